Context: an optimization exercise on an open-source flow, tuned for small area and a short achievable clock period. The choices shown serve that exercise and are no tape-out recipe.
RTL that was checked went through simulation tests only; none was proved equivalent to the original.
Runs are listed by start time; runs that overlapped did not see each other's results, and the first one shown may already differ from the original design.
Not every run is shown, and edits may drop behaviour that the tests do not exercise.
Only the layout flow was run in runs 2, 8, 9, 13, 16 to 18 and 20; the RTL was not checked for function there.
Power and IR drop assume default switching activity.

<file path="design/flow/config.mk">
export PLATFORM = sky130hd
export DESIGN_NAME = ALU_TOP
export DESIGN_NICKNAME = ALU_TOP
export VERILOG_FILES = /design/flow/design.v
export SDC_FILE = /design/flow/constraint.sdc
export NUM_CORES = 4
export LEC_CHECK = 0
export ABC_CLOCK_PERIOD_IN_PS = 90000
export CAP_MARGIN = 20
export CORE_MARGIN = 2
export CORE_UTILIZATION = 40
export SLEW_MARGIN = 20
</file>
<file path="design/flow/constraint.sdc">
create_clock -name core_clock -period 90.0 [get_ports {CLK}]
set_input_delay 18.0000 -clock core_clock [delete_from_list [all_inputs] [get_ports {CLK}]]
set_output_delay 18.0000 -clock core_clock [all_outputs]
set_load 0.01 [all_outputs]
</file>
<file path="design/flow/design.v">
module Decoder (
    input wire [1:0] ALU_FUN_Upper,
    output reg Arith_Enable, Logic_Enable, CMP_Enable, SHIFT_Enable
);
    always @(*) begin
        Arith_Enable = 1'b0;
        Logic_Enable = 1'b0;
        CMP_Enable = 1'b0;
        SHIFT_Enable = 1'b0;
        case (ALU_FUN_Upper)
            2'b00: Arith_Enable = 1'b1;
            2'b01: Logic_Enable = 1'b1;
            2'b10: CMP_Enable = 1'b1;
            2'b11: SHIFT_Enable = 1'b1;
        endcase
    end
endmodule
module ARITHMETIC_UNIT #(parameter width = 16)
(
    input wire signed [width-1:0] A, B,
    input wire [1:0] ALU_FUN_Lower,
    input wire Arith_Enable, CLK, RST,
    output reg signed [(width*2)-1:0] Arith_OUT,
    output reg Carry_OUT,
    output reg Arith_Flag
);
    reg [(width*2)-1:0] Arith_OUT_Comb;
    wire Carry_OUT_Comb;
    assign Carry_OUT_Comb = Arith_OUT_Comb[width];
    always @(*) begin
        if (Arith_Enable) begin
            Arith_OUT_Comb = 'b0;
            case (ALU_FUN_Lower)
                2'b00: Arith_OUT_Comb = A + B;
                2'b01: Arith_OUT_Comb = A - B;
                2'b10: Arith_OUT_Comb = A * B;
                2'b11: if (B != 0) Arith_OUT_Comb = A / B;
            endcase
        end else begin
            Arith_OUT_Comb = 'b0;
        end
    end
    always @(posedge CLK, negedge RST) begin
        if (!RST) begin
            Arith_OUT <= 'b0;
            Carry_OUT <= 1'b0;
            Arith_Flag <= 1'b0;
        end else begin
            Arith_OUT <= Arith_OUT_Comb;
            Carry_OUT <= Carry_OUT_Comb;
            Arith_Flag <= Arith_Enable;
        end
    end
endmodule
module lOGIC_UNIT #(parameter width = 16)
(
    input wire [width-1:0] A, B,
    input wire [1:0] ALU_FUN_Lower,
    input wire Logic_Enable, CLK, RST,
    output reg [width-1:0] Logic_OUT,
    output reg Logic_Flag
);
    reg [width-1:0] Logic_OUT_Comb;
    always @(*) begin
        if (Logic_Enable) begin
            Logic_OUT_Comb = 'b0;
            case (ALU_FUN_Lower)
                2'b00: Logic_OUT_Comb = A & B;
                2'b01: Logic_OUT_Comb = A | B;
                2'b10: Logic_OUT_Comb = ~(A & B);
                2'b11: Logic_OUT_Comb = ~(A | B);
            endcase
        end else begin
            Logic_OUT_Comb = 'b0;
        end
    end
    always @(posedge CLK, negedge RST) begin
        if (!RST) begin
            Logic_OUT <= 'b0;
            Logic_Flag <= 1'b0;
        end else begin
            Logic_OUT <= Logic_OUT_Comb;
            Logic_Flag <= Logic_Enable;
        end
    end
endmodule
module CMP_UNIT #(parameter width = 16)
(
    input wire [width-1:0] A, B,
    input wire [1:0] ALU_FUN_Lower,
    input wire CMP_Enable, CLK, RST,
    output reg [width-1:0] CMP_OUT,
    output reg CMP_Flag
);
    reg [width-1:0] CMP_OUT_Comb;
    always @(*) begin
        if (CMP_Enable) begin
            CMP_OUT_Comb = 'b0;
            case (ALU_FUN_Lower)
                2'b00: CMP_OUT_Comb = 'b0;
                2'b01: begin
                    if (A == B)
                        CMP_OUT_Comb = 'b1;
                    else
                        CMP_OUT_Comb = 'b0;
                end
                2'b10: begin
                    if (A > B)
                        CMP_OUT_Comb = 'b10;
                    else
                        CMP_OUT_Comb = 'b0;
                end
                2'b11: begin
                    if (A < B)
                        CMP_OUT_Comb = 'b11;
                    else
                        CMP_OUT_Comb = 'b0;
                end
            endcase
        end else begin
            CMP_OUT_Comb = 'b0;
        end
    end
    always @(posedge CLK, negedge RST) begin
        if (!RST) begin
            CMP_OUT <= 'b0;
            CMP_Flag <= 1'b0;
        end else begin
            CMP_OUT <= CMP_OUT_Comb;
            CMP_Flag <= CMP_Enable;
        end
    end
endmodule
module SHIFT_UNIT #(parameter width = 16)
(
    input wire [width-1:0] A, B,
    input wire [1:0] ALU_FUN_Lower,
    input wire SHIFT_Enable, CLK, RST,
    output reg [width:0] SHIFT_OUT,
    output reg SHIFT_Flag
);
    reg [width:0] SHIFT_OUT_Comb;
    always @(*) begin
        if (SHIFT_Enable) begin
            SHIFT_OUT_Comb = 'b0;
            case (ALU_FUN_Lower)
                2'b00: SHIFT_OUT_Comb = A >> 1;
                2'b01: SHIFT_OUT_Comb = A << 1;
                2'b10: SHIFT_OUT_Comb = B >> 1;
                2'b11: SHIFT_OUT_Comb = B << 1;
            endcase
        end else begin
            SHIFT_OUT_Comb = 'b0;
        end
    end
    always @(posedge CLK, negedge RST) begin
        if (!RST) begin
            SHIFT_OUT <= 'b0;
            SHIFT_Flag <= 1'b0;
        end else begin
            SHIFT_OUT <= SHIFT_OUT_Comb;
            SHIFT_Flag <= SHIFT_Enable;
        end
    end
endmodule
module ALU_TOP #(parameter width = 16)
(
    input wire [width-1:0] A, B,
    input wire [3:0] ALU_FUN,
    input wire CLK, RST,
    output wire [(width*2)-1:0] Arith_OUT,
    output wire [width-1:0] Logic_OUT, CMP_OUT,
    output wire [width:0] SHIFT_OUT,
    output wire Carry_OUT, Arith_Flag, Logic_Flag, CMP_Flag, SHIFT_Flag
);
    wire Arith_Enable, Logic_Enable, CMP_Enable, SHIFT_Enable;
    wire [1:0] ALU_FUN_Upper, ALU_FUN_Lower;
    assign ALU_FUN_Upper = ALU_FUN[3:2];
    assign ALU_FUN_Lower = ALU_FUN[1:0];
    Decoder Decoder(.ALU_FUN_Upper(ALU_FUN_Upper), .Arith_Enable(Arith_Enable), .Logic_Enable(Logic_Enable), .CMP_Enable(CMP_Enable), .SHIFT_Enable(SHIFT_Enable));
    ARITHMETIC_UNIT #(.width(width)) ARITHMETIC_UNIT(.A(A), .B(B), .ALU_FUN_Lower(ALU_FUN_Lower), .Arith_Enable(Arith_Enable), .CLK(CLK), .RST(RST), .Arith_OUT(Arith_OUT), .Carry_OUT(Carry_OUT), .Arith_Flag(Arith_Flag));
    lOGIC_UNIT #(.width(width)) lOGIC_UNIT(.A(A), .B(B), .ALU_FUN_Lower(ALU_FUN_Lower), .Logic_Enable(Logic_Enable), .CLK(CLK), .RST(RST), .Logic_OUT(Logic_OUT), .Logic_Flag(Logic_Flag));
    CMP_UNIT #(.width(width)) CMP_UNIT(.A(A), .B(B), .ALU_FUN_Lower(ALU_FUN_Lower), .CMP_Enable(CMP_Enable), .CLK(CLK), .RST(RST), .CMP_OUT(CMP_OUT), .CMP_Flag(CMP_Flag));
    SHIFT_UNIT #(.width(width)) SHIFT_UNIT(.A(A), .B(B), .ALU_FUN_Lower(ALU_FUN_Lower), .SHIFT_Enable(SHIFT_Enable), .CLK(CLK), .RST(RST), .SHIFT_OUT(SHIFT_OUT), .SHIFT_Flag(SHIFT_Flag));
endmodule
</file>
<file path="design/flow/run.sh">
#!/bin/bash
# synth_recipe.tcl (not shown) runs the flow's synth.tcl, then flattens the netlist and writes it again
# the make line also repeats each setting of config.mk as NAME=value (left out here)
make -C /OpenROAD-flow-scripts/flow DESIGN_CONFIG=/design/flow/config.mk WORK_HOME=/design/flow/orfs CLKGATE_MAP_FILE= SYNTH_SCRIPT=/design/flow/synth_recipe.tcl finish
</file>
==> results of run 1 <==
state kept, by name, summed over array words and instances, names as in the netlist:
name and flops:
ARITHMETIC_UNIT.Arith_Flag 1, SHIFT_UNIT.SHIFT_OUT 17, lOGIC_UNIT.Logic_Flag 1, SHIFT_UNIT.SHIFT_Flag 1
CMP_UNIT.CMP_Flag 1, lOGIC_UNIT.Logic_OUT 16, CMP_UNIT.CMP_OUT 2, ARITHMETIC_UNIT.Arith_OUT 32
Yosys cell counts, drive strengths merged, types with 27 or more instances:
| cell type | n | area, µm² |
|---|---|---|
| ha | 662 | 8280 |
| nand2 | 633 | 2380 |
| nor2 | 610 | 2290 |
| a21oi | 490 | 2460 |
| inv | 476 | 1790 |
| o21ai | 328 | 1640 |
| xnor2 | 285 | 2500 |
| fa | 264 | 5290 |
| clkbuf | 177 | 664 |
| nand3 | 174 | 871 |
| nor3 | 173 | 866 |
| a21o | 171 | 1290 |
| xor2 | 133 | 1160 |
| o21a | 122 | 916 |
| a31oi | 87 | 551 |
| a211oi | 81 | 613 |
| o211ai | 81 | 613 |
| dfrtp | 71 | 1780 |
| nor2b | 66 | 413 |
| or3 | 66 | 413 |
| and2 | 65 | 407 |
| and3 | 64 | 400 |
| nand2b | 62 | 388 |
| buf | 59 | 294 |
| nand4 | 59 | 369 |
| mux2i | 50 | 504 |
| o31ai | 50 | 380 |
| o21bai | 45 | 338 |
| mux2 | 44 | 495 |
| or2 | 41 | 257 |
| nor4 | 38 | 272 |
| a21boi | 36 | 270 |
| a2111oi | 29 | 258 |
| a221oi | 28 | 245 |
| a31o | 28 | 245 |
| a211o | 27 | 236 |
worst max path at each step:
stage	slack, ps	start	end
finish	2910	B[1]	ARITHMETIC_UNIT.Arith_OUT[18]
global route	-240	B[1]	ARITHMETIC_UNIT.Arith_OUT[24]
floorplan	60	B[0]	ARITHMETIC_UNIT.Arith_OUT[26]
detailed placement	-2700	B[2]	ARITHMETIC_UNIT.Arith_OUT[18]
global placement	-1740	B[2]	ARITHMETIC_UNIT.Arith_OUT[18]
CTS	110	B[0]	ARITHMETIC_UNIT.Arith_OUT[22]
final cells by class:
class,count,area share
tap,1500,0.0360
clock buffer,10,0.00439
timing repair buffer,438,0.0708
inverter,486,0.0351
sequential,71,0.0341
clock inverter,6,0.00134
multi-input combinational,5624,0.818
cells by family after synthesis:
| logic type | after synthesis |
|---|---|
| simple gates | 2142 |
| compound gates | 1862 |
| fa+ha+maj | 926 |
| buf+inv | 722 |
| xor+xnor | 418 |
| mux | 108 |
| flops | 71 |
| other cells | 2 |
timing repair:
item,in CTS,in global routing
buffers inserted,9,20
resized for setup,36,180
gates cloned,0,2
setup endpoints to repair,32,32
endpoints found under the hold margin,0,0
pin swaps,4,14
per-layer routing:
metal,GRT usage,part of all wire,vias to the layer above
li1,-,-,23200
met1,0.456,0.45,24200
met2,0.505,0.43,2164
met3,0.0499,0.083,328
met4,0.112,0.038,2
met5,0,0.000066,-
per-stage QoR:
stage | TNS, ps | area, µm² | cells | hold WS [ps]
3_5_place_dp | -73370 | 50700 | 8088 | 17980
3_3_place_gp | -41270 | 50700 | 8088 | 17980
5_1_grt | -2090 | 52100 | 8135 | 17580
6_report | 0 | 52100 | 8135 | 17540
2_1_floorplan | 0 | 46200 | 6415 | 17700
4_1_cts | 0 | 51200 | 8113 | 17550
==> reports/results.ini, run 1 <==
[clock_tree]
tritoncts = built
cts_made_buffers = 9
hold_buffers = 0
clock-sinks = 71
cts_buffer_depth = 2
h-tree-depth = 3
cts_root_buf = clkbuf_16
clk_pin_slew_worst_paths_ps = 70

[setup_path]
cp_max_fo = 31
worst-path-buf-inv = 35
cp.required_ps = 90300
critPathLaunchType = primary input
criticalPathCategory = primary input to register
cpLargestDelayFamily = compound AO/OA/AOI/OAI gates
slowest_stage = o41ai_1
path_common_cell = ha_1
cp_slowest_stage_delay_ps = 770
worstSetupPathDepth = 290
end_kind = register
cp.arrival_ps = 87390

[global_route]
grt_use_total = 0.325
grt_pass1_wl_mm = 293
gr-total-overflow = 0
grt_max_degree = 49
grt_pass1_vias = 47600
antenna_found_initial = 1

[placed_design]
dpl.hpwl_mm = 155
place.gp.congestion = 1.02
io_buffers = 109
pre_cts_slack_ps = -2700

[detailed_routing]
firstDrtPassIters = 5
wire_per_inst_um = 24.1
drt_first_iter_violations = 4903
postRouteAntennaNets = 0
vias_per_cell = 6.13
wl_mm = 196
drc = 0
vias = 49900

[sta]
fmax_mhz = 11.5
slew_headroom = 0.206
finalHoldViolations = 0
setup_ws_ps = 2910
finalCritPeriodShare = 0.968
maxSlewViolCount = 0
min_period_ps = 87090
setup_viol = 0
tightest_slew_ps = 1190

[synthesis]
yosys-mux-area-fraction = 0.0289
synth_edf_count = 0
ys_warn_count = 5
synth_compound_area_frac = 0.272
syn_avg_cell_area_um2 = 7.29
yosysSeqAreaShare = 0.0390
ys_ff_latch = 71
yosys.area_share.simple = 0.221
postSynth.asyncResetShare = 1.00
yosys_most_used_dff = dfrtp_1
ys_types = 97
synth_xor_xnor_area_share = 0.0803
synth_top_family_by_area = adder cells
syn_inst = 6251
synthesis.area_um2 = 45600
synthAdderAreaFrac = 0.298

[floorplanning]
die_w_um = 342
initial_core_util = 0.404
die-area_um2 = 117000
rows = 123
die_h_um = 342
ios = 124
coreArea_um2 = 113000

[cells_and_area]
final_nets = 7594
area_delta_synth_final_pct = 14.4
seqCellArea_um2 = 1780
utilization = 0.462
diodes = 0
n_fill_cell = 11500
mostFrequentLayoutCells = ha_1, nand2_1, nor2_1
final_common_cell = ha_1
drive_gt1_frac = 0.103
multiInputGateArea_um2 = 42700

[flow_run]
maxCapViolations = 0

[min_path]
hp-class = primary input to asynchronous set/reset pin

[status]
status = complete, no violations

Power of run 1 is not shown: default switching activity piles up to over one toggle a cycle in this logic, so the estimate is an artifact.
==> run 2: too many edits to list; what changed since run 1 <==
design/flow/design.v: 185 -> 1944 lines; modules unchanged: 5
  ARITHMETIC_UNIT: edited, 37 -> 1796 lines, shown in part
==> module ARITHMETIC_UNIT, changes in run 2, first 55 of 1806 lines <==
@@ -7,21 +7,1780 @@
     output reg Carry_OUT,
     output reg Arith_Flag
 );
-    reg [(width*2)-1:0] Arith_OUT_Comb;
-    wire Carry_OUT_Comb;
-    assign Carry_OUT_Comb = Arith_OUT_Comb[width];
+    wire [15:0] q;
+    wire [16:0] sum17 = {A[15], A} + {B[15], B};
+    wire [16:0] dif17 = {A[15], A} - {B[15], B};
+    wire pp_0_0 = A[0] & B[0];
+    wire pp_0_1 = A[0] & B[1];
+    wire pp_0_2 = A[0] & B[2];
+    wire pp_0_3 = A[0] & B[3];
+    wire pp_0_4 = A[0] & B[4];
+    wire pp_0_5 = A[0] & B[5];
+    wire pp_0_6 = A[0] & B[6];
+    wire pp_0_7 = A[0] & B[7];
+    wire pp_0_8 = A[0] & B[8];
+    wire pp_0_9 = A[0] & B[9];
+    wire pp_0_10 = A[0] & B[10];
+    wire pp_0_11 = A[0] & B[11];
+    wire pp_0_12 = A[0] & B[12];
+    wire pp_0_13 = A[0] & B[13];
+    wire pp_0_14 = A[0] & B[14];
+    wire pp_0_15 = ~(A[0] & B[15]);
+    wire pp_1_0 = A[1] & B[0];
+    wire pp_1_1 = A[1] & B[1];
+    wire pp_1_2 = A[1] & B[2];
+    wire pp_1_3 = A[1] & B[3];
+    wire pp_1_4 = A[1] & B[4];
+    wire pp_1_5 = A[1] & B[5];
+    wire pp_1_6 = A[1] & B[6];
+    wire pp_1_7 = A[1] & B[7];
+    wire pp_1_8 = A[1] & B[8];
+    wire pp_1_9 = A[1] & B[9];
+    wire pp_1_10 = A[1] & B[10];
+    wire pp_1_11 = A[1] & B[11];
+    wire pp_1_12 = A[1] & B[12];
+    wire pp_1_13 = A[1] & B[13];
+    wire pp_1_14 = A[1] & B[14];
+    wire pp_1_15 = ~(A[1] & B[15]);
+    wire pp_2_0 = A[2] & B[0];
+    wire pp_2_1 = A[2] & B[1];
+    wire pp_2_2 = A[2] & B[2];
+    wire pp_2_3 = A[2] & B[3];
+    wire pp_2_4 = A[2] & B[4];
+    wire pp_2_5 = A[2] & B[5];
+    wire pp_2_6 = A[2] & B[6];
+    wire pp_2_7 = A[2] & B[7];
+    wire pp_2_8 = A[2] & B[8];
+    wire pp_2_9 = A[2] & B[9];
+    wire pp_2_10 = A[2] & B[10];
+    wire pp_2_11 = A[2] & B[11];
+    wire pp_2_12 = A[2] & B[12];
==> run 2 against run 1 <==
Still clean on timing, DRC and antenna. Synthesized area is 59% lower. Worst setup slack better by 34000 ps. Die area is 58% lower. Via count is 67% lower.
==> reports/results.ini, run 2 <==
[synthesis]
yosysTopAreaCell = fa_1
synthTopCellsByCount = fa_1, nor2_1, inv_1
syn_avg_cell_area_um2 = 8.61
yosys_most_used_dff = dfrtp_1
ys_ff_latch = 71
synth_edf_count = 0
synthesis.area_um2 = 18800
ys_types = 93
postSynth.asyncResetShare = 1.00
netlist_top_cells_area = fa_1, ha_1, dfrtp_1, nor2_1, inv_1
yosysSeqAreaShare = 0.0946
ys_warn_count = 5
syn_inst = 2182
synthDominantCellAreaShare = 0.289
synth_most_common_cell = fa_1

[setup_path]
slowest_stage = clkdlybuf4s50_1
criticalPathCategory = primary input to register
cp_max_fo = 24
end_kind = register
cp.arrival_ps = 52960
cp.required_ps = 90210
worst-path-buf-inv = 8
path_common_cell = ha_1
critPathLaunchType = primary input
cp_slowest_stage_delay_ps = 890
cpLargestDelayFamily = compound AO/OA/AOI/OAI gates

[clock_tree]
cts_made_buffers = 9
cts_root_buf = clkbuf_16
tritoncts = built
h-tree-depth = 3
hold_buffers = 0
cts_buffer_depth = 2
clk_pin_slew_worst_paths_ps = 70
post_cts_buffers = 0
post_cts_resized = 0
clock-sinks = 71

[global_route]
grt_pass1_wl_mm = 101
grt_pass1_vias = 17100
antenna_found_initial = 1
grt_use_total = 0.277
gr-total-overflow = 0
grt_max_degree = 72

[detailed_routing]
vias_per_cell = 5.80
wl_mm = 66.0
drt_first_iter_violations = 1441
wire_per_inst_um = 23.1
vias = 16600
drc = 0
firstDrtPassIters = 5
postRouteAntennaNets = 0

[cells_and_area]
reg.largest.list = ARITHMETIC_UNIT.Arith_OUT: 32 flops, SHIFT_UNIT.SHIFT_OUT: 17 flops, lOGIC_UNIT.Logic_OUT: 16 flops
area_delta_synth_final_pct = 11.0
largest_register = ARITHMETIC_UNIT.Arith_OUT
largest_register_ffs = 32
final_common_cell = fa_1
stdcell_count = 2854
diodes = 0
drive_gt1_frac = 0.0814
mostFrequentLayoutCells = fa_1, nor2_1, inv_1
final_nets = 2718

[min_path]
hp-class = primary input to asynchronous set/reset pin

[floorplanning]
die-area_um2 = 48700
die_h_um = 221
die_w_um = 221
ios = 124
initial_core_util = 0.404
coreArea_um2 = 46500
rows = 79

[placed_design]
place.gp.congestion = 0.952
dpl.hpwl_mm = 50.6
io_buffers = 109
dp_cells = 2837

[power]
power_density_nw_per_um2 = 21.7
max-vdd-ir-drop_uv = 24.8
power_mw = 0.454
p_leak_nw = 9.53

[sta]
finalCritPeriodShare = 0.586
maxSlewViolCount = 0
grt_setup_unrepaired = no
fin_tns_setup_ps = 0
min_period_ps = 52750
setup_viol = 0
slew_headroom = 0.290
fmax_mhz = 19.0
tightest_slew_ps = 1060
finalHoldViolations = 0

[status]
status = complete, no violations

[flow_run]
maxCapViolations = 0

-- run 2: logic make-up after synthesis --
kind of cell,after synthesis,synth area share
and+or+nand+nor,648,0.155
adders and majority gates,438,0.400
AOI/OAI and AO/OA,419,0.149
buffers and inverters,398,0.0847
xor gates and xnor gates,125,0.0587
muxes,82,0.0577
DFF,71,0.0946
other,1,0.000200
-- run 2: final cells by class --
type,instances,area (µm²)
Multi-Input combinational cell,1726,15500
Fill cell,4570,25600
Clock inverter,7,81.3
Sequential cell,71,1780
Inverter,272,1020
Tap cell,607,759
Timing Repair Buffer,162,1470
Clock buffer,9,225
-- run 2: layer usage --
metal | up-vias | routed length, µm | part of all wire | GRT usage
li1 | 7310 | - | - | -
met1 | 8328 | 27600 | 0.42 | 0.367
met2 | 770 | 30600 | 0.46 | 0.451
met3 | 148 | 5380 | 0.081 | 0.0504
met4 | 2 | 2400 | 0.036 | 0.103
met5 | - | 18 | 0.00027 | 0
-- run 2: path summary, 6_finish.rpt --
kind / startpoint / to / cells after the start
max in group asynchronous: RST / ARITHMETIC_UNIT.Arith_OUT[11] / 1
setup / recovery: B[14] / ARITHMETIC_UNIT.Arith_OUT[30] / 120
hold / removal: RST / ARITHMETIC_UNIT.Arith_OUT[16] / 1
min in group core_clock: ALU_FUN[0] / CMP_UNIT.CMP_OUT[0] / 3
-- run 2: stage by stage --
stage                     area [µm²]  worst slack (ps)  hold slack, ps  utilization
final                          20900             37250           17780        0.449
after global placement         20500             38100           18210        0.442
after detailed placement       20500             37110           18220        0.442
after CTS                      20800             37450           17810        0.449
after global routing           20900             34880           17860        0.449
after floorplan                18800             41800           17700            -
-- run 2: where the power goes --
group | internal [mW] | switching, mW | leakage (nW) | total [mW]
Sequential | 0.0361 | 0.00139 | 0.954 | 0.0374
Clock | 0.0218 | 0.0176 | 0.140 | 0.0395
Combinational | 0.161 | 0.216 | 8.44 | 0.377
Total | 0.219 | 0.235 | 9.53 | 0.454
## Run 3: large edit since run 2, in outline
design/flow/design.v: 1944 -> 1590 lines; modules unchanged: 3
  ARITHMETIC_UNIT: edited, 1796 -> 1458 lines, shown in part
  CMP_UNIT: edited, 47 -> 30 lines
  ALU_TOP: edited, 20 -> 21 lines
==> module ARITHMETIC_UNIT as of run 3, first 37 of 1458 lines <==
module ARITHMETIC_UNIT #(parameter width = 16)
(
    input wire signed [width-1:0] A, B,
    input wire [3:0] ALU_FUN,
    input wire Arith_Enable, CLK, RST,
    output reg signed [(width*2)-1:0] Arith_OUT,
    output reg Carry_OUT,
    output reg Arith_Flag,
    output wire A_eq_B, A_lt_B
);
    wire [15:0] q;
    wire sub = ALU_FUN[0] | ALU_FUN[3];
    wire [16:0] as17 = {A[15], A} + ({B[15], B} ^ {17{sub}}) + {16'b0, sub};
    assign A_eq_B = ~|as17[15:0];
    assign A_lt_B = as17[16] ^ A[15] ^ B[15];    
    wire bneg0 = B[1];
    wire bone0 = B[0] ^ 1'b0;
    wire btwo0 = (B[1] & ~B[0] & ~1'b0) | (~B[1] & B[0] & 1'b0);
    wire bp_0_0 = ~(((bone0 & A[0]) | (btwo0 & 1'b0)) ^ bneg0);
    wire bp_0_1 = ~(((bone0 & A[1]) | (btwo0 & A[0])) ^ bneg0);
    wire bp_0_2 = ~(((bone0 & A[2]) | (btwo0 & A[1])) ^ bneg0);
    wire bp_0_3 = ~(((bone0 & A[3]) | (btwo0 & A[2])) ^ bneg0);
    wire bp_0_4 = ~(((bone0 & A[4]) | (btwo0 & A[3])) ^ bneg0);
    wire bp_0_5 = ~(((bone0 & A[5]) | (btwo0 & A[4])) ^ bneg0);
    wire bp_0_6 = ~(((bone0 & A[6]) | (btwo0 & A[5])) ^ bneg0);
    wire bp_0_7 = ~(((bone0 & A[7]) | (btwo0 & A[6])) ^ bneg0);
    wire bp_0_8 = ~(((bone0 & A[8]) | (btwo0 & A[7])) ^ bneg0);
    wire bp_0_9 = ~(((bone0 & A[9]) | (btwo0 & A[8])) ^ bneg0);
    wire bp_0_10 = ~(((bone0 & A[10]) | (btwo0 & A[9])) ^ bneg0);
    wire bp_0_11 = ~(((bone0 & A[11]) | (btwo0 & A[10])) ^ bneg0);
    wire bp_0_12 = ~(((bone0 & A[12]) | (btwo0 & A[11])) ^ bneg0);
    wire bp_0_13 = ~(((bone0 & A[13]) | (btwo0 & A[12])) ^ bneg0);
    wire bp_0_14 = ~(((bone0 & A[14]) | (btwo0 & A[13])) ^ bneg0);
    wire bp_0_15 = ~(((bone0 & A[15]) | (btwo0 & A[14])) ^ bneg0);
    wire bp_0_16 = ((bone0 & A[15]) | (btwo0 & A[15])) ^ bneg0;
    wire bnn0 = ~bneg0;
    wire bneg1 = B[3];
==> module CMP_UNIT as of run 3 <==
module CMP_UNIT #(parameter width = 16)
(
    input wire A_eq_B, A_lt_B,
    input wire [1:0] ALU_FUN_Lower,
    input wire CMP_Enable, CLK, RST,
    output wire [width-1:0] CMP_OUT,
    output reg CMP_Flag
);
    reg [1:0] cmp_bits;
    reg [1:0] CMP_Comb;
    always @(*) begin
        case (ALU_FUN_Lower)
            2'b01: CMP_Comb = A_eq_B ? 2'b01 : 2'b00;
            2'b10: CMP_Comb = (!A_eq_B && !A_lt_B) ? 2'b10 : 2'b00;
            2'b11: CMP_Comb = A_lt_B ? 2'b11 : 2'b00;
            default: CMP_Comb = 2'b00;
        endcase
        if (!CMP_Enable) CMP_Comb = 2'b00;
    end
    always @(posedge CLK, negedge RST) begin
        if (!RST) begin
            cmp_bits <= 2'b0;
            CMP_Flag <= 1'b0;
        end else begin
            cmp_bits <= CMP_Comb;
            CMP_Flag <= CMP_Enable;
        end
    end
    assign CMP_OUT = {{(width-2){1'b0}}, cmp_bits};
endmodule
==> module ALU_TOP as of run 3 <==
module ALU_TOP #(parameter width = 16)
(
    input wire [width-1:0] A, B,
    input wire [3:0] ALU_FUN,
    input wire CLK, RST,
    output wire [(width*2)-1:0] Arith_OUT,
    output wire [width-1:0] Logic_OUT, CMP_OUT,
    output wire [width:0] SHIFT_OUT,
    output wire Carry_OUT, Arith_Flag, Logic_Flag, CMP_Flag, SHIFT_Flag
);
    wire Arith_Enable, Logic_Enable, CMP_Enable, SHIFT_Enable;
    wire A_eq_B, A_lt_B;
    wire [1:0] ALU_FUN_Upper, ALU_FUN_Lower;
    assign ALU_FUN_Upper = ALU_FUN[3:2];
    assign ALU_FUN_Lower = ALU_FUN[1:0];
    Decoder Decoder(.ALU_FUN_Upper(ALU_FUN_Upper), .Arith_Enable(Arith_Enable), .Logic_Enable(Logic_Enable), .CMP_Enable(CMP_Enable), .SHIFT_Enable(SHIFT_Enable));
    ARITHMETIC_UNIT #(.width(width)) ARITHMETIC_UNIT(.A(A), .B(B), .ALU_FUN(ALU_FUN), .Arith_Enable(Arith_Enable), .CLK(CLK), .RST(RST), .Arith_OUT(Arith_OUT), .Carry_OUT(Carry_OUT), .Arith_Flag(Arith_Flag), .A_eq_B(A_eq_B), .A_lt_B(A_lt_B));
    lOGIC_UNIT #(.width(width)) lOGIC_UNIT(.A(A), .B(B), .ALU_FUN_Lower(ALU_FUN_Lower), .Logic_Enable(Logic_Enable), .CLK(CLK), .RST(RST), .Logic_OUT(Logic_OUT), .Logic_Flag(Logic_Flag));
    CMP_UNIT #(.width(width)) CMP_UNIT(.A_eq_B(A_eq_B), .A_lt_B(A_lt_B), .ALU_FUN_Lower(ALU_FUN_Lower), .CMP_Enable(CMP_Enable), .CLK(CLK), .RST(RST), .CMP_OUT(CMP_OUT), .CMP_Flag(CMP_Flag));
    SHIFT_UNIT #(.width(width)) SHIFT_UNIT(.A(A), .B(B), .ALU_FUN_Lower(ALU_FUN_Lower), .SHIFT_Enable(SHIFT_Enable), .CLK(CLK), .RST(RST), .SHIFT_OUT(SHIFT_OUT), .SHIFT_Flag(SHIFT_Flag));
endmodule
--- a/design/flow/config.mk
+++ b/design/flow/config.mk
@@ -5,6 +5,7 @@
 export SDC_FILE = /design/flow/constraint.sdc
 export NUM_CORES = 4
 export LEC_CHECK = 0
+export ABC_AREA = 1
 export ABC_CLOCK_PERIOD_IN_PS = 90000
 export CAP_MARGIN = 20
 export CORE_MARGIN = 2
==> run 3 against run 2 <==
Power shrank 3.6%. Combinational power shrank 5%. Final area shrank 14%. Worst hold slack lost 2.0 ps. Global-route usage shrank 1.6 points. Worst setup slack gained 70 ps. Non-clock buffer count shrank 20. Die area shrank 14%. Flip-flop and latch count is the same. Maximum frequency grew 0.13%. Synthesized cell count shrank 5.6%. Critical path depth grew 57.
==> reports/results.ini, run 3 <==
[setup_path]
worstSetupPathDepth = 177
critPathLaunchType = primary input
cp_slowest_stage_delay_ps = 830
worst-path-buf-inv = 23
cp_max_fo = 23
path_common_cell = nand2_1
cp.arrival_ps = 52890
slowest_stage = clkdlybuf4s50_1
end_kind = register
criticalPathCategory = primary input to register
cpLargestDelayFamily = simple AND/OR/NAND/NOR gates
cp.required_ps = 90200

[global_route]
grt_pass1_wl_mm = 84.5
grt_use_total = 0.261
gr-total-overflow = 0
grt_pass1_vias = 15000
antenna_found_initial = 0
grt_max_degree = 72

[power]
p_leak_nw = 8.59
pwr-share-clk = 0.097
max-vdd-ir-drop_uv = 35.5
power_density_nw_per_um2 = 24.3
p_sw_mw = 0.227
sw_frac_of_total = 0.518
power_mw = 0.437
sequentialPowerShare = 0.085
p_comb_frac = 0.818
p_int_mw = 0.211

[synthesis]
postSynth.asyncResetShare = 1.00
yosysSeqAreaShare = 0.110
ys_warn_count = 5
ys_ff_latch = 71
synthDominantCellAreaShare = 0.217
synthTopCellsByCount = nand2_1, inv_1, xor2_1
syn_inst = 2060
ys_types = 63
synth_edf_count = 0
syn_avg_cell_area_um2 = 7.85
synth_most_common_cell = nand2_1
synthesis.area_um2 = 16200
yosysTopAreaCell = fa_1
yosys_most_used_dff = dfrtp_1
netlist_top_cells_area = fa_1, ha_1, dfrtp_1, xor2_1, nand2_1

[clock_tree]
cts_buffer_depth = 2
clk_pin_slew_worst_paths_ps = 70
post_cts_buffers = 0
clock-sinks = 71
hold_buffers = 0
cts_made_buffers = 9
cts_root_buf = clkbuf_16
h-tree-depth = 3
post_cts_resized = 0
tritoncts = built

[cells_and_area]
final_nets = 2462
drive_gt1_frac = 0.0669
final_common_cell = nand2_1
fin_area_um2 = 18000
reg.largest.list = ARITHMETIC_UNIT.Arith_OUT: 32 flops, SHIFT_UNIT.SHIFT_OUT: 17 flops, lOGIC_UNIT.Logic_OUT: 16 flops
largest_register = ARITHMETIC_UNIT.Arith_OUT
n_fill_cell = 4030
seqCellArea_um2 = 1780
largest_register_ffs = 32
mostFrequentLayoutCells = nand2_1, inv_1, xor2_1
diodes = 0
area_delta_synth_final_pct = 11.3
multiInputGateArea_um2 = 12900
utilization = 0.452

[sta]
finalCritPeriodShare = 0.585
maxSlewViolCount = 0
min_period_ps = 52680
fmax_mhz = 19.0
grt_setup_unrepaired = no
finalHoldViolations = 0
slew_headroom = 0.252
setup_ws_ps = 37320
setup_viol = 0
tightest_slew_ps = 1120
fin_tns_setup_ps = 0

[placed_design]
pre_cts_slack_ps = 37310
place_area_um2 = 17700
io_buffers = 109
dpl.hpwl_mm = 40.8
place.gp.congestion = 0.889

[detailed_routing]
vias = 14800
firstDrtPassIters = 6
wl_mm = 53.5
wire_per_inst_um = 20.3
drt_first_iter_violations = 1171
drc = 0
vias_per_cell = 5.61
postRouteAntennaNets = 0

[floorplanning]
initial_core_util = 0.406
die_h_um = 205
die_w_um = 205
rows = 73
ios = 124
coreArea_um2 = 39800
die-area_um2 = 42100

[flow_run]
maxCapViolations = 0

[min_path]
hp-class = primary input to asynchronous set/reset pin

[status]
status = complete, no violations

-- run 3: area by class of cell --
class	instances	area share
multi-input combinational	1603	0.715
sequential	71	0.0986
timing repair buffer	142	0.0739
inverter	277	0.0577
tap	525	0.0365
clock buffer	10	0.0133
clock inverter	6	0.00514
-- run 3: metal layers --
layer,share of wire,routed length [µm],track usage,vias up
li1,-,-,-,6863
met1,0.41,22100,0.336,7227
met2,0.48,25700,0.434,548
met3,0.060,3220,0.0315,127
met4,0.045,2410,0.122,0
met5,0,0,0,-
-- run 3: power by group through the flow --
stage                     logic [mW]  clock network (mW)  registers (mW)
final                          0.358              0.0423          0.0373
after global routing           0.414              0.0442          0.0377
after CTS                      0.367              0.0432          0.0374
after detailed placement       0.364                   0          0.0380
after global placement         0.357                   0          0.0379
after floorplan                0.241                   0          0.0399
-- run 3: per-stage QoR --
stage,hold slack (ps),std cells
after floorplan,17700,2073
after global placement,18210,2618
after detailed placement,18220,2618
after CTS,17810,2634
after global routing,17870,2634
final,17770,2634
-- run 3: worst max path at each step --
stage,slack [ps],end,startpoint
after floorplan,42450,ARITHMETIC_UNIT.Arith_OUT[21],B[15]
after global placement,38630,ARITHMETIC_UNIT.Arith_OUT[20],A[2]
after detailed placement,37310,ARITHMETIC_UNIT.Arith_OUT[20],A[2]
after CTS,37630,ARITHMETIC_UNIT.Arith_OUT[20],A[2]
after global routing,33790,ARITHMETIC_UNIT.Arith_OUT[20],A[2]
final,37320,ARITHMETIC_UNIT.Arith_OUT[20],A[7]
-- run 3: cell families (layout without fill, tap and decap cells) --
kind of cell | after synthesis | count (layout) | share of synthesized area
AO/OA/AOI/OAI | 520 | 520 | 0.187
XOR/XNOR | 238 | 238 | 0.133
adder cells (fa/ha/maj) | 320 | 320 | 0.329
buffers and inverters | 399 | 435 | 0.0998
flip-flops | 71 | 71 | 0.110
multiplexers | 2 | 2 | 0.00124
other | 1 | 14 | 0.000232
AND/OR/NAND/NOR | 509 | 509 | 0.140
==> run 4: changes to the inputs <==
--- a/design/flow/config.mk
+++ b/design/flow/config.mk
@@ -9,5 +9,6 @@
 export ABC_CLOCK_PERIOD_IN_PS = 90000
 export CAP_MARGIN = 20
 export CORE_MARGIN = 2
-export CORE_UTILIZATION = 40
+export CORE_UTILIZATION = 65
+export PLACE_DENSITY = 0.8
 export SLEW_MARGIN = 20
==> run 4 against run 3 <==
Still clean on timing, DRC and antenna. Count of clock-buffer cells in the layout is 1 lower. Wire length is 5.2% lower. Maximum frequency is 1.1% higher. Clock power is 8.3% lower. Sequential power is 2% higher. Power is 1.6% lower. Critical endpoint is now ARITHMETIC_UNIT.Arith_OUT[16].
==> reports/results.ini, run 4 <==
[synthesis]
syn_inst = 2060
ys_ff_latch = 71
ys_types = 63
synthDominantCellAreaShare = 0.217
synth_most_common_cell = nand2_1
netlist_top_cells_area = fa_1, ha_1, dfrtp_1, xor2_1, nand2_1
yosysTopAreaCell = fa_1
yosysSeqAreaShare = 0.110
synthesis.area_um2 = 16200
yosys_most_used_dff = dfrtp_1
synthTopCellsByCount = nand2_1, inv_1, xor2_1
ys_warn_count = 5
synth_edf_count = 0
syn_avg_cell_area_um2 = 7.85
postSynth.asyncResetShare = 1.00

[clock_tree]
cts_made_buffers = 9
cts_buffer_depth = 2
cts_root_buf = clkbuf_16
tritoncts = built
post_cts_resized = 0
h-tree-depth = 3
hold_buffers = 0
clock-sinks = 71
post_cts_buffers = 0
clk_pin_slew_worst_paths_ps = 70

[detailed_routing]
drc = 0
vias = 15300
postRouteAntennaNets = 0
wl_mm = 50.7
drt_first_iter_violations = 2012
vias_per_cell = 6.27
firstDrtPassIters = 6
wire_per_inst_um = 20.8

[sta]
setup_viol = 0
fmax_mhz = 19.2
finalCritPeriodShare = 0.579
tightest_slew_ps = 908
fin_tns_setup_ps = 0
slew_headroom = 0.395
maxSlewViolCount = 0
whs_ps = 17770
grt_setup_unrepaired = no
min_period_ps = 52080
setup_ws_ps = 37920
finalHoldViolations = 0

[setup_path]
slowest_stage = o31ai_4
path_common_cell = nand2_1
cp_slowest_stage_delay_ps = 660
cp.arrival_ps = 52280
cp.required_ps = 90190
criticalPathCategory = primary input to register
cp_max_fo = 25
critPathLaunchType = primary input
end_kind = register

[global_route]
gr-total-overflow = 0
grt_max_degree = 72
grt_use_total = 0.390
antenna_found_initial = 0
grt_pass1_vias = 15100
grt_pass1_wl_mm = 80.6

[min_path]
hp-class = primary input to asynchronous set/reset pin

[cells_and_area]
final_nets = 2462
drive_gt1_frac = 0.0664
diodes = 0
reg.largest.list = ARITHMETIC_UNIT.Arith_OUT: 32 flops, SHIFT_UNIT.SHIFT_OUT: 17 flops, lOGIC_UNIT.Logic_OUT: 16 flops
area_delta_synth_final_pct = 9.60
utilization = 0.727
multiInputGateArea_um2 = 12900
largest_register = ARITHMETIC_UNIT.Arith_OUT
fin_area_um2 = 17700
final_common_cell = nand2_1
largest_register_ffs = 32
stdcell_count = 2433
n_fill_cell = 1971
seqCellArea_um2 = 1780
mostFrequentLayoutCells = nand2_1, inv_1, xor2_1

[floorplanning]
ios = 124
rows = 57
initial_core_util = 0.663
coreArea_um2 = 24400
die-area_um2 = 26200
die_h_um = 162
die_w_um = 162

[status]
status = complete, no violations

[placed_design]
place.gp.congestion = 0.986
io_buffers = 109
pre_cts_slack_ps = 37980
place_area_um2 = 17400
dpl.hpwl_mm = 38.4
dp_cells = 2417

[flow_run]
maxCapViolations = 0

[power]
max-vdd-ir-drop_uv = 55.6
power_density_nw_per_um2 = 24.3
power_mw = 0.430
p_leak_nw = 8.58

[run 4: cell counts after synthesis]
Identical to the previous run, type by type.
[run 4: area by class of cell]
type | instances | area share
Inverter | 277 | 0.0586
Clock inverter | 7 | 0.00487
Clock buffer | 9 | 0.0127
Multi-Input combinational cell | 1603 | 0.726
Timing Repair Buffer | 142 | 0.0751
Tap cell | 324 | 0.0229
Sequential cell | 71 | 0.100
[run 4: how the worst max path moves through the flow]
stage	startpoint	endpoint	slack [ps]	cells after the start
6_report	B[15]	ARITHMETIC_UNIT.Arith_OUT[16]	37920	181
5_1_grt	B[15]	ARITHMETIC_UNIT.Arith_OUT[21]	34500	183
3_3_place_gp	B[15]	ARITHMETIC_UNIT.Arith_OUT[16]	39150	180
4_1_cts	B[15]	ARITHMETIC_UNIT.Arith_OUT[21]	38270	183
3_5_place_dp	B[15]	ARITHMETIC_UNIT.Arith_OUT[26]	37980	181
2_1_floorplan	B[15]	ARITHMETIC_UNIT.Arith_OUT[21]	42450	183
[run 4: kinds of logic (layout without fill, tap and decap cells)]
group                    after synthesis  in the layout  share of synthesized area
AO/OA/AOI/OAI                        520            520                      0.187
XOR/XNOR                             238            238                      0.133
adder cells (fa/ha/maj)              320            320                      0.329
buffers and inverters                399            435                     0.0998
flip-flops                            71             71                      0.110
multiplexers                           2              2                    0.00124
other                                  1             14                   0.000232
AND/OR/NAND/NOR                      509            509                      0.140
[run 4: layer usage]
layer  routed length, µm  vias to the layer above  GRT usage  part of all wire
met2               22300                      986      0.609              0.44
met1               19800                     7164      0.537              0.39
met5                   0                        -          0                 0
met3                5740                      254     0.0621              0.11
met4                2880                        0      0.180             0.057
li1                    -                     6847          -                 -
[run 4: power breakdown]
part / switching, mW / leakage [nW] / total (mW) / internal [mW]
Clock: 0.0167 / 0.150 / 0.0388 / 0.0221
Combinational: 0.207 / 7.47 / 0.354 / 0.147
Sequential: 0.00183 / 0.955 / 0.0379 / 0.0360
Total: 0.225 / 8.58 / 0.430 / 0.205
[run 4: critical path, delay by kind of cell]
family	cells	cell delay, ps
AND/OR/NAND/NOR	67	9710
XOR/XNOR	8	1240
adder cells (fa/ha/maj)	23	8980
AO/OA/AOI/OAI	54	9110
buffers and inverters	29	5130
--- run 5: outline of the changes from run 4 ---
design/flow/design.v: 1590 -> 1334 lines; modules unchanged: 5
  ARITHMETIC_UNIT: edited, 1458 -> 1202 lines, shown in part
==> module ARITHMETIC_UNIT, changes in run 5, first 45 of 1626 lines <==
@@ -482,951 +482,695 @@
         assign alo[gi] = alo[gi-1] | A[gi-1];
     end endgenerate
     wire [15:0] ua = A ^ ({16{sa}} & alo);    
-    wire d1_p289 = ua[15] ^ ob[0];
-    wire d1_g290 = ua[15] & ob[0];
-    wire d1_g291 = d1_g290 | (d1_p289 & nsb);
-    wire d1_s292 = d1_p289 ^ nsb;
+    wire d1_g289 = ua[15] & ob[0];
+    wire d1_t290 = ua[15] | ob[0];
+    wire d1_G291 = d1_g289 | (d1_t290 & nsb);
     wire hz1 = ~|nb[15:1];
-    assign q[15] = hz1 & d1_g291;
-    wire r1_293 = q[15] ? d1_s292 : ua[15];
-    wire d2_p294 = ua[14] ^ ob[0];
-    wire d2_g295 = ua[14] & ob[0];
-    wire d2_p296 = r1_293 ^ ob[1];
-    wire d2_g297 = r1_293 & ob[1];
-    wire d2_g298 = d2_g295 | (d2_p294 & nsb);
-    wire d2_G299 = d2_g297 | (d2_p296 & d2_g298);
-    wire d2_P300 = d2_p296 & d2_p294;
-    wire d2_s301 = d2_p294 ^ nsb;
-    wire d2_s302 = d2_p296 ^ d2_g298;
+    assign q[15] = hz1 & d1_G291;
+    wire r1_292 = ua[15] ^ (q[15] & (ob[0] ^ nsb));
+    wire d2_g293 = ua[14] & ob[0];
+    wire d2_g294 = r1_292 & ob[1];
+    wire d2_t295 = ua[14] | ob[0];
+    wire d2_t296 = r1_292 | ob[1];
+    wire d2_G297 = d2_g293 | (d2_t295 & nsb);
+    wire d2_G298 = d2_g294 | (d2_t296 & d2_G297);
     wire hz2 = ~|nb[15:2];
-    assign q[14] = hz2 & d2_G299;
-    wire r2_303 = q[14] ? d2_s301 : ua[14];
-    wire r2_304 = q[14] ? d2_s302 : r1_293;
-    wire d3_p305 = ua[13] ^ ob[0];
-    wire d3_g306 = ua[13] & ob[0];
-    wire d3_p307 = r2_303 ^ ob[1];
-    wire d3_g308 = r2_303 & ob[1];
-    wire d3_p309 = r2_304 ^ ob[2];
-    wire d3_g310 = r2_304 & ob[2];
-    wire d3_g311 = d3_g306 | (d3_p305 & nsb);
-    wire d3_G312 = d3_g308 | (d3_p307 & d3_g311);
-    wire d3_P313 = d3_p307 & d3_p305;
-    wire d3_G314 = d3_g310 | (d3_p309 & d3_G312);
--- a/design/flow/config.mk
+++ b/design/flow/config.mk
@@ -9,6 +9,5 @@
 export ABC_CLOCK_PERIOD_IN_PS = 90000
 export CAP_MARGIN = 20
 export CORE_MARGIN = 2
-export CORE_UTILIZATION = 65
-export PLACE_DENSITY = 0.8
+export CORE_UTILIZATION = 40
 export SLEW_MARGIN = 20
==> run 5 against run 4 <==
Maximum frequency increased by 42%. Still clean on timing, DRC and antenna. Highest routed layer unchanged. Core utilization is 29 points lower. Via count increased by 26%. Synthesized area up 13%. Non-clock buffer count is 12 higher. Sequential power about the same. Worst setup slack gained 15000 ps.
==> reports/results.ini, run 5 <==
[status]
status = complete, no violations

[synthesis]
yosysTopAreaCell = nand2_1
synthTopCellsByCount = nand2_1, inv_1, nand3_1
synth_most_common_cell = nand2_1
synth_edf_count = 0
syn_inst = 2827
yosysSeqAreaShare = 0.0970
netlist_top_cells_area = nand2_1, fa_1, xor2_1, dfrtp_1, nand3_1
yosys_most_used_dff = dfrtp_1
syn_avg_cell_area_um2 = 6.48
ys_types = 65
postSynth.asyncResetShare = 1.00
ys_warn_count = 5
synthDominantCellAreaShare = 0.152
ys_ff_latch = 71
synthesis.area_um2 = 18300

[detailed_routing]
firstDrtPassIters = 6
wire_per_inst_um = 19.3
drt_first_iter_violations = 1832
vias_per_cell = 5.58
postRouteAntennaNets = 0
vias = 19200
wl_mm = 66.3
drc = 0

[setup_path]
worst-path-buf-inv = 16
cp_max_fo = 25
criticalPathCategory = primary input to register
critPathLaunchType = primary input
cp.required_ps = 90270
cp.arrival_ps = 37020
path_common_cell = nand2_1
cpLargestDelayFamily = simple AND/OR/NAND/NOR gates
cp_slowest_stage_delay_ps = 780
end_kind = register
slowest_stage = a21oi_1

[global_route]
grt_use_total = 0.277
grt_pass1_wl_mm = 102
antenna_found_initial = 0
gr-total-overflow = 0
grt_max_degree = 72
grt_pass1_vias = 18600

[clock_tree]
clock-sinks = 71
post_cts_buffers = 0
hold_buffers = 0
tritoncts = built
post_cts_resized = 0
h-tree-depth = 3
cts_made_buffers = 9
cts_buffer_depth = 2
cts_root_buf = clkbuf_16
clk_pin_slew_worst_paths_ps = 80

[floorplanning]
rows = 78
initial_core_util = 0.405
coreArea_um2 = 45300
die-area_um2 = 47500
die_h_um = 218
ios = 124
die_w_um = 218

[sta]
setup_ws_ps = 53250
grt_setup_unrepaired = no
slew_headroom = 0.266
finalHoldViolations = 0
fin_tns_setup_ps = 0
fmax_mhz = 27.2
whs_ps = 17780
maxSlewViolCount = 0
min_period_ps = 36750
finalCritPeriodShare = 0.408
setup_viol = 0
tightest_slew_ps = 1100

[cells_and_area]
mostFrequentLayoutCells = nand2_1, inv_1, nand3_1
final_common_cell = nand2_1
drive_gt1_frac = 0.0988
stdcell_count = 3443
diodes = 0
largest_register_ffs = 32
n_fill_cell = 4783
final_nets = 3035
reg.largest.list = ARITHMETIC_UNIT.Arith_OUT: 32 flops, SHIFT_UNIT.SHIFT_OUT: 17 flops, lOGIC_UNIT.Logic_OUT: 16 flops
largest_register = ARITHMETIC_UNIT.Arith_OUT
area_delta_synth_final_pct = 7.56

[placed_design]
io_buffers = 109
place.gp.congestion = 0.922
pre_cts_slack_ps = 53180
dpl.hpwl_mm = 50.0
dp_cells = 3427

[power]
max-vdd-ir-drop_uv = 52.3
power_density_nw_per_um2 = 23.4
p_leak_nw = 10.1
sequentialPowerShare = 0.081
p_sw_mw = 0.256
sw_frac_of_total = 0.554
pwr-share-clk = 0.082
p_int_mw = 0.206
p_comb_frac = 0.836

[flow_run]
maxCapViolations = 0

[min_path]
hp-class = primary input to asynchronous set/reset pin

run 5: worst max-delay path by stage:
stage                      from                            end  slack (ps)  cells past startpoint
final                     B[15]  ARITHMETIC_UNIT.Arith_OUT[18]       53250                    143
after global routing      B[15]  ARITHMETIC_UNIT.Arith_OUT[31]       50880                    141
after floorplan           B[15]  ARITHMETIC_UNIT.Arith_OUT[21]       57870                    156
after detailed placement  B[15]  ARITHMETIC_UNIT.Arith_OUT[17]       53180                    141
after global placement    B[15]  ARITHMETIC_UNIT.Arith_OUT[20]       53620                    139
after CTS                 B[15]  ARITHMETIC_UNIT.Arith_OUT[17]       53500                    141
run 5: kinds of logic after synthesis:
kind of cell / count (synthesis) / share of synthesized area
multiplexers: 2 / 0.00109
flip-flops: 71 / 0.0970
buffers and inverters: 568 / 0.145
other: 1 / 0.000205
AND/OR/NAND/NOR: 1362 / 0.343
AO/OA/AOI/OAI: 435 / 0.144
XOR/XNOR: 229 / 0.116
adder cells (fa/ha/maj): 159 / 0.154
run 5: metrics by stage:
| stage | util | power [mW] | instance area, µm² |
|---|---|---|---|
| after global placement | 0.428 | 0.417 | 19400 |
| after detailed placement | 0.428 | 0.426 | 19400 |
| final | 0.435 | 0.462 | 19700 |
| after CTS | 0.435 | 0.466 | 19700 |
| after global routing | 0.435 | 0.512 | 19700 |
| after floorplan | - | 0.293 | 18400 |
run 5: per-layer routing:
layer	up-vias	track usage	part of all wire
met5	-	0	0
met4	0	0.134	0.045
met3	173	0.0317	0.072
met2	825	0.473	0.48
met1	9081	0.346	0.40
li1	9146	-	-
run 5: power groups by stage:
stage	clock network (mW)	logic [mW]	registers [mW]
floorplan	0	0.253	0.0397
global placement	0	0.379	0.0381
detailed placement	0	0.388	0.0382
CTS	0.0387	0.390	0.0376
global route	0.0398	0.434	0.0378
finish	0.0380	0.386	0.0376
run 5: cell type report:
| class | instances | area (µm²) | area share |
|---|---|---|---|
| Inverter | 401 | 1510 | 0.0767 |
| Timing Repair Buffer | 154 | 1420 | 0.0719 |
| Tap cell | 600 | 751 | 0.0381 |
| Clock inverter | 6 | 68.8 | 0.00349 |
| Sequential cell | 71 | 1780 | 0.0902 |
| Clock buffer | 10 | 229 | 0.0116 |
| Multi-Input combinational cell | 2201 | 14000 | 0.708 |
==> run 6: changes to the inputs <==
==> design/flow/flow/run.sh (new file) <==
#!/bin/bash
# The standard layout (standard.sh: ORFS synthesis through finish), with
# ORFS's timing repair asked for extra setup slack.  The clock period and the
# constraints are the design's; the margin only makes repair_timing work on the
# paths to the registers, which otherwise have slack to spare.
set -euo pipefail
export SETUP_SLACK_MARGIN=56
bash standard.sh > standard.log 2>&1
==> design/flow/standard.sh (new file) <==
#!/bin/bash
# synth_recipe.tcl (not shown) runs the flow's synth.tcl, then flattens the netlist and writes it again
# the make line also repeats each setting of config.mk as NAME=value (left out here)
make -C /OpenROAD-flow-scripts/flow DESIGN_CONFIG=/design/flow/config.mk WORK_HOME=/design/flow/orfs CLKGATE_MAP_FILE= SYNTH_SCRIPT=/design/flow/synth_recipe.tcl "${@:-finish}"
removed: design/flow/run.sh
==> run 6 against run 5 <==
First-iteration DRC count grew 5.1%. Critical path depth grew 1. Critical endpoint is now ARITHMETIC_UNIT.Arith_OUT[16]. Power grew 11%. Clock power is essentially flat. Non-clock buffer count grew 158. Synthesized cell count is the same. Final cell count grew 5.1%. Count of clock-buffer cells in the layout is the same. Final area grew 18%.
==> reports/results.ini, run 6 <==
[cells_and_area]
fin_area_um2 = 23200
multiInputGateArea_um2 = 15800
reg.largest.list = ARITHMETIC_UNIT.Arith_OUT: 32 flops, SHIFT_UNIT.SHIFT_OUT: 17 flops, lOGIC_UNIT.Logic_OUT: 16 flops
final_nets = 3211
final_common_cell = nand2_1
mostFrequentLayoutCells = nand2_1, inv_1, xor2_1
drive_gt1_frac = 0.267
largest_register = ARITHMETIC_UNIT.Arith_OUT
largest_register_ffs = 32
area_delta_synth_final_pct = 26.6
seqCellArea_um2 = 1780
n_fill_cell = 4460

[detailed_routing]
wire_per_inst_um = 20.0
wl_met2_mm = 34.5
firstDrtPassIters = 6
vias_per_cell = 5.70
vias = 20600
drc = 0
dr_wl_met3_mm = 5.84
drt_first_iter_violations = 1926
wl_mm = 72.5
highest_layer = met5
wl_met1_mm = 27.6
postRouteAntennaNets = 0

[sta]
fmax_mhz = 29.9
tightest_slew_ps = 1180
maxSlewViolCount = 0
setup_viol = 0
finalHoldViolations = 0
slew_headroom = 0.212
grt_setup_unrepaired = yes
fin_tns_setup_ps = 0
finalCritPeriodShare = 0.372
min_period_ps = 33440

[global_route]
antenna_found_initial = 2
grt_max_degree = 72
gr-total-overflow = 0
grt_pass1_vias = 19000
grt_use_total = 0.284
grt_pass1_wl_mm = 105

[synthesis]
synthTopCellsByCount = nand2_1, inv_1, nand3_1
ys_types = 65
syn_inst = 2827
yosysSeqAreaShare = 0.0970
synthDominantCellAreaShare = 0.152
postSynth.asyncResetShare = 1.00
ys_ff_latch = 71
synth_edf_count = 0
netlist_top_cells_area = nand2_1, fa_1, xor2_1, dfrtp_1, nand3_1
syn_avg_cell_area_um2 = 6.48
synthesis.area_um2 = 18300
yosys_most_used_dff = dfrtp_1
yosysTopAreaCell = nand2_1
ys_warn_count = 5
synth_most_common_cell = nand2_1

[clock_tree]
clock-sinks = 71
h-tree-depth = 3
clk_pin_slew_worst_paths_ps = 80
cts_root_buf = clkbuf_16
tritoncts = built
hold_buffers = 0
cts_made_buffers = 9
cts_buffer_depth = 2

[flow_run]
maxCapViolations = 0

[placed_design]
place_area_um2 = 19400
io_buffers = 109
place.gp.congestion = 0.922
dpl.hpwl_mm = 50.0

[floorplanning]
die_h_um = 218
die_w_um = 218
coreArea_um2 = 45300
initial_core_util = 0.405
ios = 124
die-area_um2 = 47500
rows = 78

[setup_path]
end_kind = register
critPathLaunchType = primary input
cp_slowest_stage_delay_ps = 560
path_common_cell = nand2_2
slowest_stage = dlygate4sd2_1
cp.required_ps = 90210
criticalPathCategory = primary input to register
cp_max_fo = 19
cp.arrival_ps = 33650

[status]
status = complete, no violations

[power]
power_mw = 0.513
power_density_nw_per_um2 = 22.1
max-vdd-ir-drop_uv = 51.2
p_leak_nw = 11.3

[min_path]
hp-class = primary input to asynchronous set/reset pin

[run 6: cell counts after synthesis]
No cell type changed its count.
[run 6: routing by layer]
layer	track usage	vias up
met3	0.0448	247
met4	0.144	2
met2	0.481	1026
met1	0.347	9831
li1	-	9536
met5	0	-
[run 6: report_power, final]
group / switching, mW / internal [mW]
registers: 0.00164 / 0.0359
logic: 0.264 / 0.173
clock network: 0.0165 / 0.0216
total: 0.283 / 0.231
[run 6: logic make-up after synthesis]
group                      after synthesis  synth area share
AOI/OAI and AO/OA                      435             0.144
xor gates and xnor gates               229             0.116
muxes                                    2           0.00109
and+or+nand+nor                       1362             0.343
adders and majority gates              159             0.154
DFF                                     71            0.0970
buffers and inverters                  568             0.145
other                                    1          0.000205
[run 6: area by class of cell]
type                            instances  share of cell area
Sequential cell                        71              0.0766
Timing Repair inverter                  7             0.00167
Clock buffer                           10             0.00987
Tap cell                              600              0.0324
Multi-Input combinational cell       2212               0.683
Clock inverter                          6             0.00297
Timing Repair Buffer                  312               0.124
Inverter                              401              0.0694
Antenna cell                            1            0.000108
[run 6: path summary, 6_finish.rpt]
check | to | startpoint | slack (ps)
worst max-delay path | ARITHMETIC_UNIT.Arith_OUT[16] | A[7] | 56560
worst min-delay path | lOGIC_UNIT.Logic_OUT[9] | RST | 17780
max in group asynchronous | ARITHMETIC_UNIT.Arith_OUT[10] | RST | 71590
min in group core_clock | SHIFT_UNIT.SHIFT_OUT[0] | A[1] | 18090
[run 6: per-stage QoR]
| step | hold slack (ps) | cells | utilization | setup slack, ps |
|---|---|---|---|---|
| after floorplan | 17700 | 2840 | - | 57870 |
| after global placement | 18210 | 3427 | 0.428 | 53620 |
| after detailed placement | 18210 | 3427 | 0.428 | 53180 |
| after CTS | 17810 | 3484 | 0.449 | 56000 |
| after global routing | 17870 | 3620 | 0.512 | 55530 |
| final | 17780 | 3620 | 0.512 | 56560 |
[run 6: worst max-delay path, delay by kind of cell]
kind            cells  cell delay (ps)
compound gates      8             1220
buf+inv            12             1850
simple gates      123            12270
xor+xnor            1              250
[run 6: repair_timing]
action / 4_1_cts / 5_1_grt
resized for setup: 99 / 490
cloned: 9 / 11
pin swaps: 13 / 241
buffers inserted: 32 / 121
setup endpoints to repair: 32 / 32
==> run 7: changes to the inputs <==
==> design/flow/run.sh (new file) <==
#!/bin/bash
# synth_recipe.tcl (not shown) runs the flow's synth.tcl, then flattens the netlist and writes it again
# the make line also repeats each setting of config.mk as NAME=value (left out here)
make -C /OpenROAD-flow-scripts/flow DESIGN_CONFIG=/design/flow/config.mk WORK_HOME=/design/flow/orfs CLKGATE_MAP_FILE= SYNTH_SCRIPT=/design/flow/synth_recipe.tcl finish
--- a/design/flow/config.mk
+++ b/design/flow/config.mk
@@ -9,5 +9,6 @@
 export ABC_CLOCK_PERIOD_IN_PS = 90000
 export CAP_MARGIN = 20
 export CORE_MARGIN = 2
-export CORE_UTILIZATION = 40
+export CORE_UTILIZATION = 65
+export PLACE_DENSITY = 0.8
 export SLEW_MARGIN = 20
removed: design/flow/flow/run.sh
removed: design/flow/standard.sh
==> run 7 against run 6 <==
Combinational power decreased by 18%. Via count decreased by 3.8%. Sequential share of layout area increased by 1.5 points. Maximum frequency decreased by 9.6%. Final cell count decreased by 11%. Die area decreased by 38%. Wire length decreased by 11%. Critical path depth decreased by 2. Critical endpoint is now ARITHMETIC_UNIT.Arith_OUT[20]. Largest cell class unchanged.
==> reports/results.ini, run 7 <==
[global_route]
grt_pass1_vias = 18700
grt_use_total = 0.434
grt_max_degree = 72
antenna_found_initial = 2
gr-total-overflow = 0
grt_pass1_wl_mm = 98.5

[sta]
slew_headroom = 0.249
tightest_slew_ps = 1120
fin_tns_setup_ps = 0
setup_ws_ps = 53020
min_period_ps = 36980
finalCritPeriodShare = 0.411
maxSlewViolCount = 0
fmax_mhz = 27.0
grt_setup_unrepaired = no
setup_viol = 0
finalHoldViolations = 0
whs_ps = 17770

[detailed_routing]
drc = 0
vias = 19900
wire_per_inst_um = 19.9
postRouteAntennaNets = 0
vias_per_cell = 6.15
drt_first_iter_violations = 2245
wl_mm = 64.2
firstDrtPassIters = 6

[flow_run]
maxCapViolations = 0

[clock_tree]
clk_pin_slew_worst_paths_ps = 70
tritoncts = built
cts_root_buf = clkbuf_16
post_cts_resized = 0
cts_buffer_depth = 2
h-tree-depth = 3
clock-sinks = 71
post_cts_buffers = 0
cts_made_buffers = 9
hold_buffers = 0

[floorplanning]
coreArea_um2 = 27800
ios = 124
die_w_um = 172
initial_core_util = 0.659
rows = 61
die_h_um = 172
die-area_um2 = 29500

[setup_path]
cp.arrival_ps = 37240
critPathLaunchType = primary input
slowest_stage = a21oi_1
criticalPathCategory = primary input to register
cp.required_ps = 90270
cpLargestDelayFamily = simple AND/OR/NAND/NOR gates
worst-path-buf-inv = 17
cp_slowest_stage_delay_ps = 770
cp_max_fo = 25
path_common_cell = nand2_1
end_kind = register

[cells_and_area]
utilization = 0.701
mostFrequentLayoutCells = nand2_1, inv_1, nand3_1
area_delta_synth_final_pct = 6.32
largest_register_ffs = 32
largest_register = ARITHMETIC_UNIT.Arith_OUT
reg.largest.list = ARITHMETIC_UNIT.Arith_OUT: 32 flops, SHIFT_UNIT.SHIFT_OUT: 17 flops, lOGIC_UNIT.Logic_OUT: 16 flops
final_nets = 3038
drive_gt1_frac = 0.0991
n_fill_cell = 2494
final_common_cell = nand2_1

[placed_design]
dpl.hpwl_mm = 47.3
place.gp.congestion = 0.983
pre_cts_slack_ps = 53250
io_buffers = 109

[synthesis]
ys_types = 65
syn_inst = 2827
yosysSeqAreaShare = 0.0970
synthTopCellsByCount = nand2_1, inv_1, nand3_1
synthDominantCellAreaShare = 0.152
synth_most_common_cell = nand2_1
ys_warn_count = 5
synthesis.area_um2 = 18300
netlist_top_cells_area = nand2_1, fa_1, xor2_1, dfrtp_1, nand3_1
yosys_most_used_dff = dfrtp_1
synth_edf_count = 0
yosysTopAreaCell = nand2_1
postSynth.asyncResetShare = 1.00
syn_avg_cell_area_um2 = 6.48
ys_ff_latch = 71

[power]
max-vdd-ir-drop_uv = 57.1
p_leak_nw = 10.2
power_mw = 0.438
power_density_nw_per_um2 = 22.5

[status]
status = complete, no violations

[min_path]
hp-class = primary input to asynchronous set/reset pin

run 7: cell count changes in the layout (fill, tap and decap cells not counted), sizes merged, moves of 2 or more:
cell / change
buf: -156
clkdlybuf4s50: +16
clkinvlp: -14
inv: +9
dlygate4sd2: -6
nand2: -5
nand3: -5
clkbuf: -4
clkdlybuf4s15: -3
clkinv: -2
dlymetal6s2s: -2
run 7: path summary, 6_finish.rpt:
check	from	to	cells past startpoint
min in group core_clock	B[15]	SHIFT_UNIT.SHIFT_OUT[16]	4
min	RST	ARITHMETIC_UNIT.Arith_OUT[21]	1
max	B[15]	ARITHMETIC_UNIT.Arith_OUT[20]	142
max in group asynchronous	RST	SHIFT_UNIT.SHIFT_OUT[13]	1
run 7: routing by layer:
layer,routed length (µm),up-vias,GRT usage
li1,-,9149,-
met1,23300,9084,0.509
met2,29400,1263,0.722
met3,6980,358,0.0986
met4,4560,0,0.269
met5,0,-,0
run 7: final cells by class:
type	instances	area, µm²	share of cell area
timing repair buffer	157	1440	0.0739
inverter	401	1510	0.0776
sequential	71	1780	0.0912
multi-input combinational	2201	13900	0.716
antenna	2	5.00	0.000257
clock inverter	7	103	0.00527
clock buffer	9	225	0.0116
tap	378	473	0.0243
run 7: kinds of logic after synthesis:
kind of cell,Yosys count,share of synthesized area
DFF,71,0.0970
muxes,2,0.00109
other,1,0.000205
xor gates and xnor gates,229,0.116
buffers and inverters,568,0.145
adders and majority gates,159,0.154
and+or+nand+nor,1362,0.343
AOI/OAI and AO/OA,435,0.144
run 7: report_power, final:
group	internal (mW)	switching [mW]
clock network	0.0247	0.0165
registers	0.0359	0.00148
logic	0.138	0.221
run 7: metrics by stage:
| stage | cell area, µm² | cells |
|---|---|---|
| after floorplan | 18400 | 2840 |
| after global placement | 19100 | 3208 |
| after detailed placement | 19100 | 3208 |
| after CTS | 19500 | 3224 |
| after global routing | 19500 | 3224 |
| final | 19500 | 3226 |
--- run 8: outline of the changes from run 7 ---
design/flow/design.v: 1334 -> 1322 lines; modules unchanged: 5
  ARITHMETIC_UNIT: edited, 1202 -> 1190 lines, shown in part
==> module ARITHMETIC_UNIT, changes in run 8, first 42 of 1277 lines <==
@@ -522,655 +522,643 @@
     wire d4_t320 = r3_312 | ob[3];
     wire d4_G321 = d4_g313 | (d4_t317 & nsb);
     wire d4_G322 = d4_g314 | (d4_t318 & d4_G321);
-    wire d4_G323 = d4_g316 | (d4_t320 & d4_g315);
-    wire d4_T324 = d4_t320 & d4_t319;
-    wire d4_G325 = d4_G323 | (d4_T324 & d4_G322);
-    wire d4_G326 = d4_g315 | (d4_t319 & d4_G322);
+    wire d4_G323 = d4_g315 | (d4_t319 & d4_G322);
+    wire d4_G324 = d4_g316 | (d4_t320 & d4_G323);
     wire hz4 = ~|nb[15:4];
-    assign q[12] = hz4 & d4_G325;
-    wire r4_327 = ua[12] ^ (q[12] & (ob[0] ^ nsb));
-    wire r4_328 = r3_310 ^ (q[12] & (ob[1] ^ d4_G321));
-    wire r4_329 = r3_311 ^ (q[12] & (ob[2] ^ d4_G322));
-    wire r4_330 = r3_312 ^ (q[12] & (ob[3] ^ d4_G326));
-    wire d5_g331 = ua[11] & ob[0];
-    wire d5_g332 = r4_327 & ob[1];
-    wire d5_g333 = r4_328 & ob[2];
-    wire d5_g334 = r4_329 & ob[3];
-    wire d5_g335 = r4_330 & ob[4];
-    wire d5_t336 = ua[11] | ob[0];
-    wire d5_t337 = r4_327 | ob[1];
-    wire d5_t338 = r4_328 | ob[2];
-    wire d5_t339 = r4_329 | ob[3];
-    wire d5_t340 = r4_330 | ob[4];
-    wire d5_G341 = d5_g331 | (d5_t336 & nsb);
+    assign q[12] = hz4 & d4_G324;
+    wire r4_325 = ua[12] ^ (q[12] & (ob[0] ^ nsb));
+    wire r4_326 = r3_310 ^ (q[12] & (ob[1] ^ d4_G321));
+    wire r4_327 = r3_311 ^ (q[12] & (ob[2] ^ d4_G322));
+    wire r4_328 = r3_312 ^ (q[12] & (ob[3] ^ d4_G323));
+    wire d5_g329 = ua[11] & ob[0];
+    wire d5_g330 = r4_325 & ob[1];
+    wire d5_g331 = r4_326 & ob[2];
+    wire d5_g332 = r4_327 & ob[3];
+    wire d5_g333 = r4_328 & ob[4];
+    wire d5_t334 = ua[11] | ob[0];
+    wire d5_t335 = r4_325 | ob[1];
+    wire d5_t336 = r4_326 | ob[2];
+    wire d5_t337 = r4_327 | ob[3];
+    wire d5_t338 = r4_328 | ob[4];
--- a/design/flow/config.mk
+++ b/design/flow/config.mk
@@ -9,6 +9,5 @@
 export ABC_CLOCK_PERIOD_IN_PS = 90000
 export CAP_MARGIN = 20
 export CORE_MARGIN = 2
-export CORE_UTILIZATION = 65
-export PLACE_DENSITY = 0.8
+export CORE_UTILIZATION = 40
 export SLEW_MARGIN = 20
==> run 8 against run 7 <==
Still clean. Wire length hardly changed. Via count is 4.0% lower. Non-clock buffer count is 9 lower. Global-route usage is 16 points lower. Sequential share of layout area hardly changed. Combinational power is 5% higher. Critical path depth is 3 higher. Clock power is 15% lower. Core utilization is 26 points lower. Worst hold slack better by 9.3 ps. Critical path type unchanged. Critical endpoint unchanged. Largest cell class unchanged. Highest routed layer is now met5.
==> reports/results.ini, run 8 <==
[global_route]
grt_pass1_wl_mm = 101
gr-total-overflow = 0
grt_pass1_vias = 18400
antenna_found_initial = 2
grt_use_total = 0.273
grt_max_degree = 72

[cells_and_area]
fin_area_um2 = 19600
reg.largest.list = ARITHMETIC_UNIT.Arith_OUT: 32 flops, SHIFT_UNIT.SHIFT_OUT: 17 flops, lOGIC_UNIT.Logic_OUT: 16 flops
mostFrequentLayoutCells = nand2_1, inv_1, nand3_1
largest_register_ffs = 32
largest_register = ARITHMETIC_UNIT.Arith_OUT
n_fill_cell = 4699
stdcell_count = 3415
final_nets = 3013
final_common_cell = nand2_1
area_delta_synth_final_pct = 8.07
utilization = 0.440
drive_gt1_frac = 0.100

[floorplanning]
die_w_um = 217
die_h_um = 217
initial_core_util = 0.407
rows = 77
ios = 124
coreArea_um2 = 44400
die-area_um2 = 46900

[power]
power_density_nw_per_um2 = 22.9
power_mw = 0.448
p_leak_nw = 10.0
max-vdd-ir-drop_uv = 53.9

[setup_path]
cpLargestDelayFamily = simple AND/OR/NAND/NOR gates
critPathLaunchType = primary input
cp_slowest_stage_delay_ps = 930
criticalPathCategory = primary input to register
path_common_cell = nand2_1
end_kind = register
cp_max_fo = 25
cp.required_ps = 90210
cp.arrival_ps = 39070
slowest_stage = clkinv_1
worst-path-buf-inv = 17

[placed_design]
dp_cells = 3396
io_buffers = 109
pre_cts_slack_ps = 51110
place.gp.congestion = 0.950
place_area_um2 = 19300
dpl.hpwl_mm = 48.4

[detailed_routing]
dr_wl_met3_mm = 4.46
vias_per_cell = 5.58
drt_first_iter_violations = 1800
wire_per_inst_um = 18.8
wl_met2_mm = 30.2
postRouteAntennaNets = 0
highest_layer = met5
drc = 0
wl_met1_mm = 26.2
vias = 19100
wl_mm = 64.2
firstDrtPassIters = 6

[flow_run]
maxCapViolations = 0

[sta]
tightest_slew_ps = 1130
maxSlewViolCount = 0
finalCritPeriodShare = 0.432
fin_tns_setup_ps = 0
grt_setup_unrepaired = no
whs_ps = 17780
setup_viol = 0
finalHoldViolations = 0
min_period_ps = 38860
slew_headroom = 0.242
fmax_mhz = 25.7
setup_ws_ps = 51140

[synthesis]
netlist_top_cells_area = nand2_1, fa_1, xor2_1, dfrtp_1, inv_1
syn_inst = 2809
ys_ff_latch = 71
synthesis.area_um2 = 18100
ys_warn_count = 5
synth_most_common_cell = nand2_1
yosysTopAreaCell = nand2_1
yosys_most_used_dff = dfrtp_1
postSynth.asyncResetShare = 1.00
synth_edf_count = 0
synthDominantCellAreaShare = 0.151
syn_avg_cell_area_um2 = 6.44
ys_types = 72
synthTopCellsByCount = nand2_1, inv_1, nand3_1
yosysSeqAreaShare = 0.0982

[clock_tree]
tritoncts = built
clock-sinks = 71
post_cts_resized = 0
cts_root_buf = clkbuf_16
hold_buffers = 0
cts_buffer_depth = 2
clk_pin_slew_worst_paths_ps = 60
h-tree-depth = 3
cts_made_buffers = 9
post_cts_buffers = 0

[status]
status = complete, no violations

[min_path]
hp-class = primary input to asynchronous set/reset pin

run 8: changes by cell type after synthesis, moves of 7 or more:
cell / change
nand2_1: -11
nand2_2: +11
nor2_1: +16
nand3_1: -19
a21oi_1: -7
buf_2: +11
run 8: cells by family (layout without fill, tap and decap cells):
group	after synthesis	in the layout	share of synthesized area
DFF	71	71	0.0982
adders and majority gates	159	159	0.156
and+or+nand+nor	1349	1349	0.343
other	1	16	0.000207
xor gates and xnor gates	234	234	0.118
AOI/OAI and AO/OA	426	426	0.142
muxes	2	2	0.00111
buffers and inverters	567	566	0.141
run 8: path summary, 6_finish.rpt:
check	start	to	slack, ps	depth (start not counted)
max	B[15]	ARITHMETIC_UNIT.Arith_OUT[20]	51140	145
min	RST	CMP_UNIT.CMP_Flag	17780	1
max in group asynchronous	RST	ARITHMETIC_UNIT.Arith_OUT[10]	71610	1
min in group core_clock	ALU_FUN[1]	lOGIC_UNIT.Logic_OUT[3]	18290	3
run 8: report_power, final:
part | switching (mW) | leakage (nW) | internal, mW
Sequential | 0.00138 | 0.955 | 0.0359
Combinational | 0.231 | 8.92 | 0.145
Clock | 0.0161 | 0.137 | 0.0188
run 8: area by class of cell:
| cell class | instances | area (µm²) | share of cell area |
|---|---|---|---|
| Tap cell | 592 | 741 | 0.0379 |
| Clock inverter | 6 | 45.0 | 0.00230 |
| Antenna cell | 2 | 5.00 | 0.000256 |
| Multi-Input combinational cell | 2184 | 13800 | 0.708 |
| Inverter | 402 | 1540 | 0.0788 |
| Sequential cell | 71 | 1780 | 0.0909 |
| Timing Repair Buffer | 148 | 1370 | 0.0701 |
| Clock buffer | 10 | 229 | 0.0117 |
run 8: layer usage:
metal  up-vias  GRT usage
li1       9057          -
met1      9013      0.346
met2       808      0.457
met3       179     0.0285
met4         2      0.142
met5         -          0
==> run 9: changes to the inputs <==
--- a/design/flow/design.v
+++ b/design/flow/design.v
@@ -643,539 +643,421 @@
     wire d8_t416 = r7_400 | ob[7];
     wire d8_G417 = d8_g401 | (d8_t409 & nsb);
     wire d8_G418 = d8_g402 | (d8_t410 & d8_G417);
-    wire d8_G419 = d8_g404 | (d8_t412 & d8_g403);
-    wire d8_T420 = d8_t412 & d8_t411;
-    wire d8_G421 = d8_g406 | (d8_t414 & d8_g405);
-    wire d8_T422 = d8_t414 & d8_t413;
-    wire d8_G423 = d8_g408 | (d8_t416 & d8_g407);
-    wire d8_T424 = d8_t416 & d8_t415;
-    wire d8_G425 = d8_G419 | (d8_T420 & d8_G418);
-    wire d8_G426 = d8_G423 | (d8_T424 & d8_G421);
-    wire d8_T427 = d8_T424 & d8_T422;
-    wire d8_G428 = d8_G426 | (d8_T427 & d8_G425);
-    wire d8_G429 = d8_G421 | (d8_T422 & d8_G425);
-    wire d8_G430 = d8_g403 | (d8_t411 & d8_G418);
-    wire d8_G431 = d8_g405 | (d8_t413 & d8_G425);
-    wire d8_G432 = d8_g407 | (d8_t415 & d8_G429);
+    wire d8_G419 = d8_g403 | (d8_t411 & d8_G418);
+    wire d8_G420 = d8_g404 | (d8_t412 & d8_G419);
+    wire d8_G421 = d8_g405 | (d8_t413 & d8_G420);
+    wire d8_G422 = d8_g406 | (d8_t414 & d8_G421);
+    wire d8_G423 = d8_g407 | (d8_t415 & d8_G422);
+    wire d8_G424 = d8_g408 | (d8_t416 & d8_G423);
     wire hz8 = ~|nb[15:8];
-    assign q[8] = hz8 & d8_G428;
-    wire r8_433 = ua[8] ^ (q[8] & (ob[0] ^ nsb));
-    wire r8_434 = r7_394 ^ (q[8] & (ob[1] ^ d8_G417));
-    wire r8_435 = r7_395 ^ (q[8] & (ob[2] ^ d8_G418));
-    wire r8_436 = r7_396 ^ (q[8] & (ob[3] ^ d8_G430));
-    wire r8_437 = r7_397 ^ (q[8] & (ob[4] ^ d8_G425));
-    wire r8_438 = r7_398 ^ (q[8] & (ob[5] ^ d8_G431));
-    wire r8_439 = r7_399 ^ (q[8] & (ob[6] ^ d8_G429));
-    wire r8_440 = r7_400 ^ (q[8] & (ob[7] ^ d8_G432));
-    wire d9_g441 = ua[7] & ob[0];
-    wire d9_g442 = r8_433 & ob[1];
-    wire d9_g443 = r8_434 & ob[2];
-    wire d9_g444 = r8_435 & ob[3];
-    wire d9_g445 = r8_436 & ob[4];
-    wire d9_g446 = r8_437 & ob[5];
-    wire d9_g447 = r8_438 & ob[6];
-    wire d9_g448 = r8_439 & ob[7];
-    wire d9_g449 = r8_440 & ob[8];
-    wire d9_t450 = ua[7] | ob[0];
-    wire d9_t451 = r8_433 | ob[1];
-    wire d9_t452 = r8_434 | ob[2];
-    wire d9_t453 = r8_435 | ob[3];
-    wire d9_t454 = r8_436 | ob[4];
-    wire d9_t455 = r8_437 | ob[5];
-    wire d9_t456 = r8_438 | ob[6];
-    wire d9_t457 = r8_439 | ob[7];
-    wire d9_t458 = r8_440 | ob[8];
-    wire d9_G459 = d9_g441 | (d9_t450 & nsb);
-    wire d9_G460 = d9_g442 | (d9_t451 & d9_G459);
-    wire d9_G461 = d9_g444 | (d9_t453 & d9_g443);
-    wire d9_T462 = d9_t453 & d9_t452;
-    wire d9_G463 = d9_g446 | (d9_t455 & d9_g445);
-    wire d9_T464 = d9_t455 & d9_t454;
-    wire d9_G465 = d9_g448 | (d9_t457 & d9_g447);
-    wire d9_T466 = d9_t457 & d9_t456;
-    wire d9_G467 = d9_G461 | (d9_T462 & d9_G460);
-    wire d9_G468 = d9_G465 | (d9_T466 & d9_G463);
-    wire d9_T469 = d9_T466 & d9_T464;
-    wire d9_G470 = d9_G468 | (d9_T469 & d9_G467);
-    wire d9_G471 = d9_G463 | (d9_T464 & d9_G467);
-    wire d9_G472 = d9_g443 | (d9_t452 & d9_G460);
-    wire d9_G473 = d9_g445 | (d9_t454 & d9_G467);
-    wire d9_G474 = d9_g447 | (d9_t456 & d9_G471);
-    wire d9_G475 = d9_g449 | (d9_t458 & d9_G470);
+    assign q[8] = hz8 & d8_G424;
+    wire r8_425 = ua[8] ^ (q[8] & (ob[0] ^ nsb));
+    wire r8_426 = r7_394 ^ (q[8] & (ob[1] ^ d8_G417));
+    wire r8_427 = r7_395 ^ (q[8] & (ob[2] ^ d8_G418));
+    wire r8_428 = r7_396 ^ (q[8] & (ob[3] ^ d8_G419));
+    wire r8_429 = r7_397 ^ (q[8] & (ob[4] ^ d8_G420));
+    wire r8_430 = r7_398 ^ (q[8] & (ob[5] ^ d8_G421));
+    wire r8_431 = r7_399 ^ (q[8] & (ob[6] ^ d8_G422));
+    wire r8_432 = r7_400 ^ (q[8] & (ob[7] ^ d8_G423));
+    wire d9_g433 = ua[7] & ob[0];
+    wire d9_g434 = r8_425 & ob[1];
+    wire d9_g435 = r8_426 & ob[2];
+    wire d9_g436 = r8_427 & ob[3];
+    wire d9_g437 = r8_428 & ob[4];
+    wire d9_g438 = r8_429 & ob[5];
+    wire d9_g439 = r8_430 & ob[6];
+    wire d9_g440 = r8_431 & ob[7];
+    wire d9_g441 = r8_432 & ob[8];
+    wire d9_t442 = ua[7] | ob[0];
+    wire d9_t443 = r8_425 | ob[1];
+    wire d9_t444 = r8_426 | ob[2];
+    wire d9_t445 = r8_427 | ob[3];
+    wire d9_t446 = r8_428 | ob[4];
+    wire d9_t447 = r8_429 | ob[5];
+    wire d9_t448 = r8_430 | ob[6];
+    wire d9_t449 = r8_431 | ob[7];
+    wire d9_t450 = r8_432 | ob[8];
+    wire d9_G451 = d9_g433 | (d9_t442 & nsb);
+    wire d9_G452 = d9_g434 | (d9_t443 & d9_G451);
+    wire d9_G453 = d9_g435 | (d9_t444 & d9_G452);
+    wire d9_G454 = d9_g436 | (d9_t445 & d9_G453);
+    wire d9_G455 = d9_g437 | (d9_t446 & d9_G454);
+    wire d9_G456 = d9_g438 | (d9_t447 & d9_G455);
+    wire d9_G457 = d9_g439 | (d9_t448 & d9_G456);
+    wire d9_G458 = d9_g440 | (d9_t449 & d9_G457);
+    wire d9_G459 = d9_g441 | (d9_t450 & d9_G458);
     wire hz9 = ~|nb[15:9];
-    assign q[7] = hz9 & d9_G475;
-    wire r9_476 = ua[7] ^ (q[7] & (ob[0] ^ nsb));
-    wire r9_477 = r8_433 ^ (q[7] & (ob[1] ^ d9_G459));
-    wire r9_478 = r8_434 ^ (q[7] & (ob[2] ^ d9_G460));
-    wire r9_479 = r8_435 ^ (q[7] & (ob[3] ^ d9_G472));
-    wire r9_480 = r8_436 ^ (q[7] & (ob[4] ^ d9_G467));
-    wire r9_481 = r8_437 ^ (q[7] & (ob[5] ^ d9_G473));
-    wire r9_482 = r8_438 ^ (q[7] & (ob[6] ^ d9_G471));
-    wire r9_483 = r8_439 ^ (q[7] & (ob[7] ^ d9_G474));
-    wire r9_484 = r8_440 ^ (q[7] & (ob[8] ^ d9_G470));
-    wire d10_g485 = ua[6] & ob[0];
-    wire d10_g486 = r9_476 & ob[1];
-    wire d10_g487 = r9_477 & ob[2];
-    wire d10_g488 = r9_478 & ob[3];
-    wire d10_g489 = r9_479 & ob[4];
-    wire d10_g490 = r9_480 & ob[5];
-    wire d10_g491 = r9_481 & ob[6];
-    wire d10_g492 = r9_482 & ob[7];
-    wire d10_g493 = r9_483 & ob[8];
-    wire d10_g494 = r9_484 & ob[9];
-    wire d10_t495 = ua[6] | ob[0];
-    wire d10_t496 = r9_476 | ob[1];
-    wire d10_t497 = r9_477 | ob[2];
-    wire d10_t498 = r9_478 | ob[3];
-    wire d10_t499 = r9_479 | ob[4];
-    wire d10_t500 = r9_480 | ob[5];
-    wire d10_t501 = r9_481 | ob[6];
-    wire d10_t502 = r9_482 | ob[7];
-    wire d10_t503 = r9_483 | ob[8];
-    wire d10_t504 = r9_484 | ob[9];
-    wire d10_G505 = d10_g485 | (d10_t495 & nsb);
-    wire d10_G506 = d10_g486 | (d10_t496 & d10_G505);
-    wire d10_G507 = d10_g488 | (d10_t498 & d10_g487);
-    wire d10_T508 = d10_t498 & d10_t497;
-    wire d10_G509 = d10_g490 | (d10_t500 & d10_g489);
-    wire d10_T510 = d10_t500 & d10_t499;
-    wire d10_G511 = d10_g492 | (d10_t502 & d10_g491);
-    wire d10_T512 = d10_t502 & d10_t501;
-    wire d10_G513 = d10_g494 | (d10_t504 & d10_g493);
-    wire d10_T514 = d10_t504 & d10_t503;
-    wire d10_G515 = d10_G507 | (d10_T508 & d10_G506);
-    wire d10_G516 = d10_G511 | (d10_T512 & d10_G509);
-    wire d10_T517 = d10_T512 & d10_T510;
-    wire d10_G518 = d10_G516 | (d10_T517 & d10_G515);
-    wire d10_G519 = d10_G509 | (d10_T510 & d10_G515);
-    wire d10_G520 = d10_G513 | (d10_T514 & d10_G518);
-    wire d10_G521 = d10_g487 | (d10_t497 & d10_G506);
-    wire d10_G522 = d10_g489 | (d10_t499 & d10_G515);
-    wire d10_G523 = d10_g491 | (d10_t501 & d10_G519);
-    wire d10_G524 = d10_g493 | (d10_t503 & d10_G518);
+    assign q[7] = hz9 & d9_G459;
+    wire r9_460 = ua[7] ^ (q[7] & (ob[0] ^ nsb));
+    wire r9_461 = r8_425 ^ (q[7] & (ob[1] ^ d9_G451));
+    wire r9_462 = r8_426 ^ (q[7] & (ob[2] ^ d9_G452));
+    wire r9_463 = r8_427 ^ (q[7] & (ob[3] ^ d9_G453));
+    wire r9_464 = r8_428 ^ (q[7] & (ob[4] ^ d9_G454));
+    wire r9_465 = r8_429 ^ (q[7] & (ob[5] ^ d9_G455));
+    wire r9_466 = r8_430 ^ (q[7] & (ob[6] ^ d9_G456));
+    wire r9_467 = r8_431 ^ (q[7] & (ob[7] ^ d9_G457));
+    wire r9_468 = r8_432 ^ (q[7] & (ob[8] ^ d9_G458));
+    wire d10_g469 = ua[6] & ob[0];
+    wire d10_g470 = r9_460 & ob[1];
+    wire d10_g471 = r9_461 & ob[2];
+    wire d10_g472 = r9_462 & ob[3];
+    wire d10_g473 = r9_463 & ob[4];
+    wire d10_g474 = r9_464 & ob[5];
+    wire d10_g475 = r9_465 & ob[6];
+    wire d10_g476 = r9_466 & ob[7];
+    wire d10_g477 = r9_467 & ob[8];
+    wire d10_g478 = r9_468 & ob[9];
+    wire d10_t479 = ua[6] | ob[0];
+    wire d10_t480 = r9_460 | ob[1];
+    wire d10_t481 = r9_461 | ob[2];
+    wire d10_t482 = r9_462 | ob[3];
+    wire d10_t483 = r9_463 | ob[4];
+    wire d10_t484 = r9_464 | ob[5];
+    wire d10_t485 = r9_465 | ob[6];
+    wire d10_t486 = r9_466 | ob[7];
+    wire d10_t487 = r9_467 | ob[8];
+    wire d10_t488 = r9_468 | ob[9];
+    wire d10_G489 = d10_g469 | (d10_t479 & nsb);
+    wire d10_G490 = d10_g470 | (d10_t480 & d10_G489);
+    wire d10_G491 = d10_g471 | (d10_t481 & d10_G490);
+    wire d10_G492 = d10_g472 | (d10_t482 & d10_G491);
+    wire d10_G493 = d10_g473 | (d10_t483 & d10_G492);
+    wire d10_G494 = d10_g474 | (d10_t484 & d10_G493);
+    wire d10_G495 = d10_g475 | (d10_t485 & d10_G494);
+    wire d10_G496 = d10_g476 | (d10_t486 & d10_G495);
+    wire d10_G497 = d10_g477 | (d10_t487 & d10_G496);
+    wire d10_G498 = d10_g478 | (d10_t488 & d10_G497);
     wire hz10 = ~|nb[15:10];
-    assign q[6] = hz10 & d10_G520;
-    wire r10_525 = ua[6] ^ (q[6] & (ob[0] ^ nsb));
-    wire r10_526 = r9_476 ^ (q[6] & (ob[1] ^ d10_G505));
-    wire r10_527 = r9_477 ^ (q[6] & (ob[2] ^ d10_G506));
-    wire r10_528 = r9_478 ^ (q[6] & (ob[3] ^ d10_G521));
-    wire r10_529 = r9_479 ^ (q[6] & (ob[4] ^ d10_G515));
-    wire r10_530 = r9_480 ^ (q[6] & (ob[5] ^ d10_G522));
-    wire r10_531 = r9_481 ^ (q[6] & (ob[6] ^ d10_G519));
-    wire r10_532 = r9_482 ^ (q[6] & (ob[7] ^ d10_G523));
-    wire r10_533 = r9_483 ^ (q[6] & (ob[8] ^ d10_G518));
-    wire r10_534 = r9_484 ^ (q[6] & (ob[9] ^ d10_G524));
-    wire d11_g535 = ua[5] & ob[0];
-    wire d11_g536 = r10_525 & ob[1];
-    wire d11_g537 = r10_526 & ob[2];
-    wire d11_g538 = r10_527 & ob[3];
-    wire d11_g539 = r10_528 & ob[4];
-    wire d11_g540 = r10_529 & ob[5];
-    wire d11_g541 = r10_530 & ob[6];
-    wire d11_g542 = r10_531 & ob[7];
-    wire d11_g543 = r10_532 & ob[8];
-    wire d11_g544 = r10_533 & ob[9];
-    wire d11_g545 = r10_534 & ob[10];
-    wire d11_t546 = ua[5] | ob[0];
-    wire d11_t547 = r10_525 | ob[1];
-    wire d11_t548 = r10_526 | ob[2];
-    wire d11_t549 = r10_527 | ob[3];
-    wire d11_t550 = r10_528 | ob[4];
-    wire d11_t551 = r10_529 | ob[5];
-    wire d11_t552 = r10_530 | ob[6];
-    wire d11_t553 = r10_531 | ob[7];
-    wire d11_t554 = r10_532 | ob[8];
-    wire d11_t555 = r10_533 | ob[9];
-    wire d11_t556 = r10_534 | ob[10];
-    wire d11_G557 = d11_g535 | (d11_t546 & nsb);
-    wire d11_G558 = d11_g536 | (d11_t547 & d11_G557);
-    wire d11_G559 = d11_g538 | (d11_t549 & d11_g537);
-    wire d11_T560 = d11_t549 & d11_t548;
-    wire d11_G561 = d11_g540 | (d11_t551 & d11_g539);
-    wire d11_T562 = d11_t551 & d11_t550;
-    wire d11_G563 = d11_g542 | (d11_t553 & d11_g541);
-    wire d11_T564 = d11_t553 & d11_t552;
-    wire d11_G565 = d11_g544 | (d11_t555 & d11_g543);
-    wire d11_T566 = d11_t555 & d11_t554;
-    wire d11_G567 = d11_G559 | (d11_T560 & d11_G558);
-    wire d11_G568 = d11_G563 | (d11_T564 & d11_G561);
-    wire d11_T569 = d11_T564 & d11_T562;
-    wire d11_G570 = d11_G568 | (d11_T569 & d11_G567);
-    wire d11_G571 = d11_G561 | (d11_T562 & d11_G567);
-    wire d11_G572 = d11_G565 | (d11_T566 & d11_G570);
-    wire d11_G573 = d11_g537 | (d11_t548 & d11_G558);
-    wire d11_G574 = d11_g539 | (d11_t550 & d11_G567);
-    wire d11_G575 = d11_g541 | (d11_t552 & d11_G571);
-    wire d11_G576 = d11_g543 | (d11_t554 & d11_G570);
-    wire d11_G577 = d11_g545 | (d11_t556 & d11_G572);
+    assign q[6] = hz10 & d10_G498;
+    wire r10_499 = ua[6] ^ (q[6] & (ob[0] ^ nsb));
+    wire r10_500 = r9_460 ^ (q[6] & (ob[1] ^ d10_G489));
+    wire r10_501 = r9_461 ^ (q[6] & (ob[2] ^ d10_G490));
+    wire r10_502 = r9_462 ^ (q[6] & (ob[3] ^ d10_G491));
+    wire r10_503 = r9_463 ^ (q[6] & (ob[4] ^ d10_G492));
+    wire r10_504 = r9_464 ^ (q[6] & (ob[5] ^ d10_G493));
+    wire r10_505 = r9_465 ^ (q[6] & (ob[6] ^ d10_G494));
+    wire r10_506 = r9_466 ^ (q[6] & (ob[7] ^ d10_G495));
+    wire r10_507 = r9_467 ^ (q[6] & (ob[8] ^ d10_G496));
+    wire r10_508 = r9_468 ^ (q[6] & (ob[9] ^ d10_G497));
+    wire d11_g509 = ua[5] & ob[0];
+    wire d11_g510 = r10_499 & ob[1];
+    wire d11_g511 = r10_500 & ob[2];
+    wire d11_g512 = r10_501 & ob[3];
+    wire d11_g513 = r10_502 & ob[4];
+    wire d11_g514 = r10_503 & ob[5];
+    wire d11_g515 = r10_504 & ob[6];
+    wire d11_g516 = r10_505 & ob[7];
+    wire d11_g517 = r10_506 & ob[8];
+    wire d11_g518 = r10_507 & ob[9];
+    wire d11_g519 = r10_508 & ob[10];
+    wire d11_t520 = ua[5] | ob[0];
+    wire d11_t521 = r10_499 | ob[1];
+    wire d11_t522 = r10_500 | ob[2];
+    wire d11_t523 = r10_501 | ob[3];
+    wire d11_t524 = r10_502 | ob[4];
+    wire d11_t525 = r10_503 | ob[5];
+    wire d11_t526 = r10_504 | ob[6];
+    wire d11_t527 = r10_505 | ob[7];
+    wire d11_t528 = r10_506 | ob[8];
+    wire d11_t529 = r10_507 | ob[9];
+    wire d11_t530 = r10_508 | ob[10];
+    wire d11_G531 = d11_g509 | (d11_t520 & nsb);
+    wire d11_G532 = d11_g510 | (d11_t521 & d11_G531);
+    wire d11_G533 = d11_g511 | (d11_t522 & d11_G532);
+    wire d11_G534 = d11_g512 | (d11_t523 & d11_G533);
+    wire d11_G535 = d11_g513 | (d11_t524 & d11_G534);
+    wire d11_G536 = d11_g514 | (d11_t525 & d11_G535);
+    wire d11_G537 = d11_g515 | (d11_t526 & d11_G536);
+    wire d11_G538 = d11_g516 | (d11_t527 & d11_G537);
+    wire d11_G539 = d11_g517 | (d11_t528 & d11_G538);
+    wire d11_G540 = d11_g518 | (d11_t529 & d11_G539);
+    wire d11_G541 = d11_g519 | (d11_t530 & d11_G540);
     wire hz11 = ~|nb[15:11];
-    assign q[5] = hz11 & d11_G577;
-    wire r11_578 = ua[5] ^ (q[5] & (ob[0] ^ nsb));
-    wire r11_579 = r10_525 ^ (q[5] & (ob[1] ^ d11_G557));
-    wire r11_580 = r10_526 ^ (q[5] & (ob[2] ^ d11_G558));
-    wire r11_581 = r10_527 ^ (q[5] & (ob[3] ^ d11_G573));
-    wire r11_582 = r10_528 ^ (q[5] & (ob[4] ^ d11_G567));
-    wire r11_583 = r10_529 ^ (q[5] & (ob[5] ^ d11_G574));
-    wire r11_584 = r10_530 ^ (q[5] & (ob[6] ^ d11_G571));
-    wire r11_585 = r10_531 ^ (q[5] & (ob[7] ^ d11_G575));
-    wire r11_586 = r10_532 ^ (q[5] & (ob[8] ^ d11_G570));
-    wire r11_587 = r10_533 ^ (q[5] & (ob[9] ^ d11_G576));
-    wire r11_588 = r10_534 ^ (q[5] & (ob[10] ^ d11_G572));
-    wire d12_g589 = ua[4] & ob[0];
-    wire d12_g590 = r11_578 & ob[1];
-    wire d12_g591 = r11_579 & ob[2];
-    wire d12_g592 = r11_580 & ob[3];
-    wire d12_g593 = r11_581 & ob[4];
-    wire d12_g594 = r11_582 & ob[5];
-    wire d12_g595 = r11_583 & ob[6];
-    wire d12_g596 = r11_584 & ob[7];
-    wire d12_g597 = r11_585 & ob[8];
-    wire d12_g598 = r11_586 & ob[9];
-    wire d12_g599 = r11_587 & ob[10];
-    wire d12_g600 = r11_588 & ob[11];
-    wire d12_t601 = ua[4] | ob[0];
-    wire d12_t602 = r11_578 | ob[1];
-    wire d12_t603 = r11_579 | ob[2];
-    wire d12_t604 = r11_580 | ob[3];
-    wire d12_t605 = r11_581 | ob[4];
-    wire d12_t606 = r11_582 | ob[5];
-    wire d12_t607 = r11_583 | ob[6];
-    wire d12_t608 = r11_584 | ob[7];
-    wire d12_t609 = r11_585 | ob[8];
-    wire d12_t610 = r11_586 | ob[9];
-    wire d12_t611 = r11_587 | ob[10];
-    wire d12_t612 = r11_588 | ob[11];
-    wire d12_G613 = d12_g589 | (d12_t601 & nsb);
-    wire d12_G614 = d12_g590 | (d12_t602 & d12_G613);
-    wire d12_G615 = d12_g592 | (d12_t604 & d12_g591);
-    wire d12_T616 = d12_t604 & d12_t603;
-    wire d12_G617 = d12_g594 | (d12_t606 & d12_g593);
-    wire d12_T618 = d12_t606 & d12_t605;
-    wire d12_G619 = d12_g596 | (d12_t608 & d12_g595);
-    wire d12_T620 = d12_t608 & d12_t607;
-    wire d12_G621 = d12_g598 | (d12_t610 & d12_g597);
-    wire d12_T622 = d12_t610 & d12_t609;
-    wire d12_G623 = d12_g600 | (d12_t612 & d12_g599);
-    wire d12_T624 = d12_t612 & d12_t611;
-    wire d12_G625 = d12_G615 | (d12_T616 & d12_G614);
-    wire d12_G626 = d12_G619 | (d12_T620 & d12_G617);
-    wire d12_T627 = d12_T620 & d12_T618;
-    wire d12_G628 = d12_G623 | (d12_T624 & d12_G621);
-    wire d12_T629 = d12_T624 & d12_T622;
-    wire d12_G630 = d12_G626 | (d12_T627 & d12_G625);
-    wire d12_G631 = d12_G628 | (d12_T629 & d12_G630);
-    wire d12_G632 = d12_G617 | (d12_T618 & d12_G625);
-    wire d12_G633 = d12_G621 | (d12_T622 & d12_G630);
-    wire d12_G634 = d12_g591 | (d12_t603 & d12_G614);
-    wire d12_G635 = d12_g593 | (d12_t605 & d12_G625);
-    wire d12_G636 = d12_g595 | (d12_t607 & d12_G632);
-    wire d12_G637 = d12_g597 | (d12_t609 & d12_G630);
-    wire d12_G638 = d12_g599 | (d12_t611 & d12_G633);
+    assign q[5] = hz11 & d11_G541;
+    wire r11_542 = ua[5] ^ (q[5] & (ob[0] ^ nsb));
+    wire r11_543 = r10_499 ^ (q[5] & (ob[1] ^ d11_G531));
+    wire r11_544 = r10_500 ^ (q[5] & (ob[2] ^ d11_G532));
+    wire r11_545 = r10_501 ^ (q[5] & (ob[3] ^ d11_G533));
+    wire r11_546 = r10_502 ^ (q[5] & (ob[4] ^ d11_G534));
+    wire r11_547 = r10_503 ^ (q[5] & (ob[5] ^ d11_G535));
+    wire r11_548 = r10_504 ^ (q[5] & (ob[6] ^ d11_G536));
+    wire r11_549 = r10_505 ^ (q[5] & (ob[7] ^ d11_G537));
+    wire r11_550 = r10_506 ^ (q[5] & (ob[8] ^ d11_G538));
+    wire r11_551 = r10_507 ^ (q[5] & (ob[9] ^ d11_G539));
+    wire r11_552 = r10_508 ^ (q[5] & (ob[10] ^ d11_G540));
+    wire d12_g553 = ua[4] & ob[0];
+    wire d12_g554 = r11_542 & ob[1];
+    wire d12_g555 = r11_543 & ob[2];
+    wire d12_g556 = r11_544 & ob[3];
+    wire d12_g557 = r11_545 & ob[4];
+    wire d12_g558 = r11_546 & ob[5];
+    wire d12_g559 = r11_547 & ob[6];
+    wire d12_g560 = r11_548 & ob[7];
+    wire d12_g561 = r11_549 & ob[8];
+    wire d12_g562 = r11_550 & ob[9];
+    wire d12_g563 = r11_551 & ob[10];
+    wire d12_g564 = r11_552 & ob[11];
+    wire d12_t565 = ua[4] | ob[0];
+    wire d12_t566 = r11_542 | ob[1];
+    wire d12_t567 = r11_543 | ob[2];
+    wire d12_t568 = r11_544 | ob[3];
+    wire d12_t569 = r11_545 | ob[4];
+    wire d12_t570 = r11_546 | ob[5];
+    wire d12_t571 = r11_547 | ob[6];
+    wire d12_t572 = r11_548 | ob[7];
+    wire d12_t573 = r11_549 | ob[8];
+    wire d12_t574 = r11_550 | ob[9];
+    wire d12_t575 = r11_551 | ob[10];
+    wire d12_t576 = r11_552 | ob[11];
+    wire d12_G577 = d12_g553 | (d12_t565 & nsb);
+    wire d12_G578 = d12_g554 | (d12_t566 & d12_G577);
+    wire d12_G579 = d12_g555 | (d12_t567 & d12_G578);
+    wire d12_G580 = d12_g556 | (d12_t568 & d12_G579);
+    wire d12_G581 = d12_g557 | (d12_t569 & d12_G580);
+    wire d12_G582 = d12_g558 | (d12_t570 & d12_G581);
+    wire d12_G583 = d12_g559 | (d12_t571 & d12_G582);
+    wire d12_G584 = d12_g560 | (d12_t572 & d12_G583);
+    wire d12_G585 = d12_g561 | (d12_t573 & d12_G584);
+    wire d12_G586 = d12_g562 | (d12_t574 & d12_G585);
+    wire d12_G587 = d12_g563 | (d12_t575 & d12_G586);
+    wire d12_G588 = d12_g564 | (d12_t576 & d12_G587);
     wire hz12 = ~|nb[15:12];
-    assign q[4] = hz12 & d12_G631;
-    wire r12_639 = ua[4] ^ (q[4] & (ob[0] ^ nsb));
-    wire r12_640 = r11_578 ^ (q[4] & (ob[1] ^ d12_G613));
-    wire r12_641 = r11_579 ^ (q[4] & (ob[2] ^ d12_G614));
-    wire r12_642 = r11_580 ^ (q[4] & (ob[3] ^ d12_G634));
-    wire r12_643 = r11_581 ^ (q[4] & (ob[4] ^ d12_G625));
-    wire r12_644 = r11_582 ^ (q[4] & (ob[5] ^ d12_G635));
-    wire r12_645 = r11_583 ^ (q[4] & (ob[6] ^ d12_G632));
-    wire r12_646 = r11_584 ^ (q[4] & (ob[7] ^ d12_G636));
-    wire r12_647 = r11_585 ^ (q[4] & (ob[8] ^ d12_G630));
-    wire r12_648 = r11_586 ^ (q[4] & (ob[9] ^ d12_G637));
-    wire r12_649 = r11_587 ^ (q[4] & (ob[10] ^ d12_G633));
-    wire r12_650 = r11_588 ^ (q[4] & (ob[11] ^ d12_G638));
-    wire d13_g651 = ua[3] & ob[0];
-    wire d13_g652 = r12_639 & ob[1];
-    wire d13_g653 = r12_640 & ob[2];
-    wire d13_g654 = r12_641 & ob[3];
-    wire d13_g655 = r12_642 & ob[4];
-    wire d13_g656 = r12_643 & ob[5];
-    wire d13_g657 = r12_644 & ob[6];
-    wire d13_g658 = r12_645 & ob[7];
-    wire d13_g659 = r12_646 & ob[8];
-    wire d13_g660 = r12_647 & ob[9];
-    wire d13_g661 = r12_648 & ob[10];
-    wire d13_g662 = r12_649 & ob[11];
-    wire d13_g663 = r12_650 & ob[12];
-    wire d13_t664 = ua[3] | ob[0];
-    wire d13_t665 = r12_639 | ob[1];
-    wire d13_t666 = r12_640 | ob[2];
-    wire d13_t667 = r12_641 | ob[3];
-    wire d13_t668 = r12_642 | ob[4];
-    wire d13_t669 = r12_643 | ob[5];
-    wire d13_t670 = r12_644 | ob[6];
-    wire d13_t671 = r12_645 | ob[7];
-    wire d13_t672 = r12_646 | ob[8];
-    wire d13_t673 = r12_647 | ob[9];
-    wire d13_t674 = r12_648 | ob[10];
-    wire d13_t675 = r12_649 | ob[11];
-    wire d13_t676 = r12_650 | ob[12];
-    wire d13_G677 = d13_g651 | (d13_t664 & nsb);
-    wire d13_G678 = d13_g652 | (d13_t665 & d13_G677);
-    wire d13_G679 = d13_g654 | (d13_t667 & d13_g653);
-    wire d13_T680 = d13_t667 & d13_t666;
-    wire d13_G681 = d13_g656 | (d13_t669 & d13_g655);
-    wire d13_T682 = d13_t669 & d13_t668;
-    wire d13_G683 = d13_g658 | (d13_t671 & d13_g657);
-    wire d13_T684 = d13_t671 & d13_t670;
-    wire d13_G685 = d13_g660 | (d13_t673 & d13_g659);
-    wire d13_T686 = d13_t673 & d13_t672;
-    wire d13_G687 = d13_g662 | (d13_t675 & d13_g661);
-    wire d13_T688 = d13_t675 & d13_t674;
-    wire d13_G689 = d13_G679 | (d13_T680 & d13_G678);
-    wire d13_G690 = d13_G683 | (d13_T684 & d13_G681);
-    wire d13_T691 = d13_T684 & d13_T682;
-    wire d13_G692 = d13_G687 | (d13_T688 & d13_G685);
-    wire d13_T693 = d13_T688 & d13_T686;
-    wire d13_G694 = d13_G690 | (d13_T691 & d13_G689);
-    wire d13_G695 = d13_G692 | (d13_T693 & d13_G694);
-    wire d13_G696 = d13_G681 | (d13_T682 & d13_G689);
-    wire d13_G697 = d13_G685 | (d13_T686 & d13_G694);
-    wire d13_G698 = d13_g653 | (d13_t666 & d13_G678);
-    wire d13_G699 = d13_g655 | (d13_t668 & d13_G689);
-    wire d13_G700 = d13_g657 | (d13_t670 & d13_G696);
-    wire d13_G701 = d13_g659 | (d13_t672 & d13_G694);
-    wire d13_G702 = d13_g661 | (d13_t674 & d13_G697);
-    wire d13_G703 = d13_g663 | (d13_t676 & d13_G695);
+    assign q[4] = hz12 & d12_G588;
+    wire r12_589 = ua[4] ^ (q[4] & (ob[0] ^ nsb));
+    wire r12_590 = r11_542 ^ (q[4] & (ob[1] ^ d12_G577));
+    wire r12_591 = r11_543 ^ (q[4] & (ob[2] ^ d12_G578));
+    wire r12_592 = r11_544 ^ (q[4] & (ob[3] ^ d12_G579));
+    wire r12_593 = r11_545 ^ (q[4] & (ob[4] ^ d12_G580));
+    wire r12_594 = r11_546 ^ (q[4] & (ob[5] ^ d12_G581));
+    wire r12_595 = r11_547 ^ (q[4] & (ob[6] ^ d12_G582));
+    wire r12_596 = r11_548 ^ (q[4] & (ob[7] ^ d12_G583));
+    wire r12_597 = r11_549 ^ (q[4] & (ob[8] ^ d12_G584));
+    wire r12_598 = r11_550 ^ (q[4] & (ob[9] ^ d12_G585));
+    wire r12_599 = r11_551 ^ (q[4] & (ob[10] ^ d12_G586));
+    wire r12_600 = r11_552 ^ (q[4] & (ob[11] ^ d12_G587));
+    wire d13_g601 = ua[3] & ob[0];
+    wire d13_g602 = r12_589 & ob[1];
+    wire d13_g603 = r12_590 & ob[2];
+    wire d13_g604 = r12_591 & ob[3];
+    wire d13_g605 = r12_592 & ob[4];
+    wire d13_g606 = r12_593 & ob[5];
+    wire d13_g607 = r12_594 & ob[6];
+    wire d13_g608 = r12_595 & ob[7];
+    wire d13_g609 = r12_596 & ob[8];
+    wire d13_g610 = r12_597 & ob[9];
+    wire d13_g611 = r12_598 & ob[10];
+    wire d13_g612 = r12_599 & ob[11];
+    wire d13_g613 = r12_600 & ob[12];
+    wire d13_t614 = ua[3] | ob[0];
+    wire d13_t615 = r12_589 | ob[1];
+    wire d13_t616 = r12_590 | ob[2];
+    wire d13_t617 = r12_591 | ob[3];
+    wire d13_t618 = r12_592 | ob[4];
+    wire d13_t619 = r12_593 | ob[5];
+    wire d13_t620 = r12_594 | ob[6];
+    wire d13_t621 = r12_595 | ob[7];
+    wire d13_t622 = r12_596 | ob[8];
+    wire d13_t623 = r12_597 | ob[9];
+    wire d13_t624 = r12_598 | ob[10];
+    wire d13_t625 = r12_599 | ob[11];
+    wire d13_t626 = r12_600 | ob[12];
+    wire d13_G627 = d13_g601 | (d13_t614 & nsb);
+    wire d13_G628 = d13_g602 | (d13_t615 & d13_G627);
+    wire d13_G629 = d13_g603 | (d13_t616 & d13_G628);
+    wire d13_G630 = d13_g604 | (d13_t617 & d13_G629);
+    wire d13_G631 = d13_g605 | (d13_t618 & d13_G630);
+    wire d13_G632 = d13_g606 | (d13_t619 & d13_G631);
+    wire d13_G633 = d13_g607 | (d13_t620 & d13_G632);
+    wire d13_G634 = d13_g608 | (d13_t621 & d13_G633);
+    wire d13_G635 = d13_g609 | (d13_t622 & d13_G634);
+    wire d13_G636 = d13_g610 | (d13_t623 & d13_G635);
+    wire d13_G637 = d13_g611 | (d13_t624 & d13_G636);
+    wire d13_G638 = d13_g612 | (d13_t625 & d13_G637);
+    wire d13_G639 = d13_g613 | (d13_t626 & d13_G638);
     wire hz13 = ~|nb[15:13];
-    assign q[3] = hz13 & d13_G703;
-    wire r13_704 = ua[3] ^ (q[3] & (ob[0] ^ nsb));
-    wire r13_705 = r12_639 ^ (q[3] & (ob[1] ^ d13_G677));
-    wire r13_706 = r12_640 ^ (q[3] & (ob[2] ^ d13_G678));
-    wire r13_707 = r12_641 ^ (q[3] & (ob[3] ^ d13_G698));
-    wire r13_708 = r12_642 ^ (q[3] & (ob[4] ^ d13_G689));
-    wire r13_709 = r12_643 ^ (q[3] & (ob[5] ^ d13_G699));
-    wire r13_710 = r12_644 ^ (q[3] & (ob[6] ^ d13_G696));
-    wire r13_711 = r12_645 ^ (q[3] & (ob[7] ^ d13_G700));
-    wire r13_712 = r12_646 ^ (q[3] & (ob[8] ^ d13_G694));
-    wire r13_713 = r12_647 ^ (q[3] & (ob[9] ^ d13_G701));
-    wire r13_714 = r12_648 ^ (q[3] & (ob[10] ^ d13_G697));
-    wire r13_715 = r12_649 ^ (q[3] & (ob[11] ^ d13_G702));
-    wire r13_716 = r12_650 ^ (q[3] & (ob[12] ^ d13_G695));
-    wire d14_g717 = ua[2] & ob[0];
-    wire d14_g718 = r13_704 & ob[1];
-    wire d14_g719 = r13_705 & ob[2];
-    wire d14_g720 = r13_706 & ob[3];
-    wire d14_g721 = r13_707 & ob[4];
-    wire d14_g722 = r13_708 & ob[5];
-    wire d14_g723 = r13_709 & ob[6];
-    wire d14_g724 = r13_710 & ob[7];
-    wire d14_g725 = r13_711 & ob[8];
-    wire d14_g726 = r13_712 & ob[9];
-    wire d14_g727 = r13_713 & ob[10];
-    wire d14_g728 = r13_714 & ob[11];
-    wire d14_g729 = r13_715 & ob[12];
-    wire d14_g730 = r13_716 & ob[13];
-    wire d14_t731 = ua[2] | ob[0];
-    wire d14_t732 = r13_704 | ob[1];
-    wire d14_t733 = r13_705 | ob[2];
-    wire d14_t734 = r13_706 | ob[3];
-    wire d14_t735 = r13_707 | ob[4];
-    wire d14_t736 = r13_708 | ob[5];
-    wire d14_t737 = r13_709 | ob[6];
-    wire d14_t738 = r13_710 | ob[7];
-    wire d14_t739 = r13_711 | ob[8];
-    wire d14_t740 = r13_712 | ob[9];
-    wire d14_t741 = r13_713 | ob[10];
-    wire d14_t742 = r13_714 | ob[11];
-    wire d14_t743 = r13_715 | ob[12];
-    wire d14_t744 = r13_716 | ob[13];
-    wire d14_G745 = d14_g717 | (d14_t731 & nsb);
-    wire d14_G746 = d14_g718 | (d14_t732 & d14_G745);
-    wire d14_G747 = d14_g720 | (d14_t734 & d14_g719);
-    wire d14_T748 = d14_t734 & d14_t733;
-    wire d14_G749 = d14_g722 | (d14_t736 & d14_g721);
-    wire d14_T750 = d14_t736 & d14_t735;
-    wire d14_G751 = d14_g724 | (d14_t738 & d14_g723);
-    wire d14_T752 = d14_t738 & d14_t737;
-    wire d14_G753 = d14_g726 | (d14_t740 & d14_g725);
-    wire d14_T754 = d14_t740 & d14_t739;
-    wire d14_G755 = d14_g728 | (d14_t742 & d14_g727);
-    wire d14_T756 = d14_t742 & d14_t741;
-    wire d14_G757 = d14_g730 | (d14_t744 & d14_g729);
-    wire d14_T758 = d14_t744 & d14_t743;
-    wire d14_G759 = d14_G747 | (d14_T748 & d14_G746);
-    wire d14_G760 = d14_G751 | (d14_T752 & d14_G749);
-    wire d14_T761 = d14_T752 & d14_T750;
-    wire d14_G762 = d14_G755 | (d14_T756 & d14_G753);
-    wire d14_T763 = d14_T756 & d14_T754;
-    wire d14_G764 = d14_G760 | (d14_T761 & d14_G759);
-    wire d14_G765 = d14_G762 | (d14_T763 & d14_G764);
-    wire d14_G766 = d14_G749 | (d14_T750 & d14_G759);
-    wire d14_G767 = d14_G753 | (d14_T754 & d14_G764);
-    wire d14_G768 = d14_G757 | (d14_T758 & d14_G765);
-    wire d14_G769 = d14_g719 | (d14_t733 & d14_G746);
-    wire d14_G770 = d14_g721 | (d14_t735 & d14_G759);
-    wire d14_G771 = d14_g723 | (d14_t737 & d14_G766);
-    wire d14_G772 = d14_g725 | (d14_t739 & d14_G764);
-    wire d14_G773 = d14_g727 | (d14_t741 & d14_G767);
-    wire d14_G774 = d14_g729 | (d14_t743 & d14_G765);
+    assign q[3] = hz13 & d13_G639;
+    wire r13_640 = ua[3] ^ (q[3] & (ob[0] ^ nsb));
+    wire r13_641 = r12_589 ^ (q[3] & (ob[1] ^ d13_G627));
+    wire r13_642 = r12_590 ^ (q[3] & (ob[2] ^ d13_G628));
+    wire r13_643 = r12_591 ^ (q[3] & (ob[3] ^ d13_G629));
+    wire r13_644 = r12_592 ^ (q[3] & (ob[4] ^ d13_G630));
+    wire r13_645 = r12_593 ^ (q[3] & (ob[5] ^ d13_G631));
+    wire r13_646 = r12_594 ^ (q[3] & (ob[6] ^ d13_G632));
+    wire r13_647 = r12_595 ^ (q[3] & (ob[7] ^ d13_G633));
+    wire r13_648 = r12_596 ^ (q[3] & (ob[8] ^ d13_G634));
+    wire r13_649 = r12_597 ^ (q[3] & (ob[9] ^ d13_G635));
+    wire r13_650 = r12_598 ^ (q[3] & (ob[10] ^ d13_G636));
+    wire r13_651 = r12_599 ^ (q[3] & (ob[11] ^ d13_G637));
+    wire r13_652 = r12_600 ^ (q[3] & (ob[12] ^ d13_G638));
+    wire d14_g653 = ua[2] & ob[0];
+    wire d14_g654 = r13_640 & ob[1];
+    wire d14_g655 = r13_641 & ob[2];
+    wire d14_g656 = r13_642 & ob[3];
+    wire d14_g657 = r13_643 & ob[4];
+    wire d14_g658 = r13_644 & ob[5];
+    wire d14_g659 = r13_645 & ob[6];
+    wire d14_g660 = r13_646 & ob[7];
+    wire d14_g661 = r13_647 & ob[8];
+    wire d14_g662 = r13_648 & ob[9];
+    wire d14_g663 = r13_649 & ob[10];
+    wire d14_g664 = r13_650 & ob[11];
+    wire d14_g665 = r13_651 & ob[12];
+    wire d14_g666 = r13_652 & ob[13];
+    wire d14_t667 = ua[2] | ob[0];
+    wire d14_t668 = r13_640 | ob[1];
+    wire d14_t669 = r13_641 | ob[2];
+    wire d14_t670 = r13_642 | ob[3];
+    wire d14_t671 = r13_643 | ob[4];
+    wire d14_t672 = r13_644 | ob[5];
+    wire d14_t673 = r13_645 | ob[6];
+    wire d14_t674 = r13_646 | ob[7];
+    wire d14_t675 = r13_647 | ob[8];
+    wire d14_t676 = r13_648 | ob[9];
+    wire d14_t677 = r13_649 | ob[10];
+    wire d14_t678 = r13_650 | ob[11];
+    wire d14_t679 = r13_651 | ob[12];
+    wire d14_t680 = r13_652 | ob[13];
+    wire d14_G681 = d14_g653 | (d14_t667 & nsb);
+    wire d14_G682 = d14_g654 | (d14_t668 & d14_G681);
+    wire d14_G683 = d14_g655 | (d14_t669 & d14_G682);
+    wire d14_G684 = d14_g656 | (d14_t670 & d14_G683);
+    wire d14_G685 = d14_g657 | (d14_t671 & d14_G684);
+    wire d14_G686 = d14_g658 | (d14_t672 & d14_G685);
+    wire d14_G687 = d14_g659 | (d14_t673 & d14_G686);
+    wire d14_G688 = d14_g660 | (d14_t674 & d14_G687);
+    wire d14_G689 = d14_g661 | (d14_t675 & d14_G688);
+    wire d14_G690 = d14_g662 | (d14_t676 & d14_G689);
+    wire d14_G691 = d14_g663 | (d14_t677 & d14_G690);
+    wire d14_G692 = d14_g664 | (d14_t678 & d14_G691);
+    wire d14_G693 = d14_g665 | (d14_t679 & d14_G692);
+    wire d14_G694 = d14_g666 | (d14_t680 & d14_G693);
     wire hz14 = ~|nb[15:14];
-    assign q[2] = hz14 & d14_G768;
-    wire r14_775 = ua[2] ^ (q[2] & (ob[0] ^ nsb));
-    wire r14_776 = r13_704 ^ (q[2] & (ob[1] ^ d14_G745));
-    wire r14_777 = r13_705 ^ (q[2] & (ob[2] ^ d14_G746));
-    wire r14_778 = r13_706 ^ (q[2] & (ob[3] ^ d14_G769));
-    wire r14_779 = r13_707 ^ (q[2] & (ob[4] ^ d14_G759));
-    wire r14_780 = r13_708 ^ (q[2] & (ob[5] ^ d14_G770));
-    wire r14_781 = r13_709 ^ (q[2] & (ob[6] ^ d14_G766));
-    wire r14_782 = r13_710 ^ (q[2] & (ob[7] ^ d14_G771));
-    wire r14_783 = r13_711 ^ (q[2] & (ob[8] ^ d14_G764));
-    wire r14_784 = r13_712 ^ (q[2] & (ob[9] ^ d14_G772));
-    wire r14_785 = r13_713 ^ (q[2] & (ob[10] ^ d14_G767));
-    wire r14_786 = r13_714 ^ (q[2] & (ob[11] ^ d14_G773));
-    wire r14_787 = r13_715 ^ (q[2] & (ob[12] ^ d14_G765));
-    wire r14_788 = r13_716 ^ (q[2] & (ob[13] ^ d14_G774));
-    wire d15_g789 = ua[1] & ob[0];
-    wire d15_g790 = r14_775 & ob[1];
-    wire d15_g791 = r14_776 & ob[2];
-    wire d15_g792 = r14_777 & ob[3];
-    wire d15_g793 = r14_778 & ob[4];
-    wire d15_g794 = r14_779 & ob[5];
-    wire d15_g795 = r14_780 & ob[6];
-    wire d15_g796 = r14_781 & ob[7];
-    wire d15_g797 = r14_782 & ob[8];
-    wire d15_g798 = r14_783 & ob[9];
-    wire d15_g799 = r14_784 & ob[10];
-    wire d15_g800 = r14_785 & ob[11];
-    wire d15_g801 = r14_786 & ob[12];
-    wire d15_g802 = r14_787 & ob[13];
-    wire d15_g803 = r14_788 & ob[14];
-    wire d15_t804 = ua[1] | ob[0];
-    wire d15_t805 = r14_775 | ob[1];
-    wire d15_t806 = r14_776 | ob[2];
-    wire d15_t807 = r14_777 | ob[3];
-    wire d15_t808 = r14_778 | ob[4];
-    wire d15_t809 = r14_779 | ob[5];
-    wire d15_t810 = r14_780 | ob[6];
-    wire d15_t811 = r14_781 | ob[7];
-    wire d15_t812 = r14_782 | ob[8];
-    wire d15_t813 = r14_783 | ob[9];
-    wire d15_t814 = r14_784 | ob[10];
-    wire d15_t815 = r14_785 | ob[11];
-    wire d15_t816 = r14_786 | ob[12];
-    wire d15_t817 = r14_787 | ob[13];
-    wire d15_t818 = r14_788 | ob[14];
-    wire d15_G819 = d15_g789 | (d15_t804 & nsb);
-    wire d15_G820 = d15_g790 | (d15_t805 & d15_G819);
-    wire d15_G821 = d15_g792 | (d15_t807 & d15_g791);
-    wire d15_T822 = d15_t807 & d15_t806;
-    wire d15_G823 = d15_g794 | (d15_t809 & d15_g793);
-    wire d15_T824 = d15_t809 & d15_t808;
-    wire d15_G825 = d15_g796 | (d15_t811 & d15_g795);
-    wire d15_T826 = d15_t811 & d15_t810;
-    wire d15_G827 = d15_g798 | (d15_t813 & d15_g797);
-    wire d15_T828 = d15_t813 & d15_t812;
-    wire d15_G829 = d15_g800 | (d15_t815 & d15_g799);
-    wire d15_T830 = d15_t815 & d15_t814;
-    wire d15_G831 = d15_g802 | (d15_t817 & d15_g801);
-    wire d15_T832 = d15_t817 & d15_t816;
-    wire d15_G833 = d15_G821 | (d15_T822 & d15_G820);
-    wire d15_G834 = d15_G825 | (d15_T826 & d15_G823);
-    wire d15_T835 = d15_T826 & d15_T824;
-    wire d15_G836 = d15_G829 | (d15_T830 & d15_G827);
-    wire d15_T837 = d15_T830 & d15_T828;
-    wire d15_G838 = d15_G834 | (d15_T835 & d15_G833);
-    wire d15_G839 = d15_G836 | (d15_T837 & d15_G838);
-    wire d15_G840 = d15_G823 | (d15_T824 & d15_G833);
-    wire d15_G841 = d15_G827 | (d15_T828 & d15_G838);
-    wire d15_G842 = d15_G831 | (d15_T832 & d15_G839);
-    wire d15_G843 = d15_g791 | (d15_t806 & d15_G820);
-    wire d15_G844 = d15_g793 | (d15_t808 & d15_G833);
-    wire d15_G845 = d15_g795 | (d15_t810 & d15_G840);
-    wire d15_G846 = d15_g797 | (d15_t812 & d15_G838);
-    wire d15_G847 = d15_g799 | (d15_t814 & d15_G841);
-    wire d15_G848 = d15_g801 | (d15_t816 & d15_G839);
-    wire d15_G849 = d15_g803 | (d15_t818 & d15_G842);
+    assign q[2] = hz14 & d14_G694;
+    wire r14_695 = ua[2] ^ (q[2] & (ob[0] ^ nsb));
+    wire r14_696 = r13_640 ^ (q[2] & (ob[1] ^ d14_G681));
+    wire r14_697 = r13_641 ^ (q[2] & (ob[2] ^ d14_G682));
+    wire r14_698 = r13_642 ^ (q[2] & (ob[3] ^ d14_G683));
+    wire r14_699 = r13_643 ^ (q[2] & (ob[4] ^ d14_G684));
+    wire r14_700 = r13_644 ^ (q[2] & (ob[5] ^ d14_G685));
+    wire r14_701 = r13_645 ^ (q[2] & (ob[6] ^ d14_G686));
+    wire r14_702 = r13_646 ^ (q[2] & (ob[7] ^ d14_G687));
+    wire r14_703 = r13_647 ^ (q[2] & (ob[8] ^ d14_G688));
+    wire r14_704 = r13_648 ^ (q[2] & (ob[9] ^ d14_G689));
+    wire r14_705 = r13_649 ^ (q[2] & (ob[10] ^ d14_G690));
+    wire r14_706 = r13_650 ^ (q[2] & (ob[11] ^ d14_G691));
+    wire r14_707 = r13_651 ^ (q[2] & (ob[12] ^ d14_G692));
+    wire r14_708 = r13_652 ^ (q[2] & (ob[13] ^ d14_G693));
+    wire d15_g709 = ua[1] & ob[0];
+    wire d15_g710 = r14_695 & ob[1];
+    wire d15_g711 = r14_696 & ob[2];
+    wire d15_g712 = r14_697 & ob[3];
+    wire d15_g713 = r14_698 & ob[4];
+    wire d15_g714 = r14_699 & ob[5];
+    wire d15_g715 = r14_700 & ob[6];
+    wire d15_g716 = r14_701 & ob[7];
+    wire d15_g717 = r14_702 & ob[8];
+    wire d15_g718 = r14_703 & ob[9];
+    wire d15_g719 = r14_704 & ob[10];
+    wire d15_g720 = r14_705 & ob[11];
+    wire d15_g721 = r14_706 & ob[12];
+    wire d15_g722 = r14_707 & ob[13];
+    wire d15_g723 = r14_708 & ob[14];
+    wire d15_t724 = ua[1] | ob[0];
+    wire d15_t725 = r14_695 | ob[1];
+    wire d15_t726 = r14_696 | ob[2];
+    wire d15_t727 = r14_697 | ob[3];
+    wire d15_t728 = r14_698 | ob[4];
+    wire d15_t729 = r14_699 | ob[5];
+    wire d15_t730 = r14_700 | ob[6];
+    wire d15_t731 = r14_701 | ob[7];
+    wire d15_t732 = r14_702 | ob[8];
+    wire d15_t733 = r14_703 | ob[9];
+    wire d15_t734 = r14_704 | ob[10];
+    wire d15_t735 = r14_705 | ob[11];
+    wire d15_t736 = r14_706 | ob[12];
+    wire d15_t737 = r14_707 | ob[13];
+    wire d15_t738 = r14_708 | ob[14];
+    wire d15_G739 = d15_g709 | (d15_t724 & nsb);
+    wire d15_G740 = d15_g710 | (d15_t725 & d15_G739);
+    wire d15_G741 = d15_g711 | (d15_t726 & d15_G740);
+    wire d15_G742 = d15_g712 | (d15_t727 & d15_G741);
+    wire d15_G743 = d15_g713 | (d15_t728 & d15_G742);
+    wire d15_G744 = d15_g714 | (d15_t729 & d15_G743);
+    wire d15_G745 = d15_g715 | (d15_t730 & d15_G744);
+    wire d15_G746 = d15_g716 | (d15_t731 & d15_G745);
+    wire d15_G747 = d15_g717 | (d15_t732 & d15_G746);
+    wire d15_G748 = d15_g718 | (d15_t733 & d15_G747);
+    wire d15_G749 = d15_g719 | (d15_t734 & d15_G748);
+    wire d15_G750 = d15_g720 | (d15_t735 & d15_G749);
+    wire d15_G751 = d15_g721 | (d15_t736 & d15_G750);
+    wire d15_G752 = d15_g722 | (d15_t737 & d15_G751);
+    wire d15_G753 = d15_g723 | (d15_t738 & d15_G752);
     wire hz15 = ~|nb[15:15];
-    assign q[1] = hz15 & d15_G849;
-    wire r15_850 = ua[1] ^ (q[1] & (ob[0] ^ nsb));
-    wire r15_851 = r14_775 ^ (q[1] & (ob[1] ^ d15_G819));
-    wire r15_852 = r14_776 ^ (q[1] & (ob[2] ^ d15_G820));
-    wire r15_853 = r14_777 ^ (q[1] & (ob[3] ^ d15_G843));
-    wire r15_854 = r14_778 ^ (q[1] & (ob[4] ^ d15_G833));
-    wire r15_855 = r14_779 ^ (q[1] & (ob[5] ^ d15_G844));
-    wire r15_856 = r14_780 ^ (q[1] & (ob[6] ^ d15_G840));
-    wire r15_857 = r14_781 ^ (q[1] & (ob[7] ^ d15_G845));
-    wire r15_858 = r14_782 ^ (q[1] & (ob[8] ^ d15_G838));
-    wire r15_859 = r14_783 ^ (q[1] & (ob[9] ^ d15_G846));
-    wire r15_860 = r14_784 ^ (q[1] & (ob[10] ^ d15_G841));
-    wire r15_861 = r14_785 ^ (q[1] & (ob[11] ^ d15_G847));
-    wire r15_862 = r14_786 ^ (q[1] & (ob[12] ^ d15_G839));
-    wire r15_863 = r14_787 ^ (q[1] & (ob[13] ^ d15_G848));
-    wire r15_864 = r14_788 ^ (q[1] & (ob[14] ^ d15_G842));
-    wire d16_g865 = ua[0] & ob[0];
-    wire d16_g866 = r15_850 & ob[1];
-    wire d16_g867 = r15_851 & ob[2];
-    wire d16_g868 = r15_852 & ob[3];
-    wire d16_g869 = r15_853 & ob[4];
-    wire d16_g870 = r15_854 & ob[5];
-    wire d16_g871 = r15_855 & ob[6];
-    wire d16_g872 = r15_856 & ob[7];
-    wire d16_g873 = r15_857 & ob[8];
-    wire d16_g874 = r15_858 & ob[9];
-    wire d16_g875 = r15_859 & ob[10];
-    wire d16_g876 = r15_860 & ob[11];
-    wire d16_g877 = r15_861 & ob[12];
-    wire d16_g878 = r15_862 & ob[13];
-    wire d16_g879 = r15_863 & ob[14];
-    wire d16_g880 = r15_864 & ob[15];
-    wire d16_t881 = ua[0] | ob[0];
-    wire d16_t882 = r15_850 | ob[1];
-    wire d16_t883 = r15_851 | ob[2];
-    wire d16_t884 = r15_852 | ob[3];
-    wire d16_t885 = r15_853 | ob[4];
-    wire d16_t886 = r15_854 | ob[5];
-    wire d16_t887 = r15_855 | ob[6];
-    wire d16_t888 = r15_856 | ob[7];
-    wire d16_t889 = r15_857 | ob[8];
-    wire d16_t890 = r15_858 | ob[9];
-    wire d16_t891 = r15_859 | ob[10];
-    wire d16_t892 = r15_860 | ob[11];
-    wire d16_t893 = r15_861 | ob[12];
-    wire d16_t894 = r15_862 | ob[13];
-    wire d16_t895 = r15_863 | ob[14];
-    wire d16_t896 = r15_864 | ob[15];
-    wire d16_G897 = d16_g865 | (d16_t881 & nsb);
-    wire d16_G898 = d16_g866 | (d16_t882 & d16_G897);
-    wire d16_G899 = d16_g868 | (d16_t884 & d16_g867);
-    wire d16_T900 = d16_t884 & d16_t883;
-    wire d16_G901 = d16_g870 | (d16_t886 & d16_g869);
-    wire d16_T902 = d16_t886 & d16_t885;
-    wire d16_G903 = d16_g872 | (d16_t888 & d16_g871);
-    wire d16_T904 = d16_t888 & d16_t887;
-    wire d16_G905 = d16_g874 | (d16_t890 & d16_g873);
-    wire d16_T906 = d16_t890 & d16_t889;
-    wire d16_G907 = d16_g876 | (d16_t892 & d16_g875);
-    wire d16_T908 = d16_t892 & d16_t891;
-    wire d16_G909 = d16_g878 | (d16_t894 & d16_g877);
-    wire d16_T910 = d16_t894 & d16_t893;
-    wire d16_G911 = d16_g880 | (d16_t896 & d16_g879);
-    wire d16_T912 = d16_t896 & d16_t895;
-    wire d16_G913 = d16_G899 | (d16_T900 & d16_G898);
-    wire d16_G914 = d16_G903 | (d16_T904 & d16_G901);
-    wire d16_T915 = d16_T904 & d16_T902;
-    wire d16_G916 = d16_G907 | (d16_T908 & d16_G905);
-    wire d16_T917 = d16_T908 & d16_T906;
-    wire d16_G918 = d16_G911 | (d16_T912 & d16_G909);
-    wire d16_T919 = d16_T912 & d16_T910;
-    wire d16_G920 = d16_G914 | (d16_T915 & d16_G913);
-    wire d16_G921 = d16_G918 | (d16_T919 & d16_G916);
-    wire d16_T922 = d16_T919 & d16_T917;
-    wire d16_G923 = d16_G921 | (d16_T922 & d16_G920);
-    wire d16_G924 = d16_G916 | (d16_T917 & d16_G920);
-    wire d16_G925 = d16_G901 | (d16_T902 & d16_G913);
-    wire d16_G926 = d16_G905 | (d16_T906 & d16_G920);
-    wire d16_G927 = d16_G909 | (d16_T910 & d16_G924);
-    wire d16_G928 = d16_g867 | (d16_t883 & d16_G898);
-    wire d16_G929 = d16_g869 | (d16_t885 & d16_G913);
-    wire d16_G930 = d16_g871 | (d16_t887 & d16_G925);
-    wire d16_G931 = d16_g873 | (d16_t889 & d16_G920);
-    wire d16_G932 = d16_g875 | (d16_t891 & d16_G926);
-    wire d16_G933 = d16_g877 | (d16_t893 & d16_G924);
-    wire d16_G934 = d16_g879 | (d16_t895 & d16_G927);
-    assign q[0] = d16_G923;
+    assign q[1] = hz15 & d15_G753;
+    wire r15_754 = ua[1] ^ (q[1] & (ob[0] ^ nsb));
+    wire r15_755 = r14_695 ^ (q[1] & (ob[1] ^ d15_G739));
+    wire r15_756 = r14_696 ^ (q[1] & (ob[2] ^ d15_G740));
+    wire r15_757 = r14_697 ^ (q[1] & (ob[3] ^ d15_G741));
+    wire r15_758 = r14_698 ^ (q[1] & (ob[4] ^ d15_G742));
+    wire r15_759 = r14_699 ^ (q[1] & (ob[5] ^ d15_G743));
+    wire r15_760 = r14_700 ^ (q[1] & (ob[6] ^ d15_G744));
+    wire r15_761 = r14_701 ^ (q[1] & (ob[7] ^ d15_G745));
+    wire r15_762 = r14_702 ^ (q[1] & (ob[8] ^ d15_G746));
+    wire r15_763 = r14_703 ^ (q[1] & (ob[9] ^ d15_G747));
+    wire r15_764 = r14_704 ^ (q[1] & (ob[10] ^ d15_G748));
+    wire r15_765 = r14_705 ^ (q[1] & (ob[11] ^ d15_G749));
+    wire r15_766 = r14_706 ^ (q[1] & (ob[12] ^ d15_G750));
+    wire r15_767 = r14_707 ^ (q[1] & (ob[13] ^ d15_G751));
+    wire r15_768 = r14_708 ^ (q[1] & (ob[14] ^ d15_G752));
+    wire d16_g769 = ua[0] & ob[0];
+    wire d16_g770 = r15_754 & ob[1];
+    wire d16_g771 = r15_755 & ob[2];
+    wire d16_g772 = r15_756 & ob[3];
+    wire d16_g773 = r15_757 & ob[4];
+    wire d16_g774 = r15_758 & ob[5];
+    wire d16_g775 = r15_759 & ob[6];
+    wire d16_g776 = r15_760 & ob[7];
+    wire d16_g777 = r15_761 & ob[8];
+    wire d16_g778 = r15_762 & ob[9];
+    wire d16_g779 = r15_763 & ob[10];
+    wire d16_g780 = r15_764 & ob[11];
+    wire d16_g781 = r15_765 & ob[12];
+    wire d16_g782 = r15_766 & ob[13];
+    wire d16_g783 = r15_767 & ob[14];
+    wire d16_g784 = r15_768 & ob[15];
+    wire d16_t785 = ua[0] | ob[0];
+    wire d16_t786 = r15_754 | ob[1];
+    wire d16_t787 = r15_755 | ob[2];
+    wire d16_t788 = r15_756 | ob[3];
+    wire d16_t789 = r15_757 | ob[4];
+    wire d16_t790 = r15_758 | ob[5];
+    wire d16_t791 = r15_759 | ob[6];
+    wire d16_t792 = r15_760 | ob[7];
+    wire d16_t793 = r15_761 | ob[8];
+    wire d16_t794 = r15_762 | ob[9];
+    wire d16_t795 = r15_763 | ob[10];
+    wire d16_t796 = r15_764 | ob[11];
+    wire d16_t797 = r15_765 | ob[12];
+    wire d16_t798 = r15_766 | ob[13];
+    wire d16_t799 = r15_767 | ob[14];
+    wire d16_t800 = r15_768 | ob[15];
+    wire d16_G801 = d16_g769 | (d16_t785 & nsb);
+    wire d16_G802 = d16_g770 | (d16_t786 & d16_G801);
+    wire d16_G803 = d16_g771 | (d16_t787 & d16_G802);
+    wire d16_G804 = d16_g772 | (d16_t788 & d16_G803);
+    wire d16_G805 = d16_g773 | (d16_t789 & d16_G804);
+    wire d16_G806 = d16_g774 | (d16_t790 & d16_G805);
+    wire d16_G807 = d16_g775 | (d16_t791 & d16_G806);
+    wire d16_G808 = d16_g776 | (d16_t792 & d16_G807);
+    wire d16_G809 = d16_g777 | (d16_t793 & d16_G808);
+    wire d16_G810 = d16_g778 | (d16_t794 & d16_G809);
+    wire d16_G811 = d16_g779 | (d16_t795 & d16_G810);
+    wire d16_G812 = d16_g780 | (d16_t796 & d16_G811);
+    wire d16_G813 = d16_g781 | (d16_t797 & d16_G812);
+    wire d16_G814 = d16_g782 | (d16_t798 & d16_G813);
+    wire d16_G815 = d16_g783 | (d16_t799 & d16_G814);
+    wire d16_G816 = d16_g784 | (d16_t800 & d16_G815);
+    assign q[0] = d16_G816;
     wire sq = sa ^ sb;
     wire [15:0] qlo;
     assign qlo[0] = 1'b0;
==> run 9 against run 8 <==
Still clean on timing, DRC and antenna. Via count shrank 10%. First-iteration DRC count shrank 11%. Wire length is 6.1% lower. Final cell count shrank 8.6%. Worst setup slack better by 110 ps. Power fell by 2.8%. Sequential share of layout area is 0.17 points higher. Flip-flop and latch count did not move. Synthesized area decreased by 2.2%. Critical path depth grew 54. Final area down 1.8%. Largest cell class unchanged. Highest routed layer is now met4.
==> reports/results.ini, run 9 <==
[synthesis]
yosysTopAreaCell = fa_1
synth_edf_count = 0
ys_types = 71
synthesis.area_um2 = 17700
syn_avg_cell_area_um2 = 7.10
netlist_top_cells_area = fa_1, xor2_1, nand2_1, dfrtp_1, inv_1
ys_warn_count = 5
yosys_most_used_dff = dfrtp_1
yosysSeqAreaShare = 0.100
synthDominantCellAreaShare = 0.127
postSynth.asyncResetShare = 1.00
synthTopCellsByCount = nand2_1, inv_1, xor2_1
synth_most_common_cell = nand2_1
ys_ff_latch = 71
syn_inst = 2491

[placed_design]
place.gp.congestion = 0.991
io_buffers = 109
pre_cts_slack_ps = 51060
dpl.hpwl_mm = 45.4

[sta]
finalCritPeriodShare = 0.431
slew_headroom = 0.290
setup_ws_ps = 51250
finalHoldViolations = 0
whs_ps = 17780
tightest_slew_ps = 1060
fmax_mhz = 25.8
setup_viol = 0
fin_tns_setup_ps = 0
maxSlewViolCount = 0
min_period_ps = 38750
grt_setup_unrepaired = no

[detailed_routing]
drt_first_iter_violations = 1606
wire_per_inst_um = 19.3
vias = 17100
drc = 0
postRouteAntennaNets = 0
wl_mm = 60.3
vias_per_cell = 5.49
firstDrtPassIters = 5

[setup_path]
cp_slowest_stage_delay_ps = 650
worstSetupPathDepth = 199
slowest_stage = o2111ai_4
critPathLaunchType = primary input
startpoint = B[15]
end_kind = register
cp_max_fo = 26
criticalPathCategory = primary input to register
worst-path-buf-inv = 26
cp.required_ps = 90200
path_common_cell = nand3_2
cp.arrival_ps = 38950
cpLargestDelayFamily = simple AND/OR/NAND/NOR gates
endpoint = ARITHMETIC_UNIT.Arith_OUT[18]

[clock_tree]
post_cts_resized = 0
hold_buffers = 0
cts_made_buffers = 9
cts_buffer_depth = 2
h-tree-depth = 3
clock-sinks = 71
cts_root_buf = clkbuf_16
clk_pin_slew_worst_paths_ps = 80
tritoncts = built
post_cts_buffers = 0

[global_route]
grt_use_total = 0.260
gr-total-overflow = 0
grt_max_degree = 72
grt_pass1_vias = 16800
antenna_found_initial = 2
grt_pass1_wl_mm = 94.0

[cells_and_area]
largest_register = ARITHMETIC_UNIT.Arith_OUT
reg.largest.list = ARITHMETIC_UNIT.Arith_OUT: 32 flops, SHIFT_UNIT.SHIFT_OUT: 17 flops, lOGIC_UNIT.Logic_OUT: 16 flops
area_delta_synth_final_pct = 8.58
final_common_cell = nand2_1
mostFrequentLayoutCells = nand2_1, inv_1, xor2_1
final_nets = 2718
largest_register_ffs = 32
drive_gt1_frac = 0.137
seqCellArea_um2 = 1780
n_fill_cell = 4598
multiInputGateArea_um2 = 13300

[floorplanning]
ios = 124
die-area_um2 = 45900
die_w_um = 214
initial_core_util = 0.403
die_h_um = 214
rows = 77
coreArea_um2 = 43900

[power]
power_density_nw_per_um2 = 22.7
p_leak_nw = 9.46
max-vdd-ir-drop_uv = 34.1

[flow_run]
maxCapViolations = 0

[status]
status = complete, no violations

[min_path]
hp-class = primary input to asynchronous set/reset pin

==> run 9: worst min path at each step <==
stage	from	end	slack [ps]	cells past startpoint
6_report	RST	SHIFT_UNIT.SHIFT_OUT[2]	17780	1
5_1_grt	RST	lOGIC_UNIT.Logic_OUT[14]	17870	1
4_1_cts	RST	lOGIC_UNIT.Logic_OUT[14]	17820	1
3_5_place_dp	RST	SHIFT_UNIT.SHIFT_OUT[14]	18210	1
3_3_place_gp	RST	SHIFT_UNIT.SHIFT_OUT[12]	18200	1
2_1_floorplan	RST	ARITHMETIC_UNIT.Arith_Flag	17700	0
==> run 9: cell type report <==
cell class | instances | share of cell area
multi-input combinational | 1882 | 0.692
antenna | 2 | 0.000261
tap | 592 | 0.0386
timing repair buffer | 161 | 0.0765
sequential | 71 | 0.0925
inverter | 396 | 0.0819
clock buffer | 9 | 0.0117
clock inverter | 7 | 0.00652
==> run 9: cells by family (layout without fill, tap and decap cells) <==
family,count (synthesis),count (layout),synth area share
buf+inv,551,573,0.151
flops,71,71,0.100
simple gates,1010,1010,0.291
xor+xnor,288,288,0.155
mux,2,2,0.00113
compound gates,408,408,0.141
fa+ha+maj,160,160,0.161
other cells,1,16,0.000212
==> run 9: power by group <==
group          switching [mW]  total (mW)  internal [mW]  leakage (nW)
Combinational           0.212       0.354          0.141          8.33
Clock                  0.0167      0.0441         0.0274         0.171
Sequential            0.00134      0.0373         0.0359         0.955
Total                   0.230       0.435          0.205          9.46
==> run 9: per-stage QoR <==
step	power, mW	util	std cells	area (µm²)
floorplan	0.279	-	2504	17700
global placement	0.393	0.429	3102	18800
detailed placement	0.395	0.429	3102	18800
CTS	0.442	0.437	3118	19200
global route	0.484	0.437	3120	19200
finish	0.435	0.437	3120	19200
==> run 9: routing by layer <==
metal / GRT usage / routed length (µm) / vias to the layer above / part of all wire
li1: - / - / 8029 / -
met1: 0.324 / 24600 / 8254 / 0.41
met2: 0.451 / 29300 / 703 / 0.49
met3: 0.0226 / 3470 / 154 / 0.058
met4: 0.128 / 2960 / 0 / 0.049
met5: 0 / 0 / - / 0
==> run 10: changes to the inputs <==
==> design/flow/design.v: back to that of run 5 <==
--- a/design/flow/config.mk
+++ b/design/flow/config.mk
@@ -10,4 +10,5 @@
 export CAP_MARGIN = 20
 export CORE_MARGIN = 2
 export CORE_UTILIZATION = 40
+export PLACE_DENSITY = 0.75
 export SLEW_MARGIN = 20
==> run 10 against run 9 <==
Core utilization is 0.25 points lower. Flip-flop and latch count stayed put. Power is 1.8% lower. Final area is 2.5% higher. Clock power is about 10% lower.
==> reports/results.ini, run 10 <==
[status]
status = complete, no violations

[detailed_routing]
wl_met2_mm = 27.2
vias = 19200
highest_layer = met5
vias_per_cell = 5.59
firstDrtPassIters = 7
wl_met1_mm = 23.4
postRouteAntennaNets = 0
drc = 0
wl_mm = 59.4
drt_first_iter_violations = 2068
wire_per_inst_um = 17.3
dr_wl_met3_mm = 4.99

[setup_path]
end_kind = register
critPathLaunchType = primary input
slowest_stage = a21oi_1
path_common_cell = nand2_1
criticalPathCategory = primary input to register
cp_max_fo = 25
startpoint = B[15]
endpoint = ARITHMETIC_UNIT.Arith_OUT[16]
cp.required_ps = 90270
cp_slowest_stage_delay_ps = 720
cp.arrival_ps = 36760

[clock_tree]
clk_pin_slew_worst_paths_ps = 90
tritoncts = built
h-tree-depth = 3
post_cts_resized = 0
hold_buffers = 0
cts_buffer_depth = 2
cts_root_buf = clkbuf_16
cts_made_buffers = 9
post_cts_buffers = 0
clock-sinks = 71

[synthesis]
yosysTopAreaCell = nand2_1
synth_most_common_cell = nand2_1
yosysSeqAreaShare = 0.0970
postSynth.asyncResetShare = 1.00
synthDominantCellAreaShare = 0.152
yosys-mux-area-fraction = 0.00109
netlist_top_cells_area = nand2_1, fa_1, xor2_1, dfrtp_1, nand3_1
yosys.area_share.simple = 0.343
ys_types = 65
synth_compound_area_frac = 0.144
synthAdderAreaFrac = 0.154
syn_inst = 2827
synth_top_family_by_area = simple AND/OR/NAND/NOR gates
synthTopCellsByCount = nand2_1, inv_1, nand3_1
ys_ff_latch = 71
synth_edf_count = 0
ys_warn_count = 5
syn_avg_cell_area_um2 = 6.48
yosys_most_used_dff = dfrtp_1
synth_xor_xnor_area_share = 0.116
synthesis.area_um2 = 18300

[sta]
tightest_slew_ps = 1120
fin_tns_setup_ps = 0
fmax_mhz = 27.4
grt_setup_unrepaired = no
maxSlewViolCount = 0
finalHoldViolations = 0
min_period_ps = 36490
finalCritPeriodShare = 0.405
slew_headroom = 0.250
setup_viol = 0
setup_ws_ps = 53510

[global_route]
grt_max_degree = 63
grt_pass1_vias = 18000
grt_pass1_wl_mm = 93.4
gr-total-overflow = 0
antenna_found_initial = 2
grt_use_total = 0.248

[floorplanning]
rows = 78
initial_core_util = 0.405
ios = 124
die_w_um = 218
coreArea_um2 = 45300
die_h_um = 218
die-area_um2 = 47500

[placed_design]
dpl.hpwl_mm = 44.3
pre_cts_slack_ps = 53470
io_buffers = 109
place.gp.congestion = 0.967

[cells_and_area]
drive_gt1_frac = 0.0972
reg.largest.list = ARITHMETIC_UNIT.Arith_OUT: 32 flops, SHIFT_UNIT.SHIFT_OUT: 17 flops, lOGIC_UNIT.Logic_OUT: 16 flops
final_nets = 3032
area_delta_synth_final_pct = 7.42
utilization = 0.435
mostFrequentLayoutCells = nand2_1, inv_1, nand3_1
largest_register_ffs = 32
largest_register = ARITHMETIC_UNIT.Arith_OUT
final_common_cell = nand2_1

[power]
max-vdd-ir-drop_uv = 36.6
power_density_nw_per_um2 = 21.7
p_leak_nw = 10.1
power_mw = 0.427

[min_path]
hp-class = primary input to asynchronous set/reset pin

[flow_run]
maxCapViolations = 0

## run 10: cell count changes after synthesis, sizes merged, moves of 27 or more
cell	change
xor2	-43
nand4	+43
nor2	+31
clkbuf	-27
nand2	+223
buf	+37
nand3	+30
## run 10: cell families after synthesis
kind of cell               count (synthesis)
and+or+nand+nor                         1362
buffers and inverters                    568
AOI/OAI and AO/OA                        435
xor gates and xnor gates                 229
adders and majority gates                159
DFF                                       71
muxes                                      2
other                                      1
## run 10: final cells by class
type	instances	area [µm²]
clock buffer	10	229
multi-input combinational	2201	13900
timing repair buffer	151	1390
antenna	1	2.50
sequential	71	1780
tap	600	751
inverter	401	1510
clock inverter	6	68.8
fill	4718	25600
## run 10: layer usage
| metal | vias to the layer above | GRT usage |
|---|---|---|
| met5 | - | 0 |
| met4 | 2 | 0.144 |
| met3 | 250 | 0.0381 |
| met2 | 924 | 0.411 |
| met1 | 8909 | 0.306 |
| li1 | 9162 | - |
## run 10: worst min path at each step
stage | from | end | depth (start not counted)
after floorplan | RST | ARITHMETIC_UNIT.Arith_Flag | 0
after global placement | RST | ARITHMETIC_UNIT.Arith_OUT[20] | 1
after detailed placement | RST | ARITHMETIC_UNIT.Arith_OUT[20] | 1
after CTS | RST | ARITHMETIC_UNIT.Arith_OUT[9] | 1
after global routing | RST | ARITHMETIC_UNIT.Arith_OUT[17] | 1
final | RST | ARITHMETIC_UNIT.Arith_OUT[9] | 1
## run 10: worst max-delay path: cells and delay by family
family | cells | cell delay (ps)
simple gates | 119 | 13100
compound gates | 10 | 2550
buf+inv | 15 | 2430
fa+ha+maj | 1 | 540
## run 10: metrics by stage
step	area [µm²]	hold WS (ps)	std cells
after floorplan	18400	17700	2840
after CTS	19700	17480	3440
final	19700	17470	3441
after global placement	19400	17890	3424
after detailed placement	19400	17900	3424
after global routing	19700	17490	3441
## run 10: where the power goes
group | switching [mW] | leakage (nW) | total [mW] | internal, mW
Sequential | 0.00136 | 0.955 | 0.0373 | 0.0359
Combinational | 0.213 | 9.01 | 0.350 | 0.137
Clock | 0.0180 | 0.143 | 0.0397 | 0.0217
==> run 11: changes to the inputs <==
==> design/flow/flow/run.sh (new file) <==
#!/bin/bash
# The standard layout (standard.sh: ORFS synthesis through finish), with
# ORFS's timing repair asked for extra setup slack.  The clock period and the
# constraints are the design's; the margin only makes repair_timing work on the
# paths to the registers, which otherwise have slack to spare.
set -euo pipefail
export SETUP_SLACK_MARGIN=55
bash standard.sh > standard.log 2>&1
==> design/flow/standard.sh (new file) <==
#!/bin/bash
# synth_recipe.tcl (not shown) runs the flow's synth.tcl, then flattens the netlist and writes it again
# the make line also repeats each setting of config.mk as NAME=value (left out here)
make -C /OpenROAD-flow-scripts/flow DESIGN_CONFIG=/design/flow/config.mk WORK_HOME=/design/flow/orfs CLKGATE_MAP_FILE= SYNTH_SCRIPT=/design/flow/synth_recipe.tcl "${@:-finish}"
--- a/design/flow/config.mk
+++ b/design/flow/config.mk
@@ -10,5 +10,5 @@
 export CAP_MARGIN = 20
 export CORE_MARGIN = 2
 export CORE_UTILIZATION = 40
-export PLACE_DENSITY = 0.75
 export SLEW_MARGIN = 20
+export TNS_END_PERCENT = 0
removed: design/flow/run.sh
==> run 11 against run 10 <==
Synthesized cell count did not move. Combinational power is 17% higher. First-iteration DRC count shrank 3.4%. Flip-flop and latch count unchanged. Final area increased by 8.1%. Synthesized area unchanged. Final cell count up 2.8%. Worst hold slack gained 300 ps. Critical endpoint is now ARITHMETIC_UNIT.Arith_OUT[6].
==> reports/results.ini, run 11 <==
[status]
status = complete, no violations

[detailed_routing]
vias_per_cell = 5.67
drt_first_iter_violations = 1998
vias = 20000
firstDrtPassIters = 6
postRouteAntennaNets = 0
drc = 0
wire_per_inst_um = 19.6
wl_mm = 69.4

[setup_path]
cp.required_ps = 90230
slowest_stage = a21oi_4
critPathLaunchType = primary input
cp.arrival_ps = 33990
path_common_cell = nand2_1
end_kind = register
cp_slowest_stage_delay_ps = 500
cp_max_fo = 16
criticalPathCategory = primary input to register

[placed_design]
io_buffers = 109
dpl.hpwl_mm = 50.0
place_area_um2 = 19400
place.gp.congestion = 0.922

[synthesis]
ys_types = 65
synth_edf_count = 0
ys_warn_count = 5
synth_most_common_cell = nand2_1
synthDominantCellAreaShare = 0.152
synthesis.area_um2 = 18300
yosysSeqAreaShare = 0.0970
syn_inst = 2827
netlist_top_cells_area = nand2_1, fa_1, xor2_1, dfrtp_1, nand3_1
yosys_most_used_dff = dfrtp_1
yosysTopAreaCell = nand2_1
ys_ff_latch = 71
postSynth.asyncResetShare = 1.00
synthTopCellsByCount = nand2_1, inv_1, nand3_1
syn_avg_cell_area_um2 = 6.48

[power]
sw_frac_of_total = 0.553
p_int_mw = 0.217
p_leak_nw = 10.8
max-vdd-ir-drop_uv = 49.6
power_density_nw_per_um2 = 22.8
p_sw_mw = 0.268
p_comb_frac = 0.844
pwr-share-clk = 0.079
sequentialPowerShare = 0.078

[floorplanning]
initial_core_util = 0.405
ios = 124
rows = 78
die_w_um = 218
coreArea_um2 = 45300
die-area_um2 = 47500
die_h_um = 218

[global_route]
grt_pass1_vias = 18600
grt_pass1_wl_mm = 103
antenna_found_initial = 1
gr-total-overflow = 0
grt_max_degree = 72
grt_use_total = 0.278

[cells_and_area]
drive_gt1_frac = 0.168
reg.largest.list = ARITHMETIC_UNIT.Arith_OUT: 32 flops, SHIFT_UNIT.SHIFT_OUT: 17 flops, lOGIC_UNIT.Logic_OUT: 16 flops
n_fill_cell = 4624
largest_register = ARITHMETIC_UNIT.Arith_OUT
mostFrequentLayoutCells = nand2_1, inv_1, nand3_1
fin_area_um2 = 21300
largest_register_ffs = 32
final_nets = 3127
final_common_cell = nand2_1
area_delta_synth_final_pct = 16.1

[min_path]
hp-class = primary input to asynchronous set/reset pin

[clock_tree]
clk_pin_slew_worst_paths_ps = 80
cts_buffer_depth = 2
tritoncts = built
h-tree-depth = 3
cts_made_buffers = 9
clock-sinks = 71
cts_root_buf = clkbuf_16

[sta]
slew_headroom = 0.160
fin_tns_setup_ps = 0
grt_setup_unrepaired = no
maxSlewViolCount = 0
tightest_slew_ps = 1250
min_period_ps = 33750
finalHoldViolations = 0
fmax_mhz = 29.6
setup_viol = 0
finalCritPeriodShare = 0.375

[flow_run]
maxCapViolations = 0

run 11: how the worst max path moves through the flow:
stage | startpoint | to | slack, ps | depth (start not counted)
finish | B[13] | ARITHMETIC_UNIT.Arith_OUT[6] | 56250 | 140
global route | A[1] | ARITHMETIC_UNIT.Arith_OUT[15] | 54790 | 146
CTS | B[14] | ARITHMETIC_UNIT.Arith_OUT[13] | 55000 | 149
detailed placement | B[15] | ARITHMETIC_UNIT.Arith_OUT[17] | 53180 | 141
global placement | B[15] | ARITHMETIC_UNIT.Arith_OUT[20] | 53620 | 139
floorplan | B[15] | ARITHMETIC_UNIT.Arith_OUT[21] | 57870 | 156
run 11: repair_timing:
item | in CTS | in global routing
endpoints found under the setup margin | 32 | 32
hold buffers | 0 | 0
resized for setup | 25 | 214
cloned | 2 | 12
buffers inserted | 5 | 72
pin swaps | 2 | 64
run 11: kinds of logic after synthesis:
kind of cell / Yosys count / share of synthesized area
AND/OR/NAND/NOR: 1362 / 0.343
AO/OA/AOI/OAI: 435 / 0.144
buffers and inverters: 568 / 0.145
other: 1 / 0.000205
flip-flops: 71 / 0.0970
adder cells (fa/ha/maj): 159 / 0.154
multiplexers: 2 / 0.00109
XOR/XNOR: 229 / 0.116
run 11: power groups by stage:
stage	Clock, mW	Combinational [mW]	Sequential (mW)
2_1_floorplan	0	0.253	0.0397
3_3_place_gp	0	0.379	0.0381
3_5_place_dp	0	0.388	0.0382
4_1_cts	0.0387	0.391	0.0376
5_1_grt	0.0400	0.457	0.0378
6_report	0.0382	0.409	0.0376
run 11: metal layers:
layer / GRT usage / vias up / share of wire
met3: 0.0371 / 218 / 0.084
met4: 0.129 / 0 / 0.048
li1: - / 9357 / -
met5: 0 / - / 0
met1: 0.347 / 9466 / 0.39
met2: 0.475 / 994 / 0.48
run 11: worst max-delay path, delay by kind of cell:
| kind | cells | cell delay [ps] |
|---|---|---|
| buf+inv | 13 | 1760 |
| simple gates | 115 | 11560 |
| xor+xnor | 2 | 480 |
| compound gates | 10 | 2110 |
run 11: metrics by stage:
step / power, mW / hold WS (ps) / instances / worst slack, ps / util
CTS: 0.468 / 17810 / 3450 / 55000 / 0.438
finish: 0.485 / 17780 / 3536 / 56250 / 0.470
global route: 0.535 / 17870 / 3536 / 54790 / 0.470
global placement: 0.417 / 18210 / 3427 / 53620 / 0.428
detailed placement: 0.426 / 18210 / 3427 / 53180 / 0.428
floorplan: 0.293 / 17700 / 2840 / 57870 / -
run 11: layout make-up:
cell class              count  area (µm²)  area share
diodes                      1        2.50    0.000118
clock buffers              10         229      0.0108
clock inverters             6        68.8     0.00324
inverters                 401        1580      0.0743
multi-input cells        2210       14700       0.690
flip-flops and latches     71        1780      0.0836
well taps                 600         751      0.0353
repair buffers            233        2160       0.102
repair inverters            4        20.0    0.000941
==> run 12: changes to the inputs <==
--- a/design/flow/design.v
+++ b/design/flow/design.v
@@ -25,7 +25,7 @@
     output reg Arith_Flag,
     output wire A_eq_B, A_lt_B
 );
-    wire [15:0] q;
+    wire [14:0] q;
     wire sub = ALU_FUN[0] | ALU_FUN[3];
     wire [16:0] as17 = {A[15], A} + ({B[15], B} ^ {17{sub}}) + {16'b0, sub};
     assign A_eq_B = ~|as17[15:0];
@@ -499,41 +499,52 @@
         assign alo[gi] = alo[gi-1] | A[gi-1];
     end endgenerate
     wire [15:0] ua = A ^ ({16{sa}} & alo);    
-    wire d1_g289 = ua[15] & ob[0];
-    wire d1_t290 = ua[15] | ob[0];
+    wire amin = sa & ~alo[15] & ~A[14];
+    wire [14:0] ud = ua[14:0] | {15{amin}};
+    wire [15:0] blo;
+    assign blo[0] = 1'b0;
+    generate for (gi = 1; gi < 16; gi = gi + 1) begin : pw
+        assign blo[gi] = blo[gi-1] | nb[gi-1];
+    end endgenerate
+    wire b_two_bits = |(nb & blo);
+    wire b_gap = |(~nb[14:0] & nb[15:1]);
+    wire bpow2 = sb ? ~b_gap : (|nb & ~b_two_bits);
+    wire qinc = amin & bpow2;
+    wire d1_g289 = ud[14] & ob[0];
+    wire d1_t290 = ud[14] | ob[0];
     wire d1_G291 = d1_g289 | (d1_t290 & nsb);
     wire hz1 = ~|nb[15:1];
-    assign q[15] = hz1 & d1_G291;
-    wire r1_292 = ua[15] ^ (q[15] & (ob[0] ^ nsb));
-    wire d2_g293 = ua[14] & ob[0];
+    assign q[14] = hz1 & d1_G291;
+    wire r1_292 = ud[14] ^ (q[14] & (ob[0] ^ nsb));
+    wire d2_g293 = ud[13] & ob[0];
     wire d2_g294 = r1_292 & ob[1];
-    wire d2_t295 = ua[14] | ob[0];
+    wire d2_t295 = ud[13] | ob[0];
     wire d2_t296 = r1_292 | ob[1];
     wire d2_G297 = d2_g293 | (d2_t295 & nsb);
     wire d2_G298 = d2_g294 | (d2_t296 & d2_G297);
     wire hz2 = ~|nb[15:2];
-    assign q[14] = hz2 & d2_G298;
-    wire r2_299 = ua[14] ^ (q[14] & (ob[0] ^ nsb));
-    wire r2_300 = r1_292 ^ (q[14] & (ob[1] ^ d2_G297));
-    wire d3_g301 = ua[13] & ob[0];
+    assign q[13] = hz2 & d2_G298;
+    wire r2_299 = ud[13] ^ (q[13] & (ob[0] ^ nsb));
+    wire r2_300 = r1_292 ^ (q[13] & (ob[1] ^ d2_G297));
+    wire d3_g301 = ud[12] & ob[0];
     wire d3_g302 = r2_299 & ob[1];
     wire d3_g303 = r2_300 & ob[2];
-    wire d3_t304 = ua[13] | ob[0];
+    wire d3_t304 = ud[12] | ob[0];
     wire d3_t305 = r2_299 | ob[1];
     wire d3_t306 = r2_300 | ob[2];
     wire d3_G307 = d3_g301 | (d3_t304 & nsb);
     wire d3_G308 = d3_g302 | (d3_t305 & d3_G307);
     wire d3_G309 = d3_g303 | (d3_t306 & d3_G308);
     wire hz3 = ~|nb[15:3];
-    assign q[13] = hz3 & d3_G309;
-    wire r3_310 = ua[13] ^ (q[13] & (ob[0] ^ nsb));
-    wire r3_311 = r2_299 ^ (q[13] & (ob[1] ^ d3_G307));
-    wire r3_312 = r2_300 ^ (q[13] & (ob[2] ^ d3_G308));
-    wire d4_g313 = ua[12] & ob[0];
+    assign q[12] = hz3 & d3_G309;
+    wire r3_310 = ud[12] ^ (q[12] & (ob[0] ^ nsb));
+    wire r3_311 = r2_299 ^ (q[12] & (ob[1] ^ d3_G307));
+    wire r3_312 = r2_300 ^ (q[12] & (ob[2] ^ d3_G308));
+    wire d4_g313 = ud[11] & ob[0];
     wire d4_g314 = r3_310 & ob[1];
     wire d4_g315 = r3_311 & ob[2];
     wire d4_g316 = r3_312 & ob[3];
-    wire d4_t317 = ua[12] | ob[0];
+    wire d4_t317 = ud[11] | ob[0];
     wire d4_t318 = r3_310 | ob[1];
     wire d4_t319 = r3_311 | ob[2];
     wire d4_t320 = r3_312 | ob[3];
@@ -544,17 +555,17 @@
     wire d4_G325 = d4_G323 | (d4_T324 & d4_G322);
     wire d4_G326 = d4_g315 | (d4_t319 & d4_G322);
     wire hz4 = ~|nb[15:4];
-    assign q[12] = hz4 & d4_G325;
-    wire r4_327 = ua[12] ^ (q[12] & (ob[0] ^ nsb));
-    wire r4_328 = r3_310 ^ (q[12] & (ob[1] ^ d4_G321));
-    wire r4_329 = r3_311 ^ (q[12] & (ob[2] ^ d4_G322));
-    wire r4_330 = r3_312 ^ (q[12] & (ob[3] ^ d4_G326));
-    wire d5_g331 = ua[11] & ob[0];
+    assign q[11] = hz4 & d4_G325;
+    wire r4_327 = ud[11] ^ (q[11] & (ob[0] ^ nsb));
+    wire r4_328 = r3_310 ^ (q[11] & (ob[1] ^ d4_G321));
+    wire r4_329 = r3_311 ^ (q[11] & (ob[2] ^ d4_G322));
+    wire r4_330 = r3_312 ^ (q[11] & (ob[3] ^ d4_G326));
+    wire d5_g331 = ud[10] & ob[0];
     wire d5_g332 = r4_327 & ob[1];
     wire d5_g333 = r4_328 & ob[2];
     wire d5_g334 = r4_329 & ob[3];
     wire d5_g335 = r4_330 & ob[4];
-    wire d5_t336 = ua[11] | ob[0];
+    wire d5_t336 = ud[10] | ob[0];
     wire d5_t337 = r4_327 | ob[1];
     wire d5_t338 = r4_328 | ob[2];
     wire d5_t339 = r4_329 | ob[3];
@@ -567,19 +578,19 @@
     wire d5_G346 = d5_g333 | (d5_t338 & d5_G342);
     wire d5_G347 = d5_g335 | (d5_t340 & d5_G345);
     wire hz5 = ~|nb[15:5];
-    assign q[11] = hz5 & d5_G347;
-    wire r5_348 = ua[11] ^ (q[11] & (ob[0] ^ nsb));
-    wire r5_349 = r4_327 ^ (q[11] & (ob[1] ^ d5_G341));
-    wire r5_350 = r4_328 ^ (q[11] & (ob[2] ^ d5_G342));
-    wire r5_351 = r4_329 ^ (q[11] & (ob[3] ^ d5_G346));
-    wire r5_352 = r4_330 ^ (q[11] & (ob[4] ^ d5_G345));
-    wire d6_g353 = ua[10] & ob[0];
+    assign q[10] = hz5 & d5_G347;
+    wire r5_348 = ud[10] ^ (q[10] & (ob[0] ^ nsb));
+    wire r5_349 = r4_327 ^ (q[10] & (ob[1] ^ d5_G341));
+    wire r5_350 = r4_328 ^ (q[10] & (ob[2] ^ d5_G342));
+    wire r5_351 = r4_329 ^ (q[10] & (ob[3] ^ d5_G346));
+    wire r5_352 = r4_330 ^ (q[10] & (ob[4] ^ d5_G345));
+    wire d6_g353 = ud[9] & ob[0];
     wire d6_g354 = r5_348 & ob[1];
     wire d6_g355 = r5_349 & ob[2];
     wire d6_g356 = r5_350 & ob[3];
     wire d6_g357 = r5_351 & ob[4];
     wire d6_g358 = r5_352 & ob[5];
-    wire d6_t359 = ua[10] | ob[0];
+    wire d6_t359 = ud[9] | ob[0];
     wire d6_t360 = r5_348 | ob[1];
     wire d6_t361 = r5_349 | ob[2];
     wire d6_t362 = r5_350 | ob[3];
@@ -596,21 +607,21 @@
     wire d6_G373 = d6_g355 | (d6_t361 & d6_G366);
     wire d6_G374 = d6_g357 | (d6_t363 & d6_G371);
     wire hz6 = ~|nb[15:6];
-    assign q[10] = hz6 & d6_G372;
-    wire r6_375 = ua[10] ^ (q[10] & (ob[0] ^ nsb));
-    wire r6_376 = r5_348 ^ (q[10] & (ob[1] ^ d6_G365));
-    wire r6_377 = r5_349 ^ (q[10] & (ob[2] ^ d6_G366));
-    wire r6_378 = r5_350 ^ (q[10] & (ob[3] ^ d6_G373));
-    wire r6_379 = r5_351 ^ (q[10] & (ob[4] ^ d6_G371));
-    wire r6_380 = r5_352 ^ (q[10] & (ob[5] ^ d6_G374));
-    wire d7_g381 = ua[9] & ob[0];
+    assign q[9] = hz6 & d6_G372;
+    wire r6_375 = ud[9] ^ (q[9] & (ob[0] ^ nsb));
+    wire r6_376 = r5_348 ^ (q[9] & (ob[1] ^ d6_G365));
+    wire r6_377 = r5_349 ^ (q[9] & (ob[2] ^ d6_G366));
+    wire r6_378 = r5_350 ^ (q[9] & (ob[3] ^ d6_G373));
+    wire r6_379 = r5_351 ^ (q[9] & (ob[4] ^ d6_G371));
+    wire r6_380 = r5_352 ^ (q[9] & (ob[5] ^ d6_G374));
+    wire d7_g381 = ud[8] & ob[0];
     wire d7_g382 = r6_375 & ob[1];
     wire d7_g383 = r6_376 & ob[2];
     wire d7_g384 = r6_377 & ob[3];
     wire d7_g385 = r6_378 & ob[4];
     wire d7_g386 = r6_379 & ob[5];
     wire d7_g387 = r6_380 & ob[6];
-    wire d7_t388 = ua[9] | ob[0];
+    wire d7_t388 = ud[8] | ob[0];
     wire d7_t389 = r6_375 | ob[1];
     wire d7_t390 = r6_376 | ob[2];
     wire d7_t391 = r6_377 | ob[3];
@@ -629,15 +640,15 @@
     wire d7_G404 = d7_g385 | (d7_t392 & d7_G401);
     wire d7_G405 = d7_g387 | (d7_t394 & d7_G402);
     wire hz7 = ~|nb[15:7];
-    assign q[9] = hz7 & d7_G405;
-    wire r7_406 = ua[9] ^ (q[9] & (ob[0] ^ nsb));
-    wire r7_407 = r6_375 ^ (q[9] & (ob[1] ^ d7_G395));
-    wire r7_408 = r6_376 ^ (q[9] & (ob[2] ^ d7_G396));
-    wire r7_409 = r6_377 ^ (q[9] & (ob[3] ^ d7_G403));
-    wire r7_410 = r6_378 ^ (q[9] & (ob[4] ^ d7_G401));
-    wire r7_411 = r6_379 ^ (q[9] & (ob[5] ^ d7_G404));
-    wire r7_412 = r6_380 ^ (q[9] & (ob[6] ^ d7_G402));
-    wire d8_g413 = ua[8] & ob[0];
+    assign q[8] = hz7 & d7_G405;
+    wire r7_406 = ud[8] ^ (q[8] & (ob[0] ^ nsb));
+    wire r7_407 = r6_375 ^ (q[8] & (ob[1] ^ d7_G395));
+    wire r7_408 = r6_376 ^ (q[8] & (ob[2] ^ d7_G396));
+    wire r7_409 = r6_377 ^ (q[8] & (ob[3] ^ d7_G403));
+    wire r7_410 = r6_378 ^ (q[8] & (ob[4] ^ d7_G401));
+    wire r7_411 = r6_379 ^ (q[8] & (ob[5] ^ d7_G404));
+    wire r7_412 = r6_380 ^ (q[8] & (ob[6] ^ d7_G402));
+    wire d8_g413 = ud[7] & ob[0];
     wire d8_g414 = r7_406 & ob[1];
     wire d8_g415 = r7_407 & ob[2];
     wire d8_g416 = r7_408 & ob[3];
@@ -645,7 +656,7 @@
     wire d8_g418 = r7_410 & ob[5];
     wire d8_g419 = r7_411 & ob[6];
     wire d8_g420 = r7_412 & ob[7];
-    wire d8_t421 = ua[8] | ob[0];
+    wire d8_t421 = ud[7] | ob[0];
     wire d8_t422 = r7_406 | ob[1];
     wire d8_t423 = r7_407 | ob[2];
     wire d8_t424 = r7_408 | ob[3];
@@ -670,16 +681,16 @@
     wire d8_G443 = d8_g417 | (d8_t425 & d8_G437);
     wire d8_G444 = d8_g419 | (d8_t427 & d8_G441);
     wire hz8 = ~|nb[15:8];
-    assign q[8] = hz8 & d8_G440;
-    wire r8_445 = ua[8] ^ (q[8] & (ob[0] ^ nsb));
-    wire r8_446 = r7_406 ^ (q[8] & (ob[1] ^ d8_G429));
-    wire r8_447 = r7_407 ^ (q[8] & (ob[2] ^ d8_G430));
-    wire r8_448 = r7_408 ^ (q[8] & (ob[3] ^ d8_G442));
-    wire r8_449 = r7_409 ^ (q[8] & (ob[4] ^ d8_G437));
-    wire r8_450 = r7_410 ^ (q[8] & (ob[5] ^ d8_G443));
-    wire r8_451 = r7_411 ^ (q[8] & (ob[6] ^ d8_G441));
-    wire r8_452 = r7_412 ^ (q[8] & (ob[7] ^ d8_G444));
-    wire d9_g453 = ua[7] & ob[0];
+    assign q[7] = hz8 & d8_G440;
+    wire r8_445 = ud[7] ^ (q[7] & (ob[0] ^ nsb));
+    wire r8_446 = r7_406 ^ (q[7] & (ob[1] ^ d8_G429));
+    wire r8_447 = r7_407 ^ (q[7] & (ob[2] ^ d8_G430));
+    wire r8_448 = r7_408 ^ (q[7] & (ob[3] ^ d8_G442));
+    wire r8_449 = r7_409 ^ (q[7] & (ob[4] ^ d8_G437));
+    wire r8_450 = r7_410 ^ (q[7] & (ob[5] ^ d8_G443));
+    wire r8_451 = r7_411 ^ (q[7] & (ob[6] ^ d8_G441));
+    wire r8_452 = r7_412 ^ (q[7] & (ob[7] ^ d8_G444));
+    wire d9_g453 = ud[6] & ob[0];
     wire d9_g454 = r8_445 & ob[1];
     wire d9_g455 = r8_446 & ob[2];
     wire d9_g456 = r8_447 & ob[3];
@@ -688,7 +699,7 @@
     wire d9_g459 = r8_450 & ob[6];
     wire d9_g460 = r8_451 & ob[7];
     wire d9_g461 = r8_452 & ob[8];
-    wire d9_t462 = ua[7] | ob[0];
+    wire d9_t462 = ud[6] | ob[0];
     wire d9_t463 = r8_445 | ob[1];
     wire d9_t464 = r8_446 | ob[2];
     wire d9_t465 = r8_447 | ob[3];
@@ -715,17 +726,17 @@
     wire d9_G486 = d9_g459 | (d9_t468 & d9_G483);
     wire d9_G487 = d9_g461 | (d9_t470 & d9_G482);
     wire hz9 = ~|nb[15:9];
-    assign q[7] = hz9 & d9_G487;
-    wire r9_488 = ua[7] ^ (q[7] & (ob[0] ^ nsb));
-    wire r9_489 = r8_445 ^ (q[7] & (ob[1] ^ d9_G471));
-    wire r9_490 = r8_446 ^ (q[7] & (ob[2] ^ d9_G472));
-    wire r9_491 = r8_447 ^ (q[7] & (ob[3] ^ d9_G484));
-    wire r9_492 = r8_448 ^ (q[7] & (ob[4] ^ d9_G479));
-    wire r9_493 = r8_449 ^ (q[7] & (ob[5] ^ d9_G485));
-    wire r9_494 = r8_450 ^ (q[7] & (ob[6] ^ d9_G483));
-    wire r9_495 = r8_451 ^ (q[7] & (ob[7] ^ d9_G486));
-    wire r9_496 = r8_452 ^ (q[7] & (ob[8] ^ d9_G482));
-    wire d10_g497 = ua[6] & ob[0];
+    assign q[6] = hz9 & d9_G487;
+    wire r9_488 = ud[6] ^ (q[6] & (ob[0] ^ nsb));
+    wire r9_489 = r8_445 ^ (q[6] & (ob[1] ^ d9_G471));
+    wire r9_490 = r8_446 ^ (q[6] & (ob[2] ^ d9_G472));
+    wire r9_491 = r8_447 ^ (q[6] & (ob[3] ^ d9_G484));
+    wire r9_492 = r8_448 ^ (q[6] & (ob[4] ^ d9_G479));
+    wire r9_493 = r8_449 ^ (q[6] & (ob[5] ^ d9_G485));
+    wire r9_494 = r8_450 ^ (q[6] & (ob[6] ^ d9_G483));
+    wire r9_495 = r8_451 ^ (q[6] & (ob[7] ^ d9_G486));
+    wire r9_496 = r8_452 ^ (q[6] & (ob[8] ^ d9_G482));
+    wire d10_g497 = ud[5] & ob[0];
     wire d10_g498 = r9_488 & ob[1];
     wire d10_g499 = r9_489 & ob[2];
     wire d10_g500 = r9_490 & ob[3];
@@ -735,7 +746,7 @@
     wire d10_g504 = r9_494 & ob[7];
     wire d10_g505 = r9_495 & ob[8];
     wire d10_g506 = r9_496 & ob[9];
-    wire d10_t507 = ua[6] | ob[0];
+    wire d10_t507 = ud[5] | ob[0];
     wire d10_t508 = r9_488 | ob[1];
     wire d10_t509 = r9_489 | ob[2];
     wire d10_t510 = r9_490 | ob[3];
@@ -766,18 +777,18 @@
     wire d10_G535 = d10_g503 | (d10_t513 & d10_G531);
     wire d10_G536 = d10_g505 | (d10_t515 & d10_G530);
     wire hz10 = ~|nb[15:10];
-    assign q[6] = hz10 & d10_G532;
-    wire r10_537 = ua[6] ^ (q[6] & (ob[0] ^ nsb));
-    wire r10_538 = r9_488 ^ (q[6] & (ob[1] ^ d10_G517));
-    wire r10_539 = r9_489 ^ (q[6] & (ob[2] ^ d10_G518));
-    wire r10_540 = r9_490 ^ (q[6] & (ob[3] ^ d10_G533));
-    wire r10_541 = r9_491 ^ (q[6] & (ob[4] ^ d10_G527));
-    wire r10_542 = r9_492 ^ (q[6] & (ob[5] ^ d10_G534));
-    wire r10_543 = r9_493 ^ (q[6] & (ob[6] ^ d10_G531));
-    wire r10_544 = r9_494 ^ (q[6] & (ob[7] ^ d10_G535));
-    wire r10_545 = r9_495 ^ (q[6] & (ob[8] ^ d10_G530));
-    wire r10_546 = r9_496 ^ (q[6] & (ob[9] ^ d10_G536));
-    wire d11_g547 = ua[5] & ob[0];
+    assign q[5] = hz10 & d10_G532;
+    wire r10_537 = ud[5] ^ (q[5] & (ob[0] ^ nsb));
+    wire r10_538 = r9_488 ^ (q[5] & (ob[1] ^ d10_G517));
+    wire r10_539 = r9_489 ^ (q[5] & (ob[2] ^ d10_G518));
+    wire r10_540 = r9_490 ^ (q[5] & (ob[3] ^ d10_G533));
+    wire r10_541 = r9_491 ^ (q[5] & (ob[4] ^ d10_G527));
+    wire r10_542 = r9_492 ^ (q[5] & (ob[5] ^ d10_G534));
+    wire r10_543 = r9_493 ^ (q[5] & (ob[6] ^ d10_G531));
+    wire r10_544 = r9_494 ^ (q[5] & (ob[7] ^ d10_G535));
+    wire r10_545 = r9_495 ^ (q[5] & (ob[8] ^ d10_G530));
+    wire r10_546 = r9_496 ^ (q[5] & (ob[9] ^ d10_G536));
+    wire d11_g547 = ud[4] & ob[0];
     wire d11_g548 = r10_537 & ob[1];
     wire d11_g549 = r10_538 & ob[2];
     wire d11_g550 = r10_539 & ob[3];
@@ -788,7 +799,7 @@
     wire d11_g555 = r10_544 & ob[8];
     wire d11_g556 = r10_545 & ob[9];
     wire d11_g557 = r10_546 & ob[10];
-    wire d11_t558 = ua[5] | ob[0];
+    wire d11_t558 = ud[4] | ob[0];
     wire d11_t559 = r10_537 | ob[1];
     wire d11_t560 = r10_538 | ob[2];
     wire d11_t561 = r10_539 | ob[3];
@@ -821,19 +832,19 @@
     wire d11_G588 = d11_g555 | (d11_t566 & d11_G582);
     wire d11_G589 = d11_g557 | (d11_t568 & d11_G584);
     wire hz11 = ~|nb[15:11];
-    assign q[5] = hz11 & d11_G589;
-    wire r11_590 = ua[5] ^ (q[5] & (ob[0] ^ nsb));
-    wire r11_591 = r10_537 ^ (q[5] & (ob[1] ^ d11_G569));
-    wire r11_592 = r10_538 ^ (q[5] & (ob[2] ^ d11_G570));
-    wire r11_593 = r10_539 ^ (q[5] & (ob[3] ^ d11_G585));
-    wire r11_594 = r10_540 ^ (q[5] & (ob[4] ^ d11_G579));
-    wire r11_595 = r10_541 ^ (q[5] & (ob[5] ^ d11_G586));
-    wire r11_596 = r10_542 ^ (q[5] & (ob[6] ^ d11_G583));
-    wire r11_597 = r10_543 ^ (q[5] & (ob[7] ^ d11_G587));
-    wire r11_598 = r10_544 ^ (q[5] & (ob[8] ^ d11_G582));
-    wire r11_599 = r10_545 ^ (q[5] & (ob[9] ^ d11_G588));
-    wire r11_600 = r10_546 ^ (q[5] & (ob[10] ^ d11_G584));
-    wire d12_g601 = ua[4] & ob[0];
+    assign q[4] = hz11 & d11_G589;
+    wire r11_590 = ud[4] ^ (q[4] & (ob[0] ^ nsb));
+    wire r11_591 = r10_537 ^ (q[4] & (ob[1] ^ d11_G569));
+    wire r11_592 = r10_538 ^ (q[4] & (ob[2] ^ d11_G570));
+    wire r11_593 = r10_539 ^ (q[4] & (ob[3] ^ d11_G585));
+    wire r11_594 = r10_540 ^ (q[4] & (ob[4] ^ d11_G579));
+    wire r11_595 = r10_541 ^ (q[4] & (ob[5] ^ d11_G586));
+    wire r11_596 = r10_542 ^ (q[4] & (ob[6] ^ d11_G583));
+    wire r11_597 = r10_543 ^ (q[4] & (ob[7] ^ d11_G587));
+    wire r11_598 = r10_544 ^ (q[4] & (ob[8] ^ d11_G582));
+    wire r11_599 = r10_545 ^ (q[4] & (ob[9] ^ d11_G588));
+    wire r11_600 = r10_546 ^ (q[4] & (ob[10] ^ d11_G584));
+    wire d12_g601 = ud[3] & ob[0];
     wire d12_g602 = r11_590 & ob[1];
     wire d12_g603 = r11_591 & ob[2];
     wire d12_g604 = r11_592 & ob[3];
@@ -845,7 +856,7 @@
     wire d12_g610 = r11_598 & ob[9];
     wire d12_g611 = r11_599 & ob[10];
     wire d12_g612 = r11_600 & ob[11];
-    wire d12_t613 = ua[4] | ob[0];
+    wire d12_t613 = ud[3] | ob[0];
     wire d12_t614 = r11_590 | ob[1];
     wire d12_t615 = r11_591 | ob[2];
     wire d12_t616 = r11_592 | ob[3];
@@ -884,20 +895,20 @@
     wire d12_G649 = d12_g609 | (d12_t621 & d12_G642);
     wire d12_G650 = d12_g611 | (d12_t623 & d12_G645);
     wire hz12 = ~|nb[15:12];
-    assign q[4] = hz12 & d12_G643;
-    wire r12_651 = ua[4] ^ (q[4] & (ob[0] ^ nsb));
-    wire r12_652 = r11_590 ^ (q[4] & (ob[1] ^ d12_G625));
-    wire r12_653 = r11_591 ^ (q[4] & (ob[2] ^ d12_G626));
-    wire r12_654 = r11_592 ^ (q[4] & (ob[3] ^ d12_G646));
-    wire r12_655 = r11_593 ^ (q[4] & (ob[4] ^ d12_G637));
-    wire r12_656 = r11_594 ^ (q[4] & (ob[5] ^ d12_G647));
-    wire r12_657 = r11_595 ^ (q[4] & (ob[6] ^ d12_G644));
-    wire r12_658 = r11_596 ^ (q[4] & (ob[7] ^ d12_G648));
-    wire r12_659 = r11_597 ^ (q[4] & (ob[8] ^ d12_G642));
-    wire r12_660 = r11_598 ^ (q[4] & (ob[9] ^ d12_G649));
-    wire r12_661 = r11_599 ^ (q[4] & (ob[10] ^ d12_G645));
-    wire r12_662 = r11_600 ^ (q[4] & (ob[11] ^ d12_G650));
-    wire d13_g663 = ua[3] & ob[0];
+    assign q[3] = hz12 & d12_G643;
+    wire r12_651 = ud[3] ^ (q[3] & (ob[0] ^ nsb));
+    wire r12_652 = r11_590 ^ (q[3] & (ob[1] ^ d12_G625));
+    wire r12_653 = r11_591 ^ (q[3] & (ob[2] ^ d12_G626));
+    wire r12_654 = r11_592 ^ (q[3] & (ob[3] ^ d12_G646));
+    wire r12_655 = r11_593 ^ (q[3] & (ob[4] ^ d12_G637));
+    wire r12_656 = r11_594 ^ (q[3] & (ob[5] ^ d12_G647));
+    wire r12_657 = r11_595 ^ (q[3] & (ob[6] ^ d12_G644));
+    wire r12_658 = r11_596 ^ (q[3] & (ob[7] ^ d12_G648));
+    wire r12_659 = r11_597 ^ (q[3] & (ob[8] ^ d12_G642));
+    wire r12_660 = r11_598 ^ (q[3] & (ob[9] ^ d12_G649));
+    wire r12_661 = r11_599 ^ (q[3] & (ob[10] ^ d12_G645));
+    wire r12_662 = r11_600 ^ (q[3] & (ob[11] ^ d12_G650));
+    wire d13_g663 = ud[2] & ob[0];
     wire d13_g664 = r12_651 & ob[1];
     wire d13_g665 = r12_652 & ob[2];
     wire d13_g666 = r12_653 & ob[3];
@@ -910,7 +921,7 @@
     wire d13_g673 = r12_660 & ob[10];
     wire d13_g674 = r12_661 & ob[11];
     wire d13_g675 = r12_662 & ob[12];
-    wire d13_t676 = ua[3] | ob[0];
+    wire d13_t676 = ud[2] | ob[0];
     wire d13_t677 = r12_651 | ob[1];
     wire d13_t678 = r12_652 | ob[2];
     wire d13_t679 = r12_653 | ob[3];
@@ -951,21 +962,21 @@
     wire d13_G714 = d13_g673 | (d13_t686 & d13_G709);
     wire d13_G715 = d13_g675 | (d13_t688 & d13_G707);
     wire hz13 = ~|nb[15:13];
-    assign q[3] = hz13 & d13_G715;
-    wire r13_716 = ua[3] ^ (q[3] & (ob[0] ^ nsb));
-    wire r13_717 = r12_651 ^ (q[3] & (ob[1] ^ d13_G689));
-    wire r13_718 = r12_652 ^ (q[3] & (ob[2] ^ d13_G690));
-    wire r13_719 = r12_653 ^ (q[3] & (ob[3] ^ d13_G710));
-    wire r13_720 = r12_654 ^ (q[3] & (ob[4] ^ d13_G701));
-    wire r13_721 = r12_655 ^ (q[3] & (ob[5] ^ d13_G711));
-    wire r13_722 = r12_656 ^ (q[3] & (ob[6] ^ d13_G708));
-    wire r13_723 = r12_657 ^ (q[3] & (ob[7] ^ d13_G712));
-    wire r13_724 = r12_658 ^ (q[3] & (ob[8] ^ d13_G706));
-    wire r13_725 = r12_659 ^ (q[3] & (ob[9] ^ d13_G713));
-    wire r13_726 = r12_660 ^ (q[3] & (ob[10] ^ d13_G709));
-    wire r13_727 = r12_661 ^ (q[3] & (ob[11] ^ d13_G714));
-    wire r13_728 = r12_662 ^ (q[3] & (ob[12] ^ d13_G707));
-    wire d14_g729 = ua[2] & ob[0];
+    assign q[2] = hz13 & d13_G715;
+    wire r13_716 = ud[2] ^ (q[2] & (ob[0] ^ nsb));
+    wire r13_717 = r12_651 ^ (q[2] & (ob[1] ^ d13_G689));
+    wire r13_718 = r12_652 ^ (q[2] & (ob[2] ^ d13_G690));
+    wire r13_719 = r12_653 ^ (q[2] & (ob[3] ^ d13_G710));
+    wire r13_720 = r12_654 ^ (q[2] & (ob[4] ^ d13_G701));
+    wire r13_721 = r12_655 ^ (q[2] & (ob[5] ^ d13_G711));
+    wire r13_722 = r12_656 ^ (q[2] & (ob[6] ^ d13_G708));
+    wire r13_723 = r12_657 ^ (q[2] & (ob[7] ^ d13_G712));
+    wire r13_724 = r12_658 ^ (q[2] & (ob[8] ^ d13_G706));
+    wire r13_725 = r12_659 ^ (q[2] & (ob[9] ^ d13_G713));
+    wire r13_726 = r12_660 ^ (q[2] & (ob[10] ^ d13_G709));
+    wire r13_727 = r12_661 ^ (q[2] & (ob[11] ^ d13_G714));
+    wire r13_728 = r12_662 ^ (q[2] & (ob[12] ^ d13_G707));
+    wire d14_g729 = ud[1] & ob[0];
     wire d14_g730 = r13_716 & ob[1];
     wire d14_g731 = r13_717 & ob[2];
     wire d14_g732 = r13_718 & ob[3];
@@ -979,7 +990,7 @@
     wire d14_g740 = r13_726 & ob[11];
     wire d14_g741 = r13_727 & ob[12];
     wire d14_g742 = r13_728 & ob[13];
-    wire d14_t743 = ua[2] | ob[0];
+    wire d14_t743 = ud[1] | ob[0];
     wire d14_t744 = r13_716 | ob[1];
     wire d14_t745 = r13_717 | ob[2];
     wire d14_t746 = r13_718 | ob[3];
@@ -1024,22 +1035,22 @@
     wire d14_G785 = d14_g739 | (d14_t753 & d14_G779);
     wire d14_G786 = d14_g741 | (d14_t755 & d14_G777);
     wire hz14 = ~|nb[15:14];
-    assign q[2] = hz14 & d14_G780;
-    wire r14_787 = ua[2] ^ (q[2] & (ob[0] ^ nsb));
-    wire r14_788 = r13_716 ^ (q[2] & (ob[1] ^ d14_G757));
-    wire r14_789 = r13_717 ^ (q[2] & (ob[2] ^ d14_G758));
-    wire r14_790 = r13_718 ^ (q[2] & (ob[3] ^ d14_G781));
-    wire r14_791 = r13_719 ^ (q[2] & (ob[4] ^ d14_G771));
-    wire r14_792 = r13_720 ^ (q[2] & (ob[5] ^ d14_G782));
-    wire r14_793 = r13_721 ^ (q[2] & (ob[6] ^ d14_G778));
-    wire r14_794 = r13_722 ^ (q[2] & (ob[7] ^ d14_G783));
-    wire r14_795 = r13_723 ^ (q[2] & (ob[8] ^ d14_G776));
-    wire r14_796 = r13_724 ^ (q[2] & (ob[9] ^ d14_G784));
-    wire r14_797 = r13_725 ^ (q[2] & (ob[10] ^ d14_G779));
-    wire r14_798 = r13_726 ^ (q[2] & (ob[11] ^ d14_G785));
-    wire r14_799 = r13_727 ^ (q[2] & (ob[12] ^ d14_G777));
-    wire r14_800 = r13_728 ^ (q[2] & (ob[13] ^ d14_G786));
-    wire d15_g801 = ua[1] & ob[0];
+    assign q[1] = hz14 & d14_G780;
+    wire r14_787 = ud[1] ^ (q[1] & (ob[0] ^ nsb));
+    wire r14_788 = r13_716 ^ (q[1] & (ob[1] ^ d14_G757));
+    wire r14_789 = r13_717 ^ (q[1] & (ob[2] ^ d14_G758));
+    wire r14_790 = r13_718 ^ (q[1] & (ob[3] ^ d14_G781));
+    wire r14_791 = r13_719 ^ (q[1] & (ob[4] ^ d14_G771));
+    wire r14_792 = r13_720 ^ (q[1] & (ob[5] ^ d14_G782));
+    wire r14_793 = r13_721 ^ (q[1] & (ob[6] ^ d14_G778));
+    wire r14_794 = r13_722 ^ (q[1] & (ob[7] ^ d14_G783));
+    wire r14_795 = r13_723 ^ (q[1] & (ob[8] ^ d14_G776));
+    wire r14_796 = r13_724 ^ (q[1] & (ob[9] ^ d14_G784));
+    wire r14_797 = r13_725 ^ (q[1] & (ob[10] ^ d14_G779));
+    wire r14_798 = r13_726 ^ (q[1] & (ob[11] ^ d14_G785));
+    wire r14_799 = r13_727 ^ (q[1] & (ob[12] ^ d14_G777));
+    wire r14_800 = r13_728 ^ (q[1] & (ob[13] ^ d14_G786));
+    wire d15_g801 = ud[0] & ob[0];
     wire d15_g802 = r14_787 & ob[1];
     wire d15_g803 = r14_788 & ob[2];
     wire d15_g804 = r14_789 & ob[3];
@@ -1054,7 +1065,7 @@
     wire d15_g813 = r14_798 & ob[12];
     wire d15_g814 = r14_799 & ob[13];
     wire d15_g815 = r14_800 & ob[14];
-    wire d15_t816 = ua[1] | ob[0];
+    wire d15_t816 = ud[0] | ob[0];
     wire d15_t817 = r14_787 | ob[1];
     wire d15_t818 = r14_788 | ob[2];
     wire d15_t819 = r14_789 | ob[3];
@@ -1100,101 +1111,16 @@
     wire d15_G859 = d15_g811 | (d15_t826 & d15_G853);
     wire d15_G860 = d15_g813 | (d15_t828 & d15_G851);
     wire d15_G861 = d15_g815 | (d15_t830 & d15_G854);
-    wire hz15 = ~|nb[15:15];
-    assign q[1] = hz15 & d15_G861;
-    wire r15_862 = ua[1] ^ (q[1] & (ob[0] ^ nsb));
-    wire r15_863 = r14_787 ^ (q[1] & (ob[1] ^ d15_G831));
-    wire r15_864 = r14_788 ^ (q[1] & (ob[2] ^ d15_G832));
-    wire r15_865 = r14_789 ^ (q[1] & (ob[3] ^ d15_G855));
-    wire r15_866 = r14_790 ^ (q[1] & (ob[4] ^ d15_G845));
-    wire r15_867 = r14_791 ^ (q[1] & (ob[5] ^ d15_G856));
-    wire r15_868 = r14_792 ^ (q[1] & (ob[6] ^ d15_G852));
-    wire r15_869 = r14_793 ^ (q[1] & (ob[7] ^ d15_G857));
-    wire r15_870 = r14_794 ^ (q[1] & (ob[8] ^ d15_G850));
-    wire r15_871 = r14_795 ^ (q[1] & (ob[9] ^ d15_G858));
-    wire r15_872 = r14_796 ^ (q[1] & (ob[10] ^ d15_G853));
-    wire r15_873 = r14_797 ^ (q[1] & (ob[11] ^ d15_G859));
-    wire r15_874 = r14_798 ^ (q[1] & (ob[12] ^ d15_G851));
-    wire r15_875 = r14_799 ^ (q[1] & (ob[13] ^ d15_G860));
-    wire r15_876 = r14_800 ^ (q[1] & (ob[14] ^ d15_G854));
-    wire d16_g877 = ua[0] & ob[0];
-    wire d16_g878 = r15_862 & ob[1];
-    wire d16_g879 = r15_863 & ob[2];
-    wire d16_g880 = r15_864 & ob[3];
-    wire d16_g881 = r15_865 & ob[4];
-    wire d16_g882 = r15_866 & ob[5];
-    wire d16_g883 = r15_867 & ob[6];
-    wire d16_g884 = r15_868 & ob[7];
-    wire d16_g885 = r15_869 & ob[8];
-    wire d16_g886 = r15_870 & ob[9];
-    wire d16_g887 = r15_871 & ob[10];
-    wire d16_g888 = r15_872 & ob[11];
-    wire d16_g889 = r15_873 & ob[12];
-    wire d16_g890 = r15_874 & ob[13];
-    wire d16_g891 = r15_875 & ob[14];
-    wire d16_g892 = r15_876 & ob[15];
-    wire d16_t893 = ua[0] | ob[0];
-    wire d16_t894 = r15_862 | ob[1];
-    wire d16_t895 = r15_863 | ob[2];
-    wire d16_t896 = r15_864 | ob[3];
-    wire d16_t897 = r15_865 | ob[4];
-    wire d16_t898 = r15_866 | ob[5];
-    wire d16_t899 = r15_867 | ob[6];
-    wire d16_t900 = r15_868 | ob[7];
-    wire d16_t901 = r15_869 | ob[8];
-    wire d16_t902 = r15_870 | ob[9];
-    wire d16_t903 = r15_871 | ob[10];
-    wire d16_t904 = r15_872 | ob[11];
-    wire d16_t905 = r15_873 | ob[12];
-    wire d16_t906 = r15_874 | ob[13];
-    wire d16_t907 = r15_875 | ob[14];
-    wire d16_t908 = r15_876 | ob[15];
-    wire d16_G909 = d16_g877 | (d16_t893 & nsb);
-    wire d16_G910 = d16_g878 | (d16_t894 & d16_G909);
-    wire d16_G911 = d16_g880 | (d16_t896 & d16_g879);
-    wire d16_T912 = d16_t896 & d16_t895;
-    wire d16_G913 = d16_g882 | (d16_t898 & d16_g881);
-    wire d16_T914 = d16_t898 & d16_t897;
-    wire d16_G915 = d16_g884 | (d16_t900 & d16_g883);
-    wire d16_T916 = d16_t900 & d16_t899;
-    wire d16_G917 = d16_g886 | (d16_t902 & d16_g885);
-    wire d16_T918 = d16_t902 & d16_t901;
-    wire d16_G919 = d16_g888 | (d16_t904 & d16_g887);
-    wire d16_T920 = d16_t904 & d16_t903;
-    wire d16_G921 = d16_g890 | (d16_t906 & d16_g889);
-    wire d16_T922 = d16_t906 & d16_t905;
-    wire d16_G923 = d16_g892 | (d16_t908 & d16_g891);
-    wire d16_T924 = d16_t908 & d16_t907;
-    wire d16_G925 = d16_G911 | (d16_T912 & d16_G910);
-    wire d16_G926 = d16_G915 | (d16_T916 & d16_G913);
-    wire d16_T927 = d16_T916 & d16_T914;
-    wire d16_G928 = d16_G919 | (d16_T920 & d16_G917);
-    wire d16_T929 = d16_T920 & d16_T918;
-    wire d16_G930 = d16_G923 | (d16_T924 & d16_G921);
-    wire d16_T931 = d16_T924 & d16_T922;
-    wire d16_G932 = d16_G926 | (d16_T927 & d16_G925);
-    wire d16_G933 = d16_G930 | (d16_T931 & d16_G928);
-    wire d16_T934 = d16_T931 & d16_T929;
-    wire d16_G935 = d16_G933 | (d16_T934 & d16_G932);
-    wire d16_G936 = d16_G928 | (d16_T929 & d16_G932);
-    wire d16_G937 = d16_G913 | (d16_T914 & d16_G925);
-    wire d16_G938 = d16_G917 | (d16_T918 & d16_G932);
-    wire d16_G939 = d16_G921 | (d16_T922 & d16_G936);
-    wire d16_G940 = d16_g879 | (d16_t895 & d16_G910);
-    wire d16_G941 = d16_g881 | (d16_t897 & d16_G925);
-    wire d16_G942 = d16_g883 | (d16_t899 & d16_G937);
-    wire d16_G943 = d16_g885 | (d16_t901 & d16_G932);
-    wire d16_G944 = d16_g887 | (d16_t903 & d16_G938);
-    wire d16_G945 = d16_g889 | (d16_t905 & d16_G936);
-    wire d16_G946 = d16_g891 | (d16_t907 & d16_G939);
-    assign q[0] = d16_G935;
+    assign q[0] = d15_G861;    
     wire sq = sa ^ sb;
-    wire [15:0] qlo;
-    assign qlo[0] = 1'b0;
-    generate for (gi = 1; gi < 16; gi = gi + 1) begin : negq
-        assign qlo[gi] = qlo[gi-1] | q[gi-1];
+    wire [16:0] qv = {2'b00, q} ^ {17{sq}};
+    wire qci = qinc ^ sq;
+    wire [16:0] qall;
+    assign qall[0] = qci;
+    generate for (gi = 1; gi < 17; gi = gi + 1) begin : incq
+        assign qall[gi] = qall[gi-1] & qv[gi-1];
     end endgenerate
-    wire [16:0] quo = {sq & (|q), q ^ ({16{sq}} & qlo)};
+    wire [16:0] quo = qv ^ qall;
     wire bnz = |B;
     reg [31:0] res;
     always @(*) begin
==> design/flow/run.sh (new file) <==
#!/bin/bash
# synth_recipe.tcl (not shown) runs the flow's synth.tcl, then flattens the netlist and writes it again
# the make line also repeats each setting of config.mk as NAME=value (left out here)
make -C /OpenROAD-flow-scripts/flow DESIGN_CONFIG=/design/flow/config.mk WORK_HOME=/design/flow/orfs CLKGATE_MAP_FILE= SYNTH_SCRIPT=/design/flow/synth_recipe.tcl finish
--- a/design/flow/config.mk
+++ b/design/flow/config.mk
@@ -11,4 +11,3 @@
 export CORE_MARGIN = 2
 export CORE_UTILIZATION = 40
 export SLEW_MARGIN = 20
-export TNS_END_PERCENT = 0
removed: design/flow/flow/run.sh
removed: design/flow/standard.sh
==> run 12 against run 11 <==
Worst setup slack got worse by 4400 ps. Clock power decreased by 4%. Sequential power decreased by 1%. Final area decreased by 11%. Critical path depth increased by 3. Synthesized cell count decreased by 5.3%. Synthesized area decreased by 6.2%. Wire length decreased by 7.4%. Critical path type unchanged. Critical endpoint is now ARITHMETIC_UNIT.Arith_OUT[30]. Largest power group unchanged.
==> reports/results.ini, run 12 <==
[sta]
tightest_slew_ps = 1010
fin_tns_setup_ps = 0
finalCritPeriodShare = 0.424
setup_ws_ps = 51870
whs_ps = 17500
maxSlewViolCount = 0
grt_setup_unrepaired = no
setup_viol = 0
slew_headroom = 0.321
finalHoldViolations = 0
fmax_mhz = 26.2
min_period_ps = 38130

[synthesis]
syn_inst = 2677
ys_warn_count = 5
yosysSeqAreaShare = 0.103
yosys-mux-area-fraction = 0.00117
synthDominantCellAreaShare = 0.141
synth_top_family_by_area = simple AND/OR/NAND/NOR gates
synthTopCellsByCount = nand2_1, inv_1, nand3_1
yosysTopAreaCell = nand2_1
yosys_most_used_dff = dfrtp_1
synth_xor_xnor_area_share = 0.126
synth_edf_count = 0
synthAdderAreaFrac = 0.176
yosys.area_share.simple = 0.321
netlist_top_cells_area = nand2_1, fa_1, xor2_1, dfrtp_1, inv_1
syn_avg_cell_area_um2 = 6.42
synthesis.area_um2 = 17200
synth_compound_area_frac = 0.146
ys_ff_latch = 71
postSynth.asyncResetShare = 1.00
ys_types = 57
synth_most_common_cell = nand2_1

[detailed_routing]
drt_first_iter_violations = 1883
wl_mm = 64.2
drc = 0
postRouteAntennaNets = 0
firstDrtPassIters = 5
wire_per_inst_um = 19.8
vias = 18500
vias_per_cell = 5.69

[power]
p_int_mw = 0.194
p_leak_nw = 9.60
p_comb_frac = 0.830
power_density_nw_per_um2 = 23.0
pwr-share-clk = 0.085
max-vdd-ir-drop_uv = 43.0
sequentialPowerShare = 0.085
sw_frac_of_total = 0.553
power_mw = 0.435
p_sw_mw = 0.241

[floorplanning]
ios = 124
rows = 75
die-area_um2 = 44600
coreArea_um2 = 42100
die_w_um = 211
initial_core_util = 0.408
die_h_um = 211

[clock_tree]
cts_buffer_depth = 2
hold_buffers = 0
tritoncts = built
h-tree-depth = 3
cts_root_buf = clkbuf_16
clock-sinks = 71
post_cts_buffers = 0
clk_pin_slew_worst_paths_ps = 80
post_cts_resized = 0
cts_made_buffers = 9

[cells_and_area]
area_delta_synth_final_pct = 10.0
largest_register = ARITHMETIC_UNIT.Arith_OUT
final_common_cell = nand2_1
diodes = 0
fin_area_um2 = 18900
drive_gt1_frac = 0.0852
utilization = 0.449
largest_register_ffs = 32
reg.largest.list = ARITHMETIC_UNIT.Arith_OUT: 32 flops, SHIFT_UNIT.SHIFT_OUT: 17 flops, lOGIC_UNIT.Logic_OUT: 16 flops
final_nets = 2918
stdcell_count = 3249
mostFrequentLayoutCells = nand2_1, inv_1, nand3_1

[global_route]
grt_pass1_wl_mm = 100
grt_max_degree = 58
grt_use_total = 0.290
gr-total-overflow = 0
antenna_found_initial = 0
grt_pass1_vias = 18000

[setup_path]
cp.arrival_ps = 38400
worstSetupPathDepth = 143
startpoint = B[9]
slowest_stage = nor2_1
end_kind = register
worst-path-buf-inv = 16
cp.required_ps = 90270
criticalPathCategory = primary input to register
critPathLaunchType = primary input
cp_max_fo = 17
endpoint = ARITHMETIC_UNIT.Arith_OUT[30]
cpLargestDelayFamily = simple AND/OR/NAND/NOR gates
cp_slowest_stage_delay_ps = 770
path_common_cell = nand2_1

[placed_design]
pre_cts_slack_ps = 51420
dp_cells = 3233
dpl.hpwl_mm = 48.5
place.gp.congestion = 0.967
place_area_um2 = 18600
io_buffers = 109

[min_path]
hp-class = primary input to asynchronous set/reset pin

[flow_run]
maxCapViolations = 0

[status]
status = complete, no violations

-- run 12: changes by cell type after synthesis, moves of 16 or more --
| cell | change |
|---|---|
| a21oi_1 | +35 |
| clkbuf_1 | +26 |
| ha_1 | +16 |
| inv_1 | -23 |
| nand2_1 | -96 |
| nand3_1 | -23 |
| nor2_1 | +23 |
-- run 12: area by class of cell --
class	count	area [µm²]
Clock inverter	7	61.3
Clock buffer	9	225
Tap cell	539	674
Fill cell	4395	23200
Sequential cell	71	1780
Timing Repair Buffer	156	1430
Inverter	377	1420
Multi-Input combinational cell	2090	13300
-- run 12: worst min path at each step --
stage	end	cells past startpoint
2_1_floorplan	ARITHMETIC_UNIT.Arith_Flag	0
3_3_place_gp	ARITHMETIC_UNIT.Arith_OUT[0]	1
3_5_place_dp	ARITHMETIC_UNIT.Arith_OUT[0]	1
4_1_cts	ARITHMETIC_UNIT.Arith_OUT[13]	1
5_1_grt	ARITHMETIC_UNIT.Arith_OUT[13]	1
6_report	ARITHMETIC_UNIT.Arith_Flag	1
-- run 12: logic make-up (layout without fill, tap and decap cells) --
kind of cell / count (synthesis) / count (layout)
muxes: 2 / 2
AOI/OAI and AO/OA: 436 / 436
adders and majority gates: 175 / 175
buffers and inverters: 529 / 549
xor gates and xnor gates: 237 / 237
other: 1 / 14
DFF: 71 / 71
and+or+nand+nor: 1226 / 1226
-- run 12: power groups by stage --
stage	Combinational (mW)	Clock, mW	Sequential (mW)
6_report	0.361	0.0368	0.0371
5_1_grt	0.407	0.0381	0.0373
3_5_place_dp	0.358	0	0.0377
4_1_cts	0.360	0.0372	0.0371
2_1_floorplan	0.234	0	0.0391
3_3_place_gp	0.353	0	0.0377
-- run 12: routing by layer --
layer | GRT usage | wire length, µm | vias to the layer above
met2 | 0.493 | 30500 | 868
met1 | 0.366 | 25900 | 8713
met3 | 0.0335 | 4810 | 183
li1 | - | - | 8722
met5 | 0 | 0 | -
met4 | 0.137 | 3020 | 0
==> run 13: changes to the inputs <==
--- a/design/flow/design.v
+++ b/design/flow/design.v
@@ -1112,15 +1112,14 @@
     wire d15_G860 = d15_g813 | (d15_t828 & d15_G851);
     wire d15_G861 = d15_g815 | (d15_t830 & d15_G854);
     assign q[0] = d15_G861;    
+    wire [15:0] qq = {1'b0, q} ^ ({16{qinc}} & {q, 1'b1});
     wire sq = sa ^ sb;
-    wire [16:0] qv = {2'b00, q} ^ {17{sq}};
-    wire qci = qinc ^ sq;
-    wire [16:0] qall;
-    assign qall[0] = qci;
-    generate for (gi = 1; gi < 17; gi = gi + 1) begin : incq
-        assign qall[gi] = qall[gi-1] & qv[gi-1];
+    wire [15:0] qlo;
+    assign qlo[0] = 1'b0;
+    generate for (gi = 1; gi < 16; gi = gi + 1) begin : negq
+        assign qlo[gi] = qlo[gi-1] | qq[gi-1];
     end endgenerate
-    wire [16:0] quo = qv ^ qall;
+    wire [16:0] quo = {sq & (|qq), qq ^ ({16{sq}} & qlo)};
     wire bnz = |B;
     reg [31:0] res;
     always @(*) begin
==> run 13 against run 12 <==
Still clean on timing, DRC and antenna. Worst hold slack improved by 270 ps. Combinational power decreased by 2%. Power decreased by 1.1%. Non-clock buffer count increased by 13. Sequential share of layout area decreased by 0.60 points. Synthesized cell count increased by 3.0%. Sequential power about the same. Via count increased by 3.2%. Worst setup slack improved by 1400 ps.
==> reports/results.ini, run 13 <==
[synthesis]
synth_compound_area_frac = 0.147
synthesis.area_um2 = 18700
postSynth.asyncResetShare = 1.00
syn_avg_cell_area_um2 = 6.79
yosys_most_used_dff = dfrtp_1
ys_warn_count = 5
synthDominantCellAreaShare = 0.125
yosys.area_share.simple = 0.338
synthAdderAreaFrac = 0.153
synth_most_common_cell = nand2_1
netlist_top_cells_area = nand2_1, fa_1, xor2_1, dfrtp_1, inv_1
yosys-mux-area-fraction = 0.00107
synth_xor_xnor_area_share = 0.118
syn_inst = 2756
yosysSeqAreaShare = 0.0950
synthTopCellsByCount = nand2_1, inv_1, nand3_1
synth_top_family_by_area = simple AND/OR/NAND/NOR gates
ys_types = 77
ys_ff_latch = 71
synth_edf_count = 0
yosysTopAreaCell = nand2_1

[sta]
fmax_mhz = 27.2
finalCritPeriodShare = 0.408
setup_viol = 0
slew_headroom = 0.258
tightest_slew_ps = 1110
fin_tns_setup_ps = 0
grt_setup_unrepaired = no
whs_ps = 17770
finalHoldViolations = 0
min_period_ps = 36730
maxSlewViolCount = 0

[detailed_routing]
wl_mm = 66.6
postRouteAntennaNets = 0
vias_per_cell = 5.63
vias = 19100
wire_per_inst_um = 19.6
firstDrtPassIters = 6
drc = 0
drt_first_iter_violations = 1626

[power]
p_leak_nw = 10.2
power_density_nw_per_um2 = 21.3
max-vdd-ir-drop_uv = 44.5

[setup_path]
cp.required_ps = 90220
criticalPathCategory = primary input to register
cp_max_fo = 28
cp.arrival_ps = 36940
end_kind = register
critPathLaunchType = primary input
path_common_cell = nand2_1
cp_slowest_stage_delay_ps = 880
slowest_stage = clkinv_1

[cells_and_area]
mostFrequentLayoutCells = nand2_1, inv_1, nand3_1
reg.largest.list = ARITHMETIC_UNIT.Arith_OUT: 32 flops, SHIFT_UNIT.SHIFT_OUT: 17 flops, lOGIC_UNIT.Logic_OUT: 16 flops
diodes = 0
area_delta_synth_final_pct = 7.97
n_fill_cell = 4747
largest_register = ARITHMETIC_UNIT.Arith_OUT
drive_gt1_frac = 0.130
final_nets = 2976
largest_register_ffs = 32
final_common_cell = nand2_1

[floorplanning]
initial_core_util = 0.403
rows = 79
die-area_um2 = 48500
coreArea_um2 = 46400
die_w_um = 220
die_h_um = 220
ios = 124

[placed_design]
dpl.hpwl_mm = 49.6
io_buffers = 109
place.gp.congestion = 0.973

[global_route]
grtUsageMet1 = 0.346
antenna_found_initial = 2
grtUsageMet2 = 0.467
grt_pass1_wl_mm = 103
grtUsageMet3 = 0.0329
gr-total-overflow = 0
grt_pass1_vias = 18400
top_usage_layer = met2
grt_max_degree = 72
grt_use_total = 0.275

[clock_tree]
hold_buffers = 0
cts_made_buffers = 9
clock-sinks = 71
clk_pin_slew_worst_paths_ps = 70
tritoncts = built
cts_root_buf = clkbuf_16
post_cts_buffers = 0
cts_buffer_depth = 2
post_cts_resized = 0
h-tree-depth = 3

[min_path]
hp-class = primary input to asynchronous set/reset pin

[flow_run]
maxCapViolations = 0

[status]
status = complete, no violations

==> run 13: cell count changes in the layout (fill, tap and decap cells not counted), moves of 12 or more <==
| cell | change |
|---|---|
| nand3_2 | +22 |
| inv_1 | +27 |
| buf_4 | +12 |
| nand2_1 | -21 |
| inv_2 | -30 |
| nand2_2 | +56 |
| nor2_1 | -13 |
| o22ai_1 | -16 |
| ha_1 | -15 |
| nand2_4 | +25 |
| a21oi_1 | -41 |
| nand3_1 | -12 |
==> run 13: worst max path at each step <==
stage / start / end / slack (ps) / cells past startpoint
after floorplan: B[15] / ARITHMETIC_UNIT.Arith_OUT[21] / 57890 / 141
after global placement: B[15] / ARITHMETIC_UNIT.Arith_OUT[17] / 53800 / 133
after detailed placement: B[15] / ARITHMETIC_UNIT.Arith_OUT[18] / 53140 / 131
after CTS: B[15] / ARITHMETIC_UNIT.Arith_OUT[18] / 53510 / 131
after global routing: B[15] / ARITHMETIC_UNIT.Arith_OUT[19] / 51290 / 133
final: B[15] / ARITHMETIC_UNIT.Arith_OUT[18] / 53270 / 131
==> run 13: area by class of cell <==
class / instances / area, µm² / area share
clock inverter: 7 / 80.1 / 0.00397
sequential: 71 / 1780 / 0.0880
clock buffer: 9 / 225 / 0.0112
multi-input combinational: 2138 / 14200 / 0.704
tap: 607 / 759 / 0.0376
inverter: 389 / 1580 / 0.0782
timing repair buffer: 169 / 1550 / 0.0767
==> run 13: kinds of logic after synthesis <==
group	after synthesis
flip-flops	71
AND/OR/NAND/NOR	1286
XOR/XNOR	232
buffers and inverters	560
other	1
multiplexers	2
adder cells (fa/ha/maj)	161
AO/OA/AOI/OAI	443
==> run 13: through the flow <==
step	instances	worst slack (ps)	util	cell area (µm²)	total power [mW]
after detailed placement	3373	53140	0.428	19900	0.394
after floorplan	2769	57890	-	18700	0.295
after global routing	3390	51290	0.436	20200	0.484
after global placement	3373	53800	0.428	19900	0.388
final	3390	53270	0.436	20200	0.430
after CTS	3389	53510	0.435	20200	0.434
==> run 13: worst max-delay path: cells and delay by family <==
family	cells	cell delay [ps]
simple gates	100	10590
buf+inv	18	3160
compound gates	10	3740
fa+ha+maj	2	970
xor+xnor	1	280
==> run 13: power by group <==
group / switching (mW) / leakage [nW] / internal (mW) / total [mW]
registers: 0.00144 / 0.955 / 0.0359 / 0.0374
logic: 0.216 / 9.05 / 0.139 / 0.354
clock network: 0.0165 / 0.148 / 0.0218 / 0.0383
==> run 13: layer usage <==
metal,up-vias,wire [µm]
met5,-,27
met4,4,3140
met3,199,5070
met2,862,31400
met1,9057,27000
li1,8958,-
==> run 14: changes to the inputs <==
--- a/design/flow/design.v
+++ b/design/flow/design.v
@@ -1112,14 +1112,15 @@
     wire d15_G860 = d15_g813 | (d15_t828 & d15_G851);
     wire d15_G861 = d15_g815 | (d15_t830 & d15_G854);
     assign q[0] = d15_G861;    
-    wire [15:0] qq = {1'b0, q} ^ ({16{qinc}} & {q, 1'b1});
     wire sq = sa ^ sb;
-    wire [15:0] qlo;
-    assign qlo[0] = 1'b0;
-    generate for (gi = 1; gi < 16; gi = gi + 1) begin : negq
-        assign qlo[gi] = qlo[gi-1] | qq[gi-1];
+    wire [16:0] qv = {2'b00, q} ^ {17{sq}};
+    wire qci = qinc ^ sq;
+    wire [16:0] qall;
+    assign qall[0] = qci;
+    generate for (gi = 1; gi < 17; gi = gi + 1) begin : incq
+        assign qall[gi] = qall[gi-1] & qv[gi-1];
     end endgenerate
-    wire [16:0] quo = {sq & (|qq), qq ^ ({16{sq}} & qlo)};
+    wire [16:0] quo = qv ^ qall;
     wire bnz = |B;
     reg [31:0] res;
     always @(*) begin
==> design/flow/flow/run.sh (new file) <==
#!/bin/bash
# The standard layout (standard.sh: ORFS synthesis through finish).
# The one change: every input and output port still gets its own buffer, but a
# plain sky130_fd_sc_hd__buf_1 instead of the delay cell buffer_ports picks by itself.
set -euo pipefail
export BUFFER_PORTS_ARGS="-buffer_cell sky130_fd_sc_hd__buf_1"
bash standard.sh > standard.log 2>&1
==> design/flow/standard.sh (new file) <==
#!/bin/bash
# synth_recipe.tcl (not shown) runs the flow's synth.tcl, then flattens the netlist and writes it again
# the make line also repeats each setting of config.mk as NAME=value (left out here)
make -C /OpenROAD-flow-scripts/flow DESIGN_CONFIG=/design/flow/config.mk WORK_HOME=/design/flow/orfs CLKGATE_MAP_FILE= SYNTH_SCRIPT=/design/flow/synth_recipe.tcl "${@:-finish}"
removed: design/flow/run.sh
==> run 14 against run 13 <==
Count of clock-buffer cells in the layout unchanged. Synthesized area down 8.1%. Flip-flop and latch count unchanged. Synthesized cell count down 2.9%. Core utilization up 0.075 points. Power up 3.7%. Sequential share of layout area up 0.87 points. Die area down 8.0%. Wire length down 0.68%. Worst hold slack better by 84 ps. Still clean on timing, DRC and antenna.
==> reports/results.ini, run 14 <==
[sta]
tightest_slew_ps = 1060
fin_tns_setup_ps = 0
min_period_ps = 37890
setup_viol = 0
fmax_mhz = 26.4
whs_ps = 17850
slew_headroom = 0.293
finalCritPeriodShare = 0.421
grt_setup_unrepaired = no
maxSlewViolCount = 0
finalHoldViolations = 0

[synthesis]
yosys.area_share.simple = 0.321
ys_ff_latch = 71
yosys_most_used_dff = dfrtp_1
netlist_top_cells_area = nand2_1, fa_1, xor2_1, dfrtp_1, inv_1
synth_most_common_cell = nand2_1
synth_top_family_by_area = simple AND/OR/NAND/NOR gates
synth_compound_area_frac = 0.146
synthDominantCellAreaShare = 0.141
yosysTopAreaCell = nand2_1
syn_avg_cell_area_um2 = 6.42
syn_inst = 2677
postSynth.asyncResetShare = 1.00
yosys-mux-area-fraction = 0.00117
ys_warn_count = 5
synthTopCellsByCount = nand2_1, inv_1, nand3_1
synth_xor_xnor_area_share = 0.126
ys_types = 57
synthesis.area_um2 = 17200
synth_edf_count = 0
yosysSeqAreaShare = 0.103
synthAdderAreaFrac = 0.176

[power]
p_leak_nw = 9.44
max-vdd-ir-drop_uv = 54.4
p_int_mw = 0.198
sequentialPowerShare = 0.083
p_sw_mw = 0.249
power_mw = 0.446
p_comb_frac = 0.823
pwr-share-clk = 0.094
power_density_nw_per_um2 = 24.3
sw_frac_of_total = 0.557

[floorplanning]
die_w_um = 211
die_h_um = 211
coreArea_um2 = 42100
rows = 75
initial_core_util = 0.408
ios = 124
die-area_um2 = 44600

[global_route]
grt_use_total = 0.297
gr-total-overflow = 0
antenna_found_initial = 3
grt_pass1_vias = 17900
grt_pass1_wl_mm = 102
grt_max_degree = 72

[flow_run]
maxCapViolations = 0

[detailed_routing]
postRouteAntennaNets = 0
firstDrtPassIters = 8
wire_per_inst_um = 20.3
vias_per_cell = 5.67
drt_first_iter_violations = 1699
drc = 0
vias = 18500
wl_mm = 66.1

[setup_path]
cp.required_ps = 90280
end_kind = register
criticalPathCategory = primary input to register
cp_max_fo = 26
cp.arrival_ps = 38170
slowest_stage = nor2_1
cp_slowest_stage_delay_ps = 810
path_common_cell = nand2_1
critPathLaunchType = primary input

[clock_tree]
clk_pin_slew_worst_paths_ps = 70
post_cts_resized = 0
tritoncts = built
cts_made_buffers = 9
post_cts_buffers = 0
cts_buffer_depth = 2
h-tree-depth = 3
cts_root_buf = clkbuf_16
clock-sinks = 71
hold_buffers = 0

[cells_and_area]
final_nets = 2931
largest_register_ffs = 32
area_delta_synth_final_pct = 6.98
largest_register = ARITHMETIC_UNIT.Arith_OUT
reg.largest.list = ARITHMETIC_UNIT.Arith_OUT: 32 flops, SHIFT_UNIT.SHIFT_OUT: 17 flops, lOGIC_UNIT.Logic_OUT: 16 flops
mostFrequentLayoutCells = nand2_1, inv_1, nand3_1
final_common_cell = nand2_1
drive_gt1_frac = 0.0896

[status]
status = complete, no violations

[placed_design]
place.gp.congestion = 0.991
dpl.hpwl_mm = 50.4
io_buffers = 109

[min_path]
hp-class = primary input to asynchronous set/reset pin

-- run 14: power by group through the flow --
stage,registers [mW],logic [mW],clock network (mW)
CTS,0.0371,0.365,0.0427
finish,0.0370,0.367,0.0419
global route,0.0373,0.409,0.0433
detailed placement,0.0377,0.363,0
floorplan,0.0391,0.234,0
global placement,0.0376,0.358,0
-- run 14: per-layer routing --
layer,GRT usage,part of all wire,wire length [µm]
met5,0,0.00045,30
met4,0.147,0.052,3430
met3,0.0430,0.072,4770
met2,0.511,0.48,31700
met1,0.363,0.40,26200
-- run 14: area by class of cell --
cell class / count / area, µm²
fill: 4485 / 23800
multi-input combinational: 2090 / 13300
sequential: 71 / 1780
inverter: 377 / 1420
timing repair buffer: 169 / 867
tap: 539 / 674
clock buffer: 9 / 225
clock inverter: 7 / 103
antenna: 1 / 2.50
-- run 14: path summary, 6_finish.rpt --
kind	slack, ps	end	start
worst min-delay path	17850	ARITHMETIC_UNIT.Arith_OUT[15]	RST
max in group asynchronous	71470	ARITHMETIC_UNIT.Arith_OUT[31]	RST
worst max-delay path	52110	ARITHMETIC_UNIT.Arith_OUT[16]	B[15]
min in group core_clock	17990	CMP_UNIT.cmp_bits[1]	ALU_FUN[3]
-- run 14: kinds of logic (layout without fill, tap and decap cells) --
kind of cell	count (synthesis)	after routing
adders and majority gates	175	175
buffers and inverters	529	562
other	1	15
and+or+nand+nor	1226	1226
muxes	2	2
DFF	71	71
AOI/OAI and AO/OA	436	436
xor gates and xnor gates	237	237
-- run 14: through the flow --
step                utilization  std cells  cell area, µm²  setup WS [ps]
floorplan                     -       2690           17200          55560
global placement          0.428       3244           18000          52330
detailed placement        0.428       3244           18000          51770
CTS                       0.436       3260           18400          52080
global route              0.436       3262           18400          49890
finish                    0.436       3263           18400          52110
-- run 14: critical path, delay by kind of cell --
family,cells,cell delay (ps)
xor+xnor,1,200
compound gates,6,1330
buf+inv,13,1940
simple gates,109,12980
fa+ha+maj,17,3560
==> run 15: changes to the inputs <==
--- a/design/flow/config.mk
+++ b/design/flow/config.mk
@@ -10,4 +10,7 @@
 export CAP_MARGIN = 20
 export CORE_MARGIN = 2
 export CORE_UTILIZATION = 40
+export CTS_BUF_LIST = sky130_fd_sc_hd__clkbuf_8
+export CTS_CLUSTER_SIZE = 10
+export PLACE_DENSITY = 0.75
 export SLEW_MARGIN = 20
==> run 15 against run 14 <==
Final cell count fell by 0.25%. Die area stayed put. Global-route usage decreased by 4.0 points. Wire length down 14%. Critical path depth decreased by 5. Via count down 2.6%. Largest power group unchanged.
==> reports/results.ini, run 15 <==
[placed_design]
io_buffers = 109
dpl.hpwl_mm = 43.3
dp_cells = 3235
place.gp.congestion = 0.989
pre_cts_slack_ps = 52380

[cells_and_area]
largest_register_ffs = 32
area_delta_synth_final_pct = 5.82
final_common_cell = nand2_1
seqCellArea_um2 = 1780
final_nets = 2921
stdcell_count = 3255
multiInputGateArea_um2 = 13300
largest_register = ARITHMETIC_UNIT.Arith_OUT
reg.largest.list = ARITHMETIC_UNIT.Arith_OUT: 32 flops, SHIFT_UNIT.SHIFT_OUT: 17 flops, lOGIC_UNIT.Logic_OUT: 16 flops
mostFrequentLayoutCells = nand2_1, inv_1, nand3_1
n_fill_cell = 4465
drive_gt1_frac = 0.0855

[synthesis]
synthesis.area_um2 = 17200
ys_warn_count = 5
ys_types = 57
synthTopCellsByCount = nand2_1, inv_1, nand3_1
synth_most_common_cell = nand2_1
yosysTopAreaCell = nand2_1
yosys_most_used_dff = dfrtp_1
synthDominantCellAreaShare = 0.141
yosysSeqAreaShare = 0.103
netlist_top_cells_area = nand2_1, fa_1, xor2_1, dfrtp_1, inv_1
synth_edf_count = 0
postSynth.asyncResetShare = 1.00
ys_ff_latch = 71
syn_avg_cell_area_um2 = 6.42
syn_inst = 2677

[sta]
setup_ws_ps = 52830
finalCritPeriodShare = 0.413
fin_tns_setup_ps = 0
slew_headroom = 0.306
fmax_mhz = 26.9
tightest_slew_ps = 1040
maxSlewViolCount = 0
finalHoldViolations = 0
min_period_ps = 37170
grt_setup_unrepaired = no
setup_viol = 0

[setup_path]
cp.required_ps = 90310
criticalPathCategory = primary input to register
critPathLaunchType = primary input
cp.arrival_ps = 37480
path_common_cell = nand2_1
slowest_stage = nor2_1
end_kind = register
cp_slowest_stage_delay_ps = 720
cp_max_fo = 26

[floorplanning]
die_h_um = 211
initial_core_util = 0.408
die-area_um2 = 44600
coreArea_um2 = 42100
rows = 75
ios = 124
die_w_um = 211

[detailed_routing]
wire_per_inst_um = 17.5
vias = 18000
drc = 0
firstDrtPassIters = 6
postRouteAntennaNets = 0
vias_per_cell = 5.54
wl_mm = 56.8
drt_first_iter_violations = 1788

[min_path]
hp-class = primary input to asynchronous set/reset pin

[clock_tree]
h-tree-depth = 3
cts_made_buffers = 9
hold_buffers = 0
clk_pin_slew_worst_paths_ps = 90
cts_buffer_depth = 2
post_cts_buffers = 0
post_cts_resized = 0
tritoncts = built
clock-sinks = 71
cts_root_buf = clkbuf_8

[power]
sequentialPowerShare = 0.097
sw_frac_of_total = 0.549
p_leak_nw = 9.32
p_int_mw = 0.172
power_density_nw_per_um2 = 21.0
pwr-share-clk = 0.072
p_sw_mw = 0.210
p_comb_frac = 0.832
max-vdd-ir-drop_uv = 33.4

[global_route]
gr-total-overflow = 0
grt_max_degree = 72
grt_pass1_wl_mm = 90.0
grt_use_total = 0.257
antenna_found_initial = 5
grt_pass1_vias = 16900

[status]
status = complete, no violations

[flow_run]
maxCapViolations = 0

run 15: worst max-delay path, delay by kind of cell:
family | cells | cell delay (ps)
and+or+nand+nor | 98 | 11430
adders and majority gates | 17 | 3620
buffers and inverters | 16 | 2360
AOI/OAI and AO/OA | 9 | 1820
xor gates and xnor gates | 1 | 180
run 15: kinds of logic (layout without fill, tap and decap cells):
kind of cell	Yosys count	after routing	share of synthesized area
other	1	17	0.000218
flip-flops	71	71	0.103
buffers and inverters	529	552	0.126
XOR/XNOR	237	237	0.126
AND/OR/NAND/NOR	1226	1226	0.321
adder cells (fa/ha/maj)	175	175	0.176
multiplexers	2	2	0.00117
AO/OA/AOI/OAI	436	436	0.146
run 15: power by group through the flow:
| stage | Sequential (mW) | Clock [mW] | Combinational (mW) |
|---|---|---|---|
| final | 0.0369 | 0.0275 | 0.318 |
| after CTS | 0.0370 | 0.0288 | 0.321 |
| after floorplan | 0.0391 | 0 | 0.234 |
| after detailed placement | 0.0376 | 0 | 0.318 |
| after global placement | 0.0376 | 0 | 0.314 |
| after global routing | 0.0373 | 0.0299 | 0.368 |
run 15: path summary, 6_finish.rpt:
path,from,to,slack [ps]
min in group core_clock,ALU_FUN[3],CMP_UNIT.CMP_Flag,17920
worst max-delay path,B[15],ARITHMETIC_UNIT.Arith_OUT[20],52830
worst min-delay path,RST,ARITHMETIC_UNIT.Arith_OUT[16],17810
max in group asynchronous,RST,ARITHMETIC_UNIT.Arith_OUT[7],71500
run 15: cell type report:
type	instances	area share
multi-input cells	2090	0.732
flip-flops and latches	71	0.0977
inverters	377	0.0780
repair buffers	159	0.0435
well taps	539	0.0371
clock buffers	9	0.00681
clock inverters	7	0.00427
diodes	3	0.000413
run 15: per-stage QoR:
| stage | hold slack [ps] | power (mW) | area (µm²) | util |
|---|---|---|---|---|
| after floorplan | 17700 | 0.273 | 17200 | - |
| after global placement | 18310 | 0.352 | 18000 | 0.426 |
| after detailed placement | 18290 | 0.355 | 18000 | 0.426 |
| after CTS | 17820 | 0.386 | 18200 | 0.431 |
| after global routing | 17860 | 0.435 | 18200 | 0.431 |
| final | 17810 | 0.382 | 18200 | 0.432 |
run 15: metal layers:
layer / GRT usage / vias up / part of all wire
li1: - / 8736 / -
met1: 0.316 / 8275 / 0.40
met2: 0.430 / 810 / 0.47
met3: 0.0464 / 190 / 0.079
met4: 0.134 / 6 / 0.052
met5: 0 / - / 0.00070
==> run 16: changes to the inputs <==
--- a/design/flow/design.v
+++ b/design/flow/design.v
@@ -484,9 +484,9 @@
     wire mpc284 = (mhs223 & mfc222) | (mhs223 & mpc282) | (mfc222 & mpc282);
     wire mps285 = bp_7_16 ^ mhc224 ^ mpc284;
     wire mpc286 = (bp_7_16 & mhc224) | (bp_7_16 & mpc284) | (mhc224 & mpc284);
-    wire mps287 = 1'b0 ^ 1'b1 ^ mpc286;
-    wire mpc288 = (1'b0 & 1'b1) | (1'b0 & mpc286) | (1'b1 & mpc286);
-    wire [31:0] prod = ~{mps287, mps285, mps283, mps281, mps279, mps277, mps275, mps273, mps271, mps269, mps267, mps265, mps263, mps261, mps259, mps257, mps255, mps253, mps251, mps249, mps247, mps245, mps243, mps241, mps239, mps237, mps235, mps233, mps231, mps229, mps227, mps225};
+    wire [30:0] prodl = ~{mps285, mps283, mps281, mps279, mps277, mps275, mps273, mps271, mps269, mps267, mps265, mps263, mps261, mps259, mps257, mps255, mps253, mps251, mps249, mps247, mps245, mps243, mps241, mps239, mps237, mps235, mps233, mps231, mps229, mps227, mps225};
+    wire mul_top = (A == 16'h8000) & (B == 16'h8000);
+    wire [31:0] prod = {prodl[30] & ~mul_top, prodl};
     wire sa = A[15];
     wire sb = B[15];
     wire nsb = ~sb;
@@ -510,366 +510,368 @@
     wire b_gap = |(~nb[14:0] & nb[15:1]);
     wire bpow2 = sb ? ~b_gap : (|nb & ~b_two_bits);
     wire qinc = amin & bpow2;
-    wire d1_g289 = ud[14] & ob[0];
-    wire d1_t290 = ud[14] | ob[0];
-    wire d1_G291 = d1_g289 | (d1_t290 & nsb);
+    wire d1_g287 = ud[14] & ob[0];
+    wire d1_t288 = ud[14] | ob[0];
+    wire d1_G289 = d1_g287 | (d1_t288 & nsb);
     wire hz1 = ~|nb[15:1];
-    assign q[14] = hz1 & d1_G291;
-    wire r1_292 = ud[14] ^ (q[14] & (ob[0] ^ nsb));
-    wire d2_g293 = ud[13] & ob[0];
-    wire d2_g294 = r1_292 & ob[1];
-    wire d2_t295 = ud[13] | ob[0];
-    wire d2_t296 = r1_292 | ob[1];
-    wire d2_G297 = d2_g293 | (d2_t295 & nsb);
-    wire d2_G298 = d2_g294 | (d2_t296 & d2_G297);
+    assign q[14] = hz1 & d1_G289;
+    wire r1_290 = ud[14] ^ (q[14] & (ob[0] ^ nsb));
+    wire d2_g291 = ud[13] & ob[0];
+    wire d2_g292 = r1_290 & ob[1];
+    wire d2_t293 = ud[13] | ob[0];
+    wire d2_t294 = r1_290 | ob[1];
+    wire d2_G295 = d2_g291 | (d2_t293 & nsb);
+    wire d2_G296 = d2_g292 | (d2_t294 & d2_G295);
     wire hz2 = ~|nb[15:2];
-    assign q[13] = hz2 & d2_G298;
-    wire r2_299 = ud[13] ^ (q[13] & (ob[0] ^ nsb));
-    wire r2_300 = r1_292 ^ (q[13] & (ob[1] ^ d2_G297));
-    wire d3_g301 = ud[12] & ob[0];
-    wire d3_g302 = r2_299 & ob[1];
-    wire d3_g303 = r2_300 & ob[2];
-    wire d3_t304 = ud[12] | ob[0];
-    wire d3_t305 = r2_299 | ob[1];
-    wire d3_t306 = r2_300 | ob[2];
-    wire d3_G307 = d3_g301 | (d3_t304 & nsb);
-    wire d3_G308 = d3_g302 | (d3_t305 & d3_G307);
-    wire d3_G309 = d3_g303 | (d3_t306 & d3_G308);
+    assign q[13] = hz2 & d2_G296;
+    wire r2_297 = ud[13] ^ (q[13] & (ob[0] ^ nsb));
+    wire r2_298 = r1_290 ^ (q[13] & (ob[1] ^ d2_G295));
+    wire d3_g299 = ud[12] & ob[0];
+    wire d3_g300 = r2_297 & ob[1];
+    wire d3_g301 = r2_298 & ob[2];
+    wire d3_t302 = ud[12] | ob[0];
+    wire d3_t303 = r2_297 | ob[1];
+    wire d3_t304 = r2_298 | ob[2];
+    wire d3_G305 = d3_g299 | (d3_t302 & nsb);
+    wire d3_G306 = d3_g300 | (d3_t303 & d3_G305);
+    wire d3_G307 = d3_g301 | (d3_t304 & d3_G306);
     wire hz3 = ~|nb[15:3];
-    assign q[12] = hz3 & d3_G309;
-    wire r3_310 = ud[12] ^ (q[12] & (ob[0] ^ nsb));
-    wire r3_311 = r2_299 ^ (q[12] & (ob[1] ^ d3_G307));
-    wire r3_312 = r2_300 ^ (q[12] & (ob[2] ^ d3_G308));
-    wire d4_g313 = ud[11] & ob[0];
-    wire d4_g314 = r3_310 & ob[1];
-    wire d4_g315 = r3_311 & ob[2];
-    wire d4_g316 = r3_312 & ob[3];
-    wire d4_t317 = ud[11] | ob[0];
-    wire d4_t318 = r3_310 | ob[1];
-    wire d4_t319 = r3_311 | ob[2];
-    wire d4_t320 = r3_312 | ob[3];
-    wire d4_G321 = d4_g313 | (d4_t317 & nsb);
-    wire d4_G322 = d4_g314 | (d4_t318 & d4_G321);
-    wire d4_G323 = d4_g316 | (d4_t320 & d4_g315);
-    wire d4_T324 = d4_t320 & d4_t319;
-    wire d4_G325 = d4_G323 | (d4_T324 & d4_G322);
-    wire d4_G326 = d4_g315 | (d4_t319 & d4_G322);
+    assign q[12] = hz3 & d3_G307;
+    wire r3_308 = ud[12] ^ (q[12] & (ob[0] ^ nsb));
+    wire r3_309 = r2_297 ^ (q[12] & (ob[1] ^ d3_G305));
+    wire r3_310 = r2_298 ^ (q[12] & (ob[2] ^ d3_G306));
+    wire d4_g311 = ud[11] & ob[0];
+    wire d4_g312 = r3_308 & ob[1];
+    wire d4_g313 = r3_309 & ob[2];
+    wire d4_g314 = r3_310 & ob[3];
+    wire d4_t315 = ud[11] | ob[0];
+    wire d4_t316 = r3_308 | ob[1];
+    wire d4_t317 = r3_309 | ob[2];
+    wire d4_t318 = r3_310 | ob[3];
+    wire d4_G319 = d4_g311 | (d4_t315 & nsb);
+    wire d4_G320 = d4_g312 | (d4_t316 & d4_G319);
+    wire d4_G321 = d4_g314 | (d4_t318 & d4_g313);
+    wire d4_T322 = d4_t318 & d4_t317;
+    wire d4_G323 = d4_G321 | (d4_T322 & d4_G320);
+    wire d4_G324 = d4_g313 | (d4_t317 & d4_G320);
     wire hz4 = ~|nb[15:4];
-    assign q[11] = hz4 & d4_G325;
-    wire r4_327 = ud[11] ^ (q[11] & (ob[0] ^ nsb));
-    wire r4_328 = r3_310 ^ (q[11] & (ob[1] ^ d4_G321));
-    wire r4_329 = r3_311 ^ (q[11] & (ob[2] ^ d4_G322));
-    wire r4_330 = r3_312 ^ (q[11] & (ob[3] ^ d4_G326));
-    wire d5_g331 = ud[10] & ob[0];
-    wire d5_g332 = r4_327 & ob[1];
-    wire d5_g333 = r4_328 & ob[2];
-    wire d5_g334 = r4_329 & ob[3];
-    wire d5_g335 = r4_330 & ob[4];
-    wire d5_t336 = ud[10] | ob[0];
-    wire d5_t337 = r4_327 | ob[1];
-    wire d5_t338 = r4_328 | ob[2];
-    wire d5_t339 = r4_329 | ob[3];
-    wire d5_t340 = r4_330 | ob[4];
-    wire d5_G341 = d5_g331 | (d5_t336 & nsb);
-    wire d5_G342 = d5_g332 | (d5_t337 & d5_G341);
-    wire d5_G343 = d5_g334 | (d5_t339 & d5_g333);
-    wire d5_T344 = d5_t339 & d5_t338;
-    wire d5_G345 = d5_G343 | (d5_T344 & d5_G342);
-    wire d5_G346 = d5_g333 | (d5_t338 & d5_G342);
-    wire d5_G347 = d5_g335 | (d5_t340 & d5_G345);
+    assign q[11] = hz4 & d4_G323;
+    wire r4_325 = ud[11] ^ (q[11] & (ob[0] ^ nsb));
+    wire r4_326 = r3_308 ^ (q[11] & (ob[1] ^ d4_G319));
+    wire r4_327 = r3_309 ^ (q[11] & (ob[2] ^ d4_G320));
+    wire r4_328 = r3_310 ^ (q[11] & (ob[3] ^ d4_G324));
+    wire d5_g329 = ud[10] & ob[0];
+    wire d5_g330 = r4_325 & ob[1];
+    wire d5_g331 = r4_326 & ob[2];
+    wire d5_g332 = r4_327 & ob[3];
+    wire d5_g333 = r4_328 & ob[4];
+    wire d5_t334 = ud[10] | ob[0];
+    wire d5_t335 = r4_325 | ob[1];
+    wire d5_t336 = r4_326 | ob[2];
+    wire d5_t337 = r4_327 | ob[3];
+    wire d5_t338 = r4_328 | ob[4];
+    wire d5_G339 = d5_g329 | (d5_t334 & nsb);
+    wire d5_G340 = d5_g330 | (d5_t335 & d5_G339);
+    wire d5_G341 = d5_g332 | (d5_t337 & d5_g331);
+    wire d5_T342 = d5_t337 & d5_t336;
+    wire d5_G343 = d5_G341 | (d5_T342 & d5_G340);
+    wire d5_G344 = d5_g331 | (d5_t336 & d5_G340);
+    wire d5_G345 = d5_g333 | (d5_t338 & d5_G343);
     wire hz5 = ~|nb[15:5];
-    assign q[10] = hz5 & d5_G347;
-    wire r5_348 = ud[10] ^ (q[10] & (ob[0] ^ nsb));
-    wire r5_349 = r4_327 ^ (q[10] & (ob[1] ^ d5_G341));
-    wire r5_350 = r4_328 ^ (q[10] & (ob[2] ^ d5_G342));
-    wire r5_351 = r4_329 ^ (q[10] & (ob[3] ^ d5_G346));
-    wire r5_352 = r4_330 ^ (q[10] & (ob[4] ^ d5_G345));
-    wire d6_g353 = ud[9] & ob[0];
-    wire d6_g354 = r5_348 & ob[1];
-    wire d6_g355 = r5_349 & ob[2];
-    wire d6_g356 = r5_350 & ob[3];
-    wire d6_g357 = r5_351 & ob[4];
-    wire d6_g358 = r5_352 & ob[5];
-    wire d6_t359 = ud[9] | ob[0];
-    wire d6_t360 = r5_348 | ob[1];
-    wire d6_t361 = r5_349 | ob[2];
-    wire d6_t362 = r5_350 | ob[3];
-    wire d6_t363 = r5_351 | ob[4];
-    wire d6_t364 = r5_352 | ob[5];
-    wire d6_G365 = d6_g353 | (d6_t359 & nsb);
-    wire d6_G366 = d6_g354 | (d6_t360 & d6_G365);
+    assign q[10] = hz5 & d5_G345;
+    wire r5_346 = ud[10] ^ (q[10] & (ob[0] ^ nsb));
+    wire r5_347 = r4_325 ^ (q[10] & (ob[1] ^ d5_G339));
+    wire r5_348 = r4_326 ^ (q[10] & (ob[2] ^ d5_G340));
+    wire r5_349 = r4_327 ^ (q[10] & (ob[3] ^ d5_G344));
+    wire r5_350 = r4_328 ^ (q[10] & (ob[4] ^ d5_G343));
+    wire d6_g351 = ud[9] & ob[0];
+    wire d6_g352 = r5_346 & ob[1];
+    wire d6_g353 = r5_347 & ob[2];
+    wire d6_g354 = r5_348 & ob[3];
+    wire d6_g355 = r5_349 & ob[4];
+    wire d6_g356 = r5_350 & ob[5];
+    wire d6_t357 = ud[9] | ob[0];
+    wire d6_t358 = r5_346 | ob[1];
+    wire d6_t359 = r5_347 | ob[2];
+    wire d6_t360 = r5_348 | ob[3];
+    wire d6_t361 = r5_349 | ob[4];
+    wire d6_t362 = r5_350 | ob[5];
+    wire d6_G363 = d6_g351 | (d6_t357 & nsb);
+    wire d6_G364 = d6_g352 | (d6_t358 & d6_G363);
+    wire d6_G365 = d6_g354 | (d6_t360 & d6_g353);
+    wire d6_T366 = d6_t360 & d6_t359;
     wire d6_G367 = d6_g356 | (d6_t362 & d6_g355);
     wire d6_T368 = d6_t362 & d6_t361;
-    wire d6_G369 = d6_g358 | (d6_t364 & d6_g357);
-    wire d6_T370 = d6_t364 & d6_t363;
-    wire d6_G371 = d6_G367 | (d6_T368 & d6_G366);
-    wire d6_G372 = d6_G369 | (d6_T370 & d6_G371);
-    wire d6_G373 = d6_g355 | (d6_t361 & d6_G366);
-    wire d6_G374 = d6_g357 | (d6_t363 & d6_G371);
+    wire d6_G369 = d6_G365 | (d6_T366 & d6_G364);
+    wire d6_G370 = d6_G367 | (d6_T368 & d6_G369);
+    wire d6_G371 = d6_g353 | (d6_t359 & d6_G364);
+    wire d6_G372 = d6_g355 | (d6_t361 & d6_G369);
     wire hz6 = ~|nb[15:6];
-    assign q[9] = hz6 & d6_G372;
-    wire r6_375 = ud[9] ^ (q[9] & (ob[0] ^ nsb));
-    wire r6_376 = r5_348 ^ (q[9] & (ob[1] ^ d6_G365));
-    wire r6_377 = r5_349 ^ (q[9] & (ob[2] ^ d6_G366));
-    wire r6_378 = r5_350 ^ (q[9] & (ob[3] ^ d6_G373));
-    wire r6_379 = r5_351 ^ (q[9] & (ob[4] ^ d6_G371));
-    wire r6_380 = r5_352 ^ (q[9] & (ob[5] ^ d6_G374));
-    wire d7_g381 = ud[8] & ob[0];
-    wire d7_g382 = r6_375 & ob[1];
-    wire d7_g383 = r6_376 & ob[2];
-    wire d7_g384 = r6_377 & ob[3];
-    wire d7_g385 = r6_378 & ob[4];
-    wire d7_g386 = r6_379 & ob[5];
-    wire d7_g387 = r6_380 & ob[6];
-    wire d7_t388 = ud[8] | ob[0];
-    wire d7_t389 = r6_375 | ob[1];
-    wire d7_t390 = r6_376 | ob[2];
-    wire d7_t391 = r6_377 | ob[3];
-    wire d7_t392 = r6_378 | ob[4];
-    wire d7_t393 = r6_379 | ob[5];
-    wire d7_t394 = r6_380 | ob[6];
-    wire d7_G395 = d7_g381 | (d7_t388 & nsb);
-    wire d7_G396 = d7_g382 | (d7_t389 & d7_G395);
+    assign q[9] = hz6 & d6_G370;
+    wire r6_373 = ud[9] ^ (q[9] & (ob[0] ^ nsb));
+    wire r6_374 = r5_346 ^ (q[9] & (ob[1] ^ d6_G363));
+    wire r6_375 = r5_347 ^ (q[9] & (ob[2] ^ d6_G364));
+    wire r6_376 = r5_348 ^ (q[9] & (ob[3] ^ d6_G371));
+    wire r6_377 = r5_349 ^ (q[9] & (ob[4] ^ d6_G369));
+    wire r6_378 = r5_350 ^ (q[9] & (ob[5] ^ d6_G372));
+    wire d7_g379 = ud[8] & ob[0];
+    wire d7_g380 = r6_373 & ob[1];
+    wire d7_g381 = r6_374 & ob[2];
+    wire d7_g382 = r6_375 & ob[3];
+    wire d7_g383 = r6_376 & ob[4];
+    wire d7_g384 = r6_377 & ob[5];
+    wire d7_g385 = r6_378 & ob[6];
+    wire d7_t386 = ud[8] | ob[0];
+    wire d7_t387 = r6_373 | ob[1];
+    wire d7_t388 = r6_374 | ob[2];
+    wire d7_t389 = r6_375 | ob[3];
+    wire d7_t390 = r6_376 | ob[4];
+    wire d7_t391 = r6_377 | ob[5];
+    wire d7_t392 = r6_378 | ob[6];
+    wire d7_G393 = d7_g379 | (d7_t386 & nsb);
+    wire d7_G394 = d7_g380 | (d7_t387 & d7_G393);
+    wire d7_G395 = d7_g382 | (d7_t389 & d7_g381);
+    wire d7_T396 = d7_t389 & d7_t388;
     wire d7_G397 = d7_g384 | (d7_t391 & d7_g383);
     wire d7_T398 = d7_t391 & d7_t390;
-    wire d7_G399 = d7_g386 | (d7_t393 & d7_g385);
-    wire d7_T400 = d7_t393 & d7_t392;
-    wire d7_G401 = d7_G397 | (d7_T398 & d7_G396);
-    wire d7_G402 = d7_G399 | (d7_T400 & d7_G401);
-    wire d7_G403 = d7_g383 | (d7_t390 & d7_G396);
-    wire d7_G404 = d7_g385 | (d7_t392 & d7_G401);
-    wire d7_G405 = d7_g387 | (d7_t394 & d7_G402);
+    wire d7_G399 = d7_G395 | (d7_T396 & d7_G394);
+    wire d7_G400 = d7_G397 | (d7_T398 & d7_G399);
+    wire d7_G401 = d7_g381 | (d7_t388 & d7_G394);
+    wire d7_G402 = d7_g383 | (d7_t390 & d7_G399);
+    wire d7_G403 = d7_g385 | (d7_t392 & d7_G400);
     wire hz7 = ~|nb[15:7];
-    assign q[8] = hz7 & d7_G405;
-    wire r7_406 = ud[8] ^ (q[8] & (ob[0] ^ nsb));
-    wire r7_407 = r6_375 ^ (q[8] & (ob[1] ^ d7_G395));
-    wire r7_408 = r6_376 ^ (q[8] & (ob[2] ^ d7_G396));
-    wire r7_409 = r6_377 ^ (q[8] & (ob[3] ^ d7_G403));
-    wire r7_410 = r6_378 ^ (q[8] & (ob[4] ^ d7_G401));
-    wire r7_411 = r6_379 ^ (q[8] & (ob[5] ^ d7_G404));
-    wire r7_412 = r6_380 ^ (q[8] & (ob[6] ^ d7_G402));
-    wire d8_g413 = ud[7] & ob[0];
-    wire d8_g414 = r7_406 & ob[1];
-    wire d8_g415 = r7_407 & ob[2];
-    wire d8_g416 = r7_408 & ob[3];
-    wire d8_g417 = r7_409 & ob[4];
-    wire d8_g418 = r7_410 & ob[5];
-    wire d8_g419 = r7_411 & ob[6];
-    wire d8_g420 = r7_412 & ob[7];
-    wire d8_t421 = ud[7] | ob[0];
-    wire d8_t422 = r7_406 | ob[1];
-    wire d8_t423 = r7_407 | ob[2];
-    wire d8_t424 = r7_408 | ob[3];
-    wire d8_t425 = r7_409 | ob[4];
-    wire d8_t426 = r7_410 | ob[5];
-    wire d8_t427 = r7_411 | ob[6];
-    wire d8_t428 = r7_412 | ob[7];
-    wire d8_G429 = d8_g413 | (d8_t421 & nsb);
-    wire d8_G430 = d8_g414 | (d8_t422 & d8_G429);
+    assign q[8] = hz7 & d7_G403;
+    wire r7_404 = ud[8] ^ (q[8] & (ob[0] ^ nsb));
+    wire r7_405 = r6_373 ^ (q[8] & (ob[1] ^ d7_G393));
+    wire r7_406 = r6_374 ^ (q[8] & (ob[2] ^ d7_G394));
+    wire r7_407 = r6_375 ^ (q[8] & (ob[3] ^ d7_G401));
+    wire r7_408 = r6_376 ^ (q[8] & (ob[4] ^ d7_G399));
+    wire r7_409 = r6_377 ^ (q[8] & (ob[5] ^ d7_G402));
+    wire r7_410 = r6_378 ^ (q[8] & (ob[6] ^ d7_G400));
+    wire d8_g411 = ud[7] & ob[0];
+    wire d8_g412 = r7_404 & ob[1];
+    wire d8_g413 = r7_405 & ob[2];
+    wire d8_g414 = r7_406 & ob[3];
+    wire d8_g415 = r7_407 & ob[4];
+    wire d8_g416 = r7_408 & ob[5];
+    wire d8_g417 = r7_409 & ob[6];
+    wire d8_g418 = r7_410 & ob[7];
+    wire d8_t419 = ud[7] | ob[0];
+    wire d8_t420 = r7_404 | ob[1];
+    wire d8_t421 = r7_405 | ob[2];
+    wire d8_t422 = r7_406 | ob[3];
+    wire d8_t423 = r7_407 | ob[4];
+    wire d8_t424 = r7_408 | ob[5];
+    wire d8_t425 = r7_409 | ob[6];
+    wire d8_t426 = r7_410 | ob[7];
+    wire d8_G427 = d8_g411 | (d8_t419 & nsb);
+    wire d8_G428 = d8_g412 | (d8_t420 & d8_G427);
+    wire d8_G429 = d8_g414 | (d8_t422 & d8_g413);
+    wire d8_T430 = d8_t422 & d8_t421;
     wire d8_G431 = d8_g416 | (d8_t424 & d8_g415);
     wire d8_T432 = d8_t424 & d8_t423;
     wire d8_G433 = d8_g418 | (d8_t426 & d8_g417);
     wire d8_T434 = d8_t426 & d8_t425;
-    wire d8_G435 = d8_g420 | (d8_t428 & d8_g419);
-    wire d8_T436 = d8_t428 & d8_t427;
-    wire d8_G437 = d8_G431 | (d8_T432 & d8_G430);
-    wire d8_G438 = d8_G435 | (d8_T436 & d8_G433);
-    wire d8_T439 = d8_T436 & d8_T434;
-    wire d8_G440 = d8_G438 | (d8_T439 & d8_G437);
-    wire d8_G441 = d8_G433 | (d8_T434 & d8_G437);
-    wire d8_G442 = d8_g415 | (d8_t423 & d8_G430);
-    wire d8_G443 = d8_g417 | (d8_t425 & d8_G437);
-    wire d8_G444 = d8_g419 | (d8_t427 & d8_G441);
+    wire d8_G435 = d8_G429 | (d8_T430 & d8_G428);
+    wire d8_G436 = d8_G433 | (d8_T434 & d8_G431);
+    wire d8_T437 = d8_T434 & d8_T432;
+    wire d8_G438 = d8_G436 | (d8_T437 & d8_G435);
+    wire d8_G439 = d8_G431 | (d8_T432 & d8_G435);
+    wire d8_G440 = d8_g413 | (d8_t421 & d8_G428);
+    wire d8_G441 = d8_g415 | (d8_t423 & d8_G435);
+    wire d8_G442 = d8_g417 | (d8_t425 & d8_G439);
     wire hz8 = ~|nb[15:8];
-    assign q[7] = hz8 & d8_G440;
-    wire r8_445 = ud[7] ^ (q[7] & (ob[0] ^ nsb));
-    wire r8_446 = r7_406 ^ (q[7] & (ob[1] ^ d8_G429));
-    wire r8_447 = r7_407 ^ (q[7] & (ob[2] ^ d8_G430));
-    wire r8_448 = r7_408 ^ (q[7] & (ob[3] ^ d8_G442));
-    wire r8_449 = r7_409 ^ (q[7] & (ob[4] ^ d8_G437));
-    wire r8_450 = r7_410 ^ (q[7] & (ob[5] ^ d8_G443));
-    wire r8_451 = r7_411 ^ (q[7] & (ob[6] ^ d8_G441));
-    wire r8_452 = r7_412 ^ (q[7] & (ob[7] ^ d8_G444));
-    wire d9_g453 = ud[6] & ob[0];
-    wire d9_g454 = r8_445 & ob[1];
-    wire d9_g455 = r8_446 & ob[2];
-    wire d9_g456 = r8_447 & ob[3];
-    wire d9_g457 = r8_448 & ob[4];
-    wire d9_g458 = r8_449 & ob[5];
-    wire d9_g459 = r8_450 & ob[6];
-    wire d9_g460 = r8_451 & ob[7];
-    wire d9_g461 = r8_452 & ob[8];
-    wire d9_t462 = ud[6] | ob[0];
-    wire d9_t463 = r8_445 | ob[1];
-    wire d9_t464 = r8_446 | ob[2];
-    wire d9_t465 = r8_447 | ob[3];
-    wire d9_t466 = r8_448 | ob[4];
-    wire d9_t467 = r8_449 | ob[5];
-    wire d9_t468 = r8_450 | ob[6];
-    wire d9_t469 = r8_451 | ob[7];
-    wire d9_t470 = r8_452 | ob[8];
-    wire d9_G471 = d9_g453 | (d9_t462 & nsb);
-    wire d9_G472 = d9_g454 | (d9_t463 & d9_G471);
+    assign q[7] = hz8 & d8_G438;
+    wire r8_443 = ud[7] ^ (q[7] & (ob[0] ^ nsb));
+    wire r8_444 = r7_404 ^ (q[7] & (ob[1] ^ d8_G427));
+    wire r8_445 = r7_405 ^ (q[7] & (ob[2] ^ d8_G428));
+    wire r8_446 = r7_406 ^ (q[7] & (ob[3] ^ d8_G440));
+    wire r8_447 = r7_407 ^ (q[7] & (ob[4] ^ d8_G435));
+    wire r8_448 = r7_408 ^ (q[7] & (ob[5] ^ d8_G441));
+    wire r8_449 = r7_409 ^ (q[7] & (ob[6] ^ d8_G439));
+    wire r8_450 = r7_410 ^ (q[7] & (ob[7] ^ d8_G442));
+    wire d9_g451 = ud[6] & ob[0];
+    wire d9_g452 = r8_443 & ob[1];
+    wire d9_g453 = r8_444 & ob[2];
+    wire d9_g454 = r8_445 & ob[3];
+    wire d9_g455 = r8_446 & ob[4];
+    wire d9_g456 = r8_447 & ob[5];
+    wire d9_g457 = r8_448 & ob[6];
+    wire d9_g458 = r8_449 & ob[7];
+    wire d9_g459 = r8_450 & ob[8];
+    wire d9_t460 = ud[6] | ob[0];
+    wire d9_t461 = r8_443 | ob[1];
+    wire d9_t462 = r8_444 | ob[2];
+    wire d9_t463 = r8_445 | ob[3];
+    wire d9_t464 = r8_446 | ob[4];
+    wire d9_t465 = r8_447 | ob[5];
+    wire d9_t466 = r8_448 | ob[6];
+    wire d9_t467 = r8_449 | ob[7];
+    wire d9_t468 = r8_450 | ob[8];
+    wire d9_G469 = d9_g451 | (d9_t460 & nsb);
+    wire d9_G470 = d9_g452 | (d9_t461 & d9_G469);
+    wire d9_G471 = d9_g454 | (d9_t463 & d9_g453);
+    wire d9_T472 = d9_t463 & d9_t462;
     wire d9_G473 = d9_g456 | (d9_t465 & d9_g455);
     wire d9_T474 = d9_t465 & d9_t464;
     wire d9_G475 = d9_g458 | (d9_t467 & d9_g457);
     wire d9_T476 = d9_t467 & d9_t466;
-    wire d9_G477 = d9_g460 | (d9_t469 & d9_g459);
-    wire d9_T478 = d9_t469 & d9_t468;
-    wire d9_G479 = d9_G473 | (d9_T474 & d9_G472);
-    wire d9_G480 = d9_G477 | (d9_T478 & d9_G475);
-    wire d9_T481 = d9_T478 & d9_T476;
-    wire d9_G482 = d9_G480 | (d9_T481 & d9_G479);
-    wire d9_G483 = d9_G475 | (d9_T476 & d9_G479);
-    wire d9_G484 = d9_g455 | (d9_t464 & d9_G472);
-    wire d9_G485 = d9_g457 | (d9_t466 & d9_G479);
-    wire d9_G486 = d9_g459 | (d9_t468 & d9_G483);
-    wire d9_G487 = d9_g461 | (d9_t470 & d9_G482);
+    wire d9_G477 = d9_G471 | (d9_T472 & d9_G470);
+    wire d9_G478 = d9_G475 | (d9_T476 & d9_G473);
+    wire d9_T479 = d9_T476 & d9_T474;
+    wire d9_G480 = d9_G478 | (d9_T479 & d9_G477);
+    wire d9_G481 = d9_G473 | (d9_T474 & d9_G477);
+    wire d9_G482 = d9_g453 | (d9_t462 & d9_G470);
+    wire d9_G483 = d9_g455 | (d9_t464 & d9_G477);
+    wire d9_G484 = d9_g457 | (d9_t466 & d9_G481);
+    wire d9_G485 = d9_g459 | (d9_t468 & d9_G480);
     wire hz9 = ~|nb[15:9];
-    assign q[6] = hz9 & d9_G487;
-    wire r9_488 = ud[6] ^ (q[6] & (ob[0] ^ nsb));
-    wire r9_489 = r8_445 ^ (q[6] & (ob[1] ^ d9_G471));
-    wire r9_490 = r8_446 ^ (q[6] & (ob[2] ^ d9_G472));
-    wire r9_491 = r8_447 ^ (q[6] & (ob[3] ^ d9_G484));
-    wire r9_492 = r8_448 ^ (q[6] & (ob[4] ^ d9_G479));
-    wire r9_493 = r8_449 ^ (q[6] & (ob[5] ^ d9_G485));
-    wire r9_494 = r8_450 ^ (q[6] & (ob[6] ^ d9_G483));
-    wire r9_495 = r8_451 ^ (q[6] & (ob[7] ^ d9_G486));
-    wire r9_496 = r8_452 ^ (q[6] & (ob[8] ^ d9_G482));
-    wire d10_g497 = ud[5] & ob[0];
-    wire d10_g498 = r9_488 & ob[1];
-    wire d10_g499 = r9_489 & ob[2];
-    wire d10_g500 = r9_490 & ob[3];
-    wire d10_g501 = r9_491 & ob[4];
-    wire d10_g502 = r9_492 & ob[5];
-    wire d10_g503 = r9_493 & ob[6];
-    wire d10_g504 = r9_494 & ob[7];
-    wire d10_g505 = r9_495 & ob[8];
-    wire d10_g506 = r9_496 & ob[9];
-    wire d10_t507 = ud[5] | ob[0];
-    wire d10_t508 = r9_488 | ob[1];
-    wire d10_t509 = r9_489 | ob[2];
-    wire d10_t510 = r9_490 | ob[3];
-    wire d10_t511 = r9_491 | ob[4];
-    wire d10_t512 = r9_492 | ob[5];
-    wire d10_t513 = r9_493 | ob[6];
-    wire d10_t514 = r9_494 | ob[7];
-    wire d10_t515 = r9_495 | ob[8];
-    wire d10_t516 = r9_496 | ob[9];
-    wire d10_G517 = d10_g497 | (d10_t507 & nsb);
-    wire d10_G518 = d10_g498 | (d10_t508 & d10_G517);
+    assign q[6] = hz9 & d9_G485;
+    wire r9_486 = ud[6] ^ (q[6] & (ob[0] ^ nsb));
+    wire r9_487 = r8_443 ^ (q[6] & (ob[1] ^ d9_G469));
+    wire r9_488 = r8_444 ^ (q[6] & (ob[2] ^ d9_G470));
+    wire r9_489 = r8_445 ^ (q[6] & (ob[3] ^ d9_G482));
+    wire r9_490 = r8_446 ^ (q[6] & (ob[4] ^ d9_G477));
+    wire r9_491 = r8_447 ^ (q[6] & (ob[5] ^ d9_G483));
+    wire r9_492 = r8_448 ^ (q[6] & (ob[6] ^ d9_G481));
+    wire r9_493 = r8_449 ^ (q[6] & (ob[7] ^ d9_G484));
+    wire r9_494 = r8_450 ^ (q[6] & (ob[8] ^ d9_G480));
+    wire d10_g495 = ud[5] & ob[0];
+    wire d10_g496 = r9_486 & ob[1];
+    wire d10_g497 = r9_487 & ob[2];
+    wire d10_g498 = r9_488 & ob[3];
+    wire d10_g499 = r9_489 & ob[4];
+    wire d10_g500 = r9_490 & ob[5];
+    wire d10_g501 = r9_491 & ob[6];
+    wire d10_g502 = r9_492 & ob[7];
+    wire d10_g503 = r9_493 & ob[8];
+    wire d10_g504 = r9_494 & ob[9];
+    wire d10_t505 = ud[5] | ob[0];
+    wire d10_t506 = r9_486 | ob[1];
+    wire d10_t507 = r9_487 | ob[2];
+    wire d10_t508 = r9_488 | ob[3];
+    wire d10_t509 = r9_489 | ob[4];
+    wire d10_t510 = r9_490 | ob[5];
+    wire d10_t511 = r9_491 | ob[6];
+    wire d10_t512 = r9_492 | ob[7];
+    wire d10_t513 = r9_493 | ob[8];
+    wire d10_t514 = r9_494 | ob[9];
+    wire d10_G515 = d10_g495 | (d10_t505 & nsb);
+    wire d10_G516 = d10_g496 | (d10_t506 & d10_G515);
+    wire d10_G517 = d10_g498 | (d10_t508 & d10_g497);
+    wire d10_T518 = d10_t508 & d10_t507;
     wire d10_G519 = d10_g500 | (d10_t510 & d10_g499);
     wire d10_T520 = d10_t510 & d10_t509;
     wire d10_G521 = d10_g502 | (d10_t512 & d10_g501);
     wire d10_T522 = d10_t512 & d10_t511;
     wire d10_G523 = d10_g504 | (d10_t514 & d10_g503);
     wire d10_T524 = d10_t514 & d10_t513;
-    wire d10_G525 = d10_g506 | (d10_t516 & d10_g505);
-    wire d10_T526 = d10_t516 & d10_t515;
-    wire d10_G527 = d10_G519 | (d10_T520 & d10_G518);
-    wire d10_G528 = d10_G523 | (d10_T524 & d10_G521);
-    wire d10_T529 = d10_T524 & d10_T522;
-    wire d10_G530 = d10_G528 | (d10_T529 & d10_G527);
-    wire d10_G531 = d10_G521 | (d10_T522 & d10_G527);
-    wire d10_G532 = d10_G525 | (d10_T526 & d10_G530);
-    wire d10_G533 = d10_g499 | (d10_t509 & d10_G518);
-    wire d10_G534 = d10_g501 | (d10_t511 & d10_G527);
-    wire d10_G535 = d10_g503 | (d10_t513 & d10_G531);
-    wire d10_G536 = d10_g505 | (d10_t515 & d10_G530);
+    wire d10_G525 = d10_G517 | (d10_T518 & d10_G516);
+    wire d10_G526 = d10_G521 | (d10_T522 & d10_G519);
+    wire d10_T527 = d10_T522 & d10_T520;
+    wire d10_G528 = d10_G526 | (d10_T527 & d10_G525);
+    wire d10_G529 = d10_G519 | (d10_T520 & d10_G525);
+    wire d10_G530 = d10_G523 | (d10_T524 & d10_G528);
+    wire d10_G531 = d10_g497 | (d10_t507 & d10_G516);
+    wire d10_G532 = d10_g499 | (d10_t509 & d10_G525);
+    wire d10_G533 = d10_g501 | (d10_t511 & d10_G529);
+    wire d10_G534 = d10_g503 | (d10_t513 & d10_G528);
     wire hz10 = ~|nb[15:10];
-    assign q[5] = hz10 & d10_G532;
-    wire r10_537 = ud[5] ^ (q[5] & (ob[0] ^ nsb));
-    wire r10_538 = r9_488 ^ (q[5] & (ob[1] ^ d10_G517));
-    wire r10_539 = r9_489 ^ (q[5] & (ob[2] ^ d10_G518));
-    wire r10_540 = r9_490 ^ (q[5] & (ob[3] ^ d10_G533));
-    wire r10_541 = r9_491 ^ (q[5] & (ob[4] ^ d10_G527));
-    wire r10_542 = r9_492 ^ (q[5] & (ob[5] ^ d10_G534));
-    wire r10_543 = r9_493 ^ (q[5] & (ob[6] ^ d10_G531));
-    wire r10_544 = r9_494 ^ (q[5] & (ob[7] ^ d10_G535));
-    wire r10_545 = r9_495 ^ (q[5] & (ob[8] ^ d10_G530));
-    wire r10_546 = r9_496 ^ (q[5] & (ob[9] ^ d10_G536));
-    wire d11_g547 = ud[4] & ob[0];
-    wire d11_g548 = r10_537 & ob[1];
-    wire d11_g549 = r10_538 & ob[2];
-    wire d11_g550 = r10_539 & ob[3];
-    wire d11_g551 = r10_540 & ob[4];
-    wire d11_g552 = r10_541 & ob[5];
-    wire d11_g553 = r10_542 & ob[6];
-    wire d11_g554 = r10_543 & ob[7];
-    wire d11_g555 = r10_544 & ob[8];
-    wire d11_g556 = r10_545 & ob[9];
-    wire d11_g557 = r10_546 & ob[10];
-    wire d11_t558 = ud[4] | ob[0];
-    wire d11_t559 = r10_537 | ob[1];
-    wire d11_t560 = r10_538 | ob[2];
-    wire d11_t561 = r10_539 | ob[3];
-    wire d11_t562 = r10_540 | ob[4];
-    wire d11_t563 = r10_541 | ob[5];
-    wire d11_t564 = r10_542 | ob[6];
-    wire d11_t565 = r10_543 | ob[7];
-    wire d11_t566 = r10_544 | ob[8];
-    wire d11_t567 = r10_545 | ob[9];
-    wire d11_t568 = r10_546 | ob[10];
-    wire d11_G569 = d11_g547 | (d11_t558 & nsb);
-    wire d11_G570 = d11_g548 | (d11_t559 & d11_G569);
+    assign q[5] = hz10 & d10_G530;
+    wire r10_535 = ud[5] ^ (q[5] & (ob[0] ^ nsb));
+    wire r10_536 = r9_486 ^ (q[5] & (ob[1] ^ d10_G515));
+    wire r10_537 = r9_487 ^ (q[5] & (ob[2] ^ d10_G516));
+    wire r10_538 = r9_488 ^ (q[5] & (ob[3] ^ d10_G531));
+    wire r10_539 = r9_489 ^ (q[5] & (ob[4] ^ d10_G525));
+    wire r10_540 = r9_490 ^ (q[5] & (ob[5] ^ d10_G532));
+    wire r10_541 = r9_491 ^ (q[5] & (ob[6] ^ d10_G529));
+    wire r10_542 = r9_492 ^ (q[5] & (ob[7] ^ d10_G533));
+    wire r10_543 = r9_493 ^ (q[5] & (ob[8] ^ d10_G528));
+    wire r10_544 = r9_494 ^ (q[5] & (ob[9] ^ d10_G534));
+    wire d11_g545 = ud[4] & ob[0];
+    wire d11_g546 = r10_535 & ob[1];
+    wire d11_g547 = r10_536 & ob[2];
+    wire d11_g548 = r10_537 & ob[3];
+    wire d11_g549 = r10_538 & ob[4];
+    wire d11_g550 = r10_539 & ob[5];
+    wire d11_g551 = r10_540 & ob[6];
+    wire d11_g552 = r10_541 & ob[7];
+    wire d11_g553 = r10_542 & ob[8];
+    wire d11_g554 = r10_543 & ob[9];
+    wire d11_g555 = r10_544 & ob[10];
+    wire d11_t556 = ud[4] | ob[0];
+    wire d11_t557 = r10_535 | ob[1];
+    wire d11_t558 = r10_536 | ob[2];
+    wire d11_t559 = r10_537 | ob[3];
+    wire d11_t560 = r10_538 | ob[4];
+    wire d11_t561 = r10_539 | ob[5];
+    wire d11_t562 = r10_540 | ob[6];
+    wire d11_t563 = r10_541 | ob[7];
+    wire d11_t564 = r10_542 | ob[8];
+    wire d11_t565 = r10_543 | ob[9];
+    wire d11_t566 = r10_544 | ob[10];
+    wire d11_G567 = d11_g545 | (d11_t556 & nsb);
+    wire d11_G568 = d11_g546 | (d11_t557 & d11_G567);
+    wire d11_G569 = d11_g548 | (d11_t559 & d11_g547);
+    wire d11_T570 = d11_t559 & d11_t558;
     wire d11_G571 = d11_g550 | (d11_t561 & d11_g549);
     wire d11_T572 = d11_t561 & d11_t560;
     wire d11_G573 = d11_g552 | (d11_t563 & d11_g551);
     wire d11_T574 = d11_t563 & d11_t562;
     wire d11_G575 = d11_g554 | (d11_t565 & d11_g553);
     wire d11_T576 = d11_t565 & d11_t564;
-    wire d11_G577 = d11_g556 | (d11_t567 & d11_g555);
-    wire d11_T578 = d11_t567 & d11_t566;
-    wire d11_G579 = d11_G571 | (d11_T572 & d11_G570);
-    wire d11_G580 = d11_G575 | (d11_T576 & d11_G573);
-    wire d11_T581 = d11_T576 & d11_T574;
-    wire d11_G582 = d11_G580 | (d11_T581 & d11_G579);
-    wire d11_G583 = d11_G573 | (d11_T574 & d11_G579);
-    wire d11_G584 = d11_G577 | (d11_T578 & d11_G582);
-    wire d11_G585 = d11_g549 | (d11_t560 & d11_G570);
-    wire d11_G586 = d11_g551 | (d11_t562 & d11_G579);
-    wire d11_G587 = d11_g553 | (d11_t564 & d11_G583);
-    wire d11_G588 = d11_g555 | (d11_t566 & d11_G582);
-    wire d11_G589 = d11_g557 | (d11_t568 & d11_G584);
+    wire d11_G577 = d11_G569 | (d11_T570 & d11_G568);
+    wire d11_G578 = d11_G573 | (d11_T574 & d11_G571);
+    wire d11_T579 = d11_T574 & d11_T572;
+    wire d11_G580 = d11_G578 | (d11_T579 & d11_G577);
+    wire d11_G581 = d11_G571 | (d11_T572 & d11_G577);
+    wire d11_G582 = d11_G575 | (d11_T576 & d11_G580);
+    wire d11_G583 = d11_g547 | (d11_t558 & d11_G568);
+    wire d11_G584 = d11_g549 | (d11_t560 & d11_G577);
+    wire d11_G585 = d11_g551 | (d11_t562 & d11_G581);
+    wire d11_G586 = d11_g553 | (d11_t564 & d11_G580);
+    wire d11_G587 = d11_g555 | (d11_t566 & d11_G582);
     wire hz11 = ~|nb[15:11];
-    assign q[4] = hz11 & d11_G589;
-    wire r11_590 = ud[4] ^ (q[4] & (ob[0] ^ nsb));
-    wire r11_591 = r10_537 ^ (q[4] & (ob[1] ^ d11_G569));
-    wire r11_592 = r10_538 ^ (q[4] & (ob[2] ^ d11_G570));
-    wire r11_593 = r10_539 ^ (q[4] & (ob[3] ^ d11_G585));
-    wire r11_594 = r10_540 ^ (q[4] & (ob[4] ^ d11_G579));
-    wire r11_595 = r10_541 ^ (q[4] & (ob[5] ^ d11_G586));
-    wire r11_596 = r10_542 ^ (q[4] & (ob[6] ^ d11_G583));
-    wire r11_597 = r10_543 ^ (q[4] & (ob[7] ^ d11_G587));
-    wire r11_598 = r10_544 ^ (q[4] & (ob[8] ^ d11_G582));
-    wire r11_599 = r10_545 ^ (q[4] & (ob[9] ^ d11_G588));
-    wire r11_600 = r10_546 ^ (q[4] & (ob[10] ^ d11_G584));
-    wire d12_g601 = ud[3] & ob[0];
-    wire d12_g602 = r11_590 & ob[1];
-    wire d12_g603 = r11_591 & ob[2];
-    wire d12_g604 = r11_592 & ob[3];
-    wire d12_g605 = r11_593 & ob[4];
-    wire d12_g606 = r11_594 & ob[5];
-    wire d12_g607 = r11_595 & ob[6];
-    wire d12_g608 = r11_596 & ob[7];
-    wire d12_g609 = r11_597 & ob[8];
-    wire d12_g610 = r11_598 & ob[9];
-    wire d12_g611 = r11_599 & ob[10];
-    wire d12_g612 = r11_600 & ob[11];
-    wire d12_t613 = ud[3] | ob[0];
-    wire d12_t614 = r11_590 | ob[1];
-    wire d12_t615 = r11_591 | ob[2];
-    wire d12_t616 = r11_592 | ob[3];
-    wire d12_t617 = r11_593 | ob[4];
-    wire d12_t618 = r11_594 | ob[5];
-    wire d12_t619 = r11_595 | ob[6];
-    wire d12_t620 = r11_596 | ob[7];
-    wire d12_t621 = r11_597 | ob[8];
-    wire d12_t622 = r11_598 | ob[9];
-    wire d12_t623 = r11_599 | ob[10];
-    wire d12_t624 = r11_600 | ob[11];
-    wire d12_G625 = d12_g601 | (d12_t613 & nsb);
-    wire d12_G626 = d12_g602 | (d12_t614 & d12_G625);
+    assign q[4] = hz11 & d11_G587;
+    wire r11_588 = ud[4] ^ (q[4] & (ob[0] ^ nsb));
+    wire r11_589 = r10_535 ^ (q[4] & (ob[1] ^ d11_G567));
+    wire r11_590 = r10_536 ^ (q[4] & (ob[2] ^ d11_G568));
+    wire r11_591 = r10_537 ^ (q[4] & (ob[3] ^ d11_G583));
+    wire r11_592 = r10_538 ^ (q[4] & (ob[4] ^ d11_G577));
+    wire r11_593 = r10_539 ^ (q[4] & (ob[5] ^ d11_G584));
+    wire r11_594 = r10_540 ^ (q[4] & (ob[6] ^ d11_G581));
+    wire r11_595 = r10_541 ^ (q[4] & (ob[7] ^ d11_G585));
+    wire r11_596 = r10_542 ^ (q[4] & (ob[8] ^ d11_G580));
+    wire r11_597 = r10_543 ^ (q[4] & (ob[9] ^ d11_G586));
+    wire r11_598 = r10_544 ^ (q[4] & (ob[10] ^ d11_G582));
+    wire d12_g599 = ud[3] & ob[0];
+    wire d12_g600 = r11_588 & ob[1];
+    wire d12_g601 = r11_589 & ob[2];
+    wire d12_g602 = r11_590 & ob[3];
+    wire d12_g603 = r11_591 & ob[4];
+    wire d12_g604 = r11_592 & ob[5];
+    wire d12_g605 = r11_593 & ob[6];
+    wire d12_g606 = r11_594 & ob[7];
+    wire d12_g607 = r11_595 & ob[8];
+    wire d12_g608 = r11_596 & ob[9];
+    wire d12_g609 = r11_597 & ob[10];
+    wire d12_g610 = r11_598 & ob[11];
+    wire d12_t611 = ud[3] | ob[0];
+    wire d12_t612 = r11_588 | ob[1];
+    wire d12_t613 = r11_589 | ob[2];
+    wire d12_t614 = r11_590 | ob[3];
+    wire d12_t615 = r11_591 | ob[4];
+    wire d12_t616 = r11_592 | ob[5];
+    wire d12_t617 = r11_593 | ob[6];
+    wire d12_t618 = r11_594 | ob[7];
+    wire d12_t619 = r11_595 | ob[8];
+    wire d12_t620 = r11_596 | ob[9];
+    wire d12_t621 = r11_597 | ob[10];
+    wire d12_t622 = r11_598 | ob[11];
+    wire d12_G623 = d12_g599 | (d12_t611 & nsb);
+    wire d12_G624 = d12_g600 | (d12_t612 & d12_G623);
+    wire d12_G625 = d12_g602 | (d12_t614 & d12_g601);
+    wire d12_T626 = d12_t614 & d12_t613;
     wire d12_G627 = d12_g604 | (d12_t616 & d12_g603);
     wire d12_T628 = d12_t616 & d12_t615;
     wire d12_G629 = d12_g606 | (d12_t618 & d12_g605);
@@ -878,64 +880,64 @@
     wire d12_T632 = d12_t620 & d12_t619;
     wire d12_G633 = d12_g610 | (d12_t622 & d12_g609);
     wire d12_T634 = d12_t622 & d12_t621;
-    wire d12_G635 = d12_g612 | (d12_t624 & d12_g611);
-    wire d12_T636 = d12_t624 & d12_t623;
-    wire d12_G637 = d12_G627 | (d12_T628 & d12_G626);
-    wire d12_G638 = d12_G631 | (d12_T632 & d12_G629);
-    wire d12_T639 = d12_T632 & d12_T630;
-    wire d12_G640 = d12_G635 | (d12_T636 & d12_G633);
-    wire d12_T641 = d12_T636 & d12_T634;
-    wire d12_G642 = d12_G638 | (d12_T639 & d12_G637);
-    wire d12_G643 = d12_G640 | (d12_T641 & d12_G642);
-    wire d12_G644 = d12_G629 | (d12_T630 & d12_G637);
-    wire d12_G645 = d12_G633 | (d12_T634 & d12_G642);
-    wire d12_G646 = d12_g603 | (d12_t615 & d12_G626);
-    wire d12_G647 = d12_g605 | (d12_t617 & d12_G637);
-    wire d12_G648 = d12_g607 | (d12_t619 & d12_G644);
-    wire d12_G649 = d12_g609 | (d12_t621 & d12_G642);
-    wire d12_G650 = d12_g611 | (d12_t623 & d12_G645);
+    wire d12_G635 = d12_G625 | (d12_T626 & d12_G624);
+    wire d12_G636 = d12_G629 | (d12_T630 & d12_G627);
+    wire d12_T637 = d12_T630 & d12_T628;
+    wire d12_G638 = d12_G633 | (d12_T634 & d12_G631);
+    wire d12_T639 = d12_T634 & d12_T632;
+    wire d12_G640 = d12_G636 | (d12_T637 & d12_G635);
+    wire d12_G641 = d12_G638 | (d12_T639 & d12_G640);
+    wire d12_G642 = d12_G627 | (d12_T628 & d12_G635);
+    wire d12_G643 = d12_G631 | (d12_T632 & d12_G640);
+    wire d12_G644 = d12_g601 | (d12_t613 & d12_G624);
+    wire d12_G645 = d12_g603 | (d12_t615 & d12_G635);
+    wire d12_G646 = d12_g605 | (d12_t617 & d12_G642);
+    wire d12_G647 = d12_g607 | (d12_t619 & d12_G640);
+    wire d12_G648 = d12_g609 | (d12_t621 & d12_G643);
     wire hz12 = ~|nb[15:12];
-    assign q[3] = hz12 & d12_G643;
-    wire r12_651 = ud[3] ^ (q[3] & (ob[0] ^ nsb));
-    wire r12_652 = r11_590 ^ (q[3] & (ob[1] ^ d12_G625));
-    wire r12_653 = r11_591 ^ (q[3] & (ob[2] ^ d12_G626));
-    wire r12_654 = r11_592 ^ (q[3] & (ob[3] ^ d12_G646));
-    wire r12_655 = r11_593 ^ (q[3] & (ob[4] ^ d12_G637));
-    wire r12_656 = r11_594 ^ (q[3] & (ob[5] ^ d12_G647));
-    wire r12_657 = r11_595 ^ (q[3] & (ob[6] ^ d12_G644));
-    wire r12_658 = r11_596 ^ (q[3] & (ob[7] ^ d12_G648));
-    wire r12_659 = r11_597 ^ (q[3] & (ob[8] ^ d12_G642));
-    wire r12_660 = r11_598 ^ (q[3] & (ob[9] ^ d12_G649));
-    wire r12_661 = r11_599 ^ (q[3] & (ob[10] ^ d12_G645));
-    wire r12_662 = r11_600 ^ (q[3] & (ob[11] ^ d12_G650));
-    wire d13_g663 = ud[2] & ob[0];
-    wire d13_g664 = r12_651 & ob[1];
-    wire d13_g665 = r12_652 & ob[2];
-    wire d13_g666 = r12_653 & ob[3];
-    wire d13_g667 = r12_654 & ob[4];
-    wire d13_g668 = r12_655 & ob[5];
-    wire d13_g669 = r12_656 & ob[6];
-    wire d13_g670 = r12_657 & ob[7];
-    wire d13_g671 = r12_658 & ob[8];
-    wire d13_g672 = r12_659 & ob[9];
-    wire d13_g673 = r12_660 & ob[10];
-    wire d13_g674 = r12_661 & ob[11];
-    wire d13_g675 = r12_662 & ob[12];
-    wire d13_t676 = ud[2] | ob[0];
-    wire d13_t677 = r12_651 | ob[1];
-    wire d13_t678 = r12_652 | ob[2];
-    wire d13_t679 = r12_653 | ob[3];
-    wire d13_t680 = r12_654 | ob[4];
-    wire d13_t681 = r12_655 | ob[5];
-    wire d13_t682 = r12_656 | ob[6];
-    wire d13_t683 = r12_657 | ob[7];
-    wire d13_t684 = r12_658 | ob[8];
-    wire d13_t685 = r12_659 | ob[9];
-    wire d13_t686 = r12_660 | ob[10];
-    wire d13_t687 = r12_661 | ob[11];
-    wire d13_t688 = r12_662 | ob[12];
-    wire d13_G689 = d13_g663 | (d13_t676 & nsb);
-    wire d13_G690 = d13_g664 | (d13_t677 & d13_G689);
+    assign q[3] = hz12 & d12_G641;
+    wire r12_649 = ud[3] ^ (q[3] & (ob[0] ^ nsb));
+    wire r12_650 = r11_588 ^ (q[3] & (ob[1] ^ d12_G623));
+    wire r12_651 = r11_589 ^ (q[3] & (ob[2] ^ d12_G624));
+    wire r12_652 = r11_590 ^ (q[3] & (ob[3] ^ d12_G644));
+    wire r12_653 = r11_591 ^ (q[3] & (ob[4] ^ d12_G635));
+    wire r12_654 = r11_592 ^ (q[3] & (ob[5] ^ d12_G645));
+    wire r12_655 = r11_593 ^ (q[3] & (ob[6] ^ d12_G642));
+    wire r12_656 = r11_594 ^ (q[3] & (ob[7] ^ d12_G646));
+    wire r12_657 = r11_595 ^ (q[3] & (ob[8] ^ d12_G640));
+    wire r12_658 = r11_596 ^ (q[3] & (ob[9] ^ d12_G647));
+    wire r12_659 = r11_597 ^ (q[3] & (ob[10] ^ d12_G643));
+    wire r12_660 = r11_598 ^ (q[3] & (ob[11] ^ d12_G648));
+    wire d13_g661 = ud[2] & ob[0];
+    wire d13_g662 = r12_649 & ob[1];
+    wire d13_g663 = r12_650 & ob[2];
+    wire d13_g664 = r12_651 & ob[3];
+    wire d13_g665 = r12_652 & ob[4];
+    wire d13_g666 = r12_653 & ob[5];
+    wire d13_g667 = r12_654 & ob[6];
+    wire d13_g668 = r12_655 & ob[7];
+    wire d13_g669 = r12_656 & ob[8];
+    wire d13_g670 = r12_657 & ob[9];
+    wire d13_g671 = r12_658 & ob[10];
+    wire d13_g672 = r12_659 & ob[11];
+    wire d13_g673 = r12_660 & ob[12];
+    wire d13_t674 = ud[2] | ob[0];
+    wire d13_t675 = r12_649 | ob[1];
+    wire d13_t676 = r12_650 | ob[2];
+    wire d13_t677 = r12_651 | ob[3];
+    wire d13_t678 = r12_652 | ob[4];
+    wire d13_t679 = r12_653 | ob[5];
+    wire d13_t680 = r12_654 | ob[6];
+    wire d13_t681 = r12_655 | ob[7];
+    wire d13_t682 = r12_656 | ob[8];
+    wire d13_t683 = r12_657 | ob[9];
+    wire d13_t684 = r12_658 | ob[10];
+    wire d13_t685 = r12_659 | ob[11];
+    wire d13_t686 = r12_660 | ob[12];
+    wire d13_G687 = d13_g661 | (d13_t674 & nsb);
+    wire d13_G688 = d13_g662 | (d13_t675 & d13_G687);
+    wire d13_G689 = d13_g664 | (d13_t677 & d13_g663);
+    wire d13_T690 = d13_t677 & d13_t676;
     wire d13_G691 = d13_g666 | (d13_t679 & d13_g665);
     wire d13_T692 = d13_t679 & d13_t678;
     wire d13_G693 = d13_g668 | (d13_t681 & d13_g667);
@@ -944,68 +946,68 @@
     wire d13_T696 = d13_t683 & d13_t682;
     wire d13_G697 = d13_g672 | (d13_t685 & d13_g671);
     wire d13_T698 = d13_t685 & d13_t684;
-    wire d13_G699 = d13_g674 | (d13_t687 & d13_g673);
-    wire d13_T700 = d13_t687 & d13_t686;
-    wire d13_G701 = d13_G691 | (d13_T692 & d13_G690);
-    wire d13_G702 = d13_G695 | (d13_T696 & d13_G693);
-    wire d13_T703 = d13_T696 & d13_T694;
-    wire d13_G704 = d13_G699 | (d13_T700 & d13_G697);
-    wire d13_T705 = d13_T700 & d13_T698;
-    wire d13_G706 = d13_G702 | (d13_T703 & d13_G701);
-    wire d13_G707 = d13_G704 | (d13_T705 & d13_G706);
-    wire d13_G708 = d13_G693 | (d13_T694 & d13_G701);
-    wire d13_G709 = d13_G697 | (d13_T698 & d13_G706);
-    wire d13_G710 = d13_g665 | (d13_t678 & d13_G690);
-    wire d13_G711 = d13_g667 | (d13_t680 & d13_G701);
-    wire d13_G712 = d13_g669 | (d13_t682 & d13_G708);
-    wire d13_G713 = d13_g671 | (d13_t684 & d13_G706);
-    wire d13_G714 = d13_g673 | (d13_t686 & d13_G709);
-    wire d13_G715 = d13_g675 | (d13_t688 & d13_G707);
+    wire d13_G699 = d13_G689 | (d13_T690 & d13_G688);
+    wire d13_G700 = d13_G693 | (d13_T694 & d13_G691);
+    wire d13_T701 = d13_T694 & d13_T692;
+    wire d13_G702 = d13_G697 | (d13_T698 & d13_G695);
+    wire d13_T703 = d13_T698 & d13_T696;
+    wire d13_G704 = d13_G700 | (d13_T701 & d13_G699);
+    wire d13_G705 = d13_G702 | (d13_T703 & d13_G704);
+    wire d13_G706 = d13_G691 | (d13_T692 & d13_G699);
+    wire d13_G707 = d13_G695 | (d13_T696 & d13_G704);
+    wire d13_G708 = d13_g663 | (d13_t676 & d13_G688);
+    wire d13_G709 = d13_g665 | (d13_t678 & d13_G699);
+    wire d13_G710 = d13_g667 | (d13_t680 & d13_G706);
+    wire d13_G711 = d13_g669 | (d13_t682 & d13_G704);
+    wire d13_G712 = d13_g671 | (d13_t684 & d13_G707);
+    wire d13_G713 = d13_g673 | (d13_t686 & d13_G705);
     wire hz13 = ~|nb[15:13];
-    assign q[2] = hz13 & d13_G715;
-    wire r13_716 = ud[2] ^ (q[2] & (ob[0] ^ nsb));
-    wire r13_717 = r12_651 ^ (q[2] & (ob[1] ^ d13_G689));
-    wire r13_718 = r12_652 ^ (q[2] & (ob[2] ^ d13_G690));
-    wire r13_719 = r12_653 ^ (q[2] & (ob[3] ^ d13_G710));
-    wire r13_720 = r12_654 ^ (q[2] & (ob[4] ^ d13_G701));
-    wire r13_721 = r12_655 ^ (q[2] & (ob[5] ^ d13_G711));
-    wire r13_722 = r12_656 ^ (q[2] & (ob[6] ^ d13_G708));
-    wire r13_723 = r12_657 ^ (q[2] & (ob[7] ^ d13_G712));
-    wire r13_724 = r12_658 ^ (q[2] & (ob[8] ^ d13_G706));
-    wire r13_725 = r12_659 ^ (q[2] & (ob[9] ^ d13_G713));
-    wire r13_726 = r12_660 ^ (q[2] & (ob[10] ^ d13_G709));
-    wire r13_727 = r12_661 ^ (q[2] & (ob[11] ^ d13_G714));
-    wire r13_728 = r12_662 ^ (q[2] & (ob[12] ^ d13_G707));
-    wire d14_g729 = ud[1] & ob[0];
-    wire d14_g730 = r13_716 & ob[1];
-    wire d14_g731 = r13_717 & ob[2];
-    wire d14_g732 = r13_718 & ob[3];
-    wire d14_g733 = r13_719 & ob[4];
-    wire d14_g734 = r13_720 & ob[5];
-    wire d14_g735 = r13_721 & ob[6];
-    wire d14_g736 = r13_722 & ob[7];
-    wire d14_g737 = r13_723 & ob[8];
-    wire d14_g738 = r13_724 & ob[9];
-    wire d14_g739 = r13_725 & ob[10];
-    wire d14_g740 = r13_726 & ob[11];
-    wire d14_g741 = r13_727 & ob[12];
-    wire d14_g742 = r13_728 & ob[13];
-    wire d14_t743 = ud[1] | ob[0];
-    wire d14_t744 = r13_716 | ob[1];
-    wire d14_t745 = r13_717 | ob[2];
-    wire d14_t746 = r13_718 | ob[3];
-    wire d14_t747 = r13_719 | ob[4];
-    wire d14_t748 = r13_720 | ob[5];
-    wire d14_t749 = r13_721 | ob[6];
-    wire d14_t750 = r13_722 | ob[7];
-    wire d14_t751 = r13_723 | ob[8];
-    wire d14_t752 = r13_724 | ob[9];
-    wire d14_t753 = r13_725 | ob[10];
-    wire d14_t754 = r13_726 | ob[11];
-    wire d14_t755 = r13_727 | ob[12];
-    wire d14_t756 = r13_728 | ob[13];
-    wire d14_G757 = d14_g729 | (d14_t743 & nsb);
-    wire d14_G758 = d14_g730 | (d14_t744 & d14_G757);
+    assign q[2] = hz13 & d13_G713;
+    wire r13_714 = ud[2] ^ (q[2] & (ob[0] ^ nsb));
+    wire r13_715 = r12_649 ^ (q[2] & (ob[1] ^ d13_G687));
+    wire r13_716 = r12_650 ^ (q[2] & (ob[2] ^ d13_G688));
+    wire r13_717 = r12_651 ^ (q[2] & (ob[3] ^ d13_G708));
+    wire r13_718 = r12_652 ^ (q[2] & (ob[4] ^ d13_G699));
+    wire r13_719 = r12_653 ^ (q[2] & (ob[5] ^ d13_G709));
+    wire r13_720 = r12_654 ^ (q[2] & (ob[6] ^ d13_G706));
+    wire r13_721 = r12_655 ^ (q[2] & (ob[7] ^ d13_G710));
+    wire r13_722 = r12_656 ^ (q[2] & (ob[8] ^ d13_G704));
+    wire r13_723 = r12_657 ^ (q[2] & (ob[9] ^ d13_G711));
+    wire r13_724 = r12_658 ^ (q[2] & (ob[10] ^ d13_G707));
+    wire r13_725 = r12_659 ^ (q[2] & (ob[11] ^ d13_G712));
+    wire r13_726 = r12_660 ^ (q[2] & (ob[12] ^ d13_G705));
+    wire d14_g727 = ud[1] & ob[0];
+    wire d14_g728 = r13_714 & ob[1];
+    wire d14_g729 = r13_715 & ob[2];
+    wire d14_g730 = r13_716 & ob[3];
+    wire d14_g731 = r13_717 & ob[4];
+    wire d14_g732 = r13_718 & ob[5];
+    wire d14_g733 = r13_719 & ob[6];
+    wire d14_g734 = r13_720 & ob[7];
+    wire d14_g735 = r13_721 & ob[8];
+    wire d14_g736 = r13_722 & ob[9];
+    wire d14_g737 = r13_723 & ob[10];
+    wire d14_g738 = r13_724 & ob[11];
+    wire d14_g739 = r13_725 & ob[12];
+    wire d14_g740 = r13_726 & ob[13];
+    wire d14_t741 = ud[1] | ob[0];
+    wire d14_t742 = r13_714 | ob[1];
+    wire d14_t743 = r13_715 | ob[2];
+    wire d14_t744 = r13_716 | ob[3];
+    wire d14_t745 = r13_717 | ob[4];
+    wire d14_t746 = r13_718 | ob[5];
+    wire d14_t747 = r13_719 | ob[6];
+    wire d14_t748 = r13_720 | ob[7];
+    wire d14_t749 = r13_721 | ob[8];
+    wire d14_t750 = r13_722 | ob[9];
+    wire d14_t751 = r13_723 | ob[10];
+    wire d14_t752 = r13_724 | ob[11];
+    wire d14_t753 = r13_725 | ob[12];
+    wire d14_t754 = r13_726 | ob[13];
+    wire d14_G755 = d14_g727 | (d14_t741 & nsb);
+    wire d14_G756 = d14_g728 | (d14_t742 & d14_G755);
+    wire d14_G757 = d14_g730 | (d14_t744 & d14_g729);
+    wire d14_T758 = d14_t744 & d14_t743;
     wire d14_G759 = d14_g732 | (d14_t746 & d14_g731);
     wire d14_T760 = d14_t746 & d14_t745;
     wire d14_G761 = d14_g734 | (d14_t748 & d14_g733);
@@ -1016,72 +1018,72 @@
     wire d14_T766 = d14_t752 & d14_t751;
     wire d14_G767 = d14_g740 | (d14_t754 & d14_g739);
     wire d14_T768 = d14_t754 & d14_t753;
-    wire d14_G769 = d14_g742 | (d14_t756 & d14_g741);
-    wire d14_T770 = d14_t756 & d14_t755;
-    wire d14_G771 = d14_G759 | (d14_T760 & d14_G758);
-    wire d14_G772 = d14_G763 | (d14_T764 & d14_G761);
-    wire d14_T773 = d14_T764 & d14_T762;
-    wire d14_G774 = d14_G767 | (d14_T768 & d14_G765);
-    wire d14_T775 = d14_T768 & d14_T766;
-    wire d14_G776 = d14_G772 | (d14_T773 & d14_G771);
-    wire d14_G777 = d14_G774 | (d14_T775 & d14_G776);
-    wire d14_G778 = d14_G761 | (d14_T762 & d14_G771);
-    wire d14_G779 = d14_G765 | (d14_T766 & d14_G776);
-    wire d14_G780 = d14_G769 | (d14_T770 & d14_G777);
-    wire d14_G781 = d14_g731 | (d14_t745 & d14_G758);
-    wire d14_G782 = d14_g733 | (d14_t747 & d14_G771);
-    wire d14_G783 = d14_g735 | (d14_t749 & d14_G778);
-    wire d14_G784 = d14_g737 | (d14_t751 & d14_G776);
-    wire d14_G785 = d14_g739 | (d14_t753 & d14_G779);
-    wire d14_G786 = d14_g741 | (d14_t755 & d14_G777);
+    wire d14_G769 = d14_G757 | (d14_T758 & d14_G756);
+    wire d14_G770 = d14_G761 | (d14_T762 & d14_G759);
+    wire d14_T771 = d14_T762 & d14_T760;
+    wire d14_G772 = d14_G765 | (d14_T766 & d14_G763);
+    wire d14_T773 = d14_T766 & d14_T764;
+    wire d14_G774 = d14_G770 | (d14_T771 & d14_G769);
+    wire d14_G775 = d14_G772 | (d14_T773 & d14_G774);
+    wire d14_G776 = d14_G759 | (d14_T760 & d14_G769);
+    wire d14_G777 = d14_G763 | (d14_T764 & d14_G774);
+    wire d14_G778 = d14_G767 | (d14_T768 & d14_G775);
+    wire d14_G779 = d14_g729 | (d14_t743 & d14_G756);
+    wire d14_G780 = d14_g731 | (d14_t745 & d14_G769);
+    wire d14_G781 = d14_g733 | (d14_t747 & d14_G776);
+    wire d14_G782 = d14_g735 | (d14_t749 & d14_G774);
+    wire d14_G783 = d14_g737 | (d14_t751 & d14_G777);
+    wire d14_G784 = d14_g739 | (d14_t753 & d14_G775);
     wire hz14 = ~|nb[15:14];
-    assign q[1] = hz14 & d14_G780;
-    wire r14_787 = ud[1] ^ (q[1] & (ob[0] ^ nsb));
-    wire r14_788 = r13_716 ^ (q[1] & (ob[1] ^ d14_G757));
-    wire r14_789 = r13_717 ^ (q[1] & (ob[2] ^ d14_G758));
-    wire r14_790 = r13_718 ^ (q[1] & (ob[3] ^ d14_G781));
-    wire r14_791 = r13_719 ^ (q[1] & (ob[4] ^ d14_G771));
-    wire r14_792 = r13_720 ^ (q[1] & (ob[5] ^ d14_G782));
-    wire r14_793 = r13_721 ^ (q[1] & (ob[6] ^ d14_G778));
-    wire r14_794 = r13_722 ^ (q[1] & (ob[7] ^ d14_G783));
-    wire r14_795 = r13_723 ^ (q[1] & (ob[8] ^ d14_G776));
-    wire r14_796 = r13_724 ^ (q[1] & (ob[9] ^ d14_G784));
-    wire r14_797 = r13_725 ^ (q[1] & (ob[10] ^ d14_G779));
-    wire r14_798 = r13_726 ^ (q[1] & (ob[11] ^ d14_G785));
-    wire r14_799 = r13_727 ^ (q[1] & (ob[12] ^ d14_G777));
-    wire r14_800 = r13_728 ^ (q[1] & (ob[13] ^ d14_G786));
-    wire d15_g801 = ud[0] & ob[0];
-    wire d15_g802 = r14_787 & ob[1];
-    wire d15_g803 = r14_788 & ob[2];
-    wire d15_g804 = r14_789 & ob[3];
-    wire d15_g805 = r14_790 & ob[4];
-    wire d15_g806 = r14_791 & ob[5];
-    wire d15_g807 = r14_792 & ob[6];
-    wire d15_g808 = r14_793 & ob[7];
-    wire d15_g809 = r14_794 & ob[8];
-    wire d15_g810 = r14_795 & ob[9];
-    wire d15_g811 = r14_796 & ob[10];
-    wire d15_g812 = r14_797 & ob[11];
-    wire d15_g813 = r14_798 & ob[12];
-    wire d15_g814 = r14_799 & ob[13];
-    wire d15_g815 = r14_800 & ob[14];
-    wire d15_t816 = ud[0] | ob[0];
-    wire d15_t817 = r14_787 | ob[1];
-    wire d15_t818 = r14_788 | ob[2];
-    wire d15_t819 = r14_789 | ob[3];
-    wire d15_t820 = r14_790 | ob[4];
-    wire d15_t821 = r14_791 | ob[5];
-    wire d15_t822 = r14_792 | ob[6];
-    wire d15_t823 = r14_793 | ob[7];
-    wire d15_t824 = r14_794 | ob[8];
-    wire d15_t825 = r14_795 | ob[9];
-    wire d15_t826 = r14_796 | ob[10];
-    wire d15_t827 = r14_797 | ob[11];
-    wire d15_t828 = r14_798 | ob[12];
-    wire d15_t829 = r14_799 | ob[13];
-    wire d15_t830 = r14_800 | ob[14];
-    wire d15_G831 = d15_g801 | (d15_t816 & nsb);
-    wire d15_G832 = d15_g802 | (d15_t817 & d15_G831);
+    assign q[1] = hz14 & d14_G778;
+    wire r14_785 = ud[1] ^ (q[1] & (ob[0] ^ nsb));
+    wire r14_786 = r13_714 ^ (q[1] & (ob[1] ^ d14_G755));
+    wire r14_787 = r13_715 ^ (q[1] & (ob[2] ^ d14_G756));
+    wire r14_788 = r13_716 ^ (q[1] & (ob[3] ^ d14_G779));
+    wire r14_789 = r13_717 ^ (q[1] & (ob[4] ^ d14_G769));
+    wire r14_790 = r13_718 ^ (q[1] & (ob[5] ^ d14_G780));
+    wire r14_791 = r13_719 ^ (q[1] & (ob[6] ^ d14_G776));
+    wire r14_792 = r13_720 ^ (q[1] & (ob[7] ^ d14_G781));
+    wire r14_793 = r13_721 ^ (q[1] & (ob[8] ^ d14_G774));
+    wire r14_794 = r13_722 ^ (q[1] & (ob[9] ^ d14_G782));
+    wire r14_795 = r13_723 ^ (q[1] & (ob[10] ^ d14_G777));
+    wire r14_796 = r13_724 ^ (q[1] & (ob[11] ^ d14_G783));
+    wire r14_797 = r13_725 ^ (q[1] & (ob[12] ^ d14_G775));
+    wire r14_798 = r13_726 ^ (q[1] & (ob[13] ^ d14_G784));
+    wire d15_g799 = ud[0] & ob[0];
+    wire d15_g800 = r14_785 & ob[1];
+    wire d15_g801 = r14_786 & ob[2];
+    wire d15_g802 = r14_787 & ob[3];
+    wire d15_g803 = r14_788 & ob[4];
+    wire d15_g804 = r14_789 & ob[5];
+    wire d15_g805 = r14_790 & ob[6];
+    wire d15_g806 = r14_791 & ob[7];
+    wire d15_g807 = r14_792 & ob[8];
+    wire d15_g808 = r14_793 & ob[9];
+    wire d15_g809 = r14_794 & ob[10];
+    wire d15_g810 = r14_795 & ob[11];
+    wire d15_g811 = r14_796 & ob[12];
+    wire d15_g812 = r14_797 & ob[13];
+    wire d15_g813 = r14_798 & ob[14];
+    wire d15_t814 = ud[0] | ob[0];
+    wire d15_t815 = r14_785 | ob[1];
+    wire d15_t816 = r14_786 | ob[2];
+    wire d15_t817 = r14_787 | ob[3];
+    wire d15_t818 = r14_788 | ob[4];
+    wire d15_t819 = r14_789 | ob[5];
+    wire d15_t820 = r14_790 | ob[6];
+    wire d15_t821 = r14_791 | ob[7];
+    wire d15_t822 = r14_792 | ob[8];
+    wire d15_t823 = r14_793 | ob[9];
+    wire d15_t824 = r14_794 | ob[10];
+    wire d15_t825 = r14_795 | ob[11];
+    wire d15_t826 = r14_796 | ob[12];
+    wire d15_t827 = r14_797 | ob[13];
+    wire d15_t828 = r14_798 | ob[14];
+    wire d15_G829 = d15_g799 | (d15_t814 & nsb);
+    wire d15_G830 = d15_g800 | (d15_t815 & d15_G829);
+    wire d15_G831 = d15_g802 | (d15_t817 & d15_g801);
+    wire d15_T832 = d15_t817 & d15_t816;
     wire d15_G833 = d15_g804 | (d15_t819 & d15_g803);
     wire d15_T834 = d15_t819 & d15_t818;
     wire d15_G835 = d15_g806 | (d15_t821 & d15_g805);
@@ -1092,35 +1094,32 @@
     wire d15_T840 = d15_t825 & d15_t824;
     wire d15_G841 = d15_g812 | (d15_t827 & d15_g811);
     wire d15_T842 = d15_t827 & d15_t826;
-    wire d15_G843 = d15_g814 | (d15_t829 & d15_g813);
-    wire d15_T844 = d15_t829 & d15_t828;
-    wire d15_G845 = d15_G833 | (d15_T834 & d15_G832);
-    wire d15_G846 = d15_G837 | (d15_T838 & d15_G835);
-    wire d15_T847 = d15_T838 & d15_T836;
-    wire d15_G848 = d15_G841 | (d15_T842 & d15_G839);
-    wire d15_T849 = d15_T842 & d15_T840;
-    wire d15_G850 = d15_G846 | (d15_T847 & d15_G845);
-    wire d15_G851 = d15_G848 | (d15_T849 & d15_G850);
-    wire d15_G852 = d15_G835 | (d15_T836 & d15_G845);
-    wire d15_G853 = d15_G839 | (d15_T840 & d15_G850);
-    wire d15_G854 = d15_G843 | (d15_T844 & d15_G851);
-    wire d15_G855 = d15_g803 | (d15_t818 & d15_G832);
-    wire d15_G856 = d15_g805 | (d15_t820 & d15_G845);
-    wire d15_G857 = d15_g807 | (d15_t822 & d15_G852);
-    wire d15_G858 = d15_g809 | (d15_t824 & d15_G850);
-    wire d15_G859 = d15_g811 | (d15_t826 & d15_G853);
-    wire d15_G860 = d15_g813 | (d15_t828 & d15_G851);
-    wire d15_G861 = d15_g815 | (d15_t830 & d15_G854);
-    assign q[0] = d15_G861;    
+    wire d15_G843 = d15_G831 | (d15_T832 & d15_G830);
+    wire d15_G844 = d15_G835 | (d15_T836 & d15_G833);
+    wire d15_T845 = d15_T836 & d15_T834;
+    wire d15_G846 = d15_G839 | (d15_T840 & d15_G837);
+    wire d15_T847 = d15_T840 & d15_T838;
+    wire d15_G848 = d15_G844 | (d15_T845 & d15_G843);
+    wire d15_G849 = d15_G846 | (d15_T847 & d15_G848);
+    wire d15_G850 = d15_G833 | (d15_T834 & d15_G843);
+    wire d15_G851 = d15_G837 | (d15_T838 & d15_G848);
+    wire d15_G852 = d15_G841 | (d15_T842 & d15_G849);
+    wire d15_G853 = d15_g801 | (d15_t816 & d15_G830);
+    wire d15_G854 = d15_g803 | (d15_t818 & d15_G843);
+    wire d15_G855 = d15_g805 | (d15_t820 & d15_G850);
+    wire d15_G856 = d15_g807 | (d15_t822 & d15_G848);
+    wire d15_G857 = d15_g809 | (d15_t824 & d15_G851);
+    wire d15_G858 = d15_g811 | (d15_t826 & d15_G849);
+    wire d15_G859 = d15_g813 | (d15_t828 & d15_G852);
+    assign q[0] = d15_G859;    
+    wire [15:0] qq = {1'b0, q} ^ ({16{qinc}} & {q, 1'b1});
     wire sq = sa ^ sb;
-    wire [16:0] qv = {2'b00, q} ^ {17{sq}};
-    wire qci = qinc ^ sq;
-    wire [16:0] qall;
-    assign qall[0] = qci;
-    generate for (gi = 1; gi < 17; gi = gi + 1) begin : incq
-        assign qall[gi] = qall[gi-1] & qv[gi-1];
+    wire [15:0] qlo;
+    assign qlo[0] = 1'b0;
+    generate for (gi = 1; gi < 16; gi = gi + 1) begin : negq
+        assign qlo[gi] = qlo[gi-1] | qq[gi-1];
     end endgenerate
-    wire [16:0] quo = qv ^ qall;
+    wire [16:0] quo = {sq & (|qq), qq ^ ({16{sq}} & qlo)};
     wire bnz = |B;
     reg [31:0] res;
     always @(*) begin
==> run 16 against run 15 <==
Worst setup slack better by 2300 ps. Combinational power is 12% higher. Global-route usage is 0.25 points higher. Die area is 6.0% higher. Synthesized cell count is 4.4% higher. Critical path depth is 8 lower. Sequential power is 3% higher. Worst hold slack worse by 390 ps. First-iteration DRC count is 17% higher. Power is 12% higher. Via count is 6.1% higher. Sequential share of layout area is 0.41 points lower. Critical endpoint is now ARITHMETIC_UNIT.Arith_OUT[31]. Largest cell class unchanged. Highest routed layer is now met4.
==> reports/results.ini, run 16 <==
[global_route]
gr-total-overflow = 0
grt_pass1_wl_mm = 96.8
grt_use_total = 0.260
grt_max_degree = 63
grt_pass1_vias = 17600
antenna_found_initial = 4

[detailed_routing]
wire_per_inst_um = 18.2
drc = 0
firstDrtPassIters = 6
vias_per_cell = 5.59
vias = 19100
wl_mm = 62.4
postRouteAntennaNets = 0
drt_first_iter_violations = 2092

[setup_path]
slowest_stage = nor2_1
cp_max_fo = 28
path_common_cell = nand2_1
worst-path-buf-inv = 14
cp_slowest_stage_delay_ps = 770
cp.required_ps = 90280
cpLargestDelayFamily = simple AND/OR/NAND/NOR gates
cp.arrival_ps = 35190
end_kind = register
criticalPathCategory = primary input to register
critPathLaunchType = primary input

[floorplanning]
initial_core_util = 0.404
ios = 124
die_w_um = 218
coreArea_um2 = 45200
die_h_um = 218
die-area_um2 = 47300
rows = 78

[clock_tree]
clock-sinks = 71
cts_buffer_depth = 2
cts_root_buf = clkbuf_8
post_cts_resized = 0
h-tree-depth = 3
cts_made_buffers = 9
clk_pin_slew_worst_paths_ps = 130
post_cts_buffers = 0
hold_buffers = 0
tritoncts = built

[power]
max-vdd-ir-drop_uv = 25.2
pwr-share-clk = 0.074
sequentialPowerShare = 0.089
p_sw_mw = 0.239
sw_frac_of_total = 0.559
p_comb_frac = 0.837
power_density_nw_per_um2 = 22.5
p_int_mw = 0.188
p_leak_nw = 9.65

[cells_and_area]
final_common_cell = nand2_1
largest_register = ARITHMETIC_UNIT.Arith_OUT
drive_gt1_frac = 0.107
stdcell_count = 3419
area_delta_synth_final_pct = 4.12
reg.largest.list = ARITHMETIC_UNIT.Arith_OUT: 32 flops, SHIFT_UNIT.SHIFT_OUT: 17 flops, lOGIC_UNIT.Logic_OUT: 16 flops
final_nets = 3007
n_fill_cell = 4684
largest_register_ffs = 32
utilization = 0.420
mostFrequentLayoutCells = nand2_1, inv_1, nand3_1

[synthesis]
yosysSeqAreaShare = 0.0974
synthTopCellsByCount = nand2_1, inv_1, nand3_1
postSynth.asyncResetShare = 1.00
synth_edf_count = 0
syn_inst = 2795
netlist_top_cells_area = nand2_1, fa_1, dfrtp_1, xor2_1, inv_1
ys_types = 72
ys_warn_count = 5
yosysTopAreaCell = nand2_1
synthDominantCellAreaShare = 0.140
synthesis.area_um2 = 18200
syn_avg_cell_area_um2 = 6.52
yosys_most_used_dff = dfrtp_1
ys_ff_latch = 71
synth_most_common_cell = nand2_1

[sta]
tightest_slew_ps = 990
min_period_ps = 34910
maxSlewViolCount = 0
finalCritPeriodShare = 0.388
whs_ps = 17420
slew_headroom = 0.338
setup_viol = 0
fin_tns_setup_ps = 0
fmax_mhz = 28.6
finalHoldViolations = 0
grt_setup_unrepaired = no

[flow_run]
maxCapViolations = 0

[status]
status = complete, no violations

[min_path]
hp-class = primary input to asynchronous set/reset pin

[placed_design]
dpl.hpwl_mm = 46.9
place.gp.congestion = 0.967
dp_cells = 3398
io_buffers = 109

## run 16: cell count changes after synthesis, sizes merged, moves of 17 or more
cell / change
a21oi: -18
a221oi: +17
inv: +25
nand2: +71
nand3: +20
nor2: +19
## run 16: how the worst max path moves through the flow
stage,from,end,slack [ps],cells after the start
3_3_place_gp,B[15],ARITHMETIC_UNIT.Arith_OUT[31],55530,131
2_1_floorplan,B[15],ARITHMETIC_UNIT.Arith_OUT[20],58850,145
3_5_place_dp,B[15],ARITHMETIC_UNIT.Arith_OUT[31],55070,133
5_1_grt,B[15],ARITHMETIC_UNIT.Arith_OUT[31],53270,137
6_report,B[15],ARITHMETIC_UNIT.Arith_OUT[31],55090,133
4_1_cts,B[15],ARITHMETIC_UNIT.Arith_OUT[31],55450,132
## run 16: cell families (layout without fill, tap and decap cells)
family | after synthesis | count (layout) | synth area share
AND/OR/NAND/NOR | 1334 | 1334 | 0.347
multiplexers | 2 | 2 | 0.00110
other | 1 | 18 | 0.000206
AO/OA/AOI/OAI | 447 | 447 | 0.148
flip-flops | 71 | 71 | 0.0974
adder cells (fa/ha/maj) | 159 | 159 | 0.155
buffers and inverters | 566 | 573 | 0.141
XOR/XNOR | 215 | 215 | 0.110
## run 16: power groups by stage
stage / Combinational, mW / Sequential (mW) / Clock [mW]
detailed placement: 0.353 / 0.0386 / 0
CTS: 0.354 / 0.0380 / 0.0324
finish: 0.357 / 0.0380 / 0.0318
floorplan: 0.243 / 0.0396 / 0
global placement: 0.344 / 0.0386 / 0
global route: 0.401 / 0.0382 / 0.0335
## run 16: metal layers
metal	GRT usage	vias up	share of wire	wire (µm)
met5	0	-	0	0
met2	0.425	1023	0.46	28700
li1	-	9081	-	-
met4	0.143	0	0.055	3440
met3	0.0275	218	0.098	6090
met1	0.335	8797	0.39	24200
## run 16: cell type report
type / count / area (µm²) / share of cell area
clock buffers: 9 / 124 / 0.00652
inverters: 405 / 1540 / 0.0810
well taps: 600 / 751 / 0.0395
flip-flops and latches: 71 / 1780 / 0.0936
diodes: 4 / 10.0 / 0.000527
repair buffers: 152 / 741 / 0.0390
multi-input cells: 2171 / 13900 / 0.734
clock inverters: 7 / 105 / 0.00554
## run 16: through the flow
stage | cell area, µm² | power, mW | setup slack (ps)
floorplan | 18300 | 0.283 | 58850
global placement | 18700 | 0.382 | 55530
detailed placement | 18700 | 0.391 | 55070
CTS | 19000 | 0.424 | 55450
global route | 19000 | 0.472 | 53270
finish | 19000 | 0.427 | 55090
==> run 17: changes to the inputs <==
--- a/design/flow/design.v
+++ b/design/flow/design.v
@@ -552,14 +552,14 @@
     wire d4_G320 = d4_g312 | (d4_t316 & d4_G319);
     wire d4_G321 = d4_g314 | (d4_t318 & d4_g313);
     wire d4_T322 = d4_t318 & d4_t317;
-    wire d4_G323 = d4_G321 | (d4_T322 & d4_G320);
-    wire d4_G324 = d4_g313 | (d4_t317 & d4_G320);
+    wire d4_G323 = d4_g313 | (d4_t317 & d4_G320);
+    wire d4_G324 = d4_G321 | (d4_T322 & d4_G320);
     wire hz4 = ~|nb[15:4];
-    assign q[11] = hz4 & d4_G323;
+    assign q[11] = hz4 & d4_G324;
     wire r4_325 = ud[11] ^ (q[11] & (ob[0] ^ nsb));
     wire r4_326 = r3_308 ^ (q[11] & (ob[1] ^ d4_G319));
     wire r4_327 = r3_309 ^ (q[11] & (ob[2] ^ d4_G320));
-    wire r4_328 = r3_310 ^ (q[11] & (ob[3] ^ d4_G324));
+    wire r4_328 = r3_310 ^ (q[11] & (ob[3] ^ d4_G323));
     wire d5_g329 = ud[10] & ob[0];
     wire d5_g330 = r4_325 & ob[1];
     wire d5_g331 = r4_326 & ob[2];
@@ -574,16 +574,16 @@
     wire d5_G340 = d5_g330 | (d5_t335 & d5_G339);
     wire d5_G341 = d5_g332 | (d5_t337 & d5_g331);
     wire d5_T342 = d5_t337 & d5_t336;
-    wire d5_G343 = d5_G341 | (d5_T342 & d5_G340);
-    wire d5_G344 = d5_g331 | (d5_t336 & d5_G340);
-    wire d5_G345 = d5_g333 | (d5_t338 & d5_G343);
+    wire d5_G343 = d5_g331 | (d5_t336 & d5_G340);
+    wire d5_G344 = d5_G341 | (d5_T342 & d5_G340);
+    wire d5_G345 = d5_g333 | (d5_t338 & d5_G344);
     wire hz5 = ~|nb[15:5];
     assign q[10] = hz5 & d5_G345;
     wire r5_346 = ud[10] ^ (q[10] & (ob[0] ^ nsb));
     wire r5_347 = r4_325 ^ (q[10] & (ob[1] ^ d5_G339));
     wire r5_348 = r4_326 ^ (q[10] & (ob[2] ^ d5_G340));
-    wire r5_349 = r4_327 ^ (q[10] & (ob[3] ^ d5_G344));
-    wire r5_350 = r4_328 ^ (q[10] & (ob[4] ^ d5_G343));
+    wire r5_349 = r4_327 ^ (q[10] & (ob[3] ^ d5_G343));
+    wire r5_350 = r4_328 ^ (q[10] & (ob[4] ^ d5_G344));
     wire d6_g351 = ud[9] & ob[0];
     wire d6_g352 = r5_346 & ob[1];
     wire d6_g353 = r5_347 & ob[2];
@@ -602,18 +602,18 @@
     wire d6_T366 = d6_t360 & d6_t359;
     wire d6_G367 = d6_g356 | (d6_t362 & d6_g355);
     wire d6_T368 = d6_t362 & d6_t361;
-    wire d6_G369 = d6_G365 | (d6_T366 & d6_G364);
-    wire d6_G370 = d6_G367 | (d6_T368 & d6_G369);
-    wire d6_G371 = d6_g353 | (d6_t359 & d6_G364);
-    wire d6_G372 = d6_g355 | (d6_t361 & d6_G369);
+    wire d6_G369 = d6_g353 | (d6_t359 & d6_G364);
+    wire d6_G370 = d6_G365 | (d6_T366 & d6_G364);
+    wire d6_G371 = d6_g355 | (d6_t361 & d6_G370);
+    wire d6_G372 = d6_G367 | (d6_T368 & d6_G370);
     wire hz6 = ~|nb[15:6];
-    assign q[9] = hz6 & d6_G370;
+    assign q[9] = hz6 & d6_G372;
     wire r6_373 = ud[9] ^ (q[9] & (ob[0] ^ nsb));
     wire r6_374 = r5_346 ^ (q[9] & (ob[1] ^ d6_G363));
     wire r6_375 = r5_347 ^ (q[9] & (ob[2] ^ d6_G364));
-    wire r6_376 = r5_348 ^ (q[9] & (ob[3] ^ d6_G371));
-    wire r6_377 = r5_349 ^ (q[9] & (ob[4] ^ d6_G369));
-    wire r6_378 = r5_350 ^ (q[9] & (ob[5] ^ d6_G372));
+    wire r6_376 = r5_348 ^ (q[9] & (ob[3] ^ d6_G369));
+    wire r6_377 = r5_349 ^ (q[9] & (ob[4] ^ d6_G370));
+    wire r6_378 = r5_350 ^ (q[9] & (ob[5] ^ d6_G371));
     wire d7_g379 = ud[8] & ob[0];
     wire d7_g380 = r6_373 & ob[1];
     wire d7_g381 = r6_374 & ob[2];
@@ -634,484 +634,526 @@
     wire d7_T396 = d7_t389 & d7_t388;
     wire d7_G397 = d7_g384 | (d7_t391 & d7_g383);
     wire d7_T398 = d7_t391 & d7_t390;
-    wire d7_G399 = d7_G395 | (d7_T396 & d7_G394);
-    wire d7_G400 = d7_G397 | (d7_T398 & d7_G399);
-    wire d7_G401 = d7_g381 | (d7_t388 & d7_G394);
-    wire d7_G402 = d7_g383 | (d7_t390 & d7_G399);
-    wire d7_G403 = d7_g385 | (d7_t392 & d7_G400);
+    wire d7_G399 = d7_g381 | (d7_t388 & d7_G394);
+    wire d7_G400 = d7_G395 | (d7_T396 & d7_G394);
+    wire d7_G401 = d7_g385 | (d7_t392 & d7_G397);
+    wire d7_T402 = d7_t392 & d7_T398;
+    wire d7_G403 = d7_g383 | (d7_t390 & d7_G400);
+    wire d7_G404 = d7_G397 | (d7_T398 & d7_G400);
+    wire d7_G405 = d7_G401 | (d7_T402 & d7_G400);
     wire hz7 = ~|nb[15:7];
-    assign q[8] = hz7 & d7_G403;
-    wire r7_404 = ud[8] ^ (q[8] & (ob[0] ^ nsb));
-    wire r7_405 = r6_373 ^ (q[8] & (ob[1] ^ d7_G393));
-    wire r7_406 = r6_374 ^ (q[8] & (ob[2] ^ d7_G394));
-    wire r7_407 = r6_375 ^ (q[8] & (ob[3] ^ d7_G401));
-    wire r7_408 = r6_376 ^ (q[8] & (ob[4] ^ d7_G399));
-    wire r7_409 = r6_377 ^ (q[8] & (ob[5] ^ d7_G402));
-    wire r7_410 = r6_378 ^ (q[8] & (ob[6] ^ d7_G400));
-    wire d8_g411 = ud[7] & ob[0];
-    wire d8_g412 = r7_404 & ob[1];
-    wire d8_g413 = r7_405 & ob[2];
-    wire d8_g414 = r7_406 & ob[3];
-    wire d8_g415 = r7_407 & ob[4];
-    wire d8_g416 = r7_408 & ob[5];
-    wire d8_g417 = r7_409 & ob[6];
-    wire d8_g418 = r7_410 & ob[7];
-    wire d8_t419 = ud[7] | ob[0];
-    wire d8_t420 = r7_404 | ob[1];
-    wire d8_t421 = r7_405 | ob[2];
-    wire d8_t422 = r7_406 | ob[3];
-    wire d8_t423 = r7_407 | ob[4];
-    wire d8_t424 = r7_408 | ob[5];
-    wire d8_t425 = r7_409 | ob[6];
-    wire d8_t426 = r7_410 | ob[7];
-    wire d8_G427 = d8_g411 | (d8_t419 & nsb);
-    wire d8_G428 = d8_g412 | (d8_t420 & d8_G427);
-    wire d8_G429 = d8_g414 | (d8_t422 & d8_g413);
-    wire d8_T430 = d8_t422 & d8_t421;
+    assign q[8] = hz7 & d7_G405;
+    wire r7_406 = ud[8] ^ (q[8] & (ob[0] ^ nsb));
+    wire r7_407 = r6_373 ^ (q[8] & (ob[1] ^ d7_G393));
+    wire r7_408 = r6_374 ^ (q[8] & (ob[2] ^ d7_G394));
+    wire r7_409 = r6_375 ^ (q[8] & (ob[3] ^ d7_G399));
+    wire r7_410 = r6_376 ^ (q[8] & (ob[4] ^ d7_G400));
+    wire r7_411 = r6_377 ^ (q[8] & (ob[5] ^ d7_G403));
+    wire r7_412 = r6_378 ^ (q[8] & (ob[6] ^ d7_G404));
+    wire d8_g413 = ud[7] & ob[0];
+    wire d8_g414 = r7_406 & ob[1];
+    wire d8_g415 = r7_407 & ob[2];
+    wire d8_g416 = r7_408 & ob[3];
+    wire d8_g417 = r7_409 & ob[4];
+    wire d8_g418 = r7_410 & ob[5];
+    wire d8_g419 = r7_411 & ob[6];
+    wire d8_g420 = r7_412 & ob[7];
+    wire d8_t421 = ud[7] | ob[0];
+    wire d8_t422 = r7_406 | ob[1];
+    wire d8_t423 = r7_407 | ob[2];
+    wire d8_t424 = r7_408 | ob[3];
+    wire d8_t425 = r7_409 | ob[4];
+    wire d8_t426 = r7_410 | ob[5];
+    wire d8_t427 = r7_411 | ob[6];
+    wire d8_t428 = r7_412 | ob[7];
+    wire d8_G429 = d8_g413 | (d8_t421 & nsb);
+    wire d8_G430 = d8_g414 | (d8_t422 & d8_G429);
     wire d8_G431 = d8_g416 | (d8_t424 & d8_g415);
     wire d8_T432 = d8_t424 & d8_t423;
     wire d8_G433 = d8_g418 | (d8_t426 & d8_g417);
     wire d8_T434 = d8_t426 & d8_t425;
-    wire d8_G435 = d8_G429 | (d8_T430 & d8_G428);
-    wire d8_G436 = d8_G433 | (d8_T434 & d8_G431);
-    wire d8_T437 = d8_T434 & d8_T432;
-    wire d8_G438 = d8_G436 | (d8_T437 & d8_G435);
-    wire d8_G439 = d8_G431 | (d8_T432 & d8_G435);
-    wire d8_G440 = d8_g413 | (d8_t421 & d8_G428);
-    wire d8_G441 = d8_g415 | (d8_t423 & d8_G435);
-    wire d8_G442 = d8_g417 | (d8_t425 & d8_G439);
+    wire d8_G435 = d8_g420 | (d8_t428 & d8_g419);
+    wire d8_T436 = d8_t428 & d8_t427;
+    wire d8_G437 = d8_g415 | (d8_t423 & d8_G430);
+    wire d8_G438 = d8_G431 | (d8_T432 & d8_G430);
+    wire d8_G439 = d8_g419 | (d8_t427 & d8_G433);
+    wire d8_T440 = d8_t427 & d8_T434;
+    wire d8_G441 = d8_G435 | (d8_T436 & d8_G433);
+    wire d8_T442 = d8_T436 & d8_T434;
+    wire d8_G443 = d8_g417 | (d8_t425 & d8_G438);
+    wire d8_G444 = d8_G433 | (d8_T434 & d8_G438);
+    wire d8_G445 = d8_G439 | (d8_T440 & d8_G438);
+    wire d8_G446 = d8_G441 | (d8_T442 & d8_G438);
     wire hz8 = ~|nb[15:8];
-    assign q[7] = hz8 & d8_G438;
-    wire r8_443 = ud[7] ^ (q[7] & (ob[0] ^ nsb));
-    wire r8_444 = r7_404 ^ (q[7] & (ob[1] ^ d8_G427));
-    wire r8_445 = r7_405 ^ (q[7] & (ob[2] ^ d8_G428));
-    wire r8_446 = r7_406 ^ (q[7] & (ob[3] ^ d8_G440));
-    wire r8_447 = r7_407 ^ (q[7] & (ob[4] ^ d8_G435));
-    wire r8_448 = r7_408 ^ (q[7] & (ob[5] ^ d8_G441));
-    wire r8_449 = r7_409 ^ (q[7] & (ob[6] ^ d8_G439));
-    wire r8_450 = r7_410 ^ (q[7] & (ob[7] ^ d8_G442));
-    wire d9_g451 = ud[6] & ob[0];
-    wire d9_g452 = r8_443 & ob[1];
-    wire d9_g453 = r8_444 & ob[2];
-    wire d9_g454 = r8_445 & ob[3];
-    wire d9_g455 = r8_446 & ob[4];
-    wire d9_g456 = r8_447 & ob[5];
-    wire d9_g457 = r8_448 & ob[6];
-    wire d9_g458 = r8_449 & ob[7];
-    wire d9_g459 = r8_450 & ob[8];
-    wire d9_t460 = ud[6] | ob[0];
-    wire d9_t461 = r8_443 | ob[1];
-    wire d9_t462 = r8_444 | ob[2];
-    wire d9_t463 = r8_445 | ob[3];
-    wire d9_t464 = r8_446 | ob[4];
-    wire d9_t465 = r8_447 | ob[5];
-    wire d9_t466 = r8_448 | ob[6];
-    wire d9_t467 = r8_449 | ob[7];
-    wire d9_t468 = r8_450 | ob[8];
-    wire d9_G469 = d9_g451 | (d9_t460 & nsb);
-    wire d9_G470 = d9_g452 | (d9_t461 & d9_G469);
-    wire d9_G471 = d9_g454 | (d9_t463 & d9_g453);
-    wire d9_T472 = d9_t463 & d9_t462;
-    wire d9_G473 = d9_g456 | (d9_t465 & d9_g455);
-    wire d9_T474 = d9_t465 & d9_t464;
+    assign q[7] = hz8 & d8_G446;
+    wire r8_447 = ud[7] ^ (q[7] & (ob[0] ^ nsb));
+    wire r8_448 = r7_406 ^ (q[7] & (ob[1] ^ d8_G429));
+    wire r8_449 = r7_407 ^ (q[7] & (ob[2] ^ d8_G430));
+    wire r8_450 = r7_408 ^ (q[7] & (ob[3] ^ d8_G437));
+    wire r8_451 = r7_409 ^ (q[7] & (ob[4] ^ d8_G438));
+    wire r8_452 = r7_410 ^ (q[7] & (ob[5] ^ d8_G443));
+    wire r8_453 = r7_411 ^ (q[7] & (ob[6] ^ d8_G444));
+    wire r8_454 = r7_412 ^ (q[7] & (ob[7] ^ d8_G445));
+    wire d9_g455 = ud[6] & ob[0];
+    wire d9_g456 = r8_447 & ob[1];
+    wire d9_g457 = r8_448 & ob[2];
+    wire d9_g458 = r8_449 & ob[3];
+    wire d9_g459 = r8_450 & ob[4];
+    wire d9_g460 = r8_451 & ob[5];
+    wire d9_g461 = r8_452 & ob[6];
+    wire d9_g462 = r8_453 & ob[7];
+    wire d9_g463 = r8_454 & ob[8];
+    wire d9_t464 = ud[6] | ob[0];
+    wire d9_t465 = r8_447 | ob[1];
+    wire d9_t466 = r8_448 | ob[2];
+    wire d9_t467 = r8_449 | ob[3];
+    wire d9_t468 = r8_450 | ob[4];
+    wire d9_t469 = r8_451 | ob[5];
+    wire d9_t470 = r8_452 | ob[6];
+    wire d9_t471 = r8_453 | ob[7];
+    wire d9_t472 = r8_454 | ob[8];
+    wire d9_G473 = d9_g455 | (d9_t464 & nsb);
+    wire d9_G474 = d9_g456 | (d9_t465 & d9_G473);
     wire d9_G475 = d9_g458 | (d9_t467 & d9_g457);
     wire d9_T476 = d9_t467 & d9_t466;
-    wire d9_G477 = d9_G471 | (d9_T472 & d9_G470);
-    wire d9_G478 = d9_G475 | (d9_T476 & d9_G473);
-    wire d9_T479 = d9_T476 & d9_T474;
-    wire d9_G480 = d9_G478 | (d9_T479 & d9_G477);
-    wire d9_G481 = d9_G473 | (d9_T474 & d9_G477);
-    wire d9_G482 = d9_g453 | (d9_t462 & d9_G470);
-    wire d9_G483 = d9_g455 | (d9_t464 & d9_G477);
-    wire d9_G484 = d9_g457 | (d9_t466 & d9_G481);
-    wire d9_G485 = d9_g459 | (d9_t468 & d9_G480);
+    wire d9_G477 = d9_g460 | (d9_t469 & d9_g459);
+    wire d9_T478 = d9_t469 & d9_t468;
+    wire d9_G479 = d9_g462 | (d9_t471 & d9_g461);
+    wire d9_T480 = d9_t471 & d9_t470;
+    wire d9_G481 = d9_g457 | (d9_t466 & d9_G474);
+    wire d9_G482 = d9_G475 | (d9_T476 & d9_G474);
+    wire d9_G483 = d9_g461 | (d9_t470 & d9_G477);
+    wire d9_T484 = d9_t470 & d9_T478;
+    wire d9_G485 = d9_G479 | (d9_T480 & d9_G477);
+    wire d9_T486 = d9_T480 & d9_T478;
+    wire d9_G487 = d9_g459 | (d9_t468 & d9_G482);
+    wire d9_G488 = d9_G477 | (d9_T478 & d9_G482);
+    wire d9_G489 = d9_G483 | (d9_T484 & d9_G482);
+    wire d9_G490 = d9_G485 | (d9_T486 & d9_G482);
+    wire d9_G491 = d9_g463 | (d9_t472 & d9_G490);
     wire hz9 = ~|nb[15:9];
-    assign q[6] = hz9 & d9_G485;
-    wire r9_486 = ud[6] ^ (q[6] & (ob[0] ^ nsb));
-    wire r9_487 = r8_443 ^ (q[6] & (ob[1] ^ d9_G469));
-    wire r9_488 = r8_444 ^ (q[6] & (ob[2] ^ d9_G470));
-    wire r9_489 = r8_445 ^ (q[6] & (ob[3] ^ d9_G482));
-    wire r9_490 = r8_446 ^ (q[6] & (ob[4] ^ d9_G477));
-    wire r9_491 = r8_447 ^ (q[6] & (ob[5] ^ d9_G483));
-    wire r9_492 = r8_448 ^ (q[6] & (ob[6] ^ d9_G481));
-    wire r9_493 = r8_449 ^ (q[6] & (ob[7] ^ d9_G484));
-    wire r9_494 = r8_450 ^ (q[6] & (ob[8] ^ d9_G480));
-    wire d10_g495 = ud[5] & ob[0];
-    wire d10_g496 = r9_486 & ob[1];
-    wire d10_g497 = r9_487 & ob[2];
-    wire d10_g498 = r9_488 & ob[3];
-    wire d10_g499 = r9_489 & ob[4];
-    wire d10_g500 = r9_490 & ob[5];
-    wire d10_g501 = r9_491 & ob[6];
-    wire d10_g502 = r9_492 & ob[7];
-    wire d10_g503 = r9_493 & ob[8];
-    wire d10_g504 = r9_494 & ob[9];
-    wire d10_t505 = ud[5] | ob[0];
-    wire d10_t506 = r9_486 | ob[1];
-    wire d10_t507 = r9_487 | ob[2];
-    wire d10_t508 = r9_488 | ob[3];
-    wire d10_t509 = r9_489 | ob[4];
-    wire d10_t510 = r9_490 | ob[5];
-    wire d10_t511 = r9_491 | ob[6];
-    wire d10_t512 = r9_492 | ob[7];
-    wire d10_t513 = r9_493 | ob[8];
-    wire d10_t514 = r9_494 | ob[9];
-    wire d10_G515 = d10_g495 | (d10_t505 & nsb);
-    wire d10_G516 = d10_g496 | (d10_t506 & d10_G515);
-    wire d10_G517 = d10_g498 | (d10_t508 & d10_g497);
-    wire d10_T518 = d10_t508 & d10_t507;
-    wire d10_G519 = d10_g500 | (d10_t510 & d10_g499);
-    wire d10_T520 = d10_t510 & d10_t509;
-    wire d10_G521 = d10_g502 | (d10_t512 & d10_g501);
-    wire d10_T522 = d10_t512 & d10_t511;
+    assign q[6] = hz9 & d9_G491;
+    wire r9_492 = ud[6] ^ (q[6] & (ob[0] ^ nsb));
+    wire r9_493 = r8_447 ^ (q[6] & (ob[1] ^ d9_G473));
+    wire r9_494 = r8_448 ^ (q[6] & (ob[2] ^ d9_G474));
+    wire r9_495 = r8_449 ^ (q[6] & (ob[3] ^ d9_G481));
+    wire r9_496 = r8_450 ^ (q[6] & (ob[4] ^ d9_G482));
+    wire r9_497 = r8_451 ^ (q[6] & (ob[5] ^ d9_G487));
+    wire r9_498 = r8_452 ^ (q[6] & (ob[6] ^ d9_G488));
+    wire r9_499 = r8_453 ^ (q[6] & (ob[7] ^ d9_G489));
+    wire r9_500 = r8_454 ^ (q[6] & (ob[8] ^ d9_G490));
+    wire d10_g501 = ud[5] & ob[0];
+    wire d10_g502 = r9_492 & ob[1];
+    wire d10_g503 = r9_493 & ob[2];
+    wire d10_g504 = r9_494 & ob[3];
+    wire d10_g505 = r9_495 & ob[4];
+    wire d10_g506 = r9_496 & ob[5];
+    wire d10_g507 = r9_497 & ob[6];
+    wire d10_g508 = r9_498 & ob[7];
+    wire d10_g509 = r9_499 & ob[8];
+    wire d10_g510 = r9_500 & ob[9];
+    wire d10_t511 = ud[5] | ob[0];
+    wire d10_t512 = r9_492 | ob[1];
+    wire d10_t513 = r9_493 | ob[2];
+    wire d10_t514 = r9_494 | ob[3];
+    wire d10_t515 = r9_495 | ob[4];
+    wire d10_t516 = r9_496 | ob[5];
+    wire d10_t517 = r9_497 | ob[6];
+    wire d10_t518 = r9_498 | ob[7];
+    wire d10_t519 = r9_499 | ob[8];
+    wire d10_t520 = r9_500 | ob[9];
+    wire d10_G521 = d10_g501 | (d10_t511 & nsb);
+    wire d10_G522 = d10_g502 | (d10_t512 & d10_G521);
     wire d10_G523 = d10_g504 | (d10_t514 & d10_g503);
     wire d10_T524 = d10_t514 & d10_t513;
-    wire d10_G525 = d10_G517 | (d10_T518 & d10_G516);
-    wire d10_G526 = d10_G521 | (d10_T522 & d10_G519);
-    wire d10_T527 = d10_T522 & d10_T520;
-    wire d10_G528 = d10_G526 | (d10_T527 & d10_G525);
-    wire d10_G529 = d10_G519 | (d10_T520 & d10_G525);
-    wire d10_G530 = d10_G523 | (d10_T524 & d10_G528);
-    wire d10_G531 = d10_g497 | (d10_t507 & d10_G516);
-    wire d10_G532 = d10_g499 | (d10_t509 & d10_G525);
-    wire d10_G533 = d10_g501 | (d10_t511 & d10_G529);
-    wire d10_G534 = d10_g503 | (d10_t513 & d10_G528);
+    wire d10_G525 = d10_g506 | (d10_t516 & d10_g505);
+    wire d10_T526 = d10_t516 & d10_t515;
+    wire d10_G527 = d10_g508 | (d10_t518 & d10_g507);
+    wire d10_T528 = d10_t518 & d10_t517;
+    wire d10_G529 = d10_g510 | (d10_t520 & d10_g509);
+    wire d10_T530 = d10_t520 & d10_t519;
+    wire d10_G531 = d10_g503 | (d10_t513 & d10_G522);
+    wire d10_G532 = d10_G523 | (d10_T524 & d10_G522);
+    wire d10_G533 = d10_g507 | (d10_t517 & d10_G525);
+    wire d10_T534 = d10_t517 & d10_T526;
+    wire d10_G535 = d10_G527 | (d10_T528 & d10_G525);
+    wire d10_T536 = d10_T528 & d10_T526;
+    wire d10_G537 = d10_g505 | (d10_t515 & d10_G532);
+    wire d10_G538 = d10_G525 | (d10_T526 & d10_G532);
+    wire d10_G539 = d10_G533 | (d10_T534 & d10_G532);
+    wire d10_G540 = d10_G535 | (d10_T536 & d10_G532);
+    wire d10_G541 = d10_g509 | (d10_t519 & d10_G540);
+    wire d10_G542 = d10_G529 | (d10_T530 & d10_G540);
     wire hz10 = ~|nb[15:10];
-    assign q[5] = hz10 & d10_G530;
-    wire r10_535 = ud[5] ^ (q[5] & (ob[0] ^ nsb));
-    wire r10_536 = r9_486 ^ (q[5] & (ob[1] ^ d10_G515));
-    wire r10_537 = r9_487 ^ (q[5] & (ob[2] ^ d10_G516));
-    wire r10_538 = r9_488 ^ (q[5] & (ob[3] ^ d10_G531));
-    wire r10_539 = r9_489 ^ (q[5] & (ob[4] ^ d10_G525));
-    wire r10_540 = r9_490 ^ (q[5] & (ob[5] ^ d10_G532));
-    wire r10_541 = r9_491 ^ (q[5] & (ob[6] ^ d10_G529));
-    wire r10_542 = r9_492 ^ (q[5] & (ob[7] ^ d10_G533));
-    wire r10_543 = r9_493 ^ (q[5] & (ob[8] ^ d10_G528));
-    wire r10_544 = r9_494 ^ (q[5] & (ob[9] ^ d10_G534));
-    wire d11_g545 = ud[4] & ob[0];
-    wire d11_g546 = r10_535 & ob[1];
-    wire d11_g547 = r10_536 & ob[2];
-    wire d11_g548 = r10_537 & ob[3];
-    wire d11_g549 = r10_538 & ob[4];
-    wire d11_g550 = r10_539 & ob[5];
-    wire d11_g551 = r10_540 & ob[6];
-    wire d11_g552 = r10_541 & ob[7];
-    wire d11_g553 = r10_542 & ob[8];
-    wire d11_g554 = r10_543 & ob[9];
-    wire d11_g555 = r10_544 & ob[10];
-    wire d11_t556 = ud[4] | ob[0];
-    wire d11_t557 = r10_535 | ob[1];
-    wire d11_t558 = r10_536 | ob[2];
-    wire d11_t559 = r10_537 | ob[3];
-    wire d11_t560 = r10_538 | ob[4];
-    wire d11_t561 = r10_539 | ob[5];
-    wire d11_t562 = r10_540 | ob[6];
-    wire d11_t563 = r10_541 | ob[7];
-    wire d11_t564 = r10_542 | ob[8];
-    wire d11_t565 = r10_543 | ob[9];
-    wire d11_t566 = r10_544 | ob[10];
-    wire d11_G567 = d11_g545 | (d11_t556 & nsb);
-    wire d11_G568 = d11_g546 | (d11_t557 & d11_G567);
-    wire d11_G569 = d11_g548 | (d11_t559 & d11_g547);
-    wire d11_T570 = d11_t559 & d11_t558;
-    wire d11_G571 = d11_g550 | (d11_t561 & d11_g549);
-    wire d11_T572 = d11_t561 & d11_t560;
-    wire d11_G573 = d11_g552 | (d11_t563 & d11_g551);
-    wire d11_T574 = d11_t563 & d11_t562;
-    wire d11_G575 = d11_g554 | (d11_t565 & d11_g553);
-    wire d11_T576 = d11_t565 & d11_t564;
-    wire d11_G577 = d11_G569 | (d11_T570 & d11_G568);
-    wire d11_G578 = d11_G573 | (d11_T574 & d11_G571);
-    wire d11_T579 = d11_T574 & d11_T572;
-    wire d11_G580 = d11_G578 | (d11_T579 & d11_G577);
-    wire d11_G581 = d11_G571 | (d11_T572 & d11_G577);
-    wire d11_G582 = d11_G575 | (d11_T576 & d11_G580);
-    wire d11_G583 = d11_g547 | (d11_t558 & d11_G568);
-    wire d11_G584 = d11_g549 | (d11_t560 & d11_G577);
-    wire d11_G585 = d11_g551 | (d11_t562 & d11_G581);
-    wire d11_G586 = d11_g553 | (d11_t564 & d11_G580);
-    wire d11_G587 = d11_g555 | (d11_t566 & d11_G582);
+    assign q[5] = hz10 & d10_G542;
+    wire r10_543 = ud[5] ^ (q[5] & (ob[0] ^ nsb));
+    wire r10_544 = r9_492 ^ (q[5] & (ob[1] ^ d10_G521));
+    wire r10_545 = r9_493 ^ (q[5] & (ob[2] ^ d10_G522));
+    wire r10_546 = r9_494 ^ (q[5] & (ob[3] ^ d10_G531));
+    wire r10_547 = r9_495 ^ (q[5] & (ob[4] ^ d10_G532));
+    wire r10_548 = r9_496 ^ (q[5] & (ob[5] ^ d10_G537));
+    wire r10_549 = r9_497 ^ (q[5] & (ob[6] ^ d10_G538));
+    wire r10_550 = r9_498 ^ (q[5] & (ob[7] ^ d10_G539));
+    wire r10_551 = r9_499 ^ (q[5] & (ob[8] ^ d10_G540));
+    wire r10_552 = r9_500 ^ (q[5] & (ob[9] ^ d10_G541));
+    wire d11_g553 = ud[4] & ob[0];
+    wire d11_g554 = r10_543 & ob[1];
+    wire d11_g555 = r10_544 & ob[2];
+    wire d11_g556 = r10_545 & ob[3];
+    wire d11_g557 = r10_546 & ob[4];
+    wire d11_g558 = r10_547 & ob[5];
+    wire d11_g559 = r10_548 & ob[6];
+    wire d11_g560 = r10_549 & ob[7];
+    wire d11_g561 = r10_550 & ob[8];
+    wire d11_g562 = r10_551 & ob[9];
+    wire d11_g563 = r10_552 & ob[10];
+    wire d11_t564 = ud[4] | ob[0];
+    wire d11_t565 = r10_543 | ob[1];
+    wire d11_t566 = r10_544 | ob[2];
+    wire d11_t567 = r10_545 | ob[3];
+    wire d11_t568 = r10_546 | ob[4];
+    wire d11_t569 = r10_547 | ob[5];
+    wire d11_t570 = r10_548 | ob[6];
+    wire d11_t571 = r10_549 | ob[7];
+    wire d11_t572 = r10_550 | ob[8];
+    wire d11_t573 = r10_551 | ob[9];
+    wire d11_t574 = r10_552 | ob[10];
+    wire d11_G575 = d11_g553 | (d11_t564 & nsb);
+    wire d11_G576 = d11_g554 | (d11_t565 & d11_G575);
+    wire d11_G577 = d11_g556 | (d11_t567 & d11_g555);
+    wire d11_T578 = d11_t567 & d11_t566;
+    wire d11_G579 = d11_g558 | (d11_t569 & d11_g557);
+    wire d11_T580 = d11_t569 & d11_t568;
+    wire d11_G581 = d11_g560 | (d11_t571 & d11_g559);
+    wire d11_T582 = d11_t571 & d11_t570;
+    wire d11_G583 = d11_g562 | (d11_t573 & d11_g561);
+    wire d11_T584 = d11_t573 & d11_t572;
+    wire d11_G585 = d11_g555 | (d11_t566 & d11_G576);
+    wire d11_G586 = d11_G577 | (d11_T578 & d11_G576);
+    wire d11_G587 = d11_g559 | (d11_t570 & d11_G579);
+    wire d11_T588 = d11_t570 & d11_T580;
+    wire d11_G589 = d11_G581 | (d11_T582 & d11_G579);
+    wire d11_T590 = d11_T582 & d11_T580;
+    wire d11_G591 = d11_g563 | (d11_t574 & d11_G583);
+    wire d11_T592 = d11_t574 & d11_T584;
+    wire d11_G593 = d11_g557 | (d11_t568 & d11_G586);
+    wire d11_G594 = d11_G579 | (d11_T580 & d11_G586);
+    wire d11_G595 = d11_G587 | (d11_T588 & d11_G586);
+    wire d11_G596 = d11_G589 | (d11_T590 & d11_G586);
+    wire d11_G597 = d11_g561 | (d11_t572 & d11_G596);
+    wire d11_G598 = d11_G583 | (d11_T584 & d11_G596);
+    wire d11_G599 = d11_G591 | (d11_T592 & d11_G596);
     wire hz11 = ~|nb[15:11];
-    assign q[4] = hz11 & d11_G587;
-    wire r11_588 = ud[4] ^ (q[4] & (ob[0] ^ nsb));
-    wire r11_589 = r10_535 ^ (q[4] & (ob[1] ^ d11_G567));
-    wire r11_590 = r10_536 ^ (q[4] & (ob[2] ^ d11_G568));
-    wire r11_591 = r10_537 ^ (q[4] & (ob[3] ^ d11_G583));
-    wire r11_592 = r10_538 ^ (q[4] & (ob[4] ^ d11_G577));
-    wire r11_593 = r10_539 ^ (q[4] & (ob[5] ^ d11_G584));
-    wire r11_594 = r10_540 ^ (q[4] & (ob[6] ^ d11_G581));
-    wire r11_595 = r10_541 ^ (q[4] & (ob[7] ^ d11_G585));
-    wire r11_596 = r10_542 ^ (q[4] & (ob[8] ^ d11_G580));
-    wire r11_597 = r10_543 ^ (q[4] & (ob[9] ^ d11_G586));
-    wire r11_598 = r10_544 ^ (q[4] & (ob[10] ^ d11_G582));
-    wire d12_g599 = ud[3] & ob[0];
-    wire d12_g600 = r11_588 & ob[1];
-    wire d12_g601 = r11_589 & ob[2];
-    wire d12_g602 = r11_590 & ob[3];
-    wire d12_g603 = r11_591 & ob[4];
-    wire d12_g604 = r11_592 & ob[5];
-    wire d12_g605 = r11_593 & ob[6];
-    wire d12_g606 = r11_594 & ob[7];
-    wire d12_g607 = r11_595 & ob[8];
-    wire d12_g608 = r11_596 & ob[9];
-    wire d12_g609 = r11_597 & ob[10];
-    wire d12_g610 = r11_598 & ob[11];
-    wire d12_t611 = ud[3] | ob[0];
-    wire d12_t612 = r11_588 | ob[1];
-    wire d12_t613 = r11_589 | ob[2];
-    wire d12_t614 = r11_590 | ob[3];
-    wire d12_t615 = r11_591 | ob[4];
-    wire d12_t616 = r11_592 | ob[5];
-    wire d12_t617 = r11_593 | ob[6];
-    wire d12_t618 = r11_594 | ob[7];
-    wire d12_t619 = r11_595 | ob[8];
-    wire d12_t620 = r11_596 | ob[9];
-    wire d12_t621 = r11_597 | ob[10];
-    wire d12_t622 = r11_598 | ob[11];
-    wire d12_G623 = d12_g599 | (d12_t611 & nsb);
-    wire d12_G624 = d12_g600 | (d12_t612 & d12_G623);
-    wire d12_G625 = d12_g602 | (d12_t614 & d12_g601);
-    wire d12_T626 = d12_t614 & d12_t613;
-    wire d12_G627 = d12_g604 | (d12_t616 & d12_g603);
-    wire d12_T628 = d12_t616 & d12_t615;
-    wire d12_G629 = d12_g606 | (d12_t618 & d12_g605);
-    wire d12_T630 = d12_t618 & d12_t617;
-    wire d12_G631 = d12_g608 | (d12_t620 & d12_g607);
-    wire d12_T632 = d12_t620 & d12_t619;
-    wire d12_G633 = d12_g610 | (d12_t622 & d12_g609);
-    wire d12_T634 = d12_t622 & d12_t621;
-    wire d12_G635 = d12_G625 | (d12_T626 & d12_G624);
-    wire d12_G636 = d12_G629 | (d12_T630 & d12_G627);
-    wire d12_T637 = d12_T630 & d12_T628;
-    wire d12_G638 = d12_G633 | (d12_T634 & d12_G631);
-    wire d12_T639 = d12_T634 & d12_T632;
-    wire d12_G640 = d12_G636 | (d12_T637 & d12_G635);
-    wire d12_G641 = d12_G638 | (d12_T639 & d12_G640);
-    wire d12_G642 = d12_G627 | (d12_T628 & d12_G635);
-    wire d12_G643 = d12_G631 | (d12_T632 & d12_G640);
-    wire d12_G644 = d12_g601 | (d12_t613 & d12_G624);
-    wire d12_G645 = d12_g603 | (d12_t615 & d12_G635);
-    wire d12_G646 = d12_g605 | (d12_t617 & d12_G642);
-    wire d12_G647 = d12_g607 | (d12_t619 & d12_G640);
-    wire d12_G648 = d12_g609 | (d12_t621 & d12_G643);
+    assign q[4] = hz11 & d11_G599;
+    wire r11_600 = ud[4] ^ (q[4] & (ob[0] ^ nsb));
+    wire r11_601 = r10_543 ^ (q[4] & (ob[1] ^ d11_G575));
+    wire r11_602 = r10_544 ^ (q[4] & (ob[2] ^ d11_G576));
+    wire r11_603 = r10_545 ^ (q[4] & (ob[3] ^ d11_G585));
+    wire r11_604 = r10_546 ^ (q[4] & (ob[4] ^ d11_G586));
+    wire r11_605 = r10_547 ^ (q[4] & (ob[5] ^ d11_G593));
+    wire r11_606 = r10_548 ^ (q[4] & (ob[6] ^ d11_G594));
+    wire r11_607 = r10_549 ^ (q[4] & (ob[7] ^ d11_G595));
+    wire r11_608 = r10_550 ^ (q[4] & (ob[8] ^ d11_G596));
+    wire r11_609 = r10_551 ^ (q[4] & (ob[9] ^ d11_G597));
+    wire r11_610 = r10_552 ^ (q[4] & (ob[10] ^ d11_G598));
+    wire d12_g611 = ud[3] & ob[0];
+    wire d12_g612 = r11_600 & ob[1];
+    wire d12_g613 = r11_601 & ob[2];
+    wire d12_g614 = r11_602 & ob[3];
+    wire d12_g615 = r11_603 & ob[4];
+    wire d12_g616 = r11_604 & ob[5];
+    wire d12_g617 = r11_605 & ob[6];
+    wire d12_g618 = r11_606 & ob[7];
+    wire d12_g619 = r11_607 & ob[8];
+    wire d12_g620 = r11_608 & ob[9];
+    wire d12_g621 = r11_609 & ob[10];
+    wire d12_g622 = r11_610 & ob[11];
+    wire d12_t623 = ud[3] | ob[0];
+    wire d12_t624 = r11_600 | ob[1];
+    wire d12_t625 = r11_601 | ob[2];
+    wire d12_t626 = r11_602 | ob[3];
+    wire d12_t627 = r11_603 | ob[4];
+    wire d12_t628 = r11_604 | ob[5];
+    wire d12_t629 = r11_605 | ob[6];
+    wire d12_t630 = r11_606 | ob[7];
+    wire d12_t631 = r11_607 | ob[8];
+    wire d12_t632 = r11_608 | ob[9];
+    wire d12_t633 = r11_609 | ob[10];
+    wire d12_t634 = r11_610 | ob[11];
+    wire d12_G635 = d12_g611 | (d12_t623 & nsb);
+    wire d12_G636 = d12_g612 | (d12_t624 & d12_G635);
+    wire d12_G637 = d12_g614 | (d12_t626 & d12_g613);
+    wire d12_T638 = d12_t626 & d12_t625;
+    wire d12_G639 = d12_g616 | (d12_t628 & d12_g615);
+    wire d12_T640 = d12_t628 & d12_t627;
+    wire d12_G641 = d12_g618 | (d12_t630 & d12_g617);
+    wire d12_T642 = d12_t630 & d12_t629;
+    wire d12_G643 = d12_g620 | (d12_t632 & d12_g619);
+    wire d12_T644 = d12_t632 & d12_t631;
+    wire d12_G645 = d12_g622 | (d12_t634 & d12_g621);
+    wire d12_T646 = d12_t634 & d12_t633;
+    wire d12_G647 = d12_g613 | (d12_t625 & d12_G636);
+    wire d12_G648 = d12_G637 | (d12_T638 & d12_G636);
+    wire d12_G649 = d12_g617 | (d12_t629 & d12_G639);
+    wire d12_T650 = d12_t629 & d12_T640;
+    wire d12_G651 = d12_G641 | (d12_T642 & d12_G639);
+    wire d12_T652 = d12_T642 & d12_T640;
+    wire d12_G653 = d12_g621 | (d12_t633 & d12_G643);
+    wire d12_T654 = d12_t633 & d12_T644;
+    wire d12_G655 = d12_G645 | (d12_T646 & d12_G643);
+    wire d12_T656 = d12_T646 & d12_T644;
+    wire d12_G657 = d12_g615 | (d12_t627 & d12_G648);
+    wire d12_G658 = d12_G639 | (d12_T640 & d12_G648);
+    wire d12_G659 = d12_G649 | (d12_T650 & d12_G648);
+    wire d12_G660 = d12_G651 | (d12_T652 & d12_G648);
+    wire d12_G661 = d12_g619 | (d12_t631 & d12_G660);
+    wire d12_G662 = d12_G643 | (d12_T644 & d12_G660);
+    wire d12_G663 = d12_G653 | (d12_T654 & d12_G660);
+    wire d12_G664 = d12_G655 | (d12_T656 & d12_G660);
     wire hz12 = ~|nb[15:12];
-    assign q[3] = hz12 & d12_G641;
-    wire r12_649 = ud[3] ^ (q[3] & (ob[0] ^ nsb));
-    wire r12_650 = r11_588 ^ (q[3] & (ob[1] ^ d12_G623));
-    wire r12_651 = r11_589 ^ (q[3] & (ob[2] ^ d12_G624));
-    wire r12_652 = r11_590 ^ (q[3] & (ob[3] ^ d12_G644));
-    wire r12_653 = r11_591 ^ (q[3] & (ob[4] ^ d12_G635));
-    wire r12_654 = r11_592 ^ (q[3] & (ob[5] ^ d12_G645));
-    wire r12_655 = r11_593 ^ (q[3] & (ob[6] ^ d12_G642));
-    wire r12_656 = r11_594 ^ (q[3] & (ob[7] ^ d12_G646));
-    wire r12_657 = r11_595 ^ (q[3] & (ob[8] ^ d12_G640));
-    wire r12_658 = r11_596 ^ (q[3] & (ob[9] ^ d12_G647));
-    wire r12_659 = r11_597 ^ (q[3] & (ob[10] ^ d12_G643));
-    wire r12_660 = r11_598 ^ (q[3] & (ob[11] ^ d12_G648));
-    wire d13_g661 = ud[2] & ob[0];
-    wire d13_g662 = r12_649 & ob[1];
-    wire d13_g663 = r12_650 & ob[2];
-    wire d13_g664 = r12_651 & ob[3];
-    wire d13_g665 = r12_652 & ob[4];
-    wire d13_g666 = r12_653 & ob[5];
-    wire d13_g667 = r12_654 & ob[6];
-    wire d13_g668 = r12_655 & ob[7];
-    wire d13_g669 = r12_656 & ob[8];
-    wire d13_g670 = r12_657 & ob[9];
-    wire d13_g671 = r12_658 & ob[10];
-    wire d13_g672 = r12_659 & ob[11];
-    wire d13_g673 = r12_660 & ob[12];
-    wire d13_t674 = ud[2] | ob[0];
-    wire d13_t675 = r12_649 | ob[1];
-    wire d13_t676 = r12_650 | ob[2];
-    wire d13_t677 = r12_651 | ob[3];
-    wire d13_t678 = r12_652 | ob[4];
-    wire d13_t679 = r12_653 | ob[5];
-    wire d13_t680 = r12_654 | ob[6];
-    wire d13_t681 = r12_655 | ob[7];
-    wire d13_t682 = r12_656 | ob[8];
-    wire d13_t683 = r12_657 | ob[9];
-    wire d13_t684 = r12_658 | ob[10];
-    wire d13_t685 = r12_659 | ob[11];
-    wire d13_t686 = r12_660 | ob[12];
-    wire d13_G687 = d13_g661 | (d13_t674 & nsb);
-    wire d13_G688 = d13_g662 | (d13_t675 & d13_G687);
-    wire d13_G689 = d13_g664 | (d13_t677 & d13_g663);
-    wire d13_T690 = d13_t677 & d13_t676;
-    wire d13_G691 = d13_g666 | (d13_t679 & d13_g665);
-    wire d13_T692 = d13_t679 & d13_t678;
-    wire d13_G693 = d13_g668 | (d13_t681 & d13_g667);
-    wire d13_T694 = d13_t681 & d13_t680;
-    wire d13_G695 = d13_g670 | (d13_t683 & d13_g669);
-    wire d13_T696 = d13_t683 & d13_t682;
-    wire d13_G697 = d13_g672 | (d13_t685 & d13_g671);
-    wire d13_T698 = d13_t685 & d13_t684;
-    wire d13_G699 = d13_G689 | (d13_T690 & d13_G688);
-    wire d13_G700 = d13_G693 | (d13_T694 & d13_G691);
-    wire d13_T701 = d13_T694 & d13_T692;
-    wire d13_G702 = d13_G697 | (d13_T698 & d13_G695);
-    wire d13_T703 = d13_T698 & d13_T696;
-    wire d13_G704 = d13_G700 | (d13_T701 & d13_G699);
-    wire d13_G705 = d13_G702 | (d13_T703 & d13_G704);
-    wire d13_G706 = d13_G691 | (d13_T692 & d13_G699);
-    wire d13_G707 = d13_G695 | (d13_T696 & d13_G704);
-    wire d13_G708 = d13_g663 | (d13_t676 & d13_G688);
-    wire d13_G709 = d13_g665 | (d13_t678 & d13_G699);
-    wire d13_G710 = d13_g667 | (d13_t680 & d13_G706);
-    wire d13_G711 = d13_g669 | (d13_t682 & d13_G704);
-    wire d13_G712 = d13_g671 | (d13_t684 & d13_G707);
-    wire d13_G713 = d13_g673 | (d13_t686 & d13_G705);
+    assign q[3] = hz12 & d12_G664;
+    wire r12_665 = ud[3] ^ (q[3] & (ob[0] ^ nsb));
+    wire r12_666 = r11_600 ^ (q[3] & (ob[1] ^ d12_G635));
+    wire r12_667 = r11_601 ^ (q[3] & (ob[2] ^ d12_G636));
+    wire r12_668 = r11_602 ^ (q[3] & (ob[3] ^ d12_G647));
+    wire r12_669 = r11_603 ^ (q[3] & (ob[4] ^ d12_G648));
+    wire r12_670 = r11_604 ^ (q[3] & (ob[5] ^ d12_G657));
+    wire r12_671 = r11_605 ^ (q[3] & (ob[6] ^ d12_G658));
+    wire r12_672 = r11_606 ^ (q[3] & (ob[7] ^ d12_G659));
+    wire r12_673 = r11_607 ^ (q[3] & (ob[8] ^ d12_G660));
+    wire r12_674 = r11_608 ^ (q[3] & (ob[9] ^ d12_G661));
+    wire r12_675 = r11_609 ^ (q[3] & (ob[10] ^ d12_G662));
+    wire r12_676 = r11_610 ^ (q[3] & (ob[11] ^ d12_G663));
+    wire d13_g677 = ud[2] & ob[0];
+    wire d13_g678 = r12_665 & ob[1];
+    wire d13_g679 = r12_666 & ob[2];
+    wire d13_g680 = r12_667 & ob[3];
+    wire d13_g681 = r12_668 & ob[4];
+    wire d13_g682 = r12_669 & ob[5];
+    wire d13_g683 = r12_670 & ob[6];
+    wire d13_g684 = r12_671 & ob[7];
+    wire d13_g685 = r12_672 & ob[8];
+    wire d13_g686 = r12_673 & ob[9];
+    wire d13_g687 = r12_674 & ob[10];
+    wire d13_g688 = r12_675 & ob[11];
+    wire d13_g689 = r12_676 & ob[12];
+    wire d13_t690 = ud[2] | ob[0];
+    wire d13_t691 = r12_665 | ob[1];
+    wire d13_t692 = r12_666 | ob[2];
+    wire d13_t693 = r12_667 | ob[3];
+    wire d13_t694 = r12_668 | ob[4];
+    wire d13_t695 = r12_669 | ob[5];
+    wire d13_t696 = r12_670 | ob[6];
+    wire d13_t697 = r12_671 | ob[7];
+    wire d13_t698 = r12_672 | ob[8];
+    wire d13_t699 = r12_673 | ob[9];
+    wire d13_t700 = r12_674 | ob[10];
+    wire d13_t701 = r12_675 | ob[11];
+    wire d13_t702 = r12_676 | ob[12];
+    wire d13_G703 = d13_g677 | (d13_t690 & nsb);
+    wire d13_G704 = d13_g678 | (d13_t691 & d13_G703);
+    wire d13_G705 = d13_g680 | (d13_t693 & d13_g679);
+    wire d13_T706 = d13_t693 & d13_t692;
+    wire d13_G707 = d13_g682 | (d13_t695 & d13_g681);
+    wire d13_T708 = d13_t695 & d13_t694;
+    wire d13_G709 = d13_g684 | (d13_t697 & d13_g683);
+    wire d13_T710 = d13_t697 & d13_t696;
+    wire d13_G711 = d13_g686 | (d13_t699 & d13_g685);
+    wire d13_T712 = d13_t699 & d13_t698;
+    wire d13_G713 = d13_g688 | (d13_t701 & d13_g687);
+    wire d13_T714 = d13_t701 & d13_t700;
+    wire d13_G715 = d13_g679 | (d13_t692 & d13_G704);
+    wire d13_G716 = d13_G705 | (d13_T706 & d13_G704);
+    wire d13_G717 = d13_g683 | (d13_t696 & d13_G707);
+    wire d13_T718 = d13_t696 & d13_T708;
+    wire d13_G719 = d13_G709 | (d13_T710 & d13_G707);
+    wire d13_T720 = d13_T710 & d13_T708;
+    wire d13_G721 = d13_g687 | (d13_t700 & d13_G711);
+    wire d13_T722 = d13_t700 & d13_T712;
+    wire d13_G723 = d13_G713 | (d13_T714 & d13_G711);
+    wire d13_T724 = d13_T714 & d13_T712;
+    wire d13_G725 = d13_g681 | (d13_t694 & d13_G716);
+    wire d13_G726 = d13_G707 | (d13_T708 & d13_G716);
+    wire d13_G727 = d13_G717 | (d13_T718 & d13_G716);
+    wire d13_G728 = d13_G719 | (d13_T720 & d13_G716);
+    wire d13_G729 = d13_g689 | (d13_t702 & d13_G723);
+    wire d13_T730 = d13_t702 & d13_T724;
+    wire d13_G731 = d13_g685 | (d13_t698 & d13_G728);
+    wire d13_G732 = d13_G711 | (d13_T712 & d13_G728);
+    wire d13_G733 = d13_G721 | (d13_T722 & d13_G728);
+    wire d13_G734 = d13_G723 | (d13_T724 & d13_G728);
+    wire d13_G735 = d13_G729 | (d13_T730 & d13_G728);
     wire hz13 = ~|nb[15:13];
-    assign q[2] = hz13 & d13_G713;
-    wire r13_714 = ud[2] ^ (q[2] & (ob[0] ^ nsb));
-    wire r13_715 = r12_649 ^ (q[2] & (ob[1] ^ d13_G687));
-    wire r13_716 = r12_650 ^ (q[2] & (ob[2] ^ d13_G688));
-    wire r13_717 = r12_651 ^ (q[2] & (ob[3] ^ d13_G708));
-    wire r13_718 = r12_652 ^ (q[2] & (ob[4] ^ d13_G699));
-    wire r13_719 = r12_653 ^ (q[2] & (ob[5] ^ d13_G709));
-    wire r13_720 = r12_654 ^ (q[2] & (ob[6] ^ d13_G706));
-    wire r13_721 = r12_655 ^ (q[2] & (ob[7] ^ d13_G710));
-    wire r13_722 = r12_656 ^ (q[2] & (ob[8] ^ d13_G704));
-    wire r13_723 = r12_657 ^ (q[2] & (ob[9] ^ d13_G711));
-    wire r13_724 = r12_658 ^ (q[2] & (ob[10] ^ d13_G707));
-    wire r13_725 = r12_659 ^ (q[2] & (ob[11] ^ d13_G712));
-    wire r13_726 = r12_660 ^ (q[2] & (ob[12] ^ d13_G705));
-    wire d14_g727 = ud[1] & ob[0];
-    wire d14_g728 = r13_714 & ob[1];
-    wire d14_g729 = r13_715 & ob[2];
-    wire d14_g730 = r13_716 & ob[3];
-    wire d14_g731 = r13_717 & ob[4];
-    wire d14_g732 = r13_718 & ob[5];
-    wire d14_g733 = r13_719 & ob[6];
-    wire d14_g734 = r13_720 & ob[7];
-    wire d14_g735 = r13_721 & ob[8];
-    wire d14_g736 = r13_722 & ob[9];
-    wire d14_g737 = r13_723 & ob[10];
-    wire d14_g738 = r13_724 & ob[11];
-    wire d14_g739 = r13_725 & ob[12];
-    wire d14_g740 = r13_726 & ob[13];
-    wire d14_t741 = ud[1] | ob[0];
-    wire d14_t742 = r13_714 | ob[1];
-    wire d14_t743 = r13_715 | ob[2];
-    wire d14_t744 = r13_716 | ob[3];
-    wire d14_t745 = r13_717 | ob[4];
-    wire d14_t746 = r13_718 | ob[5];
-    wire d14_t747 = r13_719 | ob[6];
-    wire d14_t748 = r13_720 | ob[7];
-    wire d14_t749 = r13_721 | ob[8];
-    wire d14_t750 = r13_722 | ob[9];
-    wire d14_t751 = r13_723 | ob[10];
-    wire d14_t752 = r13_724 | ob[11];
-    wire d14_t753 = r13_725 | ob[12];
-    wire d14_t754 = r13_726 | ob[13];
-    wire d14_G755 = d14_g727 | (d14_t741 & nsb);
-    wire d14_G756 = d14_g728 | (d14_t742 & d14_G755);
-    wire d14_G757 = d14_g730 | (d14_t744 & d14_g729);
-    wire d14_T758 = d14_t744 & d14_t743;
-    wire d14_G759 = d14_g732 | (d14_t746 & d14_g731);
-    wire d14_T760 = d14_t746 & d14_t745;
-    wire d14_G761 = d14_g734 | (d14_t748 & d14_g733);
-    wire d14_T762 = d14_t748 & d14_t747;
-    wire d14_G763 = d14_g736 | (d14_t750 & d14_g735);
-    wire d14_T764 = d14_t750 & d14_t749;
-    wire d14_G765 = d14_g738 | (d14_t752 & d14_g737);
-    wire d14_T766 = d14_t752 & d14_t751;
-    wire d14_G767 = d14_g740 | (d14_t754 & d14_g739);
-    wire d14_T768 = d14_t754 & d14_t753;
-    wire d14_G769 = d14_G757 | (d14_T758 & d14_G756);
-    wire d14_G770 = d14_G761 | (d14_T762 & d14_G759);
-    wire d14_T771 = d14_T762 & d14_T760;
-    wire d14_G772 = d14_G765 | (d14_T766 & d14_G763);
-    wire d14_T773 = d14_T766 & d14_T764;
-    wire d14_G774 = d14_G770 | (d14_T771 & d14_G769);
-    wire d14_G775 = d14_G772 | (d14_T773 & d14_G774);
-    wire d14_G776 = d14_G759 | (d14_T760 & d14_G769);
-    wire d14_G777 = d14_G763 | (d14_T764 & d14_G774);
-    wire d14_G778 = d14_G767 | (d14_T768 & d14_G775);
-    wire d14_G779 = d14_g729 | (d14_t743 & d14_G756);
-    wire d14_G780 = d14_g731 | (d14_t745 & d14_G769);
-    wire d14_G781 = d14_g733 | (d14_t747 & d14_G776);
-    wire d14_G782 = d14_g735 | (d14_t749 & d14_G774);
-    wire d14_G783 = d14_g737 | (d14_t751 & d14_G777);
-    wire d14_G784 = d14_g739 | (d14_t753 & d14_G775);
+    assign q[2] = hz13 & d13_G735;
+    wire r13_736 = ud[2] ^ (q[2] & (ob[0] ^ nsb));
+    wire r13_737 = r12_665 ^ (q[2] & (ob[1] ^ d13_G703));
+    wire r13_738 = r12_666 ^ (q[2] & (ob[2] ^ d13_G704));
+    wire r13_739 = r12_667 ^ (q[2] & (ob[3] ^ d13_G715));
+    wire r13_740 = r12_668 ^ (q[2] & (ob[4] ^ d13_G716));
+    wire r13_741 = r12_669 ^ (q[2] & (ob[5] ^ d13_G725));
+    wire r13_742 = r12_670 ^ (q[2] & (ob[6] ^ d13_G726));
+    wire r13_743 = r12_671 ^ (q[2] & (ob[7] ^ d13_G727));
+    wire r13_744 = r12_672 ^ (q[2] & (ob[8] ^ d13_G728));
+    wire r13_745 = r12_673 ^ (q[2] & (ob[9] ^ d13_G731));
+    wire r13_746 = r12_674 ^ (q[2] & (ob[10] ^ d13_G732));
+    wire r13_747 = r12_675 ^ (q[2] & (ob[11] ^ d13_G733));
+    wire r13_748 = r12_676 ^ (q[2] & (ob[12] ^ d13_G734));
+    wire d14_g749 = ud[1] & ob[0];
+    wire d14_g750 = r13_736 & ob[1];
+    wire d14_g751 = r13_737 & ob[2];
+    wire d14_g752 = r13_738 & ob[3];
+    wire d14_g753 = r13_739 & ob[4];
+    wire d14_g754 = r13_740 & ob[5];
+    wire d14_g755 = r13_741 & ob[6];
+    wire d14_g756 = r13_742 & ob[7];
+    wire d14_g757 = r13_743 & ob[8];
+    wire d14_g758 = r13_744 & ob[9];
+    wire d14_g759 = r13_745 & ob[10];
+    wire d14_g760 = r13_746 & ob[11];
+    wire d14_g761 = r13_747 & ob[12];
+    wire d14_g762 = r13_748 & ob[13];
+    wire d14_t763 = ud[1] | ob[0];
+    wire d14_t764 = r13_736 | ob[1];
+    wire d14_t765 = r13_737 | ob[2];
+    wire d14_t766 = r13_738 | ob[3];
+    wire d14_t767 = r13_739 | ob[4];
+    wire d14_t768 = r13_740 | ob[5];
+    wire d14_t769 = r13_741 | ob[6];
+    wire d14_t770 = r13_742 | ob[7];
+    wire d14_t771 = r13_743 | ob[8];
+    wire d14_t772 = r13_744 | ob[9];
+    wire d14_t773 = r13_745 | ob[10];
+    wire d14_t774 = r13_746 | ob[11];
+    wire d14_t775 = r13_747 | ob[12];
+    wire d14_t776 = r13_748 | ob[13];
+    wire d14_G777 = d14_g749 | (d14_t763 & nsb);
+    wire d14_G778 = d14_g750 | (d14_t764 & d14_G777);
+    wire d14_G779 = d14_g752 | (d14_t766 & d14_g751);
+    wire d14_T780 = d14_t766 & d14_t765;
+    wire d14_G781 = d14_g754 | (d14_t768 & d14_g753);
+    wire d14_T782 = d14_t768 & d14_t767;
+    wire d14_G783 = d14_g756 | (d14_t770 & d14_g755);
+    wire d14_T784 = d14_t770 & d14_t769;
+    wire d14_G785 = d14_g758 | (d14_t772 & d14_g757);
+    wire d14_T786 = d14_t772 & d14_t771;
+    wire d14_G787 = d14_g760 | (d14_t774 & d14_g759);
+    wire d14_T788 = d14_t774 & d14_t773;
+    wire d14_G789 = d14_g762 | (d14_t776 & d14_g761);
+    wire d14_T790 = d14_t776 & d14_t775;
+    wire d14_G791 = d14_g751 | (d14_t765 & d14_G778);
+    wire d14_G792 = d14_G779 | (d14_T780 & d14_G778);
+    wire d14_G793 = d14_g755 | (d14_t769 & d14_G781);
+    wire d14_T794 = d14_t769 & d14_T782;
+    wire d14_G795 = d14_G783 | (d14_T784 & d14_G781);
+    wire d14_T796 = d14_T784 & d14_T782;
+    wire d14_G797 = d14_g759 | (d14_t773 & d14_G785);
+    wire d14_T798 = d14_t773 & d14_T786;
+    wire d14_G799 = d14_G787 | (d14_T788 & d14_G785);
+    wire d14_T800 = d14_T788 & d14_T786;
+    wire d14_G801 = d14_g753 | (d14_t767 & d14_G792);
+    wire d14_G802 = d14_G781 | (d14_T782 & d14_G792);
+    wire d14_G803 = d14_G793 | (d14_T794 & d14_G792);
+    wire d14_G804 = d14_G795 | (d14_T796 & d14_G792);
+    wire d14_G805 = d14_g761 | (d14_t775 & d14_G799);
+    wire d14_T806 = d14_t775 & d14_T800;
+    wire d14_G807 = d14_G789 | (d14_T790 & d14_G799);
+    wire d14_T808 = d14_T790 & d14_T800;
+    wire d14_G809 = d14_g757 | (d14_t771 & d14_G804);
+    wire d14_G810 = d14_G785 | (d14_T786 & d14_G804);
+    wire d14_G811 = d14_G797 | (d14_T798 & d14_G804);
+    wire d14_G812 = d14_G799 | (d14_T800 & d14_G804);
+    wire d14_G813 = d14_G805 | (d14_T806 & d14_G804);
+    wire d14_G814 = d14_G807 | (d14_T808 & d14_G804);
     wire hz14 = ~|nb[15:14];
-    assign q[1] = hz14 & d14_G778;
-    wire r14_785 = ud[1] ^ (q[1] & (ob[0] ^ nsb));
-    wire r14_786 = r13_714 ^ (q[1] & (ob[1] ^ d14_G755));
-    wire r14_787 = r13_715 ^ (q[1] & (ob[2] ^ d14_G756));
-    wire r14_788 = r13_716 ^ (q[1] & (ob[3] ^ d14_G779));
-    wire r14_789 = r13_717 ^ (q[1] & (ob[4] ^ d14_G769));
-    wire r14_790 = r13_718 ^ (q[1] & (ob[5] ^ d14_G780));
-    wire r14_791 = r13_719 ^ (q[1] & (ob[6] ^ d14_G776));
-    wire r14_792 = r13_720 ^ (q[1] & (ob[7] ^ d14_G781));
-    wire r14_793 = r13_721 ^ (q[1] & (ob[8] ^ d14_G774));
-    wire r14_794 = r13_722 ^ (q[1] & (ob[9] ^ d14_G782));
-    wire r14_795 = r13_723 ^ (q[1] & (ob[10] ^ d14_G777));
-    wire r14_796 = r13_724 ^ (q[1] & (ob[11] ^ d14_G783));
-    wire r14_797 = r13_725 ^ (q[1] & (ob[12] ^ d14_G775));
-    wire r14_798 = r13_726 ^ (q[1] & (ob[13] ^ d14_G784));
-    wire d15_g799 = ud[0] & ob[0];
-    wire d15_g800 = r14_785 & ob[1];
-    wire d15_g801 = r14_786 & ob[2];
-    wire d15_g802 = r14_787 & ob[3];
-    wire d15_g803 = r14_788 & ob[4];
-    wire d15_g804 = r14_789 & ob[5];
-    wire d15_g805 = r14_790 & ob[6];
-    wire d15_g806 = r14_791 & ob[7];
-    wire d15_g807 = r14_792 & ob[8];
-    wire d15_g808 = r14_793 & ob[9];
-    wire d15_g809 = r14_794 & ob[10];
-    wire d15_g810 = r14_795 & ob[11];
-    wire d15_g811 = r14_796 & ob[12];
-    wire d15_g812 = r14_797 & ob[13];
-    wire d15_g813 = r14_798 & ob[14];
-    wire d15_t814 = ud[0] | ob[0];
-    wire d15_t815 = r14_785 | ob[1];
-    wire d15_t816 = r14_786 | ob[2];
-    wire d15_t817 = r14_787 | ob[3];
-    wire d15_t818 = r14_788 | ob[4];
-    wire d15_t819 = r14_789 | ob[5];
-    wire d15_t820 = r14_790 | ob[6];
-    wire d15_t821 = r14_791 | ob[7];
-    wire d15_t822 = r14_792 | ob[8];
-    wire d15_t823 = r14_793 | ob[9];
-    wire d15_t824 = r14_794 | ob[10];
-    wire d15_t825 = r14_795 | ob[11];
-    wire d15_t826 = r14_796 | ob[12];
-    wire d15_t827 = r14_797 | ob[13];
-    wire d15_t828 = r14_798 | ob[14];
-    wire d15_G829 = d15_g799 | (d15_t814 & nsb);
-    wire d15_G830 = d15_g800 | (d15_t815 & d15_G829);
-    wire d15_G831 = d15_g802 | (d15_t817 & d15_g801);
-    wire d15_T832 = d15_t817 & d15_t816;
-    wire d15_G833 = d15_g804 | (d15_t819 & d15_g803);
-    wire d15_T834 = d15_t819 & d15_t818;
-    wire d15_G835 = d15_g806 | (d15_t821 & d15_g805);
-    wire d15_T836 = d15_t821 & d15_t820;
-    wire d15_G837 = d15_g808 | (d15_t823 & d15_g807);
-    wire d15_T838 = d15_t823 & d15_t822;
-    wire d15_G839 = d15_g810 | (d15_t825 & d15_g809);
-    wire d15_T840 = d15_t825 & d15_t824;
-    wire d15_G841 = d15_g812 | (d15_t827 & d15_g811);
-    wire d15_T842 = d15_t827 & d15_t826;
-    wire d15_G843 = d15_G831 | (d15_T832 & d15_G830);
-    wire d15_G844 = d15_G835 | (d15_T836 & d15_G833);
-    wire d15_T845 = d15_T836 & d15_T834;
-    wire d15_G846 = d15_G839 | (d15_T840 & d15_G837);
-    wire d15_T847 = d15_T840 & d15_T838;
-    wire d15_G848 = d15_G844 | (d15_T845 & d15_G843);
-    wire d15_G849 = d15_G846 | (d15_T847 & d15_G848);
-    wire d15_G850 = d15_G833 | (d15_T834 & d15_G843);
-    wire d15_G851 = d15_G837 | (d15_T838 & d15_G848);
-    wire d15_G852 = d15_G841 | (d15_T842 & d15_G849);
-    wire d15_G853 = d15_g801 | (d15_t816 & d15_G830);
-    wire d15_G854 = d15_g803 | (d15_t818 & d15_G843);
-    wire d15_G855 = d15_g805 | (d15_t820 & d15_G850);
-    wire d15_G856 = d15_g807 | (d15_t822 & d15_G848);
-    wire d15_G857 = d15_g809 | (d15_t824 & d15_G851);
-    wire d15_G858 = d15_g811 | (d15_t826 & d15_G849);
-    wire d15_G859 = d15_g813 | (d15_t828 & d15_G852);
-    assign q[0] = d15_G859;    
+    assign q[1] = hz14 & d14_G814;
+    wire r14_815 = ud[1] ^ (q[1] & (ob[0] ^ nsb));
+    wire r14_816 = r13_736 ^ (q[1] & (ob[1] ^ d14_G777));
+    wire r14_817 = r13_737 ^ (q[1] & (ob[2] ^ d14_G778));
+    wire r14_818 = r13_738 ^ (q[1] & (ob[3] ^ d14_G791));
+    wire r14_819 = r13_739 ^ (q[1] & (ob[4] ^ d14_G792));
+    wire r14_820 = r13_740 ^ (q[1] & (ob[5] ^ d14_G801));
+    wire r14_821 = r13_741 ^ (q[1] & (ob[6] ^ d14_G802));
+    wire r14_822 = r13_742 ^ (q[1] & (ob[7] ^ d14_G803));
+    wire r14_823 = r13_743 ^ (q[1] & (ob[8] ^ d14_G804));
+    wire r14_824 = r13_744 ^ (q[1] & (ob[9] ^ d14_G809));
+    wire r14_825 = r13_745 ^ (q[1] & (ob[10] ^ d14_G810));
+    wire r14_826 = r13_746 ^ (q[1] & (ob[11] ^ d14_G811));
+    wire r14_827 = r13_747 ^ (q[1] & (ob[12] ^ d14_G812));
+    wire r14_828 = r13_748 ^ (q[1] & (ob[13] ^ d14_G813));
+    wire d15_g829 = ud[0] & ob[0];
+    wire d15_g830 = r14_815 & ob[1];
+    wire d15_g831 = r14_816 & ob[2];
+    wire d15_g832 = r14_817 & ob[3];
+    wire d15_g833 = r14_818 & ob[4];
+    wire d15_g834 = r14_819 & ob[5];
+    wire d15_g835 = r14_820 & ob[6];
+    wire d15_g836 = r14_821 & ob[7];
+    wire d15_g837 = r14_822 & ob[8];
+    wire d15_g838 = r14_823 & ob[9];
+    wire d15_g839 = r14_824 & ob[10];
+    wire d15_g840 = r14_825 & ob[11];
+    wire d15_g841 = r14_826 & ob[12];
+    wire d15_g842 = r14_827 & ob[13];
+    wire d15_g843 = r14_828 & ob[14];
+    wire d15_t844 = ud[0] | ob[0];
+    wire d15_t845 = r14_815 | ob[1];
+    wire d15_t846 = r14_816 | ob[2];
+    wire d15_t847 = r14_817 | ob[3];
+    wire d15_t848 = r14_818 | ob[4];
+    wire d15_t849 = r14_819 | ob[5];
+    wire d15_t850 = r14_820 | ob[6];
+    wire d15_t851 = r14_821 | ob[7];
+    wire d15_t852 = r14_822 | ob[8];
+    wire d15_t853 = r14_823 | ob[9];
+    wire d15_t854 = r14_824 | ob[10];
+    wire d15_t855 = r14_825 | ob[11];
+    wire d15_t856 = r14_826 | ob[12];
+    wire d15_t857 = r14_827 | ob[13];
+    wire d15_t858 = r14_828 | ob[14];
+    wire d15_G859 = d15_g829 | (d15_t844 & nsb);
+    wire d15_G860 = d15_g830 | (d15_t845 & d15_G859);
+    wire d15_G861 = d15_g832 | (d15_t847 & d15_g831);
+    wire d15_T862 = d15_t847 & d15_t846;
+    wire d15_G863 = d15_g834 | (d15_t849 & d15_g833);
+    wire d15_T864 = d15_t849 & d15_t848;
+    wire d15_G865 = d15_g836 | (d15_t851 & d15_g835);
+    wire d15_T866 = d15_t851 & d15_t850;
+    wire d15_G867 = d15_g838 | (d15_t853 & d15_g837);
+    wire d15_T868 = d15_t853 & d15_t852;
+    wire d15_G869 = d15_g840 | (d15_t855 & d15_g839);
+    wire d15_T870 = d15_t855 & d15_t854;
+    wire d15_G871 = d15_g842 | (d15_t857 & d15_g841);
+    wire d15_T872 = d15_t857 & d15_t856;
+    wire d15_G873 = d15_g831 | (d15_t846 & d15_G860);
+    wire d15_G874 = d15_G861 | (d15_T862 & d15_G860);
+    wire d15_G875 = d15_g835 | (d15_t850 & d15_G863);
+    wire d15_T876 = d15_t850 & d15_T864;
+    wire d15_G877 = d15_G865 | (d15_T866 & d15_G863);
+    wire d15_T878 = d15_T866 & d15_T864;
+    wire d15_G879 = d15_g839 | (d15_t854 & d15_G867);
+    wire d15_T880 = d15_t854 & d15_T868;
+    wire d15_G881 = d15_G869 | (d15_T870 & d15_G867);
+    wire d15_T882 = d15_T870 & d15_T868;
+    wire d15_G883 = d15_g843 | (d15_t858 & d15_G871);
+    wire d15_T884 = d15_t858 & d15_T872;
+    wire d15_G885 = d15_g833 | (d15_t848 & d15_G874);
+    wire d15_G886 = d15_G863 | (d15_T864 & d15_G874);
+    wire d15_G887 = d15_G875 | (d15_T876 & d15_G874);
+    wire d15_G888 = d15_G877 | (d15_T878 & d15_G874);
+    wire d15_G889 = d15_g841 | (d15_t856 & d15_G881);
+    wire d15_T890 = d15_t856 & d15_T882;
+    wire d15_G891 = d15_G871 | (d15_T872 & d15_G881);
+    wire d15_T892 = d15_T872 & d15_T882;
+    wire d15_G893 = d15_G883 | (d15_T884 & d15_G881);
+    wire d15_T894 = d15_T884 & d15_T882;
+    wire d15_G895 = d15_g837 | (d15_t852 & d15_G888);
+    wire d15_G896 = d15_G867 | (d15_T868 & d15_G888);
+    wire d15_G897 = d15_G879 | (d15_T880 & d15_G888);
+    wire d15_G898 = d15_G881 | (d15_T882 & d15_G888);
+    wire d15_G899 = d15_G889 | (d15_T890 & d15_G888);
+    wire d15_G900 = d15_G891 | (d15_T892 & d15_G888);
+    wire d15_G901 = d15_G893 | (d15_T894 & d15_G888);
+    assign q[0] = d15_G901;    
     wire [15:0] qq = {1'b0, q} ^ ({16{qinc}} & {q, 1'b1});
     wire sq = sa ^ sb;
     wire [15:0] qlo;
==> run 17 against run 16 <==
Final area is 1.8% lower. Global-route usage is 1.3 points lower. Core utilization is 0.34 points higher. Combinational power is 5.6% lower. Synthesized cell count is 0.11% lower. Largest cell class unchanged. Sequential power hardly changed. Wire length is 7.7% lower. Final cell count is 0.50% lower. Clock power is 2% lower. Worst hold slack worse by 31 ps. Critical path depth is 2 higher.
==> reports/results.ini, run 17 <==
[setup_path]
criticalPathCategory = primary input to register
end_kind = register
path_common_cell = nand2_1
cp.required_ps = 90260
cp_slowest_stage_delay_ps = 560
startpoint = B[15]
cp_max_fo = 26
slowest_stage = nor2_1
critPathLaunchType = primary input
cp.arrival_ps = 35910

[placed_design]
place_area_um2 = 18400
dpl.hpwl_mm = 43.7
pre_cts_slack_ps = 54280
io_buffers = 109
place.gp.congestion = 0.987

[synthesis]
synth_edf_count = 0
synthesis.area_um2 = 17800
ys_ff_latch = 71
synthTopCellsByCount = nand2_1, inv_1, nand3_1
ys_warn_count = 5
postSynth.asyncResetShare = 1.00
synth_most_common_cell = nand2_1
synthDominantCellAreaShare = 0.142
ys_types = 71
yosys_most_used_dff = dfrtp_1
netlist_top_cells_area = nand2_1, fa_1, dfrtp_1, xor2_1, inv_1
syn_inst = 2792
yosysSeqAreaShare = 0.0998
syn_avg_cell_area_um2 = 6.38
yosysTopAreaCell = nand2_1

[clock_tree]
clock-sinks = 71
h-tree-depth = 3
cts_buffer_depth = 2
post_cts_buffers = 0
hold_buffers = 0
cts_root_buf = clkbuf_8
post_cts_resized = 0
clk_pin_slew_worst_paths_ps = 120
tritoncts = built
cts_made_buffers = 9

[cells_and_area]
drive_gt1_frac = 0.0799
final_nets = 2997
largest_register_ffs = 32
final_common_cell = nand2_1
reg.largest.list = ARITHMETIC_UNIT.Arith_OUT: 32 flops, SHIFT_UNIT.SHIFT_OUT: 17 flops, lOGIC_UNIT.Logic_OUT: 16 flops
area_delta_synth_final_pct = 4.77
mostFrequentLayoutCells = nand2_1, inv_1, nand3_1
fin_area_um2 = 18700
largest_register = ARITHMETIC_UNIT.Arith_OUT

[power]
pwr-share-clk = 0.077
max-vdd-ir-drop_uv = 62.3
p_comb_frac = 0.830
sw_frac_of_total = 0.555
sequentialPowerShare = 0.093
p_leak_nw = 9.53
p_sw_mw = 0.225
p_int_mw = 0.180
power_density_nw_per_um2 = 21.8

[detailed_routing]
drc = 0
wire_per_inst_um = 16.9
wl_mm = 57.6
firstDrtPassIters = 8
postRouteAntennaNets = 0
vias = 18800
drt_first_iter_violations = 2015
vias_per_cell = 5.52

[status]
status = complete, no violations

[global_route]
grt_max_degree = 64
grt_use_total = 0.247
gr-total-overflow = 0
grt_pass1_wl_mm = 92.2
grt_pass1_vias = 17600
antenna_found_initial = 3

[sta]
whs_ps = 17390
fin_tns_setup_ps = 0
maxSlewViolCount = 0
tightest_slew_ps = 1030
fmax_mhz = 28.1
min_period_ps = 35650
slew_headroom = 0.315
setup_viol = 0
finalCritPeriodShare = 0.396
setup_ws_ps = 54350
grt_setup_unrepaired = no
finalHoldViolations = 0

[flow_run]
maxCapViolations = 0

[floorplanning]
die-area_um2 = 46200
coreArea_um2 = 44000
initial_core_util = 0.404
rows = 77
die_h_um = 215
ios = 124
die_w_um = 215

[min_path]
hp-class = primary input to asynchronous set/reset pin

## run 17: cell count changes after synthesis, moves of 10 or more
| cell | change |
|---|---|
| a211oi_1 | +13 |
| a21oi_1 | -17 |
| a221oi_1 | -12 |
| buf_2 | +19 |
| clkbuf_4 | -11 |
| inv_1 | +20 |
| inv_2 | -23 |
| nand2_2 | -27 |
| nand3_1 | +23 |
| nand3_2 | -11 |
| nor2_1 | +17 |
| o21ai_0 | -16 |
| o21ai_1 | +10 |
| o22ai_1 | +12 |
## run 17: layout make-up
type                    instances  area [µm²]
fillers                      4683       25400
multi-input cells            2163       13600
flip-flops and latches         71        1780
inverters                     404        1540
well taps                     592         741
repair buffers                151         733
clock buffers                   9         124
clock inverters                 7         103
diodes                          5        12.5
## run 17: stage by stage
| stage | util | instances | power [mW] |
|---|---|---|---|
| after global routing | 0.423 | 3398 | 0.454 |
| final | 0.424 | 3402 | 0.406 |
| after CTS | 0.423 | 3397 | 0.408 |
| after floorplan | - | 2805 | 0.285 |
| after detailed placement | 0.418 | 3381 | 0.373 |
| after global placement | 0.418 | 3381 | 0.371 |
## run 17: path summary, 6_finish.rpt
check | endpoint | slack, ps | cells past startpoint
worst max-delay path | ARITHMETIC_UNIT.Arith_OUT[20] | 54350 | 135
worst min-delay path | SHIFT_UNIT.SHIFT_OUT[1] | 17390 | 1
max in group asynchronous | ARITHMETIC_UNIT.Arith_OUT[10] | 71490 | 2
min in group core_clock | ARITHMETIC_UNIT.Arith_Flag | 17870 | 2
## run 17: worst max-delay path: cells and delay by family
kind / cells / cell delay, ps
and+or+nand+nor: 109 / 13670
buffers and inverters: 21 / 3090
adders and majority gates: 2 / 800
xor gates and xnor gates: 1 / 140
AOI/OAI and AO/OA: 2 / 130
## run 17: power groups by stage
stage               clock network (mW)  logic (mW)  registers, mW
global route                    0.0331       0.383         0.0381
global placement                     0       0.332         0.0385
finish                          0.0313       0.337         0.0377
detailed placement                   0       0.335         0.0384
CTS                             0.0323       0.337         0.0378
floorplan                            0       0.245         0.0402
## run 17: cells by family (layout without fill, tap and decap cells)
| family | after synthesis | in the layout | share of synthesized area |
|---|---|---|---|
| muxes | 2 | 2 | 0.00112 |
| DFF | 71 | 71 | 0.0998 |
| buffers and inverters | 571 | 571 | 0.138 |
| other | 1 | 19 | 0.000211 |
| and+or+nand+nor | 1321 | 1321 | 0.335 |
| adders and majority gates | 160 | 160 | 0.159 |
| AOI/OAI and AO/OA | 441 | 441 | 0.151 |
| xor gates and xnor gates | 225 | 225 | 0.116 |
## run 17: routing by layer
layer | wire [µm] | share of wire | GRT usage
met5 | 21 | 0.00036 | 0
met4 | 2910 | 0.051 | 0.130
met3 | 5290 | 0.092 | 0.0422
met2 | 26300 | 0.46 | 0.402
met1 | 23000 | 0.40 | 0.313
==> run 18: changes to the inputs <==
==> design/flow/design.v: back to that of run 16 <==
--- a/design/flow/config.mk
+++ b/design/flow/config.mk
@@ -10,7 +10,5 @@
 export CAP_MARGIN = 20
 export CORE_MARGIN = 2
 export CORE_UTILIZATION = 40
-export CTS_BUF_LIST = sky130_fd_sc_hd__clkbuf_8
-export CTS_CLUSTER_SIZE = 10
 export PLACE_DENSITY = 0.75
 export SLEW_MARGIN = 20
==> run 18 against run 17 <==
Count of clock-buffer cells in the layout stayed put. Combinational power up 6.2%. Synthesized cell count rose by 0.11%. Worst hold slack improved by 90 ps. Non-clock buffer count up 1. First-iteration DRC count is 1.8% lower. Global-route usage is 1.3 points higher. Die area is 2.4% higher. Core utilization fell by 0.12 points. Sequential power up 1%. Final cell count grew 0.50%. Critical path type unchanged. Highest routed layer is now met4.
==> reports/results.ini, run 18 <==
[setup_path]
cp_slowest_stage_delay_ps = 750
cp_max_fo = 28
slowest_stage = nor2_1
cp.required_ps = 90240
critPathLaunchType = primary input
cpLargestDelayFamily = simple AND/OR/NAND/NOR gates
criticalPathCategory = primary input to register
end_kind = register
path_common_cell = nand2_1
worst-path-buf-inv = 13
cp.arrival_ps = 35100

[global_route]
antenna_found_initial = 4
gr-total-overflow = 0
grt_pass1_wl_mm = 97.1
grt_use_total = 0.260
grt_max_degree = 63
grt_pass1_vias = 17700

[clock_tree]
h-tree-depth = 3
post_cts_resized = 0
cts_buffer_depth = 2
cts_root_buf = clkbuf_16
tritoncts = built
clock-sinks = 71
hold_buffers = 0
cts_made_buffers = 9
clk_pin_slew_worst_paths_ps = 90
post_cts_buffers = 0

[synthesis]
netlist_top_cells_area = nand2_1, fa_1, dfrtp_1, xor2_1, inv_1
ys_warn_count = 5
syn_inst = 2795
postSynth.asyncResetShare = 1.00
synthesis.area_um2 = 18200
synth_most_common_cell = nand2_1
yosysTopAreaCell = nand2_1
synthTopCellsByCount = nand2_1, inv_1, nand3_1
ys_ff_latch = 71
ys_types = 72
yosys_most_used_dff = dfrtp_1
synth_edf_count = 0
yosysSeqAreaShare = 0.0974
syn_avg_cell_area_um2 = 6.52
synthDominantCellAreaShare = 0.140

[floorplanning]
initial_core_util = 0.404
die_w_um = 218
die_h_um = 218
rows = 78
coreArea_um2 = 45200
die-area_um2 = 47300
ios = 124

[flow_run]
maxCapViolations = 0

[sta]
tightest_slew_ps = 1010
grt_setup_unrepaired = no
setup_viol = 0
finalCritPeriodShare = 0.387
fin_tns_setup_ps = 0
slew_headroom = 0.327
min_period_ps = 34860
fmax_mhz = 28.7
finalHoldViolations = 0
maxSlewViolCount = 0

[placed_design]
dpl.hpwl_mm = 46.9
dp_cells = 3398
io_buffers = 109
place_area_um2 = 18700
place.gp.congestion = 0.967

[cells_and_area]
fin_area_um2 = 19100
mostFrequentLayoutCells = nand2_1, inv_1, nand3_1
largest_register_ffs = 32
final_nets = 3007
stdcell_count = 3419
reg.largest.list = ARITHMETIC_UNIT.Arith_OUT: 32 flops, SHIFT_UNIT.SHIFT_OUT: 17 flops, lOGIC_UNIT.Logic_OUT: 16 flops
final_common_cell = nand2_1
area_delta_synth_final_pct = 4.67
drive_gt1_frac = 0.107
largest_register = ARITHMETIC_UNIT.Arith_OUT

[detailed_routing]
postRouteAntennaNets = 0
vias = 19100
drc = 0
wl_mm = 62.5
firstDrtPassIters = 6
vias_per_cell = 5.58
wire_per_inst_um = 18.3
drt_first_iter_violations = 1978

[power]
p_leak_nw = 9.70
power_density_nw_per_um2 = 22.9
power_mw = 0.438
max-vdd-ir-drop_uv = 25.5

[status]
status = complete, no violations

[min_path]
hp-class = primary input to asynchronous set/reset pin

==> run 18: cell count changes after synthesis, moves of 13 or more <==
cell,change
buf_2,-19
nand3_1,-23
nor2_1,-17
o21ai_0,+16
inv_1,-20
a21oi_1,+17
nand2_2,+27
inv_2,+23
a211oi_1,-13
==> run 18: kinds of logic after synthesis <==
group	Yosys count	share of synthesized area
other	1	0.000206
buffers and inverters	566	0.141
and+or+nand+nor	1334	0.347
DFF	71	0.0974
xor gates and xnor gates	215	0.110
AOI/OAI and AO/OA	447	0.148
muxes	2	0.00110
adders and majority gates	159	0.155
==> run 18: layout make-up <==
cell class	count	area, µm²
fill	4668	26100
multi-input combinational	2171	13900
sequential	71	1780
inverter	405	1540
tap	600	751
timing repair buffer	152	741
clock buffer	9	225
clock inverter	7	105
antenna	4	10.0
==> run 18: routing by layer <==
metal / vias to the layer above / routed length, µm / track usage
met1: 8805 / 24300 / 0.333
li1: 9075 / - / -
met2: 1008 / 28900 / 0.425
met3: 203 / 5960 / 0.0289
met5: - / 0 / 0
met4: 0 / 3340 / 0.148
==> run 18: final timing paths <==
check	start	to	slack, ps	cells past startpoint
setup / recovery	B[15]	ARITHMETIC_UNIT.Arith_OUT[31]	55140	133
hold / removal	RST	SHIFT_UNIT.SHIFT_OUT[10]	17480	1
max in group asynchronous	RST	SHIFT_UNIT.SHIFT_OUT[7]	71430	2
min in group core_clock	A[1]	SHIFT_UNIT.SHIFT_OUT[0]	18100	4
==> run 18: power breakdown <==
group	switching [mW]	internal, mW	total (mW)
sequential	0.00219	0.0359	0.0381
combinational	0.221	0.137	0.358
clock	0.0167	0.0247	0.0414
total	0.240	0.197	0.438
==> run 18: per-stage QoR <==
step	hold WS [ps]	utilization	worst slack, ps
after floorplan	17700	-	58850
after global placement	17890	0.415	55530
after detailed placement	17890	0.415	55070
after CTS	17490	0.422	55390
after global routing	17500	0.422	53220
final	17480	0.422	55140
## Run 19: large edit since run 18, in outline
design/flow/design.v: 1259 -> 1151 lines; modules unchanged: 5
  ARITHMETIC_UNIT: edited, 1127 -> 1019 lines, not shown
==> design/flow/flow/run.sh (replaced) <==
#!/bin/bash
# The standard layout (standard.sh) with two changes:
#  1. every input and output port still gets its own buffer, but a plain
#     sky130_fd_sc_hd__buf_1 instead of the delay cell buffer_ports picks by itself;
#  2. after the standard synthesis, fa_bubble.py moves inverters through full-adder
#     cells (FA(~a,~b,~c) = ~FA(a,b,c)) to drop inverters between them. It touches
#     only inverters and the inputs of full adders; the registers are unchanged.
set -euo pipefail
export BUFFER_PORTS_ARGS="-buffer_cell sky130_fd_sc_hd__buf_1"
R="$PWD/orfs/results/$FLOW_PLATFORM/ALU_TOP/base"
bash standard.sh "$R/1_2_yosys.v" > synth.log 2>&1
cp "$R/1_2_yosys.v" yosys_standard.v
if python3 flow/fa_bubble.py yosys_standard.v yosys_bubbled.v > bubble.log 2>&1; then
  cp yosys_bubbled.v "$R/1_2_yosys.v"
fi
bash standard.sh > standard.log 2>&1
==> design/flow/flow/fa_bubble.py (new file) <==
#!/usr/bin/env python3
"""Push inverters through full-adder cells in a flat gate-level netlist.

A full adder is self-dual: FA(~a, ~b, ~c) = (~SUM, ~COUT).  For each
sky130_fd_sc_hd__fa_* cell we may "flip" it: feed it the complements of its
inputs and take complemented outputs.  Flips are chosen greedily to lower the
number of inverters the netlist needs; the logic function is unchanged.

usage: fa_bubble.py IN.v OUT.v   (prints inverter counts before and after)
"""
import re
import sys
from collections import defaultdict

src = open(sys.argv[1]).read()

# ------------------------------------------------------------------ parse
mod_m = re.search(r"\bmodule\s+(\w+)", src)
endm = src.rindex("endmodule")
cell_re = re.compile(r"^\s*(sky130_fd_sc_hd__\w+)\s+(\S+)\s*\((.*?)\);\s*$", re.S | re.M)
pin_re = re.compile(r"\.(\w+)\(\s*(.*?)\s*\)\s*(?:,|$)", re.S)

OUTPINS = {"X", "Y", "SUM", "COUT", "Q", "Q_N", "HI", "LO"}

cells = []  # dicts: type, name, pins(list of (pin, net)), span
for m in cell_re.finditer(src):
    typ, name, body = m.group(1), m.group(2), m.group(3)
    pins = [(p, n.strip()) for p, n in pin_re.findall(body)]
    cells.append({"type": typ, "name": name, "pins": pins, "span": m.span()})

assigns = re.findall(r"^\s*assign\s+(.*?)\s*=\s*(.*?)\s*;\s*$", src, re.M)

driver = {}
loads = defaultdict(list)  # net -> list of (cell index, pin)
for ci, c in enumerate(cells):
    for p, n in c["pins"]:
        if p in OUTPINS:
            driver[n] = (ci, p)
        else:
            loads[n].append((ci, p))
# assign lhs = rhs : rhs is consumed by something we do not touch
fixed_loads = defaultdict(int)
for lhs, rhs in assigns:
    fixed_loads[rhs.strip()] += 1


def is_inv(c):
    return re.match(r"sky130_fd_sc_hd__(clk)?inv_\d+$", c["type"]) is not None


def is_fa(c):
    return re.match(r"sky130_fd_sc_hd__fa_\d+$", c["type"]) is not None


def pin(c, name):
    for p, n in c["pins"]:
        if p == name:
            return n
    return None


# base signal and polarity of every net: follow inverter chains back
def base_of(net, depth=0):
    d = driver.get(net)
    if d is not None and is_inv(cells[d[0]]) and depth < 50:
        b, pol = base_of(pin(cells[d[0]], "A"), depth + 1)
        return b, pol ^ 1
    return net, 0


# only rewrite inverters that drive nothing but cell pins (not ports)
port_nets = set()
hdr = src[: src.index(";", mod_m.end())]
for m in re.finditer(r"^\s*(input|output|inout)\s+(\[[^\]]*\]\s*)?(\w+)", src, re.M):
    port_nets.add(m.group(3))


def netname_root(n):
    return re.sub(r"\s*\[.*$", "", n)


inv_removable = set()
for ci, c in enumerate(cells):
    if is_inv(c):
        y = pin(c, "Y")
        if netname_root(y) not in port_nets and fixed_loads.get(y, 0) == 0:
            inv_removable.add(ci)

# consumers: every input pin of a kept cell, wanting (base, pol)
def drives_fixed(c):
    for p in ("SUM", "COUT"):
        n = pin(c, p)
        if fixed_loads.get(n, 0) or netname_root(n) in port_nets:
            return True
    return False


fa_ids = [ci for ci, c in enumerate(cells) if is_fa(c) and not drives_fixed(c)]
fa_set = set(fa_ids)
flip = {ci: 0 for ci in fa_ids}
# fa output base signals
fa_out = {}  # net -> ci
for ci in fa_ids:
    for p in ("SUM", "COUT"):
        fa_out[pin(cells[ci], p)] = ci

consumers = defaultdict(list)  # base -> list of (ci, pin, pol)
for ci, c in enumerate(cells):
    if ci in inv_removable:
        continue
    for p, n in c["pins"]:
        if p in OUTPINS:
            continue
        b, pol = base_of(n)
        consumers[b].append((ci, p, pol))
# nets with fixed loads (ports, assigns) and kept inverters' sources want their own net
extra_want = defaultdict(set)  # base -> set of pol needed regardless
for ci, c in enumerate(cells):
    if is_inv(c) and ci not in inv_removable:
        pass  # counted above as consumer of its input
for n in list(fixed_loads) + [n for n in driver if netname_root(n) in port_nets]:
    b, pol = base_of(n)
    extra_want[b].add(pol)


def phys(b):
    """polarity the physical net of base signal b carries"""
    ci = fa_out.get(b)
    return flip[ci] if ci is not None else 0


def need_inv(b):
    pb = phys(b)
    for ci, p, pol in consumers[b]:
        w = pol ^ (flip[ci] if ci in fa_set else 0)
        if w != pb:
            return 1
    for pol in extra_want.get(b, ()):
        if pol != pb:
            return 1
    return 0


def fa_bases(ci):
    c = cells[ci]
    bs = set()
    for p in ("A", "B", "CIN"):
        bs.add(base_of(pin(c, p))[0])
    for p in ("SUM", "COUT"):
        bs.add(pin(c, p))
    return bs


def local_cost(ci):
    return sum(need_inv(b) for b in fa_bases(ci))


before = sum(need_inv(b) for b in consumers)
# simulated annealing over the flips, deterministic seed
import random
import math
rng = random.Random(1)
touch = {ci: fa_bases(ci) for ci in fa_ids}
cur = before
best = before
best_flip = dict(flip)
T0 = 2.0
steps = 200 * max(1, len(fa_ids))
for step in range(steps):
    T = T0 * (1 - step / steps) + 0.01
    ci = rng.choice(fa_ids) if fa_ids else None
    if ci is None:
        break
    c0 = sum(need_inv(b) for b in touch[ci])
    flip[ci] ^= 1
    c1 = sum(need_inv(b) for b in touch[ci])
    d = c1 - c0
    if d <= 0 or rng.random() < math.exp(-d / T):
        cur += d
        if cur < best:
            best = cur
            best_flip = dict(flip)
    else:
        flip[ci] ^= 1
flip.update(best_flip)
after = sum(need_inv(b) for b in consumers)
n_inv_old = sum(1 for ci, c in enumerate(cells) if is_inv(c))
print("inverters: %d in netlist, model %d -> %d, flipped %d of %d full adders" % (
    n_inv_old, before, after, sum(flip.values()), len(fa_ids)))

# ------------------------------------------------------------------ rewrite
# complement net of base b (physical complement)
comp_net = {}
new_cells = []
new_wires = []
k = [0]


def complement(b):
    if b in comp_net:
        return comp_net[b]
    k[0] += 1
    n = "_fab_n%d_" % k[0]
    new_wires.append(n)
    new_cells.append("  sky130_fd_sc_hd__inv_1 _fab_i%d_ (\n    .A(%s%s),\n    .Y(%s)\n  );\n" % (k[0], b, " " if b.startswith("\\") else "", n))
    comp_net[b] = n
    return n


def net_for(b, want):
    return b if want == phys(b) else complement(b)


# extra wants keep their original nets: if a kept net must carry a polarity different
# from its physical one we still need that net driven: handle by driving it from an inverter.
out_parts = []
pos = 0
for ci, c in enumerate(cells):
    s, e = c["span"]
    out_parts.append(src[pos:s])
    pos = e
    if ci in inv_removable:
        continue
    pins = []
    for p, n in c["pins"]:
        if p in OUTPINS:
            pins.append((p, n))
        else:
            b, pol = base_of(n)
            w = pol ^ (flip[ci] if ci in fa_set else 0)
            pins.append((p, net_for(b, w)))
    body = ",\n".join("    .%s(%s%s)" % (pn[0], pn[1], " " if pn[1].startswith("\\") else "") for pn in pins)
    out_parts.append("  %s %s (\n%s\n  );" % (c["type"], c["name"], body))
out_parts.append(src[pos:])
text = "".join(out_parts)

# nets with fixed loads (ports / assigns) whose physical polarity changed: a flipped FA
# driving such a net directly now carries the complement.  Rename: give the FA a new
# output net and drive the old net through an inverter.
fixes = []
for b, pols in extra_want.items():
    pass
for ci in fa_ids:
    if not flip[ci]:
        continue
    for p in ("SUM", "COUT"):
        n = pin(cells[ci], p)
        if extra_want.get(n) or fixed_loads.get(n, 0) or netname_root(n) in port_nets:
            raise SystemExit("flipped FA drives a port net; not handled")

decl = "".join("  wire %s;\n" % w for w in new_wires)
idx = text.index(";", re.search(r"\bmodule\s+\w+", text).end()) + 1
text = text[:idx] + "\n" + decl + text[idx:]
idx = text.rindex("endmodule")
text = text[:idx] + "".join(new_cells) + text[idx:]
open(sys.argv[2], "w").write(text)
print("wrote %s: %d inverters now" % (sys.argv[2], len(re.findall(r"sky130_fd_sc_hd__(?:clk)?inv_\d+ ", text))))
==> run 19 against run 18 <==
Final area is 8.7% lower. Synthesized area decreased by 10%. Flip-flop and latch count unchanged. Wire length shrank 11%. Synthesized cell count decreased by 13%. First-iteration DRC count grew 6.2%. Combinational power decreased by 4%. Sequential share of layout area grew 0.89 points. Global-route usage is 0.053 points higher. Via count shrank 11%. Worst hold slack better by 370 ps. Maximum frequency shrank 6.8%.
==> reports/results.ini, run 19 <==
[cells_and_area]
reg.largest.list = ARITHMETIC_UNIT.Arith_OUT: 32 flops, SHIFT_UNIT.SHIFT_OUT: 17 flops, lOGIC_UNIT.Logic_OUT: 16 flops
largest_register_ffs = 32
final_common_cell = nand2_1
mostFrequentLayoutCells = nand2_1, inv_1, xor2_1
fin_area_um2 = 17400
area_delta_synth_final_pct = 6.16
final_nets = 2645
drive_gt1_frac = 0.0905
largest_register = ARITHMETIC_UNIT.Arith_OUT

[global_route]
grt_pass1_wl_mm = 88.0
grt_pass1_vias = 16600
grt_use_total = 0.261
grt_max_degree = 72
antenna_found_initial = 3
gr-total-overflow = 0

[clock_tree]
cts_made_buffers = 9
post_cts_buffers = 0
hold_buffers = 0
clock-sinks = 71
tritoncts = built
clk_pin_slew_worst_paths_ps = 70
cts_root_buf = clkbuf_16
h-tree-depth = 3
cts_buffer_depth = 2
post_cts_resized = 0

[setup_path]
cp.arrival_ps = 37560
cp.required_ps = 90180
slowest_stage = a221oi_1
criticalPathCategory = primary input to register
path_common_cell = nand2_1
end_kind = register
cp_max_fo = 27
critPathLaunchType = primary input
cp_slowest_stage_delay_ps = 550

[sta]
tightest_slew_ps = 1090
finalCritPeriodShare = 0.415
finalHoldViolations = 0
fmax_mhz = 26.7
fin_tns_setup_ps = 0
min_period_ps = 37380
setup_viol = 0
grt_setup_unrepaired = no
slew_headroom = 0.273
maxSlewViolCount = 0

[detailed_routing]
postRouteAntennaNets = 0
drc = 0
vias_per_cell = 5.71
vias = 17100
wire_per_inst_um = 18.7
wl_mm = 55.9
firstDrtPassIters = 7
drt_first_iter_violations = 2101

[synthesis]
synthesis.area_um2 = 16400
syn_avg_cell_area_um2 = 6.76
ys_warn_count = 5
syn_inst = 2427

[flow_run]
maxCapViolations = 0

[status]
status = complete, no violations

[min_path]
hp-class = primary input to asynchronous set/reset pin

[placed_design]
place.gp.congestion = 0.967
io_buffers = 109
dpl.hpwl_mm = 41.6
place_area_um2 = 17100

[power]
max-vdd-ir-drop_uv = 48.1
p_leak_nw = 8.74
power_density_nw_per_um2 = 23.9

[floorplanning]
die_w_um = 207
ios = 124
initial_core_util = 0.404
die_h_um = 207
rows = 74
coreArea_um2 = 40600
die-area_um2 = 42700

## run 19: layout make-up
type | instances | area (µm²)
multi-input combinational | 1906 | 12800
clock buffer | 9 | 225
clock inverter | 7 | 66.3
antenna | 2 | 5.00
inverter | 308 | 1160
fill | 4150 | 23200
timing repair buffer | 152 | 739
sequential | 71 | 1780
tap | 532 | 666
## run 19: metal layers
metal  track usage  part of all wire
met4         0.114             0.045
met3        0.0402              0.10
met2         0.438              0.47
met1         0.331              0.38
met5             0           0.00023
## run 19: report_power, final
group | total (mW) | internal (mW) | switching (mW)
clock | 0.0350 | 0.0192 | 0.0157
combinational | 0.344 | 0.134 | 0.210
sequential | 0.0372 | 0.0359 | 0.00128
total | 0.416 | 0.189 | 0.227
## run 19: final timing paths
| kind | startpoint | end | slack, ps | cells after the start |
|---|---|---|---|---|
| worst max-delay path | B[15] | ARITHMETIC_UNIT.Arith_OUT[5] | 52620 | 183 |
| worst min-delay path | RST | ARITHMETIC_UNIT.Arith_OUT[22] | 17850 | 1 |
| max in group asynchronous | RST | ARITHMETIC_UNIT.Arith_OUT[12] | 71510 | 1 |
| min in group core_clock | ALU_FUN[2] | CMP_UNIT.CMP_Flag | 17950 | 2 |
## run 19: critical path, delay by kind of cell
family / cells / cell delay (ps)
buffers and inverters: 22 / 3670
xor gates and xnor gates: 8 / 1670
adders and majority gates: 1 / 220
AOI/OAI and AO/OA: 3 / 870
and+or+nand+nor: 149 / 13040
## run 19: stage by stage
step                      hold slack (ps)  setup slack (ps)   util  std cells  power, mW
after floorplan                     17700             55920      -       2440      0.264
after global placement              18210             53270  0.421       2969      0.375
after detailed placement            18240             52570  0.421       2969      0.382
after CTS                           17880             52890  0.428       2985      0.419
after global routing                17930             50390  0.428       2985      0.457
final                               17850             52620  0.429       2987      0.416
==> run 20: changes to the inputs <==
==> design/flow/design.v: back to that of run 16 <==
==> run 20 against run 19 <==
Maximum frequency grew 4.8%. Wire length grew 9.6%. Worst hold slack lost 380 ps. Non-clock buffer count shrank 1. Largest cell class unchanged.
==> reports/results.ini, run 20 <==
[status]
status = complete, no violations

[detailed_routing]
wire_per_inst_um = 18.3
postRouteAntennaNets = 0
wl_met1_mm = 23.7
dr_wl_met3_mm = 6.69
wl_mm = 61.3
vias = 19300
drt_first_iter_violations = 2217
firstDrtPassIters = 6
wl_met2_mm = 27.2
highest_layer = met5
drc = 0
vias_per_cell = 5.74

[setup_path]
slowest_stage = buf_1
cp_max_fo = 17
cp_slowest_stage_delay_ps = 770
criticalPathCategory = primary input to register
end_kind = register
critPathLaunchType = primary input
cp.arrival_ps = 35840
path_common_cell = nand2_1
cp.required_ps = 90170

[sta]
setup_viol = 0
finalHoldViolations = 0
fin_tns_setup_ps = 0
grt_setup_unrepaired = no
finalCritPeriodShare = 0.396
min_period_ps = 35660
slew_headroom = 0.220
maxSlewViolCount = 0
fmax_mhz = 28.0
tightest_slew_ps = 1170

[floorplanning]
rows = 77
die_h_um = 216
coreArea_um2 = 44300
die-area_um2 = 46700
ios = 124
die_w_um = 216
initial_core_util = 0.406

[synthesis]
syn_avg_cell_area_um2 = 6.57
syn_inst = 2739
ys_warn_count = 5
synthesis.area_um2 = 18000

[cells_and_area]
drive_gt1_frac = 0.0899
largest_register = ARITHMETIC_UNIT.Arith_OUT
area_delta_synth_final_pct = 4.47
final_nets = 2950
utilization = 0.425
stdcell_count = 3354
final_common_cell = nand2_1
reg.largest.list = ARITHMETIC_UNIT.Arith_OUT: 32 flops, SHIFT_UNIT.SHIFT_OUT: 17 flops, lOGIC_UNIT.Logic_OUT: 16 flops
mostFrequentLayoutCells = nand2_1, inv_1, nand3_1
largest_register_ffs = 32

[power]
sw_frac_of_total = 0.554
p_leak_nw = 9.52
sequentialPowerShare = 0.085
pwr-share-clk = 0.089
power_density_nw_per_um2 = 23.3
p_sw_mw = 0.242
p_int_mw = 0.195
max-vdd-ir-drop_uv = 38.0
p_comb_frac = 0.826

[global_route]
gr-total-overflow = 0
grt_pass1_wl_mm = 95.9
grt_use_total = 0.257
grt_pass1_vias = 17900
antenna_found_initial = 4
grt_max_degree = 66

[placed_design]
dpl.hpwl_mm = 45.1
io_buffers = 109
dp_cells = 3333
place.gp.congestion = 0.962

[clock_tree]
cts_buffer_depth = 2
h-tree-depth = 3
hold_buffers = 0
cts_made_buffers = 9
clock-sinks = 71
cts_root_buf = clkbuf_16
post_cts_buffers = 0
clk_pin_slew_worst_paths_ps = 70
post_cts_resized = 0
tritoncts = built

[min_path]
hp-class = primary input to asynchronous set/reset pin

[flow_run]
maxCapViolations = 0

==> run 20: changes by cell type in the layout (fill, tap and decap cells not counted), moves of 14 or more <==
| cell | change |
|---|---|
| a21oi_1 | +15 |
| inv_1 | +41 |
| nand2_1 | +110 |
| nand2_2 | +21 |
| nand3_1 | +103 |
| nand3_2 | -29 |
| nand4_1 | +49 |
| nor2_1 | +36 |
| o22ai_1 | -14 |
| xor2_1 | -39 |
==> run 20: critical path, delay by kind of cell <==
family	cells	cell delay (ps)
adder cells (fa/ha/maj)	1	320
AO/OA/AOI/OAI	8	2330
XOR/XNOR	4	720
buffers and inverters	17	3240
AND/OR/NAND/NOR	95	11170
==> run 20: stage by stage <==
| stage | total power, mW | hold WS (ps) | instance area (µm²) | setup slack (ps) |
|---|---|---|---|---|
| floorplan | 0.288 | 17700 | 18100 | 58590 |
| global placement | 0.385 | 17840 | 18500 | 54900 |
| detailed placement | 0.389 | 17850 | 18500 | 54420 |
| CTS | 0.430 | 17470 | 18800 | 54740 |
| global route | 0.484 | 17470 | 18800 | 52520 |
| finish | 0.438 | 17470 | 18800 | 54340 |
==> run 20: area by class of cell <==
| cell class | instances | area, µm² |
|---|---|---|
| fill | 4609 | 25500 |
| multi-input combinational | 2171 | 13900 |
| sequential | 71 | 1780 |
| inverter | 349 | 1310 |
| tap | 592 | 741 |
| timing repair buffer | 151 | 733 |
| clock buffer | 9 | 225 |
| clock inverter | 7 | 80.1 |
| antenna | 4 | 10.0 |
==> run 20: power by group through the flow <==
| stage | clock network, mW | registers [mW] | logic [mW] |
|---|---|---|---|
| after CTS | 0.0391 | 0.0372 | 0.354 |
| after global placement | 0 | 0.0377 | 0.347 |
| after detailed placement | 0 | 0.0378 | 0.351 |
| final | 0.0389 | 0.0372 | 0.362 |
| after global routing | 0.0406 | 0.0374 | 0.406 |
| after floorplan | 0 | 0.0396 | 0.248 |
==> run 20: per-layer routing <==
metal | vias up | GRT usage
met5 | - | 0
li1 | 8970 | -
met2 | 1171 | 0.410
met4 | 2 | 0.135
met1 | 8823 | 0.327
met3 | 293 | 0.0554
==> run 20: worst max-delay path by stage <==
stage                     startpoint                             to  slack [ps]  depth (start not counted)
final                           B[9]   ARITHMETIC_UNIT.Arith_OUT[4]       54340                        125
after global routing            B[9]   ARITHMETIC_UNIT.Arith_OUT[4]       52520                        135
after CTS                       B[9]  ARITHMETIC_UNIT.Arith_OUT[31]       54740                        128
after detailed placement        B[9]  ARITHMETIC_UNIT.Arith_OUT[31]       54420                        128
after global placement         B[15]  ARITHMETIC_UNIT.Arith_OUT[31]       54900                        134
after floorplan                B[15]  ARITHMETIC_UNIT.Arith_OUT[20]       58590                        148
==> run 21: changes to the inputs <==
==> design/flow/design.v: back to that of run 19 <==
==> design/flow/flow/run.sh (replaced) <==
#!/bin/bash
# The standard layout (standard.sh: ORFS synthesis through finish).
# The one change: every input and output port still gets its own buffer, but a
# plain sky130_fd_sc_hd__buf_1 instead of the delay cell buffer_ports picks by itself.
set -euo pipefail
export BUFFER_PORTS_ARGS="-buffer_cell sky130_fd_sc_hd__buf_1"
bash standard.sh > standard.log 2>&1
removed: design/flow/flow/fa_bubble.py
==> run 21 against run 20 <==
Still clean on timing, DRC and antenna. Final cell count shrank 9.6%. Wire length decreased by 13%. Worst setup slack got worse by 510 ps. Final area decreased by 6.3%. Critical path type unchanged. Largest cell class unchanged. Highest routed layer unchanged.
==> reports/results.ini, run 21 <==
[cells_and_area]
drive_gt1_frac = 0.101
area_delta_synth_final_pct = 5.94
reg.largest.list = ARITHMETIC_UNIT.Arith_OUT: 32 flops, SHIFT_UNIT.SHIFT_OUT: 17 flops, lOGIC_UNIT.Logic_OUT: 16 flops
mostFrequentLayoutCells = nand2_1, inv_1, xor2_1
largest_register = ARITHMETIC_UNIT.Arith_OUT
n_fill_cell = 4281
final_nets = 2692
final_common_cell = nand2_1
largest_register_ffs = 32
seqCellArea_um2 = 1780
multiInputGateArea_um2 = 12800

[setup_path]
path_common_cell = nand3_2
end_kind = register
criticalPathCategory = primary input to register
cp.arrival_ps = 36400
cp_max_fo = 27
critPathLaunchType = primary input
slowest_stage = buf_4
cp.required_ps = 90230
startpoint = B[15]
cp_slowest_stage_delay_ps = 470

[floorplanning]
die-area_um2 = 43200
coreArea_um2 = 40900
rows = 74
initial_core_util = 0.406
ios = 124
die_h_um = 208
die_w_um = 208

[synthesis]
ys_ff_latch = 71
synth_xor_xnor_area_share = 0.141
syn_inst = 2482
yosys-mux-area-fraction = 0.00120
synth_top_family_by_area = simple AND/OR/NAND/NOR gates
synthAdderAreaFrac = 0.170
synthDominantCellAreaShare = 0.134
synth_compound_area_frac = 0.153
synthesis.area_um2 = 16600
yosys.area_share.simple = 0.301
netlist_top_cells_area = fa_1, nand2_1, xor2_1, dfrtp_1, inv_1
synth_most_common_cell = nand2_1
ys_types = 60
syn_avg_cell_area_um2 = 6.70
synth_edf_count = 0
ys_warn_count = 5
postSynth.asyncResetShare = 1.00
yosysSeqAreaShare = 0.107
yosysTopAreaCell = fa_1
yosys_most_used_dff = dfrtp_1
synthTopCellsByCount = nand2_1, inv_1, xor2_1

[sta]
tightest_slew_ps = 1100
setup_ws_ps = 53830
fin_tns_setup_ps = 0
min_period_ps = 36170
fmax_mhz = 27.6
grt_setup_unrepaired = no
maxSlewViolCount = 0
finalHoldViolations = 0
slew_headroom = 0.265
setup_viol = 0
finalCritPeriodShare = 0.402

[clock_tree]
cts_root_buf = clkbuf_16
post_cts_resized = 0
h-tree-depth = 3
clock-sinks = 71
cts_made_buffers = 9
hold_buffers = 0
cts_buffer_depth = 2
tritoncts = built
post_cts_buffers = 0
clk_pin_slew_worst_paths_ps = 70

[status]
status = complete, no violations

[min_path]
hp-class = primary input to asynchronous set/reset pin

[detailed_routing]
wl_mm = 53.1
drc = 0
vias_per_cell = 5.48
wire_per_inst_um = 17.5
firstDrtPassIters = 7
postRouteAntennaNets = 0
drt_first_iter_violations = 1696
vias = 16600

[global_route]
gr-total-overflow = 0
grt_pass1_wl_mm = 84.6
antenna_found_initial = 4
grt_pass1_vias = 15900
grt_max_degree = 72
grt_use_total = 0.243

[power]
p_leak_nw = 8.90
max-vdd-ir-drop_uv = 35.8
power_density_nw_per_um2 = 21.9

[flow_run]
maxCapViolations = 0

[placed_design]
place.gp.congestion = 1.01
pre_cts_slack_ps = 53680
io_buffers = 109
dpl.hpwl_mm = 40.0

run 21: layout make-up:
cell class	instances	share of cell area
diodes	1	0.000142
clock buffers	9	0.0128
clock inverters	7	0.00490
inverters	363	0.0783
multi-input cells	1906	0.726
flip-flops and latches	71	0.101
well taps	532	0.0378
repair buffers	144	0.0397
run 21: kinds of logic after synthesis:
logic type      Yosys count
other cells               1
compound gates          430
mux                       2
xor+xnor                262
fa+ha+maj               159
simple gates           1039
flops                    71
buf+inv                 518
run 21: stage by stage:
| step | util | area, µm² | total power [mW] | hold slack [ps] | instances |
|---|---|---|---|---|---|
| 2_1_floorplan | - | 16700 | 0.263 | 17700 | 2495 |
| 3_3_place_gp | 0.422 | 17300 | 0.342 | 18270 | 3015 |
| 3_5_place_dp | 0.422 | 17300 | 0.344 | 18280 | 3015 |
| 4_1_cts | 0.430 | 17600 | 0.388 | 17890 | 3031 |
| 5_1_grt | 0.431 | 17600 | 0.435 | 17530 | 3033 |
| 6_report | 0.431 | 17600 | 0.386 | 17520 | 3033 |
run 21: path summary, 6_finish.rpt:
check | slack, ps | endpoint
worst max-delay path | 53830 | ARITHMETIC_UNIT.Arith_OUT[31]
worst min-delay path | 17520 | ARITHMETIC_UNIT.Arith_OUT[23]
max in group asynchronous | 71890 | lOGIC_UNIT.Logic_OUT[14]
min in group core_clock | 17960 | SHIFT_UNIT.SHIFT_OUT[15]
run 21: critical path: cells and delay by family:
| kind | cells | cell delay (ps) |
|---|---|---|
| buf+inv | 17 | 2210 |
| xor+xnor | 7 | 1460 |
| fa+ha+maj | 1 | 360 |
| simple gates | 158 | 14210 |
| compound gates | 1 | 50 |
run 21: layer usage:
| metal | share of wire | up-vias | GRT usage |
|---|---|---|---|
| li1 | - | 7971 | - |
| met1 | 0.40 | 7602 | 0.309 |
| met2 | 0.45 | 870 | 0.394 |
| met3 | 0.098 | 166 | 0.0482 |
| met4 | 0.051 | 6 | 0.121 |
| met5 | 0.0013 | - | 0 |
run 21: power breakdown:
part | total, mW | switching, mW | internal [mW] | leakage [nW]
combinational | 0.309 | 0.186 | 0.124 | 7.80
clock | 0.0394 | 0.0173 | 0.0221 | 0.150
sequential | 0.0375 | 0.00156 | 0.0359 | 0.955
==> run 22: changes to the inputs <==
--- a/design/flow/config.mk
+++ b/design/flow/config.mk
@@ -9,6 +9,6 @@
 export ABC_CLOCK_PERIOD_IN_PS = 90000
 export CAP_MARGIN = 20
 export CORE_MARGIN = 2
-export CORE_UTILIZATION = 40
+export CORE_UTILIZATION = 55
 export PLACE_DENSITY = 0.75
 export SLEW_MARGIN = 20
==> run 22 against run 21 <==
Power is 16% higher. Clock power fell by 4%. Synthesized cell count stayed put. Sequential share of layout area grew 0.092 points. Combinational power rose by 21%. Critical path depth fell by 9. Sequential power fell by 1%. Wire length grew 4.8%. Synthesized area did not move. Worst hold slack gained 350 ps. Largest cell class unchanged. Largest power group unchanged.
==> reports/results.ini, run 22 <==
[status]
status = complete, no violations

[min_path]
hp-class = primary input to asynchronous set/reset pin

[detailed_routing]
firstDrtPassIters = 7
vias = 17300
postRouteAntennaNets = 0
wire_per_inst_um = 19.2
wl_mm = 55.7
drt_first_iter_violations = 2058
drc = 0
vias_per_cell = 5.99

[global_route]
grt_pass1_wl_mm = 86.6
grt_pass1_vias = 16400
grt_use_total = 0.350
antenna_found_initial = 0
gr-total-overflow = 0
grt_max_degree = 72

[clock_tree]
tritoncts = built
clk_pin_slew_worst_paths_ps = 70
post_cts_resized = 0
hold_buffers = 0
cts_made_buffers = 9
post_cts_buffers = 0
cts_buffer_depth = 2
h-tree-depth = 3
cts_root_buf = clkbuf_16
clock-sinks = 71

[cells_and_area]
area_delta_synth_final_pct = 4.99
fin_area_um2 = 17500
final_nets = 2698
drive_gt1_frac = 0.103
n_fill_cell = 2832
largest_register_ffs = 32
reg.largest.list = ARITHMETIC_UNIT.Arith_OUT: 32 flops, SHIFT_UNIT.SHIFT_OUT: 17 flops, lOGIC_UNIT.Logic_OUT: 16 flops
final_common_cell = nand2_1
mostFrequentLayoutCells = nand2_1, inv_1, xor2_1
largest_register = ARITHMETIC_UNIT.Arith_OUT
utilization = 0.588
diodes = 0

[sta]
maxSlewViolCount = 0
grt_setup_unrepaired = no
setup_viol = 0
fmax_mhz = 27.3
slew_headroom = 0.247
fin_tns_setup_ps = 0
setup_ws_ps = 53390
tightest_slew_ps = 1130
finalHoldViolations = 0
min_period_ps = 36610
whs_ps = 17870
finalCritPeriodShare = 0.407

[floorplanning]
die_w_um = 178
die_h_um = 178
die-area_um2 = 31600
rows = 63
ios = 124
coreArea_um2 = 29700
initial_core_util = 0.560

[synthesis]
synthDominantCellAreaShare = 0.134
yosys_most_used_dff = dfrtp_1
yosysTopAreaCell = fa_1
netlist_top_cells_area = fa_1, nand2_1, xor2_1, dfrtp_1, inv_1
postSynth.asyncResetShare = 1.00
ys_types = 60
synthesis.area_um2 = 16600
synth_most_common_cell = nand2_1
synth_edf_count = 0
ys_ff_latch = 71
ys_warn_count = 5
synthTopCellsByCount = nand2_1, inv_1, xor2_1
syn_avg_cell_area_um2 = 6.70
syn_inst = 2482
yosysSeqAreaShare = 0.107

[setup_path]
cp_max_fo = 22
criticalPathCategory = primary input to register
critPathLaunchType = primary input
cp.required_ps = 90200
cp_slowest_stage_delay_ps = 660
end_kind = register
path_common_cell = nand3_2
cp.arrival_ps = 36810
slowest_stage = nand3_1

[power]
power_density_nw_per_um2 = 25.7
p_leak_nw = 8.92
max-vdd-ir-drop_uv = 52.4

[placed_design]
place.gp.congestion = 0.977
place_area_um2 = 17200
pre_cts_slack_ps = 53480
dpl.hpwl_mm = 41.3
io_buffers = 109

[flow_run]
maxCapViolations = 0

## run 22: kinds of logic (layout without fill, tap and decap cells)
group | count (synthesis) | in the layout | share of synthesized area
AO/OA/AOI/OAI | 430 | 430 | 0.153
buffers and inverters | 518 | 529 | 0.127
flip-flops | 71 | 71 | 0.107
XOR/XNOR | 262 | 262 | 0.141
adder cells (fa/ha/maj) | 159 | 159 | 0.170
other | 1 | 14 | 0.000225
multiplexers | 2 | 2 | 0.00120
AND/OR/NAND/NOR | 1039 | 1039 | 0.301
## run 22: how the worst max path moves through the flow
stage,cells after the start,startpoint,to
4_1_cts,175,A[8],ARITHMETIC_UNIT.Arith_OUT[31]
5_1_grt,184,A[8],ARITHMETIC_UNIT.Arith_OUT[31]
3_3_place_gp,178,A[8],ARITHMETIC_UNIT.Arith_OUT[31]
3_5_place_dp,179,A[8],ARITHMETIC_UNIT.Arith_OUT[31]
2_1_floorplan,187,B[15],ARITHMETIC_UNIT.Arith_OUT[20]
6_report,175,A[8],ARITHMETIC_UNIT.Arith_OUT[31]
## run 22: through the flow
| stage | instances | power [mW] |
|---|---|---|
| 6_report | 2896 | 0.449 |
| 5_1_grt | 2896 | 0.483 |
| 4_1_cts | 2896 | 0.449 |
| 3_5_place_dp | 2880 | 0.410 |
| 3_3_place_gp | 2880 | 0.403 |
| 2_1_floorplan | 2495 | 0.263 |
## run 22: critical path: cells and delay by family
kind | cells | cell delay [ps]
adders and majority gates | 1 | 400
AOI/OAI and AO/OA | 1 | 50
buffers and inverters | 20 | 2320
and+or+nand+nor | 144 | 14110
xor gates and xnor gates | 9 | 1870
## run 22: power breakdown
group          internal [mW]  switching (mW)  total [mW]
clock                 0.0221          0.0159      0.0380
sequential            0.0359         0.00117      0.0370
combinational          0.141           0.233       0.374
total                  0.199           0.250       0.449
## run 22: final cells by class
class                      instances  area (µm²)  share of cell area
clock buffer                       9         225              0.0129
clock inverter                     7        85.1             0.00487
inverter                         363        1380              0.0790
multi-input combinational       1906       12800               0.732
sequential                        71        1780               0.102
tap                              390         488              0.0279
timing repair buffer             150         722              0.0413
## run 22: metal layers
metal,part of all wire,wire [µm],GRT usage,up-vias
met3,0.10,5710,0.0583,212
met1,0.38,21300,0.442,8084
met4,0.053,2920,0.170,0
met2,0.46,25700,0.581,1037
met5,0,0,0,-
li1,-,-,-,8007
==> run 23: changes to the inputs <==
--- a/design/flow/config.mk
+++ b/design/flow/config.mk
@@ -9,6 +9,6 @@
 export ABC_CLOCK_PERIOD_IN_PS = 90000
 export CAP_MARGIN = 20
 export CORE_MARGIN = 2
-export CORE_UTILIZATION = 55
-export PLACE_DENSITY = 0.75
+export CORE_UTILIZATION = 40
+export PLACE_DENSITY = 0.85
 export SLEW_MARGIN = 20
==> run 23 against run 22 <==
Worst hold slack worse by 94 ps. Maximum frequency rose by 1.4%. Still clean. Die area is 37% higher. Synthesized area unchanged. Non-clock buffer count down 7. Final cell count increased by 4.7%. Largest cell class unchanged. Power shrank 14%.
==> reports/results.ini, run 23 <==
[cells_and_area]
final_nets = 2691
stdcell_count = 3031
drive_gt1_frac = 0.100
seqCellArea_um2 = 1780
area_delta_synth_final_pct = 5.76
fin_area_um2 = 17600
largest_register = ARITHMETIC_UNIT.Arith_OUT
reg.largest.list = ARITHMETIC_UNIT.Arith_OUT: 32 flops, SHIFT_UNIT.SHIFT_OUT: 17 flops, lOGIC_UNIT.Logic_OUT: 16 flops
utilization = 0.430
n_fill_cell = 4200
largest_register_ffs = 32
mostFrequentLayoutCells = nand2_1, inv_1, xor2_1
final_common_cell = nand2_1
diodes = 0
multiInputGateArea_um2 = 12800

[setup_path]
cp.arrival_ps = 36340
cp_slowest_stage_delay_ps = 550
cp.required_ps = 90220
slowest_stage = nand3_1
end_kind = register
criticalPathCategory = primary input to register
cp_max_fo = 26
path_common_cell = nand3_2
critPathLaunchType = primary input

[detailed_routing]
wire_per_inst_um = 17.6
firstDrtPassIters = 6
drc = 0
vias_per_cell = 5.63
postRouteAntennaNets = 0
wl_mm = 53.4
drt_first_iter_violations = 1955
vias = 17100

[floorplanning]
die_w_um = 208
die-area_um2 = 43200
ios = 124
initial_core_util = 0.406
rows = 74
die_h_um = 208
coreArea_um2 = 40900

[global_route]
antenna_found_initial = 2
grt_use_total = 0.241
grt_max_degree = 72
gr-total-overflow = 0
grt_pass1_vias = 15800
grt_pass1_wl_mm = 84.2

[sta]
setup_ws_ps = 53880
tightest_slew_ps = 1140
grt_setup_unrepaired = no
fin_tns_setup_ps = 0
setup_viol = 0
slew_headroom = 0.239
maxSlewViolCount = 0
finalHoldViolations = 0
min_period_ps = 36120
fmax_mhz = 27.7
finalCritPeriodShare = 0.401
whs_ps = 17770

[clock_tree]
h-tree-depth = 3
post_cts_resized = 0
hold_buffers = 0
clk_pin_slew_worst_paths_ps = 70
clock-sinks = 71
cts_buffer_depth = 2
cts_made_buffers = 9
post_cts_buffers = 0
cts_root_buf = clkbuf_16
tritoncts = built

[synthesis]
yosysSeqAreaShare = 0.107
synthTopCellsByCount = nand2_1, inv_1, xor2_1
syn_inst = 2482
synthDominantCellAreaShare = 0.134
syn_avg_cell_area_um2 = 6.70
postSynth.asyncResetShare = 1.00
ys_ff_latch = 71
ys_types = 60
netlist_top_cells_area = fa_1, nand2_1, xor2_1, dfrtp_1, inv_1
synthesis.area_um2 = 16600
ys_warn_count = 5
yosys_most_used_dff = dfrtp_1
synth_edf_count = 0
yosysTopAreaCell = fa_1
synth_most_common_cell = nand2_1

[power]
power_mw = 0.385
power_density_nw_per_um2 = 21.9
max-vdd-ir-drop_uv = 37.2
p_leak_nw = 8.89

[status]
status = complete, no violations

[placed_design]
dpl.hpwl_mm = 40.0
pre_cts_slack_ps = 53850
place.gp.congestion = 1.01
place_area_um2 = 17300
io_buffers = 109
dp_cells = 3014

[min_path]
hp-class = primary input to asynchronous set/reset pin

[flow_run]
maxCapViolations = 0

-- run 23: how the worst max path moves through the flow --
stage           from                       endpoint  slack [ps]
6_report       A[15]  ARITHMETIC_UNIT.Arith_OUT[31]       53880
2_1_floorplan  B[15]  ARITHMETIC_UNIT.Arith_OUT[20]       56370
3_5_place_dp   B[15]  ARITHMETIC_UNIT.Arith_OUT[31]       53850
3_3_place_gp   B[15]  ARITHMETIC_UNIT.Arith_OUT[31]       54340
5_1_grt        B[15]  ARITHMETIC_UNIT.Arith_OUT[31]       51620
4_1_cts        B[15]  ARITHMETIC_UNIT.Arith_OUT[31]       54160
-- run 23: report_power, final --
group / leakage [nW] / internal (mW) / switching (mW) / total (mW)
combinational: 7.78 / 0.124 / 0.185 / 0.309
clock: 0.150 / 0.0221 / 0.0162 / 0.0383
sequential: 0.955 / 0.0359 / 0.00171 / 0.0376
total: 8.89 / 0.182 / 0.203 / 0.385
-- run 23: critical path, delay by kind of cell --
kind / cells / cell delay [ps]
AO/OA/AOI/OAI: 1 / 60
AND/OR/NAND/NOR: 154 / 14150
XOR/XNOR: 6 / 1190
adder cells (fa/ha/maj): 1 / 360
buffers and inverters: 22 / 2470
-- run 23: area by class of cell --
type	instances	area share
Clock inverter	7	0.00491
Sequential cell	71	0.101
Clock buffer	9	0.0128
Multi-Input combinational cell	1906	0.727
Tap cell	532	0.0378
Inverter	363	0.0785
Timing Repair Buffer	143	0.0381
-- run 23: per-layer routing --
metal,share of wire,GRT usage
met5,0.00043,0
met4,0.049,0.118
met2,0.46,0.397
met1,0.38,0.306
met3,0.11,0.0418
-- run 23: cells by family (layout without fill, tap and decap cells) --
group	count (synthesis)	after routing	synth area share
other cells	1	14	0.000225
flops	71	71	0.107
simple gates	1039	1039	0.301
fa+ha+maj	159	159	0.170
compound gates	430	430	0.153
xor+xnor	262	262	0.141
buf+inv	518	522	0.127
mux	2	2	0.00120
==> run 24: changes to the inputs <==
--- a/design/flow/config.mk
+++ b/design/flow/config.mk
@@ -10,5 +10,7 @@
 export CAP_MARGIN = 20
 export CORE_MARGIN = 2
 export CORE_UTILIZATION = 40
-export PLACE_DENSITY = 0.85
+export CTS_BUF_LIST = sky130_fd_sc_hd__clkbuf_8
+export CTS_CLUSTER_SIZE = 8
+export PLACE_DENSITY = 0.75
 export SLEW_MARGIN = 20
==> run 24 against run 23 <==
Die area unchanged. Worst setup slack got worse by 12 ps. Synthesized cell count unchanged. Maximum frequency about the same. Critical endpoint unchanged. Largest cell class unchanged. Highest routed layer unchanged.
==> reports/results.ini, run 24 <==
[global_route]
grt_pass1_vias = 15800
grt_pass1_wl_mm = 84.3
grtUsageMet3 = 0.0495
top_usage_layer = met2
antenna_found_initial = 3
grt_max_degree = 72
grtUsageMet1 = 0.307
gr-total-overflow = 0
grtUsageMet2 = 0.396
grt_use_total = 0.242

[clock_tree]
h-tree-depth = 3
cts_root_buf = clkbuf_8
post_cts_resized = 0
cts_made_buffers = 9
hold_buffers = 0
tritoncts = built
post_cts_buffers = 0
cts_buffer_depth = 2
clk_pin_slew_worst_paths_ps = 90
clock-sinks = 71

[power]
p_int_mw = 0.173
sequentialPowerShare = 0.099
power_density_nw_per_um2 = 21.5
pwr-share-clk = 0.078
max-vdd-ir-drop_uv = 35.1
sw_frac_of_total = 0.540
p_comb_frac = 0.823
p_leak_nw = 8.86
p_sw_mw = 0.203

[placed_design]
dpl.hpwl_mm = 40.0
io_buffers = 109
place_area_um2 = 17300
place.gp.congestion = 1.01
dp_cells = 3015

[synthesis]
netlist_top_cells_area = fa_1, nand2_1, xor2_1, dfrtp_1, inv_1
synth_compound_area_frac = 0.153
synthesis.area_um2 = 16600
synthAdderAreaFrac = 0.170
syn_avg_cell_area_um2 = 6.70
synth_most_common_cell = nand2_1
yosys_most_used_dff = dfrtp_1
yosysSeqAreaShare = 0.107
synth_edf_count = 0
yosys.area_share.simple = 0.301
synthTopCellsByCount = nand2_1, inv_1, xor2_1
postSynth.asyncResetShare = 1.00
ys_ff_latch = 71
syn_inst = 2482
synth_xor_xnor_area_share = 0.141
ys_warn_count = 5
yosysTopAreaCell = fa_1
yosys-mux-area-fraction = 0.00120
synth_top_family_by_area = simple AND/OR/NAND/NOR gates
ys_types = 60
synthDominantCellAreaShare = 0.134

[cells_and_area]
drive_gt1_frac = 0.101
n_fill_cell = 4299
largest_register_ffs = 32
area_delta_synth_final_pct = 5.32
largest_register = ARITHMETIC_UNIT.Arith_OUT
fin_area_um2 = 17500
diodes = 0
stdcell_count = 3032
mostFrequentLayoutCells = nand2_1, inv_1, xor2_1
final_common_cell = nand2_1
final_nets = 2692
reg.largest.list = ARITHMETIC_UNIT.Arith_OUT: 32 flops, SHIFT_UNIT.SHIFT_OUT: 17 flops, lOGIC_UNIT.Logic_OUT: 16 flops

[detailed_routing]
drc = 0
drt_first_iter_violations = 1672
wl_mm = 53.1
vias = 16600
postRouteAntennaNets = 0
wire_per_inst_um = 17.5
vias_per_cell = 5.47
firstDrtPassIters = 6

[setup_path]
cp_max_fo = 27
cp_slowest_stage_delay_ps = 470
startpoint = B[15]
end_kind = register
path_common_cell = nand3_2
critPathLaunchType = primary input
slowest_stage = buf_4
cp.arrival_ps = 36400
cp.required_ps = 90270
criticalPathCategory = primary input to register

[min_path]
hp-class = primary input to asynchronous set/reset pin

[status]
status = complete, no violations

[flow_run]
maxCapViolations = 0

[sta]
tightest_slew_ps = 1070
setup_viol = 0
slew_headroom = 0.283
grt_setup_unrepaired = no
maxSlewViolCount = 0
whs_ps = 17480
fmax_mhz = 27.7
min_period_ps = 36130
finalHoldViolations = 0
fin_tns_setup_ps = 0
finalCritPeriodShare = 0.401

[floorplanning]
initial_core_util = 0.406
die_h_um = 208
die-area_um2 = 43200
die_w_um = 208
coreArea_um2 = 40900
rows = 74
ios = 124

run 24: critical path: cells and delay by family:
| kind | cells | cell delay [ps] |
|---|---|---|
| simple gates | 158 | 14300 |
| buf+inv | 18 | 2260 |
| xor+xnor | 6 | 1120 |
| fa+ha+maj | 1 | 360 |
| compound gates | 2 | 220 |
run 24: area by class of cell:
class / instances / area [µm²] / share of cell area
Multi-Input combinational cell: 1906 / 12800 / 0.730
Sequential cell: 71 / 1780 / 0.101
Clock inverter: 7 / 86.3 / 0.00493
Tap cell: 532 / 666 / 0.0380
Inverter: 363 / 1380 / 0.0788
Timing Repair Buffer: 144 / 699 / 0.0399
Clock buffer: 9 / 124 / 0.00707
run 24: per-stage QoR:
stage / worst slack (ps) / power (mW) / util
finish: 53870 / 0.376 / 0.428
global route: 51760 / 0.425 / 0.428
CTS: 54080 / 0.378 / 0.427
detailed placement: 53680 / 0.344 / 0.422
global placement: 54150 / 0.342 / 0.422
floorplan: 56370 / 0.263 / -
run 24: kinds of logic after synthesis:
logic type,after synthesis
compound gates,430
xor+xnor,262
fa+ha+maj,159
buf+inv,518
flops,71
mux,2
other cells,1
simple gates,1039
run 24: per-layer routing:
metal | up-vias | wire length [µm]
li1 | 7966 | -
met1 | 7622 | 21000
met2 | 843 | 24300
met3 | 152 | 5220
met4 | 4 | 2580
met5 | - | 27
run 24: how the worst max path moves through the flow:
stage	slack, ps	depth (start not counted)	to
after global routing	51760	190	ARITHMETIC_UNIT.Arith_OUT[31]
after floorplan	56370	187	ARITHMETIC_UNIT.Arith_OUT[20]
final	53870	185	ARITHMETIC_UNIT.Arith_OUT[31]
after CTS	54080	182	ARITHMETIC_UNIT.Arith_OUT[31]
after global placement	54150	183	ARITHMETIC_UNIT.Arith_OUT[31]
after detailed placement	53680	183	ARITHMETIC_UNIT.Arith_OUT[31]
run 24: power by group through the flow:
stage,registers [mW],clock network (mW),logic (mW)
floorplan,0.0396,0,0.223
global placement,0.0382,0,0.303
detailed placement,0.0381,0,0.306
CTS,0.0376,0.0303,0.310
global route,0.0378,0.0310,0.356
finish,0.0374,0.0293,0.309
==> run 25: changes to the inputs <==
==> design/flow/run.sh (new file) <==
#!/bin/bash
# synth_recipe.tcl (not shown) runs the flow's synth.tcl, then flattens the netlist and writes it again
# the make line also repeats each setting of config.mk as NAME=value (left out here)
make -C /OpenROAD-flow-scripts/flow DESIGN_CONFIG=/design/flow/config.mk WORK_HOME=/design/flow/orfs CLKGATE_MAP_FILE= SYNTH_SCRIPT=/design/flow/synth_recipe.tcl finish
--- a/design/flow/config.mk
+++ b/design/flow/config.mk
@@ -10,7 +10,5 @@
 export CAP_MARGIN = 20
 export CORE_MARGIN = 2
 export CORE_UTILIZATION = 40
-export CTS_BUF_LIST = sky130_fd_sc_hd__clkbuf_8
-export CTS_CLUSTER_SIZE = 8
 export PLACE_DENSITY = 0.75
 export SLEW_MARGIN = 20
removed: design/flow/flow/run.sh
removed: design/flow/standard.sh
==> run 25 against run 24 <==
Worst setup slack lost 500 ps. Global-route usage grew 1.5 points. Largest power group unchanged. Synthesized area is the same. Die area is the same. Count of clock-buffer cells in the layout is the same. Combinational power grew 3%. Wire length grew 6.7%.
==> reports/results.ini, run 25 <==
[status]
status = complete, no violations

[synthesis]
ys_warn_count = 5
synthesis.area_um2 = 16600
synthDominantCellAreaShare = 0.134
synth_compound_area_frac = 0.153
synthTopCellsByCount = nand2_1, inv_1, xor2_1
yosys-mux-area-fraction = 0.00120
syn_inst = 2482
yosys_most_used_dff = dfrtp_1
yosysSeqAreaShare = 0.107
synth_top_family_by_area = simple AND/OR/NAND/NOR gates
ys_ff_latch = 71
netlist_top_cells_area = fa_1, nand2_1, xor2_1, dfrtp_1, inv_1
synth_edf_count = 0
ys_types = 60
yosysTopAreaCell = fa_1
synthAdderAreaFrac = 0.170
synth_most_common_cell = nand2_1
postSynth.asyncResetShare = 1.00
synth_xor_xnor_area_share = 0.141
yosys.area_share.simple = 0.301
syn_avg_cell_area_um2 = 6.70

[floorplanning]
ios = 124
initial_core_util = 0.406
die_w_um = 208
die_h_um = 208
coreArea_um2 = 40900
rows = 74
die-area_um2 = 43200

[detailed_routing]
wire_per_inst_um = 18.7
wl_mm = 56.6
postRouteAntennaNets = 0
vias = 17300
vias_per_cell = 5.70
drt_first_iter_violations = 1880
drc = 0
firstDrtPassIters = 7

[min_path]
hp-class = primary input to asynchronous set/reset pin

[sta]
grt_setup_unrepaired = no
whs_ps = 17770
fin_tns_setup_ps = 0
fmax_mhz = 27.3
tightest_slew_ps = 1070
maxSlewViolCount = 0
min_period_ps = 36630
finalHoldViolations = 0
finalCritPeriodShare = 0.407
slew_headroom = 0.286
setup_viol = 0

[cells_and_area]
diodes = 0
stdcell_count = 3029
area_delta_synth_final_pct = 9.67
final_common_cell = nand2_1
multiInputGateArea_um2 = 12800
reg.largest.list = ARITHMETIC_UNIT.Arith_OUT: 32 flops, SHIFT_UNIT.SHIFT_OUT: 17 flops, lOGIC_UNIT.Logic_OUT: 16 flops
largest_register = ARITHMETIC_UNIT.Arith_OUT
mostFrequentLayoutCells = nand2_1, inv_1, xor2_1
seqCellArea_um2 = 1780
largest_register_ffs = 32
final_nets = 2689
n_fill_cell = 4176
drive_gt1_frac = 0.0997

[clock_tree]
post_cts_buffers = 0
cts_root_buf = clkbuf_16
cts_buffer_depth = 2
clk_pin_slew_worst_paths_ps = 70
clock-sinks = 71
tritoncts = built
hold_buffers = 0
cts_made_buffers = 9
post_cts_resized = 0
h-tree-depth = 3

[global_route]
grt_use_total = 0.258
grt_max_degree = 72
antenna_found_initial = 1
grt_pass1_wl_mm = 89.7
gr-total-overflow = 0
grt_pass1_vias = 17100

[setup_path]
criticalPathCategory = primary input to register
cp_slowest_stage_delay_ps = 1010
cp_max_fo = 20
path_common_cell = nand3_2
cp.required_ps = 90230
slowest_stage = clkdlybuf4s50_1
end_kind = register
critPathLaunchType = primary input
cp.arrival_ps = 36860

[power]
power_density_nw_per_um2 = 21.6
max-vdd-ir-drop_uv = 37.6
p_leak_nw = 9.14

[flow_run]
maxCapViolations = 0

[placed_design]
dpl.hpwl_mm = 42.4
io_buffers = 109
place.gp.congestion = 1.04
dp_cells = 3013

[run 25: stage by stage]
step	worst slack (ps)	utilization	cell area, µm²	total power, mW
4_1_cts	53590	0.446	18200	0.394
3_5_place_dp	53240	0.438	17900	0.350
5_1_grt	51130	0.446	18200	0.439
2_1_floorplan	56370	-	16700	0.263
6_report	53370	0.446	18200	0.393
3_3_place_gp	54030	0.438	17900	0.342
[run 25: cell type report]
class / count / area share
multi-input cells: 1906 / 0.701
flip-flops and latches: 71 / 0.0974
inverters: 363 / 0.0757
repair buffers: 141 / 0.0723
well taps: 532 / 0.0365
clock buffers: 9 / 0.0123
clock inverters: 7 / 0.00473
[run 25: worst paths after layout]
| kind | from | end | slack (ps) | cells past startpoint |
|---|---|---|---|---|
| worst max-delay path | B[5] | ARITHMETIC_UNIT.Arith_OUT[31] | 53370 | 184 |
| worst min-delay path | RST | ARITHMETIC_UNIT.Arith_OUT[25] | 17770 | 1 |
| max in group asynchronous | RST | CMP_UNIT.cmp_bits[1] | 71590 | 1 |
| min in group core_clock | B[15] | SHIFT_UNIT.SHIFT_OUT[16] | 18300 | 4 |
[run 25: critical path, delay by kind of cell]
kind	cells	cell delay [ps]
xor+xnor	9	1820
buf+inv	21	3300
compound gates	1	50
simple gates	152	13410
fa+ha+maj	1	220
[run 25: cells by family after synthesis]
family	Yosys count
DFF	71
xor gates and xnor gates	262
adders and majority gates	159
AOI/OAI and AO/OA	430
other	1
muxes	2
buffers and inverters	518
and+or+nand+nor	1039
[run 25: where the power goes]
group / leakage [nW] / total (mW) / switching [mW] / internal, mW
Sequential: 0.955 / 0.0374 / 0.00151 / 0.0359
Clock: 0.150 / 0.0389 / 0.0168 / 0.0221
Combinational: 8.03 / 0.317 / 0.187 / 0.130
[run 25: per-layer routing]
layer  vias to the layer above  track usage  part of all wire
met4                         2        0.153             0.059
met2                      1011        0.435              0.47
met3                       256       0.0427              0.10
met1                      8019        0.308              0.37
li1                       7966            -                 -
met5                         -            0           0.00026

afterwards: timing with drivers on the ports:
Ports are ideal in the flow. The routed layouts listed here were re-timed in OpenROAD. Step 1: set_driving_cell puts a clkbuf_16 on CLK and a buf_2 on each other input, an assumption about the parent block. Step 2 also shifts input and output timing later by t, the mid clock arrival at the registers, as if the neighbouring blocks saw the same clock. a / b / c = no drivers / after step 1 / after step 2; a / b = the first two.
run	t (ns)	setup WS [ns]	worst setup path at the end	worst slew at a driven data input, ns
run 1	0.455	2.911 / 2.876 / 2.421	input to register	0.16
run 2	0.419	37.247 / 37.273 / 36.853	input to register	0.04
run 3	0.418	37.317 / 37.333 / 36.915	input to register	0.05
run 4	0.394	37.915 / 37.935 / 37.542	input to register	0.07
run 5	0.413	53.248 / 53.275 / 52.862	input to register	0.10
run 6	0.417	56.559 / 56.581 / 56.164	input to register	0.11
run 7	0.408	53.023 / 53.047 / 52.639	input to register	0.09
run 8	0.412	51.139 / 51.154 / 50.742	input to register	0.09
run 9	0.422	51.250 / 51.282 / 50.860	input to register	0.10
run 10	0.430	53.512 / 53.542 / 53.112	input to register	0.15
run 11	0.416	56.246 / 56.270 / 55.854	input to register	0.11
run 12	0.412	51.872 / 51.894 / 51.482	input to register	0.09
run 13	0.415	53.272 / 53.298 / 52.883	input to register	0.13
run 14	0.409	52.112 / 52.130 / 51.721	input to register	0.12
run 15	0.438	52.835 / 52.846 / 52.408	input to register	0.11
run 16	0.442	55.091 / 55.109 / 54.667	input to register	0.12
run 17	0.451	54.351 / 54.364 / 53.913	input to register	0.12
run 18	0.406	55.142 / 55.166 / 54.759	input to register	0.12
run 19	0.386	52.616 / 52.630 / 52.244	input to register	0.09
run 20	0.407	54.337 / 54.338 / 53.931	input to register	0.13
run 21	0.412	53.831 / 53.854 / 53.442	input to register	0.12
run 22	0.378	53.387 / 53.407 / 53.029	input to register	0.07
run 23	0.394	53.880 / 53.897 / 53.503	input to register	0.10
run 24	0.433	53.868 / 53.884 / 53.451	input to register	0.10
run 25	0.406	53.368 / 53.356 / 52.950	input to register	0.06
After both steps every run listed still meets setup and hold. The setup slack of run 1, which loses most, moves by -0.035 ns with the drivers and by -0.490 ns with both steps.
